What follows belongs to an exercise in optimizing a design on an open flow for small area, a short achievable clock period and few clock cycles; a production flow would make more cautious choices. RTL that was checked went through simulation tests only; none was proved equivalent to the original. Runs are listed by start time; runs that overlapped did not see each other's results, and the first one shown may already differ from the original design. Some runs may be left out. An edit can pass the tests and still lose a function that they never use. The RTL of runs 2 to 15, 18, 19, 25 and 32 was laid out without a check of its function.

## design/flow/config.mk

```make
export PLATFORM = sky130hd
export DESIGN_NAME = RISC15
export DESIGN_NICKNAME = RISC15
export VERILOG_FILES = /design/flow/design.v
export SDC_FILE = /design/flow/constraint.sdc
export NUM_CORES = 4
export LEC_CHECK = 0
export CAP_MARGIN = 20
export CORE_MARGIN = 2
export CORE_UTILIZATION = 40
export SLEW_MARGIN = 20
```

## design/flow/constraint.sdc

```tcl
create_clock -name core_clock -period 10.0 [get_ports {clk}]
set_input_delay 2.0000 -clock core_clock [delete_from_list [all_inputs] [get_ports {clk}]]
set_output_delay 2.0000 -clock core_clock [all_outputs]
set_load 0.01 [all_outputs]
```

## design/flow/design.v

```verilog
module add16(in1, in2 , out);
	input  [15:0] in1, in2;
	output [15:0] out;
	assign out = in1 + in2;
endmodule
module nand16(in1, in2, out);
	input  [15:0] in1, in2;
	output [15:0] out;
	assign out = ~(in1 & in2);
endmodule
module carry_generate(clk,proc_rst,in1,in2,carry,op_code);
input  clk, proc_rst;
input  [15:0] in1, in2;
input  op_code;
output wire carry;
reg tmp_carry;
reg carry_q;
reg [15:0] tmp_add;
always @*
	begin
		tmp_add = {1'b0,in1[14:0]} + {1'b0,in2[14:0]};
		if(in1[15] & in2[15])
			tmp_carry = 1;
		else if(~in1[15] & ~in2[15])
			tmp_carry = 0;
		else
			tmp_carry = tmp_add[15];
	end
always @(posedge clk)
	begin
		if(proc_rst == 0)
			carry_q <= 1'b0;
		else if(op_code == 0)
			carry_q <= tmp_carry;
	end
assign carry = (op_code == 0) ? tmp_carry : carry_q;
endmodule
module alu(clk, proc_rst, in1, in2, ALU_op, compare, carry, out, zero); 
	input  [15:0] in1, in2;
	input  clk, proc_rst;
	input  ALU_op;
	output [15:0] out;
	output compare;
	output carry, zero;
	wire [15:0] outADD, outNAND;
	assign zero = ~(out[0] | out[1] | out[2] | out[3] | out[4] | out[5] | out[6] | out[7] | out[8] | out[9] | out[10] | out[11] | out[12] | out[13] | out[14] | out[15]);
	carry_generate __carry_gen(clk,proc_rst,in1,in2,carry,ALU_op);
	assign out = ALU_op ? outNAND : outADD;
	assign compare = in1 == in2 ? 1'b1 : 1'b0;
	add16 __add(in1, in2, outADD);
	nand16 __nand(in1, in2, outNAND);
endmodule
module mux_16_2(inp0, inp1, sel, out);
	output reg [15:0] out;
	input  [15:0] inp0, inp1;
	input  sel;
	always@(inp0 or inp1 or sel) begin
		case(sel)
			0: out = inp0;
			1: out = inp1;
		endcase
	end
endmodule
module mux_16_8(inp0, inp1, inp2, inp3, inp4, inp5, inp6, inp7, sel, out);   
	output reg [15:0] out;
	input  [15:0] inp0, inp1, inp2, inp3, inp4, inp5, inp6, inp7;
	input  [2:0] sel;
	always@(inp0 or inp1 or inp2 or inp3 or inp4 or inp5 or inp6 or inp7 or sel) begin
		case(sel)
			0: out = inp0;
			1: out = inp1;
			2: out = inp2;
			3: out = inp3;
			4: out = inp4;
			5: out = inp5;
			6: out = inp6;
			7: out = inp7;
		endcase
	end
endmodule
module mux_1_4(inp0, inp1, inp2, inp3, sel, out); 
	output reg out;
	input  inp0, inp1, inp2, inp3;
	input  [1:0] sel;
	always@(inp0 or inp1 or inp2 or inp3 or sel) begin
		case(sel)
			0: out = inp0;
			1: out = inp1;
			2: out = inp2;
			3: out = inp3;
		endcase
	end
endmodule
module mux_1_8(inp0, inp1, inp2, inp3, inp4, inp5, inp6, inp7, sel, out);
	output reg out;
	input  inp0, inp1, inp2, inp3, inp4, inp5, inp6, inp7;
	input  [2:0] sel;
	always@(inp0 or inp1 or inp2 or inp3 or inp4 or inp5 or inp6 or inp7 or sel) begin
		case(sel)
			0: out = inp0;
			1: out = inp1;
			2: out = inp2;
			3: out = inp3;
			4: out = inp4;
			5: out = inp5;
			6: out = inp6;
			7: out = inp7;
		endcase
	end
endmodule
module mux_3_4(inp0, inp1, inp2, inp3, sel, out);
	output reg [2:0] out;
	input  [2:0] inp0, inp1, inp2, inp3;
	input  [1:0] sel;
	always@(inp0 or inp1 or inp2 or inp3 or sel) begin
		case(sel)
			0: out = inp0;
			1: out = inp1;
			2: out = inp2;
			3: out = inp3;
		endcase
	end
endmodule
module mux_3_8(inp0, inp1, inp2, inp3, inp4, inp5, inp6, inp7, sel, out);
	output reg [2:0] out;
	input  [2:0] inp0, inp1, inp2, inp3, inp4, inp5, inp6, inp7;
	input  [2:0] sel;
	always@(inp0 or inp1 or inp2 or inp3 or inp4 or inp5 or inp6 or inp7 or sel) begin
		case(sel)
			0: out = inp0;
			1: out = inp1;
			2: out = inp2;
			3: out = inp3;
			4: out = inp4;
			5: out = inp5;
			6: out = inp6;
			7: out = inp7;
		endcase
	end
endmodule
module demux_8(sel, out);
	output reg [7:0] out;
	input  [2:0] sel;
	always@(sel) begin
		case(sel)
			0: out = 16'b00000001;
			1: out = 16'b00000010;
			2: out = 16'b00000100;
			3: out = 16'b00001000;
			4: out = 16'b00010000;
			5: out = 16'b00100000;
			6: out = 16'b01000000;
			7: out = 16'b10000000;
		endcase
	end
endmodule
module imm_6(in, out);
	input [5:0] in;
	output [15:0] out;
	assign out = {{10{in[5]}},in};
endmodule
module imm_9(in, out);
	input [8:0] in;
	output [15:0] out;
	assign out = {{7{in[8]}},in};
endmodule
module shift_7(in, out);
	input [8:0] in;
	output [15:0] out;
	assign out = in << 7;
endmodule
module priority_encoder(clk, proc_rst, capture, imm8, firstOnePosition);
	input clk, proc_rst, capture;
	input [7:0] imm8;
	output reg [2:0] firstOnePosition;
	always@(posedge clk)
		begin
			if(proc_rst == 0)
				firstOnePosition <= 0;
			else if(capture)
			begin
		   	if(imm8[0] == 1'b1) 
		   		begin
		    		firstOnePosition <= 0; 
		   		end 
			else if(imm8[1] == 1) 
		   		begin
		    		firstOnePosition <= 1; 
		   		end 
			else if(imm8[2] == 1) 
		   		begin
		    		firstOnePosition <= 2; 
		   		end
		   	else if(imm8[3] == 1) 
		   		begin
		    		firstOnePosition <= 3; 
		   		end	
		 	else if(imm8[4] == 1) 
		   		begin
		    		firstOnePosition <= 4; 
		   		end
		   	else if(imm8[5] == 1) 
		   		begin
		    		firstOnePosition <= 5; 
		   		end
		   	else if(imm8[6] == 1) 
		   		begin
		    		firstOnePosition <= 6; 
		   		end
		   	else if(imm8[7] == 1) 
		   		begin
		    		firstOnePosition <= 7; 
		   		end
			end
		end
endmodule
module setPositionZero(imm8, position, start, out );
	input  [7:0] imm8;
	input 	     start;
	input  [2:0] position;
	output reg [7:0] out;
	always@*
		begin
			if(start == 0)
				begin
					out <= imm8;
				end
			else 
				begin
					case(position)
						0:begin
							out <= imm8 & 8'b11111110;		
						end
						1:begin
							out <= imm8 & 8'b11111100;		
						end
						2:begin
							out <= imm8 & 8'b11111000;		
						end
						3:begin
							out <= imm8 & 8'b11110000;		
						end
						4:begin
							out <= imm8 & 8'b11100000;		
						end
						5:begin
							out <= imm8 & 8'b11000000;		
						end
						6:begin
							out <= imm8 & 8'b10000000;		
						end
						7:begin
							out <= imm8 & 8'd0;		
						end
						default:begin
							out <= imm8;
						end																				
					endcase
				end
		end
endmodule 
module CZ_reg(clk,proc_rst,IR_CZ,inC,inZ,en,out);
	input       clk, proc_rst;
	input       inC, inZ, en;
	input [1:0] IR_CZ;
	output      out;
	reg C_q,Z_q;
	wire C,Z;
	assign C = (en == 0) ? inC : C_q;
	assign Z = (en == 0) ? inZ : Z_q;
	assign out = ~((~IR_CZ[1]&~IR_CZ[0]) | (IR_CZ[0]&~IR_CZ[1]&Z) | (~IR_CZ[0]&IR_CZ[1]&C));
	always @(posedge clk)
		begin
			if(proc_rst == 0)
				begin
					Z_q <= 1'b0;
					C_q <= 1'b0;
				end
			else if(en == 0)
				begin
					Z_q <= inZ;
					C_q <= inC;
				end
		end
endmodule
module IRreg16(clk, out, in, write, reset);  
	output reg [15:0] out;
	input      [15:0] in;
	input      clk, write, reset;
	always@(posedge clk) begin
		if(reset==0) begin
			out <= 16'b0;
		end
		else if(write == 1'b0) begin
			out <= in;
		end
	end
endmodule
module T1reg16(clk, out, in, write, reset, proc_rst);  
	output reg [15:0] out;
	input      [15:0] in;
	input      clk, write, reset, proc_rst;
	always@(posedge clk) begin
		if(proc_rst==0) 
			begin
				out <= 16'd0;
			end
		if(reset==0) begin
			out <= 16'd0;
		end
		else if(write == 1'b0) begin
			out <= in;
		end
	end
endmodule
module reg16(clk, out, in, write, reset, proc_rst);  
	output reg [15:0] out;
	input      [15:0] in;
	input      proc_rst, clk, write, reset;
	always@(posedge clk) begin
		if(proc_rst==0)
			begin
				out <= 16'd0;
			end
		if(reset==0) begin
			out <= 16'b0;
		end
		else if(write == 1'b0) begin
			out <= in;
		end
	end
endmodule
module reg16_file(clk, proc_rst, out1, out2, readAdd1, readAdd2, write, write_select, in, reset);
	output [15:0] out1, out2;
	input  [15:0] in;
	input  [2:0]  readAdd1, readAdd2, write_select;
	input         write, clk, reset, proc_rst;
	wire [15:0] reg_data0,  reg_data1,  reg_data2,  reg_data3,  reg_data4,  reg_data5,  reg_data6,  reg_data7;
	wire [7:0]  write_line_enable, write_reg_enable;
	demux_8 __demux(write_select, write_line_enable);
	mux_16_8 __mux1(reg_data0, reg_data1, reg_data2, reg_data3, reg_data4, reg_data5, reg_data6, reg_data7, readAdd1, out1);
	mux_16_8 __mux2(reg_data0, reg_data1, reg_data2, reg_data3, reg_data4, reg_data5, reg_data6, reg_data7, readAdd2, out2);
	or a0(write_reg_enable[0], write, ~write_line_enable[0]);
	or a1(write_reg_enable[1], write, ~write_line_enable[1]);
	or a2(write_reg_enable[2], write, ~write_line_enable[2]);
	or a3(write_reg_enable[3], write, ~write_line_enable[3]);
	or a4(write_reg_enable[4], write, ~write_line_enable[4]);
	or a5(write_reg_enable[5], write, ~write_line_enable[5]);
	or a6(write_reg_enable[6], write, ~write_line_enable[6]);
	or a7(write_reg_enable[7], write, ~write_line_enable[7]);
	reg16 r0(clk, reg_data0, in, write_reg_enable[0], reset, proc_rst);
	reg16 r1(clk, reg_data1, in, write_reg_enable[1], reset, proc_rst);
	reg16 r2(clk, reg_data2, in, write_reg_enable[2], reset, proc_rst);
	reg16 r3(clk, reg_data3, in, write_reg_enable[3], reset, proc_rst);
	reg16 r4(clk, reg_data4, in, write_reg_enable[4], reset, proc_rst);
	reg16 r5(clk, reg_data5, in, write_reg_enable[5], reset, proc_rst);
	reg16 r6(clk, reg_data6, in, write_reg_enable[6], reset, proc_rst);
	reg16 r7(clk, reg_data7, in, write_reg_enable[7], reset, proc_rst);
endmodule
module datapath(clk, proc_rst, Mux1_alu_B, Mux2_alu_A, Mux3_RF_wen, Mux4_RF_wadd, Mux5_RF_read2,
				Mux6_RF_dataIn, Mux8_memwrite, Mux9_memDataIn, CZ_en, ALU_op, wIR, wAtmp, T1write, 
			   counter, compare, T1out, Mux9_memDataIn_out, memDataOut, Mux8_memwrite_out, IRout,Mux7_RF_write_out,lm_sm_wadd);
	input 		  clk, proc_rst, wIR, wAtmp;
	input [2:0]   Mux1_alu_B;
	input [2:0]   Mux2_alu_A;
	input [1:0]   Mux3_RF_wen;
	input [2:0]   Mux4_RF_wadd;
	input [1:0]   Mux5_RF_read2;
	input 		  Mux6_RF_dataIn;
	input [1:0]   Mux8_memwrite;
	input 		  Mux9_memDataIn;
	input         ALU_op,CZ_en, T1write;
	input [2:0]   counter, lm_sm_wadd;
	input [15:0]  memDataOut;	
	output 		  compare;
	output [15:0] T1out;
	output [15:0] Mux9_memDataIn_out, IRout;	
	output 		  Mux8_memwrite_out;
	output wire   Mux7_RF_write_out;
	wire [15:0] ALU_out, tmpAout;
	wire [15:0] RFout1, RFout2, Mux6_RF_dataIn_out, Mux1_alu_B_out, Mux2_alu_A_out, imm6Out, imm9Out, shift7Out;
	wire [2:0]  Mux4_RF_wadd_out, Mux5_RF_read2_out;
	wire        Mux3_RF_wen_out,   CZout, carry, zero;
	reg  [15:0] A,B;
	reg16_file 		__RF(clk, proc_rst, RFout1, RFout2, IRout[11:9], Mux5_RF_read2_out, Mux3_RF_wen_out, Mux4_RF_wadd_out, Mux6_RF_dataIn_out, 1'b1);
	alu 			__alu(clk, proc_rst, Mux1_alu_B_out, Mux2_alu_A_out, ALU_op, compare, carry, ALU_out, zero);
	CZ_reg			__CZ(clk, proc_rst, IRout[1:0],carry, zero, CZ_en, CZout);
	IRreg16 			__IR(clk, IRout, memDataOut, wIR, proc_rst);
	T1reg16			__T1(clk, T1out, ALU_out, T1write, 1'b1, proc_rst);
	reg16			__tmpA(clk, tmpAout, RFout1, wAtmp, 1'b1,proc_rst);
	imm_6			__imm6(IRout[5:0], imm6Out);
	imm_9			__imm9(IRout[8:0], imm9Out);
	shift_7			__shift7(IRout[8:0], shift7Out);
	mux_16_8 		__Mux1_alu_B(16'd0, 16'd1, B, imm6Out, {{13{1'b0}},counter}, 16'd0, 16'd0, 16'd0, Mux1_alu_B, Mux1_alu_B_out);
	mux_16_8 		__Mux2_alu_A(16'd0, 16'd1, shift7Out, imm6Out, imm9Out, A, tmpAout, 16'd0, Mux2_alu_A, Mux2_alu_A_out);
	mux_1_4			__Mux3_RF_wen(1'b0,1'b1,CZout,Mux7_RF_write_out, Mux3_RF_wen, Mux3_RF_wen_out);
	mux_3_8		    __Mux4_RF_wadd(IRout[11:9],IRout[5:3],lm_sm_wadd,3'b111,IRout[8:6],3'b000,3'b000,3'b000,Mux4_RF_wadd,Mux4_RF_wadd_out);
	mux_3_4			__Mux5_RF_read2(IRout[8:6],lm_sm_wadd,3'b111,3'b000,Mux5_RF_read2,Mux5_RF_read2_out);
	mux_16_2		__Mux6_RF_dataIn(memDataOut, T1out, Mux6_RF_dataIn, Mux6_RF_dataIn_out);
	mux_1_8			__Mux7_RF_write(~IRout[7],~IRout[6],~IRout[5],~IRout[4],~IRout[3],~IRout[2],~IRout[1],~IRout[0],counter,Mux7_RF_write_out);
	mux_1_4			__Mux8_memwrite(1'b0,1'b1,Mux7_RF_write_out,1'b0, Mux8_memwrite, Mux8_memwrite_out);
	mux_16_2		__Mux9_memDataIn(A,B, Mux9_memDataIn, Mux9_memDataIn_out);		
	always@*
		begin
			A <= RFout1;
			B <= RFout2;
		end
endmodule
module controller(clk, proc_rst, compare, IR, Mux1_alu_B, Mux2_alu_A, Mux3_RF_wen, Mux4_RF_wadd, Mux5_RF_read2,
				Mux6_RF_dataIn, counter, Mux8_memwrite, Mux9_memDataIn, CZ_en, ALU_op, memread, wIR, wAtmp, 
				StateID, T1write, Mux7_RF_write_out,lm_sm_wadd,halted);
	input             clk, proc_rst, compare, Mux7_RF_write_out;
	input      [15:0] IR;
	output reg [2:0]  Mux1_alu_B;
	output reg [2:0]  Mux2_alu_A;
	output reg [1:0]  Mux3_RF_wen;
	output reg [2:0]  Mux4_RF_wadd;
	output reg [1:0]  Mux5_RF_read2;
	output reg 		  Mux6_RF_dataIn;
	output reg [1:0]  Mux8_memwrite;
	output reg 		  Mux9_memDataIn;
	output reg        ALU_op,CZ_en, T1write;
	output reg        memread,wIR,wAtmp; 
	output reg [2:0]  counter;
	output reg [5:0]  StateID;
	output wire       halted;
	reg priEn_enable;
	reg start_setPos;
	wire [7:0] zeroPost_out; 
	output wire [2:0] lm_sm_wadd; 
	parameter halt0 = 6'd63;
	parameter halt = 6'd62;
	priority_encoder   __priEn(clk, proc_rst, proc_rst & priEn_enable & (StateID == 6'd31 || StateID == 6'd35), zeroPost_out, lm_sm_wadd);
	setPositionZero    __setPZ(IR[7:0], lm_sm_wadd, start_setPos, zeroPost_out);
	always@(posedge clk)
		begin
			if(proc_rst==0) begin
				Mux3_RF_wen <= 2'b00;
				Mux4_RF_wadd <= 3'b011;  
				Mux6_RF_dataIn <= 1'b1;
				wIR <= 0;
				memread <=0;
				T1write <= 1'b1;
				Mux1_alu_B <= 3'b000;
				Mux2_alu_A <= 3'b000;
				Mux5_RF_read2 <= 2'b00;
				Mux8_memwrite <= 2'b01;
				Mux9_memDataIn <= 1'b0;
				ALU_op <= 1'b0;
				CZ_en <= 1'b1;
				counter <= 3'b000;
				wAtmp <= 1'b1;
				priEn_enable <= 1'b1;
				start_setPos <= 1'b0;
			end
			else begin
				case(StateID)
					0:begin
						wIR <= 0;
						T1write <= 1'b1;
						memread <=0;
						Mux8_memwrite <=2'b01;
						Mux3_RF_wen <= 2'b01;
						CZ_en <= 1'b1;
						counter <= 3'b000;
						priEn_enable <= 1;
						start_setPos <= 0;
					end	
					1:begin
						wIR <= 1'b0;  
						Mux1_alu_B <= 3'b010;
						Mux2_alu_A <= 3'b101;
						Mux5_RF_read2 <= 2'b00;
						Mux6_RF_dataIn <= 1'b1;
						CZ_en <= 1'b1;
						ALU_op <= 0;
					end
					2:begin
						wIR <= 1'b1;
						T1write <= 1'b0;
						Mux3_RF_wen <= 2'b00;
						Mux4_RF_wadd <= 3'b001;
						Mux6_RF_dataIn <= 1'b1;
						ALU_op <= 0;
						CZ_en <= 0;
					end
					3:begin
						if(IR[15:12] == 4'b0100 &&  IR[11:9] == 3'b111)
							begin
								Mux3_RF_wen <= 2'b00;
							end
						Mux1_alu_B <= 3'b010;
						Mux2_alu_A <= 3'b001;
						Mux5_RF_read2 <= 2'b10;	 
						ALU_op <= 0;
						CZ_en <= 1'b1;
					end
					4:begin
						if(IR[15:12] == 4'b0100 &&  IR[11:9] == 3'b111)
							begin
								Mux3_RF_wen <= 2'b01;
							end
						else 
							begin
								Mux3_RF_wen <= 2'b00;	
							end
						wIR <= 0;
						memread <=0;
						Mux4_RF_wadd <= 3'b011;
						Mux8_memwrite <= 2'b01;
						Mux6_RF_dataIn <= 1'b1;					
						ALU_op <= 0;
						CZ_en <= 1'b1;
					end
					5:begin
						wIR <= 1'b1;
						T1write <= 1'b0;
						Mux3_RF_wen <= 2'b10;
						Mux4_RF_wadd <= 3'b001;
						Mux6_RF_dataIn <= 1'b1;
						ALU_op <= 0;
						CZ_en <= 1;
					end
					6:begin
						Mux3_RF_wen <= 2'b10;
						Mux4_RF_wadd <= 3'b001;
						CZ_en <= 1'b1;
					end
					7:begin
						wIR <= 1'b1;
						T1write <= 1'b0;
						Mux3_RF_wen <= 2'b10;
						Mux4_RF_wadd <= 3'b001;
						Mux6_RF_dataIn <= 1'b1;
						ALU_op <= 0;
						CZ_en <= 0;
					end
					8:begin
						wIR <= 1'b1;  
						Mux1_alu_B <= 3'b010;
						Mux2_alu_A <= 3'b101;
						Mux5_RF_read2 <= 2'b00;
						Mux6_RF_dataIn <= 1'b1;
						CZ_en <= 1'b1;
						ALU_op <= 1;
					end
					9:begin
						wIR <= 1'b1;
						T1write <= 1'b0;
						Mux3_RF_wen <= 2'b00;
						Mux4_RF_wadd <= 3'b001;
						Mux6_RF_dataIn <= 1'b1;
						ALU_op <= 1'b1;
						CZ_en <= 0;
					end
					10:begin
						Mux3_RF_wen <= 2'b10;
						Mux4_RF_wadd <= 3'b001;
						Mux6_RF_dataIn <= 1'b1;
						ALU_op <= 1'b1;
						CZ_en <= 1'b1;
					end
					11:begin
						wIR <= 1'b1;  
						Mux1_alu_B <= 3'b011;
						Mux2_alu_A <= 3'b101;
						Mux5_RF_read2 <= 2'b00;
						Mux6_RF_dataIn <= 1'b1;
						CZ_en <= 1'b1;
						ALU_op <= 0;
					end
					12:begin
						wIR <= 1'b1;
						T1write <= 1'b0;
						Mux3_RF_wen <= 2'b00;
						Mux4_RF_wadd <= 3'b100;
						Mux6_RF_dataIn <= 1'b1;
						ALU_op <= 0;
						CZ_en <= 0;
					end
					13:begin
						Mux1_alu_B <= 3'b000;
						Mux2_alu_A <= 3'b010;
						CZ_en <=1'b1;
						ALU_op <=0;
					end
					14:begin
						Mux3_RF_wen <= 2'b00;
						Mux4_RF_wadd <= 3'b000;
						Mux6_RF_dataIn <= 1'b1;
						ALU_op <= 0;
						CZ_en <= 0;
					end
					15:begin
						wIR <= 1'b0;  
						T1write <= 1'b0;
						Mux1_alu_B <= 3'b010;
						Mux2_alu_A <= 3'b011;
						Mux5_RF_read2 <= 2'b00;
						Mux9_memDataIn <= 1'b0;
						CZ_en <= 1'b1;
						ALU_op <= 0;
					end
					16:begin
						wIR <= 1'b1;
						T1write <= 1'b0;
						Mux9_memDataIn <= 1'b0;
						ALU_op <= 0;
						CZ_en <= 1;
					end
					17:begin
						Mux8_memwrite <= 2'b00;
						Mux9_memDataIn <= 1'b0;
						CZ_en <= 1;
						ALU_op <= 0;
					end
					18:begin
						memread <= 0;
						CZ_en <= 1;
						Mux6_RF_dataIn <= 1'b0;
						Mux3_RF_wen <= 2'b00;
						Mux4_RF_wadd <= 3'b000;
					end
					19:begin
					end
					20:begin
						wIR <= 1'b0;  
						Mux1_alu_B <= 3'b000;
						Mux2_alu_A <= 3'b010;
						Mux5_RF_read2 <= 2'b00;
						Mux6_RF_dataIn <= 1'b1;
						CZ_en <= 1'b1;
						ALU_op <= 0;
					end
					21:begin
						wIR <= 1'b1;
						T1write <= 1'b0;
						Mux3_RF_wen <= 2'b00;
						Mux4_RF_wadd <= 3'b000;
						Mux6_RF_dataIn <= 1'b1;
						ALU_op <= 0;
						CZ_en <= 1;
					end
					22:begin
						Mux2_alu_A <= 3'b101;
						Mux1_alu_B <= 3'b010;
						Mux5_RF_read2 <= 2'b00;
						CZ_en <= 1;
						ALU_op <= 0;					
					end
					23:begin
						Mux2_alu_A <= 3'b101;
						Mux1_alu_B <= 3'b010;
						T1write <= 1'b0;
						CZ_en <= 1;
						ALU_op <= 0;
					end
					24:begin
						Mux1_alu_B <= 3'b010;
						Mux2_alu_A <= 3'b011;
						Mux5_RF_read2 <= 2'b10;
						T1write <= 1'b0;
						CZ_en <= 1;
						ALU_op <= 0;
					end
					25:begin
						Mux3_RF_wen <= 2'b00;
						Mux4_RF_wadd <= 3'b000;
						T1write <= 1'b0;
						Mux6_RF_dataIn <= 1'b1;					
						ALU_op <= 0;
						CZ_en <= 1'b1;
					end
					26:begin
						Mux1_alu_B <= 3'b010;
						Mux2_alu_A <= 3'b100;
						Mux5_RF_read2 <= 2'b10;	 
						ALU_op <= 0;
						CZ_en <= 1'b1;
					end
					27:begin
						ALU_op <= 0;
						CZ_en <= 1'b1;
						Mux3_RF_wen <= 2'b00;
						Mux4_RF_wadd <= 3'b011;
						Mux6_RF_dataIn <= 1'b1;
					end
					28:begin
						ALU_op <= 0;
						CZ_en <= 1'b1;
						Mux1_alu_B <= 3'b010;
						Mux2_alu_A <= 3'b000;
						Mux5_RF_read2 <= 2'b00;
					end
					29:begin
						ALU_op <= 0;
						CZ_en <= 1'b1;
						Mux1_alu_B <= 3'b010;
						Mux2_alu_A <= 3'b000;
						Mux5_RF_read2 <= 2'b00;
						Mux3_RF_wen <= 2'b00;
						Mux4_RF_wadd <= 3'b011;
						Mux6_RF_dataIn <= 1'b1;						 
					end
					30:begin
						start_setPos <= 1;
						ALU_op <= 1'b0;
						Mux1_alu_B <= 3'b100;
						Mux2_alu_A <= 3'b110;
						wAtmp <= 0;
						T1write <= 1'b0;
						Mux6_RF_dataIn <= 0;
						Mux4_RF_wadd <= 3'b010;
						Mux3_RF_wen <= 2'b00;
					end
					31:begin
						priEn_enable <= 0;
						Mux4_RF_wadd <= 3'b010;
						Mux6_RF_dataIn <= 0;
					end
					32:begin
						wAtmp <= 1;
					end
					33:begin
						Mux3_RF_wen <= 2'b01;
					    T1write <= 1'b1;
						counter <= counter +3'b001;
						priEn_enable <= 1'b1;
					end
					34:begin
						ALU_op <= 1'b0;
						start_setPos <= 1'b1;
						Mux1_alu_B <= 3'b100;
						Mux2_alu_A <= 3'b110;
						wAtmp <= 0;
						T1write <= 1'b0;
						Mux5_RF_read2 <= 2'b01;
						Mux3_RF_wen <= 2'b01;
						Mux8_memwrite <= 2'b01;
						Mux9_memDataIn <= 1'b1;
					end
					35:begin
						priEn_enable <= 0;
						Mux8_memwrite <= 2'b00;
					end
					36:begin
					end
					37:begin
						Mux8_memwrite <= 2'b01;
						priEn_enable <= 1'b1;
						counter <= counter + 3'b001;
					end
					halt0:begin
					end
					halt:begin
						wIR <= 1'b1;
					end
			endcase
		end
	end
	assign halted = (StateID == halt0) && (IR[15:12] == 4'd10 || IR[15:12] == 4'd11 || IR[15:12] == 4'd13 || IR[15:12] == 4'd14 || IR[15:12] == 4'd15);
	always@(posedge clk)
		begin
			if(proc_rst==0) begin
				StateID <= 6'd0;
			end
			else begin
				case (StateID)
					0: StateID <= halt;
					halt: StateID <= halt0;
					halt0:begin
							case (IR[15:12])
							0: StateID <= 1;
							1: StateID <= 11;
							2: StateID <= 8;
							3: StateID <= 20;
							4: StateID <= 15;
							5: StateID <= 15;
							6: StateID <= 30;
							7: StateID <= 34;
							8: StateID <= 3;
							9: StateID <= 3;
							12: StateID <= 22;
							endcase
					  end
					1:begin
							case (IR[1:0])
							0: StateID <= 2;
							1: StateID <= 5;
							2: StateID <= 5;
							default: StateID <= 0;
							endcase
					  end 
					2: StateID <= 3;
					3:begin
							case (IR[15:12])
							8: StateID <= 25;
							9: StateID <= 25;
							default: StateID <= 4;
							endcase
					  end
					4: StateID <= 0;
					5: StateID <= 7;
					6: StateID <= 7;
					7: StateID <= 3;
					8:begin
							case (IR[1:0])
							0: StateID <= 9;
							1: StateID <= 10;
							2: StateID <= 10;
							default: StateID <= 0;
							endcase
					  end
					9: StateID <= 3;
					10: StateID <= 7;
					11: StateID <= 12;
					12: StateID <= 3;
					13: StateID <= 14;
					14: StateID <= 3;
					15:begin
							case (IR[15:12])
							4: StateID <= 18;
							5: StateID <= 16;
							default: StateID <= 0;
							endcase
					  end
					16: StateID <= 17;
					17: StateID <= 3;
					18: StateID <= 3;
					19: StateID <= 3;
					20: StateID <= 21;
					21: StateID <= 3;
					22: StateID <= 23;
					23:begin
							case (compare)
							0: StateID <= 3;
							1: StateID <= 24;
							endcase
					  end
					24: StateID <= 4;
					25:begin
							case (IR[15:12])
							8: StateID <= 26;
							9: StateID <= 28;
							default: StateID <= 0;
							endcase
					  end
					26: StateID <= 27;
					27: StateID <= 4;
					28: StateID <= 29;
					29: StateID <= 4;
					30: StateID <= 31;
					31: StateID <= 32;
					32: StateID <= 33;
					33: if(zeroPost_out==8'd0) StateID <= 3;
										  else StateID <= 30;
					34: StateID <= 35;
					35: StateID <= 36;
					36: StateID <= 37;
					37: if(zeroPost_out==8'd0) StateID <= 3;
										  else StateID <= 34;
					default: StateID <= 0;
				endcase
			end
		end
endmodule
module RISC15(clk, proc_rst, mem_addr, mem_wdata, mem_write_n, mem_rdata, halted);
	input wire  clk, proc_rst;
	output [15:0] mem_addr;
	output [15:0] mem_wdata;
	output        mem_write_n;
	input  [15:0] mem_rdata;
	output        halted;
	wire [15:0] memDataOut;
	wire [15:0] IRout, T1out, Mux9_memDataIn_out;
	wire [2:0]  Mux1_alu_B;
	wire [2:0]  Mux2_alu_A;
	wire [1:0]  Mux3_RF_wen;
	wire [2:0]  Mux4_RF_wadd;
	wire [1:0]  Mux5_RF_read2;
	wire 		Mux6_RF_dataIn;
	wire [1:0]  Mux8_memwrite;
	wire 		Mux9_memDataIn;
	wire 		Mux7_RF_write_out;
	wire        ALU_op,CZ_en;
	wire        memread,wIR,wAtmp,T1write; 
	wire [2:0]  counter,lm_sm_wadd;
	wire 		compare, Mux8_memwrite_out;
	wire [5:0]  StateID;
	controller   __controller(clk, proc_rst, compare, IRout, Mux1_alu_B, Mux2_alu_A, Mux3_RF_wen, Mux4_RF_wadd, Mux5_RF_read2,
							  Mux6_RF_dataIn, counter, Mux8_memwrite, Mux9_memDataIn, CZ_en, ALU_op, memread, wIR, wAtmp, 
				              StateID, T1write, Mux7_RF_write_out,lm_sm_wadd,halted);
	datapath 	 __datapath(clk, proc_rst, Mux1_alu_B, Mux2_alu_A, Mux3_RF_wen, Mux4_RF_wadd, Mux5_RF_read2,
				            Mux6_RF_dataIn, Mux8_memwrite, Mux9_memDataIn, CZ_en, ALU_op, wIR, wAtmp, T1write,
				            counter, compare, T1out, Mux9_memDataIn_out, memDataOut, Mux8_memwrite_out, IRout,Mux7_RF_write_out,lm_sm_wadd);
	assign mem_addr    = T1out;
	assign mem_wdata   = Mux9_memDataIn_out;
	assign mem_write_n = Mux8_memwrite_out;
	assign memDataOut  = mem_rdata;
endmodule
```

## design/flow/run.sh

```bash
#!/bin/bash
# synth_recipe.tcl (not shown) runs the flow's synth.tcl, then flattens the netlist and writes it again
# the make line also repeats each setting of config.mk as NAME=value (left out here)
make -C /OpenROAD-flow-scripts/flow DESIGN_CONFIG=/design/flow/config.mk WORK_HOME=/design/flow/orfs CLKGATE_MAP_FILE= SYNTH_SCRIPT=/design/flow/synth_recipe.tcl finish
```

==> results of run 1 <==
final timing paths:
path / startpoint / end / cells after the start
max: __controller.Mux5_RF_read2[0] / __datapath.__RF.r7.out[8] / 24
min: __controller.priEn_enable / __controller.priEn_enable / 1
min reg2reg: __controller.priEn_enable / __controller.priEn_enable / 1
max reg2reg: __controller.Mux5_RF_read2[0] / __datapath.__RF.r7.out[8] / 24
cell usage after synthesis (all sizes together) (9+ instances only):
cell type / n / area share (%)
a21o: 22 / 1.1
nor2b: 47 / 2.0
o21a: 9 / 0.47
nor2: 227 / 5.9
o221ai: 10 / 0.60
and3: 11 / 0.48
a21oi: 98 / 3.4
mux4: 20 / 3.1
a31oi: 18 / 0.78
inv: 32 / 0.83
ha: 26 / 2.2
buf: 40 / 1.4
dfxtp: 54 / 7.5
nor3: 102 / 3.5
mux2i: 72 / 5.0
nand2: 242 / 6.3
mux2: 14 / 1.1
o21ai: 98 / 3.4
a22o: 11 / 0.67
o2bb2ai: 9 / 0.54
o211ai: 10 / 0.52
a22oi: 23 / 1.2
clkbuf: 87 / 2.3
nand3: 27 / 0.93
a221oi: 18 / 1.1
edfxtp: 160 / 33
nand2b: 20 / 0.86
o22ai: 13 / 0.56
and2: 11 / 0.48
placed cells by master (no fill, tap or decap), types with 25 or more instances in the layout:
master and n:
nand2_1 242, nor2_1 227, edfxtp_1 160, nor3_1 102
a21oi_1 97, o21ai_0 86, mux2i_1 72, dfxtp_1 54
clkdlybuf4s50_1 50, nor2b_1 47, buf_4 41, inv_1 32
nand3_1 27, ha_1 26, clkbuf_16 25
stage by stage:
step | hold slack (ps) | setup WS [ps] | instances | utilization (%) | area, um2
floorplan | 435 | 2960 | 1677 | - | 14500
global placement | 448 | 1660 | 2103 | 43.3 | 15400
detailed placement | 458 | 1490 | 2103 | 43.3 | 15400
CTS | 471 | 1450 | 2149 | 45.6 | 16200
global route | 497 | 791 | 2149 | 45.6 | 16200
finish | 478 | 1320 | 2149 | 45.6 | 16200
final cells by class:
class,count,share of cell area [%]
tap,461,3.56
multi-input combinational,1300,49.4
clock buffer,31,4.12
timing repair buffer,92,5.02
clock inverter,15,0.787
inverter,36,0.833
sequential,214,36.3
layer usage:
| metal | GRT usage (%) | wire, um | vias up | share of wire, % |
|---|---|---|---|---|
| li1 | - | - | 6158 | - |
| met1 | 39.5 | 22800 | 6574 | 43 |
| met2 | 42.0 | 23000 | 892 | 43 |
| met3 | 5.50 | 5700 | 125 | 11 |
| met4 | 7.91 | 1770 | 0 | 3.3 |
| met5 | 0 | 0 | - | 0 |
cells by family (layout without fill, tap and decap cells):
kind of cell,count (synthesis),count (layout)
AND/OR/NAND/NOR,731,731
AO/OA/AOI/OAI,428,428
flip-flops,214,214
buffers and inverters,163,174
multiplexers,106,106
adder cells (fa/ha/maj),28,28
XOR/XNOR,7,7
worst max-delay path, cell delays in order, from the launching register on:
cell,delay [ps]
dfxtp_1,540
nor2b_1,590
o2bb2ai_2,400
buf_4,270
nor2_1,80
nand2_1,500
nor2_1,90
nor3_1,440
a21o_1,200
ha_1,320
o21ai_1,320
a22oi_1,160
nand2_1,100
o21ai_1,120
a21o_1,200
a21o_1,160
a21o_1,170
a21o_1,190
fa_1,450
o41ai_1,280
nand4b_1,160
or3b_1,390
nor4_1,570
a41oi_4,560
o21ai_2,1000
==> out/results.txt, run 1 <==
Top FF cell, synth: edfxtp_1
TritonCTS Buffers: 25
Initial DRC Count: 1832
Mapped Cells: 1677
R2R setup slack: 1320 ps
Final setup viols: 0
placement row count: 69
routed vias/inst: 6.40
hpwl dp: 39700 um
Max clock buf depth: 3
Startpoint Class: flip-flop
H-tree levels: 1
asr flop ratio synth: 0%
die area: 37700 um2
fin crit share: 86.8%
final net count: 1715
Post-CTS Setup Repair Bufs: 0
first-pass GRT wire length: 80200 um
EDFF count, synth: 160
Fin. Hold Viols: 0
Clock Skews: 13.1 ps
RSZ-0062 raised after global routing: false
Max-slew headroom: 28.3%
clock transition at the registers of the reported paths: 60 ps
post-synthesis compound-gate area fraction: 20.0%
CTS Root Cell: clkbuf_16
Final Max Slew Viols: 0
critical path type: flip-flop to flip-flop
CTS tree: yes
synth warn: 16
Routed WL per cell: 24.8 um
share of cells above drive strength 1: 8.65%
critical path data required time: 10170 ps
Placer Congestion: 1.01
IO buf count: 51
grt ovf: 0
ant diodes: 0
crit-path max FO: 27
Synth Area in XOR/XNOR: 0.423%
drt pass-1 iters: 6
# DRC: 0
largest family of logic cells by synthesized area: simple AND/OR/NAND/NOR gates
Die H: 194 um
initial antenna violation count: 0
post-synthesis adder-cell area fraction: 2.52%
critical path arrival: 8850 ps
Yosys cell types: 82
setup_tns: 0 ps
io pins: 52
Synth Area in Simple Gates: 22.6%
largest net degree at the start of global routing: 59
Skew-Pair Late Insertion Delay: 550 ps
total number of vias: 13749
max-cap viol count: 0
Worst setup EP type: flip-flop
Synth Cell Area: 14500 um2
Hold Crit Class: flip-flop to flip-flop
Global Route Usage Sum: 27.5%
PostCTS Resize Cnt: 0
multiplexer share of the synthesized area: 9.18%
antenna-violating nets left: 0
vias in the first global route: 12706
achievable frequency: 115 MHz
outcome: finished clean
final wirelength: 53300 um
synthesized net count: 1723
Fill cells: 3501
Chip Width: 194 um
Core ar.: 35600 um2
Multi-input gate area: 8010 um2
syn_area_per_cell: 8.63 um2
clock net sink count: 214
worst-margin pin slew: 1070 ps
sequential area share after synthesis: 40.7%
flops & latches, synth: 214
Reg area: 5890 um2
Hold Buf Count CTS: 0
Starting Density: 40.7%
Tmin final: 8680 ps
Synth-to-Final Area Change: 12.0%
Testbench counts, summed over its fixed seeds: cycles 103,933.
Power of run 1 is not shown: the default activity estimate is doubtful for this run.
==> run 2, diff against run 1 <==
==> design/flow/design.v (replaced) <==
module RISC15(clk, proc_rst, mem_addr, mem_wdata, mem_write_n, mem_rdata, halted);
	input  wire        clk, proc_rst;
	output reg  [15:0] mem_addr;
	output wire [15:0] mem_wdata;
	output reg         mem_write_n;
	input  wire [15:0] mem_rdata;
	output reg         halted;
	localparam S_START = 2'd0, S_EXEC = 2'd1, S_LWB = 2'd2, S_HALT = 2'd3;
	reg  [1:0]  state;
	reg         sw_gap;        
	reg  [15:0] pc;            
	reg  [2:0]  ld_reg;
	reg  [15:0] r [0:6];
	wire [15:0] ir = mem_rdata;
	wire [3:0]  op = ir[15:12];
	wire [2:0]  ra = ir[11:9], rb = ir[8:6], rc = ir[5:3];
	wire [15:0] simm = {{10{ir[5]}}, ir[5:0]};
	wire [15:0] va = (ra == 3'd7) ? pc : r[ra];
	wire [15:0] vb = (rb == 3'd7) ? pc : r[rb];
	wire is_add = op == 4'b0000;
	wire is_adi = op == 4'b0001;
	wire is_ndu = op == 4'b0010;
	wire is_lhi = op == 4'b0011;
	wire is_lw  = op == 4'b0100;
	wire is_sw  = op == 4'b0101;
	wire is_beq = op == 4'b1100;
	wire is_jlr = op == 4'b1001;
	wire is_hlt = op == 4'b1010 || op == 4'b1011 || op == 4'b1101 || op == 4'b1110 || op == 4'b1111;
	wire        exec = (state == S_EXEC) && !sw_gap;
	wire [15:0] pc1  = pc + 16'd1;
	wire [15:0] sum  = va + (is_adi ? simm : vb);
	wire [15:0] eaddr = vb + simm;
	wire [15:0] btgt = pc + simm;
	wire        eq   = va == vb;
	reg        we;
	reg [2:0]  wa;
	reg [15:0] wd;
	always @* begin
		we = 1'b0; wa = rc; wd = sum;
		if (state == S_LWB) begin
			we = 1'b1; wa = ld_reg; wd = mem_rdata;
		end else if (exec) begin
			case (1'b1)
				is_add: begin we = 1'b1; wa = rc; wd = sum; end
				is_ndu: begin we = 1'b1; wa = rc; wd = ~(va & vb); end
				is_adi: begin we = 1'b1; wa = rb; wd = sum; end
				is_lhi: begin we = 1'b1; wa = ra; wd = {ir[8:0], 7'd0}; end
				is_jlr: begin we = 1'b1; wa = ra; wd = pc1; end
				default: ;
			endcase
		end
	end
	always @* begin
		mem_addr = pc1;
		mem_write_n = 1'b1;
		halted = state == S_HALT;
		if (state == S_START) mem_addr = 16'd0;
		else if (state == S_HALT) mem_addr = pc;
		else if (exec) begin
			if (is_lw) mem_addr = eaddr;
			else if (is_sw) begin mem_addr = eaddr; mem_write_n = 1'b0; end
			else if (is_beq && eq) mem_addr = btgt;
			else if (is_jlr && ra != rb) mem_addr = vb;
			else if (is_hlt) begin mem_addr = pc; halted = 1'b1; end
		end
	end
	assign mem_wdata = va;
	integer i;
	always @(posedge clk) begin
		if (!proc_rst) begin
			state <= S_START;
			sw_gap <= 1'b0;
			pc <= 16'd0;
			for (i = 0; i < 7; i = i + 1) r[i] <= 16'd0;
		end else begin
			if (we && wa != 3'd7) r[wa] <= wd;
			sw_gap <= 1'b0;
			case (state)
				S_START: begin state <= S_EXEC; pc <= 16'd0; end
				S_LWB: begin state <= S_EXEC; pc <= pc1; end
				S_EXEC: begin
					if (sw_gap) pc <= pc1;
					else if (is_lw) begin state <= S_LWB; ld_reg <= ra; end
					else if (is_sw) sw_gap <= 1'b1;
					else if (is_hlt) state <= S_HALT;
					else pc <= mem_addr;
				end
				default: ;
			endcase
		end
	end
endmodule
==> out/results.txt, run 2 <==
outcome: finished clean
Buf+Inv Stages, Crit Path: 3
top-count cell post-synth: nor2_1
drt pass-1 iters: 7
flops & latches, synth: 134
cell taking the most area after synthesis: edfxtp_1
Core ar.: 29500 um2
syn_area_per_cell: 9.18 um2
Top delay family on crit path: buffers and inverters
Routed WL per cell: 23.9 um
routed vias/inst: 6.30
first-pass GRT wire length: 62200 um
placement row count: 63
final wirelength: 40700 um
crit-path max FO: 15
fin crit share: 89.8%
Tmin final: 8980 ps
ant diodes: 0
final net count: 1387
Starting Density: 40.4%
Max-slew headroom: 27.1%
critical path data required time: 8000 ps
top post-synthesis cells by area: edfxtp_1, mux4_2, ha_1, dfxtp_1, nor2_1
H-tree levels: 4
Skew-Pair Late Insertion Delay: 440 ps
share of cells above drive strength 1: 13.3%
most frequent cells in the layout: nor2_1, nand2_1, edfxtp_1, a21oi_1, o21ai_0
CTS Root Cell: clkbuf_16
clock transition at the registers of the reported paths: 70 ps
Clock Skews: 12.1 ps
Synth Cell Area: 11900 um2
Placer Congestion: 0.906
vias in the first global route: 10275
critical path arrival: 6980 ps
Fill cells: 2846
die area: 31200 um2
most common cell after layout, fill and taps aside: nor2_1
Worst setup startpoint: mem_rdata[11]
worst-margin pin slew: 1090 ps
Fin. Hold Viols: 0
Hold Buf Count CTS: 0
most frequent cells after synthesis: nor2_1, nand2_1, edfxtp_1
Hold Crit Class: flip-flop to flip-flop
IO buf count: 51
Synth top area share: 25.0%
Chip Width: 177 um
Worst setup EP type: output port
Startpoint Class: input port
Die H: 177 um
achievable frequency: 111 MHz
CTS tree: yes
Mapped Cells: 1296
io pins: 52
CP max stage delay: 1110 ps
RSZ-0062 raised after global routing: false
largest net degree at the start of global routing: 48
PostCTS Resize Cnt: 0
asr flop ratio synth: 0%
synth warn: 1
initial antenna violation count: 0
grt ovf: 0
TritonCTS Buffers: 17
critical path type: input port to output port
Top FF cell, synth: edfxtp_1
Reg2Reg Launch Point: pc[14]
Max clock buf depth: 2
antenna-violating nets left: 0
sequential area share after synthesis: 30.9%
max FFs per register: 112
Cell Chain, Critical Path: clkdlybuf4s50_1, mux2i_1, inv_1, ha_1, or4_1, or4_1, mux2i_1, o311ai_0, o211a_1, clkdlybuf4s50_1
Final setup viols: 0
EDFF count, synth: 99
min-delay src: r[6][11]
max-cap viol count: 0
# DRC: 0
Initial DRC Count: 1340
total number of vias: 10718
hpwl dp: 29700 um
Global Route Usage Sum: 26.4%
Synth-to-Final Area Change: 11.4%
setup_tns: 0 ps
Post-CTS Setup Repair Bufs: 0
Final Max Slew Viols: 0
Yosys cell types: 82
Critical-path top delay cell: clkdlybuf4s50_1
synthesized net count: 1384
clock net sink count: 134
run 2: worst min-delay path, stage by stage (launching register included):
cell and delay, ps:
dfxtp_1 320, nand3_1 60, o21ai_1 60
run 2: metrics by stage:
| step | cells | instance area [um2] | hold slack [ps] | setup WS (ps) | utilization [%] |
|---|---|---|---|---|---|
| after floorplan | 1296 | 11900 | 448 | 2120 | - |
| after global placement | 1670 | 12700 | 455 | 1140 | 43.0 |
| after detailed placement | 1670 | 12700 | 474 | 1120 | 43.0 |
| after CTS | 1702 | 13300 | 483 | 1090 | 45.0 |
| after global routing | 1702 | 13300 | 508 | 731 | 45.0 |
| final | 1702 | 13300 | 485 | 1020 | 45.0 |
run 2: routing by layer:
layer  GRT usage [%]  up-vias  wire, um  share of wire (%)
met5               0        -         0                  0
met2            42.0      558     18600                 46
met1            37.1     5244     17600                 43
li1                -     4844         -                  -
met3            3.81       72      3470                8.5
met4            8.57        0      1020                2.5
run 2: cell families after synthesis:
logic type / after synthesis / synth area share [%]
AO/OA/AOI/OAI: 342 / 18.3
buffers and inverters: 146 / 5.22
multiplexers: 110 / 16.3
adder cells (fa/ha/maj): 70 / 7.55
AND/OR/NAND/NOR: 427 / 16.8
XOR/XNOR: 67 / 4.93
flip-flops: 134 / 30.9
run 2: final cells by class:
class | instances | area (um2) | share of cell area [%]
multi-input cells | 1016 | 7610 | 57.4
flip-flops and latches | 134 | 3670 | 27.7
repair buffers | 74 | 688 | 5.19
well taps | 390 | 488 | 3.68
clock buffers | 18 | 429 | 3.24
inverters | 56 | 210 | 1.59
clock inverters | 14 | 160 | 1.21
run 2: worst paths after layout:
check                     end  slack [ps]  cells after the start
setup reg to reg        pc[1]        5560                     11
hold / removal       r[6][11]         490                      2
hold reg to reg      r[6][11]         490                      2
setup / recovery  mem_addr[1]        1020                     10
Power of run 2 is not shown: the default activity estimate is doubtful for this run.
==> run 3, diff against run 2 <==
==> design/flow/design.v (replaced) <==
module RISC15(clk, proc_rst, mem_addr, mem_wdata, mem_write_n, mem_rdata, halted);
	input  wire        clk, proc_rst;
	output wire [15:0] mem_addr;
	output wire [15:0] mem_wdata;
	output wire        mem_write_n;
	input  wire [15:0] mem_rdata;
	output reg         halted;
	reg  [15:0] MA;         
	reg  [15:0] fa;         
	reg         fetching;   
	reg         rv;         
	reg  [15:0] IR;
	reg         iv;         
	reg  [15:0] pcX;        
	reg         nj;         
	reg         lport;      
	reg  [2:0]  ldr_p;
	reg         ldp;        
	reg  [2:0]  ldr_w;
	reg         wn;
	reg  [15:0] wd;
	reg  [15:0] R0, R1, R2, R3, R4, R5, R6;
	assign mem_addr    = MA;
	assign mem_wdata   = wd;
	assign mem_write_n = wn;
	wire [3:0]  op = IR[15:12];
	wire [2:0]  ra = IR[11:9], rb = IR[8:6], rc = IR[5:3];
	wire [15:0] simm = {{10{IR[5]}}, IR[5:0]};
	reg [15:0] va, vb;
	always @* begin
		case (ra)
			3'd0: va = R0; 3'd1: va = R1; 3'd2: va = R2; 3'd3: va = R3;
			3'd4: va = R4; 3'd5: va = R5; 3'd6: va = R6; default: va = pcX;
		endcase
		case (rb)
			3'd0: vb = R0; 3'd1: vb = R1; 3'd2: vb = R2; 3'd3: vb = R3;
			3'd4: vb = R4; 3'd5: vb = R5; 3'd6: vb = R6; default: vb = pcX;
		endcase
	end
	wire is_add = op == 4'b0000;
	wire is_adi = op == 4'b0001;
	wire is_ndu = op == 4'b0010;
	wire is_lhi = op == 4'b0011;
	wire is_lw  = op == 4'b0100;
	wire is_sw  = op == 4'b0101;
	wire is_jlr = op == 4'b1001;
	wire is_beq = op == 4'b1100;
	wire is_hlt = op == 4'b1010 || op == 4'b1011 || op == 4'b1101 || op == 4'b1110 || op == 4'b1111;
	wire ra_chk = is_add | is_ndu | is_adi | is_sw | is_beq | is_lhi | is_jlr;
	wire rb_chk = is_add | is_ndu | is_adi | is_sw | is_beq | is_lw | is_jlr;
	wire rc_chk = is_add | is_ndu;
	wire dep = lport & iv & ((ra_chk & ra == ldr_p) | (rb_chk & rb == ldr_p) | (rc_chk & rc == ldr_p));
	wire run = iv & ~ldp & ~dep & ~is_hlt;
	wire [15:0] sum   = va + (is_adi ? simm : vb);
	wire [15:0] eaddr = vb + simm;
	wire [15:0] btgt  = pcX + simm;
	wire [15:0] pc1   = pcX + 16'd1;
	wire        eq    = va == vb;
	wire jump   = run & ((is_beq & eq) | (is_jlr & (ra != rb)));
	wire [15:0] target = is_beq ? btgt : vb;
	wire memop  = run & (is_lw | is_sw);
	wire rewind = dep & rv;
	wire ld_ir  = rv & (~iv | run);
	wire [15:0] nf = fetching ? MA + 16'd1 : fa;
	wire        wr_x = run & (is_add | is_ndu | is_adi | is_lhi | is_jlr);
	wire [2:0]  dest = (is_add | is_ndu) ? rc : is_adi ? rb : ra;
	reg  [15:0] res;
	always @* begin
		if (is_ndu)      res = ~(va & vb);
		else if (is_lhi) res = {IR[8:0], 7'd0};
		else if (is_jlr) res = pc1;
		else             res = sum;
	end
	wire        we   = wr_x | ldp | ~proc_rst;
	wire [2:0]  wa   = ldp ? ldr_w : dest;
	wire [15:0] wdat = ~proc_rst ? 16'd0 : ldp ? mem_rdata : res;
	wire        rst  = ~proc_rst;
	always @(posedge clk) begin
		if (we && (rst || wa == 3'd0)) R0 <= wdat;
		if (we && (rst || wa == 3'd1)) R1 <= wdat;
		if (we && (rst || wa == 3'd2)) R2 <= wdat;
		if (we && (rst || wa == 3'd3)) R3 <= wdat;
		if (we && (rst || wa == 3'd4)) R4 <= wdat;
		if (we && (rst || wa == 3'd5)) R5 <= wdat;
		if (we && (rst || wa == 3'd6)) R6 <= wdat;
	end
	always @(posedge clk) begin
		wd <= va;
		fa <= nf;
		ldr_p <= ra;
		ldr_w <= ldr_p;
		if (ld_ir) IR <= mem_rdata;
		if (rst) begin
			MA <= 16'd0;
			fetching <= 1'b1;
			rv <= 1'b0;
			iv <= 1'b0;
			pcX <= 16'd0;
			nj <= 1'b1;
			lport <= 1'b0;
			ldp <= 1'b0;
			wn <= 1'b1;
			halted <= 1'b0;
		end else begin
			MA <= jump ? target : memop ? eaddr : rewind ? pc1 : nf;
			fetching <= ~memop;
			rv <= fetching & ~jump;
			iv <= jump ? 1'b0 : ld_ir ? 1'b1 : run ? 1'b0 : iv;
			if (jump) begin pcX <= target; nj <= 1'b1; end
			else if (ld_ir) begin pcX <= nj ? pcX : pc1; nj <= 1'b0; end
			lport <= run & is_lw;
			ldp <= lport;
			wn <= ~(run & is_sw);
			halted <= halted | (iv & is_hlt);
		end
	end
endmodule
--- a/design/flow/config.mk
+++ b/design/flow/config.mk
@@ -5,7 +5,9 @@
 export SDC_FILE = /design/flow/constraint.sdc
 export NUM_CORES = 4
 export LEC_CHECK = 0
+export ABC_CLOCK_PERIOD_IN_PS = 3000
 export CAP_MARGIN = 20
 export CORE_MARGIN = 2
 export CORE_UTILIZATION = 40
+export SETUP_SLACK_MARGIN = 5
 export SLEW_MARGIN = 20
==> out/results.txt, run 3 <==
outcome: finished clean
placement row count: 65
most frequent cells after synthesis: a21oi_1, nor2_1, edfxtp_1
Core ar.: 31600 um2
asr flop ratio synth: 0%
Placer Congestion: 0.977
Yosys cell types: 89
setup_tns: 0 ps
largest net degree at the start of global routing: 55
Initial DRC Count: 981
Fin. Hold Viols: 0
Synth top area share: 29.8%
die area: 33700 um2
share of cells above drive strength 1: 9.94%
routed vias/inst: 6.01
Synth-to-Final Area Change: 14.4%
Mapped Cells: 1348
most common cell after layout, fill and taps aside: a21oi_1
min-delay src: ldr_p[0]
Startpoint Class: flip-flop
Worst setup EP type: flip-flop
# DRC: 0
critical path type: flip-flop to flip-flop
r2r worst-path depth: 18
Final Max Slew Viols: 0
drt pass-1 iters: 5
top-count cell post-synth: a21oi_1
Multi-input gate area: 7140 um2
sequential area share after synthesis: 41.9%
Reg area: 5410 um2
achievable frequency: 205 MHz
Reg2Reg Launch Point: IR[8]
Hold Buf Count CTS: 0
synthesized net count: 1430
Tmin final: 4890 ps
Global Route Usage Sum: 24.7%
Chip Width: 183 um
Synth Cell Area: 12900 um2
Hold Crit Class: flip-flop to flip-flop
crit-path max FO: 41
first-pass GRT wire length: 63000 um
CTS tree: yes
most frequent cells in the layout: a21oi_1, nor2_1, edfxtp_1, nand2_1, dfxtp_1
TritonCTS Buffers: 24
worst-margin pin slew: 1230 ps
RSZ-0062 raised after global routing: false
Worst Hold Endpoint: ldr_w[0]
Skew-Pair Late Insertion Delay: 550 ps
io pins: 52
R2R setup slack: 5110 ps
ant diodes: 0
critical path arrival: 5100 ps
final wirelength: 42000 um
syn_area_per_cell: 9.56 um2
Top FF cell, synth: edfxtp_1
hold path depth: 0
antenna-violating nets left: 0
Routed WL per cell: 23.6 um
synth warn: 1
Fill cells: 2959
Final setup viols: 0
r2r endpoint: R5[15]
flops & latches, synth: 206
Max-slew headroom: 17.0%
hpwl dp: 30400 um
clock transition at the registers of the reported paths: 70 ps
final net count: 1443
total number of vias: 10689
vias in the first global route: 10136
Starting Density: 40.7%
H-tree levels: 1
critical path data required time: 10210 ps
max-cap viol count: 0
initial antenna violation count: 0
Max clock buf depth: 3
IO buf count: 51
Die H: 183 um
CTS Root Cell: clkbuf_16
grt ovf: 0
fin crit share: 48.9%
EDFF count, synth: 128
top post-synthesis cells by area: edfxtp_1, dfxtp_1, ha_1, a21oi_1, nor2_1
Clock Skews: 14.7 ps
cell taking the most area after synthesis: edfxtp_1
clock net sink count: 206
run 3: cell count changes in the layout (fill, tap and decap cells not counted), moves of 11 or more:
cell      delta
mux4_2      -51
edfxtp_1    +29
mux2_2      -20
dfxtp_1     +43
o21ai_0     -21
inv_1       -20
nor3_1      -11
xor2_1      +19
nand3_1     -15
nor2_1      -22
a21oi_1     +55
mux2i_1     +35
run 3: cells by family (layout without fill, tap and decap cells):
family	after synthesis	count (layout)	share of synthesized area [%]
XOR/XNOR	93	93	6.32
AND/OR/NAND/NOR	385	385	13.9
flip-flops	206	206	41.9
multiplexers	75	75	7.22
buffers and inverters	118	148	3.91
AO/OA/AOI/OAI	406	406	20.2
adder cells (fa/ha/maj)	65	65	6.48
run 3: timing repair:
action,4_1_cts,5_1_grt
pin swaps,0,0
setup buffers,0,0
cloned,0,0
gates resized for setup,5,26
endpoints found under the setup margin,71,78
run 3: how the worst max path moves through the flow:
stage / from / end / depth (start not counted) / slack (ps)
detailed placement: IR[6] / R5[12] / 17 / 4510
floorplan: IR[8] / R0[15] / 18 / 5670
CTS: IR[7] / R5[15] / 18 / 5000
global route: IR[8] / R3[15] / 18 / 5000
finish: IR[8] / R5[15] / 18 / 5110
global placement: IR[6] / R2[7] / 16 / 4670
run 3: cell type report:
type,count,area share (%)
flip-flops and latches,206,36.7
repair buffers,70,4.70
multi-input cells,1024,48.4
clock buffers,30,4.58
inverters,35,0.891
well taps,402,3.41
clock inverters,13,1.32
run 3: through the flow:
stage          area [um2]  setup WS, ps  cells  utilization (%)  hold WS, ps
2_1_floorplan       12900          5670   1348                -          343
3_3_place_gp        13700          4670   1737             43.3          413
3_5_place_dp        13700          4510   1737             43.3          417
4_1_cts             14600          5000   1780             46.2          431
5_1_grt             14700          5000   1780             46.6          434
6_report            14700          5110   1780             46.6          430
run 3: critical path, stage by stage (launching register included):
cell and delay, ps:
edfxtp_1 390, buf_6 390, and2_1 320, a22oi_1 100
nor2_1 150, o22ai_1 120, a21oi_2 440, nand2_1 90
o21ai_0 180, ha_1 310, a21oi_1 240, and3b_1 230
nor2b_1 120, a221o_1 280, nor3b_2 260, a21oi_2 130
a311oi_2 310, mux2i_1 210, o21ai_1 240
run 3: layer usage:
layer | GRT usage, % | wire length [um] | vias up
met5 | 0 | 0 | -
met4 | 8.06 | 1430 | 0
met3 | 2.87 | 2640 | 81
met2 | 39.7 | 19000 | 415
met1 | 34.9 | 18900 | 5186
li1 | - | - | 5007
Power of run 3 is not shown: the default activity estimate is doubtful for this run.
==> run 4, diff against run 3 <==
==> design/flow/config.mk (replaced) <==
export PLATFORM = sky130hd
export DESIGN_NAME = RISC15
export DESIGN_NICKNAME = RISC15
export VERILOG_FILES = /design/flow/design.v
export SDC_FILE = /design/flow/constraint.sdc
export NUM_CORES = 4
export LEC_CHECK = 0
export CAP_MARGIN = 20
export CORE_MARGIN = 2
export CORE_UTILIZATION = 40
export SLEW_MARGIN = 20
==> out/results.txt, run 4 <==
worst-margin pin slew: 1240 ps
syn_area_per_cell: 9.56 um2
CTS Root Cell: clkbuf_16
hpwl dp: 30400 um
Hold Buf Count CTS: 0
min-delay src: ldr_p[1]
Die H: 183 um
post-synthesis compound-gate area fraction: 20.2%
Core ar.: 31600 um2
vias in the first global route: 10150
Final Max Slew Viols: 0
Top FF cell, synth: edfxtp_1
most frequent cells after synthesis: a21oi_1, nor2_1, edfxtp_1
critical path arrival: 5860 ps
achievable frequency: 177 MHz
Post-CTS Setup Repair Bufs: 0
die area: 33700 um2
critical path data required time: 10200 ps
Multi-input gate area: 7060 um2
PostCTS Resize Cnt: 0
io pins: 52
Worst setup EP type: flip-flop
top post-synthesis cells by area: edfxtp_1, dfxtp_1, ha_1, a21oi_1, nor2_1
clock net sink count: 206
Synth-to-Final Area Change: 13.5%
top-count cell post-synth: a21oi_1
Fin. Hold Viols: 0
CTS tree: yes
ant diodes: 0
outcome: finished clean
Synth Area in XOR/XNOR: 6.32%
final wirelength: 41900 um
Clock Skews: 14.2 ps
post-synthesis adder-cell area fraction: 6.48%
Worst setup startpoint: IR[6]
Synth Area in Simple Gates: 13.9%
clock transition at the registers of the reported paths: 70 ps
TritonCTS Buffers: 24
drt pass-1 iters: 5
synthesized net count: 1430
Max clock buf depth: 3
max-cap viol count: 0
Max-slew headroom: 16.6%
Placer Congestion: 0.977
first-pass GRT wire length: 63000 um
largest family of logic cells by synthesized area: compound AO/OA/AOI/OAI gates
# DRC: 0
fin crit share: 56.6%
sequential area share after synthesis: 41.9%
total number of vias: 10719
largest net degree at the start of global routing: 55
cell taking the most area after synthesis: edfxtp_1
H-tree levels: 1
grt ovf: 0
Routed WL per cell: 23.5 um
critical path type: flip-flop to flip-flop
RSZ-0062 raised after global routing: false
Yosys cell types: 89
Reg2Reg Launch Point: IR[6]
Fill cells: 2965
Tmin final: 5660 ps
Synth Cell Area: 12900 um2
IO buf count: 51
antenna-violating nets left: 0
Global Route Usage Sum: 24.7%
flops & latches, synth: 206
Final Core Density: 46.2%
Final setup viols: 0
most common cell after layout, fill and taps aside: a21oi_1
final net count: 1443
Skew-Pair Late Insertion Delay: 550 ps
Starting Density: 40.7%
Mapped Cells: 1348
Initial DRC Count: 1134
placement row count: 65
multiplexer share of the synthesized area: 7.22%
EDFF count, synth: 128
Synth top area share: 29.8%
setup_tns: 0 ps
initial antenna violation count: 1
crit-path max FO: 43
Startpoint Class: flip-flop
synth warn: 1
most frequent cells in the layout: a21oi_1, nor2_1, edfxtp_1, nand2_1, dfxtp_1
share of cells above drive strength 1: 9.00%
asr flop ratio synth: 0%
routed vias/inst: 6.02
Reg area: 5410 um2
Chip Width: 183 um
Hold Crit Class: flip-flop to flip-flop
## run 4: cell counts after synthesis
No cell type changed its count.
## run 4: logic make-up (layout without fill, tap and decap cells)
kind of cell,after synthesis,after routing
xor+xnor,93,93
simple gates,385,385
mux,75,75
buf+inv,118,148
fa+ha+maj,65,65
compound gates,406,406
flops,206,206
## run 4: per-stage QoR
step	instance area [um2]	hold WS [ps]	worst slack, ps	cells
after floorplan	12900	343	5670	1348
after global placement	13700	413	4670	1737
after detailed placement	13700	417	4510	1737
after CTS	14600	431	4450	1780
after global routing	14600	434	3950	1780
final	14600	433	4340	1780
## run 4: layout make-up
| cell class | instances | share of cell area (%) |
|---|---|---|
| Sequential cell | 206 | 37.0 |
| Clock inverter | 13 | 1.33 |
| Multi-Input combinational cell | 1024 | 48.3 |
| Tap cell | 402 | 3.44 |
| Timing Repair Buffer | 70 | 4.47 |
| Clock buffer | 30 | 4.61 |
| Inverter | 35 | 0.899 |
## run 4: metal layers
layer | GRT usage (%) | wire length (um)
met5 | 0 | 0
met4 | 8.19 | 1420
met3 | 2.87 | 3030
met2 | 39.5 | 18900
met1 | 34.9 | 18600
## run 4: path summary, 6_finish.rpt
path | to | slack [ps] | cells after the start
worst max-delay path | R1[12] | 4340 | 17
worst min-delay path | ldr_w[1] | 430 | 0
worst max register to register | R1[12] | 4340 | 17
worst min register to register | ldr_w[1] | 430 | 0
## run 4: critical path, cell delays in order (launching register included)
cell       delay, ps
edfxtp_1         390
buf_4            470
nor2b_1          770
a221o_2          280
o21ai_0           80
a21oi_1          490
nand2_1          100
nand2_1           90
ha_1             150
inv_1             60
fa_1             460
nor2_1           250
a2111oi_4        110
o31ai_4          370
o31ai_1          140
xnor2_1          150
a21oi_1          110
a311oi_1         810
Power of run 4 is not shown: the default activity estimate is doubtful for this run.
==> run 5, diff against run 4 <==
--- a/design/flow/design.v
+++ b/design/flow/design.v
@@ -47,12 +47,12 @@
 	wire is_beq = op == 4'b1100;
 	wire is_hlt = op == 4'b1010 || op == 4'b1011 || op == 4'b1101 || op == 4'b1110 || op == 4'b1111;
 	wire ra_chk = is_add | is_ndu | is_adi | is_sw | is_beq | is_lhi | is_jlr;
-	wire rb_chk = is_add | is_ndu | is_adi | is_sw | is_beq | is_lw | is_jlr;
+	wire rb_chk = is_add | is_ndu | is_adi | is_sw | is_beq | is_lw | is_jlr;   
 	wire rc_chk = is_add | is_ndu;
 	wire dep = lport & iv & ((ra_chk & ra == ldr_p) | (rb_chk & rb == ldr_p) | (rc_chk & rc == ldr_p));
 	wire run = iv & ~ldp & ~dep & ~is_hlt;
-	wire [15:0] sum   = va + (is_adi ? simm : vb);
-	wire [15:0] eaddr = vb + simm;
+	wire [15:0] sum   = vb + (is_add ? va : simm);
+	wire [15:0] eaddr = sum;
 	wire [15:0] btgt  = pcX + simm;
 	wire [15:0] pc1   = pcX + 16'd1;
 	wire        eq    = va == vb;
@@ -63,7 +63,7 @@
 	wire ld_ir  = rv & (~iv | run);
 	wire [15:0] nf = fetching ? MA + 16'd1 : fa;
 	wire        wr_x = run & (is_add | is_ndu | is_adi | is_lhi | is_jlr);
-	wire [2:0]  dest = (is_add | is_ndu) ? rc : is_adi ? rb : ra;
+	wire [2:0]  dest = (is_add | is_ndu) ? rc : ra;
 	reg  [15:0] res;
 	always @* begin
 		if (is_ndu)      res = ~(va & vb);
@@ -89,7 +89,7 @@
 		fa <= nf;
 		ldr_p <= ra;
 		ldr_w <= ldr_p;
-		if (ld_ir) IR <= mem_rdata;
+		if (ld_ir) IR <= (mem_rdata[15:12] == 4'b0001) ? {mem_rdata[15:12], mem_rdata[8:6], mem_rdata[11:9], mem_rdata[5:0]} : mem_rdata;
 		if (rst) begin
 			MA <= 16'd0;
 			fetching <= 1'b1;
--- a/design/flow/config.mk
+++ b/design/flow/config.mk
@@ -5,7 +5,9 @@
 export SDC_FILE = /design/flow/constraint.sdc
 export NUM_CORES = 4
 export LEC_CHECK = 0
+export ABC_AREA = 1
 export CAP_MARGIN = 20
 export CORE_MARGIN = 2
 export CORE_UTILIZATION = 40
+export SETUP_SLACK_MARGIN = 5
 export SLEW_MARGIN = 20
==> out/results.txt, run 5 <==
Reg area: 5410 um2
top-count cell post-synth: nand2_1
cell taking the most area after synthesis: edfxtp_1
Chip Width: 181 um
Final Core Density: 46.4%
worst-margin pin slew: 1080 ps
Mapped Cells: 1581
critical path data required time: 10220 ps
Hold Crit Class: flip-flop to flip-flop
synth warn: 1
achievable frequency: 211 MHz
Tmin final: 4740 ps
Fill cells: 3064
most common cell after layout, fill and taps aside: nand2_1
sequential area share after synthesis: 43.3%
flops & latches, synth: 206
outcome: finished clean
asr flop ratio synth: 0%
clock net sink count: 206
io pins: 52
Max clock buf depth: 3
H-tree levels: 1
Initial DRC Count: 1296
Hold Buf Count CTS: 0
min-delay src: lport
crit-path max FO: 8
drt pass-1 iters: 6
Top FF cell, synth: edfxtp_1
Yosys cell types: 52
total number of vias: 11687
initial antenna violation count: 3
Placer Congestion: 0.966
fin crit share: 47.4%
Starting Density: 40.7%
synthesized net count: 1649
critical path arrival: 4960 ps
most frequent cells in the layout: nand2_1, inv_1, o21ai_0, nor2_1, edfxtp_1
CTS tree: yes
# DRC: 0
Final setup viols: 0
Fin. Hold Viols: 0
Core ar.: 30700 um2
antenna-violating nets left: 0
RSZ-0062 raised after global routing: false
TritonCTS Buffers: 23
Worst setup startpoint: IR[9]
share of cells above drive strength 1: 7.26%
Die H: 181 um
hpwl dp: 32200 um
clock transition at the registers of the reported paths: 60 ps
first-pass GRT wire length: 65500 um
Synth top area share: 30.8%
die area: 32600 um2
Skew-Pair Late Insertion Delay: 550 ps
top post-synthesis cells by area: edfxtp_1, dfxtp_1, nand2_1, inv_1, o21ai_0
worst setup slack after layout: 5260 ps
Synth-to-Final Area Change: 14.0%
most frequent cells after synthesis: nand2_1, inv_1, nor2_1
critical path type: flip-flop to flip-flop
setup_tns: 0 ps
IO buf count: 51
Startpoint Class: flip-flop
Worst setup EP type: flip-flop
dpl ws: 5060 ps
Global Route Usage Sum: 26.0%
Synth Cell Area: 12500 um2
grt ovf: 0
final net count: 1689
Reg2Reg Launch Point: IR[9]
placement row count: 64
Max-slew headroom: 27.9%
largest net degree at the start of global routing: 41
Routed WL per cell: 21.5 um
EDFF count, synth: 128
max-cap viol count: 0
syn_area_per_cell: 7.89 um2
final wirelength: 43700 um
CTS Root Cell: clkbuf_16
ant diodes: 0
Multi-input gate area: 5910 um2
Clock Skews: 18.3 ps
Final Max Slew Viols: 0
routed vias/inst: 5.75
vias in the first global route: 10853
[run 5: what timing repair did]
action,4_1_cts,5_1_grt
endpoints found under the setup margin,0,77
resized for setup,0,9
buffers inserted,0,7
[run 5: kinds of logic after synthesis]
group                      count (synthesis)  share of synthesized area [%]
AOI/OAI and AO/OA                        402                           18.5
xor gates and xnor gates                  40                           2.81
adders and majority gates                 50                           5.14
buffers and inverters                    295                           9.60
DFF                                      206                           43.3
muxes                                      1                         0.0803
and+or+nand+nor                          587                           20.5
[run 5: layout make-up]
| type | count | area share (%) |
|---|---|---|
| multi-input cells | 1080 | 41.6 |
| flip-flops and latches | 206 | 38.0 |
| inverters | 239 | 6.36 |
| clock buffers | 31 | 4.76 |
| repair buffers | 71 | 4.65 |
| well taps | 396 | 3.48 |
| clock inverters | 11 | 1.14 |
[run 5: worst max-delay path: stages, from the launching register on]
cell and delay [ps]:
edfxtp_1 540, buf_4 230, nor3_2 170, buf_4 230, clkinvlp_4 260, o22ai_1 180
a221oi_1 70, a22oi_1 470, nand2_1 100, o21ai_0 110, ha_1 330, nand3_1 110
nand3_1 160, nand2_1 120, nand3b_1 130, a21o_1 210, xnor2_1 260, nor2_1 60
o21ai_0 370, a21oi_1 290
[run 5: final timing paths]
path / end / slack (ps) / cells after the start
worst min register to register: ldp / 430 / 2
worst min-delay path: ldp / 430 / 2
worst max register to register: R0[10] / 5260 / 19
worst max-delay path: R0[10] / 5260 / 19
[run 5: per-stage QoR]
stage,cell area [um2],hold slack (ps),instances
after floorplan,12500,349,1581
after global placement,13300,427,1985
after detailed placement,13300,424,1985
after CTS,14100,434,2027
after global routing,14200,459,2034
final,14200,429,2034
[run 5: routing by layer]
layer	share of wire [%]	track usage, %	routed length [um]
met1	42	35.1	18500
met2	46	42.4	19900
met3	8.3	3.78	3610
met4	3.7	9.45	1610
met5	0	0	0
Power of run 5 is not shown: the default activity estimate is doubtful for this run.
==> run 6, diff against run 5 <==
==> design/flow/flow/run.sh (new file) <==
#!/bin/bash
# Standard layout (standard.sh), with repair aiming for a larger setup margin.
bash standard.sh SETUP_SLACK_MARGIN=7 finish > standard.log 2>&1
==> design/flow/standard.sh (new file) <==
#!/bin/bash
# synth_recipe.tcl (not shown) runs the flow's synth.tcl, then flattens the netlist and writes it again
# the make line also repeats each setting of config.mk as NAME=value (left out here)
make -C /OpenROAD-flow-scripts/flow DESIGN_CONFIG=/design/flow/config.mk WORK_HOME=/design/flow/orfs CLKGATE_MAP_FILE= SYNTH_SCRIPT=/design/flow/synth_recipe.tcl "${@:-finish}"
removed: design/flow/run.sh
==> out/results.txt, run 6 <==
most frequent cells in the layout: nand2_1, inv_1, nor2_1, buf_4, edfxtp_1
sequential area share after synthesis: 43.3%
share of cells above drive strength 1: 31.8%
placement row count: 64
Chip Width: 181 um
most common cell after layout, fill and taps aside: nand2_1
Fill cells: 2655
TritonCTS Buffers: 24
most frequent CP cell: buf_6
Tmin final: 3750 ps
Buf+Inv Stages, Crit Path: 6
largest net degree at the start of global routing: 41
Initial DRC Count: 1288
Top FF cell, synth: edfxtp_1
RSZ-0062 raised after global routing: true
flops & latches, synth: 206
dpl ws: 5230 ps
Core ar.: 30700 um2
Critical-path top delay cell: edfxtp_1
die area: 32600 um2
first-pass GRT wire length: 74600 um
syn_area_per_cell: 7.89 um2
top-count cell post-synth: nand2_1
Hold Buf Count CTS: 0
Final Max Slew Viols: 0
antenna-violating nets left: 0
hpwl dp: 32600 um
Final setup viols: 0
drt pass-1 iters: 5
synthesized net count: 1649
cell taking the most area after synthesis: edfxtp_1
IO buf count: 51
Worst setup EP type: flip-flop
most frequent cells after synthesis: nand2_1, inv_1, nor2_1
Max clock buf depth: 3
Yosys cell types: 52
grt ovf: 0
Placer Congestion: 0.946
Fin. Hold Viols: 0
critical path type: flip-flop to flip-flop
total number of vias: 12926
Synth-to-Final Area Change: 40.3%
CP max stage delay: 480 ps
Routed WL per cell: 22.7 um
Top delay family on crit path: compound AO/OA/AOI/OAI gates
# DRC: 0
clock net sink count: 206
achievable frequency: 267 MHz
Global Route Usage Sum: 29.9%
asr flop ratio synth: 0%
CTS tree: yes
Starting Density: 40.7%
Die H: 181 um
H-tree levels: 1
io pins: 52
synth warn: 1
final net count: 1864
Cell Chain, Critical Path: clkinvlp_4, buf_6, nor3_4, buf_12, buf_6, a221oi_2, o2111ai_1, o21ai_2, a21oi_2, ha_4, nand2_2, nor3_4, nand2_1, nand3b_1, buf_4, xnor2_4, nor2_1, o221ai_2, a21oi_2, buf_6
worst setup slack after layout: 6250 ps
CTS Root Cell: clkbuf_16
top post-synthesis cells by area: edfxtp_1, dfxtp_1, nand2_1, inv_1, o21ai_0
vias in the first global route: 12505
worst-margin pin slew: 1120 ps
setup_tns: 0 ps
Max-slew headroom: 24.7%
Startpoint Class: flip-flop
max-cap viol count: 0
final wirelength: 50200 um
Mapped Cells: 1581
critical path data required time: 10270 ps
Worst setup startpoint: IR[10]
Clock Skews: 18.4 ps
Synth top area share: 30.8%
initial antenna violation count: 0
routed vias/inst: 5.85
crit-path max FO: 7
ant diodes: 0
Synth Cell Area: 12500 um2
min-delay src: lport
Skew-Pair Late Insertion Delay: 540 ps
Hold Crit Class: flip-flop to flip-flop
Reg2Reg Launch Point: IR[10]
clock transition at the registers of the reported paths: 60 ps
outcome: finished clean
critical path arrival: 4030 ps
fin crit share: 37.5%
EDFF count, synth: 128
-- run 6: per-stage QoR --
stage               hold slack [ps]  std cells  utilization, %  cell area [um2]
global placement                428       1977            43.6            13400
detailed placement              429       1977            43.6            13400
floorplan                       371       1581               -            12700
global route                    454       2210            57.1            17500
CTS                             438       2179            54.9            16800
finish                          432       2210            57.1            17500
-- run 6: worst reg2reg max path: stages, from the launching register on --
cell and delay [ps]:
edfxtp_1 480, clkinvlp_4 180, buf_6 120, nor3_4 40
buf_12 150, buf_6 130, a221oi_2 240, o2111ai_1 230
o21ai_2 150, a21oi_2 100, ha_4 330, nand2_2 80
nor3_4 190, nand2_1 70, nand3b_1 120, buf_4 150
xnor2_4 120, nor2_1 70, o221ai_2 250, a21oi_2 100
buf_6 190
-- run 6: cells by family after synthesis --
kind of cell,synth area share [%]
compound gates,18.5
mux,0.0803
simple gates,20.5
buf+inv,9.60
xor+xnor,2.81
flops,43.3
fa+ha+maj,5.14
-- run 6: final timing paths --
path                end  cells past startpoint  slack [ps]
setup reg to reg  R0[8]                     20        6250
hold reg to reg     ldp                      2         430
setup / recovery  R0[8]                     20        6250
hold / removal      ldp                      2         430
-- run 6: metal layers --
metal	global-route usage (%)	part of all wire [%]
met1	37.4	38
met2	48.7	46
met3	4.63	8.9
met4	18.3	6.7
met5	0	0
-- run 6: repair_timing --
| action | CTS | global route |
|---|---|---|
| gates cloned | 8 | 0 |
| setup buffers | 150 | 31 |
| endpoints found under the setup margin | 293 | 229 |
| resized for setup | 506 | 91 |
| pin swaps | 115 | 51 |
-- run 6: cell type report --
type | instances | area, um2 | area share [%]
repair inverters | 3 | 48.8 | 0.279
multi-input cells | 1085 | 7390 | 42.2
clock inverters | 7 | 90.1 | 0.515
repair buffers | 237 | 2270 | 13.0
clock buffers | 37 | 736 | 4.20
flip-flops and latches | 206 | 5480 | 31.3
well taps | 396 | 495 | 2.83
inverters | 239 | 995 | 5.68
Power of run 6 is not shown: the default activity estimate is doubtful for this run.
==> run 7, diff against run 6 <==
==> design/flow/flow/run.sh (replaced) <==
#!/bin/bash
# Standard layout (standard.sh), with repair aiming for a larger setup margin.
bash standard.sh SETUP_SLACK_MARGIN=6 finish > standard.log 2>&1
==> out/results.txt, run 7 <==
outcome: finished clean
most common cell after layout, fill and taps aside: nand2_1
share of cells above drive strength 1: 13.7%
Top FF cell, synth: edfxtp_1
Mapped Cells: 1581
Startpoint Class: flip-flop
fin crit share: 38.7%
clock net sink count: 206
sequential area share after synthesis: 43.3%
Worst setup startpoint: IR[11]
cell taking the most area after synthesis: edfxtp_1
initial antenna violation count: 3
CTS tree: yes
TritonCTS Buffers: 23
total number of vias: 11930
Yosys cell types: 52
Buf+Inv Stages, Crit Path: 3
IO buf count: 51
min-delay src: lport
hpwl dp: 32200 um
final wirelength: 44500 um
vias in the first global route: 10929
Critical-path top delay cell: edfxtp_1
placement row count: 64
top post-synthesis cells by area: edfxtp_1, dfxtp_1, nand2_1, inv_1, o21ai_0
grt ovf: 0
Core ar.: 30700 um2
Initial DRC Count: 1495
most frequent cells in the layout: nand2_1, inv_1, nor2_1, o21ai_0, edfxtp_1
RSZ-0062 raised after global routing: true
Synth top area share: 30.8%
EDFF count, synth: 128
critical path data required time: 10250 ps
Die H: 181 um
Routed WL per cell: 21.4 um
Synth-to-Final Area Change: 20.8%
Hold Crit Class: flip-flop to flip-flop
# DRC: 0
drt pass-1 iters: 5
Synth Cell Area: 12500 um2
routed vias/inst: 5.73
flops & latches, synth: 206
H-tree levels: 1
CP max stage delay: 480 ps
clock transition at the registers of the reported paths: 60 ps
achievable frequency: 258 MHz
asr flop ratio synth: 0%
Global Route Usage Sum: 26.2%
die area: 32600 um2
Max-slew headroom: 27.3%
top-count cell post-synth: nand2_1
critical path arrival: 4130 ps
Cell Chain, Critical Path: inv_4, nor3_4, buf_6, clkinvlp_4, o22ai_1, nor4_2, a21oi_2, nand2_1, o21ai_0, ha_1, a21oi_1, nand2_1, nand2_1, nand3_1, nand3_1, nand2_1, xor2_2, nand2_1, nand2_1, a21oi_2, nor2_4
CTS Root Cell: clkbuf_16
antenna-violating nets left: 0
Top delay family on crit path: simple AND/OR/NAND/NOR gates
Final setup viols: 0
most frequent CP cell: nand2_1
Tmin final: 3870 ps
first-pass GRT wire length: 66100 um
io pins: 52
largest net degree at the start of global routing: 41
synthesized net count: 1649
synth warn: 1
Skew-Pair Late Insertion Delay: 550 ps
Fin. Hold Viols: 0
most frequent cells after synthesis: nand2_1, inv_1, nor2_1
Max clock buf depth: 3
crit-path max FO: 8
Final Max Slew Viols: 0
Hold Buf Count CTS: 0
max-cap viol count: 0
Reg2Reg Launch Point: IR[11]
final net count: 1736
worst-margin pin slew: 1090 ps
Worst setup EP type: flip-flop
critical path type: flip-flop to flip-flop
Starting Density: 40.7%
ant diodes: 0
Chip Width: 181 um
Placer Congestion: 0.966
setup_tns: 0 ps
syn_area_per_cell: 7.89 um2
Clock Skews: 20.5 ps
==> run 7: cell count changes in the layout (fill, tap and decap cells not counted), sizes merged, moves of 3 or more <==
cell           previous run  this run
buf                     221        66
clkbuf                   37        31
clkdlybuf4s50            16        51
clkinv                   10         5
inv                     231       235
nand3                    78        75
==> run 7: area by class of cell <==
type                    instances  area (um2)
clock buffers                  31         677
clock inverters                11         161
fillers                      2958       15600
inverters                     239         940
multi-input cells            1080        6300
flip-flops and latches        206        5410
well taps                     396         495
repair buffers                117        1070
repair inverters                1        8.76
==> run 7: worst min-delay path, delay by kind of cell, from the launching register on <==
family        cells  cell delay [ps]
buf+inv           1               30
flops             1              310
simple gates      1               50
==> run 7: kinds of logic (layout without fill, tap and decap cells) <==
logic type      after synthesis  in the layout  share of synthesized area (%)
mux                           1              1                         0.0803
xor+xnor                     40             40                           2.81
flops                       206            206                           43.3
compound gates              402            402                           18.5
buf+inv                     295            399                           9.60
simple gates                587            587                           20.5
fa+ha+maj                    50             50                           5.14
==> run 7: per-layer routing <==
| metal | vias up | routed length (um) | track usage [%] | share of wire (%) |
|---|---|---|---|---|
| li1 | 5576 | - | - | - |
| met1 | 5603 | 18600 | 35.5 | 42 |
| met2 | 645 | 20500 | 42.7 | 46 |
| met3 | 106 | 3630 | 3.54 | 8.1 |
| met4 | 0 | 1800 | 10.1 | 4.0 |
| met5 | - | 0 | 0 | 0 |
==> run 7: path summary, 6_finish.rpt <==
kind | end | slack (ps) | cells past startpoint
worst max-delay path | R5[13] | 6130 | 21
worst min-delay path | ldp | 430 | 2
worst min register to register | ldp | 430 | 2
worst max register to register | R5[13] | 6130 | 21
==> run 7: repair_timing <==
| action | in CTS | in global routing |
|---|---|---|
| endpoints found under the setup margin | 140 | 131 |
| resized for setup | 50 | 63 |
| gates cloned | 0 | 1 |
| pin swaps | 1 | 19 |
| buffers inserted | 14 | 39 |
==> run 7: per-stage QoR <==
step                      hold slack [ps]  worst slack, ps  instances  util [%]  instance area, um2
after detailed placement              424             5060       1985      43.4               13300
after floorplan                       349             6380       1581         -               12500
after CTS                             434             5890       2041      47.2               14500
after global placement                427             5130       1985      43.4               13300
final                                 429             6130       2081      49.1               15100
after global routing                  461             5950       2081      49.1               15100
Power of run 7 is not shown: the default activity estimate is doubtful for this run.
==> run 8, diff against run 7 <==
==> design/flow/design.v (replaced) <==
module RISC15(clk, proc_rst, mem_addr, mem_wdata, mem_write_n, mem_rdata, halted);
	input  wire        clk, proc_rst;
	output wire [15:0] mem_addr;
	output wire [15:0] mem_wdata;
	output wire        mem_write_n;
	input  wire [15:0] mem_rdata;
	output reg         halted;
	reg  [15:0] MA;         
	reg  [15:0] fa;         
	reg         fetching;   
	reg         rv;         
	reg  [15:0] IR;         
	reg  [7:0]  sa, sb;     
	reg         iv;         
	reg  [15:0] pcX;        
	reg         nj;         
	reg         lport;      
	reg  [2:0]  ldr_p;
	reg         ldp;        
	reg  [2:0]  ldr_w;
	reg         wn;
	reg  [15:0] wd;
	reg         rst_q;      
	reg  [15:0] R [0:6];
	assign mem_addr    = MA;
	assign mem_wdata   = wd;
	assign mem_write_n = wn;
	wire [3:0]  op = IR[15:12];
	wire [2:0]  ra = IR[11:9], rb = IR[8:6], rc = IR[5:3];
	wire [15:0] simm = {{10{IR[5]}}, IR[5:0]};
	wire is_add = op == 4'b0000;
	wire is_adi = op == 4'b0001;
	wire is_ndu = op == 4'b0010;
	wire is_lhi = op == 4'b0011;
	wire is_lw  = op == 4'b0100;
	wire is_sw  = op == 4'b0101;
	wire is_jlr = op == 4'b1001;
	wire is_beq = op == 4'b1100;
	wire is_hlt = op == 4'b1010 || op == 4'b1011 || op == 4'b1101 || op == 4'b1110 || op == 4'b1111;
	reg [15:0] va, vb;
	integer k;
	always @* begin
		va = sa[7] ? pcX : 16'd0;
		vb = sb[7] ? pcX : 16'd0;
		for (k = 0; k < 7; k = k + 1) begin
			va = va | (sa[k] ? R[k] : 16'd0);
			vb = vb | (sb[k] ? R[k] : 16'd0);
		end
	end
	wire ra_chk = is_add | is_ndu | is_adi | is_sw | is_beq | is_lhi | is_jlr;
	wire rb_chk = is_add | is_ndu | is_adi | is_sw | is_beq | is_lw | is_jlr;
	wire rc_chk = is_add | is_ndu;
	wire dep = lport & iv & ((ra_chk & ra == ldr_p) | (rb_chk & rb == ldr_p) | (rc_chk & rc == ldr_p));
	wire run = iv & ~ldp & ~dep & ~is_hlt;
	wire [15:0] sum   = vb + (is_add ? va : simm);
	wire [15:0] btgt  = pcX + simm;
	wire [15:0] pc1   = pcX + 16'd1;
	wire        eq    = va == vb;
	wire jump   = run & ((is_beq & eq) | (is_jlr & (ra != rb)));
	wire [15:0] target = is_beq ? btgt : vb;
	wire memop  = run & (is_lw | is_sw);
	wire rewind = dep & rv;
	wire ld_ir  = rv & (~iv | run);
	wire [15:0] nf = fetching ? MA + 16'd1 : fa;
	wire        wr_x = run & (is_add | is_ndu | is_adi | is_lhi | is_jlr);
	wire [2:0]  wa   = ldp ? ldr_w : (is_add | is_ndu) ? rc : ra;
	wire        s_sum = ~rst_q & ~ldp & (is_add | is_adi);
	wire        s_ndu = ~rst_q & ~ldp & is_ndu;
	wire        s_lhi = ~rst_q & ~ldp & is_lhi;
	wire        s_jlr = ~rst_q & ~ldp & is_jlr;
	wire        s_ld  = ~rst_q & ldp;
	wire [15:0] wdat = ({16{s_sum}} & sum) | ({16{s_ndu}} & ~(va & vb)) |
	                   ({16{s_lhi}} & {IR[8:0], 7'd0}) | ({16{s_jlr}} & pc1) |
	                   ({16{s_ld}} & mem_rdata);
	wire        we   = wr_x | ldp;
	integer i;
	always @(posedge clk)
		for (i = 0; i < 7; i = i + 1)
			if (rst_q || (we && wa == i)) R[i] <= wdat;
	wire [15:0] ir_in = (mem_rdata[15:12] == 4'b0001) ?
	                    {mem_rdata[15:12], mem_rdata[8:6], mem_rdata[11:9], mem_rdata[5:0]} : mem_rdata;
	always @(posedge clk) begin
		wd <= va;
		fa <= nf;
		ldr_p <= ra;
		ldr_w <= ldr_p;
		rst_q <= ~proc_rst;
		if (ld_ir) begin
			IR <= ir_in;
			sa <= 8'd1 << ir_in[11:9];
			sb <= 8'd1 << ir_in[8:6];
		end
		if (~proc_rst) begin
			MA <= 16'd0;
			fetching <= 1'b1;
			rv <= 1'b0;
			iv <= 1'b0;
			pcX <= 16'd0;
			nj <= 1'b1;
			lport <= 1'b0;
			ldp <= 1'b0;
			wn <= 1'b1;
			halted <= 1'b0;
		end else begin
			MA <= jump ? target : memop ? sum : rewind ? pc1 : nf;
			fetching <= ~memop;
			rv <= fetching & ~jump;
			iv <= jump ? 1'b0 : ld_ir ? 1'b1 : run ? 1'b0 : iv;
			if (jump) begin pcX <= target; nj <= 1'b1; end
			else if (ld_ir) begin pcX <= nj ? pcX : pc1; nj <= 1'b0; end
			lport <= run & is_lw;
			ldp <= lport;
			wn <= ~(run & is_sw);
			halted <= halted | (iv & is_hlt);
		end
	end
endmodule
==> design/flow/run.sh (new file) <==
#!/bin/bash
# synth_recipe.tcl (not shown) runs the flow's synth.tcl, then flattens the netlist and writes it again
# the make line also repeats each setting of config.mk as NAME=value (left out here)
make -C /OpenROAD-flow-scripts/flow DESIGN_CONFIG=/design/flow/config.mk WORK_HOME=/design/flow/orfs CLKGATE_MAP_FILE= SYNTH_SCRIPT=/design/flow/synth_recipe.tcl finish
removed: design/flow/flow/run.sh
removed: design/flow/standard.sh
==> out/results.txt, run 8 <==
outcome: finished clean
TritonCTS Buffers: 25
critical path type: flip-flop to flip-flop
share of cells above drive strength 1: 4.88%
r2r endpoint: MA[15]
Routed WL per cell: 22.5 um
clock transition at the registers of the reported paths: 80 ps
Post-CTS Setup Repair Bufs: 0
GR peak layer: met2
sequential area share after synthesis: 46.5%
Global Route met3 Usage: 3.71%
final net count: 1686
met1 usage: 37.1%
Synth-to-Final Area Change: 13.5%
flops & latches, synth: 223
grt ovf: 0
most frequent cells in the layout: nand2_1, edfxtp_1, inv_1, nor2_1, nand3_1
EDFF count, synth: 144
CTS Root Cell: clkbuf_16
fin crit share: 45.7%
Initial DRC Count: 1596
synthesized net count: 1652
achievable frequency: 219 MHz
Fill cells: 3150
worst-margin pin slew: 1160 ps
top post-synthesis cells by area: edfxtp_1, nand2_1, dfxtp_1, ha_1, inv_1
die area: 33200 um2
top-count cell post-synth: nand2_1
Core ar.: 31400 um2
asr flop ratio synth: 0%
H-tree levels: 1
Starting Density: 40.4%
Clock Skews: 28.0 ps
Yosys cell types: 48
placement row count: 65
antenna-violating nets left: 0
synth warn: 2
Hold Crit Class: flip-flop to flip-flop
hold path depth: 2
first-pass GRT wire length: 68000 um
Top FF cell, synth: edfxtp_1
vias in the first global route: 10846
Worst Hold Endpoint: ldp
IO buf count: 51
Global Route Usage Sum: 27.4%
Startpoint Class: flip-flop
max-cap viol count: 0
register name with the most flops: R
initial antenna violation count: 0
Worst setup EP type: flip-flop
most common cell after layout, fill and taps aside: nand2_1
routed vias/inst: 5.63
io pins: 52
RSZ-0062 raised after global routing: false
Hold Buf Count CTS: 0
total number of vias: 11509
crit-path max FO: 35
Synth Cell Area: 12700 um2
R2R setup slack: 5430 ps
met2 GRT Util: 45.1%
drt pass-1 iters: 6
final wirelength: 46000 um
Die H: 182 um
clock net sink count: 223
Max clock buf depth: 3
setup_tns: 0 ps
max FFs per register: 112
Chip Width: 182 um
Final Max Slew Viols: 0
critical path arrival: 5000 ps
largest net degree at the start of global routing: 36
most frequent cells after synthesis: nand2_1, edfxtp_1, inv_1
critical path data required time: 10430 ps
Placer Congestion: 0.989
min-delay src: lport
Skew-Pair Late Insertion Delay: 560 ps
r2r worst-path depth: 18
cell taking the most area after synthesis: edfxtp_1
Tmin final: 4570 ps
PostCTS Resize Cnt: 0
Reg2Reg Launch Point: sa[7]
Fin. Hold Viols: 0
syn_area_per_cell: 7.99 um2
hpwl dp: 34300 um
# DRC: 0
Final setup viols: 0
CTS tree: yes
ant diodes: 0
Mapped Cells: 1588
Max-slew headroom: 21.8%
Synth top area share: 34.1%
==> run 8: worst max-delay path by stage <==
stage,slack (ps),from,depth (start not counted),to
6_report,5430,sa[7],18,MA[15]
5_1_grt,5200,sa[7],18,MA[15]
4_1_cts,5530,sa[7],18,MA[15]
3_5_place_dp,5590,sa[7],18,MA[15]
3_3_place_gp,5590,proc_rst,5,pcX[0]
2_1_floorplan,6870,mem_rdata[15],5,IR[11]
==> run 8: final cells by class <==
class	instances	area (um2)	area share, %
multi-input cells	1160	5990	41.5
repair buffers	60	578	4.01
inverters	152	571	3.96
clock buffers	35	713	4.95
clock inverters	11	150	1.04
well taps	402	503	3.49
flip-flops and latches	223	5910	41.0
==> run 8: metrics by stage <==
stage / instance area (um2) / hold slack (ps) / std cells / setup slack, ps / utilization, %
6_report: 14400 / 428 / 2043 / 5430 / 45.9
4_1_cts: 14400 / 427 / 2043 / 5530 / 45.9
2_1_floorplan: 12700 / 396 / 1588 / 6870 / -
3_3_place_gp: 13500 / 413 / 1997 / 5590 / 43.1
5_1_grt: 14400 / 435 / 2043 / 5200 / 45.9
3_5_place_dp: 13500 / 419 / 1997 / 5590 / 43.1
==> run 8: metal layers <==
metal  vias up  share of wire (%)
met5         -                  0
met4         0                4.0
met3       112                7.9
met2       542                 46
met1      5415                 42
li1       5440                  -
==> run 8: worst max-delay path: stages (launching register included) <==
cell and delay (ps):
edfxtp_1 530, inv_1 400, o22ai_1 140, a221oi_1 230, nand3_1 120, a21oi_1 140
o21ai_0 290, ha_1 390, nor4_1 290, nand3_1 120, nor2_1 170, nand3_1 100
nand2_1 170, nand3_4 370, nand2_1 450, inv_2 190, and2_1 200, nand2_1 60
nand2_1 50
==> run 8: cells by family after synthesis <==
family,count (synthesis),synth area share (%)
and+or+nand+nor,829,27.3
adders and majority gates,46,4.65
xor gates and xnor gates,48,3.31
buffers and inverters,205,6.34
AOI/OAI and AO/OA,237,11.8
DFF,223,46.5
Power of run 8 is not shown: the default activity estimate is doubtful for this run.
==> run 9, diff against run 8 <==
==> design/flow/flow/run.sh (new file) <==
#!/bin/bash
# Standard layout (standard.sh), with repair aiming for a larger setup margin.
bash standard.sh SETUP_SLACK_MARGIN=6 finish > standard.log 2>&1
==> design/flow/standard.sh (new file) <==
#!/bin/bash
# synth_recipe.tcl (not shown) runs the flow's synth.tcl, then flattens the netlist and writes it again
# the make line also repeats each setting of config.mk as NAME=value (left out here)
make -C /OpenROAD-flow-scripts/flow DESIGN_CONFIG=/design/flow/config.mk WORK_HOME=/design/flow/orfs CLKGATE_MAP_FILE= SYNTH_SCRIPT=/design/flow/synth_recipe.tcl "${@:-finish}"
removed: design/flow/run.sh
==> out/results.txt, run 9 <==
register name with the most flops: R
most frequent cells after synthesis: nand2_1, edfxtp_1, inv_1
asr flop ratio synth: 0%
achievable frequency: 258 MHz
initial antenna violation count: 0
CTS Root Cell: clkbuf_16
placement row count: 65
setup_tns: 0 ps
Mapped Cells: 1588
first-pass GRT wire length: 68600 um
share of cells above drive strength 1: 7.95%
crit-path max FO: 16
clock net sink count: 223
ant diodes: 0
final wirelength: 46600 um
most frequent cells in the layout: nand2_1, edfxtp_1, inv_1, nor2_1, nand3_1
total number of vias: 11829
Tmin final: 3880 ps
Core ar.: 31400 um2
critical path arrival: 4310 ps
Top FF cell, synth: edfxtp_1
Die H: 182 um
clock transition at the registers of the reported paths: 60 ps
TritonCTS Buffers: 25
RSZ-0062 raised after global routing: false
Clock Skews: 25.7 ps
synth warn: 2
Synth Cell Area: 12700 um2
Yosys cell types: 48
syn_area_per_cell: 7.99 um2
antenna-violating nets left: 0
CTS tree: yes
final net count: 1731
Skew-Pair Late Insertion Delay: 560 ps
R2R setup slack: 6120 ps
top post-synthesis cells by area: edfxtp_1, nand2_1, dfxtp_1, ha_1, inv_1
io pins: 52
flops & latches, synth: 223
Routed WL per cell: 22.3 um
drt pass-1 iters: 5
H-tree levels: 1
max FFs per register: 112
Max-slew headroom: 34.1%
Worst setup EP type: flip-flop
Final setup viols: 0
hpwl dp: 34300 um
synthesized net count: 1652
Placer Congestion: 0.989
Hold Crit Class: flip-flop to flip-flop
largest net degree at the start of global routing: 34
most common cell after layout, fill and taps aside: nand2_1
Chip Width: 182 um
Hold Buf Count CTS: 0
die area: 33200 um2
Startpoint Class: flip-flop
# DRC: 0
Max clock buf depth: 3
grt ovf: 0
fin crit share: 38.8%
Starting Density: 40.4%
Global Route Usage Sum: 27.7%
IO buf count: 51
critical path type: flip-flop to flip-flop
worst-margin pin slew: 984 ps
outcome: finished clean
critical path data required time: 10430 ps
sequential area share after synthesis: 46.5%
cell taking the most area after synthesis: edfxtp_1
vias in the first global route: 10969
Synth-to-Final Area Change: 16.9%
Fin. Hold Viols: 0
Final Max Slew Viols: 0
EDFF count, synth: 144
Synth top area share: 34.1%
routed vias/inst: 5.67
Initial DRC Count: 1605
top-count cell post-synth: nand2_1
max-cap viol count: 0
==> run 9: cell counts after synthesis <==
No cell type changed its count.
==> run 9: metal layers <==
layer / vias to the layer above / global-route usage [%] / share of wire [%]
li1: 5538 / - / -
met1: 5546 / 37.2 / 41
met2: 626 / 45.3 / 46
met3: 119 / 3.97 / 8.9
met4: 0 / 10.6 / 4.1
met5: - / 0 / 0
==> run 9: final timing paths <==
kind                             from  endpoint  cells after the start
worst min-delay path            lport       ldp                      2
worst max-delay path            sb[4]    MA[15]                     16
worst max register to register  sb[4]    MA[15]                     16
worst min register to register  lport       ldp                      2
==> run 9: area by class of cell <==
class	instances	area, um2
flip-flops and latches	223	5910
inverters	152	582
multi-input cells	1161	6020
repair buffers	104	961
fillers	3116	16600
clock buffers	35	713
well taps	402	503
clock inverters	11	150
==> run 9: cells by family (layout without fill, tap and decap cells) <==
family / count (synthesis) / count (layout) / share of synthesized area [%]
AOI/OAI and AO/OA: 237 / 237 / 11.8
xor gates and xnor gates: 48 / 48 / 3.31
adders and majority gates: 46 / 46 / 4.65
buffers and inverters: 205 / 302 / 6.34
DFF: 223 / 223 / 46.5
and+or+nand+nor: 829 / 830 / 27.3
==> run 9: timing repair <==
action	4_1_cts	5_1_grt
setup endpoints to repair	49	124
setup buffers	6	38
gates cloned	1	0
endpoints found under the hold margin	0	0
gates resized for setup	4	13
pin swaps	1	1
==> run 9: worst max-delay path, stage by stage, from the launching register on <==
cell	delay (ps)
edfxtp_1	740
nand2_1	180
o21ai_0	90
a221oi_1	490
nand2_1	190
ha_1	330
nor2_1	200
nand2_1	80
nor2_1	200
nand3_1	110
nand2_1	250
nand3_4	260
nand2_4	210
inv_2	140
and2_1	180
nand2_1	60
nand2_1	50
==> run 9: stage by stage <==
step / setup WS (ps) / util [%] / hold slack (ps) / instance area, um2 / cells
floorplan: 6870 / - / 396 / 12700 / 1588
global placement: 5590 / 43.1 / 413 / 13500 / 1997
detailed placement: 5590 / 43.1 / 419 / 13500 / 1997
CTS: 6010 / 46.1 / 427 / 14500 / 2050
global route: 6020 / 47.3 / 435 / 14800 / 2088
finish: 6120 / 47.3 / 428 / 14800 / 2088
Power of run 9 is not shown: the default activity estimate is doubtful for this run.
==> run 10, diff against run 9 <==
--- a/design/flow/design.v
+++ b/design/flow/design.v
@@ -37,6 +37,50 @@
 	wire is_jlr = op == 4'b1001;
 	wire is_beq = op == 4'b1100;
 	wire is_hlt = op == 4'b1010 || op == 4'b1011 || op == 4'b1101 || op == 4'b1110 || op == 4'b1111;
+	function [15:0] add16;
+		input [15:0] a, b;
+		reg   [15:0] g, p, gg, pp, g2, p2;
+		integer l, j;
+		begin
+			g = a & b; p = a ^ b;
+			gg = g; pp = p;
+			for (l = 0; l < 4; l = l + 1) begin
+				g2 = gg; p2 = pp;
+				for (j = 0; j < 16; j = j + 1)
+					if (j[l]) begin
+						g2[j] = gg[j] | (pp[j] & gg[((j >> l) << l) - 1]);
+						p2[j] = pp[j] & pp[((j >> l) << l) - 1];
+					end
+				gg = g2; pp = p2;
+			end
+			add16 = p ^ {gg[14:0], 1'b0};
+		end
+	endfunction
+	function [15:0] inc16;
+		input [15:0] a;
+		reg   [15:0] pp, p2;
+		integer l, j;
+		begin
+			pp = a;
+			for (l = 0; l < 4; l = l + 1) begin
+				p2 = pp;
+				for (j = 0; j < 16; j = j + 1)
+					if (j[l]) p2[j] = pp[j] & pp[((j >> l) << l) - 1];
+				pp = p2;
+			end
+			inc16 = a ^ {pp[14:0], 1'b1};
+		end
+	endfunction
+	function [15:0] addimm;
+		input [15:0] a;
+		input [5:0]  imm;
+		reg   [15:0] b;
+		reg   [15:0] s;
+		begin
+			b = {{10{imm[5]}}, imm};
+			addimm = add16(a, b);
+		end
+	endfunction
 	reg [15:0] va, vb;
 	integer k;
 	always @* begin
@@ -52,16 +96,16 @@
 	wire rc_chk = is_add | is_ndu;
 	wire dep = lport & iv & ((ra_chk & ra == ldr_p) | (rb_chk & rb == ldr_p) | (rc_chk & rc == ldr_p));
 	wire run = iv & ~ldp & ~dep & ~is_hlt;
-	wire [15:0] sum   = vb + (is_add ? va : simm);
-	wire [15:0] btgt  = pcX + simm;
-	wire [15:0] pc1   = pcX + 16'd1;
+	wire [15:0] sum   = add16(vb, is_add ? va : simm);
+	wire [15:0] btgt  = addimm(pcX, IR[5:0]);
+	wire [15:0] pc1   = inc16(pcX);
 	wire        eq    = va == vb;
 	wire jump   = run & ((is_beq & eq) | (is_jlr & (ra != rb)));
 	wire [15:0] target = is_beq ? btgt : vb;
 	wire memop  = run & (is_lw | is_sw);
 	wire rewind = dep & rv;
 	wire ld_ir  = rv & (~iv | run);
-	wire [15:0] nf = fetching ? MA + 16'd1 : fa;
+	wire [15:0] nf = fetching ? inc16(MA) : fa;
 	wire        wr_x = run & (is_add | is_ndu | is_adi | is_lhi | is_jlr);
 	wire [2:0]  wa   = ldp ? ldr_w : (is_add | is_ndu) ? rc : ra;
 	wire        s_sum = ~rst_q & ~ldp & (is_add | is_adi);
==> design/flow/flow/run.sh (replaced) <==
#!/bin/bash
# Standard layout (standard.sh), with repair aiming for a larger setup margin.
bash standard.sh SETUP_SLACK_MARGIN=7 finish > standard.log 2>&1
==> out/results.txt, run 10 <==
R2R setup slack: 6620 ps
WP depth: 17
Hold Buf Count CTS: 0
asr flop ratio synth: 0%
Tmin final: 3380 ps
r2r worst-path depth: 17
most frequent cells after synthesis: nand2_1, edfxtp_1, inv_1
share of cells above drive strength 1: 20.3%
critical path type: flip-flop to flip-flop
Core ar.: 30400 um2
vias in the first global route: 10641
Top FF cell, synth: edfxtp_1
top-count cell post-synth: nand2_1
Worst setup EP type: flip-flop
ant diodes: 0
clock net sink count: 223
max-cap viol count: 0
Fill cells: 2818
grt ovf: 0
Buf+Inv Stages, Crit Path: 5
H-tree levels: 1
Worst setup startpoint: sa[1]
final net count: 1697
Max clock buf depth: 3
Reg2Reg Launch Point: sa[1]
synth warn: 2
Synth-to-Final Area Change: 26.0%
hpwl dp: 27900 um
Global Route Usage Sum: 24.6%
achievable frequency: 296 MHz
fin crit share: 33.8%
CP max stage delay: 480 ps
flops & latches, synth: 223
RSZ-0062 raised after global routing: true
Fin. Hold Viols: 0
Synth Cell Area: 12300 um2
Yosys cell types: 50
Max-slew headroom: 22.4%
Skew-Pair Late Insertion Delay: 530 ps
crit-path max FO: 7
TritonCTS Buffers: 24
CTS tree: yes
cell taking the most area after synthesis: edfxtp_1
# DRC: 0
most frequent cells in the layout: nand2_1, edfxtp_1, inv_1, buf_4, nor2_1
first-pass GRT wire length: 62100 um
Cell Chain, Critical Path: buf_6, buf_6, nand2_1, o211ai_1, a221oi_1, nand4_1, buf_4, o21ai_2, inv_1, ha_4, nand2_2, inv_2, nand3_2, nand3_4, fa_2, a21oi_4, o221ai_4
syn_area_per_cell: 8.40 um2
Synth top area share: 35.1%
largest net degree at the start of global routing: 33
critical path data required time: 10230 ps
sequential area share after synthesis: 48.0%
routed vias/inst: 5.54
r2r endpoint: R[3][8]
placement row count: 64
Final setup viols: 0
total number of vias: 11270
io pins: 52
CTS Root Cell: clkbuf_16
clock transition at the registers of the reported paths: 60 ps
critical path arrival: 3620 ps
worst-margin pin slew: 1160 ps
EDFF count, synth: 144
die area: 32200 um2
Worst setup endpoint: R[3][8]
Top delay family on crit path: compound AO/OA/AOI/OAI gates
Mapped Cells: 1467
final wirelength: 41200 um
Critical-path top delay cell: fa_2
IO buf count: 51
most common cell after layout, fill and taps aside: nand2_1
drt pass-1 iters: 7
initial antenna violation count: 0
antenna-violating nets left: 0
most frequent CP cell: buf_6
synthesized net count: 1545
register name with the most flops: R
max FFs per register: 112
Starting Density: 40.5%
Startpoint Class: flip-flop
setup_tns: 0 ps
Chip Width: 179 um
outcome: finished clean
Die H: 179 um
Clock Skews: 13.7 ps
Placer Congestion: 0.937
Hold Crit Class: flip-flop to flip-flop
Final Max Slew Viols: 0
Routed WL per cell: 20.3 um
top post-synthesis cells by area: edfxtp_1, nand2_1, dfxtp_1, ha_1, inv_1
Initial DRC Count: 1195
run 10: cell types whose count changed in the layout (fill, tap and decap cells not counted), moves of 15 or more:
cell / delta
nand2_1: -61
buf_4: +60
clkdlybuf4s50_1: -38
a221oi_1: -26
buf_6: +25
xor2_1: -22
buf_2: +20
nand3_1: -20
nor2_1: -20
dfxtp_1: -18
dfxtp_2: +17
inv_1: -15
nor3_1: -15
o21ai_0: -15
run 10: cells by family (layout without fill, tap and decap cells):
| logic type | Yosys count | after routing | synth area share (%) |
|---|---|---|---|
| AOI/OAI and AO/OA | 221 | 221 | 11.4 |
| DFF | 223 | 223 | 48.0 |
| adders and majority gates | 60 | 60 | 6.58 |
| buffers and inverters | 195 | 363 | 6.46 |
| and+or+nand+nor | 732 | 734 | 25.1 |
| xor gates and xnor gates | 36 | 36 | 2.56 |
run 10: layout make-up:
| cell class | instances | area, um2 | share of cell area [%] |
|---|---|---|---|
| clock buffers | 34 | 703 | 4.53 |
| inverters | 140 | 551 | 3.55 |
| flip-flops and latches | 223 | 5930 | 38.2 |
| well taps | 396 | 495 | 3.19 |
| repair inverters | 1 | 6.26 | 0.0403 |
| repair buffers | 178 | 1510 | 9.73 |
| clock inverters | 10 | 47.5 | 0.306 |
| multi-input cells | 1051 | 6270 | 40.4 |
run 10: timing repair:
| item | in CTS | in global routing |
|---|---|---|
| cloned | 3 | 1 |
| gates resized for setup | 256 | 51 |
| pin swaps | 29 | 33 |
| setup buffers | 102 | 11 |
| endpoints found under the setup margin | 200 | 271 |
run 10: per-stage QoR:
step                utilization (%)  hold WS [ps]  cell area (um2)  cells  setup WS (ps)
global route                   51.0           445            15500   2033           6440
finish                         51.0           432            15500   2033           6620
floorplan                         -           389            12500   1467           6890
detailed placement             43.5           423            13200   1872           5580
global placement               43.5           421            13200   1872           5630
CTS                            49.9           430            15200   2021           6750
run 10: routing by layer:
layer	GRT usage [%]	routed length, um	part of all wire (%)
met4	9.46	1720	4.2
met5	0	0	0
met3	3.83	3880	9.4
met2	39.9	18700	45
met1	33.3	16900	41
run 10: worst min-delay path by stage:
stage | start | endpoint | slack, ps | cells past startpoint
floorplan | IR[11] | ldr_p[2] | 390 | 0
global placement | ldr_p[2] | ldr_w[2] | 420 | 0
detailed placement | ldr_p[0] | ldr_w[0] | 420 | 0
CTS | ldr_p[0] | ldr_w[0] | 430 | 0
global route | ldr_p[0] | ldr_w[0] | 450 | 0
finish | ldr_p[2] | ldr_w[2] | 430 | 0
Power of run 10 is not shown: the default activity estimate is doubtful for this run.
==> run 11, diff against run 10 <==
==> design/flow/flow/run.sh (replaced) <==
#!/bin/bash
# Standard layout (standard.sh), with repair aiming for a larger setup margin.
bash standard.sh SETUP_SLACK_MARGIN=6 finish > standard.log 2>&1
==> out/results.txt, run 11 <==
Clock Skews: 27.0 ps
top-count cell post-synth: nand2_1
Die H: 179 um
Starting Density: 40.5%
critical path type: flip-flop to flip-flop
synth warn: 2
vias in the first global route: 9984
Tmin final: 3830 ps
worst-margin pin slew: 1090 ps
Top FF cell, synth: edfxtp_1
Global Route met3 Usage: 4.05%
final net count: 1622
syn_area_per_cell: 8.40 um2
most frequent cells after synthesis: nand2_1, edfxtp_1, inv_1
Initial DRC Count: 1141
sequential area share after synthesis: 48.0%
placement row count: 64
setup_tns: 0 ps
max FFs per register: 112
Hold Crit Class: flip-flop to flip-flop
CTS Root Cell: clkbuf_16
Chip Width: 179 um
H-tree levels: 1
CTS tree: yes
largest family of logic cells by synthesized area: simple AND/OR/NAND/NOR gates
r2r endpoint: R[3][5]
Hold Buf Count CTS: 0
Synth Area in XOR/XNOR: 2.56%
hold path depth: 0
Yosys cell types: 50
Max clock buf depth: 3
most common cell after layout, fill and taps aside: nand2_1
Placer Congestion: 0.943
dpl ws: 5550 ps
GR peak layer: met2
share of cells above drive strength 1: 8.38%
Skew-Pair Late Insertion Delay: 550 ps
io pins: 52
Final Max Slew Viols: 0
IO buf count: 51
r2r worst-path depth: 13
Worst setup EP type: flip-flop
Post-Layout Cell Count: 1961
largest net degree at the start of global routing: 32
flops & latches, synth: 223
Finished Cell Area: 14500 um2
clock transition at the registers of the reported paths: 60 ps
min-delay src: ldr_p[0]
Fin. Hold Viols: 0
outcome: finished clean
antenna-violating nets left: 0
cell taking the most area after synthesis: edfxtp_1
Synth Area in Simple Gates: 25.1%
Synth-to-Final Area Change: 17.7%
Synth Cell Area: 12300 um2
placed instance count: 1873
achievable frequency: 261 MHz
critical path arrival: 3990 ps
post-synthesis compound-gate area fraction: 11.4%
Fill cells: 2899
TritonCTS Buffers: 26
top post-synthesis cells by area: edfxtp_1, nand2_1, dfxtp_1, ha_1, inv_1
met2 GRT Util: 37.5%
initial antenna violation count: 0
Final setup viols: 0
most frequent cells in the layout: nand2_1, edfxtp_1, inv_1, nor2_1, nand3_1
asr flop ratio synth: 0%
# DRC: 0
die area: 32200 um2
Worst Hold Endpoint: ldr_w[0]
met1 usage: 31.8%
grt ovf: 0
hpwl dp: 27700 um
EDFF count, synth: 144
synthesized net count: 1545
Global Route Usage Sum: 23.3%
clock net sink count: 223
Max-slew headroom: 27.0%
drt pass-1 iters: 6
worst setup slack after layout: 6170 ps
Core ar.: 30400 um2
multiplexer share of the synthesized area: 0%
Synth top area share: 35.1%
critical path data required time: 10160 ps
Startpoint Class: flip-flop
Routed WL per cell: 19.7 um
post-synthesis adder-cell area fraction: 6.58%
fin crit share: 38.3%
Mapped Cells: 1467
Placed Area: 13200 um2
crit-path max FO: 10
first-pass GRT wire length: 58900 um
register name with the most flops: R
Reg2Reg Launch Point: sa[5]
max-cap viol count: 0
R2R setup slack: 6170 ps
RSZ-0062 raised after global routing: false
routed vias/inst: 5.45
final wirelength: 38600 um
total number of vias: 10694
==> run 11: repair_timing <==
action / 4_1_cts / 5_1_grt
resized for setup: 4 / 14
gates cloned: 0 / 1
buffers inserted: 29 / 9
setup endpoints to repair: 66 / 96
pin swaps: 0 / 2
==> run 11: worst max-delay path by stage <==
| stage | startpoint | endpoint | slack [ps] |
|---|---|---|---|
| 2_1_floorplan | IR[13] | R[0][9] | 6530 |
| 3_5_place_dp | proc_rst | MA[0] | 5550 |
| 4_1_cts | sb[6] | MA[0] | 6030 |
| 6_report | sa[5] | R[3][5] | 6170 |
| 5_1_grt | IR[13] | R[1][12] | 6010 |
| 3_3_place_gp | proc_rst | MA[0] | 5560 |
==> run 11: cell families (layout without fill, tap and decap cells) <==
logic type | count (synthesis) | in the layout
buf+inv | 195 | 291
flops | 223 | 223
other cells | 0 | 1
simple gates | 732 | 733
fa+ha+maj | 60 | 60
xor+xnor | 36 | 36
compound gates | 221 | 221
==> run 11: metal layers <==
layer	share of wire, %	wire, um
met5	0	0
met4	3.1	1210
met3	9.0	3490
met2	45	17500
met1	43	16400
==> run 11: worst max-delay path, cell delays in order, from the launching register on <==
cell	delay, ps
edfxtp_1	360
buf_4	220
clkinvlp_4	220
o21ai_0	110
a221oi_1	230
nand2_1	260
nand2_1	110
o21ai_0	130
ha_1	320
nand3_1	80
nand2_1	110
fa_1	440
xnor2_1	400
o221ai_1	440
==> run 11: layout make-up <==
class	instances	area, um2	area share, %
Multi-Input combinational cell	1050	5680	39.1
Antenna cell	1	2.50	0.0173
Clock inverter	12	159	1.10
Inverter	140	541	3.73
Tap cell	396	495	3.42
Timing Repair Buffer	103	991	6.83
Sequential cell	223	5910	40.7
Clock buffer	36	731	5.04
==> run 11: per-stage QoR <==
step,utilization (%),hold slack [ps]
2_1_floorplan,-,389
3_3_place_gp,43.2,415
3_5_place_dp,43.2,421
4_1_cts,47.0,426
5_1_grt,47.6,448
6_report,47.7,424
Power of run 11 is not shown: the default activity estimate is doubtful for this run.
==> run 12, diff against run 11 <==
--- a/design/flow/design.v
+++ b/design/flow/design.v
@@ -6,12 +6,12 @@
 	input  wire [15:0] mem_rdata;
 	output reg         halted;
 	reg  [15:0] MA;         
-	reg  [15:0] fa;         
 	reg         fetching;   
 	reg         rv;         
 	reg  [15:0] IR;         
 	reg  [7:0]  sa, sb;     
 	reg         iv;         
+	reg         d_add;      
 	reg  [15:0] pcX;        
 	reg         nj;         
 	reg         lport;      
@@ -95,8 +95,10 @@
 	wire rb_chk = is_add | is_ndu | is_adi | is_sw | is_beq | is_lw | is_jlr;
 	wire rc_chk = is_add | is_ndu;
 	wire dep = lport & iv & ((ra_chk & ra == ldr_p) | (rb_chk & rb == ldr_p) | (rc_chk & rc == ldr_p));
-	wire run = iv & ~ldp & ~dep & ~is_hlt;
-	wire [15:0] sum   = add16(vb, is_add ? va : simm);
+	wire wr_op  = is_add | is_ndu | is_adi | is_lhi | is_jlr;
+	wire wstall = ldp & (wr_op | ((is_sw | is_beq) & ra == ldr_w) | ((is_sw | is_beq | is_lw) & rb == ldr_w));
+	wire run = iv & ~wstall & ~dep & ~is_hlt;
+	wire [15:0] sum   = add16(vb, d_add ? va : simm);
 	wire [15:0] btgt  = addimm(pcX, IR[5:0]);
 	wire [15:0] pc1   = inc16(pcX);
 	wire        eq    = va == vb;
@@ -105,8 +107,11 @@
 	wire memop  = run & (is_lw | is_sw);
 	wire rewind = dep & rv;
 	wire ld_ir  = rv & (~iv | run);
-	wire [15:0] nf = fetching ? inc16(MA) : fa;
-	wire        wr_x = run & (is_add | is_ndu | is_adi | is_lhi | is_jlr);
+	wire [1:0]  nk = {1'b0, ~nj} + {1'b0, rv} + {1'b0, fetching};
+	wire [2:0]  nlo = {1'b0, pcX[1:0]} + {1'b0, nk};
+	wire [13:0] nhi = inc16({2'b00, pcX[15:2]});
+	wire [15:0] nf = {nlo[2] ? nhi : pcX[15:2], nlo[1:0]};
+	wire        wr_x = run & wr_op;
 	wire [2:0]  wa   = ldp ? ldr_w : (is_add | is_ndu) ? rc : ra;
 	wire        s_sum = ~rst_q & ~ldp & (is_add | is_adi);
 	wire        s_ndu = ~rst_q & ~ldp & is_ndu;
@@ -125,12 +130,12 @@
 	                    {mem_rdata[15:12], mem_rdata[8:6], mem_rdata[11:9], mem_rdata[5:0]} : mem_rdata;
 	always @(posedge clk) begin
 		wd <= va;
-		fa <= nf;
 		ldr_p <= ra;
 		ldr_w <= ldr_p;
 		rst_q <= ~proc_rst;
 		if (ld_ir) begin
 			IR <= ir_in;
+			d_add <= ir_in[15:12] == 4'b0000;
 			sa <= 8'd1 << ir_in[11:9];
 			sb <= 8'd1 << ir_in[8:6];
 		end
==> out/results.txt, run 12 <==
outcome: finished clean
clock net sink count: 208
Buf+Inv Stages, Crit Path: 2
largest net degree at the start of global routing: 35
fin crit share: 39.3%
Max clock buf depth: 3
Reg2Reg Launch Point: sa[5]
final net count: 1553
first-pass GRT wire length: 58600 um
Synth-to-Final Area Change: 18.1%
Worst Hold Endpoint: ldr_w[2]
crit-path max FO: 15
Hold Buf Count CTS: 0
most frequent cells in the layout: nand2_1, edfxtp_1, inv_1, o21ai_0, nor2_1
Die H: 176 um
Yosys cell types: 43
IO buf count: 51
drt pass-1 iters: 6
Global Route Usage Sum: 25.2%
Worst setup EP type: flip-flop
post-synthesis adder-cell area fraction: 7.29%
io pins: 52
vias in the first global route: 9526
most frequent CP cell: inv_1
placement row count: 62
max-cap viol count: 0
Max-slew headroom: 26.7%
min-delay src: ldr_p[2]
Synth top area share: 36.8%
Core ar.: 28900 um2
grt ovf: 0
TritonCTS Buffers: 25
Clock Skews: 17.1 ps
r2r endpoint: R[6][8]
critical path arrival: 4170 ps
RSZ-0062 raised after global routing: false
most frequent cells after synthesis: nand2_1, edfxtp_1, inv_1
Cell Chain, Critical Path: inv_1, o2111ai_1, nand2_1, o21ai_0, ha_1, nand3_1, nand2_2, nand3_2, nand3_4, fa_1, inv_1, o22ai_1, a21oi_2, o221ai_4
Critical-path top delay cell: edfxtp_1
sequential area share after synthesis: 47.4%
critical path data required time: 10230 ps
achievable frequency: 254 MHz
Chip Width: 176 um
setup_tns: 0 ps
asr flop ratio synth: 0%
Final Max Slew Viols: 0
synthesized net count: 1476
Startpoint Class: flip-flop
initial antenna violation count: 0
worst-margin pin slew: 1090 ps
CTS Root Cell: clkbuf_16
routed vias/inst: 5.59
Starting Density: 40.9%
CP max stage delay: 900 ps
ant diodes: 0
syn_area_per_cell: 8.49 um2
R2R setup slack: 6070 ps
Worst setup startpoint: sa[5]
total number of vias: 10488
Synth Cell Area: 11800 um2
Final setup viols: 0
hold path depth: 0
Placer Congestion: 0.930
synth warn: 2
Synth Area in XOR/XNOR: 3.48%
# DRC: 0
EDFF count, synth: 145
multiplexer share of the synthesized area: 0%
most common cell after layout, fill and taps aside: nand2_1
CTS tree: yes
largest family of logic cells by synthesized area: simple AND/OR/NAND/NOR gates
antenna-violating nets left: 0
post-synthesis compound-gate area fraction: 12.9%
register name with the most flops: R
max FFs per register: 112
r2r worst-path depth: 14
Tmin final: 3930 ps
Mapped Cells: 1395
share of cells above drive strength 1: 9.05%
Top FF cell, synth: edfxtp_1
Top delay family on crit path: compound AO/OA/AOI/OAI gates
Synth Area in Simple Gates: 22.4%
top post-synthesis cells by area: edfxtp_1, nand2_1, dfxtp_1, ha_1, inv_1
Hold Crit Class: flip-flop to flip-flop
Initial DRC Count: 1282
flops & latches, synth: 208
Fin. Hold Viols: 0
critical path type: flip-flop to flip-flop
cell taking the most area after synthesis: edfxtp_1
die area: 31000 um2
top-count cell post-synth: nand2_1
H-tree levels: 1
clock transition at the registers of the reported paths: 60 ps
final wirelength: 40100 um
hpwl dp: 28400 um
Skew-Pair Late Insertion Delay: 540 ps
Routed WL per cell: 21.4 um
==> run 12: changes by cell type in the layout (fill, tap and decap cells not counted), sizes merged, moves of 5 or more <==
cell    previous run  this run
clkbuf            36        29
dfxtp             79        63
xor2              18        32
nand3             91        81
a31oi              5         0
a22oi              8         2
o21ai             84        98
nor2              97        87
nand4             24        14
o22ai              3        11
inv              136       144
nand2            498       444
a221oi            30        43
==> run 12: worst register-to-register path: stages (launching register included) <==
cell and delay, ps:
edfxtp_1 900, inv_1 170, o2111ai_1 550, nand2_1 100
o21ai_0 140, ha_1 280, nand3_1 100, nand2_2 100
nand3_2 100, nand3_4 120, fa_1 500, inv_1 90
o22ai_1 110, a21oi_2 200, o221ai_4 180
==> run 12: stage by stage <==
| step | utilization, % | hold slack [ps] | setup WS (ps) | cells | cell area, um2 |
|---|---|---|---|---|---|
| detailed placement | 44.0 | 412 | 5360 | 1795 | 12700 |
| CTS | 47.3 | 414 | 6010 | 1851 | 13700 |
| global placement | 44.0 | 410 | 5460 | 1795 | 12700 |
| global route | 48.3 | 432 | 5980 | 1875 | 14000 |
| floorplan | - | 396 | 6210 | 1395 | 11800 |
| finish | 48.3 | 417 | 6070 | 1875 | 14000 |
==> run 12: worst max path at each step <==
stage	endpoint	slack, ps	depth (start not counted)
2_1_floorplan	R[0][8]	6210	20
3_3_place_gp	R[0][9]	5460	17
3_5_place_dp	R[6][9]	5360	17
4_1_cts	R[1][9]	6010	13
5_1_grt	R[6][8]	5980	19
6_report	R[6][8]	6070	14
==> run 12: repair_timing <==
item	CTS	global route
pin swaps	0	5
setup buffers	10	22
setup endpoints to repair	91	108
cloned	0	2
gates resized for setup	6	16
==> run 12: cells by family after synthesis <==
logic type / after synthesis
AND/OR/NAND/NOR: 638
AO/OA/AOI/OAI: 242
flip-flops: 208
buffers and inverters: 197
adder cells (fa/ha/maj): 63
XOR/XNOR: 47
==> run 12: area by class of cell <==
| class | instances | area [um2] |
|---|---|---|
| Clock buffer | 29 | 661 |
| Clock inverter | 17 | 174 |
| Fill cell | 2716 | 14900 |
| Inverter | 143 | 541 |
| Multi-Input combinational cell | 992 | 5570 |
| Sequential cell | 208 | 5620 |
| Tap cell | 384 | 480 |
| Timing Repair Buffer | 102 | 943 |
==> run 12: layer usage <==
metal / track usage (%) / routed length (um)
met5: 0 / 0
met3: 3.51 / 3550
met1: 35.4 / 16900
met2: 39.3 / 18100
met4: 9.99 / 1530
Power of run 12 is not shown: the default activity estimate is doubtful for this run.
==> run 13, diff against run 12 <==
==> design/flow/design.v (replaced) <==
module RISC15(clk, proc_rst, mem_addr, mem_wdata, mem_write_n, mem_rdata, halted);
	input  wire        clk, proc_rst;
	output wire [15:0] mem_addr;
	output wire [15:0] mem_wdata;
	output wire        mem_write_n;
	input  wire [15:0] mem_rdata;
	output reg         halted;
	reg  [15:0] MA;         
	reg         fetching;   
	reg         rv;         
	reg  [15:0] IR;         
	reg  [7:0]  sa, sb;     
	reg         d_va;       
	reg         iv;         
	reg         bt;         
	reg  [15:0] pcX;        
	reg         nj;         
	reg         lport;      
	reg  [2:0]  ldr_p;
	reg         ldp;        
	reg  [2:0]  ldr_w;
	reg         wn;
	reg  [15:0] wd;
	reg         rst_q;      
	reg  [15:0] R [0:6];
	assign mem_addr    = MA;
	assign mem_wdata   = wd;
	assign mem_write_n = wn;
	wire [3:0]  op = IR[15:12];
	wire [2:0]  ra = IR[11:9], rb = IR[8:6], rc = IR[5:3];
	wire [15:0] simm = {{10{IR[5]}}, IR[5:0]};
	wire is_add = op == 4'b0000;
	wire is_adi = op == 4'b0001;
	wire is_ndu = op == 4'b0010;
	wire is_lhi = op == 4'b0011;
	wire is_lw  = op == 4'b0100;
	wire is_sw  = op == 4'b0101;
	wire is_jlr = op == 4'b1001;
	wire is_beq = op == 4'b1100;
	wire is_hlt = op == 4'b1010 || op == 4'b1011 || op == 4'b1101 || op == 4'b1110 || op == 4'b1111;
	reg [15:0] va, vb;
	integer k;
	always @* begin
		va = sa[7] ? pcX : 16'd0;
		vb = sb[7] ? pcX : 16'd0;
		for (k = 0; k < 7; k = k + 1) begin
			va = va | (sa[k] ? R[k] : 16'd0);
			vb = vb | (sb[k] ? R[k] : 16'd0);
		end
	end
	wire [15:0] opb = d_va ? va : simm;
	wire [15:0] ap  = vb ^ opb;
	wire [15:0] ag  = vb & opb;
	reg  [15:0] gg, pp, g2, p2;
	integer l, j;
	always @* begin
		gg = ag; pp = ap;
		for (l = 0; l < 4; l = l + 1) begin
			g2 = gg; p2 = pp;
			for (j = 0; j < 16; j = j + 1)
				if (j[l]) begin
					g2[j] = gg[j] | (pp[j] & gg[((j >> l) << l) - 1]);
					p2[j] = pp[j] & pp[((j >> l) << l) - 1];
				end
			gg = g2; pp = p2;
		end
	end
	wire [15:0] sum = ap ^ {gg[14:0], 1'b0};
	wire        eq  = ~|ap;
	reg  [13:0] hc;
	integer m;
	always @* begin
		hc[0] = 1'b1;
		for (m = 1; m < 14; m = m + 1) hc[m] = hc[m-1] & pcX[m+1];
	end
	wire [13:0] hinc = pcX[15:2] ^ hc;
	wire [15:0] pc1  = {&pcX[1:0] ? hinc : pcX[15:2], pcX[1:0] + 2'd1};
	wire ra_chk = is_add | is_ndu | is_adi | is_sw | is_beq | is_lhi | is_jlr;
	wire rb_chk = is_add | is_ndu | is_adi | is_sw | is_beq | is_lw | is_jlr;
	wire rc_chk = is_add | is_ndu;
	wire dep = lport & iv & ((ra_chk & ra == ldr_p) | (rb_chk & rb == ldr_p) | (rc_chk & rc == ldr_p));
	wire wr_op  = is_add | is_ndu | is_adi | is_lhi | is_jlr;
	wire wstall = ldp & (wr_op | ((is_sw | is_beq) & ra == ldr_w) | ((is_sw | is_beq | is_lw) & rb == ldr_w));
	wire go     = iv & ~bt & ~wstall & ~dep & ~is_hlt;
	wire taken  = go & is_beq & eq;            
	wire run    = (go & ~taken) | bt;
	wire jlrj   = go & is_jlr & (ra != rb);
	wire jump   = jlrj | bt;
	wire memop  = go & (is_lw | is_sw);
	wire rewind = dep & rv;
	wire ld_ir  = rv & (~iv | run);
	wire [1:0]  nk  = {1'b0, ~nj} + {1'b0, rv} + {1'b0, fetching};
	wire [2:0]  nlo = {1'b0, pcX[1:0]} + {1'b0, nk};
	wire [15:0] nf  = {nlo[2] ? hinc : pcX[15:2], nlo[1:0]};
	wire        wr_x = go & wr_op;
	wire [2:0]  wa   = ldp ? ldr_w : (is_add | is_ndu) ? rc : ra;
	wire        s_sum = ~rst_q & ~ldp & (is_add | is_adi);
	wire        s_ndu = ~rst_q & ~ldp & is_ndu;
	wire        s_lhi = ~rst_q & ~ldp & is_lhi;
	wire        s_jlr = ~rst_q & ~ldp & is_jlr;
	wire        s_ld  = ~rst_q & ldp;
	wire [15:0] wdat = ({16{s_sum}} & sum) | ({16{s_ndu}} & ~ag) |
	                   ({16{s_lhi}} & {IR[8:0], 7'd0}) | ({16{s_jlr}} & pc1) |
	                   ({16{s_ld}} & mem_rdata);
	wire        we   = wr_x | ldp;
	integer i;
	always @(posedge clk)
		for (i = 0; i < 7; i = i + 1)
			if (rst_q || (we && wa == i)) R[i] <= wdat;
	wire [15:0] ir_in = (mem_rdata[15:12] == 4'b0001) ?
	                    {mem_rdata[15:12], mem_rdata[8:6], mem_rdata[11:9], mem_rdata[5:0]} : mem_rdata;
	always @(posedge clk) begin
		wd <= va;
		ldr_p <= ra;
		ldr_w <= ldr_p;
		rst_q <= ~proc_rst;
		if (ld_ir) begin
			IR <= ir_in;
			sa <= 8'd1 << ir_in[11:9];
			sb <= 8'd1 << ir_in[8:6];
			d_va <= ir_in[15:12] == 4'b0000 || ir_in[15:12] == 4'b0010 || ir_in[15:12] == 4'b1100;
		end else if (taken) begin
			sb <= 8'h80;            
			d_va <= 1'b0;
		end
		if (~proc_rst) begin
			MA <= 16'd0;
			fetching <= 1'b1;
			rv <= 1'b0;
			iv <= 1'b0;
			bt <= 1'b0;
			pcX <= 16'd0;
			nj <= 1'b1;
			lport <= 1'b0;
			ldp <= 1'b0;
			wn <= 1'b1;
			halted <= 1'b0;
		end else begin
			MA <= jlrj ? vb : (memop | bt) ? sum : rewind ? pc1 : nf;
			fetching <= ~memop;
			rv <= fetching & ~jump;
			iv <= jump ? 1'b0 : ld_ir ? 1'b1 : run ? 1'b0 : iv;
			bt <= taken;
			if (jump) begin pcX <= jlrj ? vb : sum; nj <= 1'b1; end
			else if (ld_ir) begin pcX <= nj ? pcX : pc1; nj <= 1'b0; end
			lport <= go & is_lw;
			ldp <= lport;
			wn <= ~(go & is_sw);
			halted <= halted | (iv & is_hlt);
		end
	end
endmodule
==> design/flow/flow/run.sh (replaced) <==
#!/bin/bash
# Standard layout (standard.sh), with repair aiming for a larger setup margin.
bash standard.sh SETUP_SLACK_MARGIN=7 finish > standard.log 2>&1
==> out/results.txt, run 13 <==
final wirelength: 43900 um
Cell Chain, Critical Path: clkinvlp_4, buf_4, o21ai_0, a221oi_1, nand2_1, ha_1, nand3_2, nand2_2, nand3_2, nand2_2, inv_2, fa_2, xnor2_2, inv_1, o22ai_1, a221oi_2, o21ai_4
Reg2Reg Launch Point: sb[7]
asr flop ratio synth: 0%
total number of vias: 10835
Top FF cell, synth: edfxtp_1
Initial DRC Count: 1704
Critical-path top delay cell: edfxtp_1
top post-synthesis cells by area: edfxtp_1, dfxtp_1, nand2_1, nand3_1, inv_1
R2R setup slack: 6370 ps
routed vias/inst: 5.89
final net count: 1504
r2r endpoint: R[0][9]
outcome: finished clean
crit-path max FO: 7
Synth top area share: 39.2%
Starting Density: 41.0%
Synth Cell Area: 11100 um2
IO buf count: 51
Final setup viols: 0
grt ovf: 0
TritonCTS Buffers: 24
worst setup slack after layout: 6370 ps
critical path data required time: 10230 ps
vias in the first global route: 10132
Max clock buf depth: 3
Skew-Pair Late Insertion Delay: 540 ps
cell taking the most area after synthesis: edfxtp_1
Buf+Inv Stages, Crit Path: 4
placement row count: 60
Hold Buf Count CTS: 0
Core ar.: 27100 um2
drt pass-1 iters: 8
Mapped Cells: 1285
largest family of logic cells by synthesized area: simple AND/OR/NAND/NOR gates
Synth Area in Simple Gates: 22.8%
register name with the most flops: R
io pins: 52
first-pass GRT wire length: 63000 um
achievable frequency: 276 MHz
clock net sink count: 209
# DRC: 0
clock transition at the registers of the reported paths: 70 ps
max FFs per register: 112
largest net degree at the start of global routing: 34
min-delay src: ldr_p[2]
die area: 29100 um2
Placer Congestion: 0.961
critical path arrival: 3860 ps
worst-margin pin slew: 1160 ps
Final Max Slew Viols: 0
Routed WL per cell: 23.9 um
placed instance count: 1659
CP max stage delay: 440 ps
flops & latches, synth: 209
CTS Root Cell: clkbuf_16
RSZ-0062 raised after global routing: true
most common cell after layout, fill and taps aside: nand2_1
Synth Area in XOR/XNOR: 1.34%
multiplexer share of the synthesized area: 0%
most frequent cells after synthesis: nand2_1, edfxtp_1, inv_1
Die H: 171 um
H-tree levels: 1
Post-Layout Cell Count: 1841
Tmin final: 3630 ps
CTS tree: yes
Worst Hold Endpoint: ldr_w[2]
Chip Width: 171 um
sequential area share after synthesis: 50.8%
Hold WS: 423 ps
dpl ws: 5470 ps
setup_tns: 0 ps
post-synthesis compound-gate area fraction: 13.6%
Global Route Usage Sum: 29.2%
fin crit share: 36.3%
r2r worst-path depth: 17
Synth-to-Final Area Change: 36.4%
max-cap viol count: 0
share of cells above drive strength 1: 30.2%
hpwl dp: 27500 um
Top delay family on crit path: compound AO/OA/AOI/OAI gates
Clock Skews: 22.3 ps
synthesized net count: 1339
syn_area_per_cell: 8.64 um2
WP depth: 17
antenna-violating nets left: 0
Fill cells: 2351
Max-slew headroom: 22.5%
Hold Crit Class: flip-flop to flip-flop
hold path depth: 0
most frequent cells in the layout: nand2_1, edfxtp_1, inv_1, nand3_1, buf_4
EDFF count, synth: 145
Worst setup EP type: flip-flop
Fin. Hold Viols: 0
critical path type: flip-flop to flip-flop
Yosys cell types: 44
top-count cell post-synth: nand2_1
initial antenna violation count: 0
synth warn: 2
Startpoint Class: flip-flop
post-synthesis adder-cell area fraction: 4.46%
[run 13: cell count changes after synthesis, sizes merged, moves of 5 or more]
cell    before  now
nand4       13   29
o21ai       98   93
nand3       81  126
a21oi       47   32
ha          53   30
a22o         6   11
o211ai      13    5
xnor2       15   10
inv        143  131
nor2        86   78
a221oi      43   49
xor2        32    7
nand2      444  348
clkbuf      38   51
[run 13: cell type report]
cell class	count	area, um2	share of cell area, %
clock inverter	12	96.3	0.636
timing repair inverter	1	7.51	0.0496
timing repair buffer	201	1740	11.5
antenna	1	2.50	0.0165
sequential	209	5650	37.3
multi-input combinational	880	5920	39.1
clock buffer	32	737	4.86
tap	372	465	3.07
inverter	133	518	3.42
[run 13: routing by layer]
| metal | part of all wire, % | GRT usage, % |
|---|---|---|
| met1 | 38 | 39.3 |
| met2 | 44 | 44.8 |
| met3 | 12 | 5.64 |
| met4 | 6.6 | 15.0 |
| met5 | 0 | 0 |
[run 13: how the worst max path moves through the flow]
stage                from       to  slack [ps]
CTS                 sa[5]  R[1][9]        6500
finish              sb[7]  R[0][9]        6370
floorplan           sa[1]  R[0][9]        6830
detailed placement  sb[7]    sb[0]        5470
global placement    sb[7]    sb[0]        5490
global route        sb[0]  R[0][9]        6300
[run 13: worst reg2reg max path, delay by kind of cell (launching register included)]
family / cells / cell delay (ps)
buffers and inverters: 4 / 490
AOI/OAI and AO/OA: 5 / 920
adders and majority gates: 2 / 740
xor gates and xnor gates: 1 / 160
DFF: 1 / 440
and+or+nand+nor: 5 / 580
[run 13: kinds of logic (layout without fill, tap and decap cells)]
logic type | after synthesis | in the layout
adder cells (fa/ha/maj) | 36 | 36
XOR/XNOR | 17 | 17
buffers and inverters | 199 | 379
AND/OR/NAND/NOR | 594 | 597
other | 0 | 1
AO/OA/AOI/OAI | 230 | 230
flip-flops | 209 | 209
[run 13: per-stage QoR]
step           utilization [%]  instance area (um2)
3_3_place_gp              45.5                12300
6_report                  55.9                15100
3_5_place_dp              45.5                12300
4_1_cts                   52.9                14300
2_1_floorplan                -                11600
5_1_grt                   55.9                15100
[run 13: timing repair]
action,4_1_cts,5_1_grt
buffers inserted,103,29
resized for setup,259,136
pin swaps,32,69
gates cloned,3,2
setup endpoints to repair,346,315
Power of run 13 is not shown: the default activity estimate is doubtful for this run.
==> run 14, diff against run 13 <==
==> design/flow/flow/run.sh (replaced) <==
#!/bin/bash
# Standard layout (standard.sh) with two changes in how it is made:
# repair aims for a larger setup margin, and the port buffers are buf_1.
bash standard.sh SETUP_SLACK_MARGIN=7 "BUFFER_PORTS_ARGS=-buffer_cell sky130_fd_sc_hd__buf_1" finish > standard.log 2>&1
--- a/design/flow/config.mk
+++ b/design/flow/config.mk
@@ -8,6 +8,7 @@
 export ABC_AREA = 1
 export CAP_MARGIN = 20
 export CORE_MARGIN = 2
-export CORE_UTILIZATION = 40
+export CORE_UTILIZATION = 60
+export CTS_BUF_LIST = sky130_fd_sc_hd__clkbuf_4 sky130_fd_sc_hd__clkbuf_8
 export SETUP_SLACK_MARGIN = 5
 export SLEW_MARGIN = 20
==> out/results.txt, run 14 <==
io pins: 52
Synth Cell Area: 11100 um2
Routed WL per cell: 26.9 um
critical path arrival: 4000 ps
Starting Density: 61.4%
crit-path max FO: 10
routed vias/inst: 6.80
synthesized net count: 1339
vias in the first global route: 10383
Top FF cell, synth: edfxtp_1
sequential area share after synthesis: 50.8%
Synth-to-Final Area Change: 37.8%
Hold Crit Class: flip-flop to flip-flop
synth warn: 2
placement row count: 49
syn_area_per_cell: 8.64 um2
EDFF count, synth: 145
Die H: 140 um
clock transition at the registers of the reported paths: 60 ps
critical path data required time: 10240 ps
top post-synthesis cells by area: edfxtp_1, dfxtp_1, nand2_1, nand3_1, inv_1
Clock Skews: 33.7 ps
Synth top area share: 39.2%
Chip Width: 140 um
Final Max Slew Viols: 0
top-count cell post-synth: nand2_1
met2 WL post-DR: 19500 um
Placer Congestion: 0.965
# DRC: 0
setup_tns: 0 ps
die area: 19600 um2
Mapped Cells: 1285
flops & latches, synth: 209
Global Route Usage Sum: 41.8%
Core ar.: 18100 um2
Initial DRC Count: 2022
multiplexer share of the synthesized area: 0%
post-synthesis adder-cell area fraction: 4.46%
outcome: finished clean
clock net sink count: 209
worst-margin pin slew: 1200 ps
Startpoint Class: flip-flop
fin crit share: 37.6%
share of cells above drive strength 1: 34.9%
wl on met1: 15800 um
antenna-violating nets left: 0
cell taking the most area after synthesis: edfxtp_1
Max-slew headroom: 19.7%
Max clock buf depth: 3
met3 wire len: 7360 um
Tmin final: 3760 ps
CTS tree: yes
Worst setup EP type: flip-flop
CTS Root Cell: clkbuf_8
Skew-Pair Late Insertion Delay: 560 ps
Yosys cell types: 44
asr flop ratio synth: 0%
drt pass-1 iters: 20
register name with the most flops: R
Final Core Density: 84.6%
initial antenna violation count: 0
hpwl dp: 26000 um
critical path type: flip-flop to flip-flop
grt ovf: 0
Fin. Hold Viols: 0
Synth Area in XOR/XNOR: 1.34%
largest net degree at the start of global routing: 34
H-tree levels: 2
final net count: 1533
post-synthesis compound-gate area fraction: 13.6%
RSZ-0062 raised after global routing: true
Final setup viols: 0
Synth Area in Simple Gates: 22.8%
largest family of logic cells by synthesized area: simple AND/OR/NAND/NOR gates
TritonCTS Buffers: 37
achievable frequency: 266 MHz
most frequent cells in the layout: nand2_1, edfxtp_1, inv_1, buf_4, nand3_1
total number of vias: 11797
Top Metal Used: met4
max FFs per register: 112
IO buf count: 51
final wirelength: 46800 um
most frequent cells after synthesis: nand2_1, edfxtp_1, inv_1
max-cap viol count: 0
most common cell after layout, fill and taps aside: nand2_1
first-pass GRT wire length: 61500 um
-- run 14: stage by stage --
stage | instances | worst slack (ps) | hold slack [ps] | cell area, um2
after global placement | 1508 | 5750 | 415 | 11800
after global routing | 1735 | 6190 | 430 | 15300
final | 1736 | 6240 | 426 | 15300
after floorplan | 1285 | 6830 | 394 | 11600
after detailed placement | 1508 | 5730 | 419 | 11800
after CTS | 1686 | 6500 | 422 | 14100
-- run 14: what timing repair did --
item                                    in CTS  in global routing
gates cloned                                 2                  3
pin swaps                                   21                 82
buffers inserted                           110                 46
hold buffers                                 0                  0
endpoints found under the setup margin     327                333
resized for setup                          160                201
-- run 14: worst paths after layout --
check / end / cells after the start / slack (ps) / startpoint
setup / recovery: R[6][9] / 17 / 6240 / sb[6]
hold / removal: ldr_w[2] / 0 / 430 / ldr_p[2]
setup reg to reg: R[6][9] / 17 / 6240 / sb[6]
hold reg to reg: ldr_w[2] / 0 / 430 / ldr_p[2]
-- run 14: layout make-up --
type / count / area, um2
tap: 229 / 287
inverter: 133 / 524
multi-input combinational: 879 / 6140
sequential: 209 / 5660
clock buffer: 54 / 649
timing repair inverter: 1 / 7.51
clock inverter: 12 / 97.6
timing repair buffer: 218 / 1930
fill: 956 / 2790
antenna: 1 / 2.50
-- run 14: critical path, cell delays in order (launching register included) --
cell and delay, ps:
edfxtp_1 370, buf_4 200, nand2_1 110, nand3_1 100, a221oi_1 270, o2111ai_1 370
ha_4 440, a21oi_1 90, nand2_2 100, nand3_2 100, nand2_4 90, inv_2 40
fa_2 400, xnor2_2 160, inv_2 80, o22ai_2 70, a221oi_2 260, o21ai_2 200
-- run 14: kinds of logic after synthesis --
logic type,Yosys count
AND/OR/NAND/NOR,594
AO/OA/AOI/OAI,230
adder cells (fa/ha/maj),36
buffers and inverters,199
flip-flops,209
XOR/XNOR,17
-- run 14: layer usage --
metal	GRT usage [%]	vias to the layer above
met4	23.9	0
met2	62.4	1184
met1	56.5	5373
met5	0	-
met3	9.85	359
li1	-	4881
Power of run 14 is not shown: the default activity estimate is doubtful for this run.
==> run 15, diff against run 14 <==
--- a/design/flow/design.v
+++ b/design/flow/design.v
@@ -87,9 +87,8 @@
 	wire jlrj   = go & is_jlr & (ra != rb);
 	wire jump   = jlrj | bt;
 	wire memop  = go & (is_lw | is_sw);
-	wire rewind = dep & rv;
 	wire ld_ir  = rv & (~iv | run);
-	wire [1:0]  nk  = {1'b0, ~nj} + {1'b0, rv} + {1'b0, fetching};
+	wire [1:0]  nk  = {1'b0, ~nj} + {1'b0, rv & ~dep} + {1'b0, fetching};
 	wire [2:0]  nlo = {1'b0, pcX[1:0]} + {1'b0, nk};
 	wire [15:0] nf  = {nlo[2] ? hinc : pcX[15:2], nlo[1:0]};
 	wire        wr_x = go & wr_op;
@@ -136,7 +135,7 @@
 			wn <= 1'b1;
 			halted <= 1'b0;
 		end else begin
-			MA <= jlrj ? vb : (memop | bt) ? sum : rewind ? pc1 : nf;
+			MA <= jlrj ? vb : (memop | bt) ? sum : nf;
 			fetching <= ~memop;
 			rv <= fetching & ~jump;
 			iv <= jump ? 1'b0 : ld_ir ? 1'b1 : run ? 1'b0 : iv;
==> design/flow/flow/run.sh (replaced) <==
#!/bin/bash
# Standard layout (standard.sh), with repair aiming for a larger setup margin.
bash standard.sh SETUP_SLACK_MARGIN=7 finish > standard.log 2>&1
--- a/design/flow/config.mk
+++ b/design/flow/config.mk
@@ -8,7 +8,6 @@
 export ABC_AREA = 1
 export CAP_MARGIN = 20
 export CORE_MARGIN = 2
-export CORE_UTILIZATION = 60
-export CTS_BUF_LIST = sky130_fd_sc_hd__clkbuf_4 sky130_fd_sc_hd__clkbuf_8
+export CORE_UTILIZATION = 40
 export SETUP_SLACK_MARGIN = 5
 export SLEW_MARGIN = 20
==> out/results.txt, run 15 <==
hpwl dp: 25500 um
routed vias/inst: 5.84
first-pass GRT wire length: 60300 um
CTS Root Cell: clkbuf_16
Worst setup EP type: flip-flop
top post-synthesis cells by area: edfxtp_1, dfxtp_1, nand2_1, nand3_1, a221oi_1
crit-path max FO: 7
CTS tree: yes
H-tree levels: 1
Routed WL per cell: 23.0 um
max-cap viol count: 0
Global Route Usage Sum: 28.0%
Initial DRC Count: 1475
RSZ-0062 raised after global routing: true
multiplexer share of the synthesized area: 0%
initial antenna violation count: 0
flops & latches, synth: 209
Die H: 169 um
clock transition at the registers of the reported paths: 60 ps
achievable frequency: 276 MHz
worst-margin pin slew: 938 ps
die area: 28700 um2
Yosys cell types: 48
ant diodes: 0
largest net degree at the start of global routing: 34
Clock Skews: 33.5 ps
Final Max Slew Viols: 0
cell taking the most area after synthesis: edfxtp_1
synth warn: 2
setup_tns: 0 ps
register name with the most flops: R
Placer Congestion: 0.902
post-synthesis adder-cell area fraction: 4.53%
Chip Width: 169 um
Synth top area share: 39.8%
# DRC: 0
Hold Crit Class: flip-flop to flip-flop
syn_area_per_cell: 8.89 um2
Startpoint Class: flip-flop
Synth-to-Final Area Change: 35.3%
Synth Area in Simple Gates: 22.7%
clock net sink count: 209
critical path arrival: 3880 ps
TritonCTS Buffers: 25
Hold Buf Count CTS: 0
largest family of logic cells by synthesized area: simple AND/OR/NAND/NOR gates
post-synthesis compound-gate area fraction: 13.5%
Cell Chain, Critical Path: buf_4, buf_4, nand2_1, o21ai_0, a221oi_1, a31oi_2, fa_2, nand3_4, nand3_4, nand3_2, nand2_4, inv_4, fa_2, xnor2_2, inv_2, o22ai_2, a221oi_4, o21ai_4
final wirelength: 40200 um
Synth Area in XOR/XNOR: 1.44%
Starting Density: 40.7%
antenna-violating nets left: 0
share of cells above drive strength 1: 31.4%
Tmin final: 3620 ps
most common cell after layout, fill and taps aside: nand2_1
vias in the first global route: 10038
CP max stage delay: 480 ps
fin crit share: 36.2%
io pins: 52
max FFs per register: 112
Critical-path top delay cell: fa_2
most frequent cells after synthesis: nand2_1, edfxtp_1, nand3_1
IO buf count: 51
final net count: 1443
total number of vias: 10212
Synth Cell Area: 10900 um2
grt ovf: 0
placement row count: 60
drt pass-1 iters: 5
synthesized net count: 1284
Top FF cell, synth: edfxtp_1
critical path type: flip-flop to flip-flop
Final setup viols: 0
Max-slew headroom: 37.4%
Core ar.: 26900 um2
top-count cell post-synth: nand2_1
Mapped Cells: 1230
Fin. Hold Viols: 0
Skew-Pair Late Insertion Delay: 560 ps
EDFF count, synth: 145
Max clock buf depth: 3
critical path data required time: 10260 ps
most frequent cells in the layout: nand2_1, edfxtp_1, buf_4, inv_1, nand3_1
sequential area share after synthesis: 51.5%
asr flop ratio synth: 0%
outcome: finished clean
==> run 15: kinds of logic (layout without fill, tap and decap cells) <==
family | after synthesis | count (layout)
flops | 209 | 209
xor+xnor | 18 | 18
buf+inv | 176 | 350
fa+ha+maj | 36 | 36
simple gates | 566 | 570
compound gates | 225 | 225
==> run 15: cell type report <==
| cell class | count | area (um2) |
|---|---|---|
| Fill cell | 2372 | 12100 |
| Multi-Input combinational cell | 849 | 5780 |
| Sequential cell | 209 | 5660 |
| Timing Repair Buffer | 188 | 1610 |
| Clock buffer | 27 | 633 |
| Inverter | 115 | 453 |
| Tap cell | 341 | 427 |
| Clock inverter | 19 | 226 |
| Timing Repair inverter | 1 | 7.51 |
==> run 15: path summary, 6_finish.rpt <==
| path | slack (ps) | to | startpoint | cells after the start |
|---|---|---|---|---|
| hold / removal | 420 | ldr_w[2] | ldr_p[2] | 0 |
| setup / recovery | 6380 | R[6][9] | sa[0] | 18 |
| hold reg to reg | 420 | ldr_w[2] | ldr_p[2] | 0 |
| setup reg to reg | 6380 | R[6][9] | sa[0] | 18 |
==> run 15: per-layer routing <==
metal  part of all wire (%)  track usage (%)  up-vias  routed length (um)
met3                    9.9             5.95      144                4000
li1                       -                -     4620                   -
met1                     40             36.5     4837               16000
met4                    4.9             13.6        0                1980
met5                      0                0        -                   0
met2                     45             44.4      611               18200
==> run 15: metrics by stage <==
| step | hold slack, ps | setup slack [ps] | std cells | area [um2] | util, % |
|---|---|---|---|---|---|
| floorplan | 396 | 6740 | 1230 | 11300 | - |
| global placement | 424 | 5410 | 1575 | 12100 | 44.9 |
| detailed placement | 423 | 5400 | 1575 | 12100 | 44.9 |
| CTS | 428 | 6470 | 1731 | 14400 | 53.5 |
| global route | 437 | 6200 | 1749 | 14800 | 55.1 |
| finish | 425 | 6380 | 1749 | 14800 | 55.1 |
==> run 15: what timing repair did <==
item | in CTS | in global routing
setup buffers | 105 | 18
gates cloned | 5 | 0
pin swaps | 62 | 33
resized for setup | 312 | 62
endpoints found under the setup margin | 231 | 239
==> run 15: critical path, delay by kind of cell, from the launching register on <==
family / cells / cell delay (ps)
simple gates: 5 / 400
buf+inv: 4 / 440
compound gates: 6 / 1310
fa+ha+maj: 2 / 680
flops: 1 / 400
xor+xnor: 1 / 100
Power of run 15 is not shown: the default activity estimate is doubtful for this run.
==> run 16, diff against run 15 <==
--- a/design/flow/design.v
+++ b/design/flow/design.v
@@ -80,7 +80,7 @@
 	wire rc_chk = is_add | is_ndu;
 	wire dep = lport & iv & ((ra_chk & ra == ldr_p) | (rb_chk & rb == ldr_p) | (rc_chk & rc == ldr_p));
 	wire wr_op  = is_add | is_ndu | is_adi | is_lhi | is_jlr;
-	wire wstall = ldp & (wr_op | ((is_sw | is_beq) & ra == ldr_w) | ((is_sw | is_beq | is_lw) & rb == ldr_w));
+	wire wstall = ldp;
 	wire go     = iv & ~bt & ~wstall & ~dep & ~is_hlt;
 	wire taken  = go & is_beq & eq;            
 	wire run    = (go & ~taken) | bt;
--- a/design/flow/config.mk
+++ b/design/flow/config.mk
@@ -9,5 +9,4 @@
 export CAP_MARGIN = 20
 export CORE_MARGIN = 2
 export CORE_UTILIZATION = 40
-export SETUP_SLACK_MARGIN = 5
 export SLEW_MARGIN = 20
==> out/results.txt, run 16 <==
placement row count: 60
final net count: 1426
ant diodes: 0
Synth top area share: 40.5%
Starting Density: 40.3%
clock transition at the registers of the reported paths: 60 ps
achievable frequency: 279 MHz
Final Max Slew Viols: 0
# DRC: 0
Finished Cell Area: 14700 um2
IO buf count: 51
RSZ-0062 raised after global routing: true
critical path type: flip-flop to flip-flop
io pins: 52
drt pass-1 iters: 6
Global Route Usage Sum: 28.2%
outcome: finished clean
Placer Congestion: 1.02
Post-Layout Cell Count: 1731
worst-margin pin slew: 1150 ps
placed instance count: 1557
Hold WS: 405 ps
Startpoint Class: flip-flop
max-cap viol count: 0
Core ar.: 26700 um2
total number of vias: 10228
Critical-path top delay cell: fa_2
top post-synthesis cells by area: edfxtp_1, dfxtp_1, nand2_1, a221oi_1, inv_1
flops & latches, synth: 209
Fin. Hold Viols: 0
critical path arrival: 3880 ps
Yosys cell types: 48
synth warn: 2
Top FF cell, synth: edfxtp_1
initial antenna violation count: 0
Multi-input gate area: 5580 um2
share of cells above drive strength 1: 30.5%
Final setup viols: 0
Max-slew headroom: 22.8%
sequential area share after synthesis: 52.4%
Routed WL per cell: 23.7 um
register name with the most flops: R
routed vias/inst: 5.91
Cell Chain, Critical Path: nand2_2, o21ai_4, a221oi_2, nand2_1, a221oi_2, o21ai_1, nand2_1, o21ai_1, ha_2, fa_2, nand3_2, nand3_2, nand4_1, o311ai_4, inv_2, fa_2, o221ai_4
Clock Skews: 8.79 ps
Synth Cell Area: 10800 um2
Reg area: 5650 um2
Chip Width: 168 um
Synth-to-Final Area Change: 36.4%
Initial DRC Count: 1346
CP max stage delay: 490 ps
crit-path max FO: 7
clock net sink count: 209
EDFF count, synth: 145
most frequent cells in the layout: nand2_1, edfxtp_1, inv_1, buf_4, nor2_1
syn_area_per_cell: 8.92 um2
final wirelength: 41000 um
hpwl dp: 25800 um
Hold Crit Class: flip-flop to flip-flop
largest net degree at the start of global routing: 28
Worst setup EP type: flip-flop
first-pass GRT wire length: 59800 um
most common cell after layout, fill and taps aside: nand2_1
top-count cell post-synth: nand2_1
grt ovf: 0
most frequent cells after synthesis: nand2_1, edfxtp_1, inv_1
CTS tree: yes
die area: 28200 um2
max FFs per register: 112
Max clock buf depth: 3
TritonCTS Buffers: 24
antenna-violating nets left: 0
synthesized net count: 1259
Fill cells: 2231
Mapped Cells: 1205
Placed Area: 11800 um2
critical path data required time: 10290 ps
Skew-Pair Late Insertion Delay: 530 ps
Hold Buf Count CTS: 0
cell taking the most area after synthesis: edfxtp_1
CTS Root Cell: clkbuf_16
H-tree levels: 1
setup_tns: 0 ps
asr flop ratio synth: 0%
vias in the first global route: 9678
fin crit share: 35.9%
Die H: 168 um
Tmin final: 3590 ps
[run 16: cell count changes in the layout (fill, tap and decap cells not counted), moves of 11 or more]
cell     change
buf_4       -14
inv_2       +11
nand3_1     -24
nand3_2     -13
nor2_1      +16
o21ai_1     +17
[run 16: worst max-delay path, delay by kind of cell, from the launching register on]
kind	cells	cell delay, ps
simple gates	6	630
fa+ha+maj	3	1090
flops	1	470
compound gates	7	1060
buf+inv	1	80
[run 16: final timing paths]
check / start / endpoint / slack (ps) / depth (start not counted)
min reg2reg: ldr_p[1] / ldr_w[1] / 410 / 0
max: sa[0] / R[6][8] / 6410 / 17
min: ldr_p[1] / ldr_w[1] / 410 / 0
max reg2reg: sa[0] / R[6][8] / 6410 / 17
[run 16: per-stage QoR]
step	setup slack [ps]	utilization (%)
floorplan	6700	-
global placement	5920	44.4
detailed placement	5920	44.4
CTS	6420	52.9
global route	6300	55.0
finish	6410	55.0
[run 16: area by class of cell]
type / instances / share of cell area [%]
Sequential cell: 209 / 38.5
Multi-Input combinational cell: 818 / 38.0
Timing Repair Buffer: 183 / 11.3
Tap cell: 341 / 2.91
Timing Repair inverter: 3 / 0.205
Clock inverter: 15 / 0.964
Inverter: 133 / 3.62
Clock buffer: 29 / 4.44
[run 16: kinds of logic after synthesis]
family,synth area share (%)
adder cells (fa/ha/maj),4.61
AND/OR/NAND/NOR,20.5
flip-flops,52.4
XOR/XNOR,1.06
AO/OA/AOI/OAI,14.6
buffers and inverters,6.79
[run 16: layer usage]
layer	GRT usage [%]	part of all wire (%)	vias up
met3	4.72	11	147
met4	13.4	5.9	0
met5	0	0	-
met1	37.4	38	4889
li1	-	-	4539
met2	45.1	45	653
[run 16: what timing repair did]
| item | 4_1_cts | 5_1_grt |
|---|---|---|
| resized for setup | 284 | 93 |
| gates cloned | 9 | 0 |
| pin swaps | 45 | 55 |
| setup endpoints to repair | 243 | 194 |
| buffers inserted | 102 | 19 |
Testbench counts for the RTL of run 16, summed over its fixed seeds: cycles 20,518.
Power of run 16 is not shown: the default activity estimate is doubtful for this run.
==> run 17, diff against run 16 <==
--- a/design/flow/config.mk
+++ b/design/flow/config.mk
@@ -5,7 +5,7 @@
 export SDC_FILE = /design/flow/constraint.sdc
 export NUM_CORES = 4
 export LEC_CHECK = 0
-export ABC_AREA = 1
+export ABC_AREA = 0
 export CAP_MARGIN = 20
 export CORE_MARGIN = 2
 export CORE_UTILIZATION = 40
==> out/results.txt, run 17 <==
most common cell after layout, fill and taps aside: edfxtp_1
drt pass-1 iters: 8
critical path arrival: 4070 ps
Die H: 166 um
grt ovf: 0
achievable frequency: 265 MHz
clock transition at the registers of the reported paths: 60 ps
asr flop ratio synth: 0%
Worst setup EP type: flip-flop
Hold Crit Class: flip-flop to flip-flop
Starting Density: 40.5%
synth warn: 2
clock net sink count: 209
Fill cells: 2093
flops & latches, synth: 209
Startpoint Class: flip-flop
Reg area: 5650 um2
H-tree levels: 1
EDFF count, synth: 145
Final setup viols: 0
Top FF cell, synth: edfxtp_1
Fin. Hold Viols: 0
max-cap viol count: 0
Initial DRC Count: 1316
Yosys cell types: 71
# DRC: 0
share of cells above drive strength 1: 35.5%
routed vias/inst: 6.38
placement row count: 59
largest net degree at the start of global routing: 29
Max-slew headroom: 20.0%
setup_tns: 0 ps
Multi-input gate area: 5460 um2
Final Core Density: 55.0%
io pins: 52
synthesized net count: 1009
vias in the first global route: 9125
Hold Buf Count CTS: 0
fin crit share: 37.7%
final wirelength: 38800 um
Core ar.: 26000 um2
top post-synthesis cells by area: edfxtp_1, dfxtp_1, a22oi_1, ha_1, mux2i_1
Synth Cell Area: 10500 um2
IO buf count: 51
Tmin final: 3770 ps
Placer Congestion: 0.953
Finished Cell Area: 14300 um2
Routed WL per cell: 26.2 um
Post-Layout Cell Count: 1481
initial antenna violation count: 1
Chip Width: 166 um
CTS Root Cell: clkbuf_16
die area: 27600 um2
Mapped Cells: 955
worst-margin pin slew: 1200 ps
placed instance count: 1280
CTS tree: yes
most frequent cells after synthesis: edfxtp_1, a22oi_1, nor2_1
Max clock buf depth: 3
sequential area share after synthesis: 53.5%
Synth top area share: 41.3%
Clock Skews: 20.7 ps
cell taking the most area after synthesis: edfxtp_1
ant diodes: 0
RSZ-0062 raised after global routing: true
Final Max Slew Viols: 0
Placed Area: 11300 um2
Synth-to-Final Area Change: 35.7%
final net count: 1182
outcome: finished clean
critical path data required time: 10300 ps
Skew-Pair Late Insertion Delay: 550 ps
register name with the most flops: R
Global Route Usage Sum: 26.5%
hpwl dp: 24200 um
top-count cell post-synth: edfxtp_1
antenna-violating nets left: 0
most frequent cells in the layout: edfxtp_1, a22oi_1, buf_4, nor2_1, nand2_1
first-pass GRT wire length: 56400 um
total number of vias: 9449
syn_area_per_cell: 11.0 um2
TritonCTS Buffers: 24
critical path type: flip-flop to flip-flop
crit-path max FO: 7
max FFs per register: 112
## run 17: cell count changes after synthesis, sizes merged, moves of 33 or more
cell / previous run / this run
o21ai: 103 / 37
nand2: 326 / 71
mux2i: 0 / 33
nand3: 83 / 12
a221oi: 52 / 1
inv: 129 / 24
a22oi: 4 / 138
## run 17: cell families after synthesis
group | count (synthesis) | share of synthesized area (%)
AOI/OAI and AO/OA | 300 | 20.3
and+or+nand+nor | 249 | 11.5
DFF | 209 | 53.5
buffers and inverters | 91 | 3.56
muxes | 43 | 4.20
adders and majority gates | 36 | 4.70
xor gates and xnor gates | 27 | 2.24
## run 17: cell type report
cell class,count,area share (%)
timing repair inverter,1,0.0525
tap,335,2.93
multi-input combinational,659,38.2
sequential,209,39.5
timing repair buffer,208,12.8
clock inverter,18,1.32
inverter,25,0.735
clock buffer,26,4.40
## run 17: routing by layer
metal	vias up	wire, um	global-route usage [%]
li1	4049	-	-
met1	4530	14400	34.3
met2	691	17600	42.8
met3	179	4330	5.60
met4	0	2470	12.6
met5	-	0	0
## run 17: metrics by stage
step | hold WS (ps) | worst slack, ps
final | 447 | 6230
after global routing | 449 | 6150
after CTS | 442 | 6370
after detailed placement | 413 | 5290
after global placement | 420 | 5360
after floorplan | 397 | 6460
## run 17: timing repair
item | in CTS | in global routing
buffers inserted | 117 | 32
gates cloned | 6 | 2
gates resized for setup | 304 | 72
pin swaps | 64 | 42
endpoints found under the setup margin | 342 | 310
## run 17: final timing paths
path	from	to	slack, ps	depth (start not counted)
worst min register to register	ldr_p[0]	ldr_w[0]	450	0
worst max-delay path	sa[1]	IR[4]	6230	15
worst min-delay path	ldr_p[0]	ldr_w[0]	450	0
worst max register to register	sa[1]	IR[4]	6230	15
## run 17: critical path: stages (launching register included)
cell,delay [ps]
edfxtp_1,470
buf_4,180
a22oi_1,170
nand4_1,240
nor2_1,180
nor2_1,70
ha_2,270
or4_4,530
nor4_4,200
and4_4,330
o31ai_4,100
o21ai_4,270
buf_6,160
clkinvlp_4,80
buf_4,140
buf_12,130
Power of run 17 is not shown: the default activity estimate is doubtful for this run.
==> run 18, diff against run 17 <==
--- a/design/flow/design.v
+++ b/design/flow/design.v
@@ -11,6 +11,8 @@
 	reg  [15:0] IR;         
 	reg  [7:0]  sa, sb;     
 	reg         d_va;       
+	reg         d_jlr;      
+	reg         d_lhi;      
 	reg         iv;         
 	reg         bt;         
 	reg  [15:0] pcX;        
@@ -48,7 +50,7 @@
 			vb = vb | (sb[k] ? R[k] : 16'd0);
 		end
 	end
-	wire [15:0] opb = d_va ? va : simm;
+	wire [15:0] opb = d_va ? va : d_lhi ? {IR[8:0], 7'd0} : {simm[15:1], simm[0] | d_jlr};
 	wire [15:0] ap  = vb ^ opb;
 	wire [15:0] ag  = vb & opb;
 	reg  [15:0] gg, pp, g2, p2;
@@ -93,14 +95,10 @@
 	wire [15:0] nf  = {nlo[2] ? hinc : pcX[15:2], nlo[1:0]};
 	wire        wr_x = go & wr_op;
 	wire [2:0]  wa   = ldp ? ldr_w : (is_add | is_ndu) ? rc : ra;
-	wire        s_sum = ~rst_q & ~ldp & (is_add | is_adi);
+	wire        s_sum = ~rst_q & ~ldp & (is_add | is_adi | is_jlr | is_lhi);
 	wire        s_ndu = ~rst_q & ~ldp & is_ndu;
-	wire        s_lhi = ~rst_q & ~ldp & is_lhi;
-	wire        s_jlr = ~rst_q & ~ldp & is_jlr;
 	wire        s_ld  = ~rst_q & ldp;
-	wire [15:0] wdat = ({16{s_sum}} & sum) | ({16{s_ndu}} & ~ag) |
-	                   ({16{s_lhi}} & {IR[8:0], 7'd0}) | ({16{s_jlr}} & pc1) |
-	                   ({16{s_ld}} & mem_rdata);
+	wire [15:0] wdat = ({16{s_sum}} & sum) | ({16{s_ndu}} & ~ag) | ({16{s_ld}} & mem_rdata);
 	wire        we   = wr_x | ldp;
 	integer i;
 	always @(posedge clk)
@@ -115,8 +113,10 @@
 		rst_q <= ~proc_rst;
 		if (ld_ir) begin
 			IR <= ir_in;
-			sa <= 8'd1 << ir_in[11:9];
-			sb <= 8'd1 << ir_in[8:6];
+			sa <= 8'd1 << (ir_in[15:12] == 4'b1001 ? ir_in[8:6] : ir_in[11:9]);
+			sb <= ir_in[15:12] == 4'b1001 ? 8'h80 : ir_in[15:12] == 4'b0011 ? 8'h00 : 8'd1 << ir_in[8:6];
+			d_jlr <= ir_in[15:12] == 4'b1001;
+			d_lhi <= ir_in[15:12] == 4'b0011;
 			d_va <= ir_in[15:12] == 4'b0000 || ir_in[15:12] == 4'b0010 || ir_in[15:12] == 4'b1100;
 		end else if (taken) begin
 			sb <= 8'h80;            
@@ -135,12 +135,12 @@
 			wn <= 1'b1;
 			halted <= 1'b0;
 		end else begin
-			MA <= jlrj ? vb : (memop | bt) ? sum : nf;
+			MA <= jlrj ? va : (memop | bt) ? sum : nf;
 			fetching <= ~memop;
 			rv <= fetching & ~jump;
 			iv <= jump ? 1'b0 : ld_ir ? 1'b1 : run ? 1'b0 : iv;
 			bt <= taken;
-			if (jump) begin pcX <= jlrj ? vb : sum; nj <= 1'b1; end
+			if (jump) begin pcX <= jlrj ? va : sum; nj <= 1'b1; end
 			else if (ld_ir) begin pcX <= nj ? pcX : pc1; nj <= 1'b0; end
 			lport <= go & is_lw;
 			ldp <= lport;
--- a/design/flow/config.mk
+++ b/design/flow/config.mk
@@ -5,7 +5,7 @@
 export SDC_FILE = /design/flow/constraint.sdc
 export NUM_CORES = 4
 export LEC_CHECK = 0
-export ABC_AREA = 0
+export ABC_AREA = 1
 export CAP_MARGIN = 20
 export CORE_MARGIN = 2
 export CORE_UTILIZATION = 40
==> out/results.txt, run 18 <==
grt ovf: 0
outcome: finished clean
Tmin final: 3510 ps
Max clock buf depth: 3
Placer Congestion: 0.934
Clock Skews: 9.19 ps
antenna-violating nets left: 0
Synth-to-Final Area Change: 46.0%
Mapped Cells: 1227
final net count: 1532
Reg2Reg Launch Point: sa[5]
initial antenna violation count: 0
register name with the most flops: R
Starting Density: 40.5%
R2R setup slack: 6490 ps
achievable frequency: 285 MHz
largest net degree at the start of global routing: 30
top-count cell post-synth: nand2_1
placement row count: 60
final wirelength: 41100 um
Multi-input gate area: 5950 um2
H-tree levels: 1
max FFs per register: 112
top post-synthesis cells by area: edfxtp_1, nand2_1, dfxtp_1, inv_1, nand3_1
Global Route Usage Sum: 27.6%
EDFF count, synth: 147
max-cap viol count: 0
sequential area share after synthesis: 52.4%
total number of vias: 10720
setup_tns: 0 ps
Final Core Density: 59.2%
Routed WL per cell: 22.4 um
Synth Cell Area: 10900 um2
Final Max Slew Viols: 0
Final setup viols: 0
CTS Root Cell: clkbuf_16
RSZ-0062 raised after global routing: true
Worst setup EP type: flip-flop
Hold Crit Class: flip-flop to flip-flop
most common cell after layout, fill and taps aside: nand2_1
CTS tree: yes
Fin. Hold Viols: 0
crit-path max FO: 7
io pins: 52
clock transition at the registers of the reported paths: 60 ps
hold path depth: 0
drt pass-1 iters: 5
routed vias/inst: 5.84
Chip Width: 169 um
most frequent cells after synthesis: nand2_1, edfxtp_1, inv_1
TritonCTS Buffers: 23
critical path type: flip-flop to flip-flop
Reg area: 5700 um2
IO buf count: 51
first-pass GRT wire length: 59700 um
# DRC: 0
ant diodes: 0
critical path data required time: 10440 ps
synth warn: 2
Max-slew headroom: 32.2%
Startpoint Class: flip-flop
Core ar.: 26800 um2
most frequent cells in the layout: nand2_1, buf_4, edfxtp_1, inv_1, nand3_1
Top FF cell, synth: edfxtp_1
worst setup slack after layout: 6490 ps
clock net sink count: 211
fin crit share: 35.1%
asr flop ratio synth: 0%
dpl ws: 5720 ps
die area: 28500 um2
Synth top area share: 40.6%
syn_area_per_cell: 8.86 um2
Initial DRC Count: 1366
r2r worst-path depth: 21
Worst Hold Endpoint: ldr_w[1]
worst-margin pin slew: 1010 ps
cell taking the most area after synthesis: edfxtp_1
r2r endpoint: MA[13]
Die H: 169 um
Hold Buf Count CTS: 0
share of cells above drive strength 1: 40.1%
Yosys cell types: 47
vias in the first global route: 10087
min-delay src: ldr_p[1]
hpwl dp: 24700 um
critical path arrival: 3960 ps
flops & latches, synth: 211
Fill cells: 2030
Skew-Pair Late Insertion Delay: 520 ps
synthesized net count: 1280
==> run 18: timing repair <==
action	CTS	global route
endpoints found under the hold margin	0	0
setup buffers	174	39
setup endpoints to repair	238	309
gates cloned	7	0
pin swaps	88	61
gates resized for setup	371	150
==> run 18: how the worst max path moves through the flow <==
| stage | from | endpoint | slack (ps) | cells past startpoint |
|---|---|---|---|---|
| 5_1_grt | sa[5] | MA[13] | 6370 | 21 |
| 3_5_place_dp | sa[7] | sa[7] | 5720 | 17 |
| 3_3_place_gp | proc_rst | iv | 5810 | 4 |
| 2_1_floorplan | sa[0] | IR[0] | 6830 | 17 |
| 6_report | sa[5] | MA[13] | 6490 | 21 |
| 4_1_cts | sa[2] | pcX[9] | 6720 | 19 |
==> run 18: stage by stage <==
| stage | instance area (um2) | instances | hold WS, ps |
|---|---|---|---|
| 2_1_floorplan | 11100 | 1227 | 391 |
| 3_3_place_gp | 11800 | 1575 | 415 |
| 3_5_place_dp | 11800 | 1575 | 419 |
| 4_1_cts | 15000 | 1797 | 428 |
| 5_1_grt | 15900 | 1836 | 443 |
| 6_report | 15900 | 1836 | 424 |
==> run 18: cells by family after synthesis <==
kind of cell             synth area share [%]
AO/OA/AOI/OAI                            12.1
XOR/XNOR                                 1.05
adder cells (fa/ha/maj)                  4.38
buffers and inverters                    7.21
flip-flops                               52.4
AND/OR/NAND/NOR                          22.9
==> run 18: metal layers <==
layer | up-vias | global-route usage (%) | share of wire (%)
li1 | 4735 | - | -
met1 | 5073 | 35.6 | 37
met2 | 716 | 43.9 | 45
met3 | 196 | 4.84 | 10
met4 | 0 | 15.7 | 6.9
met5 | - | 0 | 0
==> run 18: area by class of cell <==
class | count | area share [%]
Clock buffer | 25 | 3.68
Clock inverter | 16 | 1.48
Sequential cell | 211 | 36.0
Multi-Input combinational cell | 820 | 37.5
Timing Repair Buffer | 275 | 15.0
Timing Repair inverter | 2 | 0.0947
Tap cell | 341 | 2.69
Inverter | 146 | 3.62
==> run 18: worst max-delay path, stage by stage, from the launching register on <==
cell and delay (ps):
edfxtp_1 390, buf_4 200, buf_4 170, nand2_1 70
o21ai_0 90, a221oi_2 230, nand3_2 160, o22ai_2 130
inv_1 110, ha_4 280, a21oi_2 200, o21ai_1 130
nand2_1 150, nand2_1 140, a21oi_2 270, nand2_1 120
nand2_2 120, nand2_4 70, buf_4 140, nand2_1 50
nand3_1 70, a21oi_1 150
Power of run 18 is not shown: the default activity estimate is doubtful for this run.
==> run 19, diff against run 18 <==
--- a/design/flow/design.v
+++ b/design/flow/design.v
@@ -15,6 +15,7 @@
 	reg         d_lhi;      
 	reg         iv;         
 	reg         bt;         
+	reg  [6:0]  bimm;       
 	reg  [15:0] pcX;        
 	reg         nj;         
 	reg         lport;      
@@ -30,7 +31,8 @@
 	assign mem_write_n = wn;
 	wire [3:0]  op = IR[15:12];
 	wire [2:0]  ra = IR[11:9], rb = IR[8:6], rc = IR[5:3];
-	wire [15:0] simm = {{10{IR[5]}}, IR[5:0]};
+	wire [6:0]  imm7 = bt ? bimm : {IR[5], IR[5:0]};
+	wire [15:0] simm = {{9{imm7[6]}}, imm7};
 	wire is_add = op == 4'b0000;
 	wire is_adi = op == 4'b0001;
 	wire is_ndu = op == 4'b0010;
@@ -50,7 +52,7 @@
 			vb = vb | (sb[k] ? R[k] : 16'd0);
 		end
 	end
-	wire [15:0] opb = d_va ? va : d_lhi ? {IR[8:0], 7'd0} : {simm[15:1], simm[0] | d_jlr};
+	wire [15:0] opb = d_va ? va : (d_lhi & ~bt) ? {IR[8:0], 7'd0} : {simm[15:1], simm[0] | (d_jlr & ~bt)};
 	wire [15:0] ap  = vb ^ opb;
 	wire [15:0] ag  = vb & opb;
 	reg  [15:0] gg, pp, g2, p2;
@@ -89,7 +91,7 @@
 	wire jlrj   = go & is_jlr & (ra != rb);
 	wire jump   = jlrj | bt;
 	wire memop  = go & (is_lw | is_sw);
-	wire ld_ir  = rv & (~iv | run);
+	wire ld_ir  = rv & (~iv | go);       
 	wire [1:0]  nk  = {1'b0, ~nj} + {1'b0, rv & ~dep} + {1'b0, fetching};
 	wire [2:0]  nlo = {1'b0, pcX[1:0]} + {1'b0, nk};
 	wire [15:0] nf  = {nlo[2] ? hinc : pcX[15:2], nlo[1:0]};
@@ -108,6 +110,7 @@
 	                    {mem_rdata[15:12], mem_rdata[8:6], mem_rdata[11:9], mem_rdata[5:0]} : mem_rdata;
 	always @(posedge clk) begin
 		wd <= va;
+		bimm <= {IR[5], IR[5:0]} - {6'd0, ld_ir & ~nj};    
 		ldr_p <= ra;
 		ldr_w <= ldr_p;
 		rst_q <= ~proc_rst;
@@ -118,7 +121,8 @@
 			d_jlr <= ir_in[15:12] == 4'b1001;
 			d_lhi <= ir_in[15:12] == 4'b0011;
 			d_va <= ir_in[15:12] == 4'b0000 || ir_in[15:12] == 4'b0010 || ir_in[15:12] == 4'b1100;
-		end else if (taken) begin
+		end
+		if (taken) begin
 			sb <= 8'h80;            
 			d_va <= 1'b0;
 		end
@@ -145,7 +149,7 @@
 			lport <= go & is_lw;
 			ldp <= lport;
 			wn <= ~(go & is_sw);
-			halted <= halted | (iv & is_hlt);
+			halted <= halted | (iv & ~bt & is_hlt);
 		end
 	end
 endmodule
==> out/results.txt, run 19 <==
ant diodes: 0
top-count cell post-synth: nand2_1
post-synthesis compound-gate area fraction: 13.7%
Synth Area in XOR/XNOR: 1.57%
Die H: 171 um
Routed WL per cell: 23.7 um
EDFF count, synth: 138
share of cells above drive strength 1: 30.5%
Max-slew headroom: 33.3%
Tmin final: 3700 ps
Final Max Slew Viols: 0
fin crit share: 37.0%
total number of vias: 10326
Synth Area in Simple Gates: 21.7%
dpl ws: 5680 ps
top post-synthesis cells by area: edfxtp_1, dfxtp_1, nand2_1, nand3_1, inv_1
Startpoint Class: flip-flop
syn_area_per_cell: 8.93 um2
synthesized net count: 1305
Hold Buf Count CTS: 0
final wirelength: 42200 um
die area: 29200 um2
outcome: finished clean
synth warn: 2
antenna-violating nets left: 0
CTS tree: yes
hpwl dp: 27800 um
# DRC: 0
clock net sink count: 218
Synth-to-Final Area Change: 32.0%
Synth top area share: 37.2%
multiplexer share of the synthesized area: 0%
achievable frequency: 271 MHz
max FFs per register: 112
most frequent cells after synthesis: nand2_1, edfxtp_1, inv_1
Clock Skews: 14.8 ps
TritonCTS Buffers: 24
worst setup slack after layout: 6300 ps
Hold WS: 424 ps
critical path data required time: 10210 ps
flops & latches, synth: 218
sequential area share after synthesis: 51.5%
H-tree levels: 1
Synth Cell Area: 11200 um2
IO buf count: 51
Max clock buf depth: 3
clock transition at the registers of the reported paths: 70 ps
setup_tns: 0 ps
asr flop ratio synth: 0%
Placer Congestion: 1.05
most common cell after layout, fill and taps aside: nand2_1
worst-margin pin slew: 997 ps
Skew-Pair Late Insertion Delay: 530 ps
Mapped Cells: 1249
crit-path max FO: 7
Initial DRC Count: 1435
io pins: 52
largest net degree at the start of global routing: 39
final net count: 1444
first-pass GRT wire length: 60000 um
Top FF cell, synth: edfxtp_1
initial antenna violation count: 0
cell taking the most area after synthesis: edfxtp_1
grt ovf: 0
Worst setup EP type: flip-flop
RSZ-0062 raised after global routing: true
Hold Crit Class: flip-flop to flip-flop
Chip Width: 171 um
Global Route Usage Sum: 28.1%
post-synthesis adder-cell area fraction: 4.67%
Starting Density: 40.4%
placement row count: 61
Final setup viols: 0
routed vias/inst: 5.79
register name with the most flops: R
drt pass-1 iters: 6
Yosys cell types: 50
Core ar.: 27600 um2
most frequent cells in the layout: nand2_1, edfxtp_1, inv_1, nand3_1, buf_4
critical path arrival: 3910 ps
CTS Root Cell: clkbuf_16
critical path type: flip-flop to flip-flop
Fin. Hold Viols: 0
vias in the first global route: 9519
largest family of logic cells by synthesized area: simple AND/OR/NAND/NOR gates
max-cap viol count: 0
==> run 19: cell types whose count changed in the layout (fill, tap and decap cells not counted), moves of 10 or more <==
cell,delta
buf_4,-82
nand3_1,+33
dfxtp_1,+10
nand2_1,-32
o21ai_0,+20
buf_6,-29
a21oi_1,+11
nor2_1,+12
nor2_2,-10
==> run 19: worst max-delay path, stage by stage, from the launching register on <==
cell      delay [ps]
edfxtp_1         530
nand2_1          110
o211ai_1         100
a221oi_2         200
nand4_1          210
o21ai_1          190
inv_1             70
ha_2             200
fa_2             390
a21oi_2          150
o21bai_2          90
nand2_2           90
nand2_2           70
buf_6            120
buf_6            110
buf_6            110
a21oi_4          160
xor2_2           170
buf_4            140
o221ai_4         170
==> run 19: kinds of logic (layout without fill, tap and decap cells) <==
group                      count (synthesis)  after routing
buffers and inverters                    193            348
DFF                                      218            218
xor gates and xnor gates                  20             20
and+or+nand+nor                          549            550
adders and majority gates                 38             38
AOI/OAI and AO/OA                        231            232
==> run 19: final timing paths <==
kind / start / to / slack (ps) / cells after the start
worst max-delay path: sa[1] / R[3][7] / 6300 / 19
worst min-delay path: ldr_p[1] / ldr_w[1] / 420 / 0
worst max register to register: sa[1] / R[3][7] / 6300 / 19
worst min register to register: ldr_p[1] / ldr_w[1] / 420 / 0
==> run 19: metal layers <==
layer | GRT usage (%) | up-vias | share of wire (%)
met5 | 0 | - | 0
met4 | 15.4 | 0 | 6.2
met3 | 5.71 | 142 | 11
met2 | 42.3 | 651 | 43
met1 | 37.8 | 4906 | 40
li1 | - | 4627 | -
==> run 19: stage by stage <==
step                      cells  utilization (%)  cell area [um2]
after CTS                  1751             50.1            13800
after floorplan            1249                -            11400
after global routing       1784             53.3            14700
after detailed placement   1638             44.0            12200
after global placement     1638             44.0            12200
final                      1784             53.3            14700
==> run 19: cell type report <==
class                   count  area [um2]
repair inverters            2        12.5
fillers                  2505       12900
well taps                 378         473
clock buffers              30         664
clock inverters            14         158
inverters                 141         558
repair buffers            161        1340
multi-input cells         840        5760
flip-flops and latches    218        5760
==> run 19: timing repair <==
item                       4_1_cts  5_1_grt
setup buffers                   66       30
pin swaps                       63       71
setup endpoints to repair      220      269
cloned                           3        2
gates resized for setup        270      141
hold endpoints to repair         0        0
Power of run 19 is not shown: the default activity estimate is doubtful for this run.
==> run 20, diff against run 19 <==
==> design/flow/design.v: back to that of run 16 <==
==> design/flow/flow/run.sh (replaced) <==
#!/bin/bash
# Standard layout (standard.sh), with repair aiming for a larger setup margin.
bash standard.sh SETUP_SLACK_MARGIN=7 SKIP_CTS_REPAIR_TIMING=1 finish > standard.log 2>&1
==> out/results.txt, run 20 <==
critical path type: flip-flop to flip-flop
CP max stage delay: 550 ps
sequential area share after synthesis: 52.4%
Clock Skews: 11.4 ps
CTS tree: yes
total number of vias: 9938
TritonCTS Buffers: 24
share of cells above drive strength 1: 29.0%
worst-margin pin slew: 1140 ps
Buf+Inv Stages, Crit Path: 2
Top FF cell, synth: edfxtp_1
Skew-Pair Late Insertion Delay: 530 ps
placement row count: 60
Initial DRC Count: 1227
H-tree levels: 1
Reg2Reg Launch Point: sa[7]
Chip Width: 168 um
final wirelength: 39800 um
max FFs per register: 112
Fin. Hold Viols: 0
antenna-violating nets left: 0
first-pass GRT wire length: 54100 um
CTS Root Cell: clkbuf_16
syn_area_per_cell: 8.92 um2
io pins: 52
IO buf count: 51
setup_tns: 0 ps
most frequent cells in the layout: nand2_1, edfxtp_1, inv_1, buf_4, nor2_1
Routed WL per cell: 23.4 um
Top delay family on crit path: compound AO/OA/AOI/OAI gates
crit-path max FO: 7
Startpoint Class: flip-flop
Synth Area in XOR/XNOR: 1.06%
flops & latches, synth: 209
Hold Crit Class: flip-flop to flip-flop
Cell Chain, Critical Path: clkinv_4, o21ai_2, a221oi_2, nand2_1, a221oi_2, o21ai_1, nand2_1, o21ai_1, ha_2, fa_2, nand3_2, nand3_4, nand4_1, o311ai_4, inv_2, fa_2, o221ai_4
Synth top area share: 40.5%
clock transition at the registers of the reported paths: 70 ps
Tmin final: 3760 ps
Worst setup EP type: flip-flop
Final Max Slew Viols: 0
fin crit share: 37.6%
Placer Congestion: 1.02
synthesized net count: 1259
Max-slew headroom: 23.7%
top post-synthesis cells by area: edfxtp_1, dfxtp_1, nand2_1, a221oi_1, inv_1
ant diodes: 0
Final setup viols: 0
Fill cells: 2292
critical path arrival: 4050 ps
largest family of logic cells by synthesized area: simple AND/OR/NAND/NOR gates
vias in the first global route: 8772
top-count cell post-synth: nand2_1
multiplexer share of the synthesized area: 0%
EDFF count, synth: 145
Mapped Cells: 1205
drt pass-1 iters: 5
most common cell after layout, fill and taps aside: nand2_1
max-cap viol count: 0
synth warn: 2
initial antenna violation count: 0
routed vias/inst: 5.84
register name with the most flops: R
Synth Cell Area: 10800 um2
Critical-path top delay cell: edfxtp_1
most frequent cells after synthesis: nand2_1, edfxtp_1, inv_1
final net count: 1396
# DRC: 0
Core ar.: 26700 um2
Worst setup startpoint: sa[7]
Global Route Usage Sum: 25.4%
Synth Area in Simple Gates: 20.5%
achievable frequency: 266 MHz
Starting Density: 40.3%
post-synthesis compound-gate area fraction: 14.6%
min-delay src: ldr_p[1]
Synth-to-Final Area Change: 33.2%
R2R setup slack: 6240 ps
Max clock buf depth: 3
outcome: finished clean
largest net degree at the start of global routing: 29
critical path data required time: 10280 ps
RSZ-0062 raised after global routing: true
die area: 28200 um2
asr flop ratio synth: 0%
clock net sink count: 209
Yosys cell types: 48
grt ovf: 0
Die H: 168 um
hpwl dp: 25800 um
cell taking the most area after synthesis: edfxtp_1
post-synthesis adder-cell area fraction: 4.61%
-- run 20: cell types whose count changed after synthesis, sizes merged, moves of 7 or more --
cell | before | now
nand3 | 119 | 83
a221oi | 36 | 52
nand4 | 24 | 9
edfxtp | 138 | 145
buf | 16 | 8
o211ai | 18 | 8
inv | 140 | 129
nand2 | 313 | 326
nor2 | 77 | 88
o21ai | 85 | 103
dfxtp | 80 | 64
xor2 | 10 | 2
-- run 20: through the flow --
| step | cells | instance area, um2 | util, % | hold slack, ps | worst slack (ps) |
|---|---|---|---|---|---|
| 6_report | 1701 | 14300 | 53.7 | 403 | 6240 |
| 5_1_grt | 1701 | 14300 | 53.7 | 422 | 6110 |
| 4_1_cts | 1601 | 12600 | 47.3 | 404 | 5940 |
| 3_5_place_dp | 1557 | 11800 | 44.4 | 399 | 5920 |
| 3_3_place_gp | 1557 | 11800 | 44.4 | 400 | 5920 |
| 2_1_floorplan | 1205 | 11000 | - | 376 | 6700 |
-- run 20: cell type report --
type	count	area, um2	share of cell area, %
Clock buffer	29	651	4.54
Clock inverter	15	141	0.987
Inverter	133	546	3.81
Multi-Input combinational cell	818	5560	38.8
Sequential cell	209	5650	39.4
Tap cell	341	427	2.98
Timing Repair Buffer	152	1310	9.11
Timing Repair inverter	4	46.3	0.323
-- run 20: kinds of logic after synthesis --
family / after synthesis
compound gates: 244
xor+xnor: 13
fa+ha+maj: 36
buf+inv: 183
flops: 209
simple gates: 520
-- run 20: worst paths after layout --
path | cells after the start | endpoint
max | 17 | R[6][8]
min | 0 | ldr_w[1]
max reg2reg | 17 | R[6][8]
min reg2reg | 0 | ldr_w[1]
-- run 20: worst register-to-register path: stages, from the launching register on --
cell,delay (ps)
edfxtp_1,550
clkinv_4,140
o21ai_2,70
a221oi_2,180
nand2_1,90
a221oi_2,170
o21ai_1,150
nand2_1,90
o21ai_1,80
ha_2,220
fa_2,410
nand3_2,110
nand3_4,80
nand4_1,120
o311ai_4,140
inv_2,90
fa_2,480
o221ai_4,330
-- run 20: metal layers --
layer	GRT usage, %	vias up	part of all wire [%]
met5	0	-	0
met4	10.4	0	4.6
met3	5.15	113	11
met2	40.2	607	45
met1	34.2	4750	40
li1	-	4468	-
Testbench counts for the RTL of run 20, summed over its fixed seeds: cycles 20,518.
Power of run 20 is not shown: the default activity estimate is doubtful for this run.
==> run 21, diff against run 20 <==
==> design/flow/flow/run.sh (replaced) <==
#!/bin/bash
# Standard layout (standard.sh), with repair aiming for a larger setup margin.
bash standard.sh SETUP_SLACK_MARGIN=7  finish > standard.log 2>&1
--- a/design/flow/config.mk
+++ b/design/flow/config.mk
@@ -10,3 +10,4 @@
 export CORE_MARGIN = 2
 export CORE_UTILIZATION = 40
 export SLEW_MARGIN = 20
+export TNS_END_PERCENT = 5
==> out/results.txt, run 21 <==
Synth-to-Final Area Change: 27.8%
Buf+Inv Stages, Crit Path: 5
critical path data required time: 10190 ps
CTS Root Cell: clkbuf_16
hold path depth: 0
first-pass GRT wire length: 54800 um
routed vias/inst: 5.79
r2r endpoint: R[3][8]
CP max stage delay: 620 ps
synthesized net count: 1259
Top FF cell, synth: edfxtp_1
ant diodes: 0
Synth Area in XOR/XNOR: 1.06%
Fin. Hold Viols: 0
sequential area share after synthesis: 52.4%
hpwl dp: 25000 um
Synth Cell Area: 10800 um2
Placer Congestion: 0.963
total number of vias: 9720
cell taking the most area after synthesis: edfxtp_1
post-synthesis compound-gate area fraction: 14.6%
top post-synthesis cells by area: edfxtp_1, dfxtp_1, nand2_1, a221oi_1, inv_1
Reg area: 5640 um2
syn_area_per_cell: 8.92 um2
Multi-input gate area: 5090 um2
share of cells above drive strength 1: 19.6%
antenna-violating nets left: 0
Final Max Slew Viols: 0
drt pass-1 iters: 6
achievable frequency: 273 MHz
final wirelength: 37500 um
Skew-Pair Late Insertion Delay: 520 ps
max FFs per register: 112
max-cap viol count: 0
flops & latches, synth: 209
Yosys cell types: 48
EDFF count, synth: 145
Clock Skews: 14.1 ps
clock transition at the registers of the reported paths: 60 ps
critical path type: flip-flop to flip-flop
register name with the most flops: R
TritonCTS Buffers: 23
H-tree levels: 1
critical path arrival: 3850 ps
IO buf count: 51
Fill cells: 2384
Starting Density: 40.3%
final net count: 1376
Final setup viols: 0
Top delay family on crit path: compound AO/OA/AOI/OAI gates
Worst setup EP type: flip-flop
multiplexer share of the synthesized area: 0%
synth warn: 2
RSZ-0062 raised after global routing: true
Global Route Usage Sum: 25.7%
setup_tns: 0 ps
Worst Hold Endpoint: ldr_w[1]
Synth top area share: 40.5%
Routed WL per cell: 22.3 um
CTS tree: yes
largest family of logic cells by synthesized area: simple AND/OR/NAND/NOR gates
Core ar.: 26700 um2
Startpoint Class: flip-flop
most common cell after layout, fill and taps aside: nand2_1
Hold Buf Count CTS: 0
most frequent cells in the layout: nand2_1, edfxtp_1, inv_1, nor2_1, buf_4
io pins: 52
Global Route met3 Usage: 4.63%
Die H: 168 um
Initial DRC Count: 1328
largest net degree at the start of global routing: 29
Chip Width: 168 um
Max clock buf depth: 3
most frequent cells after synthesis: nand2_1, edfxtp_1, inv_1
Tmin final: 3660 ps
Hold Crit Class: flip-flop to flip-flop
Synth Area in Simple Gates: 20.5%
crit-path max FO: 7
top-count cell post-synth: nand2_1
Critical-path top delay cell: fa_2
met2 GRT Util: 40.1%
GR peak layer: met2
Cell Chain, Critical Path: clkinv_4, buf_4, buf_4, o22ai_1, a221oi_1, nand2_1, o21ai_1, inv_1, ha_4, a21oi_1, o311ai_4, inv_1, fa_2, o221ai_4
asr flop ratio synth: 0%
# DRC: 0
worst-margin pin slew: 1150 ps
Max-slew headroom: 23.1%
Reg2Reg Launch Point: sa[7]
r2r worst-path depth: 14
met1 usage: 35.0%
post-synthesis adder-cell area fraction: 4.61%
die area: 28200 um2
min-delay src: ldr_p[1]
R2R setup slack: 6340 ps
vias in the first global route: 8957
Mapped Cells: 1205
fin crit share: 36.6%
grt ovf: 0
initial antenna violation count: 0
clock net sink count: 209
outcome: finished clean
placement row count: 60
-- run 21: cell counts after synthesis --
No cell type changed its count.
-- run 21: cell type report --
type,count,share of cell area (%)
clock inverters,14,1.13
well taps,341,3.11
repair buffers,141,9.33
clock buffers,27,4.37
inverters,133,3.91
repair inverters,1,0.0637
flip-flops and latches,209,41.0
multi-input cells,813,37.0
-- run 21: cell families (layout without fill, tap and decap cells) --
logic type / Yosys count / in the layout
buffers and inverters: 183 / 316
flip-flops: 209 / 209
AO/OA/AOI/OAI: 244 / 244
adder cells (fa/ha/maj): 36 / 36
AND/OR/NAND/NOR: 520 / 520
XOR/XNOR: 13 / 13
-- run 21: metal layers --
metal | part of all wire (%) | routed length, um
met5 | 0 | 0
met4 | 5.2 | 1960
met3 | 11 | 4110
met2 | 44 | 16600
met1 | 39 | 14800
-- run 21: worst max path at each step --
stage	start	to	slack [ps]	cells past startpoint
floorplan	sa[7]	pcX[8]	6700	20
global placement	sa[0]	R[3][13]	5800	18
detailed placement	sa[0]	R[1][13]	5710	18
CTS	sa[7]	R[2][8]	6370	17
global route	sa[7]	R[3][8]	6240	17
finish	sa[7]	R[3][8]	6340	14
-- run 21: worst reg2reg max path: stages, from the launching register on --
cell	delay, ps
edfxtp_1	510
clkinv_4	130
buf_4	130
buf_4	110
o22ai_1	100
a221oi_1	270
nand2_1	180
o21ai_1	150
inv_1	90
ha_4	290
a21oi_1	120
o311ai_4	380
inv_1	100
fa_2	620
o221ai_4	160
-- run 21: repair_timing --
action	CTS	global route
gates cloned	0	1
pin swaps	13	36
resized for setup	44	99
endpoints found under the setup margin	242	243
buffers inserted	40	39
-- run 21: stage by stage --
step           util [%]  setup WS (ps)  std cells  area [um2]  hold WS, ps
6_report           51.6           6340       1679       13700          407
5_1_grt            51.6           6240       1679       13700          426
4_1_cts            48.6           6370       1639       12900          404
3_5_place_dp       43.7           5710       1558       11700          397
3_3_place_gp       43.7           5800       1558       11700          393
2_1_floorplan         -           6700       1205       10900          376
Power of run 21 is not shown: the default activity estimate is doubtful for this run.
==> run 22, diff against run 21 <==
==> design/flow/flow/run.sh (replaced) <==
#!/bin/bash
# Standard layout (standard.sh), with repair aiming for a larger setup margin.
bash standard.sh SETUP_SLACK_MARGIN=8  finish > standard.log 2>&1
==> out/results.txt, run 22 <==
Mapped Cells: 1205
asr flop ratio synth: 0%
most frequent cells in the layout: nand2_1, edfxtp_1, inv_1, nor2_1, nand3_1
Routed WL per cell: 22.5 um
top-count cell post-synth: nand2_1
grt ovf: 0
Buf+Inv Stages, Crit Path: 3
top post-synthesis cells by area: edfxtp_1, dfxtp_1, nand2_1, a221oi_1, inv_1
met1 usage: 34.8%
Die H: 168 um
Tmin final: 3660 ps
TritonCTS Buffers: 24
CP max stage delay: 520 ps
Starting Density: 40.3%
Top delay family on crit path: compound AO/OA/AOI/OAI gates
largest net degree at the start of global routing: 29
Final setup viols: 0
Global Route met3 Usage: 5.01%
GR peak layer: met2
setup_tns: 0 ps
most common cell after layout, fill and taps aside: nand2_1
outcome: finished clean
max-cap viol count: 0
critical path data required time: 10240 ps
Global Route Usage Sum: 25.8%
Startpoint Class: flip-flop
Hold Crit Class: flip-flop to flip-flop
first-pass GRT wire length: 55100 um
Synth Cell Area: 10800 um2
Yosys cell types: 48
routed vias/inst: 5.77
ant diodes: 0
Initial DRC Count: 1194
Chip Width: 168 um
Final Max Slew Viols: 0
clock net sink count: 209
# DRC: 0
Placer Congestion: 0.949
placement row count: 60
final net count: 1355
Top FF cell, synth: edfxtp_1
Fin. Hold Viols: 0
register name with the most flops: R
die area: 28200 um2
vias in the first global route: 8971
max FFs per register: 112
Skew-Pair Late Insertion Delay: 520 ps
most frequent cells after synthesis: nand2_1, edfxtp_1, inv_1
critical path type: flip-flop to flip-flop
Hold Buf Count CTS: 0
RSZ-0062 raised after global routing: true
clock transition at the registers of the reported paths: 60 ps
Worst setup EP type: flip-flop
Max-slew headroom: 19.9%
Clock Skews: 10.6 ps
Placed Area: 11800 um2
met2 GRT Util: 39.8%
Finished Cell Area: 13500 um2
flops & latches, synth: 209
hpwl dp: 25200 um
final wirelength: 37300 um
EDFF count, synth: 145
initial antenna violation count: 0
Synth top area share: 40.5%
io pins: 52
IO buf count: 51
cell taking the most area after synthesis: edfxtp_1
most frequent CP cell: nand2_1
syn_area_per_cell: 8.92 um2
critical path arrival: 3900 ps
worst-margin pin slew: 1200 ps
H-tree levels: 1
CTS tree: yes
crit-path max FO: 7
Cell Chain, Critical Path: buf_4, nand2_1, nand3_1, a221oi_1, o2111ai_2, nand2_1, nand2_1, ha_1, nand3_2, nand3_4, inv_1, fa_2, xnor2_1, inv_1, o221ai_2
Core ar.: 26700 um2
total number of vias: 9586
synth warn: 2
Critical-path top delay cell: edfxtp_1
achievable frequency: 273 MHz
CTS Root Cell: clkbuf_16
fin crit share: 36.6%
antenna-violating nets left: 0
Synth-to-Final Area Change: 25.3%
share of cells above drive strength 1: 17.9%
Max clock buf depth: 3
sequential area share after synthesis: 52.4%
synthesized net count: 1259
drt pass-1 iters: 8
==> run 22: cell counts after synthesis <==
Identical to the previous run, type by type.
==> run 22: cells by family (layout without fill, tap and decap cells) <==
group | Yosys count | in the layout | share of synthesized area (%)
fa+ha+maj | 36 | 36 | 4.61
flops | 209 | 209 | 52.4
simple gates | 520 | 520 | 20.5
buf+inv | 183 | 297 | 6.79
xor+xnor | 13 | 13 | 1.06
compound gates | 244 | 244 | 14.6
==> run 22: routing by layer <==
| layer | up-vias | wire length, um |
|---|---|---|
| li1 | 4377 | - |
| met5 | - | 0 |
| met1 | 4504 | 14600 |
| met2 | 582 | 16300 |
| met4 | 0 | 2090 |
| met3 | 123 | 4260 |
==> run 22: stage by stage <==
| stage | std cells | setup WS [ps] | utilization [%] | hold WS, ps |
|---|---|---|---|---|
| floorplan | 1205 | 6700 | - | 376 |
| global placement | 1557 | 5760 | 44.2 | 398 |
| detailed placement | 1557 | 5700 | 44.2 | 397 |
| CTS | 1640 | 6390 | 49.2 | 406 |
| global route | 1660 | 6250 | 50.6 | 426 |
| finish | 1660 | 6340 | 50.6 | 407 |
==> run 22: repair_timing <==
| item | CTS | global route |
|---|---|---|
| buffers inserted | 39 | 19 |
| gates cloned | 0 | 1 |
| pin swaps | 18 | 24 |
| gates resized for setup | 56 | 57 |
| endpoints found under the hold margin | 0 | 0 |
| endpoints found under the setup margin | 366 | 366 |
==> run 22: layout make-up <==
class | instances | area [um2]
clock buffer | 29 | 651
timing repair inverter | 1 | 7.51
multi-input combinational | 813 | 5010
sequential | 209 | 5640
inverter | 133 | 526
fill | 2388 | 13200
tap | 341 | 427
clock inverter | 15 | 125
timing repair buffer | 119 | 1090
==> run 22: worst paths after layout <==
check | depth (start not counted) | to | slack (ps) | startpoint
max reg2reg | 15 | R[6][5] | 6340 | sa[7]
min | 0 | ldr_w[1] | 410 | ldr_p[1]
max | 15 | R[6][5] | 6340 | sa[7]
min reg2reg | 0 | ldr_w[1] | 410 | ldr_p[1]
Power of run 22 is not shown: the default activity estimate is doubtful for this run.
==> run 23, diff against run 22 <==
==> design/flow/flow/run.sh (replaced) <==
#!/bin/bash
# Standard layout (standard.sh), with two changes in how it is made:
# repair aims for a larger setup margin, and the port buffers are buf_1 cells.
bash standard.sh SETUP_SLACK_MARGIN=7 "BUFFER_PORTS_ARGS=-buffer_cell sky130_fd_sc_hd__buf_1"  finish > standard.log 2>&1
==> out/results.txt, run 23 <==
Synth-to-Final Area Change: 19.7%
Synth top area share: 40.5%
flops & latches, synth: 209
max FFs per register: 112
Skew-Pair Late Insertion Delay: 520 ps
most frequent cells after synthesis: nand2_1, edfxtp_1, inv_1
placement row count: 60
most frequent CP cell: inv_1
Max clock buf depth: 3
Reg area: 5640 um2
Top delay family on crit path: compound AO/OA/AOI/OAI gates
Core ar.: 26700 um2
largest net degree at the start of global routing: 29
cell taking the most area after synthesis: edfxtp_1
most common cell after layout, fill and taps aside: nand2_1
clock transition at the registers of the reported paths: 60 ps
synth warn: 2
Max-slew headroom: 22.6%
Tmin final: 3710 ps
vias in the first global route: 8998
share of cells above drive strength 1: 15.0%
die area: 28200 um2
H-tree levels: 1
Hold Crit Class: flip-flop to flip-flop
r2r worst-path depth: 15
Final setup viols: 0
critical path arrival: 3990 ps
most frequent cells in the layout: nand2_1, edfxtp_1, inv_1, nor2_1, nand3_1
ant diodes: 0
Placer Congestion: 0.951
max-cap viol count: 0
Starting Density: 40.3%
grt ovf: 0
Routed WL per cell: 22.4 um
Multi-input gate area: 4830 um2
Reg2Reg Launch Point: sa[1]
Worst setup EP type: flip-flop
RSZ-0062 raised after global routing: true
total number of vias: 9535
setup_tns: 0 ps
io pins: 52
CTS tree: yes
drt pass-1 iters: 6
Fin. Hold Viols: 0
Critical-path top delay cell: edfxtp_1
Global Route Usage Sum: 26.0%
worst-margin pin slew: 1160 ps
Yosys cell types: 48
fin crit share: 37.1%
Initial DRC Count: 1204
syn_area_per_cell: 8.92 um2
crit-path max FO: 7
Die H: 168 um
Fill cells: 2441
placed instance count: 1560
R2R setup slack: 6290 ps
routed vias/inst: 5.75
Clock Skews: 20.6 ps
asr flop ratio synth: 0%
initial antenna violation count: 0
sequential area share after synthesis: 52.4%
register name with the most flops: R
TritonCTS Buffers: 23
IO buf count: 51
Synth Cell Area: 10800 um2
Post-Layout Cell Count: 1658
Startpoint Class: flip-flop
antenna-violating nets left: 0
Cell Chain, Critical Path: buf_4, a221oi_1, nand3_1, a21oi_1, o21ai_1, o21ai_0, inv_1, ha_4, inv_1, o311ai_4, inv_2, fa_2, xnor2_2, inv_1, o221ai_4
Final Max Slew Viols: 0
CP max stage delay: 480 ps
top-count cell post-synth: nand2_1
first-pass GRT wire length: 55400 um
synthesized net count: 1259
r2r endpoint: R[4][9]
achievable frequency: 270 MHz
final wirelength: 37200 um
Buf+Inv Stages, Crit Path: 5
Worst Hold Endpoint: ldr_w[1]
CTS Root Cell: clkbuf_16
Top FF cell, synth: edfxtp_1
critical path type: flip-flop to flip-flop
hold path depth: 0
Chip Width: 168 um
outcome: finished clean
hpwl dp: 25300 um
Hold WS: 420 ps
min-delay src: ldr_p[1]
clock net sink count: 209
critical path data required time: 10280 ps
top post-synthesis cells by area: edfxtp_1, dfxtp_1, nand2_1, a221oi_1, inv_1
Mapped Cells: 1205
# DRC: 0
EDFF count, synth: 145
final net count: 1357
-- run 23: changes by cell type in the layout (fill, tap and decap cells not counted), moves of 3 or more --
cell / delta
buf_1: +51
clkdlybuf4s50_1: -50
nand2_1: +19
nand2_2: -16
buf_4: +8
o21ai_0: +6
clkinv_4: +3
clkinvlp_4: -3
ha_4: -3
inv_1: +3
nand2_4: -3
nor2_1: +3
nor2_2: -3
o21ai_2: -3
-- run 23: logic make-up (layout without fill, tap and decap cells) --
family,count (synthesis),count (layout),share of synthesized area [%]
AO/OA/AOI/OAI,244,244,14.6
XOR/XNOR,13,13,1.06
adder cells (fa/ha/maj),36,36,4.61
buffers and inverters,183,295,6.79
flip-flops,209,209,52.4
AND/OR/NAND/NOR,520,520,20.5
-- run 23: worst max path at each step --
stage | from | depth (start not counted) | slack [ps] | end
floorplan | sa[7] | 20 | 6700 | pcX[8]
CTS | sa[1] | 15 | 6380 | R[4][9]
global route | sa[1] | 19 | 6130 | R[3][13]
global placement | sa[0] | 18 | 5840 | R[1][13]
finish | sa[1] | 15 | 6290 | R[4][9]
detailed placement | sa[0] | 18 | 5760 | R[6][13]
-- run 23: cell type report --
class	instances	area share (%)
clock buffers	25	4.53
flip-flops and latches	209	43.8
inverters	133	4.06
repair buffers	123	5.94
clock inverters	14	0.798
multi-input cells	813	37.5
well taps	341	3.32
-- run 23: metrics by stage --
| stage | utilization (%) | cell area (um2) | setup WS [ps] |
|---|---|---|---|
| CTS | 47.6 | 12700 | 6380 |
| global route | 48.3 | 12900 | 6130 |
| floorplan | - | 10900 | 6700 |
| detailed placement | 42.6 | 11400 | 5760 |
| finish | 48.3 | 12900 | 6290 |
| global placement | 42.6 | 11400 | 5840 |
-- run 23: routing by layer --
metal | share of wire (%) | wire [um] | vias up | global-route usage [%]
met1 | 41 | 15200 | 4486 | 35.9
li1 | - | - | 4380 | -
met3 | 9.7 | 3610 | 122 | 4.00
met5 | 0 | 0 | - | 0
met2 | 44 | 16400 | 547 | 40.2
met4 | 5.2 | 1940 | 0 | 12.7
-- run 23: what timing repair did --
action / in CTS / in global routing
setup buffers: 49 / 10
hold buffers: 0 / 0
pin swaps: 13 / 4
cloned: 0 / 0
endpoints found under the setup margin: 197 / 213
resized for setup: 57 / 18
Power of run 23 is not shown: the default activity estimate is doubtful for this run.
==> run 24, diff against run 23 <==
==> design/flow/flow/run.sh (replaced) <==
#!/bin/bash
# Standard layout (standard.sh), with two changes in how it is made:
# repair aims for a larger setup margin, and the port buffers are buf_1 cells.
bash standard.sh SETUP_SLACK_MARGIN=8 "BUFFER_PORTS_ARGS=-buffer_cell sky130_fd_sc_hd__buf_1"  finish > standard.log 2>&1
--- a/design/flow/config.mk
+++ b/design/flow/config.mk
@@ -9,5 +9,6 @@
 export CAP_MARGIN = 20
 export CORE_MARGIN = 2
 export CORE_UTILIZATION = 40
+export CTS_BUF_LIST = sky130_fd_sc_hd__clkbuf_8
 export SLEW_MARGIN = 20
 export TNS_END_PERCENT = 5
==> out/results.txt, run 24 <==
critical path data required time: 10300 ps
die area: 28200 um2
R2R setup slack: 6410 ps
grt ovf: 0
Synth top area share: 40.5%
r2r endpoint: R[3][9]
most frequent cells after synthesis: nand2_1, edfxtp_1, inv_1
EDFF count, synth: 145
multiplexer share of the synthesized area: 0%
Global Route Usage Sum: 26.0%
cell taking the most area after synthesis: edfxtp_1
placement row count: 60
final wirelength: 37600 um
drt pass-1 iters: 6
fin crit share: 35.9%
setup_tns: 0 ps
Final setup viols: 0
Max clock buf depth: 3
top post-synthesis cells by area: edfxtp_1, dfxtp_1, nand2_1, a221oi_1, inv_1
share of cells above drive strength 1: 19.0%
Fin. Hold Viols: 0
Hold Crit Class: flip-flop to flip-flop
final net count: 1372
Clock Skews: 38.9 ps
Top delay family on crit path: compound AO/OA/AOI/OAI gates
vias in the first global route: 9305
Mapped Cells: 1205
antenna-violating nets left: 0
ant diodes: 0
Reg2Reg Launch Point: sb[3]
hpwl dp: 25600 um
outcome: finished clean
io pins: 52
TritonCTS Buffers: 35
post-synthesis compound-gate area fraction: 14.6%
largest family of logic cells by synthesized area: simple AND/OR/NAND/NOR gates
Max-slew headroom: 15.8%
min-delay src: ldr_p[1]
most common cell after layout, fill and taps aside: nand2_1
CP max stage delay: 770 ps
CTS tree: yes
r2r worst-path depth: 12
Worst setup EP type: flip-flop
Synth Area in Simple Gates: 20.5%
Hold WS: 403 ps
Chip Width: 168 um
register name with the most flops: R
critical path arrival: 3890 ps
Die H: 168 um
Yosys cell types: 48
post-synthesis adder-cell area fraction: 4.61%
Tmin final: 3590 ps
most frequent CP cell: nand2_1
Synth Area in XOR/XNOR: 1.06%
Skew-Pair Late Insertion Delay: 550 ps
Final Max Slew Viols: 0
crit-path max FO: 16
routed vias/inst: 5.75
# DRC: 0
Cell Chain, Critical Path: nand2_1, nand2_1, a221oi_1, nand2_1, ha_2, inv_1, o311ai_4, inv_2, fa_2, xnor2_2, inv_1, o221ai_4
Critical-path top delay cell: edfxtp_1
flops & latches, synth: 209
initial antenna violation count: 0
sequential area share after synthesis: 52.4%
IO buf count: 51
synth warn: 2
Top FF cell, synth: edfxtp_1
CTS Root Cell: clkbuf_8
Synth-to-Final Area Change: 22.8%
RSZ-0062 raised after global routing: true
achievable frequency: 279 MHz
Initial DRC Count: 1231
Worst Hold Endpoint: ldr_w[1]
H-tree levels: 2
clock transition at the registers of the reported paths: 60 ps
hold path depth: 0
Synth Cell Area: 10800 um2
Starting Density: 40.3%
Startpoint Class: flip-flop
Placer Congestion: 0.915
worst-margin pin slew: 1260 ps
most frequent cells in the layout: nand2_1, edfxtp_1, inv_1, nor2_1, nand3_1
Routed WL per cell: 22.3 um
first-pass GRT wire length: 55400 um
asr flop ratio synth: 0%
largest net degree at the start of global routing: 29
Core ar.: 26700 um2
syn_area_per_cell: 8.92 um2
synthesized net count: 1259
Worst setup startpoint: sb[3]
critical path type: flip-flop to flip-flop
top-count cell post-synth: nand2_1
clock net sink count: 209
max FFs per register: 112
max-cap viol count: 0
Buf+Inv Stages, Crit Path: 3
total number of vias: 9692
run 24: cell counts after synthesis:
Identical to the previous run, type by type.
run 24: how the worst max path moves through the flow:
stage	cells past startpoint	slack, ps	to
global route	20	6260	R[3][14]
CTS	17	6460	R[0][8]
floorplan	20	6700	pcX[8]
finish	12	6410	R[3][9]
global placement	18	5830	R[1][13]
detailed placement	18	5770	R[2][13]
run 24: routing by layer:
metal / part of all wire, % / vias to the layer above / track usage, % / wire [um]
met5: 0 / - / 0 / 0
met4: 6.7 / 0 / 16.0 / 2510
met3: 9.6 / 157 / 4.72 / 3590
met2: 43 / 609 / 39.7 / 16300
met1: 40 / 4504 / 34.6 / 15200
li1: - / 4422 / - / -
run 24: per-stage QoR:
step	area, um2	util [%]	std cells	worst slack [ps]
after floorplan	11000	-	1205	6700
after global placement	11500	43.0	1558	5830
after detailed placement	11500	43.0	1558	5770
after CTS	12700	47.8	1662	6460
after global routing	13200	49.5	1685	6260
final	13200	49.5	1685	6410
run 24: cell type report:
| cell class | instances | area (um2) |
|---|---|---|
| Fill cell | 2480 | 13500 |
| Sequential cell | 209 | 5640 |
| Multi-Input combinational cell | 815 | 5100 |
| Timing Repair Buffer | 123 | 777 |
| Inverter | 133 | 529 |
| Clock buffer | 37 | 509 |
| Tap cell | 341 | 427 |
| Clock inverter | 26 | 205 |
| Timing Repair inverter | 1 | 8.76 |
run 24: repair_timing:
action | CTS | global route
pin swaps | 19 | 21
endpoints found under the setup margin | 355 | 356
endpoints found under the hold margin | 0 | 0
cloned | 0 | 3
gates resized for setup | 50 | 59
hold buffers | 0 | 0
buffers inserted | 41 | 20
run 24: cells by family after synthesis:
family,after synthesis
and+or+nand+nor,520
AOI/OAI and AO/OA,244
buffers and inverters,183
adders and majority gates,36
DFF,209
xor gates and xnor gates,13
Power of run 24 is not shown: the default activity estimate is doubtful for this run.
==> run 25, diff against run 24 <==
--- a/design/flow/design.v
+++ b/design/flow/design.v
@@ -11,6 +11,8 @@
 	reg  [15:0] IR;         
 	reg  [7:0]  sa, sb;     
 	reg         d_va;       
+	reg         d_jlr;      
+	reg         d_lhi;      
 	reg         iv;         
 	reg         bt;         
 	reg  [15:0] pcX;        
@@ -48,7 +50,7 @@
 			vb = vb | (sb[k] ? R[k] : 16'd0);
 		end
 	end
-	wire [15:0] opb = d_va ? va : simm;
+	wire [15:0] opb = d_va ? va : d_lhi ? {IR[8:0], 7'd0} : {simm[15:1], simm[0] | d_jlr};
 	wire [15:0] ap  = vb ^ opb;
 	wire [15:0] ag  = vb & opb;
 	reg  [15:0] gg, pp, g2, p2;
@@ -93,14 +95,10 @@
 	wire [15:0] nf  = {nlo[2] ? hinc : pcX[15:2], nlo[1:0]};
 	wire        wr_x = go & wr_op;
 	wire [2:0]  wa   = ldp ? ldr_w : (is_add | is_ndu) ? rc : ra;
-	wire        s_sum = ~rst_q & ~ldp & (is_add | is_adi);
+	wire        s_sum = ~rst_q & ~ldp & (is_add | is_adi | is_jlr | is_lhi);
 	wire        s_ndu = ~rst_q & ~ldp & is_ndu;
-	wire        s_lhi = ~rst_q & ~ldp & is_lhi;
-	wire        s_jlr = ~rst_q & ~ldp & is_jlr;
 	wire        s_ld  = ~rst_q & ldp;
-	wire [15:0] wdat = ({16{s_sum}} & sum) | ({16{s_ndu}} & ~ag) |
-	                   ({16{s_lhi}} & {IR[8:0], 7'd0}) | ({16{s_jlr}} & pc1) |
-	                   ({16{s_ld}} & mem_rdata);
+	wire [15:0] wdat = ({16{s_sum}} & sum) | ({16{s_ndu}} & ~ag) | ({16{s_ld}} & mem_rdata);
 	wire        we   = wr_x | ldp;
 	integer i;
 	always @(posedge clk)
@@ -115,8 +113,10 @@
 		rst_q <= ~proc_rst;
 		if (ld_ir) begin
 			IR <= ir_in;
-			sa <= 8'd1 << ir_in[11:9];
-			sb <= 8'd1 << ir_in[8:6];
+			sa <= 8'd1 << (ir_in[15:12] == 4'b1001 ? ir_in[8:6] : ir_in[11:9]);
+			sb <= ir_in[15:12] == 4'b1001 ? 8'h80 : ir_in[15:12] == 4'b0011 ? 8'h00 : 8'd1 << ir_in[8:6];
+			d_jlr <= ir_in[15:12] == 4'b1001;
+			d_lhi <= ir_in[15:12] == 4'b0011;
 			d_va <= ir_in[15:12] == 4'b0000 || ir_in[15:12] == 4'b0010 || ir_in[15:12] == 4'b1100;
 		end else if (taken) begin
 			sb <= 8'h80;            
@@ -135,12 +135,12 @@
 			wn <= 1'b1;
 			halted <= 1'b0;
 		end else begin
-			MA <= jlrj ? vb : (memop | bt) ? sum : nf;
+			MA <= jlrj ? va : (memop | bt) ? sum : nf;
 			fetching <= ~memop;
 			rv <= fetching & ~jump;
 			iv <= jump ? 1'b0 : ld_ir ? 1'b1 : run ? 1'b0 : iv;
 			bt <= taken;
-			if (jump) begin pcX <= jlrj ? vb : sum; nj <= 1'b1; end
+			if (jump) begin pcX <= jlrj ? va : sum; nj <= 1'b1; end
 			else if (ld_ir) begin pcX <= nj ? pcX : pc1; nj <= 1'b0; end
 			lport <= go & is_lw;
 			ldp <= lport;
==> out/results.txt, run 25 <==
outcome: finished clean
# DRC: 0
WP depth: 17
Startpoint Class: flip-flop
first-pass GRT wire length: 55000 um
R2R setup slack: 6560 ps
routed vias/inst: 5.69
critical path data required time: 10240 ps
CTS Root Cell: clkbuf_8
Fill cells: 2372
final wirelength: 37500 um
Placer Congestion: 0.961
hpwl dp: 24500 um
Chip Width: 169 um
total number of vias: 9929
Synth-to-Final Area Change: 29.0%
Top FF cell, synth: edfxtp_1
die area: 28500 um2
vias in the first global route: 9239
Core ar.: 26800 um2
grt ovf: 0
Skew-Pair Late Insertion Delay: 560 ps
initial antenna violation count: 0
Buf+Inv Stages, Crit Path: 5
syn_area_per_cell: 8.86 um2
Critical-path top delay cell: ha_1
crit-path max FO: 9
IO buf count: 51
Final Max Slew Viols: 0
TritonCTS Buffers: 36
flops & latches, synth: 211
worst-margin pin slew: 996 ps
sequential area share after synthesis: 52.4%
Die H: 169 um
register name with the most flops: R
drt pass-1 iters: 5
EDFF count, synth: 147
Mapped Cells: 1227
fin crit share: 34.4%
synthesized net count: 1280
max-cap viol count: 0
placement row count: 60
CTS tree: yes
share of cells above drive strength 1: 25.4%
antenna-violating nets left: 0
top-count cell post-synth: nand2_1
achievable frequency: 291 MHz
most common cell after layout, fill and taps aside: nand2_1
top post-synthesis cells by area: edfxtp_1, nand2_1, dfxtp_1, inv_1, nand3_1
Cell Chain, Critical Path: buf_4, buf_4, a221oi_1, nand3_1, o22ai_1, inv_1, ha_1, buf_4, nand2_1, nor3_4, inv_1, nor2_1, nand2_4, nand2_2, nand2_2, nand2_2, o221ai_4
Worst Hold Endpoint: ldr_w[1]
Final setup viols: 0
synth warn: 2
critical path type: flip-flop to flip-flop
Synth Cell Area: 10900 um2
max FFs per register: 112
Hold WS: 424 ps
Clock Skews: 28.9 ps
clock transition at the registers of the reported paths: 60 ps
r2r endpoint: R[2][13]
Max-slew headroom: 33.3%
Starting Density: 40.5%
critical path arrival: 3680 ps
Routed WL per cell: 21.5 um
most frequent cells in the layout: nand2_1, edfxtp_1, inv_1, buf_4, nand3_1
asr flop ratio synth: 0%
Hold Crit Class: flip-flop to flip-flop
Initial DRC Count: 1066
ant diodes: 0
largest net degree at the start of global routing: 30
Worst setup EP type: flip-flop
setup_tns: 0 ps
min-delay src: ldr_p[1]
final net count: 1428
Yosys cell types: 47
Synth top area share: 40.6%
RSZ-0062 raised after global routing: true
most frequent cells after synthesis: nand2_1, edfxtp_1, inv_1
Top delay family on crit path: simple AND/OR/NAND/NOR gates
r2r worst-path depth: 17
clock net sink count: 211
Max clock buf depth: 3
hold path depth: 0
io pins: 52
CP max stage delay: 390 ps
H-tree levels: 2
Reg2Reg Launch Point: sa[3]
Hold Buf Count CTS: 0
Fin. Hold Viols: 0
cell taking the most area after synthesis: edfxtp_1
Tmin final: 3440 ps
Global Route Usage Sum: 25.6%
## run 25: logic make-up after synthesis
family,Yosys count,synth area share (%)
simple gates,573,22.9
flops,211,52.4
fa+ha+maj,35,4.38
compound gates,196,12.1
buf+inv,199,7.21
xor+xnor,13,1.05
## run 25: repair_timing
action	CTS	global route
setup buffers	71	25
pin swaps	31	60
cloned	2	0
setup endpoints to repair	360	359
gates resized for setup	80	108
## run 25: per-layer routing
metal	GRT usage [%]	routed length, um	vias to the layer above
met2	39.7	16900	583
met3	5.00	3610	150
met5	0	0	-
met4	15.3	2300	0
li1	-	-	4527
met1	33.4	14700	4669
## run 25: per-stage QoR
stage | instance area, um2 | cells | setup slack (ps) | util [%]
2_1_floorplan | 11000 | 1227 | 6830 | -
3_3_place_gp | 11500 | 1578 | 5820 | 42.9
3_5_place_dp | 11500 | 1579 | 5720 | 42.9
4_1_cts | 13300 | 1718 | 6640 | 49.6
5_1_grt | 14000 | 1744 | 6450 | 52.3
6_report | 14000 | 1744 | 6560 | 52.3
## run 25: worst max path at each step
stage                from       end  slack, ps
global placement    sa[7]     sa[6]       5820
finish              sa[3]  R[2][13]       6560
detailed placement  sa[7]     sa[6]       5720
floorplan           sa[0]     IR[0]       6830
global route        sa[7]  R[2][10]       6450
CTS                 sb[7]   pcX[11]       6640
## run 25: final cells by class
cell class	count	area, um2	share of cell area [%]
Clock inverter	26	205	1.46
Inverter	146	569	4.06
Timing Repair Buffer	161	1150	8.24
Sequential cell	211	5700	40.7
Tap cell	341	427	3.04
Timing Repair inverter	1	7.51	0.0536
Multi-Input combinational cell	818	5400	38.5
Clock buffer	40	551	3.93
## run 25: worst reg2reg max path, delay by kind of cell, from the launching register on
kind                       cells  cell delay (ps)
AOI/OAI and AO/OA              3              660
DFF                            1              350
and+or+nand+nor                8              990
adders and majority gates      1              390
buffers and inverters          5              730
Power of run 25 is not shown: the default activity estimate is doubtful for this run.
==> run 26, diff against run 25 <==
--- a/design/flow/design.v
+++ b/design/flow/design.v
@@ -11,8 +11,6 @@
 	reg  [15:0] IR;         
 	reg  [7:0]  sa, sb;     
 	reg         d_va;       
-	reg         d_jlr;      
-	reg         d_lhi;      
 	reg         iv;         
 	reg         bt;         
 	reg  [15:0] pcX;        
@@ -50,7 +48,7 @@
 			vb = vb | (sb[k] ? R[k] : 16'd0);
 		end
 	end
-	wire [15:0] opb = d_va ? va : d_lhi ? {IR[8:0], 7'd0} : {simm[15:1], simm[0] | d_jlr};
+	wire [15:0] opb = d_va ? va : simm;
 	wire [15:0] ap  = vb ^ opb;
 	wire [15:0] ag  = vb & opb;
 	reg  [15:0] gg, pp, g2, p2;
@@ -60,9 +58,9 @@
 		for (l = 0; l < 4; l = l + 1) begin
 			g2 = gg; p2 = pp;
 			for (j = 0; j < 16; j = j + 1)
-				if (j[l]) begin
-					g2[j] = gg[j] | (pp[j] & gg[((j >> l) << l) - 1]);
-					p2[j] = pp[j] & pp[((j >> l) << l) - 1];
+				if (j >= (1 << l)) begin
+					g2[j] = gg[j] | (pp[j] & gg[j - (1 << l)]);
+					p2[j] = pp[j] & pp[j - (1 << l)];
 				end
 			gg = g2; pp = p2;
 		end
@@ -95,10 +93,14 @@
 	wire [15:0] nf  = {nlo[2] ? hinc : pcX[15:2], nlo[1:0]};
 	wire        wr_x = go & wr_op;
 	wire [2:0]  wa   = ldp ? ldr_w : (is_add | is_ndu) ? rc : ra;
-	wire        s_sum = ~rst_q & ~ldp & (is_add | is_adi | is_jlr | is_lhi);
+	wire        s_sum = ~rst_q & ~ldp & (is_add | is_adi);
 	wire        s_ndu = ~rst_q & ~ldp & is_ndu;
+	wire        s_lhi = ~rst_q & ~ldp & is_lhi;
+	wire        s_jlr = ~rst_q & ~ldp & is_jlr;
 	wire        s_ld  = ~rst_q & ldp;
-	wire [15:0] wdat = ({16{s_sum}} & sum) | ({16{s_ndu}} & ~ag) | ({16{s_ld}} & mem_rdata);
+	wire [15:0] wdat = ({16{s_sum}} & sum) | ({16{s_ndu}} & ~ag) |
+	                   ({16{s_lhi}} & {IR[8:0], 7'd0}) | ({16{s_jlr}} & pc1) |
+	                   ({16{s_ld}} & mem_rdata);
 	wire        we   = wr_x | ldp;
 	integer i;
 	always @(posedge clk)
@@ -113,10 +115,8 @@
 		rst_q <= ~proc_rst;
 		if (ld_ir) begin
 			IR <= ir_in;
-			sa <= 8'd1 << (ir_in[15:12] == 4'b1001 ? ir_in[8:6] : ir_in[11:9]);
-			sb <= ir_in[15:12] == 4'b1001 ? 8'h80 : ir_in[15:12] == 4'b0011 ? 8'h00 : 8'd1 << ir_in[8:6];
-			d_jlr <= ir_in[15:12] == 4'b1001;
-			d_lhi <= ir_in[15:12] == 4'b0011;
+			sa <= 8'd1 << ir_in[11:9];
+			sb <= 8'd1 << ir_in[8:6];
 			d_va <= ir_in[15:12] == 4'b0000 || ir_in[15:12] == 4'b0010 || ir_in[15:12] == 4'b1100;
 		end else if (taken) begin
 			sb <= 8'h80;            
@@ -135,12 +135,12 @@
 			wn <= 1'b1;
 			halted <= 1'b0;
 		end else begin
-			MA <= jlrj ? va : (memop | bt) ? sum : nf;
+			MA <= jlrj ? vb : (memop | bt) ? sum : nf;
 			fetching <= ~memop;
 			rv <= fetching & ~jump;
 			iv <= jump ? 1'b0 : ld_ir ? 1'b1 : run ? 1'b0 : iv;
 			bt <= taken;
-			if (jump) begin pcX <= jlrj ? va : sum; nj <= 1'b1; end
+			if (jump) begin pcX <= jlrj ? vb : sum; nj <= 1'b1; end
 			else if (ld_ir) begin pcX <= nj ? pcX : pc1; nj <= 1'b0; end
 			lport <= go & is_lw;
 			ldp <= lport;
==> design/flow/flow/run.sh (replaced) <==
#!/bin/bash
# Standard layout (standard.sh), with two changes in how it is made:
# repair aims for a larger setup margin, and the port buffers are buf_1 cells.
bash standard.sh SETUP_SLACK_MARGIN=8 "BUFFER_PORTS_ARGS=-buffer_cell sky130_fd_sc_hd__buf_1" finish > standard.log 2>&1
==> out/results.txt, run 26 <==
outcome: finished clean
Worst setup endpoint: sb[1]
CTS Root Cell: clkbuf_8
CP max stage delay: 450 ps
Buf+Inv Stages, Crit Path: 4
share of cells above drive strength 1: 21.1%
TritonCTS Buffers: 37
Initial DRC Count: 1416
fin crit share: 34.2%
Die H: 169 um
die area: 28400 um2
Critical-path top delay cell: edfxtp_1
Tmin final: 3420 ps
most common cell after layout, fill and taps aside: nand2_1
R2R setup slack: 6580 ps
post-synthesis adder-cell area fraction: 3.95%
critical path data required time: 10300 ps
max FFs per register: 112
first-pass GRT wire length: 57200 um
most frequent cells after synthesis: nand2_1, edfxtp_1, inv_1
Starting Density: 40.5%
critical path arrival: 3730 ps
crit-path max FO: 7
Worst setup startpoint: sa[7]
worst setup slack after layout: 6580 ps
final net count: 1429
Placer Congestion: 0.987
Top FF cell, synth: edfxtp_1
routed vias/inst: 5.76
antenna-violating nets left: 0
CTS tree: yes
post-synthesis compound-gate area fraction: 15.5%
flops & latches, synth: 209
Mapped Cells: 1226
Fin. Hold Viols: 0
Core ar.: 26800 um2
Reg2Reg Launch Point: sa[7]
synth warn: 2
grt ovf: 0
Startpoint Class: flip-flop
placed instance count: 1570
synthesized net count: 1277
asr flop ratio synth: 0%
max-cap viol count: 0
worst-margin pin slew: 1040 ps
placement row count: 60
top-count cell post-synth: nand2_1
Chip Width: 169 um
Worst setup EP type: flip-flop
Global Route Usage Sum: 26.6%
IO buf count: 51
Synth Area in Simple Gates: 19.9%
register name with the most flops: R
vias in the first global route: 9689
RSZ-0062 raised after global routing: true
multiplexer share of the synthesized area: 0%
most frequent cells in the layout: nand2_1, edfxtp_1, inv_1, buf_4, nand3_1
ant diodes: 0
total number of vias: 10059
largest family of logic cells by synthesized area: simple AND/OR/NAND/NOR gates
Synth-to-Final Area Change: 25.9%
Skew-Pair Late Insertion Delay: 550 ps
clock transition at the registers of the reported paths: 60 ps
largest net degree at the start of global routing: 46
Top delay family on crit path: simple AND/OR/NAND/NOR gates
Routed WL per cell: 21.9 um
hpwl dp: 25600 um
setup_tns: 0 ps
WP depth: 18
achievable frequency: 292 MHz
Yosys cell types: 46
r2r endpoint: sb[1]
critical path type: flip-flop to flip-flop
Final Max Slew Viols: 0
dpl ws: 5710 ps
final wirelength: 38200 um
Cell Chain, Critical Path: buf_6, clkinvlp_4, o21ai_1, a221oi_1, nand2_1, nand2_1, o21ai_1, ha_1, inv_2, nand4_1, nor3_1, nand4_1, nand3_1, nand2_2, nand2_4, clkinvlp_4, nand2_2, nor2_1
Clock Skews: 21.1 ps
Max-slew headroom: 30.4%
Fill cells: 2420
Post-Layout Cell Count: 1747
Synth Cell Area: 10800 um2
# DRC: 0
clock net sink count: 209
syn_area_per_cell: 8.85 um2
Synth Area in XOR/XNOR: 1.78%
io pins: 52
top post-synthesis cells by area: edfxtp_1, dfxtp_1, nand2_1, inv_1, o21ai_0
EDFF count, synth: 145
Hold Crit Class: flip-flop to flip-flop
cell taking the most area after synthesis: edfxtp_1
H-tree levels: 2
Final setup viols: 0
initial antenna violation count: 0
Final Core Density: 50.9%
r2r worst-path depth: 18
drt pass-1 iters: 5
Max clock buf depth: 3
Synth top area share: 40.1%
sequential area share after synthesis: 52.0%
-- run 26: worst min path at each step --
stage | startpoint | end | slack (ps) | cells after the start
after global placement | lport | ldp | 420 | 2
after detailed placement | ldr_p[1] | ldr_w[1] | 420 | 0
after floorplan | ldr_p[1] | ldr_w[1] | 400 | 0
after CTS | lport | ldp | 420 | 2
final | lport | ldp | 420 | 2
after global routing | lport | ldp | 420 | 2
-- run 26: logic make-up after synthesis --
kind of cell,count (synthesis)
AOI/OAI and AO/OA,258
and+or+nand+nor,517
DFF,209
adders and majority gates,33
xor gates and xnor gates,22
buffers and inverters,187
-- run 26: final cells by class --
class / instances / area [um2] / area share, %
Tap cell: 341 / 427 / 3.13
Inverter: 129 / 502 / 3.68
Sequential cell: 209 / 5640 / 41.3
Multi-Input combinational cell: 830 / 5140 / 37.7
Clock inverter: 27 / 185 / 1.36
Timing Repair Buffer: 169 / 1190 / 8.70
Clock buffer: 40 / 551 / 4.03
Timing Repair inverter: 2 / 15.0 / 0.110
-- run 26: what timing repair did --
item / in CTS / in global routing
gates resized for setup: 67 / 28
setup endpoints to repair: 355 / 357
gates cloned: 2 / 0
pin swaps: 29 / 14
hold buffers: 0 / 0
buffers inserted: 99 / 9
-- run 26: metal layers --
| layer | vias to the layer above | GRT usage (%) | routed length [um] |
|---|---|---|---|
| li1 | 4588 | - | - |
| met1 | 4727 | 35.3 | 15400 |
| met2 | 603 | 41.7 | 17000 |
| met3 | 141 | 5.10 | 3690 |
| met4 | 0 | 13.6 | 2070 |
| met5 | - | 0 | 0 |
-- run 26: worst reg2reg max path, delay by kind of cell, from the launching register on --
| family | cells | cell delay, ps |
|---|---|---|
| AOI/OAI and AO/OA | 3 | 370 |
| buffers and inverters | 4 | 690 |
| adders and majority gates | 1 | 350 |
| DFF | 1 | 450 |
| and+or+nand+nor | 10 | 1320 |
-- run 26: through the flow --
step | hold WS (ps) | instance area (um2)
CTS | 420 | 13500
floorplan | 397 | 11200
global placement | 415 | 11600
global route | 421 | 13700
detailed placement | 415 | 11600
finish | 420 | 13700
Testbench counts for the RTL of run 26, summed over its fixed seeds: cycles 20,518.
Power of run 26 is not shown: the default activity estimate is doubtful for this run.
==> run 27, diff against run 26 <==
--- a/design/flow/design.v
+++ b/design/flow/design.v
@@ -58,9 +58,9 @@
 		for (l = 0; l < 4; l = l + 1) begin
 			g2 = gg; p2 = pp;
 			for (j = 0; j < 16; j = j + 1)
-				if (j >= (1 << l)) begin
-					g2[j] = gg[j] | (pp[j] & gg[j - (1 << l)]);
-					p2[j] = pp[j] & pp[j - (1 << l)];
+				if (j[l]) begin
+					g2[j] = gg[j] | (pp[j] & gg[((j >> l) << l) - 1]);
+					p2[j] = pp[j] & pp[((j >> l) << l) - 1];
 				end
 			gg = g2; pp = p2;
 		end
--- a/design/flow/config.mk
+++ b/design/flow/config.mk
@@ -9,6 +9,7 @@
 export CAP_MARGIN = 20
 export CORE_MARGIN = 2
 export CORE_UTILIZATION = 40
-export CTS_BUF_LIST = sky130_fd_sc_hd__clkbuf_8
+export CTS_CLUSTER_DIAMETER = 80
+export CTS_CLUSTER_SIZE = 20
 export SLEW_MARGIN = 20
 export TNS_END_PERCENT = 5
==> out/results.txt, run 27 <==
outcome: finished clean
Tmin final: 3600 ps
final net count: 1331
Chip Width: 168 um
worst setup slack after layout: 6400 ps
Synth top area share: 40.5%
met2 WL post-DR: 15800 um
grt ovf: 0
max FFs per register: 112
TritonCTS Buffers: 15
Cell Chain, Critical Path: buf_4, a221oi_2, nand2_1, a221oi_2, o21ai_1, nand2_1, o21ai_1, ha_2, fa_2, nand3_2, nand3_2, nand4_1, o311ai_4, inv_2, fa_2, o221ai_4
critical path type: flip-flop to flip-flop
share of cells above drive strength 1: 13.9%
dpl ws: 5770 ps
Die H: 168 um
H-tree levels: 1
Routed WL per cell: 22.5 um
most frequent cells in the layout: nand2_1, edfxtp_1, inv_1, nor2_1, nand3_1
Global Route Usage Sum: 25.6%
synth warn: 2
wl on met1: 15100 um
most frequent cells after synthesis: nand2_1, edfxtp_1, inv_1
Clock Skews: 22.2 ps
sequential area share after synthesis: 52.4%
Hold WS: 407 ps
cell taking the most area after synthesis: edfxtp_1
critical path data required time: 10250 ps
ant diodes: 0
routed vias/inst: 5.75
Final Max Slew Viols: 0
hpwl dp: 25600 um
# DRC: 0
Worst setup EP type: flip-flop
Core ar.: 26700 um2
CTS Root Cell: clkbuf_16
Initial DRC Count: 1098
Hold Crit Class: flip-flop to flip-flop
clock net sink count: 209
Skew-Pair Late Insertion Delay: 500 ps
drt pass-1 iters: 5
top post-synthesis cells by area: edfxtp_1, dfxtp_1, nand2_1, a221oi_1, inv_1
asr flop ratio synth: 0%
Fill cells: 2512
Max-slew headroom: 20.4%
syn_area_per_cell: 8.92 um2
Placer Congestion: 0.915
antenna-violating nets left: 0
Mapped Cells: 1205
first-pass GRT wire length: 54500 um
Startpoint Class: flip-flop
Max clock buf depth: 3
fin crit share: 36.0%
Top FF cell, synth: edfxtp_1
most common cell after layout, fill and taps aside: nand2_1
Hold Buf Count CTS: 0
total number of vias: 9347
Synth Cell Area: 10800 um2
Final setup viols: 0
placement row count: 60
RSZ-0062 raised after global routing: true
Critical-path top delay cell: fa_2
Yosys cell types: 48
critical path arrival: 3850 ps
met3 wire len: 3410 um
top-count cell post-synth: nand2_1
EDFF count, synth: 145
Top Metal Used: met4
Synth-to-Final Area Change: 17.4%
initial antenna violation count: 0
vias in the first global route: 9027
largest net degree at the start of global routing: 29
worst-margin pin slew: 1190 ps
final wirelength: 36600 um
crit-path max FO: 7
flops & latches, synth: 209
die area: 28200 um2
register name with the most flops: R
io pins: 52
achievable frequency: 278 MHz
Starting Density: 40.3%
CTS tree: yes
IO buf count: 51
synthesized net count: 1259
max-cap viol count: 0
clock transition at the registers of the reported paths: 90 ps
Fin. Hold Viols: 0
CP max stage delay: 470 ps
setup_tns: 0 ps
-- run 27: changes by cell type in the layout (fill, tap and decap cells not counted), moves of 9 or more --
cell	before	now
nand2_1	298	307
clkbuf_16	0	15
ha_4	23	12
a221oi_1	37	46
o211ai_1	24	8
a21oi_1	42	31
o21ai_2	13	2
clkbuf_8	40	1
xor2_1	13	2
nand2_2	19	10
buf_4	106	47
o21ai_1	23	39
-- run 27: worst paths after layout --
kind                                from  endpoint  slack, ps  cells past startpoint
worst max-delay path               sa[1]   R[2][8]       6400                     16
worst min-delay path            ldr_p[1]  ldr_w[1]        410                      0
worst max register to register     sa[1]   R[2][8]       6400                     16
worst min register to register  ldr_p[1]  ldr_w[1]        410                      0
-- run 27: layer usage --
layer	GRT usage, %	up-vias
li1	-	4321
met1	34.7	4352
met2	39.5	550
met3	3.86	124
met4	13.7	0
met5	0	-
-- run 27: final cells by class --
class                   count  area [um2]  area share (%)
multi-input cells         813        4910            38.9
well taps                 341         427            3.38
inverters                 133         522            4.13
clock buffers              20         404            3.20
flip-flops and latches    209        5640            44.7
clock inverters             5        60.1           0.476
repair buffers            105         658            5.21
-- run 27: what timing repair did --
action / CTS / global route
endpoints found under the setup margin: 357 / 357
hold endpoints to repair: 0 / 0
setup buffers: 41 / 2
resized for setup: 51 / 26
pin swaps: 17 / 12
-- run 27: cell families after synthesis --
| logic type | after synthesis | share of synthesized area, % |
|---|---|---|
| AO/OA/AOI/OAI | 244 | 14.6 |
| AND/OR/NAND/NOR | 520 | 20.5 |
| buffers and inverters | 183 | 6.79 |
| adder cells (fa/ha/maj) | 36 | 4.61 |
| flip-flops | 209 | 52.4 |
| XOR/XNOR | 13 | 1.06 |
-- run 27: worst max-delay path: cells and delay by family (launching register included) --
family,cells,cell delay [ps]
fa+ha+maj,3,1060
flops,1,430
simple gates,5,490
compound gates,6,1110
buf+inv,2,270
-- run 27: per-stage QoR --
| step | std cells | util, % | area (um2) |
|---|---|---|---|
| finish | 1626 | 47.4 | 12600 |
| global route | 1626 | 47.4 | 12600 |
| floorplan | 1205 | - | 11000 |
| global placement | 1558 | 43.0 | 11500 |
| CTS | 1624 | 46.9 | 12500 |
| detailed placement | 1558 | 43.0 | 11500 |
Testbench counts for the RTL of run 27, summed over its fixed seeds: cycles 20,518.
Power of run 27 is not shown: the default activity estimate is doubtful for this run.
==> run 28, diff against run 27 <==
--- a/design/flow/config.mk
+++ b/design/flow/config.mk
@@ -9,7 +9,7 @@
 export CAP_MARGIN = 20
 export CORE_MARGIN = 2
 export CORE_UTILIZATION = 40
-export CTS_CLUSTER_DIAMETER = 80
-export CTS_CLUSTER_SIZE = 20
+export CTS_CLUSTER_DIAMETER = 90
+export CTS_CLUSTER_SIZE = 25
 export SLEW_MARGIN = 20
 export TNS_END_PERCENT = 5
==> out/results.txt, run 28 <==
outcome: finished clean
Max-slew headroom: 28.4%
r2r endpoint: MA[9]
RSZ-0062 raised after global routing: true
post-synthesis adder-cell area fraction: 4.61%
IO buf count: 51
multiplexer share of the synthesized area: 0%
cell taking the most area after synthesis: edfxtp_1
setup_tns: 0 ps
io pins: 52
Chip Width: 168 um
Tmin final: 3640 ps
Synth-to-Final Area Change: 18.0%
EDFF count, synth: 145
ant diodes: 0
Mapped Cells: 1205
sequential area share after synthesis: 52.4%
Synth top area share: 40.5%
Hold WS: 412 ps
R2R setup slack: 6360 ps
synth warn: 2
asr flop ratio synth: 0%
Worst setup EP type: flip-flop
Global Route Usage Sum: 25.8%
hold path depth: 0
hpwl dp: 25600 um
total number of vias: 9499
die area: 28200 um2
Synth Area in Simple Gates: 20.5%
CTS Root Cell: clkbuf_16
Routed WL per cell: 22.7 um
Reg2Reg Launch Point: sa[2]
TritonCTS Buffers: 13
clock net sink count: 209
most common cell after layout, fill and taps aside: nand2_1
top-count cell post-synth: nand2_1
register name with the most flops: R
Final Core Density: 47.6%
Hold Crit Class: flip-flop to flip-flop
Placer Congestion: 0.915
most frequent cells after synthesis: nand2_1, edfxtp_1, inv_1
critical path arrival: 4040 ps
synthesized net count: 1259
Yosys cell types: 48
H-tree levels: 1
final net count: 1341
r2r worst-path depth: 16
CTS tree: yes
Initial DRC Count: 1115
max-cap viol count: 0
Final Max Slew Viols: 0
worst-margin pin slew: 1070 ps
critical path data required time: 10400 ps
top post-synthesis cells by area: edfxtp_1, dfxtp_1, nand2_1, a221oi_1, inv_1
Hold Buf Count CTS: 0
clock transition at the registers of the reported paths: 100 ps
critical path type: flip-flop to flip-flop
initial antenna violation count: 0
min-delay src: ldr_p[1]
routed vias/inst: 5.81
Die H: 168 um
syn_area_per_cell: 8.92 um2
flops & latches, synth: 209
placement row count: 60
vias in the first global route: 8982
final wirelength: 37100 um
Synth Cell Area: 10800 um2
drt pass-1 iters: 8
Core ar.: 26700 um2
# DRC: 0
antenna-violating nets left: 0
fin crit share: 36.4%
Clock Skews: 14.7 ps
Final setup viols: 0
Fin. Hold Viols: 0
Starting Density: 40.3%
Startpoint Class: flip-flop
Top FF cell, synth: edfxtp_1
crit-path max FO: 9
first-pass GRT wire length: 54900 um
Fill cells: 2518
largest family of logic cells by synthesized area: simple AND/OR/NAND/NOR gates
Synth Area in XOR/XNOR: 1.06%
share of cells above drive strength 1: 15.8%
most frequent cells in the layout: nand2_1, edfxtp_1, inv_1, nor2_1, nand3_1
max FFs per register: 112
achievable frequency: 274 MHz
grt ovf: 0
Worst Hold Endpoint: ldr_w[1]
Skew-Pair Late Insertion Delay: 490 ps
Max clock buf depth: 3
post-synthesis compound-gate area fraction: 14.6%
largest net degree at the start of global routing: 29
[run 28: critical path, cell delays in order, from the launching register on]
cell	delay, ps
edfxtp_1	370
buf_4	200
buf_4	180
a221oi_1	340
nand2_1	250
o21ai_0	220
inv_1	80
ha_1	300
inv_1	100
o311ai_4	400
inv_2	60
fa_2	360
xnor2_2	210
inv_1	120
nand2_1	90
nand3_1	80
a21oi_2	180
[run 28: worst max-delay path by stage]
stage	startpoint	end	slack (ps)	cells after the start
floorplan	sa[7]	pcX[8]	6700	20
global placement	sa[0]	R[1][13]	5830	18
detailed placement	sa[0]	R[2][13]	5770	18
CTS	sa[7]	R[0][8]	6410	17
global route	sa[0]	R[3][8]	6280	18
finish	sa[2]	MA[9]	6360	16
[run 28: logic make-up (layout without fill, tap and decap cells)]
group                    count (synthesis)  count (layout)
AND/OR/NAND/NOR                        520             520
XOR/XNOR                                13              13
flip-flops                             209             209
AO/OA/AOI/OAI                          244             244
adder cells (fa/ha/maj)                 36              36
buffers and inverters                  183             271
[run 28: area by class of cell]
cell class | instances | area [um2] | share of cell area (%)
multi-input combinational | 813 | 4990 | 39.3
sequential | 209 | 5640 | 44.5
clock buffer | 16 | 337 | 2.65
clock inverter | 5 | 47.5 | 0.375
timing repair buffer | 117 | 719 | 5.67
inverter | 133 | 522 | 4.11
tap | 341 | 427 | 3.36
[run 28: routing by layer]
metal | vias to the layer above | share of wire (%) | global-route usage, %
met4 | 0 | 5.8 | 13.4
met5 | - | 0 | 0
li1 | 4326 | - | -
met3 | 128 | 9.6 | 3.78
met2 | 581 | 43 | 39.7
met1 | 4464 | 41 | 35.4
[run 28: repair_timing]
| item | 4_1_cts | 5_1_grt |
|---|---|---|
| endpoints found under the setup margin | 357 | 357 |
| pin swaps | 19 | 18 |
| resized for setup | 51 | 37 |
| buffers inserted | 45 | 10 |
| hold endpoints to repair | 0 | 0 |
[run 28: through the flow]
step / area (um2) / worst slack (ps) / instances
after floorplan: 11000 / 6700 / 1205
after global placement: 11500 / 5830 / 1558
after detailed placement: 11500 / 5770 / 1558
after CTS: 12400 / 6410 / 1624
after global routing: 12700 / 6280 / 1634
final: 12700 / 6360 / 1634
Power of run 28 is not shown: the default activity estimate is doubtful for this run.
==> run 29, diff against run 28 <==
--- a/design/flow/design.v
+++ b/design/flow/design.v
@@ -58,9 +58,9 @@
 		for (l = 0; l < 4; l = l + 1) begin
 			g2 = gg; p2 = pp;
 			for (j = 0; j < 16; j = j + 1)
-				if (j[l]) begin
-					g2[j] = gg[j] | (pp[j] & gg[((j >> l) << l) - 1]);
-					p2[j] = pp[j] & pp[((j >> l) << l) - 1];
+				if (j >= (1 << l)) begin
+					g2[j] = gg[j] | (pp[j] & gg[j - (1 << l)]);
+					p2[j] = pp[j] & pp[j - (1 << l)];
 				end
 			gg = g2; pp = p2;
 		end
--- a/design/flow/config.mk
+++ b/design/flow/config.mk
@@ -9,7 +9,7 @@
 export CAP_MARGIN = 20
 export CORE_MARGIN = 2
 export CORE_UTILIZATION = 40
-export CTS_CLUSTER_DIAMETER = 90
-export CTS_CLUSTER_SIZE = 25
+export CTS_CLUSTER_DIAMETER = 80
+export CTS_CLUSTER_SIZE = 20
 export SLEW_MARGIN = 20
 export TNS_END_PERCENT = 5
==> out/results.txt, run 29 <==
top post-synthesis cells by area: edfxtp_1, dfxtp_1, nand2_1, inv_1, o21ai_0
synth warn: 2
worst-margin pin slew: 1040 ps
# DRC: 0
most frequent cells in the layout: nand2_1, edfxtp_1, inv_1, nand3_1, nor2_1
critical path type: flip-flop to flip-flop
max-cap viol count: 0
synthesized net count: 1277
io pins: 52
achievable frequency: 294 MHz
most common cell after layout, fill and taps aside: nand2_1
Mapped Cells: 1226
total number of vias: 9858
Worst setup EP type: flip-flop
IO buf count: 51
Yosys cell types: 46
cell taking the most area after synthesis: edfxtp_1
critical path data required time: 10140 ps
Core ar.: 26800 um2
register name with the most flops: R
clock transition at the registers of the reported paths: 90 ps
routed vias/inst: 5.87
clock net sink count: 209
first-pass GRT wire length: 55300 um
Reg area: 5640 um2
Final Max Slew Viols: 0
Initial DRC Count: 1374
most frequent cells after synthesis: nand2_1, edfxtp_1, inv_1
die area: 28400 um2
RSZ-0062 raised after global routing: true
sequential area share after synthesis: 52.0%
top-count cell post-synth: nand2_1
met2 WL post-DR: 16800 um
Final setup viols: 0
Synth top area share: 40.1%
drt pass-1 iters: 6
Fill cells: 2396
most frequent CP cell: ha_4
H-tree levels: 1
met3 wire len: 3260 um
Max-slew headroom: 31.0%
Fin. Hold Viols: 0
Clock Skews: 27.9 ps
Routed WL per cell: 22.5 um
CTS tree: yes
Top FF cell, synth: edfxtp_1
Die H: 169 um
asr flop ratio synth: 0%
Final Core Density: 49.8%
Cell Chain, Critical Path: ha_4, ha_4, ha_4, ha_4, ha_4, ha_4, ha_4, ha_4, ha_4, ha_4, ha_4, ha_4, nand2_2, o21ai_4, a221oi_4, o221ai_4
final net count: 1381
critical path arrival: 3530 ps
CTS Root Cell: clkbuf_16
Hold Crit Class: flip-flop to flip-flop
setup_tns: 0 ps
Critical-path top delay cell: dfxtp_4
Skew-Pair Late Insertion Delay: 490 ps
vias in the first global route: 9234
hpwl dp: 25600 um
Top delay family on crit path: adder cells
Multi-input gate area: 5270 um2
Global Route Usage Sum: 25.7%
fin crit share: 34.0%
Placer Congestion: 0.987
crit-path max FO: 7
Max clock buf depth: 3
flops & latches, synth: 209
Startpoint Class: flip-flop
final wirelength: 37700 um
Top Metal Used: met4
TritonCTS Buffers: 15
wl on met1: 15600 um
syn_area_per_cell: 8.85 um2
initial antenna violation count: 0
max FFs per register: 112
grt ovf: 0
ant diodes: 0
largest net degree at the start of global routing: 46
Synth Cell Area: 10800 um2
Tmin final: 3400 ps
placement row count: 60
outcome: finished clean
CP max stage delay: 370 ps
Buf+Inv Stages, Crit Path: 0
antenna-violating nets left: 0
share of cells above drive strength 1: 19.3%
Starting Density: 40.5%
Chip Width: 169 um
Synth-to-Final Area Change: 23.0%
EDFF count, synth: 145
## run 29: per-layer routing
layer,vias to the layer above,global-route usage [%]
met3,130,3.72
met4,0,12.6
li1,4481,-
met2,565,40.1
met5,-,0
met1,4682,35.2
## run 29: layout make-up
| cell class | count | share of cell area [%] |
|---|---|---|
| Multi-Input combinational cell | 830 | 39.5 |
| Sequential cell | 209 | 42.3 |
| Clock inverter | 3 | 0.272 |
| Inverter | 129 | 3.85 |
| Timing Repair Buffer | 140 | 7.63 |
| Clock buffer | 22 | 3.01 |
| Timing Repair inverter | 5 | 0.272 |
| Tap cell | 341 | 3.20 |
## run 29: worst reg2reg max path, stage by stage (launching register included)
cell and delay [ps]:
dfxtp_4 370, ha_4 160, ha_4 150, ha_4 150
ha_4 150, ha_4 160, ha_4 160, ha_4 160
ha_4 160, ha_4 150, ha_4 160, ha_4 160
ha_4 210, nand2_2 80, o21ai_4 80, a221oi_4 330
o221ai_4 240
## run 29: what timing repair did
item                       in CTS  in global routing
hold buffers                    0                  0
resized for setup              55                 81
setup endpoints to repair     356                357
setup buffers                  59                 20
pin swaps                      27                 39
cloned                          3                  2
## run 29: path summary, 6_finish.rpt
path / startpoint / end / slack, ps / depth (start not counted)
setup / recovery: pcX[2] / R[4][14] / 6600 / 16
hold / removal: lport / ldp / 430 / 2
setup reg to reg: pcX[2] / R[4][14] / 6600 / 16
hold reg to reg: lport / ldp / 430 / 2
## run 29: logic make-up (layout without fill, tap and decap cells)
logic type / after synthesis / in the layout / synth area share, %
AOI/OAI and AO/OA: 258 / 258 / 15.5
xor gates and xnor gates: 22 / 22 / 1.78
adders and majority gates: 33 / 33 / 3.95
buffers and inverters: 187 / 299 / 6.92
DFF: 209 / 209 / 52.0
and+or+nand+nor: 517 / 517 / 19.9
## run 29: metrics by stage
stage | cells | cell area (um2) | setup WS (ps) | hold slack (ps)
final | 1679 | 13300 | 6600 | 429
after global routing | 1679 | 13300 | 6480 | 440
after CTS | 1657 | 12800 | 6650 | 428
after detailed placement | 1570 | 11600 | 5710 | 415
after global placement | 1570 | 11600 | 5790 | 415
after floorplan | 1226 | 11200 | 6870 | 397
Testbench counts for the RTL of run 29, summed over its fixed seeds: cycles 20,518.
Power of run 29 is not shown: the default activity estimate is doubtful for this run.
==> run 30, diff against run 29 <==
==> design/flow/flow/run.sh (replaced) <==
#!/bin/bash
# Standard layout (standard.sh), with two changes in how it is made:
# repair aims for a larger setup margin, and the port buffers are buf_1 cells.
bash standard.sh SETUP_SLACK_MARGIN=9 "BUFFER_PORTS_ARGS=-buffer_cell sky130_fd_sc_hd__buf_1" finish > standard.log 2>&1
==> out/results.txt, run 30 <==
Top FF cell, synth: edfxtp_1
post-synthesis adder-cell area fraction: 3.95%
share of cells above drive strength 1: 19.3%
Hold Crit Class: flip-flop to flip-flop
Synth Area in XOR/XNOR: 1.78%
io pins: 52
Max clock buf depth: 3
Chip Width: 169 um
ant diodes: 0
Initial DRC Count: 1374
Die H: 169 um
die area: 28400 um2
Buf+Inv Stages, Crit Path: 0
largest family of logic cells by synthesized area: simple AND/OR/NAND/NOR gates
Synth Cell Area: 10800 um2
RSZ-0062 raised after global routing: true
Worst setup endpoint: R[4][14]
Worst setup startpoint: pcX[2]
final wirelength: 37700 um
Starting Density: 40.5%
Skew-Pair Late Insertion Delay: 490 ps
WP depth: 16
flops & latches, synth: 209
Synth-to-Final Area Change: 23.0%
Synth top area share: 40.1%
top-count cell post-synth: nand2_1
Placer Congestion: 0.987
Fill cells: 2396
largest net degree at the start of global routing: 46
critical path arrival: 3530 ps
CP max stage delay: 370 ps
synth warn: 2
top post-synthesis cells by area: edfxtp_1, dfxtp_1, nand2_1, inv_1, o21ai_0
setup_tns: 0 ps
most frequent CP cell: ha_4
R2R setup slack: 6600 ps
asr flop ratio synth: 0%
r2r worst-path depth: 16
# DRC: 0
placed instance count: 1570
Final Max Slew Viols: 0
outcome: finished clean
Worst setup EP type: flip-flop
register name with the most flops: R
Top delay family on crit path: adder cells
Finished Cell Area: 13300 um2
IO buf count: 51
hpwl dp: 25600 um
Post-Layout Cell Count: 1679
Synth Area in Simple Gates: 19.9%
grt ovf: 0
Tmin final: 3400 ps
critical path type: flip-flop to flip-flop
EDFF count, synth: 145
synthesized net count: 1277
vias in the first global route: 9234
min-delay src: lport
routed vias/inst: 5.87
most common cell after layout, fill and taps aside: nand2_1
r2r endpoint: R[4][14]
worst setup slack after layout: 6600 ps
syn_area_per_cell: 8.85 um2
dpl ws: 5710 ps
fin crit share: 34.0%
critical path data required time: 10140 ps
final net count: 1381
TritonCTS Buffers: 15
total number of vias: 9858
antenna-violating nets left: 0
Clock Skews: 27.9 ps
max FFs per register: 112
clock net sink count: 209
Global Route Usage Sum: 25.7%
crit-path max FO: 7
Fin. Hold Viols: 0
Startpoint Class: flip-flop
Max-slew headroom: 31.0%
sequential area share after synthesis: 52.0%
placement row count: 60
Cell Chain, Critical Path: ha_4, ha_4, ha_4, ha_4, ha_4, ha_4, ha_4, ha_4, ha_4, ha_4, ha_4, ha_4, nand2_2, o21ai_4, a221oi_4, o221ai_4
Critical-path top delay cell: dfxtp_4
initial antenna violation count: 0
CTS tree: yes
achievable frequency: 294 MHz
worst-margin pin slew: 1040 ps
Mapped Cells: 1226
Core ar.: 26800 um2
Placed Area: 11600 um2
H-tree levels: 1
most frequent cells after synthesis: nand2_1, edfxtp_1, inv_1
Final setup viols: 0
most frequent cells in the layout: nand2_1, edfxtp_1, inv_1, nand3_1, nor2_1
CTS Root Cell: clkbuf_16
max-cap viol count: 0
cell taking the most area after synthesis: edfxtp_1
post-synthesis compound-gate area fraction: 15.5%
first-pass GRT wire length: 55300 um
Reg2Reg Launch Point: pcX[2]
Routed WL per cell: 22.5 um
Yosys cell types: 46
drt pass-1 iters: 6
multiplexer share of the synthesized area: 0%
clock transition at the registers of the reported paths: 90 ps
## run 30: cell counts after synthesis
No cell type changed its count.
## run 30: kinds of logic after synthesis
family,after synthesis
flops,209
xor+xnor,22
buf+inv,187
compound gates,258
simple gates,517
fa+ha+maj,33
## run 30: layout make-up
type | count | area, um2 | area share, %
flip-flops and latches | 209 | 5640 | 42.3
multi-input cells | 830 | 5270 | 39.5
repair buffers | 140 | 1020 | 7.63
inverters | 129 | 514 | 3.85
well taps | 341 | 427 | 3.20
clock buffers | 22 | 402 | 3.01
clock inverters | 3 | 36.3 | 0.272
repair inverters | 5 | 36.3 | 0.272
## run 30: worst min path at each step
stage	slack (ps)	depth (start not counted)	to
final	430	2	ldp
after global routing	440	2	ldp
after CTS	430	0	ldr_w[1]
after detailed placement	420	0	ldr_w[1]
after global placement	420	2	ldp
after floorplan	400	0	ldr_w[1]
## run 30: what timing repair did
item,4_1_cts,5_1_grt
resized for setup,55,81
pin swaps,27,39
setup buffers,59,20
cloned,3,2
endpoints found under the setup margin,382,382
hold buffers,0,0
## run 30: tightest hold or removal path, cell delays in order, from the launching register on
cell,delay [ps]
dfxtp_1,310
nand2_1,50
inv_1,30
## run 30: routing by layer
| metal | part of all wire (%) | vias up | global-route usage, % | routed length (um) |
|---|---|---|---|---|
| li1 | - | 4481 | - | - |
| met1 | 41 | 4682 | 35.2 | 15600 |
| met2 | 45 | 565 | 40.1 | 16800 |
| met3 | 8.7 | 130 | 3.72 | 3260 |
| met4 | 5.4 | 0 | 12.6 | 2030 |
| met5 | 0 | - | 0 | 0 |
## run 30: stage by stage
step                hold slack [ps]  utilization [%]
CTS                             428             47.9
floorplan                       397                -
finish                          429             49.8
global route                    440             49.8
detailed placement              415             43.3
global placement                415             43.3
Power of run 30 is not shown: the default activity estimate is doubtful for this run.
==> run 31, diff against run 30 <==
==> design/flow/flow/run.sh (replaced) <==
#!/bin/bash
# Standard layout (standard.sh), with two changes in how it is made:
# repair aims for a larger setup margin, and the port buffers are buf_1 cells.
bash standard.sh SETUP_SLACK_MARGIN=8 "BUFFER_PORTS_ARGS=-buffer_cell sky130_fd_sc_hd__buf_1" finish > standard.log 2>&1
--- a/design/flow/config.mk
+++ b/design/flow/config.mk
@@ -11,5 +11,6 @@
 export CORE_UTILIZATION = 40
 export CTS_CLUSTER_DIAMETER = 80
 export CTS_CLUSTER_SIZE = 20
+export PLACE_DENSITY = 0.75
 export SLEW_MARGIN = 20
 export TNS_END_PERCENT = 5
==> out/results.txt, run 31 <==
max-cap viol count: 0
Synth top area share: 40.1%
critical path data required time: 10140 ps
sequential area share after synthesis: 52.0%
min-delay src: ldr_p[1]
Final Core Density: 49.6%
initial antenna violation count: 0
Synth Cell Area: 10800 um2
Final setup viols: 0
cell taking the most area after synthesis: edfxtp_1
Die H: 169 um
final wirelength: 37900 um
die area: 28400 um2
# DRC: 0
placement row count: 60
io pins: 52
most frequent cells after synthesis: nand2_1, edfxtp_1, inv_1
Routed WL per cell: 22.4 um
Clock Skews: 25.3 ps
Skew-Pair Late Insertion Delay: 490 ps
hold path depth: 0
Yosys cell types: 46
Mapped Cells: 1226
vias in the first global route: 9630
Synth-to-Final Area Change: 22.7%
R2R setup slack: 6620 ps
Top FF cell, synth: edfxtp_1
antenna-violating nets left: 0
TritonCTS Buffers: 15
Max-slew headroom: 36.1%
hpwl dp: 25100 um
Final Max Slew Viols: 0
crit-path max FO: 7
max FFs per register: 112
Chip Width: 169 um
IO buf count: 51
top-count cell post-synth: nand2_1
top post-synthesis cells by area: edfxtp_1, dfxtp_1, nand2_1, inv_1, o21ai_0
first-pass GRT wire length: 55900 um
CTS tree: yes
Hold Crit Class: flip-flop to flip-flop
Starting Density: 40.5%
EDFF count, synth: 145
register name with the most flops: R
flops & latches, synth: 209
H-tree levels: 1
achievable frequency: 296 MHz
drt pass-1 iters: 8
Worst setup EP type: flip-flop
Worst Hold Endpoint: ldr_w[1]
Initial DRC Count: 1377
synth warn: 2
share of cells above drive strength 1: 18.7%
routed vias/inst: 6.01
Core ar.: 26800 um2
Startpoint Class: flip-flop
syn_area_per_cell: 8.85 um2
Global Route Usage Sum: 25.7%
synthesized net count: 1277
Fin. Hold Viols: 0
Max clock buf depth: 3
asr flop ratio synth: 0%
grt ovf: 0
clock transition at the registers of the reported paths: 90 ps
total number of vias: 10178
most common cell after layout, fill and taps aside: nand2_1
Reg2Reg Launch Point: pcX[2]
Placer Congestion: 1.02
Tmin final: 3380 ps
fin crit share: 33.8%
most frequent cells in the layout: nand2_1, edfxtp_1, inv_1, buf_4, nand3_1
CTS Root Cell: clkbuf_16
RSZ-0062 raised after global routing: true
r2r worst-path depth: 16
final net count: 1395
r2r endpoint: R[2][14]
clock net sink count: 209
largest net degree at the start of global routing: 46
outcome: finished clean
Hold Buf Count CTS: 0
critical path type: flip-flop to flip-flop
setup_tns: 0 ps
critical path arrival: 3520 ps
worst-margin pin slew: 956 ps
run 31: cell counts after synthesis:
No cell type changed its count.
run 31: repair_timing:
action,in CTS,in global routing
pin swaps,32,31
buffers inserted,77,17
setup endpoints to repair,357,358
resized for setup,67,44
gates cloned,3,0
run 31: cells by family (layout without fill, tap and decap cells):
family	Yosys count	in the layout	share of synthesized area, %
AO/OA/AOI/OAI	258	258	15.5
XOR/XNOR	22	22	1.78
adder cells (fa/ha/maj)	33	33	3.95
buffers and inverters	187	313	6.92
flip-flops	209	209	52.0
other	0	1	0
AND/OR/NAND/NOR	517	517	19.9
run 31: layer usage:
layer | up-vias | GRT usage, % | wire (um)
met4 | 0 | 13.0 | 2240
met2 | 730 | 40.8 | 16900
met1 | 4760 | 33.0 | 14200
met3 | 173 | 6.10 | 4540
met5 | - | 0 | 0
li1 | 4515 | - | -
run 31: layout make-up:
type | count | area (um2)
fillers | 2349 | 13500
flip-flops and latches | 209 | 5640
clock buffers | 21 | 398
multi-input cells | 830 | 5140
well taps | 341 | 427
inverters | 129 | 504
clock inverters | 4 | 36.3
diodes | 1 | 2.50
repair inverters | 2 | 15.0
repair buffers | 157 | 1140
run 31: worst max-delay path, stage by stage (launching register included):
cell and delay (ps):
dfxtp_4 350, ha_4 160, ha_4 150, ha_4 150, ha_4 150, ha_4 160
ha_4 160, ha_4 170, ha_4 160, ha_4 160, ha_4 160, ha_4 160
ha_4 210, nand2_2 80, o21ai_4 80, a221oi_4 330, o221ai_4 240
run 31: how the worst max path moves through the flow:
stage | start | endpoint | slack [ps] | depth (start not counted)
after floorplan | sa[1] | sb[0] | 6870 | 17
after global placement | sa[7] | sb[3] | 6040 | 19
after detailed placement | sa[7] | sb[3] | 5860 | 19
after CTS | pcX[2] | R[3][14] | 6650 | 16
after global routing | sa[7] | R[4][13] | 6480 | 17
final | pcX[2] | R[2][14] | 6620 | 16
run 31: metrics by stage:
stage               area, um2  hold slack (ps)  setup slack [ps]  instances
global route            13300              446              6480       1693
global placement        11600              410              6040       1571
floorplan               11200              397              6870       1226
finish                  13300              439              6620       1694
detailed placement      11600              422              5860       1571
CTS                     12900              430              6650       1676
Power of run 31 is not shown: the default activity estimate is doubtful for this run.
==> run 32, diff against run 31 <==
--- a/design/flow/design.v
+++ b/design/flow/design.v
@@ -11,6 +11,8 @@
 	reg  [15:0] IR;         
 	reg  [7:0]  sa, sb;     
 	reg         d_va;       
+	reg         d_jlr;      
+	reg         d_lhi;      
 	reg         iv;         
 	reg         bt;         
 	reg  [15:0] pcX;        
@@ -48,7 +50,7 @@
 			vb = vb | (sb[k] ? R[k] : 16'd0);
 		end
 	end
-	wire [15:0] opb = d_va ? va : simm;
+	wire [15:0] opb = d_va ? va : d_lhi ? {IR[8:0], 7'd0} : {simm[15:1], simm[0] | d_jlr};
 	wire [15:0] ap  = vb ^ opb;
 	wire [15:0] ag  = vb & opb;
 	reg  [15:0] gg, pp, g2, p2;
@@ -93,14 +95,10 @@
 	wire [15:0] nf  = {nlo[2] ? hinc : pcX[15:2], nlo[1:0]};
 	wire        wr_x = go & wr_op;
 	wire [2:0]  wa   = ldp ? ldr_w : (is_add | is_ndu) ? rc : ra;
-	wire        s_sum = ~rst_q & ~ldp & (is_add | is_adi);
+	wire        s_sum = ~rst_q & ~ldp & (is_add | is_adi | is_jlr | is_lhi);
 	wire        s_ndu = ~rst_q & ~ldp & is_ndu;
-	wire        s_lhi = ~rst_q & ~ldp & is_lhi;
-	wire        s_jlr = ~rst_q & ~ldp & is_jlr;
 	wire        s_ld  = ~rst_q & ldp;
-	wire [15:0] wdat = ({16{s_sum}} & sum) | ({16{s_ndu}} & ~ag) |
-	                   ({16{s_lhi}} & {IR[8:0], 7'd0}) | ({16{s_jlr}} & pc1) |
-	                   ({16{s_ld}} & mem_rdata);
+	wire [15:0] wdat = ({16{s_sum}} & sum) | ({16{s_ndu}} & ~ag) | ({16{s_ld}} & mem_rdata);
 	wire        we   = wr_x | ldp;
 	integer i;
 	always @(posedge clk)
@@ -115,8 +113,10 @@
 		rst_q <= ~proc_rst;
 		if (ld_ir) begin
 			IR <= ir_in;
-			sa <= 8'd1 << ir_in[11:9];
-			sb <= 8'd1 << ir_in[8:6];
+			sa <= 8'd1 << (ir_in[15:12] == 4'b1001 ? ir_in[8:6] : ir_in[11:9]);
+			sb <= ir_in[15:12] == 4'b1001 ? 8'h80 : ir_in[15:12] == 4'b0011 ? 8'h00 : 8'd1 << ir_in[8:6];
+			d_jlr <= ir_in[15:12] == 4'b1001;
+			d_lhi <= ir_in[15:12] == 4'b0011;
 			d_va <= ir_in[15:12] == 4'b0000 || ir_in[15:12] == 4'b0010 || ir_in[15:12] == 4'b1100;
 		end else if (taken) begin
 			sb <= 8'h80;            
@@ -135,12 +135,12 @@
 			wn <= 1'b1;
 			halted <= 1'b0;
 		end else begin
-			MA <= jlrj ? vb : (memop | bt) ? sum : nf;
+			MA <= jlrj ? va : (memop | bt) ? sum : nf;
 			fetching <= ~memop;
 			rv <= fetching & ~jump;
 			iv <= jump ? 1'b0 : ld_ir ? 1'b1 : run ? 1'b0 : iv;
 			bt <= taken;
-			if (jump) begin pcX <= jlrj ? vb : sum; nj <= 1'b1; end
+			if (jump) begin pcX <= jlrj ? va : sum; nj <= 1'b1; end
 			else if (ld_ir) begin pcX <= nj ? pcX : pc1; nj <= 1'b0; end
 			lport <= go & is_lw;
 			ldp <= lport;
--- a/design/flow/config.mk
+++ b/design/flow/config.mk
@@ -11,6 +11,5 @@
 export CORE_UTILIZATION = 40
 export CTS_CLUSTER_DIAMETER = 80
 export CTS_CLUSTER_SIZE = 20
-export PLACE_DENSITY = 0.75
 export SLEW_MARGIN = 20
 export TNS_END_PERCENT = 5
==> out/results.txt, run 32 <==
io pins: 52
outcome: finished clean
register name with the most flops: R
final net count: 1445
Synth top area share: 40.7%
most frequent cells after synthesis: nand2_1, edfxtp_1, inv_1
Yosys cell types: 48
Worst Hold Endpoint: ldp
Reg2Reg Launch Point: sa[3]
IO buf count: 51
RSZ-0062 raised after global routing: true
Fin. Hold Viols: 0
min-delay src: lport
Top FF cell, synth: edfxtp_1
cell taking the most area after synthesis: edfxtp_1
Finished Cell Area: 14200 um2
critical path arrival: 3500 ps
die area: 28500 um2
most common cell after layout, fill and taps aside: nand2_1
largest net degree at the start of global routing: 32
r2r endpoint: R[1][8]
Final setup viols: 0
TritonCTS Buffers: 15
hold path depth: 2
synth warn: 2
asr flop ratio synth: 0%
total number of vias: 10088
antenna-violating nets left: 0
Synth-to-Final Area Change: 31.3%
setup_tns: 0 ps
Max-slew headroom: 15.7%
critical path type: flip-flop to flip-flop
synthesized net count: 1265
Skew-Pair Late Insertion Delay: 500 ps
hpwl dp: 25600 um
Clock Skews: 19.8 ps
Hold Crit Class: flip-flop to flip-flop
Die H: 169 um
achievable frequency: 298 MHz
routed vias/inst: 5.79
Placed Area: 11500 um2
Global Route Usage Sum: 26.4%
CTS Root Cell: clkbuf_16
grt ovf: 0
Starting Density: 40.5%
clock net sink count: 211
worst setup slack after layout: 6640 ps
most frequent cells in the layout: nand2_1, edfxtp_1, buf_4, inv_1, nand3_1
Worst setup startpoint: sa[3]
R2R setup slack: 6640 ps
placement row count: 60
Chip Width: 169 um
fin crit share: 33.6%
Tmin final: 3360 ps
sequential area share after synthesis: 52.5%
clock transition at the registers of the reported paths: 90 ps
Worst setup EP type: flip-flop
CTS tree: yes
# DRC: 0
H-tree levels: 1
top post-synthesis cells by area: edfxtp_1, nand2_1, dfxtp_1, nand3_1, inv_1
Synth Cell Area: 10800 um2
r2r worst-path depth: 13
max-cap viol count: 0
worst-margin pin slew: 1260 ps
Initial DRC Count: 1266
final wirelength: 39000 um
Startpoint Class: flip-flop
Routed WL per cell: 22.4 um
Final Max Slew Viols: 0
top-count cell post-synth: nand2_1
crit-path max FO: 16
share of cells above drive strength 1: 27.1%
Placer Congestion: 0.952
Max clock buf depth: 3
initial antenna violation count: 0
Core ar.: 26800 um2
vias in the first global route: 9473
syn_area_per_cell: 8.94 um2
EDFF count, synth: 147
Mapped Cells: 1214
critical path data required time: 10150 ps
dpl ws: 5770 ps
max FFs per register: 112
flops & latches, synth: 211
ant diodes: 0
first-pass GRT wire length: 56700 um
drt pass-1 iters: 6
-- run 32: changes by cell type in the layout (fill, tap and decap cells not counted), sizes merged, moves of 8 or more --
cell,change
buf,+51
nand2,+39
o21ai,-29
o211ai,-14
o221ai,+9
a221oi,-8
inv,-8
-- run 32: layout make-up --
type | count | area (um2)
fillers | 2333 | 12600
flip-flops and latches | 211 | 5700
multi-input cells | 828 | 5550
repair buffers | 208 | 1590
inverters | 127 | 520
well taps | 341 | 427
clock buffers | 19 | 400
clock inverters | 4 | 32.5
repair inverters | 3 | 22.5
-- run 32: critical path: stages, from the launching register on --
cell	delay [ps]
edfxtp_1	370
buf_4	240
nand2_2	110
nand3_2	100
nor4_4	330
o22ai_1	160
ha_4	200
fa_2	380
nand3_2	110
nand3_4	100
a21boi_4	240
o21ai_2	110
xnor2_2	300
o221ai_2	250
-- run 32: worst max path at each step --
stage,to,slack [ps]
floorplan,sa[4],6900
global placement,IR[2],5800
detailed placement,IR[13],5770
CTS,sb[7],6710
global route,sa[3],6540
finish,R[1][8],6640
-- run 32: cell families (layout without fill, tap and decap cells) --
kind of cell	count (synthesis)	count (layout)	synth area share [%]
buf+inv	176	361	6.52
xor+xnor	23	23	1.86
simple gates	554	555	21.8
flops	211	211	52.5
mux	2	2	0.185
fa+ha+maj	33	33	4.01
compound gates	215	215	13.1
-- run 32: repair_timing --
item                                   in CTS  in global routing
endpoints found under the hold margin       0                  0
pin swaps                                  43                 64
hold buffers                                0                  0
gates cloned                                5                  2
gates resized for setup                   116                119
buffers inserted                          103                 40
setup endpoints to repair                 364                364
-- run 32: per-layer routing --
layer | share of wire, % | GRT usage [%] | up-vias | routed length, um
met2 | 43 | 41.2 | 609 | 16900
met4 | 7.1 | 14.1 | 0 | 2760
met5 | 0 | 0 | - | 0
met3 | 10 | 4.68 | 158 | 3910
li1 | - | - | 4559 | -
met1 | 40 | 35.2 | 4762 | 15400
-- run 32: stage by stage --
step	instances	hold WS, ps	util [%]
floorplan	1214	396	-
global placement	1568	421	42.9
detailed placement	1568	421	42.9
CTS	1699	434	50.0
global route	1741	442	53.1
finish	1741	434	53.1
Power of run 32 is not shown: the default activity estimate is doubtful for this run.
==> run 33, diff against run 32 <==
--- a/design/flow/design.v
+++ b/design/flow/design.v
@@ -11,8 +11,6 @@
 	reg  [15:0] IR;         
 	reg  [7:0]  sa, sb;     
 	reg         d_va;       
-	reg         d_jlr;      
-	reg         d_lhi;      
 	reg         iv;         
 	reg         bt;         
 	reg  [15:0] pcX;        
@@ -50,7 +48,7 @@
 			vb = vb | (sb[k] ? R[k] : 16'd0);
 		end
 	end
-	wire [15:0] opb = d_va ? va : d_lhi ? {IR[8:0], 7'd0} : {simm[15:1], simm[0] | d_jlr};
+	wire [15:0] opb = d_va ? va : simm;
 	wire [15:0] ap  = vb ^ opb;
 	wire [15:0] ag  = vb & opb;
 	reg  [15:0] gg, pp, g2, p2;
@@ -95,10 +93,14 @@
 	wire [15:0] nf  = {nlo[2] ? hinc : pcX[15:2], nlo[1:0]};
 	wire        wr_x = go & wr_op;
 	wire [2:0]  wa   = ldp ? ldr_w : (is_add | is_ndu) ? rc : ra;
-	wire        s_sum = ~rst_q & ~ldp & (is_add | is_adi | is_jlr | is_lhi);
+	wire        s_sum = ~rst_q & ~ldp & (is_add | is_adi);
 	wire        s_ndu = ~rst_q & ~ldp & is_ndu;
+	wire        s_lhi = ~rst_q & ~ldp & is_lhi;
+	wire        s_jlr = ~rst_q & ~ldp & is_jlr;
 	wire        s_ld  = ~rst_q & ldp;
-	wire [15:0] wdat = ({16{s_sum}} & sum) | ({16{s_ndu}} & ~ag) | ({16{s_ld}} & mem_rdata);
+	wire [15:0] wdat = ({16{s_sum}} & sum) | ({16{s_ndu}} & ~ag) |
+	                   ({16{s_lhi}} & {IR[8:0], 7'd0}) | ({16{s_jlr}} & pc1) |
+	                   ({16{s_ld}} & mem_rdata);
 	wire        we   = wr_x | ldp;
 	integer i;
 	always @(posedge clk)
@@ -113,10 +115,8 @@
 		rst_q <= ~proc_rst;
 		if (ld_ir) begin
 			IR <= ir_in;
-			sa <= 8'd1 << (ir_in[15:12] == 4'b1001 ? ir_in[8:6] : ir_in[11:9]);
-			sb <= ir_in[15:12] == 4'b1001 ? 8'h80 : ir_in[15:12] == 4'b0011 ? 8'h00 : 8'd1 << ir_in[8:6];
-			d_jlr <= ir_in[15:12] == 4'b1001;
-			d_lhi <= ir_in[15:12] == 4'b0011;
+			sa <= 8'd1 << ir_in[11:9];
+			sb <= 8'd1 << ir_in[8:6];
 			d_va <= ir_in[15:12] == 4'b0000 || ir_in[15:12] == 4'b0010 || ir_in[15:12] == 4'b1100;
 		end else if (taken) begin
 			sb <= 8'h80;            
@@ -135,12 +135,12 @@
 			wn <= 1'b1;
 			halted <= 1'b0;
 		end else begin
-			MA <= jlrj ? va : (memop | bt) ? sum : nf;
+			MA <= jlrj ? vb : (memop | bt) ? sum : nf;
 			fetching <= ~memop;
 			rv <= fetching & ~jump;
 			iv <= jump ? 1'b0 : ld_ir ? 1'b1 : run ? 1'b0 : iv;
 			bt <= taken;
-			if (jump) begin pcX <= jlrj ? va : sum; nj <= 1'b1; end
+			if (jump) begin pcX <= jlrj ? vb : sum; nj <= 1'b1; end
 			else if (ld_ir) begin pcX <= nj ? pcX : pc1; nj <= 1'b0; end
 			lport <= go & is_lw;
 			ldp <= lport;
--- a/design/flow/config.mk
+++ b/design/flow/config.mk
@@ -12,4 +12,4 @@
 export CTS_CLUSTER_DIAMETER = 80
 export CTS_CLUSTER_SIZE = 20
 export SLEW_MARGIN = 20
-export TNS_END_PERCENT = 5
+export TNS_END_PERCENT = 0
==> out/results.txt, run 33 <==
outcome: finished clean
Yosys cell types: 46
synth warn: 2
Placed Area: 11500 um2
register name with the most flops: R
first-pass GRT wire length: 54900 um
Core ar.: 26800 um2
initial antenna violation count: 0
hpwl dp: 25300 um
Max clock buf depth: 3
routed vias/inst: 5.86
CP max stage delay: 510 ps
worst-margin pin slew: 1020 ps
hold path depth: 0
r2r worst-path depth: 13
RSZ-0062 raised after global routing: true
max-cap viol count: 0
synthesized net count: 1277
H-tree levels: 1
most frequent cells in the layout: nand2_1, edfxtp_1, inv_1, nand3_1, buf_4
io pins: 52
Mapped Cells: 1226
syn_area_per_cell: 8.85 um2
Buf+Inv Stages, Crit Path: 2
Post-Layout Cell Count: 1686
most frequent CP cell: o21ai_1
Final setup viols: 0
Fin. Hold Viols: 0
Finished Cell Area: 13300 um2
top-count cell post-synth: nand2_1
Final Max Slew Viols: 0
CTS Root Cell: clkbuf_16
Top FF cell, synth: edfxtp_1
max FFs per register: 112
crit-path max FO: 7
Tmin final: 3380 ps
Chip Width: 169 um
clock transition at the registers of the reported paths: 90 ps
fin crit share: 33.8%
setup_tns: 0 ps
Max-slew headroom: 31.6%
sequential area share after synthesis: 52.0%
largest net degree at the start of global routing: 46
final wirelength: 37400 um
total number of vias: 9878
flops & latches, synth: 209
Synth-to-Final Area Change: 22.4%
critical path type: flip-flop to flip-flop
Reg2Reg Launch Point: sa[7]
Placer Congestion: 0.976
Cell Chain, Critical Path: buf_6, nand2_1, nand3_1, a221oi_2, o2111ai_2, o21ai_1, inv_1, ha_4, a21o_1, a21oi_1, nand3_2, xor2_1, o21ai_1
top post-synthesis cells by area: edfxtp_1, dfxtp_1, nand2_1, inv_1, o21ai_0
worst setup slack after layout: 6620 ps
Skew-Pair Late Insertion Delay: 490 ps
Synth Cell Area: 10800 um2
Worst setup EP type: flip-flop
IO buf count: 51
critical path arrival: 3590 ps
share of cells above drive strength 1: 18.4%
WP depth: 13
ant diodes: 0
Worst setup endpoint: R[3][11]
Initial DRC Count: 1271
Synth top area share: 40.1%
vias in the first global route: 9047
dpl ws: 5890 ps
Clock Skews: 20.3 ps
drt pass-1 iters: 8
clock net sink count: 209
Starting Density: 40.5%
most frequent cells after synthesis: nand2_1, edfxtp_1, inv_1
asr flop ratio synth: 0%
Startpoint Class: flip-flop
CTS tree: yes
TritonCTS Buffers: 15
Hold Crit Class: flip-flop to flip-flop
Critical-path top delay cell: edfxtp_1
achievable frequency: 296 MHz
Top delay family on crit path: compound AO/OA/AOI/OAI gates
R2R setup slack: 6620 ps
die area: 28400 um2
Global Route Usage Sum: 25.6%
final net count: 1388
EDFF count, synth: 145
cell taking the most area after synthesis: edfxtp_1
placed instance count: 1570
r2r endpoint: R[3][11]
most common cell after layout, fill and taps aside: nand2_1
antenna-violating nets left: 0
Worst setup startpoint: sa[7]
# DRC: 0
placement row count: 60
Routed WL per cell: 22.2 um
grt ovf: 0
Die H: 169 um
critical path data required time: 10210 ps
==> run 33: cell types whose count changed after synthesis, moves of 7 or more <==
cell / previous run / this run
o21ai_0: 62 / 88
o221ai_1: 17 / 8
o22ai_1: 12 / 5
o211ai_1: 10 / 24
xnor2_1: 13 / 6
a221oi_1: 39 / 47
nand2_1: 349 / 311
nand4_1: 8 / 16
==> run 33: layout make-up <==
| cell class | instances | area [um2] |
|---|---|---|
| timing repair buffer | 149 | 1070 |
| tap | 341 | 427 |
| inverter | 129 | 507 |
| multi-input combinational | 830 | 5170 |
| sequential | 209 | 5640 |
| fill | 2452 | 13500 |
| timing repair inverter | 3 | 20.0 |
| clock buffer | 21 | 398 |
| clock inverter | 4 | 38.8 |
==> run 33: how the worst min path moves through the flow <==
| stage | startpoint | to |
|---|---|---|
| after detailed placement | ldr_p[0] | ldr_w[0] |
| after floorplan | ldr_p[1] | ldr_w[1] |
| after CTS | ldr_p[2] | ldr_w[2] |
| after global routing | ldr_p[2] | ldr_w[2] |
| after global placement | lport | ldp |
| final | ldr_p[2] | ldr_w[2] |
==> run 33: stage by stage <==
step	util [%]	hold slack, ps
final	49.5	422
after detailed placement	42.7	419
after floorplan	-	397
after global routing	49.5	436
after CTS	47.8	425
after global placement	42.7	416
==> run 33: repair_timing <==
| item | in CTS | in global routing |
|---|---|---|
| cloned | 3 | 0 |
| setup endpoints to repair | 356 | 356 |
| hold buffers | 0 | 0 |
| resized for setup | 68 | 71 |
| buffers inserted | 66 | 22 |
| pin swaps | 23 | 54 |
==> run 33: cells by family after synthesis <==
logic type | share of synthesized area, %
AOI/OAI and AO/OA | 15.5
DFF | 52.0
buffers and inverters | 6.92
xor gates and xnor gates | 1.78
and+or+nand+nor | 19.9
adders and majority gates | 3.95
==> run 33: worst reg2reg max path: stages, from the launching register on <==
cell and delay, ps:
edfxtp_1 510, buf_6 190, nand2_1 90, nand3_1 100
a221oi_2 210, o2111ai_2 200, o21ai_1 160, inv_1 90
ha_4 270, a21o_1 220, a21oi_1 190, nand3_2 160
xor2_1 210, o21ai_1 510
==> run 33: metal layers <==
layer	wire length, um	vias to the layer above	GRT usage (%)
met5	0	-	0
met4	1570	0	9.71
met3	3610	113	4.37
met2	17100	578	41.1
met1	15200	4695	34.8
li1	-	4492	-
Testbench counts for the RTL of run 33, summed over its fixed seeds: cycles 20,518.
Power of run 33 is not shown: the default activity estimate is doubtful for this run.
==> run 34, diff against run 33 <==
--- a/design/flow/config.mk
+++ b/design/flow/config.mk
@@ -12,4 +12,4 @@
 export CTS_CLUSTER_DIAMETER = 80
 export CTS_CLUSTER_SIZE = 20
 export SLEW_MARGIN = 20
-export TNS_END_PERCENT = 0
+export TNS_END_PERCENT = 20
==> out/results.txt, run 34 <==
critical path arrival: 3610 ps
Startpoint Class: flip-flop
Hold Crit Class: flip-flop to flip-flop
Routed WL per cell: 22.6 um
outcome: finished clean
setup_tns: 0 ps
Worst Hold Endpoint: ldr_w[1]
Starting Density: 40.5%
Final setup viols: 0
cell taking the most area after synthesis: edfxtp_1
die area: 28400 um2
min-delay src: ldr_p[1]
drt pass-1 iters: 6
placement row count: 60
register name with the most flops: R
Hold WS: 429 ps
# DRC: 0
grt ovf: 0
Chip Width: 169 um
Global Route Usage Sum: 26.5%
r2r worst-path depth: 15
crit-path max FO: 7
first-pass GRT wire length: 56800 um
CTS tree: yes
R2R setup slack: 6550 ps
Top FF cell, synth: edfxtp_1
Tmin final: 3450 ps
Synth Cell Area: 10800 um2
asr flop ratio synth: 0%
flops & latches, synth: 209
critical path data required time: 10160 ps
Max clock buf depth: 3
Final Core Density: 51.3%
Hold Buf Count CTS: 0
Die H: 169 um
top-count cell post-synth: nand2_1
Placer Congestion: 0.985
synthesized net count: 1277
most frequent cells in the layout: nand2_1, edfxtp_1, inv_1, buf_4, nand3_1
final net count: 1409
initial antenna violation count: 0
synth warn: 2
hpwl dp: 25700 um
EDFF count, synth: 145
largest net degree at the start of global routing: 46
most common cell after layout, fill and taps aside: nand2_1
vias in the first global route: 9308
clock net sink count: 209
sequential area share after synthesis: 52.0%
clock transition at the registers of the reported paths: 80 ps
fin crit share: 34.5%
Fin. Hold Viols: 0
most frequent cells after synthesis: nand2_1, edfxtp_1, inv_1
Initial DRC Count: 1165
Max-slew headroom: 32.4%
antenna-violating nets left: 0
max FFs per register: 112
total number of vias: 9948
critical path type: flip-flop to flip-flop
IO buf count: 51
routed vias/inst: 5.82
ant diodes: 0
Synth-to-Final Area Change: 26.6%
Yosys cell types: 46
syn_area_per_cell: 8.85 um2
Mapped Cells: 1226
CTS Root Cell: clkbuf_16
r2r endpoint: R[2][12]
io pins: 52
hold path depth: 0
top post-synthesis cells by area: edfxtp_1, dfxtp_1, nand2_1, inv_1, o21ai_0
Core ar.: 26800 um2
worst-margin pin slew: 1010 ps
Synth top area share: 40.1%
TritonCTS Buffers: 15
Worst setup EP type: flip-flop
share of cells above drive strength 1: 23.2%
max-cap viol count: 0
final wirelength: 38600 um
Reg2Reg Launch Point: sa[7]
H-tree levels: 1
Skew-Pair Late Insertion Delay: 510 ps
Final Max Slew Viols: 0
achievable frequency: 290 MHz
Clock Skews: 14.0 ps
RSZ-0062 raised after global routing: true
[run 34: cell counts after synthesis]
No cell type changed its count.
[run 34: cell families after synthesis]
group | share of synthesized area (%)
compound gates | 15.5
fa+ha+maj | 3.95
flops | 52.0
simple gates | 19.9
xor+xnor | 1.78
buf+inv | 6.92
[run 34: cell type report]
class | count | area, um2
Timing Repair inverter | 3 | 20.0
Timing Repair Buffer | 170 | 1250
Multi-Input combinational cell | 830 | 5450
Clock inverter | 5 | 48.8
Clock buffer | 21 | 398
Inverter | 129 | 502
Fill cell | 2382 | 13100
Tap cell | 341 | 427
Sequential cell | 209 | 5640
[run 34: metal layers]
metal	vias to the layer above	track usage (%)	wire length [um]
met5	-	0	0
met3	121	2.95	3460
li1	4543	-	-
met2	569	41.8	17300
met1	4715	36.6	15800
met4	0	12.4	1990
[run 34: how the worst max path moves through the flow]
| stage | start | to | slack (ps) |
|---|---|---|---|
| floorplan | sa[1] | sb[0] | 6870 |
| global placement | sa[7] | sb[7] | 5770 |
| detailed placement | sa[7] | sb[7] | 5680 |
| CTS | pcX[2] | R[1][14] | 6670 |
| global route | sa[7] | sb[4] | 6480 |
| finish | sa[7] | R[2][12] | 6550 |
[run 34: critical path, stage by stage (launching register included)]
cell        delay [ps]
edfxtp_1           430
buf_6              140
clkinvlp_4         120
buf_6              110
o211ai_1           100
a221oi_2           210
o2111ai_2          190
o21ai_1            170
inv_1               90
ha_4               240
buf_4              150
a21oi_2            200
o21a_1             130
nand3_1            110
xor2_1             380
o221ai_2           300
[run 34: timing repair]
item                                   CTS  global route
setup endpoints to repair              357           359
cloned                                   3             0
gates resized for setup                 93            78
buffers inserted                        92            18
endpoints found under the hold margin    0             0
pin swaps                               31            34
[run 34: metrics by stage]
| stage | cell area, um2 | setup slack (ps) | cells |
|---|---|---|---|
| 2_1_floorplan | 11300 | 6870 | 1226 |
| 5_1_grt | 13700 | 6480 | 1708 |
| 6_report | 13700 | 6550 | 1708 |
| 3_5_place_dp | 11700 | 5680 | 1569 |
| 3_3_place_gp | 11700 | 5770 | 1569 |
| 4_1_cts | 13300 | 6670 | 1690 |
Power of run 34 is not shown: the default activity estimate is doubtful for this run.
==> run 35, diff against run 34 <==
==> design/flow/flow/run.sh (replaced) <==
#!/bin/bash
# Standard layout (standard.sh), with two changes in how it is made:
# repair aims for a larger setup margin, and the port buffers are buf_2 cells.
bash standard.sh SETUP_SLACK_MARGIN=8 "BUFFER_PORTS_ARGS=-buffer_cell sky130_fd_sc_hd__buf_2" finish > standard.log 2>&1
--- a/design/flow/config.mk
+++ b/design/flow/config.mk
@@ -12,4 +12,4 @@
 export CTS_CLUSTER_DIAMETER = 80
 export CTS_CLUSTER_SIZE = 20
 export SLEW_MARGIN = 20
-export TNS_END_PERCENT = 20
+export TNS_END_PERCENT = 5
==> out/results.txt, run 35 <==
routed vias/inst: 5.82
Clock Skews: 19.4 ps
RSZ-0062 raised after global routing: true
largest net degree at the start of global routing: 46
Cell Chain, Critical Path: buf_6, clkinvlp_4, o21ai_1, a221oi_2, nand2_1, nand2_1, o21ai_0, ha_1, inv_2, nand4_1, nor3_1, nand4_1, nand3_1, nand2_2, nand2_4, clkinvlp_4, nand2_4, nor2_1
Placer Congestion: 0.977
worst setup slack after layout: 6490 ps
Max clock buf depth: 3
total number of vias: 9752
Tmin final: 3510 ps
cell taking the most area after synthesis: edfxtp_1
final net count: 1378
Mapped Cells: 1226
Top FF cell, synth: edfxtp_1
Die H: 169 um
Final setup viols: 0
TritonCTS Buffers: 15
most frequent cells in the layout: nand2_1, edfxtp_1, inv_1, nand3_1, nor2_1
placement row count: 60
# DRC: 0
min-delay src: ldr_p[1]
EDFF count, synth: 145
clock net sink count: 209
max FFs per register: 112
io pins: 52
IO buf count: 51
Worst setup startpoint: sa[7]
Startpoint Class: flip-flop
die area: 28400 um2
Worst setup EP type: flip-flop
Global Route Usage Sum: 26.5%
hpwl dp: 25900 um
Chip Width: 169 um
synthesized net count: 1277
Max-slew headroom: 38.2%
flops & latches, synth: 209
Reg area: 5640 um2
register name with the most flops: R
final wirelength: 38200 um
Starting Density: 40.5%
antenna-violating nets left: 0
Synth Cell Area: 10800 um2
initial antenna violation count: 0
asr flop ratio synth: 0%
worst-margin pin slew: 924 ps
Core ar.: 26800 um2
Synth-to-Final Area Change: 21.7%
top post-synthesis cells by area: edfxtp_1, dfxtp_1, nand2_1, inv_1, o21ai_0
critical path type: flip-flop to flip-flop
first-pass GRT wire length: 57000 um
Multi-input gate area: 5070 um2
clock transition at the registers of the reported paths: 90 ps
grt ovf: 0
dpl ws: 5690 ps
vias in the first global route: 9395
sequential area share after synthesis: 52.0%
Skew-Pair Late Insertion Delay: 490 ps
Fin. Hold Viols: 0
Reg2Reg Launch Point: sa[7]
setup_tns: 0 ps
most frequent cells after synthesis: nand2_1, edfxtp_1, inv_1
Final Core Density: 49.2%
Final Max Slew Viols: 0
synth warn: 2
CTS Root Cell: clkbuf_16
CTS tree: yes
max-cap viol count: 0
critical path data required time: 10250 ps
H-tree levels: 1
crit-path max FO: 6
Initial DRC Count: 1257
ant diodes: 0
Yosys cell types: 46
most common cell after layout, fill and taps aside: nand2_1
syn_area_per_cell: 8.85 um2
achievable frequency: 285 MHz
Hold Crit Class: flip-flop to flip-flop
outcome: finished clean
Critical-path top delay cell: edfxtp_1
fin crit share: 35.1%
share of cells above drive strength 1: 20.6%
Synth top area share: 40.1%
Fill cells: 2441
critical path arrival: 3760 ps
CP max stage delay: 400 ps
drt pass-1 iters: 6
top-count cell post-synth: nand2_1
Routed WL per cell: 22.8 um
## run 35: cell type report
cell class,instances,share of cell area [%]
inverters,129,3.82
repair buffers,140,8.18
well taps,341,3.23
flip-flops and latches,209,42.7
clock buffers,21,3.02
repair inverters,2,0.114
multi-input cells,830,38.4
clock inverters,4,0.465
## run 35: what timing repair did
item,CTS,global route
setup buffers,70,11
pin swaps,27,20
cloned,2,0
endpoints found under the setup margin,356,356
hold buffers,0,0
gates resized for setup,62,20
## run 35: kinds of logic (layout without fill, tap and decap cells)
| kind of cell | count (synthesis) | count (layout) | synth area share [%] |
|---|---|---|---|
| AND/OR/NAND/NOR | 517 | 517 | 19.9 |
| AO/OA/AOI/OAI | 258 | 258 | 15.5 |
| flip-flops | 209 | 209 | 52.0 |
| buffers and inverters | 187 | 296 | 6.92 |
| adder cells (fa/ha/maj) | 33 | 33 | 3.95 |
| XOR/XNOR | 22 | 22 | 1.78 |
## run 35: path summary, 6_finish.rpt
path,slack [ps],to,cells after the start
hold reg to reg,430,ldr_w[1],0
setup / recovery,6490,sb[0],18
hold / removal,430,ldr_w[1],0
setup reg to reg,6490,sb[0],18
## run 35: through the flow
step           area (um2)  hold WS [ps]  instances
3_5_place_dp        11700           412       1568
6_report            13200           428       1676
5_1_grt             13200           445       1676
2_1_floorplan       11200           397       1226
4_1_cts             13000           428       1665
3_3_place_gp        11700           414       1568
## run 35: metal layers
layer	up-vias	global-route usage, %	wire length, um
met1	4597	35.8	15700
met4	0	12.5	2000
met3	122	5.17	3630
met5	-	0	0
met2	569	40.9	16800
li1	4464	-	-
## run 35: worst max-delay path: cells and delay by family, from the launching register on
| kind | cells | cell delay, ps |
|---|---|---|
| simple gates | 10 | 1370 |
| fa+ha+maj | 1 | 370 |
| compound gates | 3 | 430 |
| buf+inv | 4 | 670 |
| flops | 1 | 400 |
Power of run 35 is not shown: the default activity estimate is doubtful for this run.
==> run 36, diff against run 35 <==
==> design/flow/flow/run.sh (replaced) <==
#!/bin/bash
# Standard layout (standard.sh), with two changes in how it is made:
# repair aims for a larger setup margin, and the port buffers are buf_1 cells.
bash standard.sh SETUP_SLACK_MARGIN=8 "BUFFER_PORTS_ARGS=-buffer_cell sky130_fd_sc_hd__buf_1" finish > standard.log 2>&1
--- a/design/flow/config.mk
+++ b/design/flow/config.mk
@@ -8,7 +8,7 @@
 export ABC_AREA = 1
 export CAP_MARGIN = 20
 export CORE_MARGIN = 2
-export CORE_UTILIZATION = 40
+export CORE_UTILIZATION = 50
 export CTS_CLUSTER_DIAMETER = 80
 export CTS_CLUSTER_SIZE = 20
 export SLEW_MARGIN = 20
==> out/results.txt, run 36 <==
r2r worst-path depth: 16
routed vias/inst: 6.02
Chip Width: 151 um
cell taking the most area after synthesis: edfxtp_1
total number of vias: 9930
Reg area: 5640 um2
antenna-violating nets left: 0
placed instance count: 1503
fin crit share: 34.2%
grt ovf: 0
placement row count: 53
TritonCTS Buffers: 14
R2R setup slack: 6580 ps
Worst setup endpoint: R[1][9]
achievable frequency: 293 MHz
hold path depth: 0
CTS Root Cell: clkbuf_16
Max clock buf depth: 3
die area: 22900 um2
Final Max Slew Viols: 0
Yosys cell types: 46
Hold Crit Class: flip-flop to flip-flop
worst-margin pin slew: 1100 ps
IO buf count: 51
share of cells above drive strength 1: 21.8%
Die H: 151 um
Skew-Pair Late Insertion Delay: 500 ps
Tmin final: 3420 ps
largest net degree at the start of global routing: 46
initial antenna violation count: 0
synthesized net count: 1277
final wirelength: 37900 um
most frequent cells in the layout: nand2_1, edfxtp_1, inv_1, buf_4, nand3_1
syn_area_per_cell: 8.85 um2
Worst setup EP type: flip-flop
critical path data required time: 10190 ps
EDFF count, synth: 145
clock net sink count: 209
Reg2Reg Launch Point: sa[7]
Starting Density: 51.3%
register name with the most flops: R
top post-synthesis cells by area: edfxtp_1, dfxtp_1, nand2_1, inv_1, o21ai_0
Routed WL per cell: 23.0 um
outcome: finished clean
most common cell after layout, fill and taps aside: nand2_1
critical path arrival: 3610 ps
setup_tns: 0 ps
max-cap viol count: 0
most frequent cells after synthesis: nand2_1, edfxtp_1, inv_1
vias in the first global route: 9287
Synth-to-Final Area Change: 25.2%
CTS tree: yes
min-delay src: ldr_p[1]
ant diodes: 0
Fin. Hold Viols: 0
Fill cells: 1756
r2r endpoint: R[1][9]
Worst setup startpoint: sa[7]
Multi-input gate area: 5300 um2
clock transition at the registers of the reported paths: 90 ps
Post-Layout Cell Count: 1649
Startpoint Class: flip-flop
Max-slew headroom: 26.6%
critical path type: flip-flop to flip-flop
RSZ-0062 raised after global routing: true
drt pass-1 iters: 5
Clock Skews: 16.5 ps
Core ar.: 21200 um2
Synth top area share: 40.1%
hpwl dp: 25200 um
final net count: 1417
Mapped Cells: 1226
crit-path max FO: 7
asr flop ratio synth: 0%
flops & latches, synth: 209
Final setup viols: 0
Placer Congestion: 0.963
Synth Cell Area: 10800 um2
Top FF cell, synth: edfxtp_1
max FFs per register: 112
top-count cell post-synth: nand2_1
sequential area share after synthesis: 52.0%
# DRC: 0
Initial DRC Count: 1046
first-pass GRT wire length: 55900 um
Hold Buf Count CTS: 0
Global Route Usage Sum: 33.0%
synth warn: 2
io pins: 52
H-tree levels: 1
==> run 36: final cells by class <==
class	instances	share of cell area, %
sequential	209	41.5
multi-input combinational	830	39.0
timing repair buffer	180	9.95
inverter	129	3.72
clock buffer	21	2.93
tap	275	2.53
clock inverter	3	0.193
timing repair inverter	2	0.111
==> run 36: layer usage <==
metal	share of wire (%)	GRT usage, %	up-vias
li1	-	-	4549
met5	0	0	-
met1	41	46.3	4722
met4	3.4	11.3	0
met2	45	51.7	575
met3	9.9	6.02	84
==> run 36: how the worst min path moves through the flow <==
stage | slack [ps] | to
final | 430 | ldr_w[1]
after global routing | 440 | ldr_w[1]
after CTS | 430 | ldr_w[1]
after detailed placement | 420 | ldr_w[1]
after global placement | 410 | ldr_w[1]
after floorplan | 400 | ldr_w[1]
==> run 36: worst max-delay path, cell delays in order, from the launching register on <==
cell        delay (ps)
edfxtp_1           390
buf_6              160
clkinvlp_4         130
buf_6              120
o211ai_1            90
a221oi_1           230
nand4_1            270
nand2_1            160
nand2_2             80
ha_4               260
a21oi_2            210
nand2_4             90
nand2_1             90
nand3_1            150
a21oi_1            270
xor2_2             250
o21ai_2            150
==> run 36: repair_timing <==
action | CTS | global route
buffers inserted | 89 | 30
setup endpoints to repair | 356 | 359
pin swaps | 27 | 59
resized for setup | 55 | 92
gates cloned | 2 | 1
==> run 36: cells by family after synthesis <==
logic type,synth area share [%]
and+or+nand+nor,19.9
AOI/OAI and AO/OA,15.5
DFF,52.0
buffers and inverters,6.92
adders and majority gates,3.95
xor gates and xnor gates,1.78
==> run 36: stage by stage <==
stage / instance area (um2) / util, % / setup WS [ps] / hold WS (ps)
detailed placement: 11500 / 54.4 / 5820 / 420
floorplan: 11200 / - / 6870 / 397
finish: 13600 / 64.2 / 6580 / 430
CTS: 12900 / 61.0 / 6680 / 432
global route: 13600 / 64.2 / 6490 / 441
global placement: 11500 / 54.4 / 5890 / 412
Power of run 36 is not shown: the default activity estimate is doubtful for this run.
==> run 37, diff against run 36 <==
--- a/design/flow/config.mk
+++ b/design/flow/config.mk
@@ -8,8 +8,9 @@
 export ABC_AREA = 1
 export CAP_MARGIN = 20
 export CORE_MARGIN = 2
-export CORE_UTILIZATION = 50
+export CORE_UTILIZATION = 40
 export CTS_CLUSTER_DIAMETER = 80
 export CTS_CLUSTER_SIZE = 20
+export GPL_ROUTABILITY_DRIVEN = 0
 export SLEW_MARGIN = 20
 export TNS_END_PERCENT = 5
==> out/results.txt, run 37 <==
critical path type: flip-flop to flip-flop
ant diodes: 0
Fill cells: 2397
Core ar.: 26800 um2
Routed WL per cell: 22.1 um
clock net sink count: 209
Starting Density: 40.5%
R2R setup slack: 6580 ps
Tmin final: 3420 ps
max FFs per register: 112
r2r endpoint: R[0][14]
Synth Cell Area: 10800 um2
Max clock buf depth: 3
initial antenna violation count: 0
vias in the first global route: 9321
grt ovf: 0
top-count cell post-synth: nand2_1
worst-margin pin slew: 1030 ps
Finished Cell Area: 13400 um2
outcome: finished clean
Clock Skews: 22.1 ps
Mapped Cells: 1226
Final setup viols: 0
Top delay family on crit path: compound AO/OA/AOI/OAI gates
Cell Chain, Critical Path: clkinvlp_4, buf_6, o211ai_1, a221oi_2, o2111ai_2, o21ai_1, inv_1, ha_4, a21oi_1, o21ai_0, a21oi_1, nand2_1, nand2_2, nand2_4, o221ai_4
Hold Crit Class: flip-flop to flip-flop
Skew-Pair Late Insertion Delay: 500 ps
max-cap viol count: 0
synth warn: 2
top post-synthesis cells by area: edfxtp_1, dfxtp_1, nand2_1, inv_1, o21ai_0
RSZ-0062 raised after global routing: true
Worst setup startpoint: sa[7]
synthesized net count: 1277
Worst setup EP type: flip-flop
fin crit share: 34.2%
Yosys cell types: 46
Startpoint Class: flip-flop
setup_tns: 0 ps
register name with the most flops: R
first-pass GRT wire length: 56500 um
Synth top area share: 40.1%
placement row count: 60
# DRC: 0
most frequent cells after synthesis: nand2_1, edfxtp_1, inv_1
Worst setup endpoint: R[0][14]
critical path arrival: 3690 ps
final net count: 1405
clock transition at the registers of the reported paths: 90 ps
critical path data required time: 10260 ps
Final Max Slew Viols: 0
share of cells above drive strength 1: 19.5%
CTS Root Cell: clkbuf_16
Max-slew headroom: 31.3%
CP max stage delay: 540 ps
Multi-input gate area: 5180 um2
routed vias/inst: 5.79
largest net degree at the start of global routing: 46
die area: 28400 um2
most common cell after layout, fill and taps aside: nand2_1
Chip Width: 169 um
Placed Area: 11600 um2
Top FF cell, synth: edfxtp_1
Fin. Hold Viols: 0
Hold Buf Count CTS: 0
IO buf count: 51
Reg area: 5640 um2
Initial DRC Count: 1184
drt pass-1 iters: 6
hpwl dp: 25800 um
CTS tree: yes
Die H: 169 um
antenna-violating nets left: 0
Synth-to-Final Area Change: 23.5%
Global Route Usage Sum: 26.1%
Buf+Inv Stages, Crit Path: 3
most frequent cells in the layout: nand2_1, edfxtp_1, inv_1, buf_4, nand3_1
H-tree levels: 1
final wirelength: 37700 um
most frequent CP cell: a21oi_1
sequential area share after synthesis: 52.0%
hold path depth: 0
TritonCTS Buffers: 15
asr flop ratio synth: 0%
EDFF count, synth: 145
Critical-path top delay cell: edfxtp_1
WP depth: 15
achievable frequency: 292 MHz
cell taking the most area after synthesis: edfxtp_1
crit-path max FO: 7
flops & latches, synth: 209
Hold WS: 428 ps
Reg2Reg Launch Point: sa[7]
total number of vias: 9865
syn_area_per_cell: 8.85 um2
r2r worst-path depth: 15
io pins: 52
## run 37: cell count changes in the layout (fill, tap and decap cells not counted), sizes merged
cell  before  now
inv      126  128
buf      179  165
## run 37: worst register-to-register path: stages, from the launching register on
cell and delay [ps]:
edfxtp_1 540, clkinvlp_4 240, buf_6 130, o211ai_1 110
a221oi_2 210, o2111ai_2 190, o21ai_1 170, inv_1 90
ha_4 250, a21oi_1 220, o21ai_0 180, a21oi_1 310
nand2_1 120, nand2_2 90, nand2_4 80, o221ai_4 280
## run 37: what timing repair did
action,CTS,global route
pin swaps,35,26
resized for setup,69,43
setup endpoints to repair,356,360
buffers inserted,95,9
endpoints found under the hold margin,0,0
gates cloned,2,2
## run 37: logic make-up (layout without fill, tap and decap cells)
logic type	count (synthesis)	count (layout)	share of synthesized area [%]
AOI/OAI and AO/OA	258	258	15.5
adders and majority gates	33	33	3.95
and+or+nand+nor	517	517	19.9
DFF	209	209	52.0
buffers and inverters	187	323	6.92
xor gates and xnor gates	22	22	1.78
## run 37: how the worst min path moves through the flow
stage                        start  endpoint  slack (ps)
after floorplan           ldr_p[1]  ldr_w[1]         400
after global placement    ldr_p[2]  ldr_w[2]         410
after detailed placement  ldr_p[1]  ldr_w[1]         420
after CTS                 ldr_p[1]  ldr_w[1]         430
after global routing      ldr_p[1]  ldr_w[1]         450
final                     ldr_p[1]  ldr_w[1]         430
## run 37: layout make-up
class                      count  share of cell area [%]
sequential                   209                    42.1
multi-input combinational    830                    38.7
timing repair buffer         166                    8.82
inverter                     129                    3.80
tap                          341                    3.18
clock buffer                  21                    2.97
clock inverter                 4                   0.262
timing repair inverter         3                   0.159
## run 37: per-layer routing
layer	wire (um)	track usage, %	vias up
met2	17400	42.3	521
met5	0	0	-
met1	15100	34.7	4705
met4	1770	11.4	0
li1	-	-	4527
met3	3350	4.14	112
## run 37: metrics by stage
stage / util (%) / worst slack [ps] / cells
global route: 50.0 / 6410 / 1703
global placement: 43.3 / 5860 / 1569
CTS: 48.9 / 6680 / 1692
detailed placement: 43.4 / 5830 / 1570
finish: 50.0 / 6580 / 1703
floorplan: - / 6870 / 1226
Power of run 37 is not shown: the default activity estimate is doubtful for this run.

[re-timing with driven ports]
Ports are ideal in the flow. The routed layouts listed here were re-timed in OpenROAD.
Step 1 assumes that a clkbuf_16 drives the clock port and a buf_2 every other input.
Step 2 adds t to the input delays and takes it off the output delays; t is the mean of the earliest and latest rising clock arrival at the registers after step 1. Input paths then give back, and output paths get back, about the clock's delay inside the block.
a / b / c = ideal ports / drivers / drivers and shift; a / b = the first two.
run | t, ns | slack for setup (ns) | worst setup path at the end | clock arrival spread, ns | slew at the worst register clock pin (ns)
run 1 | 0.599 | 1.321 / 1.321 / 1.321 | register to register | 0.013 / 0.013 | 0.07 / 0.07
run 2 | 0.482 | 1.018 / 0.992 / 0.992 | input to output | 0.012 / 0.012 | 0.08 / 0.08
run 3 | 0.593 | 5.113 / 5.113 / 4.869 | input to register | 0.015 / 0.015 | 0.07 / 0.07
run 4 | 0.592 | 4.340 / 4.340 / 4.340 | register to register | 0.014 / 0.014 | 0.07 / 0.07
run 5 | 0.592 | 5.260 / 5.260 / 5.260 | register to register | 0.019 / 0.018 | 0.07 / 0.07
run 6 | 0.581 | 6.249 / 6.249 / 6.150 | input to register | 0.018 / 0.019 | 0.07 / 0.07
run 7 | 0.593 | 6.127 / 6.127 / 5.722 | input to register | 0.020 / 0.021 | 0.07 / 0.07
run 8 | 0.602 | 5.426 / 5.426 / 5.426 | register to register | 0.028 / 0.028 | 0.08 / 0.08
run 9 | 0.602 | 6.122 / 6.122 / 5.861 | input to register | 0.026 / 0.026 | 0.07 / 0.07
run 10 | 0.571 | 6.618 / 6.618 / 6.320 | input to register | 0.014 / 0.013 | 0.07 / 0.07
run 11 | 0.587 | 6.172 / 6.172 / 5.850 | input to register | 0.027 / 0.027 | 0.07 / 0.07
run 12 | 0.578 | 6.065 / 6.065 / 5.738 | input to register | 0.018 / 0.018 | 0.07 / 0.07
run 13 | 0.575 | 6.373 / 6.373 / 6.346 | input to register | 0.022 / 0.023 | 0.07 / 0.07
run 14 | 0.585 | 6.239 / 6.239 / 6.239 | register to register | 0.033 / 0.034 | 0.08 / 0.08
run 15 | 0.598 | 6.379 / 6.379 / 6.342 | input to register | 0.033 / 0.034 | 0.07 / 0.07
run 16 | 0.579 | 6.415 / 6.415 / 6.385 | input to register | 0.009 / 0.009 | 0.07 / 0.07
run 17 | 0.589 | 6.225 / 6.225 / 6.225 | register to register | 0.021 / 0.021 | 0.07 / 0.07
run 18 | 0.571 | 6.488 / 6.488 / 6.488 | register to register | 0.010 / 0.009 | 0.07 / 0.07
run 19 | 0.571 | 6.304 / 6.304 / 6.304 | register to register | 0.015 / 0.015 | 0.08 / 0.08
run 20 | 0.575 | 6.238 / 6.238 / 6.238 | register to register | 0.011 / 0.011 | 0.07 / 0.07
run 21 | 0.566 | 6.340 / 6.340 / 6.096 | input to register | 0.015 / 0.015 | 0.06 / 0.06
run 22 | 0.566 | 6.340 / 6.340 / 5.860 | input to register | 0.010 / 0.011 | 0.06 / 0.06
run 23 | 0.562 | 6.290 / 6.290 / 6.016 | input to register | 0.020 / 0.021 | 0.07 / 0.07
run 24 | 0.577 | 6.414 / 6.414 / 6.086 | input to register | 0.039 / 0.040 | 0.07 / 0.07
run 25 | 0.589 | 6.559 / 6.559 / 6.239 | input to register | 0.028 / 0.029 | 0.07 / 0.07
run 26 | 0.587 | 6.580 / 6.580 / 6.394 | input to register | 0.021 / 0.021 | 0.07 / 0.07
run 27 | 0.538 | 6.397 / 6.397 / 6.080 | input to register | 0.022 / 0.022 | 0.09 / 0.09
run 28 | 0.532 | 6.357 / 6.357 / 6.038 | input to register | 0.015 / 0.015 | 0.10 / 0.10
run 29 | 0.533 | 6.603 / 6.603 / 6.424 | input to register | 0.028 / 0.028 | 0.09 / 0.09
run 30 | 0.533 | 6.603 / 6.603 / 6.424 | input to register | 0.028 / 0.028 | 0.09 / 0.09
run 31 | 0.532 | 6.623 / 6.623 / 6.390 | input to register | 0.026 / 0.026 | 0.09 / 0.09
run 32 | 0.536 | 6.645 / 6.645 / 6.205 | input to register | 0.020 / 0.020 | 0.09 / 0.09
run 33 | 0.530 | 6.617 / 6.617 / 6.221 | input to register | 0.020 / 0.020 | 0.09 / 0.09
run 34 | 0.547 | 6.550 / 6.550 / 6.428 | input to register | 0.014 / 0.014 | 0.08 / 0.08
run 35 | 0.531 | 6.487 / 6.487 / 6.487 | register to register | 0.019 / 0.020 | 0.09 / 0.09
run 36 | 0.540 | 6.583 / 6.583 / 6.449 | input to register | 0.017 / 0.017 | 0.09 / 0.09
run 37 | 0.537 | 6.575 / 6.575 / 6.420 | input to register | 0.022 / 0.022 | 0.09 / 0.09
After both steps every run listed still meets setup and hold. For run 22, which loses most, drivers alone change the setup slack by 0.000 ns; drivers and shift together by -0.480 ns.
